What follows belongs to an exercise in optimizing a design on an open flow for small area, a short achievable clock period and few clock cycles per item; a production flow would make more cautious choices. RTL that was checked went through simulation tests only; none was proved equivalent to the original. Order is by start time. A run may have started before the one above it ended, and the first run may already hold edits. The series may have gaps, and a smaller design here may also do less where the tests do not look. The RTL of runs 3 to 9, 16, 19 and 22 was laid out without a check of its function. Power and IR drop assume default switching activity.

==> design/flow/design.v <==
`timescale 1ns / 1ps
module Barrett_reduce #(
    parameter WIDTH = 24
)(
    input  wire               clk,
    input  wire [2*WIDTH-1:0] prod,  
    input  wire [WIDTH-1:0]   q,     
    input  wire [WIDTH+1:0]   mu,    
    output reg  [WIDTH-1:0]   res
);
    (* use_dsp = "yes" *) reg [3*WIDTH+1:0] r1_big_prod;
    reg [2*WIDTH-1:0] r1_prod; 
    reg [WIDTH-1:0]   r1_q;
    always @(posedge clk) begin
        r1_big_prod <= prod * mu;
        r1_prod     <= prod;
        r1_q        <= q;
    end
    (* use_dsp = "yes" *) reg [WIDTH+2:0] r2_q_times_qhat;
    reg [WIDTH+2:0]   r2_prod_low; 
    reg [WIDTH-1:0]   r2_q;
    wire [WIDTH+2:0] q_hat;
    assign q_hat = r1_big_prod >> 48; 
    always @(posedge clk) begin
        r2_q_times_qhat <= q_hat * r1_q;
        r2_prod_low     <= r1_prod[WIDTH+2:0]; 
        r2_q            <= r1_q;
    end
    wire [WIDTH+2:0] r_raw;
    wire [WIDTH+2:0] r_corr;
    wire [WIDTH-1:0] r_final;
    assign r_raw = r2_prod_low - r2_q_times_qhat;
    assign r_corr  = (r_raw >= r2_q) ? (r_raw - r2_q) : r_raw;
    assign r_final = (r_corr >= r2_q) ? (r_corr - r2_q) : r_corr[WIDTH-1:0];
    always @(posedge clk) begin
        res <= r_final;
    end
endmodule
`timescale 1ns / 1ps
module mod_add #(
    parameter WIDTH = 24
)(
    input  wire [WIDTH-1:0] a,
    input  wire [WIDTH-1:0] b,
    input  wire [WIDTH-1:0] q,  
    output wire [WIDTH-1:0] res
);
    wire [WIDTH:0] sum;
    assign sum = a + b;
    assign res = (sum >= q) ? (sum - q) : sum[WIDTH-1:0];
endmodule
`timescale 1ns / 1ps
module mod_sub #(
    parameter WIDTH = 24
)(
    input  wire [WIDTH-1:0] a,
    input  wire [WIDTH-1:0] b,
    input  wire [WIDTH-1:0] q,  
    output wire [WIDTH-1:0] res
);
    wire [WIDTH:0] sub_res;
    assign sub_res = (a >= b) ? (a - b) : (a + q - b);
    assign res = sub_res[WIDTH-1:0];
endmodule
`timescale 1ns / 1ps
(* use_dsp48="no" *)  
module g1_rom(
    g1,
    mid,
    clk
);
    output reg [23:0] g1;
    input      [8:0]  mid;
    input             clk;
    reg [23:0] lut_val;
    always @(*) begin
        case(mid)
            9'd1:   lut_val = 24'd8380416; 
            9'd2:   lut_val = 24'd4808194;   
            9'd4:   lut_val = 24'd3765607; 
            9'd8:   lut_val = 24'd5178923;  
            9'd16:  lut_val = 24'd7778734; 
            9'd32:  lut_val = 24'd5010068; 
            9'd64:  lut_val = 24'd3602218; 
            9'd128: lut_val = 24'd3073009; 
            default: lut_val = 24'd1;
        endcase
    end
    always @(posedge clk) begin
        g1 <= lut_val;
    end
endmodule
`timescale 1ns / 1ps
module ntt_core #(
    parameter WIDTH = 24
)(
    input  wire          clk,
    input  wire          rst_n,
    input  wire          start,
    output reg           done,
    output reg  [7:0]    ram_addr_a,
    output reg           ram_we_a,        
    output reg  [WIDTH-1:0] ram_wdata_a,
    input  wire [WIDTH-1:0] ram_rdata_a,
    output reg  [7:0]    ram_addr_b,
    output reg           ram_we_b,        
    output reg  [WIDTH-1:0] ram_wdata_b,
    input  wire [WIDTH-1:0] ram_rdata_b
);
    localparam [WIDTH-1:0] Q = 24'd8380417;
    localparam [WIDTH-1:0] G = 24'd1753;
    localparam [25:0]      MU = 26'd33587228;
    localparam [2:0]       MUL_LATENCY = 3'd5;
    localparam S_IDLE           = 6'd0;
    localparam S_PRE_READ       = 6'd1;
    localparam S_PRE_READ_WAIT  = 6'd2;  
    localparam S_PRE_MUL_DAT    = 6'd3;
    localparam S_PRE_WAIT_DAT   = 6'd4;
    localparam S_PRE_MUL_G      = 6'd5;
    localparam S_PRE_WAIT_G     = 6'd6;
    localparam S_BR_CHECK       = 6'd7;
    localparam S_BR_READ_AB     = 6'd8;  
    localparam S_BR_WAIT_AB     = 6'd9; 
    localparam S_BR_WRITE_AB    = 6'd10; 
    localparam S_STAGE_INIT     = 6'd11;
    localparam S_STAGE_INIT_WAIT= 6'd12;
    localparam S_LOOP_I         = 6'd13;
    localparam S_LOOP_J         = 6'd14;
    localparam S_READ_UV        = 6'd15;  
    localparam S_READ_UV_WAIT   = 6'd16; 
    localparam S_CALC_MUL_REQ   = 6'd17; 
    localparam S_CALC_MUL_WAIT  = 6'd18; 
    localparam S_CALC_ADD       = 6'd19; 
    localparam S_WRITE_UV       = 6'd20;  
    localparam S_UPD_GK_REQ     = 6'd21;
    localparam S_UPD_GK_WAIT    = 6'd22;
    localparam S_DONE           = 6'd23;
    reg [5:0] state;
    reg [2:0] wait_cnt;
    reg [8:0] cnt;
    reg [WIDTH-1:0] g_pow;
    reg [7:0] idx_u, idx_rev;
    reg [8:0] mid;
    reg [8:0] i, j;
    reg [WIDTH-1:0] g1, gk;
    reg [WIDTH-1:0] val_u, val_v, prod_y, res_u, res_v;
    reg [WIDTH-1:0] pre_cal_data;
    wire [WIDTH-1:0] mod_add_out, mod_sub_out;
    mod_add #( .WIDTH(WIDTH) ) u_mod_add ( .a(val_u), .b(prod_y), .q(Q), .res(mod_add_out) );
    mod_sub #( .WIDTH(WIDTH) ) u_mod_sub ( .a(val_u), .b(prod_y), .q(Q), .res(mod_sub_out) );
    wire [WIDTH-1:0] g1_rom_out;
    g1_rom u_g1_rom ( .clk(clk), .mid(mid), .g1(g1_rom_out) );
    reg  [WIDTH-1:0] mul_op1, mul_op2;
    wire [WIDTH-1:0] mul_res;
    (* use_dsp = "yes" *) reg [47:0] prod_reg;
    always @(posedge clk) prod_reg <= mul_op1 * mul_op2;
    Barrett_reduce #( .WIDTH(WIDTH) ) u_barrett (
        .clk(clk), .prod(prod_reg), .q(Q), .mu(MU), .res(mul_res)
    );
    function [7:0] bit_reverse(input [7:0] in);
        integer k;
        begin
            for (k = 0; k < 8; k = k + 1) bit_reverse[k] = in[7-k];
        end
    endfunction
    always @(posedge clk or negedge rst_n) begin
        if (!rst_n) begin
            state <= S_IDLE;
            done <= 0;
            ram_we_a <= 0; ram_addr_a <= 0; ram_wdata_a <= 0;
            ram_we_b <= 0; ram_addr_b <= 0; ram_wdata_b <= 0;
            cnt <= 0; g_pow <= 1;
            mid <= 1; mul_op1 <= 0; mul_op2 <= 0;
            val_u <= 0; val_v <= 0;
        end else begin
            case (state)
                S_IDLE: begin
                    done <= 0;
                    ram_we_a <= 0; ram_we_b <= 0;
                    if (start) begin
                        cnt <= 0;
                        g_pow <= 24'd1; 
                        state <= S_PRE_READ;
                    end
                end
                S_PRE_READ: begin
                    ram_we_a <= 0;
                    ram_addr_a <= cnt[7:0];
                    state <= S_PRE_READ_WAIT;
                end
                S_PRE_READ_WAIT: begin
                    state <= S_PRE_MUL_DAT;
                end
                S_PRE_MUL_DAT: begin
                    mul_op1 <= ram_rdata_a;
                    mul_op2 <= g_pow; 
                    wait_cnt <= MUL_LATENCY;
                    state <= S_PRE_WAIT_DAT;
                end
                S_PRE_WAIT_DAT: begin
                    if (wait_cnt == 0) begin
                        pre_cal_data <= mul_res; 
                        mul_op1 <= g_pow; mul_op2 <= G;
                        wait_cnt <= MUL_LATENCY;
                        state <= S_PRE_MUL_G;
                    end else wait_cnt <= wait_cnt - 1;
                end
                S_PRE_MUL_G: begin
                    ram_we_a <= 1;
                    ram_addr_a <= cnt[7:0];
                    ram_wdata_a <= pre_cal_data;
                    state <= S_PRE_WAIT_G;
                end
                S_PRE_WAIT_G: begin
                    ram_we_a <= 0; 
                    if (wait_cnt == 0) begin
                        g_pow <= mul_res;  
                        cnt <= cnt + 1;
                        if (cnt == 255) begin
                            cnt <= 0;
                            state <= S_BR_CHECK; 
                        end else state <= S_PRE_READ;
                    end else wait_cnt <= wait_cnt - 1;
                end
                S_BR_CHECK: begin
                    ram_we_a <= 0; ram_we_b <= 0;
                    if (cnt > 255) begin
                        mid <= 1;
                        state <= S_STAGE_INIT;
                    end else begin
                        idx_u = cnt[7:0];
                        idx_rev = bit_reverse(idx_u);
                        if (idx_u < idx_rev) begin
                            state <= S_BR_READ_AB;
                        end else begin
                            cnt <= cnt + 1;
                            state <= S_BR_CHECK;
                        end
                    end
                end
                S_BR_READ_AB: begin
                    ram_addr_a <= idx_u;
                    ram_addr_b <= idx_rev;
                    state <= S_BR_WAIT_AB;
                end
                S_BR_WAIT_AB: begin
                    state <= S_BR_WRITE_AB;
                end
                S_BR_WRITE_AB: begin
                    ram_we_a <= 1;
                    ram_addr_a <= idx_u;
                    ram_wdata_a <= ram_rdata_b;  
                    ram_we_b <= 1;
                    ram_addr_b <= idx_rev;
                    ram_wdata_b <= ram_rdata_a;  
                    cnt <= cnt + 1;
                    state <= S_BR_CHECK;
                end
                S_STAGE_INIT: begin
                    ram_we_a <= 0; ram_we_b <= 0;
                    if (mid < 256) state <= S_STAGE_INIT_WAIT;
                    else state <= S_DONE;
                end
                S_STAGE_INIT_WAIT: begin
                    g1 <= g1_rom_out;  
                    i <= 0;
                    state <= S_LOOP_I;
                end
                S_LOOP_I: begin
                    if (i < 256) begin
                        gk <= 24'd1;
                        j <= 0; state <= S_LOOP_J;
                    end else begin
                        mid <= mid << 1;  
                        state <= S_STAGE_INIT;
                    end
                end
                S_LOOP_J: begin
                    if (j < mid) state <= S_READ_UV;
                    else begin 
                        i <= i + (mid << 1); 
                        state <= S_LOOP_I;
                    end
                end
                S_READ_UV: begin
                    ram_addr_a <= i + j;
                    ram_addr_b <= i + j + mid;
                    state <= S_READ_UV_WAIT;
                end
                S_READ_UV_WAIT: begin
                    state <= S_CALC_MUL_REQ;
                end
                S_CALC_MUL_REQ: begin
                    val_u <= ram_rdata_a;  
                    val_v <= ram_rdata_b;  
                    mul_op1 <= ram_rdata_b; 
                    mul_op2 <= gk; 
                    wait_cnt <= MUL_LATENCY;
                    state <= S_CALC_MUL_WAIT;
                end
                S_CALC_MUL_WAIT: begin
                    if (wait_cnt == 0) begin
                        prod_y <= mul_res; 
                        state <= S_CALC_ADD;
                    end else wait_cnt <= wait_cnt - 1;
                end
                S_CALC_ADD: begin
                    res_u <= mod_add_out;
                    res_v <= mod_sub_out;
                    state <= S_WRITE_UV;
                end
                S_WRITE_UV: begin
                    ram_we_a <= 1;
                    ram_addr_a <= i + j;
                    ram_wdata_a <= res_u;
                    ram_we_b <= 1;
                    ram_addr_b <= i + j + mid;
                    ram_wdata_b <= res_v;
                    state <= S_UPD_GK_REQ;
                end
                S_UPD_GK_REQ: begin
                    ram_we_a <= 0; ram_we_b <= 0;
                    mul_op1 <= gk; mul_op2 <= g1; 
                    wait_cnt <= MUL_LATENCY;
                    state <= S_UPD_GK_WAIT;
                end
                S_UPD_GK_WAIT: begin
                    if (wait_cnt == 0) begin
                        gk <= mul_res;
                        j <= j + 1;
                        state <= S_LOOP_J;
                    end else wait_cnt <= wait_cnt - 1;
                end
                S_DONE: begin
                    done <= 1;
                    if (start == 0) state <= S_IDLE;
                end
                default: state <= S_IDLE;
            endcase
        end
    end
endmodule
==> design/flow/run.sh <==
#!/bin/bash
# synth_recipe.tcl (not shown) runs the flow's synth.tcl, then flattens the netlist and writes it again
# the make line also repeats each setting of config.mk as NAME=value (left out here)
make -C /OpenROAD-flow-scripts/flow DESIGN_CONFIG=/design/flow/config.mk WORK_HOME=/design/flow/orfs CLKGATE_MAP_FILE= SYNTH_SCRIPT=/design/flow/synth_recipe.tcl finish
==> design/flow/config.mk <==
export PLATFORM = sky130hd
export DESIGN_NAME = ntt_core
export DESIGN_NICKNAME = ntt_core
export VERILOG_FILES = /design/flow/design.v
export SDC_FILE = /design/flow/constraint.sdc
export NUM_CORES = 8
export LEC_CHECK = 0
export CAP_MARGIN = 20
export CORE_MARGIN = 2
export CORE_UTILIZATION = 40
export SLEW_MARGIN = 20
==> design/flow/constraint.sdc <==
create_clock -name core_clock -period 10.0 [get_ports {clk}]
set_input_delay 2.0000 -clock core_clock [delete_from_list [all_inputs] [get_ports {clk}]]
set_output_delay 2.0000 -clock core_clock [all_outputs]
set_load 0.01 [all_outputs]
==> results of run 1 <==
[cell usage after synthesis, types with 8 or more instances]
library cell / number
inv_1: 890
fa_1: 661
ha_1: 589
nand2_1: 577
and2_1: 323
nor2_1: 253
a21oi_1: 210
clkbuf_1: 202
dfxtp_1: 202
xnor2_1: 189
dfrtp_1: 184
edfxtp_1: 171
o21ai_0: 159
a21o_1: 80
xor2_1: 79
nor3_1: 77
a31oi_1: 67
a22oi_1: 58
nand3_1: 57
a222oi_1: 40
o21bai_1: 38
nor2b_1: 36
a22o_1: 34
nand4_1: 30
nand2b_1: 29
and3_1: 26
or3_1: 26
nor4_1: 24
o21a_1: 21
buf_1: 19
o211ai_1: 18
o31ai_1: 15
a211oi_1: 14
nor3b_1: 11
or2_2: 11
nand3b_1: 10
o22ai_1: 9
a2111oi_0: 8
mux2i_1: 8
[through the flow]
stage	area, um2	utilization (%)	cells	hold WS [ps]
after floorplan	54570	-	5614	309.6
after detailed placement	57650	42.56	7341	312.1
after global routing	59980	44.28	7463	331.6
final	59990	44.28	7465	324.4
after global placement	57640	42.55	7340	311.1
after CTS	59980	44.27	7463	325.6
[worst paths after layout]
check | end | slack, ps | cells after the start
worst max register to register | prod_reg[45] | 1400 | 29
min in group asynchronous | ram_wdata_b[4] | 1390 | 1
worst min register to register | u_barrett.r2_prod_low[24] | 320 | 0
max in group asynchronous | mul_op2[20] | 6580 | 3
worst min-delay path | u_barrett.r2_prod_low[24] | 320 | 0
worst max-delay path | prod_reg[45] | 1400 | 29
[area by class of cell]
class,instances,share of cell area [%]
Clock inverter,38,0.8260
Tap cell,1781,3.715
Timing Repair Buffer,174,2.684
Sequential cell,559,23.06
Multi-Input combinational cell,3935,61.07
Antenna cell,2,0.008343
Clock buffer,84,3.054
Inverter,892,5.582
[kinds of logic (layout without fill, tap and decap cells)]
kind of cell / after synthesis / count (layout) / share of synthesized area [%]
AND/OR/NAND/NOR: 1527 / 1527 / 13.62
other: 0 / 2 / 0
adder cells (fa/ha/maj): 1250 / 1250 / 37.76
multiplexers: 11 / 11 / 0.2132
AO/OA/AOI/OAI: 875 / 875 / 10.90
flip-flops: 559 / 559 / 25.36
buffers and inverters: 1120 / 1188 / 7.736
XOR/XNOR: 272 / 272 / 4.421
[metal layers]
metal	GRT usage (%)	vias to the layer above	routed length, um
met5	0	-	65
met4	6.241	11	4523
met3	4.129	246	10450
met2	34.69	1167	69080
met1	30.18	20010	66140
li1	-	18400	-
[worst max-delay path: cells and delay by family, from the launching register on]
kind	cells	cell delay [ps]
AO/OA/AOI/OAI	13	2930
flip-flops	1	1060
XOR/XNOR	1	130
buffers and inverters	5	260
AND/OR/NAND/NOR	2	260
adder cells (fa/ha/maj)	8	3870
[placed cells by master, fill, tap and decap left out, drive strengths merged, types with 10 or more instances in the layout]
cell type	synthesis	layout
dfrtp	184	184
clkdlybuf4s50	0	116
and2	323	323
fa	661	661
nor2b	36	36
nand3	57	57
inv	891	901
o21ai	168	168
edfxtp	171	171
o21a	22	22
and3	26	26
or3	26	26
a21o	80	80
ha	589	589
nor3	80	80
a222oi	40	40
dfxtp	202	202
a21oi	211	211
o31ai	16	16
or2	14	14
nand3b	10	10
nor4	27	27
xor2	79	79
a22oi	58	58
nor2	255	255
xnor2	193	193
o211ai	19	19
nand4	31	31
a211oi	18	18
nor3b	11	11
a31oi	67	67
o21bai	38	38
clkbuf	202	85
nand2b	29	29
nand2	578	578
a22o	34	34
clkinv	1	22
buf	26	57
==> reports/qor.yml, run 1 <==
detailedPlacementHpwl_um: 117600
slew_headroom_pct: 26.28
clk_pin_slew_worst_paths_ps: 70
crit_path_start_kind: "register"
design.portCount: 118
slowest_stage: "dfrtp_1"
finalSetupViolCount: 0
fmaxAchievable_mhz: 116.3
placement_rows: 135
fp.dieW_um: 373.4
yosys_warnings: 3
drt_first_iter_violations: 3077
seq_area_frac_synth_pct: 25.36
globalRouteTotalUtil_pct: 21.78
slew_viol_final: 0
number_of_antenna_violations_at_the_first_check_in_global_routing: 10
crit_path_largest_cell_delay_ps: 1060
io_buffers: 117
timing.clock.skew_ps: 25.44
final-hold-violation-count: 0
critPathLaunch: "mul_op2[9]"
grt_overflow_total: 0
yosys_register_bits: 559
design.core.area_um2: 135500
postSynth.topFlopCell: "dfxtp_1"
tns_ps: 0
grt_setup_unrepaired: "no"
viasPerCell: 5.337
finalWorstSetupSlack_ps: 1402
number_of_library_cell_types_mapped_by_synthesis: 103
die_h_um: 373.4
critical_path_required_ps: 10570
cts.path.max_buffers: 3
cap_viol_max_count: 0
footprint_of_the_multi_input_gates_um2: 36630
postRouteWirelength_um: 150300
wire_per_inst_um: 20.13
largest_register_ffs: 48
detailedPlace.worstSlack_ps: 1443
data_arrival_time_of_the_critical_path_ps: 9170
ctsRootBufferMaster: "clkbuf_16"
fillerInstances: 12980
synth-edff-count: 171
layout_cells_sized_above_1_pct: 4.312
run_status: "timing/DRC/antenna clean"
holdCritStartpoint: "u_barrett.r1_prod[24]"
postCtsResizedCells: 0
tritoncts.num_buffers: 67
max_slew.worst_pin.slew_ps: 1096
clock_sink_count: 559
detailedRoute.firstPassIterationCount: 8
regToRegStartpoint: "mul_op2[9]"
residual_drc_count: 0
netlist_top_cells_area: "fa_1, ha_1, edfxtp_1"
grt_start_max_net_pins: 75
grt_pass1_wl_um: 236500
worstPathMaxFanout: 25
synth_cells: 5614
clock_tree_from_tritoncts: "yes"
synthArstFlopShare_pct: 33.27
routabilityCongestion: 0.8910
timing.final.crit_period_ps: 8598
post_route_ant_nets: 0
via_count: 39840
synthesis.area_per_instance_um2: 9.720
post-synth-top-area-cell: "fa_1"
grt_pass1_vias: 40500
synth_top_cell_area_share_pct: 24.25
final.period_utilization_pct: 85.98
finish.net_count: 6930
area_growth_pct: 9.933
postCtsHoldBufs: 0
regArea_um2: 13840
crit_top_cell: "fa_1"
clk_latency_ps: 650
initial_utilization_pct: 40.28
postCtsSetupRepairBufs: 0
synthesis.area_um2: 54570
cts_max_level: 3
crit_type: "reg -> reg"
endpoint_kind_of_the_worst_setup_timing_path: "register"
floorplan.die_area_um2: 139400
timing.hold.worst.class: "reg -> reg"
Testbench counts, summed over its fixed seeds: cycles 592,952, transforms 24.
Power of run 1 is left out: the tool's default activity adds up to more than one toggle a clock period on the data nets, which glitch-free logic cannot reach.
==> run 2: changes to the inputs <==
==> design/flow/design.v (replaced) <==
`timescale 1ns / 1ps
module modmul (
    input  wire        clk,
    input  wire [22:0] a,
    input  wire [22:0] b,
    output reg  [22:0] r
);
    localparam [23:0] Q = 24'd8380417;
    reg [45:0] p1, p2;
    reg [33:0] t1;
    wire [33:0] t1_n = {1'b0, p2[45:13]} + {10'd0, Q} + {21'd0, p2[12:0]} - {11'd0, p2[12:0], 10'd0};
    wire [23:0] t2   = {3'd0, t1[33:13]} + Q + {11'd0, t1[12:0]} - {1'b0, t1[12:0], 10'd0};
    wire [24:0] t2c  = {1'b0, t2} - {1'b0, Q};
    always @(posedge clk) begin
        p1 <= a * b;
        p2 <= p1;
        t1 <= t1_n;
        r  <= t2c[24] ? t2[22:0] : t2c[22:0];
    end
endmodule
`timescale 1ns / 1ps
module bfly_addsub (
    input  wire [22:0] u,
    input  wire [22:0] t,
    output wire [22:0] s,
    output wire [22:0] d
);
    localparam [23:0] Q = 24'd8380417;
    wire [23:0] sum  = {1'b0, u} + {1'b0, t};
    wire [24:0] sumc = {1'b0, sum} - {1'b0, Q};
    assign s = sumc[24] ? sum[22:0] : sumc[22:0];
    wire [23:0] dif  = {1'b0, u} - {1'b0, t};
    wire [23:0] difc = dif + Q;
    assign d = dif[23] ? difc[22:0] : dif[22:0];
endmodule
`timescale 1ns / 1ps
module g1_rom (
    input  wire [7:0]  k,
    output wire [22:0] z
);
    localparam [5887:0] TAB = 5888'hc8bf504f1d6d824bd6cd5588338b98f90394729edfc62a5a382eb15dc7ad370d9f4b3dab1eb1753410b783b73e9e9207012f7460cdb0ccf863b60d1348e23cf0289a75c876c807a2c97160bdf381282940020ef5b5a14769ca8744850b2162c4481a628efb623f33d60edc11aa63fbf8833cb363539e28234e85cd1d06377c3bae64a453f53cfbcf711a8211f3404112d82d8c94fc5a2f58c3e580339c9497d8e5c56ec8c1f1e191178763e114b452e3d825a730c1d99b6646fe6deaad2f919ce37d67843406a0cd1e651c8283ada36765b7a966b8138caed2dc3be1edf7a258c225a9cf0615e888d57a010bc1713c8e5853c8b6c2d7ba674863b69ffc6ffccbc935d0498c0b2c54c95d083f52edb3fbc2ce0165f60b116ee85e9e57a052566e94d7fe1780c99e363dc8810fbc39df7d775c145f9ffbf983dfcd0aa1262f3cc425fa8658314e87b838c463f19238d89dc7eb25393c0b960acc762f230568bc5433c1b2cfe21ca1161dd9265e7f5a692b9dadc144380a3808fbb38bbf71243dec199fc7a23640f9b875bfd8cb35ff296595673271401f2877378590a80192df2742f87b8e0f1502887d6fe3351c123981ff3d6b01b099bd3de064d81dded8002b4e1422f482a45004162d2870773364e98a5ac1e2c45d73023575027f066ccf42fbb80bda9aa29775ab48209393c5f852a7641fc67ad33d9cc944d7d980fc491119b25ff1d4b277be86bff08e37af15adbe13397fc9a161265944595da9a65c3841c23ec199b5029c4a977b61a1d8fadf898e815b5acc450d4fa606b7b0258fd18f9f1e314a8b46c82d5919a067d1313e69c3560596c98b9b2d21f56f2ea1500d810fa62f55314ac3a21d74f6d745ccf75d3c8138d60f97c15ed73f99a8951ffaecb298aaebe731fb5525df7e89665c19e47e6469851883f65369b812f99cc24f99fd5d5dfc677e17dbedec05d01b4150925a652e2bba89ab69a3696b8ea02ffa497824d54292aa64f9701cf2befa167de42f7f07af383abed07148fe8a00fff8;
    assign z = TAB[k*23 +: 23];
endmodule
`timescale 1ns / 1ps
module ntt_core #(
    parameter WIDTH = 24
)(
    input  wire          clk,
    input  wire          rst_n,
    input  wire          start,
    output reg           done,
    output reg  [7:0]    ram_addr_a,
    output reg           ram_we_a,
    output reg  [WIDTH-1:0] ram_wdata_a,
    input  wire [WIDTH-1:0] ram_rdata_a,
    output reg  [7:0]    ram_addr_b,
    output reg           ram_we_b,
    output reg  [WIDTH-1:0] ram_wdata_b,
    input  wire [WIDTH-1:0] ram_rdata_b
);
    localparam integer WOFS = 14;
    localparam [10:0] CC_LAST = 11'd1035;    
    reg        run;       
    reg        prm;       
    reg [10:0] cc;        
    reg [2:0]  pj;        
    reg [3:0]  pd;        
    reg [1:0]  pm;        
    wire idle = !run && !prm;
    function [7:0] pos;
        input [7:0] g;
        input [1:0] e;
        begin
            case (g[7:6])
                2'd0: pos = {e, g[5:0]};
                2'd1: pos = {g[5:4], e, g[3:0]};
                2'd2: pos = {g[5:2], e, g[1:0]};
                default: pos = {g[5:0], e};
            endcase
        end
    endfunction
    function [3:0] brv4;
        input [3:0] x;
        brv4 = {x[0], x[1], x[2], x[3]};
    endfunction
    wire [10:0] cn  = cc + 11'd1;
    wire [10:0] cw  = cc + 11'd1 - WOFS;       
    wire        rd_n = run && (cn[10] == 1'b0) && (cn[1] == 1'b0);
    wire        wr_n = run && (cc >= WOFS - 1) && (cc < CC_LAST) && (cw[1] == 1'b0);
    wire [7:0]  gr   = cn[9:2];
    wire [7:0]  gw   = cw[9:2];
    wire [2:0]  pj_n   = (pj == 3'd5) ? 3'd0 : pj + 3'd1;
    wire        pf_end = (pj == 3'd5);
    wire        plast  = pf_end && (pd == 4'd8) && (pm == 2'd1);
    wire [3:0]  pd_n   = (pf_end && ((pd != 4'd8 && pm == 2'd3))) ? pd + 4'd1 : pd;
    wire [1:0]  pm_n   = pf_end ? ((pm == 2'd3 || (pd == 4'd8 && pm == 2'd1)) ? 2'd0 : pm + 2'd1) : pm;
    wire        sec_n  = pj_n[0];
    wire [3:0]  xa_n   = {pm_n, sec_n, 1'b0};
    wire [3:0]  xb_n   = {pm_n, sec_n, 1'b1};
    wire [3:0]  ya_n   = xa_n + pd_n;
    wire [3:0]  yb_n   = xb_n + pd_n;
    wire        useb_n = (pj_n[2:1] == 2'd1);     
    wire [7:0]  pa_n   = useb_n ? {ya_n, brv4(xa_n)} : {xa_n, brv4(ya_n)};
    wire [7:0]  pb_n   = useb_n ? {yb_n, brv4(xb_n)} : {xb_n, brv4(yb_n)};
    wire        pwe_n  = (pj_n >= 3'd2);
    reg  [22:0] V;                  
    reg  [22:0] H;                  
    reg  [22:0] S, D;               
    reg  [22:0] U1, U2, U3, U4, U5; 
    reg  [7:0]  tidx;               
    reg  [22:0] W;                  
    wire [22:0] T;                  
    wire [22:0] S_n, D_n;
    wire [22:0] z_rom;
    wire [1:0]  ph = cc[1:0];
    wire [7:0]  gk  = cc[9:2];
    wire [7:0]  gk1 = cc[9:2] - 8'd1;
    reg  [7:0]  tidx_n;
    always @(*) begin
        if (ph[1] == 1'b0) begin
            case (gk[7:6])
                2'd0: tidx_n = 8'd1;
                2'd1: tidx_n = {6'b000001, gk[5:4]};
                2'd2: tidx_n = {4'b0001, gk[5:2]};
                default: tidx_n = {2'b01, gk[5:0]};
            endcase
        end else begin
            case (gk1[7:6])
                2'd0: tidx_n = {7'b0000001, ph[0]};
                2'd1: tidx_n = {5'b00001, gk1[5:4], ph[0]};
                2'd2: tidx_n = {3'b001, gk1[5:2], ph[0]};
                default: tidx_n = {1'b1, gk1[5:0], ph[0]};
            endcase
        end
    end
    g1_rom u_rom (.k(tidx), .z(z_rom));
    modmul u_mul (.clk(clk), .a(V), .b(W), .r(T));
    bfly_addsub u_as (.u(U1), .t(T), .s(S_n), .d(D_n));
    always @(posedge clk) begin
        tidx <= tidx_n;
        W    <= z_rom;
        S    <= S_n;
        D    <= D_n;
        H    <= D;
        case (ph)
            2'd1, 2'd2: V <= ram_rdata_b[22:0];
            2'd3:       V <= S;
            default:    V <= H;
        endcase
        U1 <= U2;
        U2 <= U3;
        U3 <= U4;
        U4 <= (ph == 2'd0) ? S : U5;
        U5 <= (ph == 2'd0) ? D : ram_rdata_a[22:0];
    end
    always @(posedge clk or negedge rst_n) begin
        if (!rst_n) begin
            run <= 1'b0; prm <= 1'b0; done <= 1'b0;
            cc <= 11'd0; pj <= 3'd0; pd <= 4'd1; pm <= 2'd0;
            ram_we_a <= 1'b0; ram_we_b <= 1'b0;
            ram_addr_a <= 8'd64; ram_addr_b <= 8'd192;
            ram_wdata_a <= {WIDTH{1'b0}}; ram_wdata_b <= {WIDTH{1'b0}};
        end else begin
            done <= 1'b0;
            if (prm) begin
                ram_wdata_a <= ram_rdata_a;
                ram_wdata_b <= ram_rdata_b;
            end else begin
                ram_wdata_a <= {1'b0, S};
                ram_wdata_b <= {1'b0, D};
            end
            if (idle) begin
                ram_we_a <= 1'b0; ram_we_b <= 1'b0;
                cc <= 11'd0;
                if (start) begin
                    run <= 1'b1;
                    ram_addr_a <= 8'd0; ram_addr_b <= 8'd128;    
                    cc <= 11'd1;
                end
            end else if (run) begin
                cc <= cn;
                if (cc == CC_LAST) begin
                    run <= 1'b0; prm <= 1'b1;
                    pj <= 3'd0; pd <= 4'd1; pm <= 2'd0;
                    ram_we_a <= 1'b0; ram_we_b <= 1'b0;
                    ram_addr_a <= {4'd0, brv4(4'd1)};
                    ram_addr_b <= {4'd1, brv4(4'd2)};
                end else if (rd_n) begin
                    ram_we_a <= 1'b0; ram_we_b <= 1'b0;
                    ram_addr_a <= pos(gr, cn[0] ? 2'd0 : 2'd1);
                    ram_addr_b <= pos(gr, cn[0] ? 2'd2 : 2'd3);
                end else if (wr_n) begin
                    ram_we_a <= 1'b1; ram_we_b <= 1'b1;
                    ram_addr_a <= pos(gw, cw[0] ? 2'd2 : 2'd0);
                    ram_addr_b <= pos(gw, cw[0] ? 2'd3 : 2'd1);
                end else begin
                    ram_we_a <= 1'b0; ram_we_b <= 1'b0;
                end
            end else begin
                pj <= pj_n; pd <= pd_n; pm <= pm_n;
                if (plast) begin
                    prm <= 1'b0;
                    done <= 1'b1;
                    ram_we_a <= 1'b0; ram_we_b <= 1'b0;
                    ram_addr_a <= 8'd64; ram_addr_b <= 8'd192;
                end else begin
                    ram_we_a <= pwe_n; ram_we_b <= pwe_n;
                    ram_addr_a <= pa_n; ram_addr_b <= pb_n;
                end
            end
        end
    end
endmodule
==> run 2 against run 1 <==
Setup slack improved by 690 ps. Register-to-register slack improved by 690 ps. Clock skew increased by 16 ps. Flip-flop and latch count decreased by 84. Area after synthesis decreased by 15%. First-iteration DRC count increased by 40%. Highest routed layer unchanged. Critical path depth decreased by 6. Core utilization decreased by 0.41 points. Via count increased by 1.4%. Largest cell class unchanged.
==> reports/qor.yml, run 2 <==
worstRegToRegCells: 23  # -21%
synth_most_common_cell: "inv_1"
cap_viol_max_count: 0  # unchanged
clock_tree_from_tritoncts: "yes"
whs_endpoint: "U2[7]"
top_regs: "u_mul.p1 x46, u_mul.p2 x46, u_mul.t1 x34"
synthesis.area_per_instance_um2: 8.297  # -15%
grt_pass1_vias: 39920  # -1.4%
postCtsResizedCells: 0  # unchanged
timing.hold.worst.class: "reg -> reg"
die_h_um: 344.3  # -7.8%
tns_ps: 0  # unchanged
ctsRootBufferMaster: "clkbuf_16"
cts.path.max_buffers: 3  # unchanged
crit_type: "reg -> reg"
synthArstFlopShare_pct: 18.53  # -15 points
initial_utilization_pct: 40.39  # +0.11 points
routabilityCongestion: 1.056  # +18%
holdCritStartpoint: "U3[7]"
fillerInstances: 11450  # -12%
critical_path_required_ps: 10520  # -50 ps
mostFrequentLayoutCell: "inv_1"
clk_pin_slew_worst_paths_ps: 60  # about the same
tritoncts.num_buffers: 51  # -24%
finish.instance_area_um2: 50300  # -16%
number_of_antenna_violations_at_the_first_check_in_global_routing: 8  # -2
timing.final.crit_period_ps: 7905  # -693.8 ps
detailedRoute.firstPassIterationCount: 7  # -1
final-hold-violation-count: 0  # unchanged
cts_max_level: 2  # -1
fmaxAchievable_mhz: 126.5  # +8.8%
regArea_um2: 9977  # -28%
slew_headroom_pct: 21.22  # -5.1 points
fp.dieW_um: 344.3  # -7.8%
slowest_stage: "dfxtp_1"
synth_top_cells_by_count: "inv_1, nand2_1, fa_1, dfxtp_1, a21oi_1"
post_route_ant_nets: 0  # unchanged
postCtsSetupRepairBufs: 0  # unchanged
run_status: "timing/DRC/antenna clean"
crit-reg2reg-capture: "u_mul.p1[38]"
residual_drc_count: 0  # unchanged
post-synth-top-area-cell: "fa_1"
globalRouteTotalUtil_pct: 28.53  # +6.8 points
io_buffers: 117  # unchanged
data_arrival_time_of_the_critical_path_ps: 8420  # -750 ps
layout_common_cells: "inv_1, nand2_1, fa_1, dfxtp_1, a21oi_1"
max_slew.worst_pin.slew_ps: 1167  # +71.27 ps
drt_first_iter_violations: 4311  # +40%
seq_area_frac_synth_pct: 21.50  # -3.9 points
detailedPlacementHpwl_um: 127800  # +8.6%
crit_path_start_kind: "register"
grt_start_max_net_pins: 151  # +100%
via_count: 40410  # +1.4%
crit_path_largest_cell_delay_ps: 1090  # +30 ps
grt_pass1_wl_um: 256500  # +8.5%
yosys_warnings: 2  # -1
grt_overflow_total: 0  # unchanged
synthesis.area_um2: 46310  # -15%
footprint_of_the_multi_input_gates_um2: 32230  # -12%
timing.hold.worst_path_depth: 0  # unchanged
synth_top_cell_area_share_pct: 19.45  # -4.8 points
synth_cells: 5581  # -0.59%
postSynth.topFlopCell: "dfxtp_1"
netlist_top_cells_area: "fa_1, dfxtp_1, ha_1"
crit_path_cell_trace: "and2_1, fa_1, fa_1, inv_1, fa_1, fa_1, inv_1, fa_1, fa_1, inv_1, fa_1, inv_1, ha_1, nand2_1, o21bai_1, a21o_1, a2111oi_0, o21ai_0, a21oi_1, nor2_1, o21ai_0, nor4b_1, a211o_1"
worstPathMaxFanout: 23  # -8.0%
number_of_library_cell_types_mapped_by_synthesis: 95  # -7.8%
placed_cell_area_um2: 48540  # -16%
finish.net_count: 6305  # -9.0%
slew_viol_final: 0  # unchanged
synth-edff-count: 0  # -100%
grt_setup_unrepaired: "no"
area_growth_pct: 8.622
postRouteWirelength_um: 170700  # +14%
wire_per_inst_um: 24.30  # +21%
viasPerCell: 5.754  # +7.8%
design.core.area_um2: 114700  # -15%
placement_rows: 124  # -8.1%
layout_cells_sized_above_1_pct: 5.374  # +1.1 points
clock_sink_count: 475  # -15%
design.portCount: 118  # unchanged
flop2flop_setup_slack_ps: 2100  # +690 ps
crit_top_cell: "fa_1"
yosys_register_bits: 475  # -15%
final.period_utilization_pct: 79.05  # -6.9 points
endpoint_kind_of_the_worst_setup_timing_path: "register"
regToRegStartpoint: "V[14]"
floorplan.die_area_um2: 118500  # -15%
finalSetupViolCount: 0  # unchanged
postCtsHoldBufs: 0  # unchanged
clk_latency_ps: 650  # about the same
timing.clock.skew_ps: 41.03  # +15.59 ps
-- run 2: through the flow --
| stage | hold WS [ps] | worst slack, ps | std cells | utilization [%] |
|---|---|---|---|---|
| after CTS | 310.7 | 2162 | 7020 | 43.86 |
| after detailed placement | 312.1 | 2186 | 6926 | 42.34 |
| after floorplan | 309.6 | 3221 | 5581 | - |
| after global routing | 321.0 | 1686 | 7021 | 43.87 |
| after global placement | 310.8 | 2307 | 6926 | 42.34 |
| final | 310.4 | 2095 | 7023 | 43.87 |
-- run 2: final cells by class --
type | instances | area share, %
Multi-Input combinational cell | 4007 | 64.07
Sequential cell | 475 | 19.83
Inverter | 763 | 5.694
Tap cell | 1512 | 3.761
Timing Repair Buffer | 169 | 3.149
Clock buffer | 65 | 2.721
Clock inverter | 29 | 0.7537
Antenna cell | 3 | 0.01492
-- run 2: routing by layer --
metal,GRT usage [%],share of wire (%)
met4,11.82,5.0
met5,0,0.029
met2,42.68,43
met3,5.754,8.9
met1,40.10,44
-- run 2: worst max-delay path by stage --
stage / startpoint / end / slack [ps]
2_1_floorplan: V[10] / u_mul.p1[38] / 3220
3_3_place_gp: V[21] / u_mul.p1[41] / 2310
3_5_place_dp: V[21] / u_mul.p1[41] / 2190
4_1_cts: V[21] / u_mul.p1[41] / 2160
5_1_grt: V[10] / u_mul.p1[44] / 1690
6_report: V[14] / u_mul.p1[38] / 2100
-- run 2: cell families (layout without fill, tap and decap cells) --
kind of cell	after synthesis	count (layout)	synth area share, %
buffers and inverters	1099	1026	8.951
DFF	475	475	21.50
muxes	131	131	3.358
xor gates and xnor gates	216	216	4.085
and+or+nand+nor	1589	1589	16.05
other	0	3	0
adders and majority gates	788	788	28.58
AOI/OAI and AO/OA	1283	1283	17.47
-- run 2: critical path: cells and delay by family, from the launching register on --
kind,cells,cell delay (ps)
AO/OA/AOI/OAI,7,2150
adder cells (fa/ha/maj),8,3770
buffers and inverters,4,220
flip-flops,1,1090
AND/OR/NAND/NOR,4,570
Testbench counts for the RTL of run 2, summed over its fixed seeds: cycles 29,192, transforms 24.
Power of run 2 is left out for the same reason.
==> run 3: changes to the inputs <==
--- a/design/flow/design.v
+++ b/design/flow/design.v
@@ -1,20 +1,1129 @@
 `timescale 1ns / 1ps
+module booth_enc (
+    input  wire [22:0] b,
+    output wire [11:0] bn,
+    output wire [11:0] b1,
+    output wire [11:0] b2
+);
+    wire [24:0] x = {1'b0, b, 1'b0};    
+    genvar i;
+    generate
+        for (i = 0; i < 12; i = i + 1) begin : g
+            wire h = x[2*i+2], m = x[2*i+1], l = x[2*i];
+            assign bn[i] = h & ~(m & l);
+            assign b1[i] = m ^ l;
+            assign b2[i] = (h & ~m & ~l) | (~h & m & l);
+        end
+    endgenerate
+endmodule
 module modmul (
     input  wire        clk,
     input  wire [22:0] a,
-    input  wire [22:0] b,
+    input  wire [11:0] bn,
+    input  wire [11:0] b1,
+    input  wire [11:0] b2,
     output reg  [22:0] r
 );
-    localparam [23:0] Q = 24'd8380417;
-    reg [45:0] p1, p2;
-    reg [33:0] t1;
-    wire [33:0] t1_n = {1'b0, p2[45:13]} + {10'd0, Q} + {21'd0, p2[12:0]} - {11'd0, p2[12:0], 10'd0};
-    wire [23:0] t2   = {3'd0, t1[33:13]} + Q + {11'd0, t1[12:0]} - {1'b0, t1[12:0], 10'd0};
-    wire [24:0] t2c  = {1'b0, t2} - {1'b0, Q};
+    localparam [24:0] Q = 25'd8380417;
+    reg c0;
+    reg c1;
+    reg c2;
+    reg c3;
+    reg c4;
+    reg c5;
+    reg c6;
+    reg c7;
+    reg c8;
+    reg c9;
+    reg c10;
+    reg c11;
+    reg c12;
+    reg c13;
+    reg c14;
+    reg c15;
+    reg c16;
+    reg c17;
+    reg c18;
+    reg c19;
+    reg c20;
+    reg c21;
+    reg c22;
+    reg c23;
+    reg c24;
+    reg c25;
+    reg c26;
+    reg c27;
+    reg c28;
+    reg c29;
+    reg c30;
+    reg c31;
+    reg c32;
+    reg c33;
+    reg c34;
+    reg c35;
+    reg c36;
+    reg c37;
+    reg c38;
+    reg c39;
+    reg c40;
+    reg c41;
+    reg c42;
+    reg c43;
+    reg c44;
+    reg c45;
+    reg c46;
+    reg c47;
+    reg c48;
+    reg c49;
+    reg c50;
+    reg c51;
+    reg c52;
+    reg c53;
+    reg c54;
+    reg c55;
+    reg c56;
+    reg c57;
+    reg c58;
+    reg c59;
+    reg c60;
+    reg c61;
+    reg c62;
+    reg c63;
+    reg c64;
+    reg c65;
+    reg c66;
+    reg c67;
+    reg c68;
+    reg c69;
+    reg c70;
+    reg c71;
+    reg c72;
+    reg c73;
+    reg c74;
+    reg c75;
+    reg c76;
+    reg c77;
+    reg c78;
+    reg c79;
+    reg c80;
+    reg c81;
+    reg c82;
+    reg c83;
+    reg c84;
+    reg c85;
+    reg c86;
+    reg c87;
+    reg c88;
+    reg c89;
+    reg c90;
+    reg c91;
+    reg c92;
+    reg c93;
+    reg c94;
+    reg c95;
+    reg c96;
+    reg c97;
+    reg c98;
+    reg c99;
+    reg c100;
+    reg c101;
+    reg c102;
+    reg c103;
+    reg c104;
+    reg c105;
+    reg c106;
+    reg c107;
+    reg c108;
+    reg c109;
+    reg c110;
+    reg c111;
+    reg c112;
+    reg c113;
+    reg c114;
+    reg c115;
+    reg c116;
+    reg c117;
+    reg c118;
+    reg c119;
+    reg c120;
+    reg c121;
+    reg c122;
+    reg c123;
+    reg c124;
+    reg c125;
+    reg c126;
+    reg c127;
+    reg c128;
+    reg c129;
+    wire w0 = (b1[0] & a[0]) ^ bn[0];
+    wire w1 = ((b1[0] & a[1]) | (b2[0] & a[0])) ^ bn[0];
+    wire w2 = ((b1[0] & a[2]) | (b2[0] & a[1])) ^ bn[0];
+    wire w3 = ((b1[0] & a[3]) | (b2[0] & a[2])) ^ bn[0];
+    wire w4 = ((b1[0] & a[4]) | (b2[0] & a[3])) ^ bn[0];
+    wire w5 = ((b1[0] & a[5]) | (b2[0] & a[4])) ^ bn[0];
+    wire w6 = ((b1[0] & a[6]) | (b2[0] & a[5])) ^ bn[0];
+    wire w7 = ((b1[0] & a[7]) | (b2[0] & a[6])) ^ bn[0];
+    wire w8 = ((b1[0] & a[8]) | (b2[0] & a[7])) ^ bn[0];
+    wire w9 = ((b1[0] & a[9]) | (b2[0] & a[8])) ^ bn[0];
+    wire w10 = ((b1[0] & a[10]) | (b2[0] & a[9])) ^ bn[0];
+    wire w11 = ((b1[0] & a[11]) | (b2[0] & a[10])) ^ bn[0];
+    wire w12 = ((b1[0] & a[12]) | (b2[0] & a[11])) ^ bn[0];
+    wire w13 = ((b1[0] & a[13]) | (b2[0] & a[12])) ^ bn[0];
+    wire w14 = ((b1[0] & a[14]) | (b2[0] & a[13])) ^ bn[0];
+    wire w15 = ((b1[0] & a[15]) | (b2[0] & a[14])) ^ bn[0];
+    wire w16 = ((b1[0] & a[16]) | (b2[0] & a[15])) ^ bn[0];
+    wire w17 = ((b1[0] & a[17]) | (b2[0] & a[16])) ^ bn[0];
+    wire w18 = ((b1[0] & a[18]) | (b2[0] & a[17])) ^ bn[0];
+    wire w19 = ((b1[0] & a[19]) | (b2[0] & a[18])) ^ bn[0];
+    wire w20 = ((b1[0] & a[20]) | (b2[0] & a[19])) ^ bn[0];
+    wire w21 = ((b1[0] & a[21]) | (b2[0] & a[20])) ^ bn[0];
+    wire w22 = ((b1[0] & a[22]) | (b2[0] & a[21])) ^ bn[0];
+    wire w23 = (b2[0] & a[22]) ^ bn[0];
+    wire w24 = ~bn[0];
+    wire w25 = (b1[1] & a[0]) ^ bn[1];
+    wire w26 = ((b1[1] & a[1]) | (b2[1] & a[0])) ^ bn[1];
+    wire w27 = ((b1[1] & a[2]) | (b2[1] & a[1])) ^ bn[1];
+    wire w28 = ((b1[1] & a[3]) | (b2[1] & a[2])) ^ bn[1];
+    wire w29 = ((b1[1] & a[4]) | (b2[1] & a[3])) ^ bn[1];
+    wire w30 = ((b1[1] & a[5]) | (b2[1] & a[4])) ^ bn[1];
+    wire w31 = ((b1[1] & a[6]) | (b2[1] & a[5])) ^ bn[1];
+    wire w32 = ((b1[1] & a[7]) | (b2[1] & a[6])) ^ bn[1];
+    wire w33 = ((b1[1] & a[8]) | (b2[1] & a[7])) ^ bn[1];
+    wire w34 = ((b1[1] & a[9]) | (b2[1] & a[8])) ^ bn[1];
+    wire w35 = ((b1[1] & a[10]) | (b2[1] & a[9])) ^ bn[1];
+    wire w36 = ((b1[1] & a[11]) | (b2[1] & a[10])) ^ bn[1];
+    wire w37 = ((b1[1] & a[12]) | (b2[1] & a[11])) ^ bn[1];
+    wire w38 = ((b1[1] & a[13]) | (b2[1] & a[12])) ^ bn[1];
+    wire w39 = ((b1[1] & a[14]) | (b2[1] & a[13])) ^ bn[1];
+    wire w40 = ((b1[1] & a[15]) | (b2[1] & a[14])) ^ bn[1];
+    wire w41 = ((b1[1] & a[16]) | (b2[1] & a[15])) ^ bn[1];
+    wire w42 = ((b1[1] & a[17]) | (b2[1] & a[16])) ^ bn[1];
+    wire w43 = ((b1[1] & a[18]) | (b2[1] & a[17])) ^ bn[1];
+    wire w44 = ((b1[1] & a[19]) | (b2[1] & a[18])) ^ bn[1];
+    wire w45 = ((b1[1] & a[20]) | (b2[1] & a[19])) ^ bn[1];
+    wire w46 = ((b1[1] & a[21]) | (b2[1] & a[20])) ^ bn[1];
+    wire w47 = ((b1[1] & a[22]) | (b2[1] & a[21])) ^ bn[1];
+    wire w48 = (b2[1] & a[22]) ^ bn[1];
+    wire w49 = ~bn[1];
+    wire w50 = (b1[2] & a[0]) ^ bn[2];
+    wire w51 = ((b1[2] & a[1]) | (b2[2] & a[0])) ^ bn[2];
+    wire w52 = ((b1[2] & a[2]) | (b2[2] & a[1])) ^ bn[2];
+    wire w53 = ((b1[2] & a[3]) | (b2[2] & a[2])) ^ bn[2];
+    wire w54 = ((b1[2] & a[4]) | (b2[2] & a[3])) ^ bn[2];
+    wire w55 = ((b1[2] & a[5]) | (b2[2] & a[4])) ^ bn[2];
+    wire w56 = ((b1[2] & a[6]) | (b2[2] & a[5])) ^ bn[2];
+    wire w57 = ((b1[2] & a[7]) | (b2[2] & a[6])) ^ bn[2];
+    wire w58 = ((b1[2] & a[8]) | (b2[2] & a[7])) ^ bn[2];
+    wire w59 = ((b1[2] & a[9]) | (b2[2] & a[8])) ^ bn[2];
+    wire w60 = ((b1[2] & a[10]) | (b2[2] & a[9])) ^ bn[2];
+    wire w61 = ((b1[2] & a[11]) | (b2[2] & a[10])) ^ bn[2];
+    wire w62 = ((b1[2] & a[12]) | (b2[2] & a[11])) ^ bn[2];
+    wire w63 = ((b1[2] & a[13]) | (b2[2] & a[12])) ^ bn[2];
+    wire w64 = ((b1[2] & a[14]) | (b2[2] & a[13])) ^ bn[2];
+    wire w65 = ((b1[2] & a[15]) | (b2[2] & a[14])) ^ bn[2];
+    wire w66 = ((b1[2] & a[16]) | (b2[2] & a[15])) ^ bn[2];
+    wire w67 = ((b1[2] & a[17]) | (b2[2] & a[16])) ^ bn[2];
+    wire w68 = ((b1[2] & a[18]) | (b2[2] & a[17])) ^ bn[2];
+    wire w69 = ((b1[2] & a[19]) | (b2[2] & a[18])) ^ bn[2];
+    wire w70 = ((b1[2] & a[20]) | (b2[2] & a[19])) ^ bn[2];
+    wire w71 = ((b1[2] & a[21]) | (b2[2] & a[20])) ^ bn[2];
+    wire w72 = ((b1[2] & a[22]) | (b2[2] & a[21])) ^ bn[2];
+    wire w73 = (b2[2] & a[22]) ^ bn[2];
+    wire w74 = ~bn[2];
+    wire w75 = (b1[3] & a[0]) ^ bn[3];
+    wire w76 = ((b1[3] & a[1]) | (b2[3] & a[0])) ^ bn[3];
+    wire w77 = ((b1[3] & a[2]) | (b2[3] & a[1])) ^ bn[3];
+    wire w78 = ((b1[3] & a[3]) | (b2[3] & a[2])) ^ bn[3];
+    wire w79 = ((b1[3] & a[4]) | (b2[3] & a[3])) ^ bn[3];
+    wire w80 = ((b1[3] & a[5]) | (b2[3] & a[4])) ^ bn[3];
+    wire w81 = ((b1[3] & a[6]) | (b2[3] & a[5])) ^ bn[3];
+    wire w82 = ((b1[3] & a[7]) | (b2[3] & a[6])) ^ bn[3];
+    wire w83 = ((b1[3] & a[8]) | (b2[3] & a[7])) ^ bn[3];
+    wire w84 = ((b1[3] & a[9]) | (b2[3] & a[8])) ^ bn[3];
+    wire w85 = ((b1[3] & a[10]) | (b2[3] & a[9])) ^ bn[3];
+    wire w86 = ((b1[3] & a[11]) | (b2[3] & a[10])) ^ bn[3];
+    wire w87 = ((b1[3] & a[12]) | (b2[3] & a[11])) ^ bn[3];
+    wire w88 = ((b1[3] & a[13]) | (b2[3] & a[12])) ^ bn[3];
+    wire w89 = ((b1[3] & a[14]) | (b2[3] & a[13])) ^ bn[3];
+    wire w90 = ((b1[3] & a[15]) | (b2[3] & a[14])) ^ bn[3];
+    wire w91 = ((b1[3] & a[16]) | (b2[3] & a[15])) ^ bn[3];
+    wire w92 = ((b1[3] & a[17]) | (b2[3] & a[16])) ^ bn[3];
+    wire w93 = ((b1[3] & a[18]) | (b2[3] & a[17])) ^ bn[3];
+    wire w94 = ((b1[3] & a[19]) | (b2[3] & a[18])) ^ bn[3];
+    wire w95 = ((b1[3] & a[20]) | (b2[3] & a[19])) ^ bn[3];
+    wire w96 = ((b1[3] & a[21]) | (b2[3] & a[20])) ^ bn[3];
+    wire w97 = ((b1[3] & a[22]) | (b2[3] & a[21])) ^ bn[3];
+    wire w98 = (b2[3] & a[22]) ^ bn[3];
+    wire w99 = ~bn[3];
+    wire w100 = (b1[4] & a[0]) ^ bn[4];
+    wire w101 = ((b1[4] & a[1]) | (b2[4] & a[0])) ^ bn[4];
+    wire w102 = ((b1[4] & a[2]) | (b2[4] & a[1])) ^ bn[4];
+    wire w103 = ((b1[4] & a[3]) | (b2[4] & a[2])) ^ bn[4];
+    wire w104 = ((b1[4] & a[4]) | (b2[4] & a[3])) ^ bn[4];
+    wire w105 = ((b1[4] & a[5]) | (b2[4] & a[4])) ^ bn[4];
+    wire w106 = ((b1[4] & a[6]) | (b2[4] & a[5])) ^ bn[4];
+    wire w107 = ((b1[4] & a[7]) | (b2[4] & a[6])) ^ bn[4];
+    wire w108 = ((b1[4] & a[8]) | (b2[4] & a[7])) ^ bn[4];
+    wire w109 = ((b1[4] & a[9]) | (b2[4] & a[8])) ^ bn[4];
+    wire w110 = ((b1[4] & a[10]) | (b2[4] & a[9])) ^ bn[4];
+    wire w111 = ((b1[4] & a[11]) | (b2[4] & a[10])) ^ bn[4];
+    wire w112 = ((b1[4] & a[12]) | (b2[4] & a[11])) ^ bn[4];
+    wire w113 = ((b1[4] & a[13]) | (b2[4] & a[12])) ^ bn[4];
+    wire w114 = ((b1[4] & a[14]) | (b2[4] & a[13])) ^ bn[4];
+    wire w115 = ((b1[4] & a[15]) | (b2[4] & a[14])) ^ bn[4];
+    wire w116 = ((b1[4] & a[16]) | (b2[4] & a[15])) ^ bn[4];
+    wire w117 = ((b1[4] & a[17]) | (b2[4] & a[16])) ^ bn[4];
+    wire w118 = ((b1[4] & a[18]) | (b2[4] & a[17])) ^ bn[4];
+    wire w119 = ((b1[4] & a[19]) | (b2[4] & a[18])) ^ bn[4];
+    wire w120 = ((b1[4] & a[20]) | (b2[4] & a[19])) ^ bn[4];
+    wire w121 = ((b1[4] & a[21]) | (b2[4] & a[20])) ^ bn[4];
+    wire w122 = ((b1[4] & a[22]) | (b2[4] & a[21])) ^ bn[4];
+    wire w123 = (b2[4] & a[22]) ^ bn[4];
+    wire w124 = ~bn[4];
+    wire w125 = (b1[5] & a[0]) ^ bn[5];
+    wire w126 = ((b1[5] & a[1]) | (b2[5] & a[0])) ^ bn[5];
+    wire w127 = ((b1[5] & a[2]) | (b2[5] & a[1])) ^ bn[5];
+    wire w128 = ((b1[5] & a[3]) | (b2[5] & a[2])) ^ bn[5];
+    wire w129 = ((b1[5] & a[4]) | (b2[5] & a[3])) ^ bn[5];
+    wire w130 = ((b1[5] & a[5]) | (b2[5] & a[4])) ^ bn[5];
+    wire w131 = ((b1[5] & a[6]) | (b2[5] & a[5])) ^ bn[5];
+    wire w132 = ((b1[5] & a[7]) | (b2[5] & a[6])) ^ bn[5];
+    wire w133 = ((b1[5] & a[8]) | (b2[5] & a[7])) ^ bn[5];
+    wire w134 = ((b1[5] & a[9]) | (b2[5] & a[8])) ^ bn[5];
+    wire w135 = ((b1[5] & a[10]) | (b2[5] & a[9])) ^ bn[5];
+    wire w136 = ((b1[5] & a[11]) | (b2[5] & a[10])) ^ bn[5];
+    wire w137 = ((b1[5] & a[12]) | (b2[5] & a[11])) ^ bn[5];
+    wire w138 = ((b1[5] & a[13]) | (b2[5] & a[12])) ^ bn[5];
+    wire w139 = ((b1[5] & a[14]) | (b2[5] & a[13])) ^ bn[5];
+    wire w140 = ((b1[5] & a[15]) | (b2[5] & a[14])) ^ bn[5];
+    wire w141 = ((b1[5] & a[16]) | (b2[5] & a[15])) ^ bn[5];
+    wire w142 = ((b1[5] & a[17]) | (b2[5] & a[16])) ^ bn[5];
+    wire w143 = ((b1[5] & a[18]) | (b2[5] & a[17])) ^ bn[5];
+    wire w144 = ((b1[5] & a[19]) | (b2[5] & a[18])) ^ bn[5];
+    wire w145 = ((b1[5] & a[20]) | (b2[5] & a[19])) ^ bn[5];
+    wire w146 = ((b1[5] & a[21]) | (b2[5] & a[20])) ^ bn[5];
+    wire w147 = ((b1[5] & a[22]) | (b2[5] & a[21])) ^ bn[5];
+    wire w148 = (b2[5] & a[22]) ^ bn[5];
+    wire w149 = ~bn[5];
+    wire w150 = (b1[6] & a[0]) ^ bn[6];
+    wire w151 = ((b1[6] & a[1]) | (b2[6] & a[0])) ^ bn[6];
+    wire w152 = ((b1[6] & a[2]) | (b2[6] & a[1])) ^ bn[6];
+    wire w153 = ((b1[6] & a[3]) | (b2[6] & a[2])) ^ bn[6];
+    wire w154 = ((b1[6] & a[4]) | (b2[6] & a[3])) ^ bn[6];
+    wire w155 = ((b1[6] & a[5]) | (b2[6] & a[4])) ^ bn[6];
+    wire w156 = ((b1[6] & a[6]) | (b2[6] & a[5])) ^ bn[6];
+    wire w157 = ((b1[6] & a[7]) | (b2[6] & a[6])) ^ bn[6];
+    wire w158 = ((b1[6] & a[8]) | (b2[6] & a[7])) ^ bn[6];
+    wire w159 = ((b1[6] & a[9]) | (b2[6] & a[8])) ^ bn[6];
+    wire w160 = ((b1[6] & a[10]) | (b2[6] & a[9])) ^ bn[6];
+    wire w161 = ((b1[6] & a[11]) | (b2[6] & a[10])) ^ bn[6];
+    wire w162 = ((b1[6] & a[12]) | (b2[6] & a[11])) ^ bn[6];
+    wire w163 = ((b1[6] & a[13]) | (b2[6] & a[12])) ^ bn[6];
+    wire w164 = ((b1[6] & a[14]) | (b2[6] & a[13])) ^ bn[6];
+    wire w165 = ((b1[6] & a[15]) | (b2[6] & a[14])) ^ bn[6];
+    wire w166 = ((b1[6] & a[16]) | (b2[6] & a[15])) ^ bn[6];
+    wire w167 = ((b1[6] & a[17]) | (b2[6] & a[16])) ^ bn[6];
+    wire w168 = ((b1[6] & a[18]) | (b2[6] & a[17])) ^ bn[6];
+    wire w169 = ((b1[6] & a[19]) | (b2[6] & a[18])) ^ bn[6];
+    wire w170 = ((b1[6] & a[20]) | (b2[6] & a[19])) ^ bn[6];
+    wire w171 = ((b1[6] & a[21]) | (b2[6] & a[20])) ^ bn[6];
+    wire w172 = ((b1[6] & a[22]) | (b2[6] & a[21])) ^ bn[6];
+    wire w173 = (b2[6] & a[22]) ^ bn[6];
+    wire w174 = ~bn[6];
+    wire w175 = (b1[7] & a[0]) ^ bn[7];
+    wire w176 = ((b1[7] & a[1]) | (b2[7] & a[0])) ^ bn[7];
+    wire w177 = ((b1[7] & a[2]) | (b2[7] & a[1])) ^ bn[7];
+    wire w178 = ((b1[7] & a[3]) | (b2[7] & a[2])) ^ bn[7];
+    wire w179 = ((b1[7] & a[4]) | (b2[7] & a[3])) ^ bn[7];
+    wire w180 = ((b1[7] & a[5]) | (b2[7] & a[4])) ^ bn[7];
+    wire w181 = ((b1[7] & a[6]) | (b2[7] & a[5])) ^ bn[7];
+    wire w182 = ((b1[7] & a[7]) | (b2[7] & a[6])) ^ bn[7];
+    wire w183 = ((b1[7] & a[8]) | (b2[7] & a[7])) ^ bn[7];
+    wire w184 = ((b1[7] & a[9]) | (b2[7] & a[8])) ^ bn[7];
+    wire w185 = ((b1[7] & a[10]) | (b2[7] & a[9])) ^ bn[7];
+    wire w186 = ((b1[7] & a[11]) | (b2[7] & a[10])) ^ bn[7];
+    wire w187 = ((b1[7] & a[12]) | (b2[7] & a[11])) ^ bn[7];
+    wire w188 = ((b1[7] & a[13]) | (b2[7] & a[12])) ^ bn[7];
+    wire w189 = ((b1[7] & a[14]) | (b2[7] & a[13])) ^ bn[7];
+    wire w190 = ((b1[7] & a[15]) | (b2[7] & a[14])) ^ bn[7];
+    wire w191 = ((b1[7] & a[16]) | (b2[7] & a[15])) ^ bn[7];
+    wire w192 = ((b1[7] & a[17]) | (b2[7] & a[16])) ^ bn[7];
+    wire w193 = ((b1[7] & a[18]) | (b2[7] & a[17])) ^ bn[7];
+    wire w194 = ((b1[7] & a[19]) | (b2[7] & a[18])) ^ bn[7];
+    wire w195 = ((b1[7] & a[20]) | (b2[7] & a[19])) ^ bn[7];
+    wire w196 = ((b1[7] & a[21]) | (b2[7] & a[20])) ^ bn[7];
+    wire w197 = ((b1[7] & a[22]) | (b2[7] & a[21])) ^ bn[7];
+    wire w198 = (b2[7] & a[22]) ^ bn[7];
+    wire w199 = ~bn[7];
+    wire w200 = (b1[8] & a[0]) ^ bn[8];
+    wire w201 = ((b1[8] & a[1]) | (b2[8] & a[0])) ^ bn[8];
+    wire w202 = ((b1[8] & a[2]) | (b2[8] & a[1])) ^ bn[8];
+    wire w203 = ((b1[8] & a[3]) | (b2[8] & a[2])) ^ bn[8];
+    wire w204 = ((b1[8] & a[4]) | (b2[8] & a[3])) ^ bn[8];
+    wire w205 = ((b1[8] & a[5]) | (b2[8] & a[4])) ^ bn[8];
+    wire w206 = ((b1[8] & a[6]) | (b2[8] & a[5])) ^ bn[8];
+    wire w207 = ((b1[8] & a[7]) | (b2[8] & a[6])) ^ bn[8];
+    wire w208 = ((b1[8] & a[8]) | (b2[8] & a[7])) ^ bn[8];
+    wire w209 = ((b1[8] & a[9]) | (b2[8] & a[8])) ^ bn[8];
+    wire w210 = ((b1[8] & a[10]) | (b2[8] & a[9])) ^ bn[8];
+    wire w211 = ((b1[8] & a[11]) | (b2[8] & a[10])) ^ bn[8];
+    wire w212 = ((b1[8] & a[12]) | (b2[8] & a[11])) ^ bn[8];
+    wire w213 = ((b1[8] & a[13]) | (b2[8] & a[12])) ^ bn[8];
+    wire w214 = ((b1[8] & a[14]) | (b2[8] & a[13])) ^ bn[8];
+    wire w215 = ((b1[8] & a[15]) | (b2[8] & a[14])) ^ bn[8];
+    wire w216 = ((b1[8] & a[16]) | (b2[8] & a[15])) ^ bn[8];
+    wire w217 = ((b1[8] & a[17]) | (b2[8] & a[16])) ^ bn[8];
+    wire w218 = ((b1[8] & a[18]) | (b2[8] & a[17])) ^ bn[8];
+    wire w219 = ((b1[8] & a[19]) | (b2[8] & a[18])) ^ bn[8];
+    wire w220 = ((b1[8] & a[20]) | (b2[8] & a[19])) ^ bn[8];
+    wire w221 = ((b1[8] & a[21]) | (b2[8] & a[20])) ^ bn[8];
+    wire w222 = ((b1[8] & a[22]) | (b2[8] & a[21])) ^ bn[8];
+    wire w223 = (b2[8] & a[22]) ^ bn[8];
+    wire w224 = ~bn[8];
+    wire w225 = (b1[9] & a[0]) ^ bn[9];
+    wire w226 = ((b1[9] & a[1]) | (b2[9] & a[0])) ^ bn[9];
+    wire w227 = ((b1[9] & a[2]) | (b2[9] & a[1])) ^ bn[9];
+    wire w228 = ((b1[9] & a[3]) | (b2[9] & a[2])) ^ bn[9];
+    wire w229 = ((b1[9] & a[4]) | (b2[9] & a[3])) ^ bn[9];
+    wire w230 = ((b1[9] & a[5]) | (b2[9] & a[4])) ^ bn[9];
+    wire w231 = ((b1[9] & a[6]) | (b2[9] & a[5])) ^ bn[9];
+    wire w232 = ((b1[9] & a[7]) | (b2[9] & a[6])) ^ bn[9];
+    wire w233 = ((b1[9] & a[8]) | (b2[9] & a[7])) ^ bn[9];
+    wire w234 = ((b1[9] & a[9]) | (b2[9] & a[8])) ^ bn[9];
+    wire w235 = ((b1[9] & a[10]) | (b2[9] & a[9])) ^ bn[9];
+    wire w236 = ((b1[9] & a[11]) | (b2[9] & a[10])) ^ bn[9];
+    wire w237 = ((b1[9] & a[12]) | (b2[9] & a[11])) ^ bn[9];
+    wire w238 = ((b1[9] & a[13]) | (b2[9] & a[12])) ^ bn[9];
+    wire w239 = ((b1[9] & a[14]) | (b2[9] & a[13])) ^ bn[9];
+    wire w240 = ((b1[9] & a[15]) | (b2[9] & a[14])) ^ bn[9];
+    wire w241 = ((b1[9] & a[16]) | (b2[9] & a[15])) ^ bn[9];
+    wire w242 = ((b1[9] & a[17]) | (b2[9] & a[16])) ^ bn[9];
+    wire w243 = ((b1[9] & a[18]) | (b2[9] & a[17])) ^ bn[9];
+    wire w244 = ((b1[9] & a[19]) | (b2[9] & a[18])) ^ bn[9];
+    wire w245 = ((b1[9] & a[20]) | (b2[9] & a[19])) ^ bn[9];
+    wire w246 = ((b1[9] & a[21]) | (b2[9] & a[20])) ^ bn[9];
+    wire w247 = ((b1[9] & a[22]) | (b2[9] & a[21])) ^ bn[9];
+    wire w248 = (b2[9] & a[22]) ^ bn[9];
+    wire w249 = ~bn[9];
+    wire w250 = (b1[10] & a[0]) ^ bn[10];
+    wire w251 = ((b1[10] & a[1]) | (b2[10] & a[0])) ^ bn[10];
+    wire w252 = ((b1[10] & a[2]) | (b2[10] & a[1])) ^ bn[10];
+    wire w253 = ((b1[10] & a[3]) | (b2[10] & a[2])) ^ bn[10];
+    wire w254 = ((b1[10] & a[4]) | (b2[10] & a[3])) ^ bn[10];
+    wire w255 = ((b1[10] & a[5]) | (b2[10] & a[4])) ^ bn[10];
+    wire w256 = ((b1[10] & a[6]) | (b2[10] & a[5])) ^ bn[10];
+    wire w257 = ((b1[10] & a[7]) | (b2[10] & a[6])) ^ bn[10];
+    wire w258 = ((b1[10] & a[8]) | (b2[10] & a[7])) ^ bn[10];
+    wire w259 = ((b1[10] & a[9]) | (b2[10] & a[8])) ^ bn[10];
+    wire w260 = ((b1[10] & a[10]) | (b2[10] & a[9])) ^ bn[10];
+    wire w261 = ((b1[10] & a[11]) | (b2[10] & a[10])) ^ bn[10];
+    wire w262 = ((b1[10] & a[12]) | (b2[10] & a[11])) ^ bn[10];
+    wire w263 = ((b1[10] & a[13]) | (b2[10] & a[12])) ^ bn[10];
+    wire w264 = ((b1[10] & a[14]) | (b2[10] & a[13])) ^ bn[10];
+    wire w265 = ((b1[10] & a[15]) | (b2[10] & a[14])) ^ bn[10];
+    wire w266 = ((b1[10] & a[16]) | (b2[10] & a[15])) ^ bn[10];
+    wire w267 = ((b1[10] & a[17]) | (b2[10] & a[16])) ^ bn[10];
+    wire w268 = ((b1[10] & a[18]) | (b2[10] & a[17])) ^ bn[10];
+    wire w269 = ((b1[10] & a[19]) | (b2[10] & a[18])) ^ bn[10];
+    wire w270 = ((b1[10] & a[20]) | (b2[10] & a[19])) ^ bn[10];
+    wire w271 = ((b1[10] & a[21]) | (b2[10] & a[20])) ^ bn[10];
+    wire w272 = ((b1[10] & a[22]) | (b2[10] & a[21])) ^ bn[10];
+    wire w273 = (b2[10] & a[22]) ^ bn[10];
+    wire w274 = ~bn[10];
+    wire w275 = (b1[11] & a[0]) ^ bn[11];
+    wire w276 = ((b1[11] & a[1]) | (b2[11] & a[0])) ^ bn[11];
+    wire w277 = ((b1[11] & a[2]) | (b2[11] & a[1])) ^ bn[11];
+    wire w278 = ((b1[11] & a[3]) | (b2[11] & a[2])) ^ bn[11];
+    wire w279 = ((b1[11] & a[4]) | (b2[11] & a[3])) ^ bn[11];
+    wire w280 = ((b1[11] & a[5]) | (b2[11] & a[4])) ^ bn[11];
+    wire w281 = ((b1[11] & a[6]) | (b2[11] & a[5])) ^ bn[11];
+    wire w282 = ((b1[11] & a[7]) | (b2[11] & a[6])) ^ bn[11];
+    wire w283 = ((b1[11] & a[8]) | (b2[11] & a[7])) ^ bn[11];
+    wire w284 = ((b1[11] & a[9]) | (b2[11] & a[8])) ^ bn[11];
+    wire w285 = ((b1[11] & a[10]) | (b2[11] & a[9])) ^ bn[11];
+    wire w286 = ((b1[11] & a[11]) | (b2[11] & a[10])) ^ bn[11];
+    wire w287 = ((b1[11] & a[12]) | (b2[11] & a[11])) ^ bn[11];
+    wire w288 = ((b1[11] & a[13]) | (b2[11] & a[12])) ^ bn[11];
+    wire w289 = ((b1[11] & a[14]) | (b2[11] & a[13])) ^ bn[11];
+    wire w290 = ((b1[11] & a[15]) | (b2[11] & a[14])) ^ bn[11];
+    wire w291 = ((b1[11] & a[16]) | (b2[11] & a[15])) ^ bn[11];
+    wire w292 = ((b1[11] & a[17]) | (b2[11] & a[16])) ^ bn[11];
+    wire w293 = ((b1[11] & a[18]) | (b2[11] & a[17])) ^ bn[11];
+    wire w294 = ((b1[11] & a[19]) | (b2[11] & a[18])) ^ bn[11];
+    wire w295 = ((b1[11] & a[20]) | (b2[11] & a[19])) ^ bn[11];
+    wire w296 = ((b1[11] & a[21]) | (b2[11] & a[20])) ^ bn[11];
+    wire w297 = ((b1[11] & a[22]) | (b2[11] & a[21])) ^ bn[11];
+    wire w298 = (b2[11] & a[22]) ^ bn[11];
+    wire w299 = w16 ^ w39;
+    wire w300 = w16 & w39;
+    wire w301 = w17 ^ w40;
+    wire w302 = w17 & w40;
+    wire w303 = w18 ^ w41 ^ w64;
+    wire w304 = (w18 & w41) | (w18 & w64) | (w41 & w64);
+    wire w305 = w87 ^ w110;
+    wire w306 = w87 & w110;
+    wire w307 = w19 ^ w42 ^ w65;
+    wire w308 = (w19 & w42) | (w19 & w65) | (w42 & w65);
+    wire w309 = w88 ^ w111;
+    wire w310 = w88 & w111;
+    wire w311 = w20 ^ w43 ^ w66;
+    wire w312 = (w20 & w43) | (w20 & w66) | (w43 & w66);
+    wire w313 = w89 ^ w112 ^ w135;
+    wire w314 = (w89 & w112) | (w89 & w135) | (w112 & w135);
+    wire w315 = w158 ^ w181;
+    wire w316 = w158 & w181;
+    wire w317 = w21 ^ w44 ^ w67;
+    wire w318 = (w21 & w44) | (w21 & w67) | (w44 & w67);
+    wire w319 = w90 ^ w113 ^ w136;
+    wire w320 = (w90 & w113) | (w90 & w136) | (w113 & w136);
+    wire w321 = w159 ^ w182;
+    wire w322 = w159 & w182;
+    wire w323 = w22 ^ w45 ^ w68;
+    wire w324 = (w22 & w45) | (w22 & w68) | (w45 & w68);
+    wire w325 = w91 ^ w114 ^ w137;
+    wire w326 = (w91 & w114) | (w91 & w137) | (w114 & w137);
+    wire w327 = w160 ^ w183 ^ w206;
+    wire w328 = (w160 & w183) | (w160 & w206) | (w183 & w206);
+    wire w329 = w229 ^ w252;
+    wire w330 = w229 & w252;
+    wire w331 = w23 ^ w46 ^ w69;
+    wire w332 = (w23 & w46) | (w23 & w69) | (w46 & w69);
+    wire w333 = w92 ^ w115 ^ w138;
+    wire w334 = (w92 & w115) | (w92 & w138) | (w115 & w138);
+    wire w335 = w161 ^ w184 ^ w207;
+    wire w336 = (w161 & w184) | (w161 & w207) | (w184 & w207);
+    wire w337 = w230 ^ w253;
+    wire w338 = w230 & w253;
+    wire w339 = w24 ^ w47 ^ w70;
+    wire w340 = (w24 & w47) | (w24 & w70) | (w47 & w70);
+    wire w341 = w93 ^ w116 ^ w139;
+    wire w342 = (w93 & w116) | (w93 & w139) | (w116 & w139);
+    wire w343 = w162 ^ w185 ^ w208;
+    wire w344 = (w162 & w185) | (w162 & w208) | (w185 & w208);
+    wire w345 = w231 ^ w254 ^ w277;
+    wire w346 = (w231 & w254) | (w231 & w277) | (w254 & w277);
+    wire w347 = w48 ^ w71 ^ w94;
+    wire w348 = (w48 & w71) | (w48 & w94) | (w71 & w94);
+    wire w349 = w117 ^ w140 ^ w163;
+    wire w350 = (w117 & w140) | (w117 & w163) | (w140 & w163);
+    wire w351 = w186 ^ w209 ^ w232;
+    wire w352 = (w186 & w209) | (w186 & w232) | (w209 & w232);
+    wire w353 = w255 ^ w278;
+    wire w354 = w255 & w278;
+    wire w355 = w49 ^ w72 ^ w95;
+    wire w356 = (w49 & w72) | (w49 & w95) | (w72 & w95);
+    wire w357 = w118 ^ w141 ^ w164;
+    wire w358 = (w118 & w141) | (w118 & w164) | (w141 & w164);
+    wire w359 = w187 ^ w210 ^ w233;
+    wire w360 = (w187 & w210) | (w187 & w233) | (w210 & w233);
+    wire w361 = w73 ^ w96 ^ w119;
+    wire w362 = (w73 & w96) | (w73 & w119) | (w96 & w119);
+    wire w363 = w142 ^ w165 ^ w188;
+    wire w364 = (w142 & w165) | (w142 & w188) | (w165 & w188);
+    wire w365 = w211 ^ w234;
+    wire w366 = w211 & w234;
+    wire w367 = w74 ^ w97 ^ w120;
+    wire w368 = (w74 & w97) | (w74 & w120) | (w97 & w120);
+    wire w369 = w143 ^ w166 ^ w189;
+    wire w370 = (w143 & w166) | (w143 & w189) | (w166 & w189);
+    wire w371 = w98 ^ w121 ^ w144;
+    wire w372 = (w98 & w121) | (w98 & w144) | (w121 & w144);
+    wire w373 = w167 ^ w190;
+    wire w374 = w167 & w190;
+    wire w375 = w99 ^ w122 ^ w145;
+    wire w376 = (w99 & w122) | (w99 & w145) | (w122 & w145);
+    wire w377 = w123 ^ w146;
+    wire w378 = w123 & w146;
+    wire w379 = w10 ^ w33;
+    wire w380 = w10 & w33;
+    wire w381 = w11 ^ w34;
+    wire w382 = w11 & w34;
+    wire w383 = w12 ^ w35 ^ w58;
+    wire w384 = (w12 & w35) | (w12 & w58) | (w35 & w58);
+    wire w385 = w81 ^ w104;
+    wire w386 = w81 & w104;
+    wire w387 = w13 ^ w36 ^ w59;
+    wire w388 = (w13 & w36) | (w13 & w59) | (w36 & w59);
+    wire w389 = w82 ^ w105;
+    wire w390 = w82 & w105;
+    wire w391 = w14 ^ w37 ^ w60;
+    wire w392 = (w14 & w37) | (w14 & w60) | (w37 & w60);
+    wire w393 = w83 ^ w106 ^ w129;
+    wire w394 = (w83 & w106) | (w83 & w129) | (w106 & w129);
+    wire w395 = w152 ^ w175;
+    wire w396 = w152 & w175;
+    wire w397 = w15 ^ w38 ^ w61;
+    wire w398 = (w15 & w38) | (w15 & w61) | (w38 & w61);
+    wire w399 = w84 ^ w107 ^ w130;
+    wire w400 = (w84 & w107) | (w84 & w130) | (w107 & w130);
+    wire w401 = w153 ^ w176;
+    wire w402 = w153 & w176;
+    wire w403 = w299 ^ w62 ^ w85;
+    wire w404 = (w299 & w62) | (w299 & w85) | (w62 & w85);
+    wire w405 = w108 ^ w131 ^ w154;
+    wire w406 = (w108 & w131) | (w108 & w154) | (w131 & w154);
+    wire w407 = w177 ^ w200 ^ bn[8];
+    wire w408 = (w177 & w200) | (w177 & bn[8]) | (w200 & bn[8]);
+    wire w409 = w300 ^ w301 ^ w63;
+    wire w410 = (w300 & w301) | (w300 & w63) | (w301 & w63);
+    wire w411 = w86 ^ w109 ^ w132;
+    wire w412 = (w86 & w109) | (w86 & w132) | (w109 & w132);
+    wire w413 = w155 ^ w178 ^ w201;
+    wire w414 = (w155 & w178) | (w155 & w201) | (w178 & w201);
+    wire w415 = w302 ^ w303 ^ w305;
+    wire w416 = (w302 & w303) | (w302 & w305) | (w303 & w305);
+    wire w417 = w133 ^ w156 ^ w179;
+    wire w418 = (w133 & w156) | (w133 & w179) | (w156 & w179);
+    wire w419 = w202 ^ w225 ^ bn[9];
+    wire w420 = (w202 & w225) | (w202 & bn[9]) | (w225 & bn[9]);
+    wire w421 = w304 ^ w306 ^ w307;
+    wire w422 = (w304 & w306) | (w304 & w307) | (w306 & w307);
+    wire w423 = w309 ^ w134 ^ w157;
+    wire w424 = (w309 & w134) | (w309 & w157) | (w134 & w157);
+    wire w425 = w180 ^ w203 ^ w226;
+    wire w426 = (w180 & w203) | (w180 & w226) | (w203 & w226);
+    wire w427 = w308 ^ w310 ^ w311;
+    wire w428 = (w308 & w310) | (w308 & w311) | (w310 & w311);
+    wire w429 = w313 ^ w315 ^ w204;
+    wire w430 = (w313 & w315) | (w313 & w204) | (w315 & w204);
+    wire w431 = w227 ^ w250 ^ bn[10];
+    wire w432 = (w227 & w250) | (w227 & bn[10]) | (w250 & bn[10]);
+    wire w433 = w312 ^ w314 ^ w316;
+    wire w434 = (w312 & w314) | (w312 & w316) | (w314 & w316);
+    wire w435 = w317 ^ w319 ^ w321;
+    wire w436 = (w317 & w319) | (w317 & w321) | (w319 & w321);
+    wire w437 = w205 ^ w228 ^ w251;
+    wire w438 = (w205 & w228) | (w205 & w251) | (w228 & w251);
+    wire w439 = w318 ^ w320 ^ w322;
+    wire w440 = (w318 & w320) | (w318 & w322) | (w320 & w322);
+    wire w441 = w323 ^ w325 ^ w327;
+    wire w442 = (w323 & w325) | (w323 & w327) | (w325 & w327);
+    wire w443 = w329 ^ w275 ^ bn[11];
+    wire w444 = (w329 & w275) | (w329 & bn[11]) | (w275 & bn[11]);
+    wire w445 = w324 ^ w326 ^ w328;
+    wire w446 = (w324 & w326) | (w324 & w328) | (w326 & w328);
+    wire w447 = w330 ^ w331 ^ w333;
+    wire w448 = (w330 & w331) | (w330 & w333) | (w331 & w333);
+    wire w449 = w335 ^ w337 ^ w276;
+    wire w450 = (w335 & w337) | (w335 & w276) | (w337 & w276);
+    wire w451 = w332 ^ w334 ^ w336;
+    wire w452 = (w332 & w334) | (w332 & w336) | (w334 & w336);
+    wire w453 = w338 ^ w339 ^ w341;
+    wire w454 = (w338 & w339) | (w338 & w341) | (w339 & w341);
+    wire w455 = w343 ^ w345 ^ 1'b1;
+    wire w456 = (w343 & w345) | (w343 & 1'b1) | (w345 & 1'b1);
+    wire w457 = w340 ^ w342 ^ w344;
+    wire w458 = (w340 & w342) | (w340 & w344) | (w342 & w344);
+    wire w459 = w346 ^ w347 ^ w349;
+    wire w460 = (w346 & w347) | (w346 & w349) | (w347 & w349);
+    wire w461 = w351 ^ w353 ^ 1'b1;
+    wire w462 = (w351 & w353) | (w351 & 1'b1) | (w353 & 1'b1);
+    wire w463 = w348 ^ w350 ^ w352;
+    wire w464 = (w348 & w350) | (w348 & w352) | (w350 & w352);
+    wire w465 = w354 ^ w355 ^ w357;
+    wire w466 = (w354 & w355) | (w354 & w357) | (w355 & w357);
+    wire w467 = w359 ^ w256 ^ w279;
+    wire w468 = (w359 & w256) | (w359 & w279) | (w256 & w279);
+    wire w469 = w356 ^ w358 ^ w360;
+    wire w470 = (w356 & w358) | (w356 & w360) | (w358 & w360);
+    wire w471 = w361 ^ w363 ^ w365;
+    wire w472 = (w361 & w363) | (w361 & w365) | (w363 & w365);
+    wire w473 = w257 ^ w280 ^ 1'b1;
+    wire w474 = (w257 & w280) | (w257 & 1'b1) | (w280 & 1'b1);
+    wire w475 = w362 ^ w364 ^ w366;
+    wire w476 = (w362 & w364) | (w362 & w366) | (w364 & w366);
+    wire w477 = w367 ^ w369 ^ w212;
+    wire w478 = (w367 & w369) | (w367 & w212) | (w369 & w212);
+    wire w479 = w235 ^ w258 ^ w281;
+    wire w480 = (w235 & w258) | (w235 & w281) | (w258 & w281);
+    wire w481 = w368 ^ w370 ^ w371;
+    wire w482 = (w368 & w370) | (w368 & w371) | (w370 & w371);
+    wire w483 = w373 ^ w213 ^ w236;
+    wire w484 = (w373 & w213) | (w373 & w236) | (w213 & w236);
+    wire w485 = w259 ^ w282 ^ 1'b1;
+    wire w486 = (w259 & w282) | (w259 & 1'b1) | (w282 & 1'b1);
+    wire w487 = w372 ^ w374 ^ w375;
+    wire w488 = (w372 & w374) | (w372 & w375) | (w374 & w375);
+    wire w489 = w168 ^ w191 ^ w214;
+    wire w490 = (w168 & w191) | (w168 & w214) | (w191 & w214);
+    wire w491 = w237 ^ w260 ^ w283;
+    wire w492 = (w237 & w260) | (w237 & w283) | (w260 & w283);
+    wire w493 = w376 ^ w377 ^ w169;
+    wire w494 = (w376 & w377) | (w376 & w169) | (w377 & w169);
+    wire w495 = w192 ^ w215 ^ w238;
+    wire w496 = (w192 & w215) | (w192 & w238) | (w215 & w238);
+    wire w497 = w261 ^ w284 ^ 1'b1;
+    wire w498 = (w261 & w284) | (w261 & 1'b1) | (w284 & 1'b1);
+    wire w499 = w378 ^ w124 ^ w147;
+    wire w500 = (w378 & w124) | (w378 & w147) | (w124 & w147);
+    wire w501 = w170 ^ w193 ^ w216;
+    wire w502 = (w170 & w193) | (w170 & w216) | (w193 & w216);
+    wire w503 = w239 ^ w262 ^ w285;
+    wire w504 = (w239 & w262) | (w239 & w285) | (w262 & w285);
+    wire w505 = w148 ^ w171 ^ w194;
+    wire w506 = (w148 & w171) | (w148 & w194) | (w171 & w194);
+    wire w507 = w217 ^ w240 ^ w263;
+    wire w508 = (w217 & w240) | (w217 & w263) | (w240 & w263);
+    wire w509 = w286 ^ 1'b1;
+    wire w510 = w286 & 1'b1;
+    wire w511 = w149 ^ w172 ^ w195;
+    wire w512 = (w149 & w172) | (w149 & w195) | (w172 & w195);
+    wire w513 = w218 ^ w241 ^ w264;
+    wire w514 = (w218 & w241) | (w218 & w264) | (w241 & w264);
+    wire w515 = w173 ^ w196 ^ w219;
+    wire w516 = (w173 & w196) | (w173 & w219) | (w196 & w219);
+    wire w517 = w242 ^ w265;
+    wire w518 = w242 & w265;
+    wire w519 = w174 ^ w197 ^ w220;
+    wire w520 = (w174 & w197) | (w174 & w220) | (w197 & w220);
+    wire w521 = w198 ^ w221;
+    wire w522 = w198 & w221;
+    wire w523 = w6 ^ w29;
+    wire w524 = w6 & w29;
+    wire w525 = w7 ^ w30;
+    wire w526 = w7 & w30;
+    wire w527 = w8 ^ w31 ^ w54;
+    wire w528 = (w8 & w31) | (w8 & w54) | (w31 & w54);
+    wire w529 = w77 ^ w100;
+    wire w530 = w77 & w100;
+    wire w531 = w9 ^ w32 ^ w55;
+    wire w532 = (w9 & w32) | (w9 & w55) | (w32 & w55);
+    wire w533 = w78 ^ w101;
+    wire w534 = w78 & w101;
+    wire w535 = w379 ^ w56 ^ w79;
+    wire w536 = (w379 & w56) | (w379 & w79) | (w56 & w79);
+    wire w537 = w102 ^ w125 ^ bn[5];
+    wire w538 = (w102 & w125) | (w102 & bn[5]) | (w125 & bn[5]);
+    wire w539 = w380 ^ w381 ^ w57;
+    wire w540 = (w380 & w381) | (w380 & w57) | (w381 & w57);
+    wire w541 = w80 ^ w103 ^ w126;
+    wire w542 = (w80 & w103) | (w80 & w126) | (w103 & w126);
+    wire w543 = w382 ^ w383 ^ w385;
+    wire w544 = (w382 & w383) | (w382 & w385) | (w383 & w385);
+    wire w545 = w127 ^ w150 ^ bn[6];
+    wire w546 = (w127 & w150) | (w127 & bn[6]) | (w150 & bn[6]);
+    wire w547 = w384 ^ w386 ^ w387;
+    wire w548 = (w384 & w386) | (w384 & w387) | (w386 & w387);
+    wire w549 = w389 ^ w128 ^ w151;
+    wire w550 = (w389 & w128) | (w389 & w151) | (w128 & w151);
+    wire w551 = w388 ^ w390 ^ w391;
+    wire w552 = (w388 & w390) | (w388 & w391) | (w390 & w391);
+    wire w553 = w393 ^ w395 ^ bn[7];
+    wire w554 = (w393 & w395) | (w393 & bn[7]) | (w395 & bn[7]);
+    wire w555 = w392 ^ w394 ^ w396;
+    wire w556 = (w392 & w394) | (w392 & w396) | (w394 & w396);
+    wire w557 = w397 ^ w399 ^ w401;
+    wire w558 = (w397 & w399) | (w397 & w401) | (w399 & w401);
+    wire w559 = w398 ^ w400 ^ w402;
+    wire w560 = (w398 & w400) | (w398 & w402) | (w400 & w402);
+    wire w561 = w403 ^ w405 ^ w407;
+    wire w562 = (w403 & w405) | (w403 & w407) | (w405 & w407);
+    wire w563 = w404 ^ w406 ^ w408;
+    wire w564 = (w404 & w406) | (w404 & w408) | (w406 & w408);
+    wire w565 = w409 ^ w411 ^ w413;
+    wire w566 = (w409 & w411) | (w409 & w413) | (w411 & w413);
+    wire w567 = w410 ^ w412 ^ w414;
+    wire w568 = (w410 & w412) | (w410 & w414) | (w412 & w414);
+    wire w569 = w415 ^ w417 ^ w419;
+    wire w570 = (w415 & w417) | (w415 & w419) | (w417 & w419);
+    wire w571 = w416 ^ w418 ^ w420;
+    wire w572 = (w416 & w418) | (w416 & w420) | (w418 & w420);
+    wire w573 = w421 ^ w423 ^ w425;
+    wire w574 = (w421 & w423) | (w421 & w425) | (w423 & w425);
+    wire w575 = w422 ^ w424 ^ w426;
+    wire w576 = (w422 & w424) | (w422 & w426) | (w424 & w426);
+    wire w577 = w427 ^ w429 ^ w431;
+    wire w578 = (w427 & w429) | (w427 & w431) | (w429 & w431);
+    wire w579 = w428 ^ w430 ^ w432;
+    wire w580 = (w428 & w430) | (w428 & w432) | (w430 & w432);
+    wire w581 = w433 ^ w435 ^ w437;
+    wire w582 = (w433 & w435) | (w433 & w437) | (w435 & w437);
+    wire w583 = w434 ^ w436 ^ w438;
+    wire w584 = (w434 & w436) | (w434 & w438) | (w436 & w438);
+    wire w585 = w439 ^ w441 ^ w443;
+    wire w586 = (w439 & w441) | (w439 & w443) | (w441 & w443);
+    wire w587 = w440 ^ w442 ^ w444;
+    wire w588 = (w440 & w442) | (w440 & w444) | (w442 & w444);
+    wire w589 = w445 ^ w447 ^ w449;
+    wire w590 = (w445 & w447) | (w445 & w449) | (w447 & w449);
+    wire w591 = w446 ^ w448 ^ w450;
+    wire w592 = (w446 & w448) | (w446 & w450) | (w448 & w450);
+    wire w593 = w451 ^ w453 ^ w455;
+    wire w594 = (w451 & w453) | (w451 & w455) | (w453 & w455);
+    wire w595 = w452 ^ w454 ^ w456;
+    wire w596 = (w452 & w454) | (w452 & w456) | (w454 & w456);
+    wire w597 = w457 ^ w459 ^ w461;
+    wire w598 = (w457 & w459) | (w457 & w461) | (w459 & w461);
+    wire w599 = w458 ^ w460 ^ w462;
+    wire w600 = (w458 & w460) | (w458 & w462) | (w460 & w462);
+    wire w601 = w463 ^ w465 ^ w467;
+    wire w602 = (w463 & w465) | (w463 & w467) | (w465 & w467);
+    wire w603 = w464 ^ w466 ^ w468;
+    wire w604 = (w464 & w466) | (w464 & w468) | (w466 & w468);
+    wire w605 = w469 ^ w471 ^ w473;
+    wire w606 = (w469 & w471) | (w469 & w473) | (w471 & w473);
+    wire w607 = w470 ^ w472 ^ w474;
+    wire w608 = (w470 & w472) | (w470 & w474) | (w472 & w474);
+    wire w609 = w475 ^ w477 ^ w479;
+    wire w610 = (w475 & w477) | (w475 & w479) | (w477 & w479);
+    wire w611 = w476 ^ w478 ^ w480;
+    wire w612 = (w476 & w478) | (w476 & w480) | (w478 & w480);
+    wire w613 = w481 ^ w483 ^ w485;
+    wire w614 = (w481 & w483) | (w481 & w485) | (w483 & w485);
+    wire w615 = w482 ^ w484 ^ w486;
+    wire w616 = (w482 & w484) | (w482 & w486) | (w484 & w486);
+    wire w617 = w487 ^ w489 ^ w491;
+    wire w618 = (w487 & w489) | (w487 & w491) | (w489 & w491);
+    wire w619 = w488 ^ w490 ^ w492;
+    wire w620 = (w488 & w490) | (w488 & w492) | (w490 & w492);
+    wire w621 = w493 ^ w495 ^ w497;
+    wire w622 = (w493 & w495) | (w493 & w497) | (w495 & w497);
+    wire w623 = w494 ^ w496 ^ w498;
+    wire w624 = (w494 & w496) | (w494 & w498) | (w496 & w498);
+    wire w625 = w499 ^ w501 ^ w503;
+    wire w626 = (w499 & w501) | (w499 & w503) | (w501 & w503);
+    wire w627 = w500 ^ w502 ^ w504;
+    wire w628 = (w500 & w502) | (w500 & w504) | (w502 & w504);
+    wire w629 = w505 ^ w507 ^ w509;
+    wire w630 = (w505 & w507) | (w505 & w509) | (w507 & w509);
+    wire w631 = w506 ^ w508 ^ w510;
+    wire w632 = (w506 & w508) | (w506 & w510) | (w508 & w510);
+    wire w633 = w511 ^ w513 ^ w287;
+    wire w634 = (w511 & w513) | (w511 & w287) | (w513 & w287);
+    wire w635 = w512 ^ w514 ^ w515;
+    wire w636 = (w512 & w514) | (w512 & w515) | (w514 & w515);
+    wire w637 = w517 ^ w288 ^ 1'b1;
+    wire w638 = (w517 & w288) | (w517 & 1'b1) | (w288 & 1'b1);
+    wire w639 = w516 ^ w518 ^ w519;
+    wire w640 = (w516 & w518) | (w516 & w519) | (w518 & w519);
+    wire w641 = w243 ^ w266 ^ w289;
+    wire w642 = (w243 & w266) | (w243 & w289) | (w266 & w289);
+    wire w643 = w520 ^ w521 ^ w244;
+    wire w644 = (w520 & w521) | (w520 & w244) | (w521 & w244);
+    wire w645 = w267 ^ w290 ^ 1'b1;
+    wire w646 = (w267 & w290) | (w267 & 1'b1) | (w290 & 1'b1);
+    wire w647 = w522 ^ w199 ^ w222;
+    wire w648 = (w522 & w199) | (w522 & w222) | (w199 & w222);
+    wire w649 = w245 ^ w268 ^ w291;
+    wire w650 = (w245 & w268) | (w245 & w291) | (w268 & w291);
+    wire w651 = w223 ^ w246 ^ w269;
+    wire w652 = (w223 & w246) | (w223 & w269) | (w246 & w269);
+    wire w653 = w292 ^ 1'b1;
+    wire w654 = w292 & 1'b1;
+    wire w655 = w224 ^ w247 ^ w270;
+    wire w656 = (w224 & w247) | (w224 & w270) | (w247 & w270);
+    wire w657 = w248 ^ w271;
+    wire w658 = w248 & w271;
+    wire w659 = w4 ^ w27;
+    wire w660 = w4 & w27;
+    wire w661 = w5 ^ w28;
+    wire w662 = w5 & w28;
+    wire w663 = w523 ^ w52 ^ w75;
+    wire w664 = (w523 & w52) | (w523 & w75) | (w52 & w75);
+    wire w665 = w524 ^ w525 ^ w53;
+    wire w666 = (w524 & w525) | (w524 & w53) | (w525 & w53);
+    wire w667 = w526 ^ w527 ^ w529;
+    wire w668 = (w526 & w527) | (w526 & w529) | (w527 & w529);
+    wire w669 = w528 ^ w530 ^ w531;
+    wire w670 = (w528 & w530) | (w528 & w531) | (w530 & w531);
+    wire w671 = w532 ^ w534 ^ w535;
+    wire w672 = (w532 & w534) | (w532 & w535) | (w534 & w535);
+    wire w673 = w536 ^ w538 ^ w539;
+    wire w674 = (w536 & w538) | (w536 & w539) | (w538 & w539);
+    wire w675 = w540 ^ w542 ^ w543;
+    wire w676 = (w540 & w542) | (w540 & w543) | (w542 & w543);
+    wire w677 = w544 ^ w546 ^ w547;
+    wire w678 = (w544 & w546) | (w544 & w547) | (w546 & w547);
+    wire w679 = w548 ^ w550 ^ w551;
+    wire w680 = (w548 & w550) | (w548 & w551) | (w550 & w551);
+    wire w681 = w552 ^ w554 ^ w555;
+    wire w682 = (w552 & w554) | (w552 & w555) | (w554 & w555);
+    wire w683 = w556 ^ w558 ^ w559;
+    wire w684 = (w556 & w558) | (w556 & w559) | (w558 & w559);
+    wire w685 = w560 ^ w562 ^ w563;
+    wire w686 = (w560 & w562) | (w560 & w563) | (w562 & w563);
+    wire w687 = w564 ^ w566 ^ w567;
+    wire w688 = (w564 & w566) | (w564 & w567) | (w566 & w567);
+    wire w689 = w568 ^ w570 ^ w571;
+    wire w690 = (w568 & w570) | (w568 & w571) | (w570 & w571);
+    wire w691 = w572 ^ w574 ^ w575;
+    wire w692 = (w572 & w574) | (w572 & w575) | (w574 & w575);
+    wire w693 = w576 ^ w578 ^ w579;
+    wire w694 = (w576 & w578) | (w576 & w579) | (w578 & w579);
+    wire w695 = w580 ^ w582 ^ w583;
+    wire w696 = (w580 & w582) | (w580 & w583) | (w582 & w583);
+    wire w697 = w584 ^ w586 ^ w587;
+    wire w698 = (w584 & w586) | (w584 & w587) | (w586 & w587);
+    wire w699 = w588 ^ w590 ^ w591;
+    wire w700 = (w588 & w590) | (w588 & w591) | (w590 & w591);
+    wire w701 = w592 ^ w594 ^ w595;
+    wire w702 = (w592 & w594) | (w592 & w595) | (w594 & w595);
+    wire w703 = w596 ^ w598 ^ w599;
+    wire w704 = (w596 & w598) | (w596 & w599) | (w598 & w599);
+    wire w705 = w600 ^ w602 ^ w603;
+    wire w706 = (w600 & w602) | (w600 & w603) | (w602 & w603);
+    wire w707 = w604 ^ w606 ^ w607;
+    wire w708 = (w604 & w606) | (w604 & w607) | (w606 & w607);
+    wire w709 = w608 ^ w610 ^ w611;
+    wire w710 = (w608 & w610) | (w608 & w611) | (w610 & w611);
+    wire w711 = w612 ^ w614 ^ w615;
+    wire w712 = (w612 & w614) | (w612 & w615) | (w614 & w615);
+    wire w713 = w616 ^ w618 ^ w619;
+    wire w714 = (w616 & w618) | (w616 & w619) | (w618 & w619);
+    wire w715 = w620 ^ w622 ^ w623;
+    wire w716 = (w620 & w622) | (w620 & w623) | (w622 & w623);
+    wire w717 = w624 ^ w626 ^ w627;
+    wire w718 = (w624 & w626) | (w624 & w627) | (w626 & w627);
+    wire w719 = w628 ^ w630 ^ w631;
+    wire w720 = (w628 & w630) | (w628 & w631) | (w630 & w631);
+    wire w721 = w632 ^ w634 ^ w635;
+    wire w722 = (w632 & w634) | (w632 & w635) | (w634 & w635);
+    wire w723 = w636 ^ w638 ^ w639;
+    wire w724 = (w636 & w638) | (w636 & w639) | (w638 & w639);
+    wire w725 = w640 ^ w642 ^ w643;
+    wire w726 = (w640 & w642) | (w640 & w643) | (w642 & w643);
+    wire w727 = w644 ^ w646 ^ w647;
+    wire w728 = (w644 & w646) | (w644 & w647) | (w646 & w647);
+    wire w729 = w648 ^ w650 ^ w651;
+    wire w730 = (w648 & w650) | (w648 & w651) | (w650 & w651);
+    wire w731 = w652 ^ w654 ^ w655;
+    wire w732 = (w652 & w654) | (w652 & w655) | (w654 & w655);
+    wire w733 = w656 ^ w657 ^ w294;
+    wire w734 = (w656 & w657) | (w656 & w294) | (w657 & w294);
+    wire w735 = w658 ^ w249 ^ w272;
+    wire w736 = (w658 & w249) | (w658 & w272) | (w249 & w272);
+    wire w737 = w273 ^ w296;
+    wire w738 = w273 & w296;
+    wire w739 = c3 ^ c4;
+    wire w740 = c3 & c4;
+    wire w741 = c6 ^ c7;
+    wire w742 = c6 & c7;
+    wire w743 = c8 ^ c9 ^ c10;
+    wire w744 = (c8 & c9) | (c8 & c10) | (c9 & c10);
+    wire w745 = c11 ^ c12 ^ c13;
+    wire w746 = (c11 & c12) | (c11 & c13) | (c12 & c13);
+    wire w747 = c14 ^ c15 ^ c16;
+    wire w748 = (c14 & c15) | (c14 & c16) | (c15 & c16);
+    wire w749 = c17 ^ c18 ^ c19;
+    wire w750 = (c17 & c18) | (c17 & c19) | (c18 & c19);
+    wire w751 = c20 ^ c21 ^ c22;
+    wire w752 = (c20 & c21) | (c20 & c22) | (c21 & c22);
+    wire w753 = c23 ^ c24 ^ c25;
+    wire w754 = (c23 & c24) | (c23 & c25) | (c24 & c25);
+    wire w755 = c26 ^ c27 ^ c28;
+    wire w756 = (c26 & c27) | (c26 & c28) | (c27 & c28);
+    wire w757 = c29 ^ c30 ^ c31;
+    wire w758 = (c29 & c30) | (c29 & c31) | (c30 & c31);
+    wire w759 = c32 ^ c33 ^ c34;
+    wire w760 = (c32 & c33) | (c32 & c34) | (c33 & c34);
+    wire w761 = c35 ^ c36 ^ c37;
+    wire w762 = (c35 & c36) | (c35 & c37) | (c36 & c37);
+    wire w763 = c38 ^ c39 ^ c40;
+    wire w764 = (c38 & c39) | (c38 & c40) | (c39 & c40);
+    wire w765 = c41 ^ c42 ^ c43;
+    wire w766 = (c41 & c42) | (c41 & c43) | (c42 & c43);
+    wire w767 = c44 ^ c45 ^ c46;
+    wire w768 = (c44 & c45) | (c44 & c46) | (c45 & c46);
+    wire w769 = c47 ^ c48 ^ c49;
+    wire w770 = (c47 & c48) | (c47 & c49) | (c48 & c49);
+    wire w771 = c50 ^ c51 ^ c52;
+    wire w772 = (c50 & c51) | (c50 & c52) | (c51 & c52);
+    wire w773 = c53 ^ c54 ^ c55;
+    wire w774 = (c53 & c54) | (c53 & c55) | (c54 & c55);
+    wire w775 = c56 ^ c57 ^ c58;
+    wire w776 = (c56 & c57) | (c56 & c58) | (c57 & c58);
+    wire w777 = c59 ^ c60 ^ c61;
+    wire w778 = (c59 & c60) | (c59 & c61) | (c60 & c61);
+    wire w779 = c62 ^ c63 ^ c64;
+    wire w780 = (c62 & c63) | (c62 & c64) | (c63 & c64);
+    wire w781 = c65 ^ c66 ^ c67;
+    wire w782 = (c65 & c66) | (c65 & c67) | (c66 & c67);
+    wire w783 = c68 ^ c69 ^ c70;
+    wire w784 = (c68 & c69) | (c68 & c70) | (c69 & c70);
+    wire w785 = c71 ^ c72 ^ c73;
+    wire w786 = (c71 & c72) | (c71 & c73) | (c72 & c73);
+    wire w787 = c74 ^ c75 ^ c76;
+    wire w788 = (c74 & c75) | (c74 & c76) | (c75 & c76);
+    wire w789 = c77 ^ c78 ^ c79;
+    wire w790 = (c77 & c78) | (c77 & c79) | (c78 & c79);
+    wire w791 = c80 ^ c81 ^ c82;
+    wire w792 = (c80 & c81) | (c80 & c82) | (c81 & c82);
+    wire w793 = c83 ^ c84 ^ c85;
+    wire w794 = (c83 & c84) | (c83 & c85) | (c84 & c85);
+    wire w795 = c86 ^ c87 ^ c88;
+    wire w796 = (c86 & c87) | (c86 & c88) | (c87 & c88);
+    wire w797 = c89 ^ c90 ^ c91;
+    wire w798 = (c89 & c90) | (c89 & c91) | (c90 & c91);
+    wire w799 = c92 ^ c93 ^ c94;
+    wire w800 = (c92 & c93) | (c92 & c94) | (c93 & c94);
+    wire w801 = c95 ^ c96 ^ c97;
+    wire w802 = (c95 & c96) | (c95 & c97) | (c96 & c97);
+    wire w803 = c98 ^ c99 ^ c100;
+    wire w804 = (c98 & c99) | (c98 & c100) | (c99 & c100);
+    wire w805 = c101 ^ c102 ^ c103;
+    wire w806 = (c101 & c102) | (c101 & c103) | (c102 & c103);
+    wire w807 = c104 ^ c105 ^ c106;
+    wire w808 = (c104 & c105) | (c104 & c106) | (c105 & c106);
+    wire w809 = c107 ^ c108 ^ c109;
+    wire w810 = (c107 & c108) | (c107 & c109) | (c108 & c109);
+    wire w811 = c110 ^ c111 ^ c112;
+    wire w812 = (c110 & c111) | (c110 & c112) | (c111 & c112);
+    wire w813 = c113 ^ c114 ^ c115;
+    wire w814 = (c113 & c114) | (c113 & c115) | (c114 & c115);
+    wire w815 = c116 ^ c117 ^ c118;
+    wire w816 = (c116 & c117) | (c116 & c118) | (c117 & c118);
+    wire w817 = c119 ^ c120 ^ 1'b1;
+    wire w818 = (c119 & c120) | (c119 & 1'b1) | (c120 & 1'b1);
+    wire w819 = c121 ^ c122 ^ c123;
+    wire w820 = (c121 & c122) | (c121 & c123) | (c122 & c123);
+    wire w821 = c124 ^ c125 ^ 1'b1;
+    wire w822 = (c124 & c125) | (c124 & 1'b1) | (c125 & 1'b1);
+    wire w823 = c126 ^ c127 ^ c128;
+    wire w824 = (c126 & c127) | (c126 & c128) | (c127 & c128);
+    wire w825 = c129 ^ 1'b1;
+    wire w826 = c129 & 1'b1;
+    always @(posedge clk) begin
+        c0 <= w0;
+        c1 <= bn[0];
+        c2 <= w1;
+        c3 <= w2;
+        c4 <= w25;
+        c5 <= bn[1];
+        c6 <= w3;
+        c7 <= w26;
+        c8 <= w659;
+        c9 <= w50;
+        c10 <= bn[2];
+        c11 <= w660;
+        c12 <= w661;
+        c13 <= w51;
+        c14 <= w662;
+        c15 <= w663;
+        c16 <= bn[3];
+        c17 <= w664;
+        c18 <= w665;
+        c19 <= w76;
+        c20 <= w666;
+        c21 <= w667;
+        c22 <= bn[4];
+        c23 <= w668;
+        c24 <= w669;
+        c25 <= w533;
+        c26 <= w670;
+        c27 <= w671;
+        c28 <= w537;
+        c29 <= w672;
+        c30 <= w673;
+        c31 <= w541;
+        c32 <= w674;
+        c33 <= w675;
+        c34 <= w545;
+        c35 <= w676;
+        c36 <= w677;
+        c37 <= w549;
+        c38 <= w678;
+        c39 <= w679;
+        c40 <= w553;
+        c41 <= w680;
+        c42 <= w681;
+        c43 <= w557;
+        c44 <= w682;
+        c45 <= w683;
+        c46 <= w561;
+        c47 <= w684;
+        c48 <= w685;
+        c49 <= w565;
+        c50 <= w686;
+        c51 <= w687;
+        c52 <= w569;
+        c53 <= w688;
+        c54 <= w689;
+        c55 <= w573;
+        c56 <= w690;
+        c57 <= w691;
+        c58 <= w577;
+        c59 <= w692;
+        c60 <= w693;
+        c61 <= w581;
+        c62 <= w694;
+        c63 <= w695;
+        c64 <= w585;
+        c65 <= w696;
+        c66 <= w697;
+        c67 <= w589;
+        c68 <= w698;
+        c69 <= w699;
+        c70 <= w593;
+        c71 <= w700;
+        c72 <= w701;
+        c73 <= w597;
+        c74 <= w702;
+        c75 <= w703;
+        c76 <= w601;
+        c77 <= w704;
+        c78 <= w705;
+        c79 <= w605;
+        c80 <= w706;
+        c81 <= w707;
+        c82 <= w609;
+        c83 <= w708;
+        c84 <= w709;
+        c85 <= w613;
+        c86 <= w710;
+        c87 <= w711;
+        c88 <= w617;
+        c89 <= w712;
+        c90 <= w713;
+        c91 <= w621;
+        c92 <= w714;
+        c93 <= w715;
+        c94 <= w625;
+        c95 <= w716;
+        c96 <= w717;
+        c97 <= w629;
+        c98 <= w718;
+        c99 <= w719;
+        c100 <= w633;
+        c101 <= w720;
+        c102 <= w721;
+        c103 <= w637;
+        c104 <= w722;
+        c105 <= w723;
+        c106 <= w641;
+        c107 <= w724;
+        c108 <= w725;
+        c109 <= w645;
+        c110 <= w726;
+        c111 <= w727;
+        c112 <= w649;
+        c113 <= w728;
+        c114 <= w729;
+        c115 <= w653;
+        c116 <= w730;
+        c117 <= w731;
+        c118 <= w293;
+        c119 <= w732;
+        c120 <= w733;
+        c121 <= w734;
+        c122 <= w735;
+        c123 <= w295;
+        c124 <= w736;
+        c125 <= w737;
+        c126 <= w738;
+        c127 <= w274;
+        c128 <= w297;
+        c129 <= w298;
+    end
+    wire [45:0] ps = {w824, w822, w820, w818, w816, w814, w812, w810, w808, w806, w804, w802, w800, w798, w796, w794, w792, w790, w788, w786, w784, w782, w780, w778, w776, w774, w772, w770, w768, w766, w764, w762, w760, w758, w756, w754, w752, w750, w748, w746, w744, w742, w740, w739, c2, c0};
+    wire [45:0] pc = {w825, w823, w821, w819, w817, w815, w813, w811, w809, w807, w805, w803, w801, w799, w797, w795, w793, w791, w789, w787, w785, w783, w781, w779, w777, w775, w773, w771, w769, w767, w765, w763, w761, w759, w757, w755, w753, w751, w749, w747, w745, w743, w741, c5, 1'b0, c1};
+    reg  [45:0] p;
+    reg  [33:0] t1;
+    wire [33:0] t1_n = {1'b0, p[45:13]} + {9'd0, Q} + {21'd0, p[12:0]} - {11'd0, p[12:0], 10'd0};
+    wire [24:0] x0 = {4'd0, t1[33:13]} + {12'd0, t1[12:0]} - {2'd0, t1[12:0], 10'd0};
+    wire [24:0] x1 = {4'd0, t1[33:13]} + {12'd0, t1[12:0]} - {2'd0, t1[12:0], 10'd0} + Q;
     always @(posedge clk) begin
-        p1 <= a * b;
-        p2 <= p1;
+        p  <= ps + pc;
         t1 <= t1_n;
-        r  <= t2c[24] ? t2[22:0] : t2c[22:0];
+        r  <= x0[24] ? x1[22:0] : x0[22:0];
     end
 endmodule
@@ -26,11 +1135,11 @@
     output wire [22:0] d
 );
-    localparam [23:0] Q = 24'd8380417;
-    wire [23:0] sum  = {1'b0, u} + {1'b0, t};
-    wire [24:0] sumc = {1'b0, sum} - {1'b0, Q};
-    assign s = sumc[24] ? sum[22:0] : sumc[22:0];
-    wire [23:0] dif  = {1'b0, u} - {1'b0, t};
-    wire [23:0] difc = dif + Q;
-    assign d = dif[23] ? difc[22:0] : dif[22:0];
+    localparam [24:0] Q = 25'd8380417;
+    wire [24:0] s0 = {2'd0, u} + {2'd0, t};
+    wire [24:0] s1 = {2'd0, u} + {2'd0, t} - Q;
+    wire [24:0] d0 = {2'd0, u} - {2'd0, t};
+    wire [24:0] d1 = {2'd0, u} - {2'd0, t} + Q;
+    assign s = s1[24] ? s0[22:0] : s1[22:0];
+    assign d = d0[24] ? d1[22:0] : d0[22:0];
 endmodule
 `timescale 1ns / 1ps
@@ -109,8 +1218,9 @@
     reg  [22:0] U1, U2, U3, U4, U5; 
     reg  [7:0]  tidx;               
-    reg  [22:0] W;                  
+    reg  [11:0] Wn, W1, W2;         
     wire [22:0] T;                  
     wire [22:0] S_n, D_n;
     wire [22:0] z_rom;
+    wire [11:0] zn, z1, z2;
     wire [1:0]  ph = cc[1:0];
     wire [7:0]  gk  = cc[9:2];
@@ -135,9 +1245,12 @@
     end
     g1_rom u_rom (.k(tidx), .z(z_rom));
-    modmul u_mul (.clk(clk), .a(V), .b(W), .r(T));
+    booth_enc u_enc (.b(z_rom), .bn(zn), .b1(z1), .b2(z2));
+    modmul u_mul (.clk(clk), .a(V), .bn(Wn), .b1(W1), .b2(W2), .r(T));
     bfly_addsub u_as (.u(U1), .t(T), .s(S_n), .d(D_n));
     always @(posedge clk) begin
         tidx <= tidx_n;
-        W    <= z_rom;
+        Wn   <= zn;
+        W1   <= z1;
+        W2   <= z2;
         S    <= S_n;
         D    <= D_n;
==> run 3 against run 2 <==
Synthesized cell count down 11%. Clock-buffer cell count up 20. First-iteration DRC count increased by 11%. Non-clock buffer count is 49 higher. Routed wire length down 4.1%. Sequential share of layout area up 4.9 points. Final area is 4.2% lower. Flip-flop and latch count grew 96. Worst hold slack got worse by 13 ps. Via count decreased by 4.7%. Critical path type unchanged.
==> reports/qor.yml, run 3 <==
postCtsResizedCells: 0  # unchanged
clk_pin_slew_worst_paths_ps: 60  # about the same
yosys_warnings: 2  # unchanged
layout_common_cells: "dfxtp_1, inv_1, xnor2_1, nand2_1, nor2_1"
residual_drc_count: 0  # unchanged
net-switching-power_mw: 7.320
synth_top_cells_by_count: "dfxtp_1, inv_1, xnor2_1, nand2_1, nor2_1"
floorplan.die_area_um2: 111400  # -6.0%
holdCritStartpoint: "U3[2]"
cellInternalPower_mw: 8.874
detailedRoute.firstPassIterationCount: 9  # +2
layout_cells_sized_above_1_pct: 8.206  # +2.8 points
post-synth-top-area-cell: "dfxtp_1"
cap_viol_max_count: 0  # unchanged
tns_ps: 0  # unchanged
via_count: 38500  # -4.7%
synthesis.area_um2: 43500  # -6.1%
clock_sink_count: 571  # +20%
final-hold-violation-count: 0  # unchanged
top_regs: "u_mul.p x46, u_mul.t1 x34"
synth_top_cell_area_share_pct: 22.23  # +2.8 points
fmaxAchievable_mhz: 206.6  # +63%
p_seq_share_pct: 23.4
grt_start_max_net_pins: 153  # +1.3%
post_route_ant_nets: 0  # unchanged
p_leak_nw: 20.00
regToRegStartpoint: "tidx[0]"
grt_pass1_vias: 37490  # -6.1%
totalPowerFinal_mw: 16.19
finalWorstSetupSlack_ps: 5161  # +3065 ps
power.clock.fraction_pct: 15.7
netlist_top_cells_area: "dfxtp_1, fa_1, ha_1"
detailedPlace.worstSlack_ps: 5520  # +3335 ps
yosys_register_bits: 571  # +20%
critical_path_required_ps: 10520  # about the same
worstPathMaxFanout: 22  # -4.3%
wire_per_inst_um: 25.70  # +5.7%
sw_frac_of_total_pct: 45.20
finalSetupViolCount: 0  # unchanged
tritoncts.num_buffers: 66  # +29%
slew_viol_final: 0  # unchanged
holdWs_ps: 297.3  # -13.10 ps
number_of_library_cell_types_mapped_by_synthesis: 98  # +3.2%
synthesis.area_per_instance_um2: 8.724  # +5.1%
cts.path.max_buffers: 3  # unchanged
grt_pass1_wl_um: 244000  # -4.8%
timing.hold.worst.class: "reg -> reg"
crit-reg2reg-capture: "W1[3]"
data_arrival_time_of_the_critical_path_ps: 5360  # -3060 ps
area_growth_pct: 10.77
finish.instance_area_um2: 48190  # -4.2%
place_inst: 6242  # -9.9%
synth-edff-count: 0  # unchanged
seq_area_frac_synth_pct: 27.30  # +5.8 points
critPathLaunch: "tidx[0]"
io_buffers: 117  # unchanged
cts_max_level: 3  # +1
ctsRootBufferMaster: "clkbuf_16"
placement_rows: 120  # -3.2%
number_of_antenna_violations_at_the_first_check_in_global_routing: 11  # +3
grt_setup_unrepaired: "no"
flop2flop_setup_slack_ps: 5160  # +3070 ps
critPathCapture: "W1[3]"
routabilityCongestion: 1.095  # +3.8%
largest_register_ffs: 46
design.portCount: 118  # unchanged
initial_utilization_pct: 40.46  # +0.074 points
timing.final.crit_period_ps: 4839  # -3065 ps
worstRegToRegCells: 13  # -43%
final.period_utilization_pct: 48.39  # -31 points
postSynth.topFlopCell: "dfxtp_1"
final-instance-count-excl-fill: 6366  # -9.4%
postCtsSetupRepairBufs: 0  # unchanged
synth_most_common_cell: "dfxtp_1"
die_h_um: 333.8  # -3.0%
clk_latency_ps: 650  # about the same
globalRouteTotalUtil_pct: 28.80  # +0.26 points
finish.net_count: 5465  # -13%
clock_tree_from_tritoncts: "yes"
p_comb_share_pct: 60.9
placed_cell_area_um2: 45850  # -5.6%
vdd.ir_drop.worst_mv: 0.2591
crit_path_start_kind: "register"
max_slew.worst_pin.slew_ps: 1238  # +70.90 ps
postCtsHoldBufs: 0  # unchanged
postRouteWirelength_um: 163600  # -4.1%
endpoint_kind_of_the_worst_setup_timing_path: "register"
power.density_cell_area_nw_per_um2: 336.1
design.core.area_um2: 107500  # -6.2%
timing.clock.skew_ps: 61.10  # +20.07 ps
mostFrequentLayoutCell: "dfxtp_1"
viasPerCell: 6.048  # +5.1%
run_status: "timing/DRC/antenna clean"
slew_headroom_pct: 16.84  # -4.4 points
synth_cells: 4986  # -11%
drt_first_iter_violations: 4786  # +11%
final_util_pct: 44.82  # +0.95 points
fp.dieW_um: 333.8  # -3.0%
synthArstFlopShare_pct: 15.41  # -3.1 points
detailedPlacementHpwl_um: 117000  # -8.5%
grt_overflow_total: 0  # unchanged
crit_type: "reg -> reg"
-- run 3: cell type report --
cell class | count | area [um2]
Timing Repair Buffer | 218 | 1952
Clock buffer | 85 | 1846
Antenna cell | 3 | 7.507
Multi-Input combinational cell | 3617 | 28620
Tap cell | 1403 | 1755
Sequential cell | 571 | 11900
Clock inverter | 36 | 483.0
Inverter | 433 | 1625
Fill cell | 10560 | 59320
-- run 3: worst max-delay path, cell delays in order, from the launching register on --
cell and delay, ps:
dfxtp_1 300, buf_4 280, inv_1 280, ha_1 680, nor2_2 230, nor2_1 560
nor2_1 350, a211oi_1 510, a211oi_1 120, a31oi_1 190, a21oi_1 100, o21ai_0 580
inv_1 180, ha_1 320
-- run 3: per-layer routing --
metal	wire, um	global-route usage, %	up-vias
met4	9203	14.56	2
met1	67420	38.19	18630
met2	71710	44.10	2109
li1	-	-	17250
met3	15230	6.349	513
met5	13	0	-
-- run 3: power by group through the flow --
stage	Clock, mW	Sequential (mW)	Combinational, mW
after floorplan	0	3.65	7.19
after global placement	0	3.83	9.77
after detailed placement	0	3.84	9.80
after CTS	2.60	3.80	9.90
after global routing	2.69	3.87	11.0
final	2.54	3.79	9.87
-- run 3: cells by family (layout without fill, tap and decap cells) --
kind of cell	count (synthesis)	after routing	share of synthesized area [%]
buf+inv	798	772	6.955
xor+xnor	481	481	9.702
fa+ha+maj	510	510	18.59
other cells	0	3	0
simple gates	1100	1100	11.86
flops	571	571	27.30
compound gates	1378	1378	21.24
mux	148	148	4.358
-- run 3: how the worst min path moves through the flow --
stage,endpoint,slack [ps],depth (start not counted)
after floorplan,U1[0],310,0
after global placement,U3[11],310,0
after detailed placement,U2[13],310,0
after CTS,U2[2],290,0
after global routing,U2[2],300,0
final,U2[2],300,0
==> run 4: changes to the inputs <==
--- a/design/flow/config.mk
+++ b/design/flow/config.mk
@@ -6,6 +6,8 @@
 export NUM_CORES = 8
 export LEC_CHECK = 0
+export ABC_CLOCK_PERIOD_IN_PS = 3000
 export CAP_MARGIN = 20
 export CORE_MARGIN = 2
 export CORE_UTILIZATION = 40
+export SETUP_SLACK_MARGIN = 5
 export SLEW_MARGIN = 20
==> run 4 against run 3 <==
Largest cell class unchanged. Routed wire length unchanged. Core utilization unchanged. Flip-flop and latch count unchanged. Clock skew stayed put.
==> reports/qor.yml, run 4 <==
run_status: "timing/DRC/antenna clean"
fillerInstances: 10560  # unchanged
yosys_register_bits: 571  # unchanged
vdd.ir_drop.worst_mv: 0.2591  # unchanged
final.period_utilization_pct: 48.39  # unchanged
grt_start_max_net_pins: 153  # unchanged
crit_path_largest_cell_delay_ps: 680  # about the same
postCtsHoldBufs: 0  # unchanged
synth_top_cell_area_share_pct: 22.23  # unchanged
critical_path_required_ps: 10520  # about the same
worstRegToRegCells: 13  # unchanged
initial_utilization_pct: 40.46  # unchanged
grt_pass1_wl_um: 244000  # unchanged
detailedPlacementHpwl_um: 117000  # unchanged
residual_drc_count: 0  # unchanged
top_regs: "u_mul.p x46, u_mul.t1 x34"
io_buffers: 117  # unchanged
synth_top_cells_by_count: "dfxtp_1, inv_1, xnor2_1, nand2_1, nor2_1"
floorplan.die_area_um2: 111400  # unchanged
synthesis.area_per_instance_um2: 8.724  # unchanged
yosys.area_share.simple_pct: 11.86  # unchanged
routabilityCongestion: 1.095  # unchanged
regArea_um2: 11900  # unchanged
placed_cell_area_um2: 45850  # unchanged
timing.clock.skew_ps: 61.10  # unchanged
footprint_of_the_multi_input_gates_um2: 28620  # unchanged
max_slew.worst_pin.slew_ps: 1238  # unchanged
p_leak_nw: 20.00  # unchanged
synth.mux.area_fraction_pct: 4.358  # unchanged
grt_pass1_vias: 37490  # unchanged
clock_tree_from_tritoncts: "yes"
area_growth_pct: 10.77  # unchanged
synthArstFlopShare_pct: 15.41  # unchanged
viasPerCell: 6.048  # unchanged
crit_type: "reg -> reg"
clock_sink_count: 571  # unchanged
tritoncts.num_buffers: 66  # unchanged
slowest_stage: "ha_1"
cts.path.max_buffers: 3  # unchanged
ctsRootBufferMaster: "clkbuf_16"
clk_latency_ps: 650  # about the same
number_of_library_cell_types_mapped_by_synthesis: 98  # unchanged
layout_common_cells: "dfxtp_1, inv_1, xnor2_1, nand2_1, nor2_1"
grt_overflow_total: 0  # unchanged
timing.hold.worst_path_depth: 0  # unchanged
largest_register_ffs: 46  # unchanged
finish.net_count: 5465  # unchanged
synth-edff-count: 0  # unchanged
synth_most_common_cell: "dfxtp_1"
holdWs_ps: 297.3  # unchanged
clk_pin_slew_worst_paths_ps: 60  # about the same
synth_cells: 4986  # unchanged
synth_top_family_by_area: "compound AO/OA/AOI/OAI gates"
fp.dieW_um: 333.8  # unchanged
postCtsSetupRepairBufs: 0  # unchanged
final-hold-violation-count: 0  # unchanged
seq_area_frac_synth_pct: 27.30  # unchanged
mostFrequentLayoutCell: "dfxtp_1"
post-synth-top-area-cell: "dfxtp_1"
layout_cells_sized_above_1_pct: 8.206  # unchanged
crit_path_cell_trace: "buf_4, inv_1, ha_1, nor2_2, nor2_1, nor2_1, a211oi_1, a211oi_1, a31oi_1, a21oi_1, o21ai_0, inv_1, ha_1"
finish.instance_area_um2: 48190  # unchanged
drt_first_iter_violations: 4786  # unchanged
netlist_top_cells_area: "dfxtp_1, fa_1, ha_1"
grt_setup_unrepaired: "no"
postSynth.topFlopCell: "dfxtp_1"
fmaxAchievable_mhz: 206.6  # unchanged
synthAdderAreaFrac_pct: 18.59  # unchanged
crit_path_start_kind: "register"
wire_per_inst_um: 25.70  # unchanged
slew_headroom_pct: 16.84  # unchanged
slew_viol_final: 0  # unchanged
cap_viol_max_count: 0  # unchanged
worstPathMaxFanout: 22  # unchanged
via_count: 38500  # unchanged
placement_rows: 120  # unchanged
endpoint_kind_of_the_worst_setup_timing_path: "register"
totalPowerFinal_mw: 16.19  # unchanged
die_h_um: 333.8  # unchanged
detailedRoute.firstPassIterationCount: 9  # unchanged
data_arrival_time_of_the_critical_path_ps: 5360  # about the same
timing.hold.worst.class: "reg -> reg"
synthesized_area_fraction_occupied_by_xor_and_xnor_cells_pct: 9.702  # unchanged
yosys_warnings: 2  # unchanged
timing.final.crit_period_ps: 4839  # unchanged
power.density_cell_area_nw_per_um2: 336.1  # unchanged
globalRouteTotalUtil_pct: 28.80  # unchanged
design.portCount: 118  # unchanged
synthesis.area_um2: 43500  # unchanged
postRouteWirelength_um: 163600  # unchanged
cts_max_level: 3  # unchanged
fraction_of_the_mapped_netlist_area_in_compound_gates_pct: 21.24  # unchanged
postCtsResizedCells: 0  # unchanged
design.core.area_um2: 107500  # unchanged
tns_ps: 0  # unchanged
number_of_antenna_violations_at_the_first_check_in_global_routing: 11  # unchanged
post_route_ant_nets: 0  # unchanged
finalSetupViolCount: 0  # unchanged
==> run 4: worst max-delay path, delay by kind of cell (launching register included) <==
family,cells,cell delay (ps)
AOI/OAI and AO/OA,5,1500
adders and majority gates,2,1000
buffers and inverters,3,740
DFF,1,300
and+or+nand+nor,3,1140
==> run 4: layout make-up <==
type,instances,share of cell area [%]
Clock buffer,85,3.830
Multi-Input combinational cell,3617,59.39
Sequential cell,571,24.69
Timing Repair Buffer,218,4.051
Clock inverter,36,1.002
Inverter,433,3.373
Tap cell,1403,3.643
Antenna cell,3,0.01558
==> run 4: report_power, final <==
part	switching (mW)	internal (mW)	leakage, nW	total [mW]
Clock	1.06	1.47	1.12	2.54
Combinational	5.74	4.13	13.8	9.87
Sequential	0.520	3.27	5.12	3.79
Total	7.32	8.87	20.0	16.2
==> run 4: path summary, 6_finish.rpt <==
kind / end / startpoint / slack, ps
worst max register to register: W1[3] / tidx[0] / 5160
worst min register to register: U2[2] / U3[2] / 300
max in group asynchronous: prm / rst_n / 7500
worst max-delay path: W1[3] / tidx[0] / 5160
min in group asynchronous: ram_addr_a[2] / rst_n / 1270
worst min-delay path: U2[2] / U3[2] / 300
==> run 4: cell families (layout without fill, tap and decap cells) <==
logic type,count (synthesis),after routing
multiplexers,148,148
AO/OA/AOI/OAI,1378,1378
flip-flops,571,571
other,0,3
XOR/XNOR,481,481
buffers and inverters,798,772
adder cells (fa/ha/maj),510,510
AND/OR/NAND/NOR,1100,1100
==> run 4: per-stage QoR <==
step	instances	util (%)	setup slack, ps
floorplan	4986	-	6236
global placement	6241	42.64	5336
detailed placement	6242	42.65	5520
CTS	6363	44.81	5480
global route	6364	44.82	5108
finish	6366	44.82	5161
==> run 4: routing by layer <==
layer / GRT usage (%) / vias up / routed length [um]
met1: 38.19 / 18630 / 67420
met3: 6.349 / 513 / 15230
li1: - / 17250 / -
met4: 14.56 / 2 / 9203
met2: 44.10 / 2109 / 71710
met5: 0 / - / 13
==> run 5: changes to the inputs <==
--- a/design/flow/design.v
+++ b/design/flow/design.v
@@ -1218,4 +1218,5 @@
     reg  [22:0] U1, U2, U3, U4, U5; 
     reg  [7:0]  tidx;               
+    reg  [22:0] Z;                  
     reg  [11:0] Wn, W1, W2;         
     wire [22:0] T;                  
@@ -1224,9 +1225,10 @@
     wire [11:0] zn, z1, z2;
     wire [1:0]  ph = cc[1:0];
-    wire [7:0]  gk  = cc[9:2];
-    wire [7:0]  gk1 = cc[9:2] - 8'd1;
+    wire [1:0]  phn = cn[1:0];
+    wire [7:0]  gk  = cn[9:2];
+    wire [7:0]  gk1 = cn[9:2] - 8'd1;
     reg  [7:0]  tidx_n;
     always @(*) begin
-        if (ph[1] == 1'b0) begin
+        if (phn[1] == 1'b0) begin
             case (gk[7:6])
                 2'd0: tidx_n = 8'd1;
@@ -1237,17 +1239,18 @@
         end else begin
             case (gk1[7:6])
-                2'd0: tidx_n = {7'b0000001, ph[0]};
-                2'd1: tidx_n = {5'b00001, gk1[5:4], ph[0]};
-                2'd2: tidx_n = {3'b001, gk1[5:2], ph[0]};
-                default: tidx_n = {1'b1, gk1[5:0], ph[0]};
+                2'd0: tidx_n = {7'b0000001, phn[0]};
+                2'd1: tidx_n = {5'b00001, gk1[5:4], phn[0]};
+                2'd2: tidx_n = {3'b001, gk1[5:2], phn[0]};
+                default: tidx_n = {1'b1, gk1[5:0], phn[0]};
             endcase
         end
     end
     g1_rom u_rom (.k(tidx), .z(z_rom));
-    booth_enc u_enc (.b(z_rom), .bn(zn), .b1(z1), .b2(z2));
+    booth_enc u_enc (.b(Z), .bn(zn), .b1(z1), .b2(z2));
     modmul u_mul (.clk(clk), .a(V), .bn(Wn), .b1(W1), .b2(W2), .r(T));
     bfly_addsub u_as (.u(U1), .t(T), .s(S_n), .d(D_n));
     always @(posedge clk) begin
         tidx <= tidx_n;
+        Z    <= z_rom;
         Wn   <= zn;
         W1   <= z1;
@@ -1295,4 +1298,5 @@
                 if (cc == CC_LAST) begin
                     run <= 1'b0; prm <= 1'b1;
+                    cc <= 11'd0;
                     pj <= 3'd0; pd <= 4'd1; pm <= 2'd0;
                     ram_we_a <= 1'b0; ram_we_b <= 1'b0;
==> design/flow/flow/run.sh (new file) <==
#!/bin/bash
# Layout flow: the standard ORFS flow (standard synthesis unchanged), with the
# setup repair aiming for more slack than the 10 ns clock needs, so that the
# resizer works on the design's real critical paths.
set -euo pipefail
MARGIN=$(cat flow/margin.txt)
bash standard.sh SETUP_SLACK_MARGIN=$MARGIN finish > standard.log 2>&1
==> design/flow/flow/margin.txt (new file) <==
6.5
==> design/flow/standard.sh (new file) <==
#!/bin/bash
# synth_recipe.tcl (not shown) runs the flow's synth.tcl, then flattens the netlist and writes it again
# the make line also repeats each setting of config.mk as NAME=value (left out here)
make -C /OpenROAD-flow-scripts/flow DESIGN_CONFIG=/design/flow/config.mk WORK_HOME=/design/flow/orfs CLKGATE_MAP_FILE= SYNTH_SCRIPT=/design/flow/synth_recipe.tcl "${@:-finish}"
--- a/design/flow/config.mk
+++ b/design/flow/config.mk
@@ -6,8 +6,6 @@
 export NUM_CORES = 8
 export LEC_CHECK = 0
-export ABC_CLOCK_PERIOD_IN_PS = 3000
 export CAP_MARGIN = 20
 export CORE_MARGIN = 2
 export CORE_UTILIZATION = 40
-export SETUP_SLACK_MARGIN = 5
 export SLEW_MARGIN = 20
removed: design/flow/run.sh
==> run 5 against run 4 <==
Still clean on timing, DRC and antenna. Worst hold slack better by 21 ps. Area after synthesis up 2.1%. Global-route usage up 1.4 points. Routed wire length up 8.5%. Critical endpoint is now u_mul.r[20].
==> reports/qor.yml, run 5 <==
synth-edff-count: 0  # unchanged
crit_path_cell_trace: "inv_2, ha_4, inv_2, ha_4, a21o_1, a31o_1, a31o_1, a31o_1, o31a_1, a2111o_1, a22o_4, or4_4, buf_6, nor2_4, xor2_1"
number_of_library_cell_types_mapped_by_synthesis: 88  # -10%
area_growth_pct: 17.84
io_buffers: 117  # unchanged
synthAdderAreaFrac_pct: 17.47  # -1.1 points
floorplan.die_area_um2: 113700  # +2.0%
yosys_warnings: 2  # unchanged
p_leak_nw: 21.27  # +6.4%
via_count: 41560  # +7.9%
grt_setup_unrepaired: "yes"
placement_rows: 122  # +1.7%
detailedPlace.worstSlack_ps: 5468  # -52.03 ps
crit_top_cell: "a31o_1"
clock_tree_from_tritoncts: "yes"
finalWorstSetupSlack_ps: 6223  # +1063 ps
worstRegToRegCells: 15  # +2
final_util_pct: 47.40  # +2.6 points
grt_pass1_wl_um: 259800  # +6.5%
flop2flop_setup_slack_ps: 6220  # +1060 ps
synthArstFlopShare_pct: 14.81  # -0.60 points
worstPathMaxFanout: 6  # -73%
timing.clock.skew_ps: 48.13  # -12.96 ps
tritoncts.num_buffers: 71  # +7.6%
drt_first_iter_violations: 5354  # +12%
design.portCount: 118  # unchanged
clock_sink_count: 594  # +4.0%
synth_top_family_by_area: "compound AO/OA/AOI/OAI gates"
timing.hold.worst_path_depth: 0  # unchanged
routabilityCongestion: 1.078  # -1.6%
final.period_utilization_pct: 37.77  # -11 points
finish.net_count: 5734  # +4.9%
synth_cells: 5167  # +3.6%
fraction_of_the_mapped_netlist_area_in_compound_gates_pct: 23.18  # +1.9 points
crit_path_start_kind: "register"
crit-reg2reg-capture: "u_mul.r[20]"
data_arrival_time_of_the_critical_path_ps: 4340  # -1020 ps
seq_area_frac_synth_pct: 27.79  # +0.49 points
grt_pass1_vias: 39940  # +6.5%
clk_latency_ps: 680  # +30 ps
cts_max_level: 3  # unchanged
grt_overflow_total: 0  # unchanged
residual_drc_count: 0  # unchanged
timing.hold.worst.class: "reg -> reg"
wire_per_inst_um: 26.29  # +2.3%
max_slew.worst_pin.slew_ps: 1256  # +18.25 ps
post-synth-top-area-cell: "dfxtp_1"
globalRouteTotalUtil_pct: 30.23  # +1.4 points
die_h_um: 337.2  # +1.0%
synth.mux.area_fraction_pct: 3.543  # -0.82 points
slew_headroom_pct: 15.95  # -0.89 points
viasPerCell: 6.157  # +1.8%
fmaxAchievable_mhz: 264.8  # +28%
mostFrequentLayoutCell: "dfxtp_1"
detailedPlacementHpwl_um: 120800  # +3.3%
finish.instance_area_um2: 52320  # +8.6%
cts.path.max_buffers: 3  # unchanged
slew_viol_final: 0  # unchanged
layout_common_cells: "dfxtp_1, inv_1, nand2_1, xnor2_1, o21ai_0"
grt_start_max_net_pins: 155  # +1.3%
number_of_antenna_violations_at_the_first_check_in_global_routing: 8  # -3
synth_top_cell_area_share_pct: 22.82  # +0.59 points
postSynth.topFlopCell: "dfxtp_1"
endpoint_kind_of_the_worst_setup_timing_path: "register"
postRouteWirelength_um: 177500  # +8.5%
regToRegStartpoint: "u_mul.t1[3]"
slowest_stage: "or4_4"
netlist_top_cells_area: "dfxtp_1, fa_1, ha_1"
final-hold-violation-count: 0  # unchanged
yosys.area_share.simple_pct: 11.72  # -0.14 points
timing.final.crit_period_ps: 3777  # -1063 ps
crit_type: "reg -> reg"
layout_cells_sized_above_1_pct: 15.01  # +6.8 points
vdd.ir_drop.worst_mv: 0.3061  # +18%
crit_path_largest_cell_delay_ps: 510  # -170 ps
detailedRoute.firstPassIterationCount: 9  # unchanged
holdWs_ps: 318.0  # +20.67 ps
synthesis.area_um2: 44400  # +2.1%
cap_viol_max_count: 0  # unchanged
yosys_register_bits: 594  # +4.0%
critical_path_required_ps: 10570  # +50 ps
synthesized_area_fraction_occupied_by_xor_and_xnor_cells_pct: 9.607  # -0.095 points
power.density_cell_area_nw_per_um2: 364.1  # +8.3%
fp.dieW_um: 337.2  # +1.0%
synth_top_cells_by_count: "dfxtp_1, inv_1, xnor2_1, nand2_1, o21ai_0"
holdCritStartpoint: "U4[13]"
top_regs: "u_mul.p x46, u_mul.t1 x34"
finalSetupViolCount: 0  # unchanged
ctsRootBufferMaster: "clkbuf_16"
run_status: "timing/DRC/antenna clean"
post_route_ant_nets: 0  # unchanged
clk_pin_slew_worst_paths_ps: 60  # about the same
synth_most_common_cell: "dfxtp_1"
initial_utilization_pct: 40.23  # -0.24 points
design.core.area_um2: 110400  # +2.7%
synthesis.area_per_instance_um2: 8.592  # -1.5%
largest_register_ffs: 46  # unchanged
whs_endpoint: "U3[13]"
tns_ps: 0  # unchanged
placed_cell_area_um2: 47010  # +2.5%
[run 5: changes by cell type in the layout (fill, tap and decap cells not counted), moves of 27 or more]
cell	before	now
ha_1	278	217
xnor2_1	385	343
a21oi_1	277	330
nor2_1	305	274
dlygate4sd2_1	0	64
clkdlybuf4s50_1	116	49
buf_4	100	166
inv_1	422	395
o21ai_0	271	337
[run 5: layout make-up]
class	count	area, um2
timing repair buffer	323	2957
multi-input combinational	3786	31010
clock inverter	37	459.2
antenna	3	7.507
clock buffer	95	1999
tap	1488	1862
fill	10570	58050
sequential	594	12400
inverter	423	1618
[run 5: worst max-delay path: cells and delay by family (launching register included)]
| kind | cells | cell delay [ps] |
|---|---|---|
| flip-flops | 1 | 320 |
| buffers and inverters | 3 | 250 |
| adder cells (fa/ha/maj) | 2 | 510 |
| AND/OR/NAND/NOR | 2 | 580 |
| AO/OA/AOI/OAI | 7 | 1840 |
| XOR/XNOR | 1 | 180 |
[run 5: timing repair]
item	CTS	global route
buffers inserted	42	53
hold buffers	0	0
pin swaps	72	102
resized for setup	310	204
setup endpoints to repair	224	130
cloned	3	1
endpoints found under the hold margin	0	0
[run 5: worst max path at each step]
stage	end	slack [ps]	cells after the start	from
2_1_floorplan	u_mul.r[22]	6380	13	u_mul.t1[0]
3_3_place_gp	D[5]	5590	12	u_mul.r[1]
3_5_place_dp	D[17]	5470	12	u_mul.r[1]
4_1_cts	u_mul.r[22]	6130	13	u_mul.t1[0]
5_1_grt	u_mul.r[22]	6110	16	u_mul.t1[10]
6_report	u_mul.r[20]	6220	15	u_mul.t1[3]
[run 5: through the flow]
| stage | total power [mW] | instances |
|---|---|---|
| after detailed placement | 14.03 | 6515 |
| after global routing | 20.37 | 6746 |
| after CTS | 17.98 | 6692 |
| final | 19.05 | 6749 |
| after global placement | 13.98 | 6515 |
| after floorplan | 11.13 | 5167 |
[run 5: per-layer routing]
metal  GRT usage (%)  vias to the layer above  wire length (um)
met2           45.87                     2496             77070
met5               0                        -                30
li1                -                    18260                 -
met3           7.841                      682             18350
met4           16.95                        4             11210
met1           39.00                    20120             70800
[run 5: cell families after synthesis]
group                    count (synthesis)
adder cells (fa/ha/maj)                486
AND/OR/NAND/NOR                       1117
XOR/XNOR                               487
flip-flops                             594
AO/OA/AOI/OAI                         1569
buffers and inverters                  787
multiplexers                           127
[run 5: power breakdown]
part | switching (mW) | internal, mW
combinational | 7.06 | 5.44
sequential | 0.485 | 3.37
clock | 1.15 | 1.55
total | 8.69 | 10.4
==> run 6: changes to the inputs <==
==> design/flow/flow/margin.txt (replaced) <==
7.0
==> run 6 against run 5 <==
Fmax grew 1.1%. Routed wire length is 12% higher. Critical path depth is 2 lower. Sequential share of layout area is 2.1 points lower. Setup slack better by 42 ps. Global-route usage is 2.7 points higher. Register-to-register slack better by 40 ps. Synthesized cell count did not move. Non-clock buffer count increased by 270. Via count is 4.6% higher. Final area increased by 11%. Area after synthesis is the same. Largest power group unchanged. Highest routed layer unchanged.
==> reports/qor.yml, run 6 <==
synth_most_common_cell: "dfxtp_1"
layout_common_cells: "dfxtp_1, inv_1, xnor2_1, nand2_1, buf_4"
tritoncts.num_buffers: 71  # unchanged
power.clock.fraction_pct: 13.9  # -0.2 points
yosys.area_share.simple_pct: 11.72  # unchanged
synthAdderAreaFrac_pct: 17.47  # unchanged
clk_latency_ps: 660  # -20 ps
post-synth-top-area-cell: "dfxtp_1"
data_arrival_time_of_the_critical_path_ps: 4300  # -40 ps
detailedRoute.firstPassIterationCount: 7  # -2
slew_viol_final: 0  # unchanged
finish.net_count: 6004  # +4.7%
detailedPlace.worstSlack_ps: 5333  # -134.8 ps
design.portCount: 118  # unchanged
number_of_library_cell_types_mapped_by_synthesis: 88  # unchanged
whs_endpoint: "U3[22]"
yosys_register_bits: 594  # unchanged
ctsRootBufferMaster: "clkbuf_16"
synth_top_cells_by_count: "dfxtp_1, inv_1, xnor2_1, nand2_1, o21ai_0"
grt_overflow_total: 0  # unchanged
cellInternalPower_mw: 11.53  # +11%
fmaxAchievable_mhz: 267.7  # +1.1%
number_of_antenna_violations_at_the_first_check_in_global_routing: 5  # -3
crit_path_start_kind: "register"
finalSetupViolCount: 0  # unchanged
timing.hold.worst_path_depth: 0  # unchanged
final.period_utilization_pct: 37.35  # -0.42 points
crit_type: "reg -> reg"
globalRouteTotalUtil_pct: 32.95  # +2.7 points
placed_cell_area_um2: 47310  # +0.64%
sw_frac_of_total_pct: 44.81  # -0.80 points
finish.instance_area_um2: 58080  # +11%
fraction_of_the_mapped_netlist_area_in_compound_gates_pct: 23.18  # unchanged
mostFrequentLayoutCell: "dfxtp_1"
seq_area_frac_synth_pct: 27.79  # unchanged
clock_tree_from_tritoncts: "yes"
grt_pass1_vias: 41790  # +4.6%
design.core.area_um2: 110400  # unchanged
clk_pin_slew_worst_paths_ps: 70  # about the same
netlist_top_cells_area: "dfxtp_1, fa_1, ha_1"
top_regs: "u_mul.p x46, u_mul.t1 x34"
grt_start_max_net_pins: 158  # +1.9%
final-hold-violation-count: 0  # unchanged
post_route_ant_nets: 0  # unchanged
fp.dieW_um: 337.2  # unchanged
placement_rows: 122  # unchanged
viasPerCell: 6.192  # +0.56%
synthesized_area_fraction_occupied_by_xor_and_xnor_cells_pct: 9.607  # unchanged
worstRegToRegCells: 13  # -2
detailedPlacementHpwl_um: 124500  # +3.0%
worstPathMaxFanout: 4  # -2
p_leak_nw: 23.61  # +11%
synthArstFlopShare_pct: 14.81  # unchanged
final-instance-count-excl-fill: 7018  # +4.0%
initial_utilization_pct: 40.23  # unchanged
die_h_um: 337.2  # unchanged
timing.hold.worst.class: "reg -> reg"
net-switching-power_mw: 9.364  # +7.8%
place_inst: 6513  # -0.031%
critical_path_required_ps: 10570  # about the same
vdd.ir_drop.worst_mv: 0.2758  # -9.9%
yosys_warnings: 2  # unchanged
power.density_cell_area_nw_per_um2: 359.8  # -1.2%
p_comb_share_pct: 67.5  # +1.9 points
finalWorstSetupSlack_ps: 6265  # +41.97 ps
drt_first_iter_violations: 5440  # +1.6%
area_growth_pct: 30.81
crit-reg2reg-capture: "u_mul.r[20]"
synth_cells: 5167  # unchanged
fillerInstances: 9913  # -6.3%
regToRegStartpoint: "u_mul.t1[0]"
synth-edff-count: 0  # unchanged
layout_cells_sized_above_1_pct: 27.56  # +13 points
floorplan.die_area_um2: 113700  # unchanged
synthesis.area_um2: 44400  # unchanged
synth_top_cell_area_share_pct: 22.82  # unchanged
grt_pass1_wl_um: 279500  # +7.6%
largest_register_ffs: 46  # unchanged
cts_max_level: 3  # unchanged
timing.final.crit_period_ps: 3735  # -41.97 ps
routabilityCongestion: 1.054  # -2.2%
synth.mux.area_fraction_pct: 3.543  # unchanged
run_status: "timing/DRC/antenna clean"
postRouteWirelength_um: 198800  # +12%
postCtsHoldBufs: 0  # unchanged
postSynth.topFlopCell: "dfxtp_1"
endpoint_kind_of_the_worst_setup_timing_path: "register"
critPathLaunch: "u_mul.t1[0]"
synth_top_family_by_area: "compound AO/OA/AOI/OAI gates"
synthesis.area_per_instance_um2: 8.592  # unchanged
clock_sink_count: 594  # unchanged
cts.path.max_buffers: 3  # unchanged
grt_setup_unrepaired: "yes"
flop2flop_setup_slack_ps: 6270  # +40 ps
timing.clock.skew_ps: 33.29  # -14.84 ps
via_count: 43460  # +4.6%
cap_viol_max_count: 0  # unchanged
holdCritStartpoint: "U4[22]"
wire_per_inst_um: 28.32  # +7.7%
slew_headroom_pct: 26.58  # +11 points
io_buffers: 117  # unchanged
max_slew.worst_pin.slew_ps: 1097  # -158.9 ps
residual_drc_count: 0  # unchanged
p_seq_share_pct: 18.6  # -1.7 points
tns_ps: 0  # unchanged
==> run 6: cell counts after synthesis <==
No cell type changed its count.
==> run 6: cell type report <==
type	instances	area, um2	area share [%]
repair buffers	593	6250	10.76
inverters	423	1659	2.857
multi-input cells	3786	33110	57.01
well taps	1488	1862	3.206
flip-flops and latches	594	12550	21.61
diodes	3	7.507	0.01293
clock buffers	89	2061	3.548
clock inverters	42	578.1	0.9953
==> run 6: how the worst max path moves through the flow <==
| stage | end | cells after the start |
|---|---|---|
| floorplan | u_mul.r[22] | 13 |
| global placement | Z[6] | 12 |
| detailed placement | Z[7] | 12 |
| CTS | u_mul.r[20] | 13 |
| global route | u_mul.r[22] | 13 |
| finish | u_mul.r[20] | 13 |
==> run 6: power groups by stage <==
| stage | registers (mW) | logic, mW | clock network (mW) |
|---|---|---|---|
| global route | 3.96 | 15.2 | 3.02 |
| CTS | 3.89 | 12.6 | 2.94 |
| global placement | 3.92 | 10.4 | 0 |
| floorplan | 3.74 | 7.70 | 0 |
| detailed placement | 3.92 | 10.4 | 0 |
| finish | 3.89 | 14.1 | 2.90 |
==> run 6: per-stage QoR <==
step	utilization, %	hold WS [ps]	power, mW
after floorplan	-	309.6	11.45
after global routing	52.62	321.9	22.18
after global placement	42.85	309.8	14.29
after CTS	49.26	319.0	19.40
after detailed placement	42.87	312.1	14.32
final	52.62	319.3	20.90
==> run 6: routing by layer <==
| layer | vias up | share of wire, % | global-route usage [%] | routed length (um) |
|---|---|---|---|---|
| li1 | 18820 | - | - | - |
| met1 | 20840 | 38 | 41.10 | 74960 |
| met2 | 2843 | 43 | 50.64 | 86420 |
| met3 | 948 | 11 | 8.237 | 21250 |
| met4 | 8 | 8.1 | 21.32 | 16070 |
| met5 | - | 0.025 | 0 | 50 |
==> run 6: repair_timing <==
| item | CTS | global route |
|---|---|---|
| buffers inserted | 165 | 170 |
| resized for setup | 928 | 465 |
| cloned | 19 | 16 |
| pin swaps | 173 | 236 |
| setup endpoints to repair | 277 | 241 |
==> run 6: cell families after synthesis <==
| kind of cell | after synthesis |
|---|---|
| AND/OR/NAND/NOR | 1117 |
| buffers and inverters | 787 |
| flip-flops | 594 |
| multiplexers | 127 |
| adder cells (fa/ha/maj) | 486 |
| XOR/XNOR | 487 |
| AO/OA/AOI/OAI | 1569 |
==> run 6: worst max-delay path, cell delays in order (launching register included) <==
cell      delay (ps)
dfxtp_4          360
fa_1             560
inv_2             50
ha_4             240
nand2_2           60
nand4_1          120
a41o_1           270
a31o_1           210
o31a_1           260
a2111o_1         400
a22o_4           260
or4_4            550
nor2_2           140
xor2_1           170
==> run 7: changes to the inputs <==
==> design/flow/flow/margin.txt (replaced) <==
6.0
==> run 7 against run 6 <==
Die area did not move. Clock skew increased by 15 ps. Cell count is 5.0% lower. Register-to-register slack lost 430 ps. Routed wire length shrank 12%. Critical path depth decreased by 1. Non-clock buffer count fell by 352. Critical endpoint is now Z[10]. Largest cell class unchanged. Highest routed layer unchanged.
==> reports/qor.yml, run 7 <==
clk_pin_slew_worst_paths_ps: 70  # about the same
synth_most_common_cell: "dfxtp_1"
mostFrequentLayoutCell: "dfxtp_1"
area_growth_pct: 12.87
max_slew.worst_pin.slew_ps: 1225  # +127.9 ps
endpoint_kind_of_the_worst_setup_timing_path: "register"
clock_sink_count: 594  # unchanged
wire_per_inst_um: 26.24  # -7.4%
holdWs_ps: 321.1  # +1.763 ps
number_of_library_cell_types_mapped_by_synthesis: 88  # unchanged
postSynth.topFlopCell: "dfxtp_1"
post-synth-top-area-cell: "dfxtp_1"
initial_utilization_pct: 40.23  # unchanged
final-hold-violation-count: 0  # unchanged
finalSetupViolCount: 0  # unchanged
grt_overflow_total: 0  # unchanged
design.portCount: 118  # unchanged
viasPerCell: 6.129  # -1.0%
yosys_warnings: 2  # unchanged
synthesis.area_per_instance_um2: 8.592  # unchanged
detailedPlacementHpwl_um: 122200  # -1.8%
worstPathBufferInverterCount: 3  # +2
crit_path_largest_cell_delay_ps: 670  # +110 ps
detailedRoute.firstPassIterationCount: 9  # +2
run_status: "timing/DRC/antenna clean"
final_util_pct: 45.41  # -7.2 points
fmaxAchievable_mhz: 240.0  # -10%
yosys_register_bits: 594  # unchanged
slew_headroom_pct: 18.22  # -8.4 points
crit_top_cell: "buf_4"
placement_rows: 122  # unchanged
data_arrival_time_of_the_critical_path_ps: 4650  # +350 ps
number_of_antenna_violations_at_the_first_check_in_global_routing: 12  # +7
critical_path_required_ps: 10480  # -90 ps
floorplan.die_area_um2: 113700  # unchanged
postRouteWirelength_um: 175000  # -12%
tns_ps: 0  # unchanged
post_route_ant_nets: 0  # unchanged
timing.hold.worst.class: "reg -> reg"
grt_pass1_vias: 39080  # -6.5%
finish.net_count: 5653  # -5.8%
top_regs: "u_mul.p x46, u_mul.t1 x34"
seq_area_frac_synth_pct: 27.79  # unchanged
p_leak_nw: 20.38  # -14%
residual_drc_count: 0  # unchanged
cap_viol_max_count: 0  # unchanged
globalRouteTotalUtil_pct: 29.85  # -3.1 points
cts.path.max_buffers: 3  # unchanged
slew_viol_final: 0  # unchanged
tritoncts.num_buffers: 72  # +1.4%
cts_max_level: 3  # unchanged
netlist_top_cells_area: "dfxtp_1, fa_1, ha_1"
grt_start_max_net_pins: 137  # -13%
design.core.area_um2: 110400  # unchanged
layout_cells_sized_above_1_pct: 9.525  # -18 points
via_count: 40870  # -5.9%
grt_pass1_wl_um: 255900  # -8.5%
clock_tree_from_tritoncts: "yes"
synth-edff-count: 0  # unchanged
io_buffers: 117  # unchanged
synth_cells: 5167  # unchanged
layout_common_cells: "dfxtp_1, inv_1, xnor2_1, nand2_1, o21ai_0"
crit_path_cell_trace: "buf_4, inv_1, ha_1, buf_4, nor2_1, nand2_1, a211oi_1, a21oi_1, o211ai_1, o311ai_0, o311ai_1, o21ai_0"
postCtsHoldBufs: 0  # unchanged
crit_path_start_kind: "register"
routabilityCongestion: 1.113  # +5.6%
fp.dieW_um: 337.2  # unchanged
power.density_cell_area_nw_per_um2: 343.6  # -4.5%
slowest_stage: "nor2_1"
drt_first_iter_violations: 5663  # +4.1%
crit_type: "reg -> reg"
final.period_utilization_pct: 41.66  # +4.3 points
die_h_um: 337.2  # unchanged
grt_setup_unrepaired: "yes"
vdd.ir_drop.worst_mv: 0.2159  # -22%
critPathTopFamily: "compound AO/OA/AOI/OAI gates"
ctsRootBufferMaster: "clkbuf_16"
worstPathMaxFanout: 24  # +20
timing.clock.skew_ps: 48.38  # +15.08 ps
timing.final.crit_period_ps: 4166  # +431.4 ps
synth_top_cells_by_count: "dfxtp_1, inv_1, xnor2_1, nand2_1, o21ai_0"
clk_latency_ps: 660  # about the same
synthesis.area_um2: 44400  # unchanged
synth_top_cell_area_share_pct: 22.82  # unchanged
synthArstFlopShare_pct: 14.81  # unchanged
largest_register_ffs: 46  # unchanged
## run 7: what timing repair did
item,in CTS,in global routing
gates cloned,0,2
pin swaps,3,20
setup buffers,5,15
setup endpoints to repair,49,88
gates resized for setup,18,79
## run 7: logic make-up after synthesis
kind of cell    share of synthesized area (%)
simple gates                            11.72
buf+inv                                 6.691
compound gates                          23.18
xor+xnor                                9.607
fa+ha+maj                               17.47
mux                                     3.543
flops                                   27.79
## run 7: power by group
group	switching, mW	total, mW	leakage (nW)	internal [mW]
Sequential	0.486	3.85	5.31	3.37
Combinational	6.14	10.6	13.8	4.42
Clock	1.16	2.80	1.22	1.64
Total	7.79	17.2	20.4	9.42
## run 7: area by class of cell
cell class	count	area [um2]
clock inverter	39	575.6
multi-input combinational	3786	29580
tap	1488	1862
sequential	594	12370
timing repair buffer	241	2152
fill	10760	60250
antenna	5	12.51
clock buffer	93	1971
inverter	423	1595
## run 7: per-layer routing
layer | track usage (%) | wire length [um] | vias up
met1 | 38.38 | 70250 | 19590
li1 | - | - | 18090
met5 | 0 | 84 | -
met2 | 45.48 | 75150 | 2472
met4 | 16.68 | 11340 | 12
met3 | 7.738 | 18150 | 707
## run 7: path summary, 6_finish.rpt
| kind | to | startpoint | slack [ps] | cells after the start |
|---|---|---|---|---|
| min reg2reg | U2[2] | U3[2] | 320 | 0 |
| max | Z[10] | tidx[0] | 5830 | 12 |
| min | U2[2] | U3[2] | 320 | 0 |
| max reg2reg | Z[10] | tidx[0] | 5830 | 12 |
| min in group asynchronous | pd[2] | rst_n | 1280 | 1 |
| max in group asynchronous | ram_wdata_b[16] | rst_n | 7510 | 2 |
## run 7: metrics by stage
| stage | worst slack [ps] | instance area, um2 | total power [mW] | instances |
|---|---|---|---|---|
| floorplan | 6255 | 44400 | 11.05 | 5167 |
| global placement | 5755 | 46880 | 13.83 | 6509 |
| detailed placement | 5695 | 46890 | 13.88 | 6510 |
| CTS | 6005 | 49550 | 16.86 | 6647 |
| global route | 5896 | 50100 | 18.53 | 6666 |
| finish | 5834 | 50110 | 17.22 | 6669 |
==> run 8: changes to the inputs <==
--- a/design/flow/design.v
+++ b/design/flow/design.v
@@ -23,5 +23,5 @@
     input  wire [11:0] b1,
     input  wire [11:0] b2,
-    output reg  [22:0] r
+    output reg  [24:0] r
 );
     localparam [24:0] Q = 25'd8380417;
@@ -1121,25 +1121,29 @@
     wire [33:0] t1_n = {1'b0, p[45:13]} + {9'd0, Q} + {21'd0, p[12:0]} - {11'd0, p[12:0], 10'd0};
     wire [24:0] x0 = {4'd0, t1[33:13]} + {12'd0, t1[12:0]} - {2'd0, t1[12:0], 10'd0};
-    wire [24:0] x1 = {4'd0, t1[33:13]} + {12'd0, t1[12:0]} - {2'd0, t1[12:0], 10'd0} + Q;
     always @(posedge clk) begin
         p  <= ps + pc;
         t1 <= t1_n;
-        r  <= x0[24] ? x1[22:0] : x0[22:0];
+        r  <= x0;
     end
 endmodule
 `timescale 1ns / 1ps
-module bfly_addsub (
+module bfly_add1 (
     input  wire [22:0] u,
-    input  wire [22:0] t,
-    output wire [22:0] s,
-    output wire [22:0] d
+    input  wire [24:0] x,
+    output wire [24:0] s,
+    output wire [24:0] d
 );
-    localparam [24:0] Q = 25'd8380417;
-    wire [24:0] s0 = {2'd0, u} + {2'd0, t};
-    wire [24:0] s1 = {2'd0, u} + {2'd0, t} - Q;
-    wire [24:0] d0 = {2'd0, u} - {2'd0, t};
-    wire [24:0] d1 = {2'd0, u} - {2'd0, t} + Q;
-    assign s = s1[24] ? s0[22:0] : s1[22:0];
-    assign d = d0[24] ? d1[22:0] : d0[22:0];
+    assign s = {2'd0, u} + x;
+    assign d = {2'd0, u} - x;
+endmodule
+module bfly_red (
+    input  wire [24:0] a,      
+    output wire [22:0] r       
+);
+    wire        neg = a[24];
+    wire        ge  = ~neg & (a[23] | ((&a[22:13]) & (|a[12:0])));    
+    wire [22:0] ap  = a[22:0] - 23'd8191;                                
+    wire [22:0] am  = a[22:0] + 23'd8191;                                
+    assign r = neg ? ap : (ge ? am : a[22:0]);
 endmodule
 `timescale 1ns / 1ps
@@ -1168,6 +1172,5 @@
     input  wire [WIDTH-1:0] ram_rdata_b
 );
-    localparam integer WOFS = 14;
-    localparam [10:0] CC_LAST = 11'd1035;    
+    localparam [10:0] CC_LAST = 11'd1037;    
     reg        run;       
     reg        prm;       
@@ -1193,10 +1196,11 @@
         brv4 = {x[0], x[1], x[2], x[3]};
     endfunction
-    wire [10:0] cn  = cc + 11'd1;
-    wire [10:0] cw  = cc + 11'd1 - WOFS;       
-    wire        rd_n = run && (cn[10] == 1'b0) && (cn[1] == 1'b0);
-    wire        wr_n = run && (cc >= WOFS - 1) && (cc < CC_LAST) && (cw[1] == 1'b0);
-    wire [7:0]  gr   = cn[9:2];
-    wire [7:0]  gw   = cw[9:2];
+    wire [10:0] cn   = cc + 11'd1;
+    wire [8:0]  kn   = cn[10:2];
+    wire [8:0]  kw1  = kn - 9'd3;               
+    wire [8:0]  kw2  = kn - 9'd4;               
+    wire        rd_n = run && (kn[8] == 1'b0) && (cn[0] == 1'b0);
+    wire        w1_n = run && (cn[1:0] == 2'd3) && (kn >= 9'd3) && (kw1[8] == 1'b0);
+    wire        w2_n = run && (cn[1:0] == 2'd1) && (kn >= 9'd4) && (kw2[8] == 1'b0);
     wire [2:0]  pj_n   = (pj == 3'd5) ? 3'd0 : pj + 3'd1;
     wire        pf_end = (pj == 3'd5);
@@ -1215,32 +1219,38 @@
     reg  [22:0] V;                  
     reg  [22:0] H;                  
-    reg  [22:0] S, D;               
+    reg  [24:0] SA, DA;             
     reg  [22:0] U1, U2, U3, U4, U5; 
     reg  [7:0]  tidx;               
     reg  [22:0] Z;                  
     reg  [11:0] Wn, W1, W2;         
-    wire [22:0] T;                  
+    wire [24:0] T;                  
+    wire [24:0] SA_n, DA_n;
     wire [22:0] S_n, D_n;
     wire [22:0] z_rom;
     wire [11:0] zn, z1, z2;
     wire [1:0]  ph = cc[1:0];
-    wire [1:0]  phn = cn[1:0];
-    wire [7:0]  gk  = cn[9:2];
-    wire [7:0]  gk1 = cn[9:2] - 8'd1;
+    wire [22:0] S  = ram_wdata_a[22:0];    
+    wire [22:0] D  = ram_wdata_b[22:0];
+    wire [10:0] ci  = cc + 11'd3;
+    wire [7:0]  gk  = ci[9:2];
+    wire [7:0]  gz1 = (ci[1:0] == 2'd2) ? gk : gk - 8'd1;    
+    wire [7:0]  gz2 = gk - 8'd2;                             
     reg  [7:0]  tidx_n;
     always @(*) begin
-        if (phn[1] == 1'b0) begin
-            case (gk[7:6])
+        if (!run) begin
+            tidx_n = 8'd1;
+        end else if (ci[0] == 1'b0) begin
+            case (gz1[7:6])
                 2'd0: tidx_n = 8'd1;
-                2'd1: tidx_n = {6'b000001, gk[5:4]};
-                2'd2: tidx_n = {4'b0001, gk[5:2]};
-                default: tidx_n = {2'b01, gk[5:0]};
+                2'd1: tidx_n = {6'b000001, gz1[5:4]};
+                2'd2: tidx_n = {4'b0001, gz1[5:2]};
+                default: tidx_n = {2'b01, gz1[5:0]};
             endcase
         end else begin
-            case (gk1[7:6])
-                2'd0: tidx_n = {7'b0000001, phn[0]};
-                2'd1: tidx_n = {5'b00001, gk1[5:4], phn[0]};
-                2'd2: tidx_n = {3'b001, gk1[5:2], phn[0]};
-                default: tidx_n = {1'b1, gk1[5:0], phn[0]};
+            case (gz2[7:6])
+                2'd0: tidx_n = {7'b0000001, ci[1]};
+                2'd1: tidx_n = {5'b00001, gz2[5:4], ci[1]};
+                2'd2: tidx_n = {3'b001, gz2[5:2], ci[1]};
+                default: tidx_n = {1'b1, gz2[5:0], ci[1]};
             endcase
         end
@@ -1249,5 +1259,7 @@
     booth_enc u_enc (.b(Z), .bn(zn), .b1(z1), .b2(z2));
     modmul u_mul (.clk(clk), .a(V), .bn(Wn), .b1(W1), .b2(W2), .r(T));
-    bfly_addsub u_as (.u(U1), .t(T), .s(S_n), .d(D_n));
+    bfly_add1 u_as1 (.u(U1), .x(T), .s(SA_n), .d(DA_n));
+    bfly_red  u_rs  (.a(SA), .r(S_n));
+    bfly_red  u_rd  (.a(DA), .r(D_n));
     always @(posedge clk) begin
         tidx <= tidx_n;
@@ -1256,17 +1268,17 @@
         W1   <= z1;
         W2   <= z2;
-        S    <= S_n;
-        D    <= D_n;
-        H    <= D;
+        SA   <= SA_n;
+        DA   <= DA_n;
+        if (ph == 2'd0) H <= D;
         case (ph)
-            2'd1, 2'd2: V <= ram_rdata_b[22:0];
-            2'd3:       V <= S;
+            2'd1, 2'd3: V <= ram_rdata_b[22:0];
+            2'd0:       V <= S;
             default:    V <= H;
         endcase
         U1 <= U2;
         U2 <= U3;
-        U3 <= U4;
-        U4 <= (ph == 2'd0) ? S : U5;
-        U5 <= (ph == 2'd0) ? D : ram_rdata_a[22:0];
+        U3 <= (ph == 2'd2) ? S : U4;
+        U4 <= U5;
+        U5 <= (ph == 2'd2) ? D : ram_rdata_a[22:0];
     end
     always @(posedge clk or negedge rst_n) begin
@@ -1280,9 +1292,9 @@
             done <= 1'b0;
             if (prm) begin
-                ram_wdata_a <= ram_rdata_a;
-                ram_wdata_b <= ram_rdata_b;
+                ram_wdata_a <= {1'b0, ram_rdata_a[22:0]};
+                ram_wdata_b <= {1'b0, ram_rdata_b[22:0]};
             end else begin
-                ram_wdata_a <= {1'b0, S};
-                ram_wdata_b <= {1'b0, D};
+                ram_wdata_a <= {1'b0, S_n};
+                ram_wdata_b <= {1'b0, D_n};
             end
             if (idle) begin
@@ -1291,5 +1303,4 @@
                 if (start) begin
                     run <= 1'b1;
-                    ram_addr_a <= 8'd0; ram_addr_b <= 8'd128;    
                     cc <= 11'd1;
                 end
@@ -1305,10 +1316,14 @@
                 end else if (rd_n) begin
                     ram_we_a <= 1'b0; ram_we_b <= 1'b0;
-                    ram_addr_a <= pos(gr, cn[0] ? 2'd0 : 2'd1);
-                    ram_addr_b <= pos(gr, cn[0] ? 2'd2 : 2'd3);
-                end else if (wr_n) begin
+                    ram_addr_a <= pos(kn[7:0], cn[1] ? 2'd0 : 2'd1);
+                    ram_addr_b <= pos(kn[7:0], cn[1] ? 2'd2 : 2'd3);
+                end else if (w1_n) begin
+                    ram_we_a <= 1'b1; ram_we_b <= 1'b1;
+                    ram_addr_a <= pos(kw1[7:0], 2'd0);
+                    ram_addr_b <= pos(kw1[7:0], 2'd1);
+                end else if (w2_n) begin
                     ram_we_a <= 1'b1; ram_we_b <= 1'b1;
-                    ram_addr_a <= pos(gw, cw[0] ? 2'd2 : 2'd0);
-                    ram_addr_b <= pos(gw, cw[0] ? 2'd3 : 2'd1);
+                    ram_addr_a <= pos(kw2[7:0], 2'd2);
+                    ram_addr_b <= pos(kw2[7:0], 2'd3);
                 end else begin
                     ram_we_a <= 1'b0; ram_we_b <= 1'b0;
==> design/flow/flow/margin.txt (replaced) <==
6.5
==> run 8 against run 7 <==
Area after synthesis rose by 2.4%. Via count rose by 2.1%. Routed wire length rose by 0.31%. First-iteration DRC count fell by 11%. Sequential power fell by 3%. Final area rose by 3.8%. Flip-flop and latch count rose by 3. Sequential share of layout area fell by 0.33 points. Total power fell by 21%. Die area rose by 2.4%. Synthesized cell count rose by 3.0%.
==> reports/qor.yml, run 8 <==
fillerInstances: 11050  # +2.7%
timing.hold.worst.class: "reg -> reg"
slew_viol_final: 0  # unchanged
synth_most_common_cell: "dfxtp_1"
top_regs: "u_mul.p x46, u_mul.t1 x34"
cts.path.max_buffers: 3  # unchanged
final-instance-count-excl-fill: 6860  # +2.9%
power.clock.fraction_pct: 20.3  # +4.0 points
initial_utilization_pct: 40.36  # +0.13 points
synthesis.area_um2: 45460  # +2.4%
finalWorstSetupSlack_ps: 6027  # +192.9 ps
synthesis.area_per_instance_um2: 8.546  # -0.54%
grt_start_max_net_pins: 194  # +42%
synth_top_cells_by_count: "dfxtp_1, o21ai_0, inv_1, xnor2_1, nand2_1"
regToRegStartpoint: "u_mul.t1[0]"
mostFrequentLayoutCell: "dfxtp_1"
p_comb_share_pct: 52.1  # -9.2 points
design.portCount: 118  # unchanged
postRouteWirelength_um: 175500  # +0.31%
clk_latency_ps: 650  # about the same
power.density_cell_area_nw_per_um2: 260.4  # -24%
netlist_top_cells_area: "dfxtp_1, fa_1, xnor2_1"
worstRegToRegCells: 22  # +10
postCtsHoldBufs: 0  # unchanged
data_arrival_time_of_the_critical_path_ps: 4560  # -90 ps
worstPathMaxFanout: 3  # -88%
sw_frac_of_total_pct: 41.96  # -3.3 points
post-synth-top-area-cell: "dfxtp_1"
run_status: "timing/DRC/antenna clean"
tns_ps: 0  # unchanged
number_of_library_cell_types_mapped_by_synthesis: 105  # +19%
holdCritStartpoint: "U2[7]"
synth.mux.area_fraction_pct: 2.793  # -0.75 points
final.period_utilization_pct: 39.73  # -1.9 points
fraction_of_the_mapped_netlist_area_in_compound_gates_pct: 23.29  # +0.11 points
synthArstFlopShare_pct: 14.41  # -0.41 points
crit_path_start_kind: "register"
grt_pass1_wl_um: 258600  # +1.1%
die_h_um: 341.1  # +1.2%
ctsRootBufferMaster: "clkbuf_16"
synth_cells: 5320  # +3.0%
number_of_antenna_violations_at_the_first_check_in_global_routing: 15  # +3
flop2flop_setup_slack_ps: 6030  # +190 ps
critical_path_required_ps: 10580  # +100 ps
final_util_pct: 46.18  # +0.78 points
floorplan.die_area_um2: 116400  # +2.4%
synthesized_area_fraction_occupied_by_xor_and_xnor_cells_pct: 9.701  # +0.094 points
placed_cell_area_um2: 47850  # +2.0%
cap_viol_max_count: 0  # unchanged
finalSetupViolCount: 0  # unchanged
placement_rows: 123  # +0.82%
detailedPlace.worstSlack_ps: 4968  # -726.8 ps
fmaxAchievable_mhz: 251.7  # +4.9%
synth-edff-count: 23  # +23
synthAdderAreaFrac_pct: 16.88  # -0.60 points
detailedPlacementHpwl_um: 123100  # +0.67%
holdWs_ps: 304.0  # -17.02 ps
totalPowerFinal_mw: 13.55  # -21%
routabilityCongestion: 1.013  # -9.0%
tritoncts.num_buffers: 70  # -2.8%
grt_setup_unrepaired: "yes"
grt_overflow_total: 0  # unchanged
globalRouteTotalUtil_pct: 29.15  # -0.70 points
area_growth_pct: 14.43
yosys.area_share.simple_pct: 12.79  # +1.1 points
post_route_ant_nets: 0  # unchanged
clock_sink_count: 597  # +0.51%
place_inst: 6643  # +2.0%
drt_first_iter_violations: 5027  # -11%
whs_endpoint: "U1[7]"
yosys_warnings: 2  # unchanged
layout_common_cells: "dfxtp_1, inv_1, xnor2_1, nand2_1, o21ai_0"
yosys_register_bits: 597  # +0.51%
finish.instance_area_um2: 52030  # +3.8%
vdd.ir_drop.worst_mv: 0.2224  # +3.0%
net-switching-power_mw: 5.686  # -27%
timing.hold.worst_path_depth: 0  # unchanged
final-hold-violation-count: 0  # unchanged
residual_drc_count: 0  # unchanged
clock_tree_from_tritoncts: "yes"
slew_headroom_pct: 28.80  # +11 points
fp.dieW_um: 341.1  # +1.2%
p_seq_share_pct: 27.6  # +5.2 points
seq_area_frac_synth_pct: 27.75  # -0.036 points
crit_type: "reg -> reg"
endpoint_kind_of_the_worst_setup_timing_path: "register"
largest_register_ffs: 46  # unchanged
cts_max_level: 3  # unchanged
grt_pass1_vias: 39490  # +1.0%
p_leak_nw: 20.93  # +2.7%
timing.final.crit_period_ps: 3973  # -192.9 ps
via_count: 41730  # +2.1%
wire_per_inst_um: 25.59  # -2.5%
clk_pin_slew_worst_paths_ps: 60  # about the same
viasPerCell: 6.084  # -0.74%
detailedRoute.firstPassIterationCount: 9  # unchanged
max_slew.worst_pin.slew_ps: 1064  # -161.0 ps
synth_top_family_by_area: "compound AO/OA/AOI/OAI gates"
design.core.area_um2: 112700  # +2.1%
io_buffers: 113  # -3.4%
finish.net_count: 5820  # +3.0%
cellInternalPower_mw: 7.864  # -17%
postSynth.topFlopCell: "dfxtp_1"
layout_cells_sized_above_1_pct: 12.15  # +2.6 points
crit-reg2reg-capture: "u_mul.r[22]"
synth_top_cell_area_share_pct: 21.49  # -1.3 points
timing.clock.skew_ps: 38.43  # -9.944 ps
==> run 8: cell count changes after synthesis, sizes merged, moves of 24 or more <==
cell    before  now
o21ai      358  417
nand2      359  391
xnor2      370  396
o21bai       8   32
clkbuf     295  328
mux2       101   55
==> run 8: timing repair <==
item	in CTS	in global routing
endpoints found under the setup margin	160	82
pin swaps	33	36
setup buffers	42	32
resized for setup	217	129
gates cloned	1	2
==> run 8: logic make-up (layout without fill, tap and decap cells) <==
family          after synthesis  after routing
compound gates             1622           1623
simple gates               1220           1220
buf+inv                     804            831
flops                       597            597
xor+xnor                    501            501
fa+ha+maj                   480            480
mux                          95             95
other cells                   1             13
==> run 8: how the worst max path moves through the flow <==
stage | start | end | cells after the start
floorplan | u_mul.t1[0] | u_mul.r[22] | 22
global placement | cc[1] | ram_addr_b[6] | 13
detailed placement | cc[1] | ram_addr_a[6] | 13
CTS | u_mul.t1[0] | u_mul.r[22] | 21
global route | u_mul.t1[0] | u_mul.r[22] | 25
finish | u_mul.t1[0] | u_mul.r[22] | 22
==> run 8: critical path, stage by stage (launching register included) <==
cell and delay, ps:
dfxtp_2 350, ha_4 130, inv_2 30, fa_2 350, nor2b_2 140, o21ai_2 70, a21boi_2 200, o21ai_2 90
a21oi_2 190, o2111ai_2 190, nand3_2 170, ha_4 150, inv_2 40, fa_2 390, a21o_1 180, a21oi_2 170
o21ai_2 70, a21oi_2 150, nor2b_1 60, o21a_1 180, o31a_1 270, o21bai_2 180, xor2_1 150
==> run 8: power by group through the flow <==
stage | sequential (mW) | clock [mW] | combinational, mW
floorplan | 3.58 | 0 | 4.91
global placement | 3.77 | 0 | 6.63
detailed placement | 3.78 | 0 | 6.67
CTS | 3.74 | 2.81 | 6.80
global route | 3.82 | 2.91 | 7.78
finish | 3.74 | 2.76 | 7.06
==> run 8: final cells by class <==
cell class,instances,area [um2],area share [%]
timing repair buffer,295,2579,4.957
antenna,11,27.53,0.05291
sequential,597,12670,24.35
inverter,407,1556,2.992
multi-input combinational,3921,30810,59.22
clock buffer,87,1948,3.745
clock inverter,42,563.0,1.082
tap,1500,1877,3.607
==> run 8: metal layers <==
metal  GRT usage, %  up-vias  share of wire [%]
met3          6.066      560                9.0
met1          38.24    20190                 41
li1               -    18730                  -
met5              0        -              0.038
met4          15.03       10                5.7
met2          45.27     2244                 44
==> run 9: changes to the inputs <==
==> design/flow/flow/margin.txt (replaced) <==
6.8
==> run 9 against run 8 <==
Setup slack got worse by 100 ps. Via count grew 1.8%. Sequential power about the same. Critical path depth unchanged. Routed wire length is 1.7% higher. Global-route usage grew 0.24 points. Clock power shrank 2%. Register-to-register slack lost 100 ps. Flip-flop and latch count stayed put. Non-clock buffer count up 102. Still clean. Die area stayed put. Worst hold slack about the same.
==> reports/qor.yml, run 9 <==
design.portCount: 118  # unchanged
fmaxAchievable_mhz: 245.2  # -2.6%
postSynth.topFlopCell: "dfxtp_1"
timing.clock.skew_ps: 55.22  # +16.79 ps
power.density_cell_area_nw_per_um2: 260.9  # +0.17%
regToRegStartpoint: "u_mul.t1[0]"
cts_max_level: 3  # unchanged
endpoint_kind_of_the_worst_setup_timing_path: "register"
synthesis.area_um2: 45460  # unchanged
mostFrequentLayoutCell: "dfxtp_1"
placement_rows: 123  # unchanged
synthesis.area_per_instance_um2: 8.546  # unchanged
clk_latency_ps: 640  # about the same
cap_viol_max_count: 0  # unchanged
yosys.area_share.simple_pct: 12.79  # unchanged
synth_cells: 5320  # unchanged
clk_pin_slew_worst_paths_ps: 60  # about the same
vdd.ir_drop.worst_mv: 0.1910  # -14%
crit_type: "reg -> reg"
finalSetupViolCount: 0  # unchanged
worstPathMaxFanout: 3  # unchanged
yosys_register_bits: 597  # unchanged
synth_top_family_by_area: "compound AO/OA/AOI/OAI gates"
globalRouteTotalUtil_pct: 29.39  # +0.24 points
clock_sink_count: 597  # unchanged
routabilityCongestion: 1.063  # +4.9%
postRouteWirelength_um: 178500  # +1.7%
synth.mux.area_fraction_pct: 2.793  # unchanged
grt_overflow_total: 0  # unchanged
clock_tree_from_tritoncts: "yes"
drt_first_iter_violations: 5167  # +2.8%
p_leak_nw: 21.66  # +3.5%
layout_cells_sized_above_1_pct: 17.35  # +5.2 points
post_route_ant_nets: 0  # unchanged
tritoncts.num_buffers: 71  # +1.4%
design.core.area_um2: 112700  # unchanged
detailedRoute.firstPassIterationCount: 8  # -1
number_of_antenna_violations_at_the_first_check_in_global_routing: 9  # -6
final.period_utilization_pct: 40.78  # +1.0 points
top_regs: "u_mul.p x46, u_mul.t1 x34"
whs_endpoint: "U1[7]"
synth_most_common_cell: "dfxtp_1"
holdCritStartpoint: "U2[7]"
fp.dieW_um: 341.1  # unchanged
finish.net_count: 5925  # +1.8%
holdWs_ps: 304.5  # +0.4290 ps
die_h_um: 341.1  # unchanged
wire_per_inst_um: 25.66  # +0.29%
layout_common_cells: "dfxtp_1, xnor2_1, inv_1, nand2_1, o21ai_0"
grt_setup_unrepaired: "yes"
via_count: 42490  # +1.8%
initial_utilization_pct: 40.36  # unchanged
synthesized_area_fraction_occupied_by_xor_and_xnor_cells_pct: 9.701  # unchanged
run_status: "timing/DRC/antenna clean"
largest_register_ffs: 46  # unchanged
area_growth_pct: 18.78
io_buffers: 113  # unchanged
synth-edff-count: 23  # unchanged
grt_pass1_wl_um: 260900  # +0.88%
data_arrival_time_of_the_critical_path_ps: 4650  # +90 ps
tns_ps: 0  # unchanged
crit_path_start_kind: "register"
postCtsHoldBufs: 0  # unchanged
cts.path.max_buffers: 3  # unchanged
synthArstFlopShare_pct: 14.41  # unchanged
residual_drc_count: 0  # unchanged
timing.final.crit_period_ps: 4078  # +104.8 ps
ctsRootBufferMaster: "clkbuf_16"
floorplan.die_area_um2: 116400  # unchanged
timing.hold.worst.class: "reg -> reg"
seq_area_frac_synth_pct: 27.75  # unchanged
slew_viol_final: 0  # unchanged
crit-reg2reg-capture: "u_mul.r[22]"
post-synth-top-area-cell: "dfxtp_1"
synth_top_cells_by_count: "dfxtp_1, o21ai_0, inv_1, xnor2_1, nand2_1"
synth_top_cell_area_share_pct: 21.49  # unchanged
timing.hold.worst_path_depth: 0  # unchanged
max_slew.worst_pin.slew_ps: 1034  # -30.39 ps
worstRegToRegCells: 22  # unchanged
final-hold-violation-count: 0  # unchanged
fillerInstances: 10840  # -1.9%
fraction_of_the_mapped_netlist_area_in_compound_gates_pct: 23.29  # unchanged
critical_path_required_ps: 10570  # about the same
grt_pass1_vias: 40490  # +2.5%
yosys_warnings: 2  # unchanged
netlist_top_cells_area: "dfxtp_1, fa_1, xnor2_1"
viasPerCell: 6.106  # +0.37%
slew_headroom_pct: 31.09  # +2.3 points
flop2flop_setup_slack_ps: 5920  # -100 ps
synthAdderAreaFrac_pct: 16.88  # unchanged
detailedPlacementHpwl_um: 121500  # -1.2%
number_of_library_cell_types_mapped_by_synthesis: 105  # unchanged
grt_start_max_net_pins: 118  # -39%
==> run 9: cell counts after synthesis <==
Identical to the previous run, type by type.
==> run 9: through the flow <==
step / worst slack [ps] / area (um2) / power [mW] / utilization, % / cells
detailed placement: 4885 / 47760 / 10.48 / 42.40 / 6633
global route: 5719 / 53990 / 15.02 / 47.93 / 6955
CTS: 5932 / 52200 / 13.70 / 46.34 / 6877
finish: 5922 / 54000 / 14.09 / 47.94 / 6958
floorplan: 6271 / 45560 / 8.498 / - / 5321
global placement: 4896 / 47760 / 10.43 / 42.40 / 6633
==> run 9: worst max path at each step <==
stage            startpoint            end  slack (ps)  cells past startpoint
2_1_floorplan   u_mul.t1[0]    u_mul.r[22]        6270                     22
3_3_place_gp          cc[1]  ram_addr_a[0]        4900                     12
3_5_place_dp          cc[1]  ram_addr_b[0]        4880                     12
4_1_cts        u_mul.t1[13]    u_mul.r[22]        5930                     22
5_1_grt         u_mul.t1[0]    u_mul.r[22]        5720                     25
6_report        u_mul.t1[0]    u_mul.r[22]        5920                     22
==> run 9: cell type report <==
type | instances | area (um2) | share of cell area [%]
Timing Repair inverter | 1 | 7.507 | 0.01390
Multi-Input combinational cell | 3922 | 31660 | 58.62
Tap cell | 1500 | 1877 | 3.475
Clock buffer | 101 | 2063 | 3.821
Inverter | 407 | 1598 | 2.959
Clock inverter | 29 | 424.2 | 0.7854
Timing Repair Buffer | 397 | 3642 | 6.745
Antenna cell | 4 | 10.01 | 0.01854
Sequential cell | 597 | 12720 | 23.56
==> run 9: repair_timing <==
action | 4_1_cts | 5_1_grt
resized for setup | 577 | 275
buffers inserted | 108 | 74
cloned | 6 | 3
endpoints found under the setup margin | 215 | 168
pin swaps | 68 | 97
==> run 9: critical path: stages (launching register included) <==
cell and delay, ps:
dfxtp_2 340, ha_4 130, inv_2 30, fa_2 350, nor2b_2 140, o21ai_2 80
a21boi_2 180, o21ai_2 80, a21oi_2 220, o2111ai_4 170, nand3b_1 150, a21oi_2 80
xnor2_2 230, ha_1 290, a21o_1 200, a21oi_2 170, o21ai_2 80, a21oi_2 150
nor2b_1 60, o21a_1 180, o31a_1 290, o21bai_4 220, xor2_1 160
==> run 9: metal layers <==
metal / vias up / global-route usage [%] / routed length, um
met5: - / 0 / 37
met4: 6 / 16.06 / 11870
met3: 678 / 6.785 / 17790
met2: 2420 / 45.41 / 78280
met1: 20450 / 37.99 / 70570
li1: 18930 / - / -
==> run 9: cells by family (layout without fill, tap and decap cells) <==
logic type,Yosys count,after routing
xor+xnor,501,501
buf+inv,804,935
mux,95,95
other cells,1,6
compound gates,1622,1624
flops,597,597
fa+ha+maj,480,480
simple gates,1220,1220
==> run 9: where the power goes <==
part / leakage, nW / internal, mW / switching [mW]
Clock: 1.21 / 1.64 / 1.07
Sequential: 5.35 / 3.19 / 0.536
Combinational: 15.1 / 3.38 / 4.27
Total: 21.7 / 8.20 / 5.89
==> run 10: changes to the inputs <==
--- a/design/flow/design.v
+++ b/design/flow/design.v
@@ -23,5 +23,5 @@
     input  wire [11:0] b1,
     input  wire [11:0] b2,
-    output reg  [24:0] r
+    output reg  [23:0] r
 );
     localparam [24:0] Q = 25'd8380417;
@@ -1119,10 +1119,18 @@
     reg  [45:0] p;
     reg  [33:0] t1;
-    wire [33:0] t1_n = {1'b0, p[45:13]} + {9'd0, Q} + {21'd0, p[12:0]} - {11'd0, p[12:0], 10'd0};
-    wire [24:0] x0 = {4'd0, t1[33:13]} + {12'd0, t1[12:0]} - {2'd0, t1[12:0], 10'd0};
+    wire [33:0] r1a = {1'b0, p[45:13]};
+    wire [33:0] r1b = {21'd0, p[12:0]};
+    wire [33:0] r1c = {11'd0, ~p[12:0], 10'd0};
+    wire [33:0] sm1 = r1a ^ r1b ^ r1c;
+    wire [33:0] cy1 = (r1a & r1b) | (r1a & r1c) | (r1b & r1c);
+    wire [23:0] r2a = {3'd0, t1[33:13]};
+    wire [23:0] r2b = {11'd0, t1[12:0]};
+    wire [23:0] r2c = {1'b0, ~t1[12:0], 10'd0};
+    wire [23:0] sm2 = r2a ^ r2b ^ r2c;
+    wire [23:0] cy2 = (r2a & r2b) | (r2a & r2c) | (r2b & r2c);
     always @(posedge clk) begin
         p  <= ps + pc;
-        t1 <= t1_n;
-        r  <= x0;
+        t1 <= sm1 + {cy1[32:0], 1'b0};
+        r  <= sm2 + {cy2[22:0], 1'b0};
     end
 endmodule
@@ -1130,10 +1138,19 @@
 module bfly_add1 (
     input  wire [22:0] u,
-    input  wire [24:0] x,
-    output wire [24:0] s,
-    output wire [24:0] d
+    input  wire [23:0] x,      
+    output wire [24:0] s,      
+    output wire [24:0] d       
 );
-    assign s = {2'd0, u} + x;
-    assign d = {2'd0, u} - x;
+    localparam [24:0] KS = -25'd1055743;        
+    localparam [24:0] KD = 25'd1055744;         
+    wire [24:0] uu = {2'd0, u};
+    wire [24:0] xs = {1'b0, x};
+    wire [24:0] xd = ~{1'b0, x};
+    wire [24:0] ss = uu ^ xs ^ KS;
+    wire [24:0] sc = (uu & xs) | (uu & KS) | (xs & KS);
+    wire [24:0] ds = uu ^ xd ^ KD;
+    wire [24:0] dc = (uu & xd) | (uu & KD) | (xd & KD);
+    assign s = ss + {sc[23:0], 1'b0};
+    assign d = ds + {dc[23:0], 1'b0};
 endmodule
 module bfly_red (
@@ -1224,5 +1241,5 @@
     reg  [22:0] Z;                  
     reg  [11:0] Wn, W1, W2;         
-    wire [24:0] T;                  
+    wire [23:0] T;                  
     wire [24:0] SA_n, DA_n;
     wire [22:0] S_n, D_n;
==> design/flow/flow/margin.txt (replaced) <==
6.2
==> run 10 against run 9 <==
Still clean on timing, DRC and antenna. Worst hold slack gained 9.2 ps. Setup slack gained 150 ps. Routed wire length shrank 7.6%. Sequential power shrank 2%. Largest cell class unchanged. Non-clock buffer count shrank 145. Total power shrank 9.1%. Core utilization shrank 2.4 points. Final area shrank 6.3%. First-iteration DRC count shrank 10%. Clock skew grew 1.6 ps. Cell count shrank 3.6%. Critical path type unchanged. Critical path depth shrank 12. Highest routed layer unchanged.
==> reports/qor.yml, run 10 <==
timing.clock.skew_ps: 56.79  # +1.573 ps
synthesis.area_per_instance_um2: 8.620  # +0.86%
power.density_cell_area_nw_per_um2: 253.2  # -2.9%
postCtsHoldBufs: 0  # unchanged
timing.hold.worst.class: "reg -> reg"
mostFrequentLayoutCell: "dfxtp_1"
io_buffers: 113  # unchanged
detailedPlacementHpwl_um: 115800  # -4.7%
endpoint_kind_of_the_worst_setup_timing_path: "register"
die_h_um: 338.9  # -0.66%
design.core.area_um2: 111000  # -1.5%
design.portCount: 118  # unchanged
layout_common_cells: "dfxtp_1, nand2_1, inv_1, xnor2_1, o21ai_0"
number_of_library_cell_types_mapped_by_synthesis: 94  # -10%
synth_cells: 5204  # -2.2%
p_comb_share_pct: 50.6  # -3.7 points
fillerInstances: 10790  # -0.52%
post_route_ant_nets: 0  # unchanged
power.clock.fraction_pct: 21.0  # +1.7 points
finish.net_count: 5738  # -3.2%
fmaxAchievable_mhz: 254.6  # +3.8%
globalRouteTotalUtil_pct: 27.70  # -1.7 points
residual_drc_count: 0  # unchanged
synthArstFlopShare_pct: 14.43  # +0.024 points
detailedPlace.worstSlack_ps: 4515  # -370.1 ps
synth_top_cell_area_share_pct: 21.73  # +0.25 points
slew_headroom_pct: 18.44  # -13 points
max_slew.worst_pin.slew_ps: 1215  # +181.5 ps
synth_top_cells_by_count: "dfxtp_1, nand2_1, inv_1, o21ai_0, xnor2_1"
run_status: "timing/DRC/antenna clean"
via_count: 40200  # -5.4%
cellInternalPower_mw: 7.669  # -6.5%
net-switching-power_mw: 5.142  # -13%
timing.final.crit_period_ps: 3927  # -151.1 ps
synth-edff-count: 23  # unchanged
finish.instance_area_um2: 50590  # -6.3%
largest_register_ffs: 46  # unchanged
postSynth.topFlopCell: "dfxtp_1"
worstPathMaxFanout: 22  # +19
slew_viol_final: 0  # unchanged
area_growth_pct: 12.77
final-hold-violation-count: 0  # unchanged
tns_ps: 0  # unchanged
tritoncts.num_buffers: 70  # -1.4%
yosys_warnings: 2  # unchanged
wire_per_inst_um: 24.60  # -4.1%
postRouteWirelength_um: 165000  # -7.6%
sw_frac_of_total_pct: 40.14  # -1.6 points
post-synth-top-area-cell: "dfxtp_1"
cts.path.max_buffers: 3  # unchanged
grt_setup_unrepaired: "yes"
yosys_register_bits: 596  # -0.17%
clk_latency_ps: 640  # about the same
clk_pin_slew_worst_paths_ps: 60  # about the same
placed_cell_area_um2: 47220  # -1.1%
vdd.ir_drop.worst_mv: 0.1817  # -4.9%
final_util_pct: 45.58  # -2.4 points
viasPerCell: 5.992  # -1.9%
floorplan.die_area_um2: 114800  # -1.3%
synth_most_common_cell: "dfxtp_1"
final.period_utilization_pct: 39.27  # -1.5 points
p_seq_share_pct: 28.5  # +2.1 points
top_regs: "u_mul.p x46, u_mul.t1 x34, SA x25"
data_arrival_time_of_the_critical_path_ps: 4370  # -280 ps
cts_max_level: 3  # unchanged
grt_overflow_total: 0  # unchanged
fp.dieW_um: 338.9  # -0.66%
crit_type: "reg -> reg"
grt_start_max_net_pins: 122  # +3.4%
finalSetupViolCount: 0  # unchanged
grt_pass1_vias: 38720  # -4.4%
grt_pass1_wl_um: 245300  # -6.0%
regArea_um2: 12650  # -0.60%
totalPowerFinal_mw: 12.81  # -9.1%
routabilityCongestion: 1.029  # -3.2%
synthesis.area_um2: 44860  # -1.3%
drt_first_iter_violations: 4626  # -10%
initial_utilization_pct: 40.42  # +0.064 points
number_of_antenna_violations_at_the_first_check_in_global_routing: 10  # +1
detailedRoute.firstPassIterationCount: 7  # -1
seq_area_frac_synth_pct: 28.08  # +0.33 points
ctsRootBufferMaster: "clkbuf_16"
footprint_of_the_multi_input_gates_um2: 29750  # -6.0%
p_leak_nw: 20.56  # -5.1%
cap_viol_max_count: 0  # unchanged
crit_path_start_kind: "register"
finalWorstSetupSlack_ps: 6073  # +151.1 ps
critical_path_required_ps: 10440  # -130 ps
layout_cells_sized_above_1_pct: 9.093  # -8.3 points
netlist_top_cells_area: "dfxtp_1, fa_1, ha_1"
clock_tree_from_tritoncts: "yes"
placement_rows: 122  # -0.81%
clock_sink_count: 596  # -0.17%
## run 10: cell count changes after synthesis, moves of 12 or more
cell	delta
ha_1	+51
clkbuf_1	-39
nand3_1	-35
nand2_1	+24
a31oi_1	+23
a21o_1	-20
buf_1	+15
o21ai_0	-14
nor3_1	-12
## run 10: kinds of logic after synthesis
group                    Yosys count  synth area share [%]
AND/OR/NAND/NOR                 1135                 11.66
other                              1              0.008360
XOR/XNOR                         490                 9.567
AO/OA/AOI/OAI                   1578                 22.68
adder cells (fa/ha/maj)          533                 18.62
flip-flops                       596                 28.08
multiplexers                      92                 2.764
buffers and inverters            779                 6.616
## run 10: cell type report
| class | count | area share [%] |
|---|---|---|
| clock buffer | 99 | 4.061 |
| clock inverter | 29 | 0.8212 |
| tap | 1488 | 3.680 |
| sequential | 596 | 25.00 |
| inverter | 406 | 3.040 |
| timing repair buffer | 252 | 4.558 |
| antenna | 7 | 0.03463 |
| multi-input combinational | 3831 | 58.81 |
## run 10: power by group through the flow
stage	Sequential (mW)	Clock, mW	Combinational, mW
global placement	3.69	0	6.22
global route	3.74	2.85	7.20
CTS	3.65	2.74	6.40
finish	3.65	2.68	6.48
floorplan	3.56	0	4.58
detailed placement	3.70	0	6.26
## run 10: repair_timing
action,4_1_cts,5_1_grt
pin swaps,10,13
hold endpoints to repair,0,0
resized for setup,60,73
endpoints found under the setup margin,72,78
buffers inserted,14,26
gates cloned,2,0
## run 10: metal layers
layer	wire length, um	share of wire [%]	GRT usage, %
met4	8394	5.1	13.10
met2	73250	44	42.95
met5	44	0.027	0
met1	68150	41	36.69
met3	15170	9.2	5.922
## run 10: stage by stage
step,std cells,hold WS (ps)
after floorplan,5205,309.6
after global placement,6530,309.9
after detailed placement,6531,312.1
after CTS,6675,314.6
after global routing,6703,326.4
final,6708,313.6
## run 10: final timing paths
kind / to / from / slack (ps) / depth (start not counted)
setup / recovery: Z[13] / tidx[1] / 6070 / 10
hold / removal: U4[19] / U5[19] / 310 / 0
setup reg to reg: Z[13] / tidx[1] / 6070 / 10
hold reg to reg: U4[19] / U5[19] / 310 / 0
max in group asynchronous: prm / rst_n / 7340 / 2
min in group asynchronous: cc[10] / rst_n / 1290 / 1
## run 10: worst max-delay path, cell delays in order (launching register included)
cell	delay, ps
dfxtp_1	310
inv_1	50
buf_4	350
ha_1	690
inv_1	320
nor2_2	490
nor3_1	80
o311ai_0	500
o21ai_0	160
o21ai_0	520
o21ai_0	270
Testbench counts for the RTL of run 10, summed over its fixed seeds: cycles 29,240, transforms 24.
==> run 11: changes to the inputs <==
==> design/flow/flow/margin.txt (replaced) <==
6.5
==> run 11 against run 10 <==
First-iteration DRC count decreased by 9.4%. Setup slack improved by 330 ps. Sequential power about the same. Worst hold slack improved by 9.7 ps. Still clean on timing, DRC and antenna.
==> reports/qor.yml, run 11 <==
run_status: "timing/DRC/antenna clean"
synthArstFlopShare_pct: 14.43  # unchanged
grt_pass1_wl_um: 252800  # +3.1%
timing.hold.worst_path_depth: 0  # unchanged
whs_endpoint: "U1[19]"
number_of_antenna_violations_at_the_first_check_in_global_routing: 7  # -3
place_inst: 6544  # +0.20%
layout_common_cells: "dfxtp_1, nand2_1, inv_1, xnor2_1, o21ai_0"
die_h_um: 338.9  # unchanged
io_buffers: 113  # unchanged
endpoint_kind_of_the_worst_setup_timing_path: "register"
tns_ps: 0  # unchanged
drt_first_iter_violations: 4189  # -9.4%
design.portCount: 118  # unchanged
cts_max_level: 3  # unchanged
synth-edff-count: 23  # unchanged
vdd.ir_drop.worst_mv: 0.1787  # -1.7%
seq_area_frac_synth_pct: 28.08  # unchanged
fmaxAchievable_mhz: 278.3  # +9.3%
top_regs: "u_mul.p x46, u_mul.t1 x34, SA x25"
tritoncts.num_buffers: 70  # unchanged
fp.dieW_um: 338.9  # unchanged
postRouteWirelength_um: 170500  # +3.4%
detailedPlacementHpwl_um: 120300  # +3.9%
clk_latency_ps: 630  # about the same
flop2flop_setup_slack_ps: 6410  # +330 ps
final.period_utilization_pct: 35.93  # -3.3 points
max_slew.worst_pin.slew_ps: 1028  # -186.9 ps
postSynth.topFlopCell: "dfxtp_1"
number_of_library_cell_types_mapped_by_synthesis: 94  # unchanged
ctsRootBufferMaster: "clkbuf_16"
grt_overflow_total: 0  # unchanged
cap_viol_max_count: 0  # unchanged
timing.clock.skew_ps: 32.06  # -24.74 ps
wire_per_inst_um: 25.15  # +2.3%
floorplan.die_area_um2: 114800  # unchanged
power.density_cell_area_nw_per_um2: 254.0  # +0.28%
viasPerCell: 6.050  # +0.97%
p_leak_nw: 21.07  # +2.5%
timing.final.crit_period_ps: 3593  # -333.9 ps
timing.hold.worst.class: "reg -> reg"
area_growth_pct: 15.25
post-synth-top-area-cell: "dfxtp_1"
grt_setup_unrepaired: "yes"
yosys_register_bits: 596  # unchanged
grt_start_max_net_pins: 89  # -27%
largest_register_ffs: 46  # unchanged
via_count: 41020  # +2.1%
netlist_top_cells_area: "dfxtp_1, fa_1, ha_1"
initial_utilization_pct: 40.42  # unchanged
slew_viol_final: 0  # unchanged
synth_cells: 5204  # unchanged
grt_pass1_vias: 39610  # +2.3%
clk_pin_slew_worst_paths_ps: 60  # about the same
clock_sink_count: 596  # unchanged
detailedRoute.firstPassIterationCount: 6  # -1
finalSetupViolCount: 0  # unchanged
final-instance-count-excl-fill: 6780  # +1.1%
synthesis.area_per_instance_um2: 8.620  # unchanged
globalRouteTotalUtil_pct: 28.67  # +0.97 points
worstPathMaxFanout: 83  # +280%
synth_most_common_cell: "dfxtp_1"
residual_drc_count: 0  # unchanged
yosys_warnings: 2  # unchanged
design.core.area_um2: 111000  # unchanged
totalPowerFinal_mw: 13.13  # +2.5%
synth_top_cell_area_share_pct: 21.73  # unchanged
mostFrequentLayoutCell: "dfxtp_1"
synthesis.area_um2: 44860  # unchanged
regToRegStartpoint: "tidx[2]"
post_route_ant_nets: 0  # unchanged
crit_type: "reg -> reg"
critical_path_required_ps: 10430  # about the same
finish.net_count: 5814  # +1.3%
clock_tree_from_tritoncts: "yes"
final-hold-violation-count: 0  # unchanged
synth_top_cells_by_count: "dfxtp_1, nand2_1, inv_1, o21ai_0, xnor2_1"
crit-reg2reg-capture: "Z[3]"
critPathLaunch: "tidx[2]"
worstRegToRegCells: 8  # -2
routabilityCongestion: 1.007  # -2.1%
layout_cells_sized_above_1_pct: 12.65  # +3.6 points
slew_headroom_pct: 31.20  # +13 points
placement_rows: 122  # unchanged
holdCritStartpoint: "U2[19]"
cts.path.max_buffers: 3  # unchanged
crit_path_start_kind: "register"
data_arrival_time_of_the_critical_path_ps: 4020  # -350 ps
run 11: cell type report:
type,count,area [um2]
fill,10890,59270
multi-input combinational,3831,30480
sequential,596,12660
timing repair buffer,328,2861
clock buffer,87,1876
tap,1488,1862
inverter,406,1563
clock inverter,41,390.4
antenna,3,7.507
run 11: power breakdown:
part	switching [mW]	leakage, nW	total [mW]	internal (mW)
Sequential	0.490	5.34	3.67	3.18
Clock	1.05	1.10	2.51	1.45
Combinational	3.87	14.6	6.96	3.09
Total	5.42	21.1	13.1	7.71
run 11: cell families (layout without fill, tap and decap cells):
logic type                 Yosys count  after routing  synth area share [%]
AOI/OAI and AO/OA                 1578           1579                 22.68
xor gates and xnor gates           490            490                 9.567
adders and majority gates          533            533                 18.62
buffers and inverters              779            862                 6.616
DFF                                596            596                 28.08
muxes                               92             92                 2.764
other                                1              5              0.008360
and+or+nand+nor                   1135           1135                 11.66
run 11: critical path, cell delays in order (launching register included):
cell	delay, ps
dfxtp_4	580
buf_16	320
inv_2	70
buf_8	210
nor2_1	700
o31ai_1	210
mux4_2	480
o21ai_0	500
o21ai_2	230
run 11: timing repair:
item / CTS / global route
gates resized for setup: 242 / 152
hold buffers: 0 / 0
setup endpoints to repair: 195 / 97
buffers inserted: 60 / 41
gates cloned: 2 / 2
pin swaps: 30 / 61
run 11: worst max-delay path by stage:
stage	cells past startpoint	endpoint	slack, ps
5_1_grt	15	Z[9]	6330
3_3_place_gp	14	ram_addr_a[7]	4680
3_5_place_dp	14	ram_addr_a[7]	4600
4_1_cts	19	DA[17]	6460
6_report	8	Z[3]	6410
2_1_floorplan	14	DA[23]	6490
run 11: through the flow:
step / hold WS, ps / setup WS [ps] / area (um2) / util (%)
3_3_place_gp: 309.9 / 4679 / 47310 / 42.63
2_1_floorplan: 309.6 / 6495 / 44870 / -
4_1_cts: 323.9 / 6456 / 50690 / 45.68
6_report: 323.4 / 6407 / 51700 / 46.59
3_5_place_dp: 312.1 / 4600 / 47310 / 42.63
5_1_grt: 330.1 / 6326 / 51690 / 46.58
run 11: metal layers:
metal  up-vias  routed length, um  global-route usage [%]
met3       508              15450                   6.113
met4         4               9339                   14.10
met2      2078              75950                   44.67
met1     20030              69780                   37.60
met5         -                 25                       0
li1      18400                  -                       -
==> run 12: changes to the inputs <==
--- a/design/flow/design.v
+++ b/design/flow/design.v
@@ -1166,9 +1166,13 @@
 `timescale 1ns / 1ps
 module g1_rom (
-    input  wire [7:0]  k,
+    input  wire [7:0]  k,       
+    input  wire [7:0]  kn,      
     output wire [22:0] z
 );
-    localparam [5887:0] TAB = 5888'hc8bf504f1d6d824bd6cd5588338b98f90394729edfc62a5a382eb15dc7ad370d9f4b3dab1eb1753410b783b73e9e9207012f7460cdb0ccf863b60d1348e23cf0289a75c876c807a2c97160bdf381282940020ef5b5a14769ca8744850b2162c4481a628efb623f33d60edc11aa63fbf8833cb363539e28234e85cd1d06377c3bae64a453f53cfbcf711a8211f3404112d82d8c94fc5a2f58c3e580339c9497d8e5c56ec8c1f1e191178763e114b452e3d825a730c1d99b6646fe6deaad2f919ce37d67843406a0cd1e651c8283ada36765b7a966b8138caed2dc3be1edf7a258c225a9cf0615e888d57a010bc1713c8e5853c8b6c2d7ba674863b69ffc6ffccbc935d0498c0b2c54c95d083f52edb3fbc2ce0165f60b116ee85e9e57a052566e94d7fe1780c99e363dc8810fbc39df7d775c145f9ffbf983dfcd0aa1262f3cc425fa8658314e87b838c463f19238d89dc7eb25393c0b960acc762f230568bc5433c1b2cfe21ca1161dd9265e7f5a692b9dadc144380a3808fbb38bbf71243dec199fc7a23640f9b875bfd8cb35ff296595673271401f2877378590a80192df2742f87b8e0f1502887d6fe3351c123981ff3d6b01b099bd3de064d81dded8002b4e1422f482a45004162d2870773364e98a5ac1e2c45d73023575027f066ccf42fbb80bda9aa29775ab48209393c5f852a7641fc67ad33d9cc944d7d980fc491119b25ff1d4b277be86bff08e37af15adbe13397fc9a161265944595da9a65c3841c23ec199b5029c4a977b61a1d8fadf898e815b5acc450d4fa606b7b0258fd18f9f1e314a8b46c82d5919a067d1313e69c3560596c98b9b2d21f56f2ea1500d810fa62f55314ac3a21d74f6d745ccf75d3c8138d60f97c15ed73f99a8951ffaecb298aaebe731fb5525df7e89665c19e47e6469851883f65369b812f99cc24f99fd5d5dfc677e17dbedec05d01b4150925a652e2bba89ab69a3696b8ea02ffa497824d54292aa64f9701cf2befa167de42f7f07af383abed07148fe8a00fff8;
-    assign z = TAB[k*23 +: 23];
+    localparam [3071:0] TABL = 3072'hfa875b97a558c5c40e53d62ac177716e14b38f54d0f07e9e380d1861963b89a8f31348763d1c58e702940776853954850b12061df3f30766a97f1cb39cf8d39a3377d7314f9f711a8f90445b1fc5ac66009298e5764c782f0e11297096183b66f36b4b39c678035479905da32db9ae195dc3f6f963b5361546a042e275855b6ee90c7ffce65d7418154c841bb6785165588a17af45666bfe03c6c881e1cf5d28bfbfefea84e795fac181ee88c9234eec94817acc791a2f678cfe508764cfe92b6e0e0211f8bb921066f440f9adf2cd52c673a001dcb211923a1ee32a07d69a88e6e7a1b0e9e936bdb2b4117a9182c8709b2296c58730ba8c19e8580bd51d6a412c5f53bf1967b944cc024464bd4bdf4fc2f5edbecbf858b285da2e170833329cbbd876bf181566253ed6f58f7cfc528d959133e4f96ac6c9d96d5b42a81017a52b43a6d767bf20ac1c159fc2545d98aa398549fd15c13f36147ec9b8cce3e6bab677edf01768225a71526a46d8eafd20935254f9e79e85c8507a1d51c5d14ff8;
+    localparam [2815:0] TABH = 2816'hc8a4f1826cd8338f9475fc5a2b17ad59fdab1750b3739212f4cdcf860c8e302f5cc80c94bd9280035b4768740b2c4662b623d7c123f83363428285d06c3a4a753cf7821406d8494a2e3e73997dc56c1d917634b43da7359946feab91b7d4340ce5183a677a9413ed2be17a0224f0e897a3c148e3c82d674b696ffc9049b2c95df533fce0f616ee9e052e95e1499bdc0fbdf75c79f982d0a62c428654e838bf18d87eb93960763054541b221d61e65da69db442383b3f71dedfc364b87d8dff595271f2b78280df2f860f288fe3c101feb099be041d800e15481002d2772e9ac1c5d23427eccfbbda89774839385241fad1ccd7cfc519ff12766bce315a133c99264599a7843ec3504a9618fa98eb5a50e60302d191e28b02d9a11329c0598b921f2e80dfa75303a74f45d5d138f97ed79a9ffb29ebffb5df1669e44698853612ec25fd5fce16ded01d09653bab6996b02e979542a6700bee7df7ff39ed08f80f;
+    wire [7:0] kh = ~kn;
+    assign z[11:0]  = TABL[k*12 +: 12];
+    assign z[22:12] = TABH[kh*11 +: 11];
 endmodule
 `timescale 1ns / 1ps
@@ -1192,5 +1196,5 @@
     reg        run;       
     reg        prm;       
-    reg [10:0] cc;        
+    reg [10:0] cn;        
     reg [2:0]  pj;        
     reg [3:0]  pd;        
@@ -1213,5 +1217,4 @@
         brv4 = {x[0], x[1], x[2], x[3]};
     endfunction
-    wire [10:0] cn   = cc + 11'd1;
     wire [8:0]  kn   = cn[10:2];
     wire [8:0]  kw1  = kn - 9'd3;               
@@ -1239,4 +1242,5 @@
     reg  [22:0] U1, U2, U3, U4, U5; 
     reg  [7:0]  tidx;               
+    reg  [7:0]  tidxn;              
     reg  [22:0] Z;                  
     reg  [11:0] Wn, W1, W2;         
@@ -1246,8 +1250,8 @@
     wire [22:0] z_rom;
     wire [11:0] zn, z1, z2;
-    wire [1:0]  ph = cc[1:0];
+    wire [1:0]  ph = cn[1:0] - 2'd1;     
     wire [22:0] S  = ram_wdata_a[22:0];    
     wire [22:0] D  = ram_wdata_b[22:0];
-    wire [10:0] ci  = cc + 11'd3;
+    wire [10:0] ci  = cn + 11'd2;
     wire [7:0]  gk  = ci[9:2];
     wire [7:0]  gz1 = (ci[1:0] == 2'd2) ? gk : gk - 8'd1;    
@@ -1273,5 +1277,5 @@
         end
     end
-    g1_rom u_rom (.k(tidx), .z(z_rom));
+    g1_rom u_rom (.k(tidx), .kn(tidxn), .z(z_rom));
     booth_enc u_enc (.b(Z), .bn(zn), .b1(z1), .b2(z2));
     modmul u_mul (.clk(clk), .a(V), .bn(Wn), .b1(W1), .b2(W2), .r(T));
@@ -1281,4 +1285,5 @@
     always @(posedge clk) begin
         tidx <= tidx_n;
+        tidxn <= ~tidx_n;
         Z    <= z_rom;
         Wn   <= zn;
@@ -1302,5 +1307,5 @@
         if (!rst_n) begin
             run <= 1'b0; prm <= 1'b0; done <= 1'b0;
-            cc <= 11'd0; pj <= 3'd0; pd <= 4'd1; pm <= 2'd0;
+            cn <= 11'd1; pj <= 3'd0; pd <= 4'd1; pm <= 2'd0;
             ram_we_a <= 1'b0; ram_we_b <= 1'b0;
             ram_addr_a <= 8'd64; ram_addr_b <= 8'd192;
@@ -1317,14 +1322,14 @@
             if (idle) begin
                 ram_we_a <= 1'b0; ram_we_b <= 1'b0;
-                cc <= 11'd0;
+                cn <= 11'd1;
                 if (start) begin
                     run <= 1'b1;
-                    cc <= 11'd1;
+                    cn <= 11'd2;
                 end
             end else if (run) begin
-                cc <= cn;
-                if (cc == CC_LAST) begin
+                cn <= cn + 11'd1;
+                if (cn == CC_LAST + 11'd1) begin
                     run <= 1'b0; prm <= 1'b1;
-                    cc <= 11'd0;
+                    cn <= 11'd1;
                     pj <= 3'd0; pd <= 4'd1; pm <= 2'd0;
                     ram_we_a <= 1'b0; ram_we_b <= 1'b0;
--- a/design/flow/config.mk
+++ b/design/flow/config.mk
@@ -8,4 +8,4 @@
 export CAP_MARGIN = 20
 export CORE_MARGIN = 2
-export CORE_UTILIZATION = 40
+export CORE_UTILIZATION = 55
 export SLEW_MARGIN = 20
==> run 12 against run 11 <==
Clock skew shrank 4.7 ps. Register-to-register slack improved by 100 ps. Non-clock buffer count shrank 102. Core utilization rose by 14 points. First-iteration DRC count increased by 14%. Via count about the same. Cell count down 5.8%. Synthesized cell count increased by 2.9%. Fmax is 2.9% higher. Still clean.
==> reports/qor.yml, run 12 <==
cts_max_level: 3  # unchanged
postRouteWirelength_um: 153800  # -9.8%
cts.path.max_buffers: 3  # unchanged
synthesized_area_fraction_occupied_by_xor_and_xnor_cells_pct: 9.149  # -0.42 points
grt_pass1_vias: 38550  # -2.7%
residual_drc_count: 0  # unchanged
synthesis.area_um2: 46310  # +3.2%
grt_start_max_net_pins: 94  # +5.6%
drt_first_iter_violations: 4761  # +14%
synth_top_cells_by_count: "dfxtp_1, nand2_1, inv_1, xnor2_1, a21oi_1"
post-synth-top-area-cell: "dfxtp_1"
globalRouteTotalUtil_pct: 34.63  # +6.0 points
run_status: "timing/DRC/antenna clean"
grt_pass1_wl_um: 231200  # -8.5%
timing.final.crit_period_ps: 3491  # -102.7 ps
viasPerCell: 6.417  # +6.1%
endpoint_kind_of_the_worst_setup_timing_path: "register"
synth_cells: 5353  # +2.9%
yosys.area_share.simple_pct: 11.96  # +0.29 points
fillerInstances: 7461  # -31%
crit_type: "reg -> reg"
synth_top_cell_area_share_pct: 21.40  # -0.33 points
layout_common_cells: "dfxtp_1, nand2_1, inv_1, xnor2_1, a21oi_1"
final.period_utilization_pct: 34.91  # -1.0 points
timing.clock.skew_ps: 27.40  # -4.663 ps
number_of_antenna_violations_at_the_first_check_in_global_routing: 4  # -3
post_route_ant_nets: 0  # unchanged
synth.mux.area_fraction_pct: 3.123  # +0.36 points
routabilityCongestion: 1.023  # +1.6%
worstPathMaxFanout: 20  # -76%
slew_viol_final: 0  # unchanged
die_h_um: 294.2  # -13%
detailedRoute.firstPassIterationCount: 8  # +2
tritoncts.num_buffers: 69  # -1.4%
crit_path_cell_trace: "buf_4, ha_1, nand2_1, nand2_1, a21oi_1, mux4_2, mux2i_1, a21oi_1"
cap_viol_max_count: 0  # unchanged
global_route.usage.met3_pct: 6.986  # +0.87 points
postCtsHoldBufs: 0  # unchanged
largest_register_ffs: 46  # unchanged
gr-max-usage-layer: "met2"
worstPathBufferInverterCount: 1  # -2
crit_path_start_kind: "register"
yosys_register_bits: 604  # +1.3%
tns_ps: 0  # unchanged
synthArstFlopShare_pct: 14.24  # -0.19 points
io_buffers: 113  # unchanged
synthesis.area_per_instance_um2: 8.651  # +0.36%
netlist_top_cells_area: "dfxtp_1, fa_1, ha_1"
fmaxAchievable_mhz: 286.5  # +2.9%
mostFrequentLayoutCell: "dfxtp_1"
clock_tree_from_tritoncts: "yes"
design.portCount: 118  # unchanged
flop2flop_setup_slack_ps: 6510  # +100 ps
postSynth.topFlopCell: "dfxtp_1"
slowest_stage: "ha_1"
grt_overflow_total: 0  # unchanged
synth_most_common_cell: "dfxtp_1"
placement_rows: 106  # -13%
fp.dieW_um: 294.2  # -13%
yosys_warnings: 2  # unchanged
seq_area_frac_synth_pct: 27.55  # -0.53 points
slew_headroom_pct: 29.04  # -2.2 points
finish.net_count: 5853  # +0.67%
fraction_of_the_mapped_netlist_area_in_compound_gates_pct: 23.02  # +0.34 points
finalSetupViolCount: 0  # unchanged
top_regs: "u_mul.p x46, u_mul.t1 x34, DA x25"
ctsRootBufferMaster: "clkbuf_16"
critPathTopFamily: "multiplexers"
detailedPlacementHpwl_um: 106600  # -11%
wire_per_inst_um: 24.07  # -4.3%
grt_setup_unrepaired: "yes"
initial_utilization_pct: 55.42  # +15 points
via_count: 41010  # -0.037%
crit_path_largest_cell_delay_ps: 720  # +20 ps
max_slew.worst_pin.slew_ps: 1060  # +32.28 ps
groute.layer.met2.usage_pct: 53.55  # +8.9 points
timing.hold.worst.class: "reg -> reg"
synth_top_family_by_area: "compound AO/OA/AOI/OAI gates"
critical_path_required_ps: 10480  # +50 ps
clock_sink_count: 604  # +1.3%
final-hold-violation-count: 0  # unchanged
synth-edff-count: 23  # unchanged
number_of_library_cell_types_mapped_by_synthesis: 102  # +8.5%
clk_pin_slew_worst_paths_ps: 60  # about the same
layout_cells_sized_above_1_pct: 8.402  # -4.2 points
data_arrival_time_of_the_critical_path_ps: 3970  # -50 ps
clk_latency_ps: 640  # about the same
met1_usage_in_global_routing_pct: 47.10  # +9.5 points
floorplan.die_area_um2: 86530  # -25%
design.core.area_um2: 83560  # -25%
synthAdderAreaFrac_pct: 18.55  # -0.064 points
area_growth_pct: 9.689
-- run 12: changes by cell type in the layout (fill, tap and decap cells not counted), sizes merged, moves of 20 or more --
| cell | before | now |
|---|---|---|
| a21oi | 337 | 366 |
| ha | 305 | 325 |
| nor2 | 292 | 239 |
| buf | 215 | 114 |
| nand3 | 81 | 123 |
| o21ai | 396 | 352 |
| nor3 | 75 | 106 |
-- run 12: logic make-up (layout without fill, tap and decap cells) --
family,Yosys count,in the layout
compound gates,1632,1632
xor+xnor,479,479
fa+ha+maj,552,552
buf+inv,809,763
flops,604,604
mux,106,106
other cells,1,4
simple gates,1170,1170
-- run 12: path summary, 6_finish.rpt --
check / from / to / cells past startpoint
worst max-delay path: tidx[1] / Z[3] / 8
worst min-delay path: U5[5] / U4[5] / 0
worst max register to register: tidx[1] / Z[3] / 8
worst min register to register: U5[5] / U4[5] / 0
max in group asynchronous: rst_n / ram_wdata_b[11] / 2
min in group asynchronous: rst_n / cn[5] / 1
-- run 12: repair_timing --
item                                    4_1_cts  5_1_grt
cloned                                        0        0
setup buffers                                 9       13
resized for setup                            91       45
pin swaps                                     2        4
endpoints found under the setup margin      133       56
-- run 12: metal layers --
layer,share of wire [%],up-vias
met1,41,19530
met2,44,2282
met3,9.8,500
met4,4.6,2
met5,0.0085,-
li1,-,18700
-- run 12: layout make-up --
type,count,area (um2),area share (%)
timing repair buffer,226,1927,3.793
inverter,410,1554,3.059
clock inverter,35,421.7,0.8301
tap,1080,1351,2.660
sequential,604,12790,25.18
antenna,2,5.005,0.009853
multi-input combinational,3941,30730,60.49
clock buffer,92,2017,3.971
-- run 12: worst reg2reg max path, delay by kind of cell, from the launching register on --
family                   cells  cell delay [ps]
AO/OA/AOI/OAI                2              220
AND/OR/NAND/NOR              2              750
buffers and inverters        1              370
flip-flops                   1              370
adder cells (fa/ha/maj)      1              720
multiplexers                 2              910
-- run 12: stage by stage --
step / std cells / worst slack, ps / hold slack, ps / area, um2 / utilization, %
CTS: 6375 / 6450 / 318.1 / 50500 / 60.44
global placement: 6239 / 5762 / 309.7 / 47970 / 57.41
global route: 6390 / 6435 / 329.0 / 50790 / 60.79
finish: 6390 / 6509 / 309.6 / 50790 / 60.79
detailed placement: 6239 / 5771 / 312.1 / 47970 / 57.41
floorplan: 5354 / 6549 / 309.6 / 46310 / -
Testbench counts for the RTL of run 12, summed over its fixed seeds: cycles 29,240, transforms 24.
Power of run 12 is not shown: the default activity estimate is doubtful for this run.
==> run 13: changes to the inputs <==
--- a/design/flow/config.mk
+++ b/design/flow/config.mk
@@ -6,6 +6,7 @@
 export NUM_CORES = 8
 export LEC_CHECK = 0
+export ABC_AREA = 1
 export CAP_MARGIN = 20
 export CORE_MARGIN = 2
-export CORE_UTILIZATION = 55
+export CORE_UTILIZATION = 40
 export SLEW_MARGIN = 20
==> run 13 against run 12 <==
Sequential share of layout area down 0.69 points. First-iteration DRC count up 7.5%. Non-clock buffer count up 13. Register-to-register slack worse by 70 ps. Setup slack worse by 66 ps. Critical endpoint is now Z[9]. Die area up 39%. Critical path type unchanged. Flip-flop and latch count unchanged. Via count up 11%. Worst hold slack better by 8.7 ps. Critical path depth up 2. Fmax down 1.8%.
==> reports/qor.yml, run 13 <==
run_status: "timing/DRC/antenna clean"
viasPerCell: 5.742  # -11%
drt_first_iter_violations: 5118  # +7.5%
ctsRootBufferMaster: "clkbuf_16"
postCtsHoldBufs: 0  # unchanged
globalRouteTotalUtil_pct: 29.84  # -4.8 points
final_util_pct: 45.00  # -16 points
postSynth.topFlopCell: "dfxtp_1"
design.portCount: 118  # unchanged
synthArstFlopShare_pct: 14.24  # unchanged
residual_drc_count: 0  # unchanged
top_regs: "u_mul.p x46, u_mul.t1 x34, DA x25"
die_h_um: 346.3  # +18%
largest_register_ffs: 46  # unchanged
wire_per_inst_um: 23.35  # -3.0%
crit_type: "reg -> reg"
worstPathMaxFanout: 13  # -35%
number_of_library_cell_types_mapped_by_synthesis: 69  # -32%
post_route_ant_nets: 0  # unchanged
final.period_utilization_pct: 35.56  # +0.66 points
netlist_top_cells_area: "dfxtp_1, nand2_1, fa_1"
initial_utilization_pct: 40.34  # -15 points
finalWorstSetupSlack_ps: 6444  # -65.71 ps
slew_viol_final: 0  # unchanged
crit_path_start_kind: "register"
layout_common_cells: "nand2_1, inv_1, nand3_1, dfxtp_1, nor2_1"
number_of_antenna_violations_at_the_first_check_in_global_routing: 7  # +3
clk_latency_ps: 640  # about the same
grt_pass1_wl_um: 274800  # +19%
finish.net_count: 6959  # +19%
yosys_register_bits: 604  # unchanged
synth_cells: 6309  # +18%
cts_max_level: 3  # unchanged
synth_top_cells_by_count: "nand2_1, inv_1, dfxtp_1, nand3_1, nor2_1"
design.core.area_um2: 116200  # +39%
grt_overflow_total: 0  # unchanged
detailedRoute.firstPassIterationCount: 7  # -1
grt_setup_unrepaired: "yes"
detailedPlace.worstSlack_ps: 5879  # +107.5 ps
io_buffers: 113  # unchanged
clk_pin_slew_worst_paths_ps: 60  # about the same
max_slew.worst_pin.slew_ps: 971.6  # -88.86 ps
slew_headroom_pct: 35.14  # +6.1 points
layout_cells_sized_above_1_pct: 6.877  # -1.5 points
grt_pass1_vias: 43590  # +13%
via_count: 45590  # +11%
timing.clock.skew_ps: 30.93  # +3.538 ps
data_arrival_time_of_the_critical_path_ps: 4030  # +60 ps
tns_ps: 0  # unchanged
synthesis.area_um2: 46870  # +1.2%
post-synth-top-area-cell: "dfxtp_1"
floorplan.die_area_um2: 119900  # +39%
synthesis.area_per_instance_um2: 7.430  # -14%
fillerInstances: 11920  # +60%
timing.final.crit_period_ps: 3556  # +65.71 ps
mostFrequentLayoutCell: "nand2_1"
area_growth_pct: 11.55
fp.dieW_um: 346.3  # +18%
placement_rows: 125  # +18%
tritoncts.num_buffers: 70  # +1.4%
detailedPlacementHpwl_um: 134800  # +26%
seq_area_frac_synth_pct: 27.22  # -0.33 points
synth_most_common_cell: "nand2_1"
routabilityCongestion: 0.9964  # -2.6%
clock_tree_from_tritoncts: "yes"
grt_start_max_net_pins: 80  # -15%
cts.path.max_buffers: 3  # unchanged
critical_path_required_ps: 10480  # about the same
final-hold-violation-count: 0  # unchanged
synth_top_cell_area_share_pct: 21.14  # -0.26 points
endpoint_kind_of_the_worst_setup_timing_path: "register"
finalSetupViolCount: 0  # unchanged
synth-edff-count: 23  # unchanged
fmaxAchievable_mhz: 281.2  # -1.8%
cap_viol_max_count: 0  # unchanged
clock_sink_count: 604  # unchanged
postRouteWirelength_um: 185400  # +21%
yosys_warnings: 2  # unchanged
timing.hold.worst.class: "reg -> reg"
==> run 13: changes by cell type in the layout (fill, tap and decap cells not counted), moves of 224 or more <==
cell / change
o22ai_1: +257
a22oi_1: -264
nand3_1: +360
nand2_1: +808
nor2_1: +224
xor2_1: +285
inv_1: +375
xnor2_1: -336
==> run 13: layout make-up <==
type | instances | area, um2 | area share [%]
Sequential cell | 604 | 12810 | 24.49
Antenna cell | 4 | 10.01 | 0.01914
Inverter | 827 | 3211 | 6.140
Tap cell | 1524 | 1907 | 3.647
Timing Repair Buffer | 239 | 2062 | 3.944
Clock buffer | 97 | 1986 | 3.798
Multi-Input combinational cell | 4593 | 29840 | 57.08
Timing Repair inverter | 23 | 127.6 | 0.2441
Clock inverter | 30 | 335.3 | 0.6413
==> run 13: worst max-delay path, stage by stage (launching register included) <==
cell and delay, ps:
dfxtp_2 580, inv_1 400, ha_1 390, nand2_1 350, inv_1 190, o21ai_0 180
nand2_1 240, o21ai_0 230, o21ai_0 110, o21ai_0 510, o21ai_0 200
==> run 13: path summary, 6_finish.rpt <==
check / start / endpoint / slack, ps / depth (start not counted)
worst max register to register: tidx[0] / Z[9] / 6440 / 10
worst max-delay path: tidx[0] / Z[9] / 6440 / 10
min in group asynchronous: rst_n / ram_addr_b[5] / 1310 / 1
worst min-delay path: U2[22] / U1[22] / 320 / 0
max in group asynchronous: rst_n / ram_wdata_a[4] / 7380 / 2
worst min register to register: U2[22] / U1[22] / 320 / 0
==> run 13: cells by family (layout without fill, tap and decap cells) <==
logic type	count (synthesis)	count (layout)	share of synthesized area [%]
simple gates	2377	2377	21.50
buf+inv	1113	1216	9.209
other cells	1	6	0.008000
fa+ha+maj	552	552	18.33
compound gates	1234	1234	15.69
xor+xnor	422	422	7.901
mux	6	6	0.1441
flops	604	604	27.22
==> run 13: stage by stage <==
stage | cells | cell area, um2 | hold WS [ps]
3_3_place_gp | 7724 | 49200 | 310.2
3_5_place_dp | 7725 | 49220 | 312.1
5_1_grt | 7937 | 52280 | 325.1
4_1_cts | 7893 | 51870 | 317.9
2_1_floorplan | 6310 | 46880 | 309.6
6_report | 7941 | 52290 | 318.3
==> run 13: routing by layer <==
metal	global-route usage, %	routed length, um	share of wire [%]
met1	39.76	76710	41
met2	46.80	81460	44
met3	5.479	16610	9.0
met4	13.80	10570	5.7
met5	0	34	0.018
==> run 13: timing repair <==
action / in CTS / in global routing
setup buffers: 29 / 33
gates resized for setup: 113 / 35
endpoints found under the hold margin: 0 / 0
pin swaps: 0 / 1
gates cloned: 12 / 11
setup endpoints to repair: 124 / 30
Power of run 13 is not shown: default switching activity piles up to over one toggle a cycle in this logic, so the estimate is an artifact.
==> run 14: changes to the inputs <==
==> design/flow/flow/margin.txt (replaced) <==
6.4
--- a/design/flow/config.mk
+++ b/design/flow/config.mk
@@ -6,5 +6,4 @@
 export NUM_CORES = 8
 export LEC_CHECK = 0
-export ABC_AREA = 1
 export CAP_MARGIN = 20
 export CORE_MARGIN = 2
==> run 14 against run 13 <==
Flip-flop and latch count unchanged. Critical path depth unchanged. Via count decreased by 10%. Worst hold slack improved by 7.0 ps. Fmax decreased by 3.9%. Final area decreased by 2.0%. Global-route usage decreased by 3.6 points. Setup slack got worse by 140 ps. Register-to-register slack got worse by 140 ps. Largest cell class unchanged.
==> reports/qor.yml, run 14 <==
run_status: "timing/DRC/antenna clean"
synthesis.area_per_instance_um2: 8.651  # +16%
crit_type: "reg -> reg"
area_growth_pct: 10.63
grt_overflow_total: 0  # unchanged
regToRegStartpoint: "tidx[0]"
cts_max_level: 3  # unchanged
data_arrival_time_of_the_critical_path_ps: 4190  # +160 ps
residual_drc_count: 0  # unchanged
critPathLaunch: "tidx[0]"
viasPerCell: 6.003  # +4.6%
wire_per_inst_um: 23.27  # -0.31%
finalSetupViolCount: 0  # unchanged
clk_pin_slew_worst_paths_ps: 60  # about the same
holdCritStartpoint: "U5[16]"
tritoncts.num_buffers: 71  # +1.4%
via_count: 40930  # -10%
clock_sink_count: 604  # unchanged
synth_top_cells_by_count: "dfxtp_1, nand2_1, inv_1, xnor2_1, a21oi_1"
cts.path.max_buffers: 3  # unchanged
max_slew.worst_pin.slew_ps: 901.8  # -69.83 ps
slew_headroom_pct: 39.12  # +4.0 points
layout_cells_sized_above_1_pct: 8.206  # +1.3 points
endpoint_kind_of_the_worst_setup_timing_path: "register"
final-hold-violation-count: 0  # unchanged
largest_register_ffs: 46  # unchanged
die_h_um: 344.2  # -0.60%
synthArstFlopShare_pct: 14.24  # unchanged
cap_viol_max_count: 0  # unchanged
fillerInstances: 11190  # -6.1%
seq_area_frac_synth_pct: 27.55  # +0.33 points
number_of_library_cell_types_mapped_by_synthesis: 102  # +48%
fmaxAchievable_mhz: 270.3  # -3.9%
placement_rows: 124  # -0.80%
post_route_ant_nets: 0  # unchanged
grt_pass1_vias: 39300  # -9.8%
grt_pass1_wl_um: 241800  # -12%
globalRouteTotalUtil_pct: 26.24  # -3.6 points
postRouteWirelength_um: 158600  # -14%
detailedRoute.firstPassIterationCount: 6  # -1
floorplan.die_area_um2: 118500  # -1.2%
mostFrequentLayoutCell: "dfxtp_1"
ctsRootBufferMaster: "clkbuf_16"
io_buffers: 113  # unchanged
timing.final.crit_period_ps: 3700  # +143.9 ps
yosys_register_bits: 604  # unchanged
synthesis.area_um2: 46310  # -1.2%
synth-edff-count: 23  # unchanged
number_of_antenna_violations_at_the_first_check_in_global_routing: 8  # +1
drt_first_iter_violations: 4316  # -16%
finish.net_count: 5849  # -16%
tns_ps: 0  # unchanged
yosys_warnings: 2  # unchanged
synth_cells: 5353  # -15%
crit_path_start_kind: "register"
layout_common_cells: "dfxtp_1, nand2_1, inv_1, xnor2_1, a21oi_1"
grt_start_max_net_pins: 103  # +29%
design.portCount: 118  # unchanged
grt_setup_unrepaired: "yes"
slew_viol_final: 0  # unchanged
post-synth-top-area-cell: "dfxtp_1"
design.core.area_um2: 114700  # -1.3%
synth_top_cell_area_share_pct: 21.40  # +0.26 points
routabilityCongestion: 0.9815  # -1.5%
clk_latency_ps: 630  # about the same
final.period_utilization_pct: 37.00  # +1.4 points
timing.hold.worst.class: "reg -> reg"
clock_tree_from_tritoncts: "yes"
critical_path_required_ps: 10490  # about the same
detailedPlacementHpwl_um: 111100  # -18%
synth_most_common_cell: "dfxtp_1"
postSynth.topFlopCell: "dfxtp_1"
worstPathMaxFanout: 18  # +5
top_regs: "u_mul.p x46, u_mul.t1 x34, DA x25"
initial_utilization_pct: 40.39  # +0.050 points
netlist_top_cells_area: "dfxtp_1, fa_1, ha_1"
timing.clock.skew_ps: 25.85  # -5.079 ps
fp.dieW_um: 344.2  # -0.60%
-- run 14: final timing paths --
kind / end / slack, ps / cells past startpoint
setup / recovery: Z[4] / 6300 / 10
min in group asynchronous: ram_addr_a[3] / 1210 / 1
setup reg to reg: Z[4] / 6300 / 10
max in group asynchronous: ram_wdata_b[12] / 7750 / 2
hold reg to reg: U4[16] / 330 / 0
hold / removal: U4[16] / 330 / 0
-- run 14: worst max-delay path, cell delays in order (launching register included) --
cell and delay [ps]:
dfxtp_1 300, buf_4 290, clkinv_2 350, ha_4 440, nor2b_1 170, buf_4 220
a21oi_1 720, a32oi_1 280, mux4_2 580, nand2_1 100, o31ai_1 70
-- run 14: kinds of logic (layout without fill, tap and decap cells) --
family | after synthesis | count (layout) | share of synthesized area [%]
buf+inv | 809 | 756 | 6.644
compound gates | 1632 | 1632 | 23.02
xor+xnor | 479 | 479 | 9.149
fa+ha+maj | 552 | 552 | 18.55
other cells | 1 | 6 | 0.008098
flops | 604 | 604 | 27.55
mux | 106 | 106 | 3.123
simple gates | 1170 | 1170 | 11.96
-- run 14: timing repair --
action | CTS | global route
resized for setup | 69 | 44
buffers inserted | 12 | 11
pin swaps | 2 | 3
endpoints found under the setup margin | 133 | 69
hold buffers | 0 | 0
-- run 14: final cells by class --
type	instances	area, um2	share of cell area (%)
Antenna cell	4	10.01	0.01954
Clock buffer	94	2017	3.937
Clock inverter	32	349.1	0.6814
Inverter	410	1548	3.021
Multi-Input combinational cell	3941	30670	59.87
Sequential cell	604	12800	24.99
Tap cell	1512	1892	3.693
Timing Repair Buffer	220	1943	3.793
-- run 14: per-layer routing --
metal	share of wire [%]	vias up	track usage, %	wire length [um]
met3	7.9	468	3.803	12470
met1	42	19750	35.82	67070
li1	-	18730	-	-
met4	5.2	2	12.80	8215
met2	45	1976	40.66	70880
met5	0.0082	-	0	13
-- run 14: per-stage QoR --
stage               setup WS, ps  cells  cell area [um2]  hold WS, ps  utilization [%]
finish                      6300   6817            51230        325.3            44.68
global route                6246   6817            51230        330.7            44.68
CTS                         6376   6802            50970        326.0            44.46
detailed placement          5609   6664            48460        312.1            42.27
global placement            5607   6664            48460        310.0            42.27
floorplan                   6549   5354            46310        309.6                -
Power of run 14 is not shown: the default activity estimate is doubtful for this run.
==> run 15: changes to the inputs <==
==> design/flow/flow/margin.txt (replaced) <==
6.5
==> run 15 against run 14 <==
Largest cell class unchanged. Setup slack improved by 220 ps. Sequential share of layout area decreased by 0.067 points. Non-clock buffer count increased by 2. First-iteration DRC count increased by 0.28%. Clock skew increased by 2.2 ps. Critical path depth unchanged. Flip-flop and latch count unchanged. Core utilization increased by 0.15 points. Global-route usage about the same.
==> reports/qor.yml, run 15 <==
detailedRoute.firstPassIterationCount: 6  # unchanged
clk_pin_slew_worst_paths_ps: 60  # about the same
layout_cells_sized_above_1_pct: 8.693  # +0.49 points
critical_path_required_ps: 10550  # +60 ps
grt_start_max_net_pins: 103  # unchanged
timing.clock.skew_ps: 28.04  # +2.188 ps
residual_drc_count: 0  # unchanged
mostFrequentLayoutCell: "dfxtp_1"
synthesis.area_per_instance_um2: 8.651  # unchanged
ctsRootBufferMaster: "clkbuf_16"
drt_first_iter_violations: 4328  # +0.28%
synth_cells: 5353  # unchanged
fmaxAchievable_mhz: 287.0  # +6.2%
cts.path.max_buffers: 3  # unchanged
place_inst: 6664  # unchanged
fraction_of_the_mapped_netlist_area_in_compound_gates_pct: 23.02  # unchanged
via_count: 40930  # +0.0098%
crit_type: "reg -> reg"
design.core.area_um2: 114700  # unchanged
slowest_stage: "o21ai_1"
die_h_um: 344.2  # unchanged
finalSetupViolCount: 0  # unchanged
synthAdderAreaFrac_pct: 18.55  # unchanged
clock_tree_from_tritoncts: "yes"
data_arrival_time_of_the_critical_path_ps: 4040  # -150 ps
synth_top_family_by_area: "compound AO/OA/AOI/OAI gates"
number_of_antenna_violations_at_the_first_check_in_global_routing: 8  # unchanged
seq_area_frac_synth_pct: 27.55  # unchanged
synthesized_area_fraction_occupied_by_xor_and_xnor_cells_pct: 9.149  # unchanged
post-synth-top-area-cell: "dfxtp_1"
area_growth_pct: 10.99
placement_rows: 124  # unchanged
top_regs: "u_mul.p x46, u_mul.t1 x34, DA x25"
synth_most_common_cell: "dfxtp_1"
timing.final.crit_period_ps: 3484  # -216.2 ps
detailedPlacementHpwl_um: 111100  # unchanged
timing.hold.worst.class: "reg -> reg"
synthesis.area_um2: 46310  # unchanged
tritoncts.num_buffers: 71  # unchanged
cap_viol_max_count: 0  # unchanged
yosys_register_bits: 604  # unchanged
fp.dieW_um: 344.2  # unchanged
synth.mux.area_fraction_pct: 3.123  # unchanged
worstPathMaxFanout: 21  # +3
cts_max_level: 3  # unchanged
initial_utilization_pct: 40.39  # unchanged
synthArstFlopShare_pct: 14.24  # unchanged
crit_path_largest_cell_delay_ps: 650  # -70 ps
detailedPlace.worstSlack_ps: 5609  # unchanged
grt_setup_unrepaired: "yes"
timing.hold.worst_path_depth: 0  # unchanged
final.period_utilization_pct: 34.84  # -2.2 points
clock_sink_count: 604  # unchanged
io_buffers: 113  # unchanged
viasPerCell: 6.001  # about the same
run_status: "timing/DRC/antenna clean"
design.portCount: 118  # unchanged
layout_common_cells: "dfxtp_1, nand2_1, inv_1, xnor2_1, a21oi_1"
crit_path_start_kind: "register"
finalWorstSetupSlack_ps: 6516  # +216.2 ps
synth-edff-count: 23  # unchanged
clk_latency_ps: 630  # about the same
floorplan.die_area_um2: 118500  # unchanged
netlist_top_cells_area: "dfxtp_1, fa_1, ha_1"
yosys.area_share.simple_pct: 11.96  # unchanged
grt_pass1_wl_um: 242100  # +0.10%
yosys_warnings: 2  # unchanged
worstRegToRegCells: 10  # unchanged
postRouteWirelength_um: 158900  # +0.13%
endpoint_kind_of_the_worst_setup_timing_path: "register"
wire_per_inst_um: 23.29  # about the same
final-hold-violation-count: 0  # unchanged
globalRouteTotalUtil_pct: 26.26  # about the same
synth_top_cell_area_share_pct: 21.40  # unchanged
largest_register_ffs: 46  # unchanged
grt_pass1_vias: 39390  # +0.22%
finish.net_count: 5851  # +0.034%
final-instance-count-excl-fill: 6820  # +0.044%
tns_ps: 0  # unchanged
crit_path_cell_trace: "buf_4, clkinv_1, buf_4, ha_2, nand2b_1, o21ai_1, o22ai_1, o21ai_0, o21ai_0, a21oi_1"
number_of_library_cell_types_mapped_by_synthesis: 102  # unchanged
slew_headroom_pct: 37.79  # -1.3 points
synth_top_cells_by_count: "dfxtp_1, nand2_1, inv_1, xnor2_1, a21oi_1"
max_slew.worst_pin.slew_ps: 932.1  # +30.24 ps
post_route_ant_nets: 0  # unchanged
postSynth.topFlopCell: "dfxtp_1"
routabilityCongestion: 0.9815  # unchanged
slew_viol_final: 0  # unchanged
grt_overflow_total: 0  # unchanged
-- run 15: cell counts after synthesis --
Identical to the previous run, type by type.
-- run 15: worst paths after layout --
kind	startpoint	endpoint	slack, ps
max reg2reg	tidx[1]	Z[7]	6520
min	U5[18]	U4[18]	330
max	tidx[1]	Z[7]	6520
min reg2reg	U5[18]	U4[18]	330
min in group asynchronous	rst_n	ram_addr_b[1]	1200
max in group asynchronous	rst_n	ram_wdata_b[12]	7750
-- run 15: worst max-delay path, delay by kind of cell, from the launching register on --
kind            cells  cell delay [ps]
flops               1              290
fa+ha+maj           1              550
simple gates        1              340
buf+inv             3              610
compound gates      5             1590
-- run 15: area by class of cell --
class | instances | area [um2]
fillers | 11180 | 63260
inverters | 410 | 1554
well taps | 1512 | 1892
clock buffers | 94 | 2017
repair buffers | 222 | 1929
clock inverters | 32 | 349.1
flip-flops and latches | 604 | 12810
multi-input cells | 3941 | 30830
diodes | 5 | 12.51
-- run 15: what timing repair did --
| item | CTS | global route |
|---|---|---|
| setup buffers | 17 | 8 |
| pin swaps | 3 | 8 |
| gates resized for setup | 107 | 70 |
| endpoints found under the hold margin | 0 | 0 |
| setup endpoints to repair | 170 | 65 |
| hold buffers | 0 | 0 |
-- run 15: per-layer routing --
metal  up-vias  track usage, %  share of wire (%)
met5         -               0             0.0082
met4         2           12.69                5.2
met2      1974           40.78                 45
met1     19750           35.83                 42
li1      18750               -                  -
met3       458           3.803                7.7
-- run 15: cells by family after synthesis --
logic type               after synthesis
AO/OA/AOI/OAI                       1632
AND/OR/NAND/NOR                     1170
buffers and inverters                809
flip-flops                           604
adder cells (fa/ha/maj)              552
XOR/XNOR                             479
multiplexers                         106
other                                  1
-- run 15: metrics by stage --
step                cell area [um2]  hold WS [ps]  utilization [%]
floorplan                     46310         309.6                -
finish                        51400         325.3            44.83
global placement              48460         310.0            42.27
global route                  51400         330.7            44.83
detailed placement            48460         312.1            42.27
CTS                           51010         326.0            44.49
Power of run 15 is not shown: the default activity estimate is doubtful for this run.
==> run 16: changes to the inputs <==
--- a/design/flow/design.v
+++ b/design/flow/design.v
@@ -23,7 +23,8 @@
     input  wire [11:0] b1,
     input  wire [11:0] b2,
-    output reg  [23:0] r
+    output reg  [24:0] r
 );
     localparam [24:0] Q = 25'd8380417;
+    localparam [24:0] NE = -25'd1055743;
     reg c0;
     reg c1;
@@ -1129,8 +1130,12 @@
     wire [23:0] sm2 = r2a ^ r2b ^ r2c;
     wire [23:0] cy2 = (r2a & r2b) | (r2a & r2c) | (r2b & r2c);
+    wire [24:0] q2a = {1'b0, sm2};
+    wire [24:0] q2b = {cy2, 1'b0};
+    wire [24:0] sm3 = q2a ^ q2b ^ NE;
+    wire [24:0] cy3 = (q2a & q2b) | (q2a & NE) | (q2b & NE);
     always @(posedge clk) begin
         p  <= ps + pc;
         t1 <= sm1 + {cy1[32:0], 1'b0};
-        r  <= sm2 + {cy2[22:0], 1'b0};
+        r  <= sm3 + {cy3[23:0], 1'b0};
     end
 endmodule
@@ -1138,19 +1143,10 @@
 module bfly_add1 (
     input  wire [22:0] u,
-    input  wire [23:0] x,      
+    input  wire [24:0] x,      
     output wire [24:0] s,      
     output wire [24:0] d       
 );
-    localparam [24:0] KS = -25'd1055743;        
-    localparam [24:0] KD = 25'd1055744;         
-    wire [24:0] uu = {2'd0, u};
-    wire [24:0] xs = {1'b0, x};
-    wire [24:0] xd = ~{1'b0, x};
-    wire [24:0] ss = uu ^ xs ^ KS;
-    wire [24:0] sc = (uu & xs) | (uu & KS) | (xs & KS);
-    wire [24:0] ds = uu ^ xd ^ KD;
-    wire [24:0] dc = (uu & xd) | (uu & KD) | (xd & KD);
-    assign s = ss + {sc[23:0], 1'b0};
-    assign d = ds + {dc[23:0], 1'b0};
+    assign s = {2'd0, u} + x;
+    assign d = {2'd0, u} - x;
 endmodule
 module bfly_red (
@@ -1245,5 +1241,5 @@
     reg  [22:0] Z;                  
     reg  [11:0] Wn, W1, W2;         
-    wire [23:0] T;                  
+    wire [24:0] T;                  
     wire [24:0] SA_n, DA_n;
     wire [22:0] S_n, D_n;
==> run 16 against run 15 <==
Still clean on timing, DRC and antenna. Clock-buffer cell count decreased by 4. Via count decreased by 0.22%. Die area decreased by 0.23%. Clock skew about the same. Routed wire length decreased by 0.41%. First-iteration DRC count increased by 15%. Largest cell class unchanged.
==> reports/qor.yml, run 16 <==
detailedPlacementHpwl_um: 109600  # -1.4%
synth_top_cell_area_share_pct: 21.49  # +0.093 points
initial_utilization_pct: 40.35  # about the same
finalSetupViolCount: 0  # unchanged
yosys_warnings: 2  # unchanged
placed_cell_area_um2: 48310  # -0.31%
grt_pass1_wl_um: 239900  # -0.91%
post_route_ant_nets: 0  # unchanged
residual_drc_count: 0  # unchanged
clk_latency_ps: 660  # +30 ps
clock_tree_from_tritoncts: "yes"
largest_register_ffs: 46  # unchanged
detailedPlace.worstSlack_ps: 5735  # +125.3 ps
number_of_library_cell_types_mapped_by_synthesis: 105  # +2.9%
ctsRootBufferMaster: "clkbuf_16"
finish.net_count: 5866  # +0.26%
yosys_register_bits: 605  # +0.17%
worstPathMaxFanout: 19  # -9.5%
postRouteWirelength_um: 158200  # -0.41%
worstRegToRegCells: 9  # -1
crit_path_cell_trace: "buf_4, clkinvlp_4, buf_4, ha_1, a21oi_2, inv_1, a211oi_1, a221oi_1, mux4_2"
place_inst: 6691  # +0.41%
synth_top_cells_by_count: "dfxtp_1, nand2_1, inv_1, xnor2_1, o21ai_0"
number_of_antenna_violations_at_the_first_check_in_global_routing: 5  # -3
netlist_top_cells_area: "dfxtp_1, fa_1, ha_1"
design.core.area_um2: 114500  # -0.14%
max_slew.worst_pin.slew_ps: 998.5  # +66.46 ps
worstPathBufferInverterCount: 4  # +1
area_growth_pct: 11.03  # about the same
floorplan.die_area_um2: 118200  # -0.23%
slowest_stage: "a211oi_1"
timing.hold.worst_path_depth: 0  # unchanged
grt_overflow_total: 0  # unchanged
run_status: "timing/DRC/antenna clean"
final_util_pct: 44.80  # about the same
cap_viol_max_count: 0  # unchanged
critPathTopFamily: "compound AO/OA/AOI/OAI gates"
timing.final.crit_period_ps: 3615  # +131.0 ps
layout_common_cells: "dfxtp_1, nand2_1, inv_1, xnor2_1, o21ai_0"
grt_start_max_net_pins: 113  # +9.7%
data_arrival_time_of_the_critical_path_ps: 4120  # +80 ps
final-instance-count-excl-fill: 6859  # +0.57%
detailedRoute.firstPassIterationCount: 6  # unchanged
clock_sink_count: 605  # +0.17%
synthArstFlopShare_pct: 14.21  # -0.024 points
regToRegStartpoint: "tidx[0]"
via_count: 40840  # -0.22%
crit-reg2reg-capture: "Z[3]"
totalPowerFinal_mw: 12.94
fmaxAchievable_mhz: 276.6  # -3.6%
crit_path_largest_cell_delay_ps: 620  # -30 ps
mostFrequentLayoutCell: "dfxtp_1"
drt_first_iter_violations: 4958  # +15%
synth_cells: 5390  # +0.69%
synth-edff-count: 23  # unchanged
placement_rows: 124  # unchanged
fillerInstances: 11240  # +0.56%
crit_path_start_kind: "register"
die_h_um: 343.9  # -0.11%
synth_most_common_cell: "dfxtp_1"
finalWorstSetupSlack_ps: 6385  # -131.0 ps
cts.path.max_buffers: 3  # unchanged
tns_ps: 0  # unchanged
tritoncts.num_buffers: 71  # unchanged
synthesis.area_um2: 46200  # -0.23%
grt_setup_unrepaired: "yes"
routabilityCongestion: 0.9702  # -1.2%
crit_type: "reg -> reg"
vdd.ir_drop.worst_mv: 0.1843
timing.hold.worst.class: "reg -> reg"
fp.dieW_um: 343.9  # -0.11%
whs_endpoint: "U4[11]"
seq_area_frac_synth_pct: 27.66  # +0.11 points
viasPerCell: 5.954  # -0.78%
endpoint_kind_of_the_worst_setup_timing_path: "register"
holdCritStartpoint: "U5[11]"
finish.instance_area_um2: 51290  # -0.20%
postSynth.topFlopCell: "dfxtp_1"
timing.clock.skew_ps: 28.28  # +0.2337 ps
final.period_utilization_pct: 36.15  # +1.3 points
post-synth-top-area-cell: "dfxtp_1"
layout_cells_sized_above_1_pct: 8.458  # -0.24 points
design.portCount: 118  # unchanged
slew_headroom_pct: 33.43  # -4.4 points
critical_path_required_ps: 10500  # -50 ps
final-hold-violation-count: 0  # unchanged
io_buffers: 113  # unchanged
synthesis.area_per_instance_um2: 8.571  # -0.92%
crit_top_cell: "buf_4"
slew_viol_final: 0  # unchanged
wire_per_inst_um: 23.06  # -0.98%
flop2flop_setup_slack_ps: 6390  # -130 ps
p_leak_nw: 21.13
top_regs: "u_mul.p x46, u_mul.t1 x34"
cts_max_level: 3  # unchanged
clk_pin_slew_worst_paths_ps: 60  # about the same
power.density_cell_area_nw_per_um2: 252.2
holdWs_ps: 304.9  # -20.33 ps
globalRouteTotalUtil_pct: 26.19  # -0.069 points
grt_pass1_vias: 38890  # -1.3%
-- run 16: final cells by class --
| class | count | area, um2 | area share (%) |
|---|---|---|---|
| Sequential cell | 605 | 12820 | 25.00 |
| Clock buffer | 90 | 1919 | 3.742 |
| Clock inverter | 41 | 553.0 | 1.078 |
| Tap cell | 1512 | 1892 | 3.688 |
| Antenna cell | 3 | 7.507 | 0.01464 |
| Multi-Input combinational cell | 3956 | 30550 | 59.55 |
| Timing Repair Buffer | 231 | 1952 | 3.805 |
| Inverter | 421 | 1599 | 3.117 |
-- run 16: worst reg2reg max path, delay by kind of cell (launching register included) --
kind	cells	cell delay, ps
compound gates	3	1190
fa+ha+maj	1	450
buf+inv	4	1040
flops	1	310
mux	1	490
-- run 16: what timing repair did --
action / in CTS / in global routing
pin swaps: 2 / 9
setup buffers: 15 / 19
endpoints found under the setup margin: 147 / 67
resized for setup: 106 / 52
hold buffers: 0 / 0
-- run 16: per-layer routing --
metal  vias up  GRT usage [%]  wire [um]
li1      18740              -          -
met4         2          11.23       7420
met1     19630          35.60      66950
met3       425          4.443      13360
met5         -         0.4006         64
met2      2042          40.97      70390
-- run 16: how the worst max path moves through the flow --
stage | from | end | slack [ps] | depth (start not counted)
finish | tidx[0] | Z[3] | 6390 | 9
global placement | cn[2] | tidx[0] | 5740 | 11
detailed placement | cn[2] | tidx[0] | 5730 | 11
floorplan | Wn[7] | u_mul.c78 | 6550 | 9
CTS | tidx[2] | Z[2] | 6490 | 6
global route | tidx[3] | Z[9] | 6280 | 11
-- run 16: logic make-up (layout without fill, tap and decap cells) --
logic type                 Yosys count  after routing  share of synthesized area [%]
muxes                              105            105                          3.104
adders and majority gates          531            531                          18.03
AOI/OAI and AO/OA                 1614           1614                          22.77
buffers and inverters              830            783                          6.855
and+or+nand+nor                   1224           1224                          12.39
xor gates and xnor gates           480            480                          9.189
other                                1              5                       0.008117
DFF                                605            605                          27.66
-- run 16: report_power, final --
group          total (mW)  switching [mW]  internal (mW)
combinational        6.49            3.78           2.71
clock                2.71            1.13           1.58
sequential           3.74           0.537           3.20
total                12.9            5.45           7.49
==> run 17: changes to the inputs <==
--- a/design/flow/design.v
+++ b/design/flow/design.v
@@ -23,8 +23,7 @@
     input  wire [11:0] b1,
     input  wire [11:0] b2,
-    output reg  [24:0] r
+    output reg  [23:0] r
 );
     localparam [24:0] Q = 25'd8380417;
-    localparam [24:0] NE = -25'd1055743;
     reg c0;
     reg c1;
@@ -1130,12 +1129,8 @@
     wire [23:0] sm2 = r2a ^ r2b ^ r2c;
     wire [23:0] cy2 = (r2a & r2b) | (r2a & r2c) | (r2b & r2c);
-    wire [24:0] q2a = {1'b0, sm2};
-    wire [24:0] q2b = {cy2, 1'b0};
-    wire [24:0] sm3 = q2a ^ q2b ^ NE;
-    wire [24:0] cy3 = (q2a & q2b) | (q2a & NE) | (q2b & NE);
     always @(posedge clk) begin
         p  <= ps + pc;
         t1 <= sm1 + {cy1[32:0], 1'b0};
-        r  <= sm3 + {cy3[23:0], 1'b0};
+        r  <= sm2 + {cy2[22:0], 1'b0};
     end
 endmodule
@@ -1143,10 +1138,19 @@
 module bfly_add1 (
     input  wire [22:0] u,
-    input  wire [24:0] x,      
+    input  wire [23:0] x,      
     output wire [24:0] s,      
     output wire [24:0] d       
 );
-    assign s = {2'd0, u} + x;
-    assign d = {2'd0, u} - x;
+    localparam [24:0] KS = -25'd1055743;        
+    localparam [24:0] KD = 25'd1055744;         
+    wire [24:0] uu = {2'd0, u};
+    wire [24:0] xs = {1'b0, x};
+    wire [24:0] xd = ~{1'b0, x};
+    wire [24:0] ss = uu ^ xs ^ KS;
+    wire [24:0] sc = (uu & xs) | (uu & KS) | (xs & KS);
+    wire [24:0] ds = uu ^ xd ^ KD;
+    wire [24:0] dc = (uu & xd) | (uu & KD) | (xd & KD);
+    assign s = ss + {sc[23:0], 1'b0};
+    assign d = ds + {dc[23:0], 1'b0};
 endmodule
 module bfly_red (
@@ -1241,5 +1245,5 @@
     reg  [22:0] Z;                  
     reg  [11:0] Wn, W1, W2;         
-    wire [24:0] T;                  
+    wire [23:0] T;                  
     wire [24:0] SA_n, DA_n;
     wire [22:0] S_n, D_n;
@@ -1294,4 +1298,11 @@
             default:    V <= H;
         endcase
+        if (prm) begin
+            ram_wdata_a <= {1'b0, ram_rdata_a[22:0]};
+            ram_wdata_b <= {1'b0, ram_rdata_b[22:0]};
+        end else begin
+            ram_wdata_a <= {1'b0, S_n};
+            ram_wdata_b <= {1'b0, D_n};
+        end
         U1 <= U2;
         U2 <= U3;
@@ -1306,14 +1317,6 @@
             ram_we_a <= 1'b0; ram_we_b <= 1'b0;
             ram_addr_a <= 8'd64; ram_addr_b <= 8'd192;
-            ram_wdata_a <= {WIDTH{1'b0}}; ram_wdata_b <= {WIDTH{1'b0}};
         end else begin
             done <= 1'b0;
-            if (prm) begin
-                ram_wdata_a <= {1'b0, ram_rdata_a[22:0]};
-                ram_wdata_b <= {1'b0, ram_rdata_b[22:0]};
-            end else begin
-                ram_wdata_a <= {1'b0, S_n};
-                ram_wdata_b <= {1'b0, D_n};
-            end
             if (idle) begin
                 ram_we_a <= 1'b0; ram_we_b <= 1'b0;
==> run 17 against run 16 <==
Final area down 0.70%. Global-route usage up 0.48 points. Routed wire length rose by 2.1%. Total power decreased by 9.3%. Flip-flop and latch count decreased by 1. Setup slack gained 130 ps. Clock-buffer cell count unchanged. Cell count shrank 0.58%. Critical path depth grew 1. Register-to-register slack improved by 130 ps.
==> reports/qor.yml, run 17 <==
globalRouteTotalUtil_pct: 26.68  # +0.48 points
critical_path_required_ps: 10500  # about the same
placed_cell_area_um2: 48060  # -0.51%
clk_pin_slew_worst_paths_ps: 60  # about the same
max_slew.worst_pin.slew_ps: 1004  # +5.509 ps
grt_setup_unrepaired: "yes"
final_util_pct: 44.66  # -0.13 points
totalPowerFinal_mw: 11.73  # -9.3%
synth_top_cells_by_count: "dfxtp_1, nand2_1, inv_1, o21ai_0, xnor2_1"
finalSetupViolCount: 0  # unchanged
synth_top_cell_area_share_pct: 23.60  # +2.1 points
final-instance-count-excl-fill: 6819  # -0.58%
layout_common_cells: "dfxtp_1, nand2_1, inv_1, o21ai_0, xnor2_1"
cts.path.max_buffers: 3  # unchanged
detailedRoute.firstPassIterationCount: 7  # +1
synthesis.area_per_instance_um2: 8.573  # about the same
postRouteWirelength_um: 161500  # +2.1%
via_count: 40730  # -0.26%
synth-edff-count: 23  # unchanged
data_arrival_time_of_the_critical_path_ps: 3990  # -130 ps
cap_viol_max_count: 0  # unchanged
slew_viol_final: 0  # unchanged
grt_pass1_vias: 39530  # +1.7%
io_buffers: 113  # unchanged
number_of_antenna_violations_at_the_first_check_in_global_routing: 9  # +4
mostFrequentLayoutCell: "dfxtp_1"
vdd.ir_drop.worst_mv: 0.1678  # -8.9%
grt_overflow_total: 0  # unchanged
slew_headroom_pct: 33.06  # -0.37 points
post_route_ant_nets: 0  # unchanged
synthArstFlopShare_pct: 6.623  # -7.6 points
crit_type: "reg -> reg"
holdWs_ps: 321.9  # +16.96 ps
endpoint_kind_of_the_worst_setup_timing_path: "register"
finish.net_count: 5848  # -0.31%
viasPerCell: 5.973  # +0.32%
yosys_warnings: 2  # unchanged
largest_register_ffs: 46  # unchanged
worstPathMaxFanout: 24  # +5
fp.dieW_um: 342.7  # -0.33%
final-hold-violation-count: 0  # unchanged
routabilityCongestion: 0.9656  # -0.47%
top_regs: "u_mul.p x46, u_mul.t1 x34, DA x25"
floorplan.die_area_um2: 117500  # -0.66%
power.density_cell_area_nw_per_um2: 230.4  # -8.7%
grt_pass1_wl_um: 242800  # +1.2%
postCtsHoldBufs: 0  # unchanged
yosys_register_bits: 604  # -0.17%
finalWorstSetupSlack_ps: 6513  # +128.0 ps
post-synth-top-area-cell: "dfxtp_1"
design.portCount: 118  # unchanged
synthesis.area_um2: 45890  # -0.67%
cts_max_level: 3  # unchanged
design.core.area_um2: 114000  # -0.41%
synth_most_common_cell: "dfxtp_1"
wire_per_inst_um: 23.69  # +2.7%
ctsRootBufferMaster: "clkbuf_16"
place_inst: 6669  # -0.33%
area_growth_pct: 10.98  # about the same
die_h_um: 342.7  # -0.33%
timing.clock.skew_ps: 25.46  # -2.819 ps
fmaxAchievable_mhz: 286.8  # +3.7%
run_status: "timing/DRC/antenna clean"
initial_utilization_pct: 40.24  # -0.11 points
residual_drc_count: 0  # unchanged
number_of_library_cell_types_mapped_by_synthesis: 105  # unchanged
final.period_utilization_pct: 34.87  # -1.3 points
netlist_top_cells_area: "dfxtp_1, fa_1, ha_1"
drt_first_iter_violations: 4846  # -2.3%
detailedPlace.worstSlack_ps: 5311  # -423.7 ps
timing.hold.worst.class: "reg -> reg"
synth_cells: 5353  # -0.69%
p_leak_nw: 21.12  # about the same
clock_sink_count: 604  # -0.17%
tns_ps: 0  # unchanged
clock_tree_from_tritoncts: "yes"
seq_area_frac_synth_pct: 27.30  # -0.36 points
placement_rows: 124  # unchanged
postSynth.topFlopCell: "dfxtp_1"
clk_latency_ps: 650  # about the same
timing.final.crit_period_ps: 3487  # -128.0 ps
tritoncts.num_buffers: 71  # unchanged
grt_start_max_net_pins: 96  # -15%
finish.instance_area_um2: 50930  # -0.70%
crit_path_start_kind: "register"
detailedPlacementHpwl_um: 111900  # +2.2%
layout_cells_sized_above_1_pct: 8.242  # -0.22 points
-- run 17: cell type report --
class	instances	area, um2
clock buffer	90	1958
clock inverter	38	430.4
multi-input combinational	3951	30640
timing repair buffer	217	1893
inverter	402	1529
tap	1512	1892
fill	11230	63100
antenna	5	12.51
sequential	604	12580
-- run 17: cell families after synthesis --
| group | synth area share (%) |
|---|---|
| AO/OA/AOI/OAI | 22.70 |
| AND/OR/NAND/NOR | 12.43 |
| buffers and inverters | 6.661 |
| flip-flops | 27.30 |
| adder cells (fa/ha/maj) | 18.72 |
| XOR/XNOR | 9.215 |
| multiplexers | 2.966 |
| other | 0.008171 |
-- run 17: worst paths after layout --
kind                                from            end  slack, ps  depth (start not counted)
worst max-delay path            tidxn[0]          Z[16]       6510                         10
worst min-delay path               U3[3]          U2[3]        320                          0
worst max register to register  tidxn[0]          Z[16]       6510                         10
worst min register to register     U3[3]          U2[3]        320                          0
max in group asynchronous          rst_n          cn[3]       7810                          1
min in group asynchronous          rst_n  ram_addr_b[0]       1500                          1
-- run 17: repair_timing --
item | in CTS | in global routing
setup endpoints to repair | 156 | 59
pin swaps | 3 | 8
buffers inserted | 5 | 11
cloned | 0 | 1
gates resized for setup | 115 | 47
-- run 17: report_power, final --
group	switching, mW	internal (mW)	leakage, nW
Sequential	0.520	3.14	5.26
Clock	1.12	1.52	1.16
Combinational	3.13	2.30	14.7
Total	4.77	6.96	21.1
-- run 17: worst max-delay path, cell delays in order (launching register included) --
cell,delay (ps)
dfxtp_1,300
buf_4,350
clkinvlp_4,260
buf_12,180
ha_4,390
nand2b_1,430
nand2_1,130
mux4_2,530
a211oi_1,310
a211oi_1,90
a21oi_1,350
-- run 17: metal layers --
| metal | GRT usage, % | vias up | routed length, um |
|---|---|---|---|
| met4 | 12.85 | 6 | 7645 |
| met3 | 5.031 | 480 | 14010 |
| met5 | 0 | - | 40 |
| li1 | - | 18660 | - |
| met1 | 35.61 | 19530 | 67710 |
| met2 | 41.47 | 2061 | 72130 |
Testbench counts for the RTL of run 17, summed over its fixed seeds: cycles 29,240, transforms 24.
==> run 18: changes to the inputs <==
==> design/flow/flow/margin.txt (replaced) <==
6.6
==> run 18 against run 17 <==
Still clean on timing, DRC and antenna. Final area grew 0.55%. Cell count increased by 0.12%. Setup slack improved by 66 ps. Clock-buffer cell count grew 2. First-iteration DRC count decreased by 4.0%. Non-clock buffer count up 9. Global-route usage is 0.70 points lower. Via count rose by 0.37%. Fmax grew 1.9%. Die area is the same. Critical path type unchanged. Largest cell class unchanged. Largest power group unchanged.
==> reports/qor.yml, run 18 <==
run_status: "timing/DRC/antenna clean"
final_util_pct: 44.91  # +0.25 points
detailedPlacementHpwl_um: 108100  # -3.4%
area_growth_pct: 11.60
floorplan.die_area_um2: 117500  # unchanged
cts.path.max_buffers: 3  # unchanged
grt_pass1_vias: 39260  # -0.69%
fmaxAchievable_mhz: 292.3  # +1.9%
cap_viol_max_count: 0  # unchanged
flop2flop_setup_slack_ps: 6580  # +70 ps
clock_tree_from_tritoncts: "yes"
synth_cells: 5353  # unchanged
totalPowerFinal_mw: 11.82  # +0.72%
synthesis.area_um2: 45890  # unchanged
slew_viol_final: 0  # unchanged
design.core.area_um2: 114000  # unchanged
detailedRoute.firstPassIterationCount: 7  # unchanged
number_of_antenna_violations_at_the_first_check_in_global_routing: 4  # -5
crit_path_largest_cell_delay_ps: 510  # -20 ps
grt_pass1_wl_um: 238300  # -1.9%
synth_most_common_cell: "dfxtp_1"
critPathCapture: "Z[5]"
placement_rows: 124  # unchanged
grt_start_max_net_pins: 95  # -1.0%
crit_path_start_kind: "register"
postSynth.topFlopCell: "dfxtp_1"
fp.dieW_um: 342.7  # unchanged
top_regs: "u_mul.p x46, u_mul.t1 x34, DA x25"
timing.final.crit_period_ps: 3421  # -65.96 ps
wire_per_inst_um: 22.90  # -3.3%
p_leak_nw: 21.19  # +0.35%
critPathLaunch: "tidx[0]"
synthArstFlopShare_pct: 6.623  # unchanged
fillerInstances: 11090  # -1.3%
routabilityCongestion: 1.047  # +8.5%
yosys_register_bits: 604  # unchanged
layout_common_cells: "dfxtp_1, nand2_1, inv_1, o21ai_0, xnor2_1"
crit_type: "reg -> reg"
netlist_top_cells_area: "dfxtp_1, fa_1, ha_1"
residual_drc_count: 0  # unchanged
max_slew.worst_pin.slew_ps: 985.7  # -18.36 ps
number_of_library_cell_types_mapped_by_synthesis: 105  # unchanged
holdCritStartpoint: "U3[6]"
endpoint_kind_of_the_worst_setup_timing_path: "register"
final-hold-violation-count: 0  # unchanged
cts_max_level: 3  # unchanged
detailedPlace.worstSlack_ps: 5877  # +565.8 ps
grt_setup_unrepaired: "yes"
timing.clock.skew_ps: 22.35  # -3.106 ps
finalWorstSetupSlack_ps: 6579  # +65.96 ps
grt_overflow_total: 0  # unchanged
ctsRootBufferMaster: "clkbuf_16"
post_route_ant_nets: 0  # unchanged
post-synth-top-area-cell: "dfxtp_1"
yosys_warnings: 2  # unchanged
postRouteWirelength_um: 156400  # -3.2%
crit_path_cell_trace: "buf_4, clkinvlp_4, ha_4, inv_1, nand2_2, nand2_1, nor2_1, a211oi_1, nor3_2, a21oi_1, mux4_2"
die_h_um: 342.7  # unchanged
postCtsHoldBufs: 0  # unchanged
worstPathMaxFanout: 22  # -8.3%
slew_headroom_pct: 34.29  # +1.2 points
slowest_stage: "mux4_2"
tritoncts.num_buffers: 70  # -1.4%
viasPerCell: 5.989  # +0.26%
finish.net_count: 5857  # +0.15%
seq_area_frac_synth_pct: 27.30  # unchanged
via_count: 40890  # +0.37%
layout_cells_sized_above_1_pct: 9.132  # +0.89 points
drt_first_iter_violations: 4652  # -4.0%
worstRegToRegCells: 11  # +1
timing.hold.worst_path_depth: 0  # unchanged
power.density_cell_area_nw_per_um2: 230.7  # +0.16%
largest_register_ffs: 46  # unchanged
finalSetupViolCount: 0  # unchanged
clk_pin_slew_worst_paths_ps: 60  # about the same
crit-reg2reg-capture: "Z[5]"
io_buffers: 113  # unchanged
clock_sink_count: 604  # unchanged
synth_top_cells_by_count: "dfxtp_1, nand2_1, inv_1, o21ai_0, xnor2_1"
finish.instance_area_um2: 51210  # +0.55%
placed_cell_area_um2: 48030  # about the same
design.portCount: 118  # unchanged
tns_ps: 0  # unchanged
mostFrequentLayoutCell: "dfxtp_1"
initial_utilization_pct: 40.24  # unchanged
globalRouteTotalUtil_pct: 25.98  # -0.70 points
critical_path_required_ps: 10510  # about the same
vdd.ir_drop.worst_mv: 0.1725  # +2.8%
final.period_utilization_pct: 34.21  # -0.66 points
timing.hold.worst.class: "reg -> reg"
regToRegStartpoint: "tidx[0]"
synthesis.area_per_instance_um2: 8.573  # unchanged
data_arrival_time_of_the_critical_path_ps: 3930  # -60 ps
synth-edff-count: 23  # unchanged
clk_latency_ps: 640  # about the same
synth_top_cell_area_share_pct: 23.60  # unchanged
==> run 18: cell counts after synthesis <==
Identical to the previous run, type by type.
==> run 18: timing repair <==
action                                  in CTS  in global routing
buffers inserted                             3                 26
resized for setup                          150                 80
endpoints found under the setup margin     166                 81
gates cloned                                 0                  2
hold endpoints to repair                     0                  0
pin swaps                                    6                 17
==> run 18: routing by layer <==
metal  vias up  track usage (%)  share of wire [%]
li1      18690                -                  -
met3       563            4.699                8.8
met5         -                0                  0
met4         0            12.03                5.4
met1     19450            35.06                 42
met2      2179            40.27                 44
==> run 18: report_power, final <==
part           switching (mW)  total (mW)  internal, mW
Sequential              0.531        3.67          3.14
Combinational            3.13        5.47          2.34
Clock                    1.10        2.68          1.57
==> run 18: through the flow <==
stage                     hold slack [ps]  instances
final                               319.0       6827
after global routing                327.4       6826
after CTS                           318.8       6795
after detailed placement            312.1       6665
after global placement              310.4       6665
after floorplan                     309.6       5354
==> run 18: worst min path at each step <==
stage	end	slack [ps]
final	U2[6]	320
after global routing	U2[6]	330
after CTS	U2[6]	320
after detailed placement	U1[4]	310
after global placement	U4[10]	310
after floorplan	U1[0]	310
==> run 18: final cells by class <==
type	instances	area, um2	share of cell area [%]
multi-input combinational	3951	30780	60.10
tap	1512	1892	3.694
sequential	604	12620	24.63
timing repair inverter	1	5.005	0.009773
clock buffer	92	1976	3.858
timing repair buffer	226	1943	3.794
clock inverter	35	459.2	0.8966
antenna	4	10.01	0.01955
inverter	402	1533	2.993
==> run 18: worst max-delay path: cells and delay by family, from the launching register on <==
| family | cells | cell delay [ps] |
|---|---|---|
| fa+ha+maj | 1 | 450 |
| compound gates | 2 | 170 |
| buf+inv | 3 | 810 |
| flops | 1 | 300 |
| simple gates | 4 | 1010 |
| mux | 1 | 510 |
==> run 18: cell families after synthesis <==
family                   Yosys count  share of synthesized area, %
buffers and inverters            800                         6.661
AND/OR/NAND/NOR                 1224                         12.43
adder cells (fa/ha/maj)          552                         18.72
multiplexers                     103                         2.966
XOR/XNOR                         479                         9.215
other                              1                      0.008171
flip-flops                       604                         27.30
AO/OA/AOI/OAI                   1590                         22.70
==> run 19: changes to the inputs <==
--- a/design/flow/design.v
+++ b/design/flow/design.v
@@ -1166,13 +1166,18 @@
 `timescale 1ns / 1ps
 module g1_rom (
-    input  wire [7:0]  k,       
-    input  wire [7:0]  kn,      
-    output wire [22:0] z
+    input  wire [6:0]  k,       
+    input  wire [6:0]  kn,      
+    output wire [22:0] z0,      
+    output wire [22:0] z1       
 );
-    localparam [3071:0] TABL = 3072'hfa875b97a558c5c40e53d62ac177716e14b38f54d0f07e9e380d1861963b89a8f31348763d1c58e702940776853954850b12061df3f30766a97f1cb39cf8d39a3377d7314f9f711a8f90445b1fc5ac66009298e5764c782f0e11297096183b66f36b4b39c678035479905da32db9ae195dc3f6f963b5361546a042e275855b6ee90c7ffce65d7418154c841bb6785165588a17af45666bfe03c6c881e1cf5d28bfbfefea84e795fac181ee88c9234eec94817acc791a2f678cfe508764cfe92b6e0e0211f8bb921066f440f9adf2cd52c673a001dcb211923a1ee32a07d69a88e6e7a1b0e9e936bdb2b4117a9182c8709b2296c58730ba8c19e8580bd51d6a412c5f53bf1967b944cc024464bd4bdf4fc2f5edbecbf858b285da2e170833329cbbd876bf181566253ed6f58f7cfc528d959133e4f96ac6c9d96d5b42a81017a52b43a6d767bf20ac1c159fc2545d98aa398549fd15c13f36147ec9b8cce3e6bab677edf01768225a71526a46d8eafd20935254f9e79e85c8507a1d51c5d14ff8;
-    localparam [2815:0] TABH = 2816'hc8a4f1826cd8338f9475fc5a2b17ad59fdab1750b3739212f4cdcf860c8e302f5cc80c94bd9280035b4768740b2c4662b623d7c123f83363428285d06c3a4a753cf7821406d8494a2e3e73997dc56c1d917634b43da7359946feab91b7d4340ce5183a677a9413ed2be17a0224f0e897a3c148e3c82d674b696ffc9049b2c95df533fce0f616ee9e052e95e1499bdc0fbdf75c79f982d0a62c428654e838bf18d87eb93960763054541b221d61e65da69db442383b3f71dedfc364b87d8dff595271f2b78280df2f860f288fe3c101feb099be041d800e15481002d2772e9ac1c5d23427eccfbbda89774839385241fad1ccd7cfc519ff12766bce315a133c99264599a7843ec3504a9618fa98eb5a50e60302d191e28b02d9a11329c0598b921f2e80dfa75303a74f45d5d138f97ed79a9ffb29ebffb5df1669e44698853612ec25fd5fce16ded01d09653bab6996b02e979542a6700bee7df7ff39ed08f80f;
-    wire [7:0] kh = ~kn;
-    assign z[11:0]  = TABL[k*12 +: 12];
-    assign z[22:12] = TABH[kh*11 +: 11];
+    localparam [1535:0] TL0 = 1536'h6e0e0211f8bb921066f440f9adf2cd52c673a001dcb211923a1ee32a07d69a88e6e7a1b0e9e936bdb2b4117a9182c8709b2296c58730ba8c19e8580bd51d6a412c5f53bf1967b944cc024464bd4bdf4fc2f5edbecbf858b285da2e170833329cbbd876bf181566253ed6f58f7cfc528d959133e4f96ac6c9d96d5b42a81017a52b43a6d767bf20ac1c159fc2545d98aa398549fd15c13f36147ec9b8cce3e6bab677edf01768225a71526a46d8eafd20935254f9e79e85c8507a1d51c5d14ff8;
+    localparam [1407:0] TH0 = 1408'h9db442383b3f71dedfc364b87d8dff595271f2b78280df2f860f288fe3c101feb099be041d800e15481002d2772e9ac1c5d23427eccfbbda89774839385241fad1ccd7cfc519ff12766bce315a133c99264599a7843ec3504a9618fa98eb5a50e60302d191e28b02d9a11329c0598b921f2e80dfa75303a74f45d5d138f97ed79a9ffb29ebffb5df1669e44698853612ec25fd5fce16ded01d09653bab6996b02e979542a6700bee7df7ff39ed08f80f;
+    localparam [1535:0] TL1 = 1536'hfa875b97a558c5c40e53d62ac177716e14b38f54d0f07e9e380d1861963b89a8f31348763d1c58e702940776853954850b12061df3f30766a97f1cb39cf8d39a3377d7314f9f711a8f90445b1fc5ac66009298e5764c782f0e11297096183b66f36b4b39c678035479905da32db9ae195dc3f6f963b5361546a042e275855b6ee90c7ffce65d7418154c841bb6785165588a17af45666bfe03c6c881e1cf5d28bfbfefea84e795fac181ee88c9234eec94817acc791a2f678cfe508764cfe92b;
+    localparam [1407:0] TH1 = 1408'hc8a4f1826cd8338f9475fc5a2b17ad59fdab1750b3739212f4cdcf860c8e302f5cc80c94bd9280035b4768740b2c4662b623d7c123f83363428285d06c3a4a753cf7821406d8494a2e3e73997dc56c1d917634b43da7359946feab91b7d4340ce5183a677a9413ed2be17a0224f0e897a3c148e3c82d674b696ffc9049b2c95df533fce0f616ee9e052e95e1499bdc0fbdf75c79f982d0a62c428654e838bf18d87eb93960763054541b221d61e65da6;
+    wire [6:0] kh = ~kn;
+    assign z0[11:0]  = TL0[k*12 +: 12];
+    assign z0[22:12] = TH0[kh*11 +: 11];
+    assign z1[11:0]  = TL1[k*12 +: 12];
+    assign z1[22:12] = TH1[kh*11 +: 11];
 endmodule
 `timescale 1ns / 1ps
@@ -1242,11 +1247,13 @@
     reg  [22:0] U1, U2, U3, U4, U5; 
     reg  [7:0]  tidx;               
-    reg  [7:0]  tidxn;              
-    reg  [22:0] Z;                  
+    reg  [6:0]  tidxn;              
+    reg  [22:0] Z0, Z1;             
+    reg         Zs;                 
+    wire [22:0] Z = Zs ? Z1 : Z0;   
     reg  [11:0] Wn, W1, W2;         
     wire [23:0] T;                  
     wire [24:0] SA_n, DA_n;
     wire [22:0] S_n, D_n;
-    wire [22:0] z_rom;
+    wire [22:0] z_rom0, z_rom1;
     wire [11:0] zn, z1, z2;
     wire [1:0]  ph = cn[1:0] - 2'd1;     
@@ -1277,5 +1284,5 @@
         end
     end
-    g1_rom u_rom (.k(tidx), .kn(tidxn), .z(z_rom));
+    g1_rom u_rom (.k(tidx[6:0]), .kn(tidxn), .z0(z_rom0), .z1(z_rom1));
     booth_enc u_enc (.b(Z), .bn(zn), .b1(z1), .b2(z2));
     modmul u_mul (.clk(clk), .a(V), .bn(Wn), .b1(W1), .b2(W2), .r(T));
@@ -1285,6 +1292,8 @@
     always @(posedge clk) begin
         tidx <= tidx_n;
-        tidxn <= ~tidx_n;
-        Z    <= z_rom;
+        tidxn <= ~tidx_n[6:0];
+        Z0   <= z_rom0;
+        Z1   <= z_rom1;
+        Zs   <= tidx[7];
         Wn   <= zn;
         W1   <= z1;
==> run 19 against run 18 <==
Highest routed layer is now met5. Core utilization rose by 0.31 points. Largest cell class unchanged. Total power up 1.8%. Area after synthesis about the same. Die area about the same. Routed wire length decreased by 0.28%. Combinational power is essentially flat. Flip-flop and latch count up 23. Cell count up 0.73%. Critical endpoint is now u_mul.p[43]. Clock skew grew 3.7 ps. Setup slack got worse by 2.2 ps.
==> reports/qor.yml, run 19 <==
run_status: "timing/DRC/antenna clean"
vdd.ir_drop.worst_mv: 0.1573  # -8.8%
synth_cells: 5380  # +0.50%
globalRouteTotalUtil_pct: 25.76  # -0.22 points
design.portCount: 118  # unchanged
synth-edff-count: 23  # unchanged
timing.final.crit_period_ps: 3423  # +2.170 ps
wl_met3_um: 12480  # -8.8%
drt_first_iter_violations: 4617  # -0.75%
crit_path_start_kind: "register"
cts_max_level: 3  # unchanged
synth_top_cell_area_share_pct: 24.61  # +1.0 points
synthArstFlopShare_pct: 6.380  # -0.24 points
grt_setup_unrepaired: "yes"
yosys_register_bits: 627  # +3.8%
synthesis.area_um2: 45880  # about the same
postRouteWirelength_um: 155900  # -0.28%
top_regs: "u_mul.p x46, u_mul.t1 x34, DA x25"
via_count: 40710  # -0.43%
die_h_um: 342.7  # about the same
grt_overflow_total: 0  # unchanged
finalSetupViolCount: 0  # unchanged
finish.net_count: 5903  # +0.79%
slew_viol_final: 0  # unchanged
area_growth_pct: 12.40
layout_cells_sized_above_1_pct: 9.306  # +0.17 points
wl_met2_um: 69270  # +1.2%
routabilityCongestion: 0.9998  # -4.5%
routedLengthMet1_um: 66460  # +0.93%
crit_type: "reg -> reg"
synthesis.area_per_instance_um2: 8.527  # -0.53%
design.core.area_um2: 114000  # unchanged
viasPerCell: 5.919  # -1.2%
mostFrequentLayoutCell: "dfxtp_1"
data_arrival_time_of_the_critical_path_ps: 3970  # +40 ps
tritoncts.num_buffers: 73  # +4.3%
timing.clock.skew_ps: 26.05  # +3.702 ps
clk_pin_slew_worst_paths_ps: 60  # about the same
holdWs_ps: 321.3  # +2.283 ps
ctsRootBufferMaster: "clkbuf_16"
fillerInstances: 11110  # +0.22%
floorplan.die_area_um2: 117400  # about the same
max_slew.worst_pin.slew_ps: 975.8  # -9.825 ps
layout_common_cells: "dfxtp_1, nand2_1, inv_1, xnor2_1, o21ai_0"
yosys_warnings: 2  # unchanged
detailedRoute.firstPassIterationCount: 8  # +1
p_leak_nw: 21.26  # +0.31%
io_buffers: 113  # unchanged
grt_pass1_wl_um: 235600  # -1.1%
timing.hold.worst.class: "reg -> reg"
endpoint_kind_of_the_worst_setup_timing_path: "register"
synth_most_common_cell: "dfxtp_1"
post-synth-top-area-cell: "dfxtp_1"
largest_register_ffs: 46  # unchanged
fmaxAchievable_mhz: 292.1  # about the same
post_route_ant_nets: 0  # unchanged
power.density_cell_area_nw_per_um2: 233.3  # +1.1%
number_of_antenna_violations_at_the_first_check_in_global_routing: 9  # +5
final-hold-violation-count: 0  # unchanged
clock_tree_from_tritoncts: "yes"
clk_latency_ps: 630  # about the same
slew_headroom_pct: 34.70  # +0.41 points
worstPathMaxFanout: 3  # -86%
crit_path_cell_trace: "inv_2, fa_1, inv_2, ha_4, nor2_4, a211oi_4, a221oi_2, or4_4, a2111oi_4, buf_4, buf_6, nor2_4, o31ai_4, a41o_1, xor2_1"
placement_rows: 124  # unchanged
crit_path_largest_cell_delay_ps: 540  # +30 ps
critical_path_required_ps: 10540  # +30 ps
cap_viol_max_count: 0  # unchanged
wire_per_inst_um: 22.67  # -1.0%
cts.path.max_buffers: 3  # unchanged
number_of_library_cell_types_mapped_by_synthesis: 93  # -11%
detailedPlacementHpwl_um: 107700  # -0.40%
final.period_utilization_pct: 34.23  # about the same
clock_sink_count: 627  # +3.8%
grt_pass1_vias: 38770  # -1.3%
residual_drc_count: 0  # unchanged
initial_utilization_pct: 40.23  # about the same
highest_layer: "met5"
slowest_stage: "fa_1"
grt_start_max_net_pins: 97  # +2.1%
postSynth.topFlopCell: "dfxtp_1"
netlist_top_cells_area: "dfxtp_1, fa_1, ha_1"
seq_area_frac_synth_pct: 28.31  # +1.0 points
fp.dieW_um: 342.7  # about the same
tns_ps: 0  # unchanged
synth_top_cells_by_count: "dfxtp_1, nand2_1, inv_1, xnor2_1, o21ai_0"
==> run 19: cell types whose count changed after synthesis, sizes merged, moves of 16 or more <==
cell	change
nor2	+51
dfxtp	+23
xnor2	+23
nor2b	-20
xor2	-19
o22ai	+18
a221oi	+17
inv	+17
nand2b	-17
nor3	-16
==> run 19: area by class of cell <==
cell class	instances	area, um2	area share [%]
flip-flops and latches	627	13060	25.32
multi-input cells	3947	30520	59.19
well taps	1512	1892	3.669
clock buffers	96	2056	3.987
diodes	3	7.507	0.01456
clock inverters	39	488.0	0.9463
inverters	423	1610	3.123
repair buffers	230	1938	3.758
==> run 19: cell families (layout without fill, tap and decap cells) <==
logic type / Yosys count / after routing / share of synthesized area, %
xor gates and xnor gates: 483 / 484 / 9.221
muxes: 112 / 112 / 2.981
adders and majority gates: 552 / 552 / 18.73
and+or+nand+nor: 1220 / 1220 / 11.98
buffers and inverters: 808 / 788 / 6.665
AOI/OAI and AO/OA: 1577 / 1577 / 22.10
other: 1 / 5 / 0.008174
DFF: 627 / 627 / 28.31
==> run 19: power by group <==
| part | switching [mW] | internal (mW) |
|---|---|---|
| registers | 0.529 | 3.24 |
| logic | 3.12 | 2.36 |
| clock network | 1.13 | 1.65 |
==> run 19: per-stage QoR <==
step                      cells  util (%)  total power [mW]  worst slack [ps]  area [um2]
after global placement     6709     42.20             8.973              5835       48120
after floorplan            5381         -             7.388              6667       45890
final                      6877     45.22             12.03              6577       51570
after detailed placement   6709     42.21             9.002              5836       48130
after CTS                  6856     44.70             11.88              6477       50970
after global routing       6876     45.22             12.84              6452       51560
==> run 19: per-layer routing <==
| metal | GRT usage [%] | vias to the layer above |
|---|---|---|
| li1 | - | 18710 |
| met1 | 34.79 | 19620 |
| met2 | 40.15 | 1922 |
| met3 | 3.890 | 451 |
| met4 | 12.67 | 4 |
| met5 | 0 | - |
==> run 19: worst max-delay path: cells and delay by family, from the launching register on <==
family / cells / cell delay, ps
DFF: 1 / 320
and+or+nand+nor: 3 / 610
adders and majority gates: 2 / 810
xor gates and xnor gates: 1 / 140
buffers and inverters: 4 / 370
AOI/OAI and AO/OA: 5 / 1080
==> run 19: repair_timing <==
| item | CTS | global route |
|---|---|---|
| gates resized for setup | 151 | 105 |
| setup buffers | 12 | 17 |
| pin swaps | 19 | 28 |
| gates cloned | 0 | 1 |
| endpoints found under the setup margin | 192 | 105 |
| hold buffers | 0 | 0 |
==> run 19: worst paths after layout <==
kind	from	end	slack, ps	depth (start not counted)
min in group asynchronous	rst_n	ram_addr_b[5]	1490	1
min reg2reg	U2[1]	U1[1]	320	0
min	U2[1]	U1[1]	320	0
max reg2reg	u_mul.c8	u_mul.p[43]	6580	15
max in group asynchronous	rst_n	cn[5]	7890	1
max	u_mul.c8	u_mul.p[43]	6580	15
==> run 20: changes to the inputs <==
--- a/design/flow/design.v
+++ b/design/flow/design.v
@@ -1200,25 +1200,42 @@
     localparam [10:0] CC_LAST = 11'd1037;    
     reg        run;       
-    reg        prm;       
     reg [10:0] cn;        
-    reg [2:0]  pj;        
-    reg [3:0]  pd;        
-    reg [1:0]  pm;        
-    wire idle = !run && !prm;
-    function [7:0] pos;
+    function [1:0] r2;
+        input [1:0] x;
+        r2 = {x[0], x[1]};
+    endfunction
+    function [7:0] posr;
         input [7:0] g;
         input [1:0] e;
         begin
             case (g[7:6])
-                2'd0: pos = {e, g[5:0]};
-                2'd1: pos = {g[5:4], e, g[3:0]};
-                2'd2: pos = {g[5:2], e, g[1:0]};
-                default: pos = {g[5:0], e};
+                2'd0: posr = {e, g[5:0]};
+                2'd1: posr = {g[5:4], e, g[3:0]};
+                2'd2: posr = {g[5:4], g[1:0], e, g[3:2]};
+                default: posr = {g[1:0], r2(g[3:2]), r2(g[5:4]), e};
             endcase
         end
     endfunction
-    function [3:0] brv4;
-        input [3:0] x;
-        brv4 = {x[0], x[1], x[2], x[3]};
+    function [7:0] posw;
+        input [7:0] g;
+        input [1:0] e;
+        begin
+            case (g[7:6])
+                2'd0: posw = {e, g[5:0]};
+                2'd1: posw = {g[5:4], e, g[3:0]};
+                2'd2: posw = {g[5:4], r2(e), r2(g[1:0]), g[3:2]};
+                default: posw = {r2(e), r2(g[3:2]), r2(g[5:4]), r2(g[1:0])};
+            endcase
+        end
+    endfunction
+    function [5:0] nat;
+        input [7:0] g;
+        begin
+            case (g[7:6])
+                2'd0, 2'd1: nat = g[5:0];
+                2'd2: nat = {g[5:4], g[1:0], g[3:2]};
+                default: nat = {g[1:0], g[5:4], g[3:2]};
+            endcase
+        end
     endfunction
     wire [8:0]  kn   = cn[10:2];
@@ -1228,18 +1245,4 @@
     wire        w1_n = run && (cn[1:0] == 2'd3) && (kn >= 9'd3) && (kw1[8] == 1'b0);
     wire        w2_n = run && (cn[1:0] == 2'd1) && (kn >= 9'd4) && (kw2[8] == 1'b0);
-    wire [2:0]  pj_n   = (pj == 3'd5) ? 3'd0 : pj + 3'd1;
-    wire        pf_end = (pj == 3'd5);
-    wire        plast  = pf_end && (pd == 4'd8) && (pm == 2'd1);
-    wire [3:0]  pd_n   = (pf_end && ((pd != 4'd8 && pm == 2'd3))) ? pd + 4'd1 : pd;
-    wire [1:0]  pm_n   = pf_end ? ((pm == 2'd3 || (pd == 4'd8 && pm == 2'd1)) ? 2'd0 : pm + 2'd1) : pm;
-    wire        sec_n  = pj_n[0];
-    wire [3:0]  xa_n   = {pm_n, sec_n, 1'b0};
-    wire [3:0]  xb_n   = {pm_n, sec_n, 1'b1};
-    wire [3:0]  ya_n   = xa_n + pd_n;
-    wire [3:0]  yb_n   = xb_n + pd_n;
-    wire        useb_n = (pj_n[2:1] == 2'd1);     
-    wire [7:0]  pa_n   = useb_n ? {ya_n, brv4(xa_n)} : {xa_n, brv4(ya_n)};
-    wire [7:0]  pb_n   = useb_n ? {yb_n, brv4(xb_n)} : {xb_n, brv4(yb_n)};
-    wire        pwe_n  = (pj_n >= 3'd2);
     reg  [22:0] V;                  
     reg  [22:0] H;                  
@@ -1262,6 +1265,8 @@
     wire [10:0] ci  = cn + 11'd2;
     wire [7:0]  gk  = ci[9:2];
-    wire [7:0]  gz1 = (ci[1:0] == 2'd2) ? gk : gk - 8'd1;    
-    wire [7:0]  gz2 = gk - 8'd2;                             
+    wire [7:0]  gq1 = (ci[1:0] == 2'd2) ? gk : gk - 8'd1;    
+    wire [7:0]  gq2 = gk - 8'd2;                             
+    wire [7:0]  gz1 = {gq1[7:6], nat(gq1)};
+    wire [7:0]  gz2 = {gq2[7:6], nat(gq2)};
     reg  [7:0]  tidx_n;
     always @(*) begin
@@ -1307,11 +1312,6 @@
             default:    V <= H;
         endcase
-        if (prm) begin
-            ram_wdata_a <= {1'b0, ram_rdata_a[22:0]};
-            ram_wdata_b <= {1'b0, ram_rdata_b[22:0]};
-        end else begin
-            ram_wdata_a <= {1'b0, S_n};
-            ram_wdata_b <= {1'b0, D_n};
-        end
+        ram_wdata_a <= {1'b0, S_n};
+        ram_wdata_b <= {1'b0, D_n};
         U1 <= U2;
         U2 <= U3;
@@ -1322,11 +1322,11 @@
     always @(posedge clk or negedge rst_n) begin
         if (!rst_n) begin
-            run <= 1'b0; prm <= 1'b0; done <= 1'b0;
-            cn <= 11'd1; pj <= 3'd0; pd <= 4'd1; pm <= 2'd0;
+            run <= 1'b0; done <= 1'b0;
+            cn <= 11'd1;
             ram_we_a <= 1'b0; ram_we_b <= 1'b0;
             ram_addr_a <= 8'd64; ram_addr_b <= 8'd192;
         end else begin
             done <= 1'b0;
-            if (idle) begin
+            if (!run) begin
                 ram_we_a <= 1'b0; ram_we_b <= 1'b0;
                 cn <= 11'd1;
@@ -1338,36 +1338,24 @@
                 cn <= cn + 11'd1;
                 if (cn == CC_LAST + 11'd1) begin
-                    run <= 1'b0; prm <= 1'b1;
+                    run <= 1'b0;
+                    done <= 1'b1;
                     cn <= 11'd1;
-                    pj <= 3'd0; pd <= 4'd1; pm <= 2'd0;
                     ram_we_a <= 1'b0; ram_we_b <= 1'b0;
-                    ram_addr_a <= {4'd0, brv4(4'd1)};
-                    ram_addr_b <= {4'd1, brv4(4'd2)};
+                    ram_addr_a <= 8'd64; ram_addr_b <= 8'd192;
                 end else if (rd_n) begin
                     ram_we_a <= 1'b0; ram_we_b <= 1'b0;
-                    ram_addr_a <= pos(kn[7:0], cn[1] ? 2'd0 : 2'd1);
-                    ram_addr_b <= pos(kn[7:0], cn[1] ? 2'd2 : 2'd3);
+                    ram_addr_a <= posr(kn[7:0], cn[1] ? 2'd0 : 2'd1);
+                    ram_addr_b <= posr(kn[7:0], cn[1] ? 2'd2 : 2'd3);
                 end else if (w1_n) begin
                     ram_we_a <= 1'b1; ram_we_b <= 1'b1;
-                    ram_addr_a <= pos(kw1[7:0], 2'd0);
-                    ram_addr_b <= pos(kw1[7:0], 2'd1);
+                    ram_addr_a <= posw(kw1[7:0], 2'd0);
+                    ram_addr_b <= posw(kw1[7:0], 2'd1);
                 end else if (w2_n) begin
                     ram_we_a <= 1'b1; ram_we_b <= 1'b1;
-                    ram_addr_a <= pos(kw2[7:0], 2'd2);
-                    ram_addr_b <= pos(kw2[7:0], 2'd3);
+                    ram_addr_a <= posw(kw2[7:0], 2'd2);
+                    ram_addr_b <= posw(kw2[7:0], 2'd3);
                 end else begin
                     ram_we_a <= 1'b0; ram_we_b <= 1'b0;
                 end
-            end else begin
-                pj <= pj_n; pd <= pd_n; pm <= pm_n;
-                if (plast) begin
-                    prm <= 1'b0;
-                    done <= 1'b1;
-                    ram_we_a <= 1'b0; ram_we_b <= 1'b0;
-                    ram_addr_a <= 8'd64; ram_addr_b <= 8'd192;
-                end else begin
-                    ram_we_a <= pwe_n; ram_we_b <= pwe_n;
-                    ram_addr_a <= pa_n; ram_addr_b <= pb_n;
-                end
             end
         end
==> run 20 against run 19 <==
Core utilization is 0.22 points higher. First-iteration DRC count decreased by 7.5%. Fmax increased by 0.57%. Largest cell class unchanged. Clock power is essentially flat. Flip-flop and latch count is 12 lower. Synthesized cell count decreased by 6.2%. Critical endpoint is now Z1[1]. Final area shrank 3.8%. Sequential share of layout area up 0.48 points. Setup slack better by 20 ps.
==> reports/qor.yml, run 20 <==
finalSetupViolCount: 0  # unchanged
crit_top_cell: "buf_4"
slew_viol_final: 0  # unchanged
place_inst: 6349  # -5.4%
vdd.ir_drop.worst_mv: 0.1634  # +3.9%
postRouteWirelength_um: 146900  # -5.8%
slowest_stage: "a211oi_1"
synth-edff-count: 23  # unchanged
mostFrequentLayoutCell: "dfxtp_1"
wire_per_inst_um: 22.59  # -0.37%
ctsRootBufferMaster: "clkbuf_16"
final.period_utilization_pct: 34.04  # -0.20 points
tritoncts.num_buffers: 70  # -4.1%
grt_overflow_total: 0  # unchanged
data_arrival_time_of_the_critical_path_ps: 3860  # -110 ps
clock_sink_count: 615  # -1.9%
layout_common_cells: "dfxtp_1, nand2_1, xnor2_1, inv_1, a21oi_1"
area_growth_pct: 12.26
number_of_library_cell_types_mapped_by_synthesis: 93  # unchanged
initial_utilization_pct: 40.48  # +0.25 points
critPathTopFamily: "compound AO/OA/AOI/OAI gates"
cap_viol_max_count: 0  # unchanged
timing.clock.skew_ps: 28.86  # +2.805 ps
largest_register_ffs: 46  # unchanged
post_route_ant_nets: 0  # unchanged
postSynth.topFlopCell: "dfxtp_1"
crit_type: "reg -> reg"
timing.hold.worst.class: "reg -> reg"
final-instance-count-excl-fill: 6503  # -5.4%
grt_pass1_vias: 36630  # -5.5%
timing.final.crit_period_ps: 3404  # -19.52 ps
globalRouteTotalUtil_pct: 25.32  # -0.44 points
yosys_register_bits: 615  # -1.9%
io_buffers: 113  # unchanged
drt_first_iter_violations: 4273  # -7.5%
power.density_cell_area_nw_per_um2: 237.1  # +1.6%
die_h_um: 336.4  # -1.8%
postCtsHoldBufs: 0  # unchanged
layout_cells_sized_above_1_pct: 9.411  # +0.10 points
cts_max_level: 3  # unchanged
grt_setup_unrepaired: "yes"
fp.dieW_um: 336.4  # -1.8%
grt_pass1_wl_um: 222700  # -5.5%
final-hold-violation-count: 0  # unchanged
synthesis.area_per_instance_um2: 8.760  # +2.7%
synth_cells: 5044  # -6.2%
worstPathBufferInverterCount: 3  # -1
synth_top_cell_area_share_pct: 25.55  # +0.94 points
placement_rows: 121  # -2.4%
crit_path_largest_cell_delay_ps: 580  # +40 ps
regToRegStartpoint: "tidx[1]"
detailedRoute.firstPassIterationCount: 6  # -2
clk_latency_ps: 650  # +20 ps
residual_drc_count: 0  # unchanged
p_leak_nw: 20.73  # -2.5%
synth_most_common_cell: "dfxtp_1"
detailedPlacementHpwl_um: 102400  # -4.9%
synth_top_cells_by_count: "dfxtp_1, xnor2_1, nand2_1, inv_1, a21oi_1"
holdCritStartpoint: "U5[13]"
max_slew.worst_pin.slew_ps: 1151  # +175.5 ps
tns_ps: 0  # unchanged
fmaxAchievable_mhz: 293.8  # +0.57%
number_of_antenna_violations_at_the_first_check_in_global_routing: 4  # -5
seq_area_frac_synth_pct: 28.71  # +0.40 points
yosys_warnings: 2  # unchanged
floorplan.die_area_um2: 113100  # -3.6%
top_regs: "u_mul.p x46, u_mul.t1 x34, DA x25"
slew_headroom_pct: 23.14  # -12 points
clock_tree_from_tritoncts: "yes"
finish.net_count: 5562  # -5.8%
endpoint_kind_of_the_worst_setup_timing_path: "register"
netlist_top_cells_area: "dfxtp_1, fa_1, ha_1"
synthesis.area_um2: 44190  # -3.7%
design.portCount: 118  # unchanged
flop2flop_setup_slack_ps: 6600  # +20 ps
routabilityCongestion: 1.001  # +0.16%
via_count: 38310  # -5.9%
clk_pin_slew_worst_paths_ps: 70  # about the same
crit_path_cell_trace: "buf_4, inv_1, ha_1, buf_4, nor2_4, nor2_1, o21ai_0, a221oi_1, a211oi_1, a21oi_1"
viasPerCell: 5.891  # -0.49%
design.core.area_um2: 109200  # -4.3%
critical_path_required_ps: 10450  # -90 ps
cts.path.max_buffers: 3  # unchanged
worstPathMaxFanout: 21  # +18
synthArstFlopShare_pct: 4.553  # -1.8 points
run_status: "timing/DRC/antenna clean"
grt_start_max_net_pins: 103  # +6.2%
post-synth-top-area-cell: "dfxtp_1"
critPathLaunch: "tidx[1]"
crit_path_start_kind: "register"
==> run 20: layer usage <==
metal | global-route usage (%) | vias up | share of wire (%)
met5 | 0 | - | 0
met3 | 4.758 | 465 | 8.6
met2 | 38.42 | 1979 | 44
li1 | - | 17590 | -
met1 | 34.53 | 18270 | 43
met4 | 12.22 | 0 | 5.1
==> run 20: final cells by class <==
type,instances,area [um2]
clock inverters,32,556.8
well taps,1476,1847
fillers,10700,59550
flip-flops and latches,615,12800
multi-input cells,3687,29100
repair buffers,219,1858
clock buffers,95,1998
diodes,1,2.502
inverters,378,1443
==> run 20: cells by family (layout without fill, tap and decap cells) <==
kind of cell	count (synthesis)	in the layout	synth area share, %
buffers and inverters	743	724	6.399
flip-flops	615	615	28.71
multiplexers	111	111	3.191
AO/OA/AOI/OAI	1482	1482	22.04
adder cells (fa/ha/maj)	543	543	19.15
XOR/XNOR	481	481	9.551
other	1	3	0.008487
AND/OR/NAND/NOR	1068	1068	10.96
==> run 20: worst paths after layout <==
| kind | depth (start not counted) | to |
|---|---|---|
| hold reg to reg | 0 | U4[13] |
| setup reg to reg | 10 | Z1[1] |
| hold / removal | 0 | U4[13] |
| max in group asynchronous | 2 | cn[0] |
| min in group asynchronous | 2 | ram_addr_a[5] |
| setup / recovery | 10 | Z1[1] |
==> run 20: where the power goes <==
| part | switching, mW | internal [mW] |
|---|---|---|
| Sequential | 0.517 | 3.19 |
| Combinational | 2.92 | 2.34 |
| Clock | 1.10 | 1.69 |
| Total | 4.54 | 7.22 |
==> run 20: what timing repair did <==
item	in CTS	in global routing
resized for setup	147	84
pin swaps	5	20
setup buffers	7	19
endpoints found under the setup margin	174	87
gates cloned	0	0
==> run 20: per-stage QoR <==
step	setup slack (ps)	power [mW]	utilization [%]	hold slack (ps)	cell area, um2
2_1_floorplan	6625	7.256	-	309.6	44190
3_3_place_gp	5974	8.734	42.51	310.2	46400
3_5_place_dp	6030	8.751	42.51	312.1	46400
4_1_cts	6551	11.64	44.99	309.9	49100
5_1_grt	6433	12.59	45.44	315.5	49600
6_report	6596	11.76	45.44	311.5	49610
Testbench counts for the RTL of run 20, summed over its fixed seeds: cycles 24,920, transforms 24.
==> run 21: changes to the inputs <==
==> design/flow/flow/margin.txt (replaced) <==
6.5
==> run 21 against run 20 <==
Routed wire length increased by 1.3%. Clock-buffer cell count up 5. Sequential share of layout area hardly changed. Highest routed layer unchanged. Critical endpoint is now ram_wdata_a[10]. Cell count hardly changed. Largest cell class unchanged. Clock power about the same. Largest power group unchanged.
==> reports/qor.yml, run 21 <==
power.density_cell_area_nw_per_um2: 237.2  # about the same
crit_path_start_kind: "register"
fmaxAchievable_mhz: 290.4  # -1.1%
synthAdderAreaFrac_pct: 19.15  # unchanged
cts.path.max_buffers: 3  # unchanged
number_of_library_cell_types_mapped_by_synthesis: 93  # unchanged
cellInternalPower_mw: 7.152  # -0.97%
synth.mux.area_fraction_pct: 3.191  # unchanged
final.period_utilization_pct: 34.43  # +0.39 points
synth_cells: 5044  # unchanged
finalSetupViolCount: 0  # unchanged
p_seq_share_pct: 31.7  # +0.2 points
tns_ps: 0  # unchanged
clk_pin_slew_worst_paths_ps: 60  # about the same
mostFrequentLayoutCell: "dfxtp_1"
fp.dieW_um: 336.4  # unchanged
worstPathMaxFanout: 3  # -86%
top_regs: "u_mul.p x46, u_mul.t1 x34, DA x25"
layout_cells_sized_above_1_pct: 8.690  # -0.72 points
routabilityCongestion: 1.022  # +2.1%
max_slew.worst_pin.slew_ps: 1014  # -137.4 ps
post-synth-top-area-cell: "dfxtp_1"
cts_max_level: 3  # unchanged
timing.final.crit_period_ps: 3443  # +39.38 ps
area_growth_pct: 11.79
synth-edff-count: 23  # unchanged
design.portCount: 118  # unchanged
slowest_stage: "dfxtp_1"
power.clock.fraction_pct: 24.0  # +0.3 points
p_comb_share_pct: 44.3  # -0.4 points
data_arrival_time_of_the_critical_path_ps: 1440  # -2420 ps
floorplan.die_area_um2: 113100  # unchanged
vdd.ir_drop.worst_mv: 0.1796  # +9.9%
clk_latency_ps: 660  # about the same
synthesized_area_fraction_occupied_by_xor_and_xnor_cells_pct: 9.551  # unchanged
post_route_ant_nets: 0  # unchanged
slew_headroom_pct: 31.88  # +8.7 points
synthesis.area_um2: 44190  # unchanged
finish.instance_area_um2: 49400  # -0.42%
grt_overflow_total: 0  # unchanged
placed_cell_area_um2: 46430  # about the same
globalRouteTotalUtil_pct: 25.72  # +0.41 points
viasPerCell: 5.929  # +0.65%
seq_area_frac_synth_pct: 28.71  # unchanged
timing.clock.skew_ps: 34.03  # +5.175 ps
initial_utilization_pct: 40.48  # unchanged
net-switching-power_mw: 4.564  # +0.60%
run_status: "timing/DRC/antenna clean"
synthArstFlopShare_pct: 4.553  # unchanged
synth_most_common_cell: "dfxtp_1"
layout_common_cells: "dfxtp_1, nand2_1, xnor2_1, inv_1, a21oi_1"
cap_viol_max_count: 0  # unchanged
grt_start_max_net_pins: 106  # +2.9%
yosys.area_share.simple_pct: 10.96  # unchanged
detailedPlacementHpwl_um: 103700  # +1.3%
placement_rows: 121  # unchanged
clock_tree_from_tritoncts: "yes"
postRouteWirelength_um: 148800  # +1.3%
synthesis.area_per_instance_um2: 8.760  # unchanged
wire_per_inst_um: 22.87  # +1.3%
synth_top_cell_area_share_pct: 25.55  # unchanged
clock_sink_count: 615  # unchanged
final-hold-violation-count: 0  # unchanged
netlist_top_cells_area: "dfxtp_1, fa_1, ha_1"
synth_top_family_by_area: "compound AO/OA/AOI/OAI gates"
detailedRoute.firstPassIterationCount: 8  # +2
critPathTopFamily: "flip-flops"
critical_path_required_ps: 8000  # -2450 ps
slew_viol_final: 0  # unchanged
p_leak_nw: 20.72  # about the same
postSynth.topFlopCell: "dfxtp_1"
crit_path_largest_cell_delay_ps: 440  # -140 ps
grt_pass1_vias: 36740  # +0.31%
timing.hold.worst.class: "reg -> reg"
tritoncts.num_buffers: 74  # +5.7%
via_count: 38570  # +0.68%
crit_path_cell_trace: "dlygate4sd2_1"
synth_top_cells_by_count: "dfxtp_1, xnor2_1, nand2_1, inv_1, a21oi_1"
die_h_um: 336.4  # unchanged
holdWs_ps: 315.9  # +4.467 ps
grt_pass1_wl_um: 225600  # +1.3%
endpoint_kind_of_the_worst_setup_timing_path: "output pin"
worstPathBufferInverterCount: 1  # -2
yosys_register_bits: 615  # unchanged
fillerInstances: 10700  # -0.019%
fraction_of_the_mapped_netlist_area_in_compound_gates_pct: 22.04  # unchanged
sw_frac_of_total_pct: 38.95  # +0.37 points
grt_setup_unrepaired: "yes"
yosys_warnings: 2  # unchanged
number_of_diodes_added_for_antenna_fixing: 0  # -1
largest_register_ffs: 46  # unchanged
residual_drc_count: 0  # unchanged
ctsRootBufferMaster: "clkbuf_16"
final_util_pct: 45.26  # -0.19 points
design.core.area_um2: 109200  # unchanged
crit_type: "reg -> out"
finish.net_count: 5559  # -0.054%
io_buffers: 113  # unchanged
number_of_antenna_violations_at_the_first_check_in_global_routing: 3  # -1
drt_first_iter_violations: 4286  # +0.30%
## run 21: changes by cell type in the layout (fill, tap and decap cells not counted), sizes merged
cell,before,now
buf,109,99
bufinv,10,7
clkbuf,95,100
clkdlybuf4s15,6,3
clkinv,20,30
clkinvlp,5,2
diode,1,0
dlygate4sd2,56,62
inv,375,376
## run 21: what timing repair did
action	4_1_cts	5_1_grt
buffers inserted	6	9
pin swaps	4	12
resized for setup	118	42
hold buffers	0	0
endpoints found under the setup margin	165	70
## run 21: area by class of cell
class                   instances  area [um2]  area share (%)
repair buffers                212        1807           3.657
clock buffers                 100        2110           4.270
well taps                    1476        1847           3.739
clock inverters                37       513.0           1.038
flip-flops and latches        615       12750           25.81
multi-input cells            3687       28940           58.59
inverters                     378        1430           2.895
## run 21: final timing paths
| check | start | endpoint | slack, ps | depth (start not counted) |
|---|---|---|---|---|
| max | ram_wdata_a[10] | ram_wdata_a[10] | 6560 | 1 |
| max reg2reg | Wn[8] | u_mul.c69 | 6590 | 8 |
| min | U3[9] | U2[9] | 320 | 0 |
| min in group asynchronous | rst_n | ram_addr_a[5] | 1740 | 2 |
| max in group asynchronous | rst_n | cn[0] | 7950 | 2 |
| min reg2reg | U3[9] | U2[9] | 320 | 0 |
## run 21: logic make-up after synthesis
kind of cell,after synthesis
muxes,111
buffers and inverters,743
and+or+nand+nor,1068
AOI/OAI and AO/OA,1482
DFF,615
xor gates and xnor gates,481
other,1
adders and majority gates,543
## run 21: routing by layer
| layer | up-vias | global-route usage [%] | routed length [um] |
|---|---|---|---|
| li1 | 17580 | - | - |
| met1 | 18410 | 35.18 | 62970 |
| met2 | 2109 | 39.17 | 64500 |
| met3 | 472 | 4.625 | 13680 |
| met4 | 0 | 12.23 | 7639 |
| met5 | - | 0 | 0 |
## run 21: power groups by stage
| stage | Sequential (mW) | Combinational (mW) | Clock [mW] |
|---|---|---|---|
| finish | 3.71 | 5.19 | 2.82 |
| global route | 3.78 | 5.74 | 2.97 |
| CTS | 3.71 | 5.08 | 2.87 |
| detailed placement | 3.75 | 5.03 | 0 |
| global placement | 3.75 | 5.01 | 0 |
| floorplan | 3.54 | 3.71 | 0 |
## run 21: stage by stage
step           power [mW]  cells  worst slack (ps)
6_report            11.72   6505              6557
5_1_grt             12.49   6505              6426
3_3_place_gp        8.768   6353              5968
2_1_floorplan       7.256   5045              6560
3_5_place_dp        8.784   6353              6023
4_1_cts             11.67   6496              6503
==> run 22: changes to the inputs <==
--- a/design/flow/design.v
+++ b/design/flow/design.v
@@ -1166,18 +1166,13 @@
 `timescale 1ns / 1ps
 module g1_rom (
-    input  wire [6:0]  k,       
-    input  wire [6:0]  kn,      
-    output wire [22:0] z0,      
-    output wire [22:0] z1       
+    input  wire [7:0]  k,       
+    input  wire [7:0]  kn,      
+    output wire [22:0] z
 );
-    localparam [1535:0] TL0 = 1536'h6e0e0211f8bb921066f440f9adf2cd52c673a001dcb211923a1ee32a07d69a88e6e7a1b0e9e936bdb2b4117a9182c8709b2296c58730ba8c19e8580bd51d6a412c5f53bf1967b944cc024464bd4bdf4fc2f5edbecbf858b285da2e170833329cbbd876bf181566253ed6f58f7cfc528d959133e4f96ac6c9d96d5b42a81017a52b43a6d767bf20ac1c159fc2545d98aa398549fd15c13f36147ec9b8cce3e6bab677edf01768225a71526a46d8eafd20935254f9e79e85c8507a1d51c5d14ff8;
-    localparam [1407:0] TH0 = 1408'h9db442383b3f71dedfc364b87d8dff595271f2b78280df2f860f288fe3c101feb099be041d800e15481002d2772e9ac1c5d23427eccfbbda89774839385241fad1ccd7cfc519ff12766bce315a133c99264599a7843ec3504a9618fa98eb5a50e60302d191e28b02d9a11329c0598b921f2e80dfa75303a74f45d5d138f97ed79a9ffb29ebffb5df1669e44698853612ec25fd5fce16ded01d09653bab6996b02e979542a6700bee7df7ff39ed08f80f;
-    localparam [1535:0] TL1 = 1536'hfa875b97a558c5c40e53d62ac177716e14b38f54d0f07e9e380d1861963b89a8f31348763d1c58e702940776853954850b12061df3f30766a97f1cb39cf8d39a3377d7314f9f711a8f90445b1fc5ac66009298e5764c782f0e11297096183b66f36b4b39c678035479905da32db9ae195dc3f6f963b5361546a042e275855b6ee90c7ffce65d7418154c841bb6785165588a17af45666bfe03c6c881e1cf5d28bfbfefea84e795fac181ee88c9234eec94817acc791a2f678cfe508764cfe92b;
-    localparam [1407:0] TH1 = 1408'hc8a4f1826cd8338f9475fc5a2b17ad59fdab1750b3739212f4cdcf860c8e302f5cc80c94bd9280035b4768740b2c4662b623d7c123f83363428285d06c3a4a753cf7821406d8494a2e3e73997dc56c1d917634b43da7359946feab91b7d4340ce5183a677a9413ed2be17a0224f0e897a3c148e3c82d674b696ffc9049b2c95df533fce0f616ee9e052e95e1499bdc0fbdf75c79f982d0a62c428654e838bf18d87eb93960763054541b221d61e65da6;
-    wire [6:0] kh = ~kn;
-    assign z0[11:0]  = TL0[k*12 +: 12];
-    assign z0[22:12] = TH0[kh*11 +: 11];
-    assign z1[11:0]  = TL1[k*12 +: 12];
-    assign z1[22:12] = TH1[kh*11 +: 11];
+    localparam [3071:0] TABL = 3072'hfa875b97a558c5c40e53d62ac177716e14b38f54d0f07e9e380d1861963b89a8f31348763d1c58e702940776853954850b12061df3f30766a97f1cb39cf8d39a3377d7314f9f711a8f90445b1fc5ac66009298e5764c782f0e11297096183b66f36b4b39c678035479905da32db9ae195dc3f6f963b5361546a042e275855b6ee90c7ffce65d7418154c841bb6785165588a17af45666bfe03c6c881e1cf5d28bfbfefea84e795fac181ee88c9234eec94817acc791a2f678cfe508764cfe92b6e0e0211f8bb921066f440f9adf2cd52c673a001dcb211923a1ee32a07d69a88e6e7a1b0e9e936bdb2b4117a9182c8709b2296c58730ba8c19e8580bd51d6a412c5f53bf1967b944cc024464bd4bdf4fc2f5edbecbf858b285da2e170833329cbbd876bf181566253ed6f58f7cfc528d959133e4f96ac6c9d96d5b42a81017a52b43a6d767bf20ac1c159fc2545d98aa398549fd15c13f36147ec9b8cce3e6bab677edf01768225a71526a46d8eafd20935254f9e79e85c8507a1d51c5d14ff8;
+    localparam [2815:0] TABH = 2816'hc8a4f1826cd8338f9475fc5a2b17ad59fdab1750b3739212f4cdcf860c8e302f5cc80c94bd9280035b4768740b2c4662b623d7c123f83363428285d06c3a4a753cf7821406d8494a2e3e73997dc56c1d917634b43da7359946feab91b7d4340ce5183a677a9413ed2be17a0224f0e897a3c148e3c82d674b696ffc9049b2c95df533fce0f616ee9e052e95e1499bdc0fbdf75c79f982d0a62c428654e838bf18d87eb93960763054541b221d61e65da69db442383b3f71dedfc364b87d8dff595271f2b78280df2f860f288fe3c101feb099be041d800e15481002d2772e9ac1c5d23427eccfbbda89774839385241fad1ccd7cfc519ff12766bce315a133c99264599a7843ec3504a9618fa98eb5a50e60302d191e28b02d9a11329c0598b921f2e80dfa75303a74f45d5d138f97ed79a9ffb29ebffb5df1669e44698853612ec25fd5fce16ded01d09653bab6996b02e979542a6700bee7df7ff39ed08f80f;
+    wire [7:0] kh = ~kn;
+    assign z[11:0]  = TABL[k*12 +: 12];
+    assign z[22:12] = TABH[kh*11 +: 11];
 endmodule
 `timescale 1ns / 1ps
@@ -1250,13 +1245,11 @@
     reg  [22:0] U1, U2, U3, U4, U5; 
     reg  [7:0]  tidx;               
-    reg  [6:0]  tidxn;              
-    reg  [22:0] Z0, Z1;             
-    reg         Zs;                 
-    wire [22:0] Z = Zs ? Z1 : Z0;   
+    reg  [7:0]  tidxn;              
+    reg  [22:0] Z;                  
     reg  [11:0] Wn, W1, W2;         
     wire [23:0] T;                  
     wire [24:0] SA_n, DA_n;
     wire [22:0] S_n, D_n;
-    wire [22:0] z_rom0, z_rom1;
+    wire [22:0] z_rom;
     wire [11:0] zn, z1, z2;
     wire [1:0]  ph = cn[1:0] - 2'd1;     
@@ -1289,5 +1282,5 @@
         end
     end
-    g1_rom u_rom (.k(tidx[6:0]), .kn(tidxn), .z0(z_rom0), .z1(z_rom1));
+    g1_rom u_rom (.k(tidx), .kn(tidxn), .z(z_rom));
     booth_enc u_enc (.b(Z), .bn(zn), .b1(z1), .b2(z2));
     modmul u_mul (.clk(clk), .a(V), .bn(Wn), .b1(W1), .b2(W2), .r(T));
@@ -1297,8 +1290,6 @@
     always @(posedge clk) begin
         tidx <= tidx_n;
-        tidxn <= ~tidx_n[6:0];
-        Z0   <= z_rom0;
-        Z1   <= z_rom1;
-        Zs   <= tidx[7];
+        tidxn <= ~tidx_n;
+        Z    <= z_rom;
         Wn   <= zn;
         W1   <= z1;
==> design/flow/flow/margin.txt (replaced) <==
6.7
==> run 22 against run 21 <==
First-iteration DRC count increased by 0.91%. Routed wire length increased by 1.0%. Fmax increased by 3.3%. Largest cell class unchanged.
==> reports/qor.yml, run 22 <==
grt_overflow_total: 0  # unchanged
max_slew.worst_pin.slew_ps: 1077  # +63.39 ps
crit_path_largest_cell_delay_ps: 700  # +260 ps
synth_most_common_cell: "dfxtp_1"
post_route_ant_nets: 0  # unchanged
footprint_of_the_multi_input_gates_um2: 29710  # +2.6%
groute.layer.met2.usage_pct: 39.68  # +0.51 points
postSynth.topFlopCell: "dfxtp_1"
holdWs_ps: 315.2  # -0.7280 ps
crit_path_cell_trace: "buf_4, ha_1, nor2_1, or3_1, nand2_1, mux4_2, mux4_2"
timing.final.crit_period_ps: 3334  # -108.8 ps
netlist_top_cells_area: "dfxtp_1, fa_1, ha_1"
grt_pass1_wl_um: 227200  # +0.69%
initial_utilization_pct: 40.43  # -0.047 points
fp.dieW_um: 335.9  # -0.12%
fmaxAchievable_mhz: 299.9  # +3.3%
detailedRoute.firstPassIterationCount: 8  # unchanged
synth_top_cell_area_share_pct: 24.57  # -0.98 points
synthArstFlopShare_pct: 4.730  # +0.18 points
mostFrequentLayoutCell: "dfxtp_1"
synthesis.area_per_instance_um2: 8.707  # -0.61%
finalSetupViolCount: 0  # unchanged
endpoint_kind_of_the_worst_setup_timing_path: "register"
critPathTopFamily: "simple AND/OR/NAND/NOR gates"
ctsRootBufferMaster: "clkbuf_16"
cts.path.max_buffers: 3  # unchanged
synth_cells: 5062  # +0.36%
crit_type: "reg -> reg"
final_util_pct: 45.72  # +0.46 points
clk_pin_slew_worst_paths_ps: 60  # about the same
yosys_warnings: 2  # unchanged
slowest_stage: "nor2_1"
timing.clock.skew_ps: 27.22  # -6.816 ps
cap_viol_max_count: 0  # unchanged
synth_top_cells_by_count: "dfxtp_1, xnor2_1, inv_1, a21oi_1, nand2_1"
fillerInstances: 10630  # -0.58%
design.portCount: 118  # unchanged
yosys_register_bits: 592  # -3.7%
global_route.usage.met3_pct: 4.758  # +0.13 points
detailedPlacementHpwl_um: 103700  # about the same
gr-max-usage-layer: "met2"
run_status: "timing/DRC/antenna clean"
residual_drc_count: 0  # unchanged
layout_common_cells: "dfxtp_1, xnor2_1, inv_1, nand2_1, a21oi_1"
cts_max_level: 3  # unchanged
flop2flop_setup_slack_ps: 6670  # +80 ps
synth-edff-count: 23  # unchanged
post-synth-top-area-cell: "dfxtp_1"
finish.net_count: 5582  # +0.41%
grt_pass1_vias: 37430  # +1.9%
grt_start_max_net_pins: 189  # +78%
regArea_um2: 12340  # -3.2%
drt_first_iter_violations: 4325  # +0.91%
final.period_utilization_pct: 33.34  # -1.1 points
area_growth_pct: 13.07
io_buffers: 113  # unchanged
postRouteWirelength_um: 150300  # +1.0%
via_count: 38790  # +0.57%
globalRouteTotalUtil_pct: 25.89  # +0.16 points
timing.hold.worst.class: "reg -> reg"
slew_viol_final: 0  # unchanged
die_h_um: 335.9  # -0.12%
design.core.area_um2: 109000  # -0.14%
placement_rows: 121  # unchanged
final-hold-violation-count: 0  # unchanged
number_of_library_cell_types_mapped_by_synthesis: 99  # +6.5%
layout_cells_sized_above_1_pct: 11.65  # +3.0 points
top_regs: "u_mul.p x46, u_mul.t1 x34, DA x25"
clock_sink_count: 592  # -3.7%
floorplan.die_area_um2: 112900  # -0.25%
seq_area_frac_synth_pct: 27.74  # -0.97 points
met1_usage_in_global_routing_pct: 35.14  # -0.041 points
worstPathBufferInverterCount: 1  # unchanged
postCtsHoldBufs: 0  # unchanged
clk_latency_ps: 630  # -30 ps
critical_path_required_ps: 10470  # +2470 ps
wire_per_inst_um: 23.26  # +1.7%
clock_tree_from_tritoncts: "yes"
slew_headroom_pct: 27.91  # -4.0 points
crit_top_cell: "mux4_2"
routabilityCongestion: 0.9207  # -9.9%
tns_ps: 0  # unchanged
tritoncts.num_buffers: 68  # -8.1%
viasPerCell: 6.002  # +1.2%
synthesis.area_um2: 44070  # -0.25%
largest_register_ffs: 46  # unchanged
grt_setup_unrepaired: "yes"
worstPathMaxFanout: 18  # +15
number_of_antenna_violations_at_the_first_check_in_global_routing: 6  # +3
data_arrival_time_of_the_critical_path_ps: 3810  # +2370 ps
crit_path_start_kind: "register"
==> run 22: cell count changes after synthesis, moves of 11 or more <==
cell | before | now
a31oi_1 | 59 | 79
clkbuf_1 | 288 | 307
dfxtp_1 | 564 | 541
nor2b_1 | 27 | 53
inv_1 | 366 | 348
mux2i_1 | 34 | 16
o211ai_1 | 45 | 56
nand2_1 | 370 | 337
nor3_1 | 106 | 95
==> run 22: what timing repair did <==
action                     CTS  global route
gates cloned                 0             0
pin swaps                   12            25
setup endpoints to repair  198           114
gates resized for setup    290           139
setup buffers               19            15
==> run 22: per-layer routing <==
metal  vias to the layer above  part of all wire [%]
li1                      17690                     -
met1                     18570                    42
met2                      2048                    44
met3                       474                   9.4
met4                         8                   5.0
met5                         -                 0.036
==> run 22: layout make-up <==
class | instances | share of cell area, %
tap | 1414 | 3.550
timing repair buffer | 233 | 4.233
clock inverter | 27 | 0.8386
inverter | 367 | 2.865
multi-input combinational | 3729 | 59.62
clock buffer | 98 | 4.118
antenna | 2 | 0.01004
sequential | 592 | 24.77
==> run 22: per-stage QoR <==
step / setup slack, ps / cells / cell area, um2
after floorplan: 6722 / 5063 / 44080
after CTS: 6698 / 6445 / 49290
after detailed placement: 5321 / 6301 / 46240
after global routing: 6643 / 6460 / 49830
after global placement: 5368 / 6301 / 46240
final: 6666 / 6462 / 49830
==> run 22: worst register-to-register path: cells and delay by family (launching register included) <==
family,cells,cell delay [ps]
and+or+nand+nor,3,1070
muxes,2,1030
adders and majority gates,1,560
DFF,1,290
buffers and inverters,1,230
==> run 22: cell families after synthesis <==
kind of cell,synth area share [%]
simple gates,11.88
other cells,0.008508
buf+inv,6.399
xor+xnor,9.632
flops,27.74
compound gates,22.33
mux,2.816
fa+ha+maj,19.20
==> run 22: path summary, 6_finish.rpt <==
path | end | cells past startpoint | startpoint
setup / recovery | Z[7] | 7 | tidx[0]
hold / removal | U1[18] | 0 | U2[18]
setup reg to reg | Z[7] | 7 | tidx[0]
hold reg to reg | U1[18] | 0 | U2[18]
max in group asynchronous | ram_addr_a[6] | 2 | rst_n
min in group asynchronous | cn[9] | 2 | rst_n
Power of run 22 is not shown: default switching activity piles up to over one toggle a cycle in this logic, so the estimate is an artifact.
==> run 23: changes to the inputs <==
==> design/flow/design.v: back to that of run 20 <==
==> run 23 against run 22 <==
Via count is 0.24% lower. Setup slack improved by 60 ps. Critical path type is now reg -> out. Area after synthesis grew 0.26%.
==> reports/qor.yml, run 23 <==
crit_path_start_kind: "register"
timing.clock.skew_ps: 51.10  # +23.88 ps
data_arrival_time_of_the_critical_path_ps: 1270  # -2540 ps
footprint_of_the_multi_input_gates_um2: 29250  # -1.6%
slew_headroom_pct: 20.26  # -7.6 points
cts.path.max_buffers: 3  # unchanged
synth_top_cell_area_share_pct: 25.55  # +0.98 points
grt_overflow_total: 0  # unchanged
synthesis.area_per_instance_um2: 8.760  # +0.61%
slew_viol_final: 0  # unchanged
via_count: 38690  # -0.24%
endpoint_kind_of_the_worst_setup_timing_path: "output pin"
detailedPlacementHpwl_um: 104700  # +1.0%
cap_viol_max_count: 0  # unchanged
timing.final.crit_period_ps: 3274  # -60.36 ps
layout_cells_sized_above_1_pct: 11.71  # +0.054 points
final-instance-count-excl-fill: 6533  # +1.1%
grt_pass1_wl_um: 227100  # about the same
finalSetupViolCount: 0  # unchanged
synthesis.area_um2: 44190  # +0.26%
clock_sink_count: 615  # +3.9%
grt_start_max_net_pins: 208  # +10%
synth_top_cells_by_count: "dfxtp_1, xnor2_1, nand2_1, inv_1, a21oi_1"
regToRegStartpoint: "tidx[0]"
fillerInstances: 10600  # -0.33%
postCtsHoldBufs: 0  # unchanged
area_growth_pct: 13.17  # about the same
top_regs: "u_mul.p x46, u_mul.t1 x34, DA x25"
run_status: "timing/DRC/antenna clean"
p_comb_share_pct: 45.4
clk_pin_slew_worst_paths_ps: 60  # about the same
clock_tree_from_tritoncts: "yes"
timing.hold.worst.class: "reg -> reg"
number_of_antenna_violations_at_the_first_check_in_global_routing: 3  # -3
synth-edff-count: 23  # unchanged
routabilityCongestion: 0.9895  # +7.5%
post_route_ant_nets: 0  # unchanged
number_of_diodes_added_for_antenna_fixing: 0  # -2
synth_most_common_cell: "dfxtp_1"
finalWorstSetupSlack_ps: 6726  # +60.36 ps
slowest_stage: "dfstp_2"
grt_setup_unrepaired: "yes"
globalRouteTotalUtil_pct: 25.93  # +0.037 points
post-synth-top-area-cell: "dfxtp_1"
seq_area_frac_synth_pct: 28.71  # +0.97 points
yosys_warnings: 2  # unchanged
wire_per_inst_um: 23.06  # -0.86%
netlist_top_cells_area: "dfxtp_1, fa_1, ha_1"
layout_common_cells: "dfxtp_1, nand2_1, xnor2_1, inv_1, a21oi_1"
crit_path_largest_cell_delay_ps: 540  # -160 ps
worstPathBufferInverterCount: 1  # unchanged
placement_rows: 121  # unchanged
design.core.area_um2: 109200  # +0.14%
synth_cells: 5044  # -0.36%
placed_cell_area_um2: 46460  # +0.47%
fmaxAchievable_mhz: 305.5  # +1.8%
sw_frac_of_total_pct: 39.13
postSynth.topFlopCell: "dfxtp_1"
finish.instance_area_um2: 50010  # +0.35%
cts_max_level: 3  # unchanged
power.clock.fraction_pct: 23.1
drt_first_iter_violations: 4409  # +1.9%
residual_drc_count: 0  # unchanged
io_buffers: 113  # unchanged
p_seq_share_pct: 31.5
critPathTopFamily: "flip-flops"
totalPowerFinal_mw: 11.82
critPathLaunch: "ram_addr_a[6]"
tns_ps: 0  # unchanged
clk_latency_ps: 650  # +20 ps
viasPerCell: 5.923  # -1.3%
crit_type: "reg -> out"
holdCritStartpoint: "U3[10]"
detailedPlace.worstSlack_ps: 5799  # +478.4 ps
worstPathMaxFanout: 2  # -16
net-switching-power_mw: 4.625
initial_utilization_pct: 40.48  # +0.047 points
final-hold-violation-count: 0  # unchanged
die_h_um: 336.4  # +0.13%
yosys_register_bits: 615  # +3.9%
detailedRoute.firstPassIterationCount: 7  # -1
final.period_utilization_pct: 32.74  # -0.60 points
design.portCount: 118  # unchanged
vdd.ir_drop.worst_mv: 0.1727
crit_path_cell_trace: "buf_6"
mostFrequentLayoutCell: "dfxtp_1"
cellInternalPower_mw: 7.194
tritoncts.num_buffers: 72  # +5.9%
number_of_library_cell_types_mapped_by_synthesis: 93  # -6.1%
finish.net_count: 5588  # +0.11%
grt_pass1_vias: 37000  # -1.1%
largest_register_ffs: 46  # unchanged
regArea_um2: 12860  # +4.2%
max_slew.worst_pin.slew_ps: 1194  # +117.0 ps
power.density_cell_area_nw_per_um2: 236.3
critical_path_required_ps: 8000  # -2470 ps
place_inst: 6355  # +0.86%
fp.dieW_um: 336.4  # +0.13%
synthArstFlopShare_pct: 4.553  # -0.18 points
ctsRootBufferMaster: "clkbuf_16"
p_leak_nw: 20.81
postRouteWirelength_um: 150600  # +0.23%
floorplan.die_area_um2: 113100  # +0.25%
## run 23: cell families after synthesis
| logic type | Yosys count | share of synthesized area (%) |
|---|---|---|
| other | 1 | 0.008487 |
| muxes | 111 | 3.191 |
| adders and majority gates | 543 | 19.15 |
| buffers and inverters | 743 | 6.399 |
| DFF | 615 | 28.71 |
| xor gates and xnor gates | 481 | 9.551 |
| and+or+nand+nor | 1068 | 10.96 |
| AOI/OAI and AO/OA | 1482 | 22.04 |
## run 23: power groups by stage
| stage | Sequential (mW) | Combinational (mW) | Clock [mW] |
|---|---|---|---|
| final | 3.72 | 5.37 | 2.73 |
| after global routing | 3.80 | 5.95 | 2.89 |
| after floorplan | 3.54 | 3.71 | 0 |
| after CTS | 3.72 | 5.23 | 2.79 |
| after global placement | 3.74 | 5.02 | 0 |
| after detailed placement | 3.74 | 5.05 | 0 |
## run 23: worst paths after layout
| check | endpoint | slack [ps] | cells past startpoint |
|---|---|---|---|
| setup / recovery | ram_addr_a[6] | 6730 | 1 |
| hold / removal | U2[10] | 310 | 0 |
| setup reg to reg | Z1[4] | 6760 | 11 |
| hold reg to reg | U2[10] | 310 | 0 |
| max in group asynchronous | cn[0] | 7940 | 2 |
| min in group asynchronous | ram_addr_a[4] | 1750 | 2 |
## run 23: metal layers
layer | global-route usage (%) | wire length, um | vias up
met3 | 4.181 | 12830 | 484
met1 | 35.43 | 63860 | 18550
li1 | - | - | 17630
met5 | 0 | 26 | -
met4 | 12.87 | 7963 | 4
met2 | 39.62 | 65960 | 2022
## run 23: area by class of cell
type	instances	area share (%)
Timing Repair Buffer	242	4.206
Sequential cell	615	25.71
Timing Repair inverter	1	0.01001
Multi-Input combinational cell	3687	58.49
Clock inverter	39	1.028
Inverter	378	2.912
Clock buffer	95	3.956
Tap cell	1476	3.693
## run 23: repair_timing
action / CTS / global route
setup buffers: 24 / 18
gates resized for setup: 333 / 116
gates cloned: 0 / 2
endpoints found under the hold margin: 0 / 0
pin swaps: 19 / 29
setup endpoints to repair: 209 / 122
## run 23: through the flow
| stage | hold slack (ps) | util [%] |
|---|---|---|
| floorplan | 309.6 | - |
| global placement | 310.0 | 42.56 |
| detailed placement | 312.1 | 42.56 |
| CTS | 310.4 | 45.25 |
| global route | 324.3 | 45.81 |
| finish | 305.4 | 45.81 |
Testbench counts for the RTL of run 23, summed over its fixed seeds: cycles 24,920, transforms 24.
==> run 24: changes to the inputs <==
==> design/flow/flow/margin.txt (replaced) <==
6.9
==> run 24 against run 23 <==
Clock power is 2% lower. Setup slack worse by 22 ps. Critical endpoint is now ram_addr_b[6]. Sequential power is essentially flat. Core utilization rose by 2.0 points. Via count increased by 1.8%. Critical path depth unchanged. Largest cell class unchanged.
==> reports/qor.yml, run 24 <==
run_status: "timing/DRC/antenna clean"
holdCritStartpoint: "U2[15]"
postCtsHoldBufs: 0  # unchanged
synthesis.area_um2: 44190  # unchanged
floorplan.die_area_um2: 113100  # unchanged
layout_cells_sized_above_1_pct: 16.26  # +4.6 points
fmaxAchievable_mhz: 303.4  # -0.67%
crit_path_start_kind: "register"
synth_most_common_cell: "dfxtp_1"
fp.dieW_um: 336.4  # unchanged
finalSetupViolCount: 0  # unchanged
via_count: 39400  # +1.8%
yosys_warnings: 2  # unchanged
p_leak_nw: 21.65  # +4.0%
synth-edff-count: 23  # unchanged
place_inst: 6355  # unchanged
postSynth.topFlopCell: "dfxtp_1"
detailedRoute.firstPassIterationCount: 6  # -1
tritoncts.num_buffers: 71  # -1.4%
clk_pin_slew_worst_paths_ps: 60  # about the same
io_buffers: 113  # unchanged
cts.path.max_buffers: 3  # unchanged
power.density_cell_area_nw_per_um2: 234.9  # -0.63%
routabilityCongestion: 0.9851  # -0.44%
slew_headroom_pct: 18.53  # -1.7 points
largest_register_ffs: 46  # unchanged
timing.final.crit_period_ps: 3296  # +22.21 ps
wire_per_inst_um: 24.10  # +4.5%
synth_top_cell_area_share_pct: 25.55  # unchanged
regToRegStartpoint: "u_mul.r[2]"
detailedPlacementHpwl_um: 106300  # +1.5%
worstRegToRegCells: 12  # +1
synth_top_cells_by_count: "dfxtp_1, xnor2_1, nand2_1, inv_1, a21oi_1"
yosys_register_bits: 615  # unchanged
die_h_um: 336.4  # unchanged
viasPerCell: 5.937  # +0.23%
design.portCount: 118  # unchanged
critPathTopFamily: "flip-flops"
drt_first_iter_violations: 4413  # +0.091%
footprint_of_the_multi_input_gates_um2: 29890  # +2.2%
clock_tree_from_tritoncts: "yes"
tns_ps: 0  # unchanged
design.core.area_um2: 109200  # unchanged
initial_utilization_pct: 40.48  # unchanged
number_of_library_cell_types_mapped_by_synthesis: 93  # unchanged
crit_type: "reg -> out"
wl_met3_um: 14980  # +17%
routedLengthMet1_um: 65440  # +2.5%
number_of_antenna_violations_at_the_first_check_in_global_routing: 2  # -1
vdd.ir_drop.worst_mv: 0.1777  # +2.9%
highest_layer: "met4"
area_growth_pct: 18.11
endpoint_kind_of_the_worst_setup_timing_path: "output pin"
post-synth-top-area-cell: "dfxtp_1"
final-instance-count-excl-fill: 6637  # +1.6%
seq_area_frac_synth_pct: 28.71  # unchanged
post_route_ant_nets: 0  # unchanged
ctsRootBufferMaster: "clkbuf_16"
layout_common_cells: "dfxtp_1, nand2_1, inv_1, xnor2_1, a21oi_1"
worstPathBufferInverterCount: 1  # unchanged
grt_overflow_total: 0  # unchanged
mostFrequentLayoutCell: "dfxtp_1"
whs_endpoint: "U1[15]"
grt_start_max_net_pins: 92  # -56%
regArea_um2: 12950  # +0.73%
cap_viol_max_count: 0  # unchanged
slowest_stage: "dfstp_2"
critical_path_required_ps: 8000  # about the same
worstPathMaxFanout: 2  # unchanged
synth_cells: 5044  # unchanged
final-hold-violation-count: 0  # unchanged
timing.hold.worst.class: "reg -> reg"
max_slew.worst_pin.slew_ps: 1209  # +14.82 ps
clock_sink_count: 615  # unchanged
data_arrival_time_of_the_critical_path_ps: 1300  # +30 ps
finish.net_count: 5693  # +1.9%
timing.hold.worst_path_depth: 0  # unchanged
slew_viol_final: 0  # unchanged
synthArstFlopShare_pct: 4.553  # unchanged
grt_setup_unrepaired: "yes"
grt_pass1_wl_um: 233600  # +2.9%
netlist_top_cells_area: "dfxtp_1, fa_1, ha_1"
globalRouteTotalUtil_pct: 26.78  # +0.85 points
residual_drc_count: 0  # unchanged
grt_pass1_vias: 38130  # +3.0%
placement_rows: 121  # unchanged
clk_latency_ps: 660  # about the same
synthesis.area_per_instance_um2: 8.760  # unchanged
top_regs: "u_mul.p x46, u_mul.t1 x34, DA x25"
crit_path_cell_trace: "buf_6"
timing.clock.skew_ps: 37.37  # -13.73 ps
cts_max_level: 3  # unchanged
crit-reg2reg-capture: "DA[22]"
fillerInstances: 10380  # -2.1%
flop2flop_setup_slack_ps: 6780  # +20 ps
crit_path_largest_cell_delay_ps: 540  # about the same
postRouteWirelength_um: 160000  # +6.2%
final.period_utilization_pct: 32.96  # +0.22 points
wl_met2_um: 71090  # +7.8%
==> run 24: what timing repair did <==
action                     CTS  global route
setup buffers               72            64
gates cloned                 0            14
pin swaps                   40            56
resized for setup          592           214
setup endpoints to repair  259           182
==> run 24: logic make-up after synthesis <==
group           synth area share, %
buf+inv                       6.399
xor+xnor                      9.551
simple gates                  10.96
flops                         28.71
fa+ha+maj                     19.15
other cells                0.008487
mux                           3.191
compound gates                22.04
==> run 24: how the worst max path moves through the flow <==
stage	depth (start not counted)	slack, ps	start	end
floorplan	10	6900	Wn[7]	u_mul.c78
global placement	10	5840	tidx[0]	Z0[2]
detailed placement	10	5900	tidx[0]	Z0[2]
CTS	1	6670	ram_addr_b[6]	ram_addr_b[6]
global route	12	6640	u_mul.r[2]	DA[22]
finish	1	6700	ram_addr_b[6]	ram_addr_b[6]
==> run 24: metal layers <==
metal / vias up / global-route usage [%]
met3: 504 / 4.458
met2: 2127 / 41.71
met1: 18900 / 35.84
li1: 17870 / -
met4: 0 / 13.31
met5: - / 0
==> run 24: area by class of cell <==
type	instances	share of cell area (%)
inverter	378	2.824
timing repair buffer	349	6.857
antenna	1	0.004795
sequential	615	24.81
tap	1476	3.539
multi-input combinational	3687	57.28
clock inverter	38	0.8919
clock buffer	93	3.795
==> run 24: power by group <==
group	switching, mW	internal [mW]	leakage (nW)
combinational	3.15	2.71	15.2
clock	1.14	1.54	1.16
sequential	0.504	3.22	5.30
==> run 24: per-stage QoR <==
| stage | hold WS (ps) | util [%] | area [um2] | total power, mW | setup slack (ps) |
|---|---|---|---|---|---|
| after floorplan | 309.6 | - | 44270 | 7.268 | 6897 |
| after global placement | 310.1 | 42.58 | 46470 | 8.757 | 5839 |
| after detailed placement | 312.1 | 42.58 | 46480 | 8.768 | 5895 |
| after CTS | 302.8 | 46.18 | 50400 | 11.94 | 6667 |
| after global routing | 327.9 | 47.81 | 52190 | 13.08 | 6640 |
| final | 310.2 | 47.81 | 52190 | 12.26 | 6704 |
==> run 25: changes to the inputs <==
==> design/flow/flow/margin.txt (replaced) <==
6.7
--- a/design/flow/config.mk
+++ b/design/flow/config.mk
@@ -8,4 +8,4 @@
 export CAP_MARGIN = 20
 export CORE_MARGIN = 2
-export CORE_UTILIZATION = 40
+export CORE_UTILIZATION = 60
 export SLEW_MARGIN = 20
==> run 25 against run 24 <==
Clock-buffer cell count decreased by 1. Non-clock buffer count decreased by 119. Setup slack got worse by 58 ps. Critical endpoint is now Z0[12]. Total power decreased by 3.0%. Critical path depth increased by 7. Clock skew increased by 27 ps. Synthesized cell count unchanged. Cell count decreased by 9.6%. Global-route usage increased by 10 points. Sequential share of layout area increased by 1.3 points. Largest power group unchanged.
==> reports/qor.yml, run 25 <==
finalSetupViolCount: 0  # unchanged
power.density_cell_area_nw_per_um2: 241.6  # +2.9%
top_regs: "u_mul.p x46, u_mul.t1 x34, DA x25"
fp.dieW_um: 275.4  # -18%
placement_rows: 99  # -18%
number_of_antenna_violations_at_the_first_check_in_global_routing: 3  # +1
synthesized_area_fraction_occupied_by_xor_and_xnor_cells_pct: 9.551  # unchanged
crit_top_cell: "o21ai_0"
residual_drc_count: 0  # unchanged
postRouteWirelength_um: 144000  # -10%
timing.clock.skew_ps: 64.35  # +26.98 ps
synthArstFlopShare_pct: 4.553  # unchanged
detailedPlacementHpwl_um: 98380  # -7.5%
cts.path.max_buffers: 3  # unchanged
cap_viol_max_count: 0  # unchanged
grt_start_max_net_pins: 207  # +130%
sw_frac_of_total_pct: 39.37  # +0.26 points
largest_register_ffs: 46  # unchanged
cts_max_level: 3  # unchanged
data_arrival_time_of_the_critical_path_ps: 3780  # +2480 ps
wire_per_inst_um: 24.01  # -0.40%
initial_utilization_pct: 60.56  # +20 points
timing.final.crit_period_ps: 3354  # +58.02 ps
crit_path_cell_trace: "buf_4, nand2_1, nand2_1, o21ai_0, nand2_1, o21ai_0, o21ai_0, o21ai_0"
crit_type: "reg -> reg"
worstPathMaxFanout: 46  # +44
seq_area_frac_synth_pct: 28.71  # unchanged
crit-reg2reg-capture: "Z0[12]"
clk_pin_slew_worst_paths_ps: 60  # about the same
critical_path_required_ps: 10430  # +2430 ps
finish.net_count: 5573  # -2.1%
fraction_of_the_mapped_netlist_area_in_compound_gates_pct: 22.04  # unchanged
ctsRootBufferMaster: "clkbuf_16"
final.period_utilization_pct: 33.54  # +0.58 points
area_growth_pct: 11.35
final-hold-violation-count: 0  # unchanged
mostFrequentLayoutCell: "dfxtp_1"
clock_tree_from_tritoncts: "yes"
run_status: "timing/DRC/antenna clean"
io_buffers: 113  # unchanged
worstRegToRegCells: 8  # -4
p_seq_share_pct: 31.1  # +0.7 points
floorplan.die_area_um2: 75830  # -33%
synth_top_cells_by_count: "dfxtp_1, xnor2_1, nand2_1, inv_1, a21oi_1"
clock_sink_count: 615  # unchanged
yosys.area_share.simple_pct: 10.96  # unchanged
drt_first_iter_violations: 5398  # +22%
number_of_diodes_added_for_antenna_fixing: 0  # -1
synth_cells: 5044  # unchanged
vdd.ir_drop.worst_mv: 0.3881  # +120%
yosys_warnings: 2  # unchanged
flop2flop_setup_slack_ps: 6650  # -130 ps
slew_headroom_pct: 21.24  # +2.7 points
timing.hold.worst.class: "reg -> reg"
post-synth-top-area-cell: "dfxtp_1"
p_leak_nw: 20.73  # -4.2%
regToRegStartpoint: "tidxn[2]"
net-switching-power_mw: 4.680  # -2.4%
yosys_register_bits: 615  # unchanged
crit_path_start_kind: "register"
synth_top_family_by_area: "compound AO/OA/AOI/OAI gates"
synthesis.area_per_instance_um2: 8.760  # unchanged
grt_pass1_wl_um: 216300  # -7.4%
regArea_um2: 12830  # -0.92%
synth-edff-count: 23  # unchanged
design.core.area_um2: 72960  # -33%
tritoncts.num_buffers: 70  # -1.4%
synthesis.area_um2: 44190  # unchanged
slew_viol_final: 0  # unchanged
routabilityCongestion: 1.015  # +3.0%
synth_most_common_cell: "dfxtp_1"
globalRouteTotalUtil_pct: 36.88  # +10 points
detailedRoute.firstPassIterationCount: 7  # +1
postSynth.topFlopCell: "dfxtp_1"
power.clock.fraction_pct: 22.8  # +1.0 points
max_slew.worst_pin.slew_ps: 1181  # -27.88 ps
critPathCapture: "Z0[12]"
p_comb_share_pct: 46.1  # -1.7 points
finish.instance_area_um2: 49200  # -5.7%
synth.mux.area_fraction_pct: 3.191  # unchanged
layout_common_cells: "dfxtp_1, nand2_1, xnor2_1, inv_1, a21oi_1"
clk_latency_ps: 640  # -20 ps
cellInternalPower_mw: 7.206  # -3.4%
die_h_um: 275.4  # -18%
endpoint_kind_of_the_worst_setup_timing_path: "register"
grt_pass1_vias: 36780  # -3.5%
fmaxAchievable_mhz: 298.1  # -1.7%
layout_cells_sized_above_1_pct: 10.70  # -5.6 points
netlist_top_cells_area: "dfxtp_1, fa_1, ha_1"
footprint_of_the_multi_input_gates_um2: 29190  # -2.4%
number_of_library_cell_types_mapped_by_synthesis: 93  # unchanged
grt_setup_unrepaired: "yes"
postCtsHoldBufs: 0  # unchanged
placed_cell_area_um2: 45730  # -1.6%
critPathLaunch: "tidxn[2]"
tns_ps: 0  # unchanged
grt_overflow_total: 0  # unchanged
fillerInstances: 6013  # -42%
post_route_ant_nets: 0  # unchanged
synth_top_cell_area_share_pct: 25.55  # unchanged
synthAdderAreaFrac_pct: 19.15  # unchanged
via_count: 38830  # -1.5%
slowest_stage: "dfxtp_2"
design.portCount: 118  # unchanged
crit_path_largest_cell_delay_ps: 720  # +180 ps
viasPerCell: 6.475  # +9.1%
-- run 25: cell count changes in the layout (fill, tap and decap cells not counted), moves of 26 or more --
cell	before	now
a22oi_2	26	0
dfxtp_1	472	505
a22oi_1	261	287
clkdlybuf4s15_1	0	33
dfxtp_4	54	22
buf_6	75	15
buf_4	164	104
-- run 25: critical path: cells and delay by family (launching register included) --
kind | cells | cell delay (ps)
flip-flops | 1 | 720
buffers and inverters | 1 | 540
AND/OR/NAND/NOR | 3 | 900
AO/OA/AOI/OAI | 4 | 980
-- run 25: cell families after synthesis --
group | after synthesis
AO/OA/AOI/OAI | 1482
XOR/XNOR | 481
adder cells (fa/ha/maj) | 543
buffers and inverters | 743
flip-flops | 615
multiplexers | 111
other | 1
AND/OR/NAND/NOR | 1068
-- run 25: power by group through the flow --
stage          Combinational, mW  Sequential [mW]  Clock [mW]
2_1_floorplan               3.71             3.54           0
4_1_cts                     5.22             3.69        2.74
5_1_grt                     6.00             3.76        2.85
3_5_place_dp                5.03             3.72           0
6_report                    5.48             3.70        2.71
3_3_place_gp                4.98             3.71           0
-- run 25: worst min path at each step --
stage	endpoint	slack [ps]	start	cells past startpoint
3_3_place_gp	U1[11]	310	U2[11]	0
3_5_place_dp	U1[20]	310	U2[20]	0
5_1_grt	U4[10]	320	U5[10]	0
4_1_cts	U2[21]	320	U3[21]	0
2_1_floorplan	U1[0]	310	U2[0]	0
6_report	U1[22]	320	U2[22]	0
-- run 25: per-layer routing --
metal	wire length, um	vias up	track usage [%]
met5	24	-	0
met3	14990	504	7.482
met1	58320	18450	49.81
met4	7283	4	17.30
li1	-	17600	-
met2	63350	2267	56.82
-- run 25: layout make-up --
| class | instances | share of cell area, % |
|---|---|---|
| flip-flops and latches | 615 | 26.08 |
| clock inverters | 36 | 0.9866 |
| clock buffers | 92 | 4.081 |
| multi-input cells | 3687 | 59.32 |
| well taps | 959 | 2.439 |
| inverters | 378 | 2.960 |
| repair buffers | 230 | 4.137 |
-- run 25: repair_timing --
item | 4_1_cts | 5_1_grt
setup endpoints to repair | 210 | 131
setup buffers | 14 | 30
pin swaps | 20 | 25
gates cloned | 0 | 0
gates resized for setup | 244 | 117
-- run 25: metrics by stage --
step / power (mW) / instances / worst slack (ps) / hold WS [ps] / utilization, %
after floorplan: 7.256 / 5045 / 6710 / 309.6 / -
after global placement: 8.691 / 5825 / 5517 / 310.3 / 62.66
after detailed placement: 8.754 / 5825 / 5613 / 312.1 / 62.67
after CTS: 11.66 / 5967 / 6656 / 316.9 / 66.68
after global routing: 12.62 / 5997 / 6647 / 324.7 / 67.44
final: 11.89 / 5997 / 6646 / 320.5 / 67.44
==> run 26: changes to the inputs <==
--- a/design/flow/config.mk
+++ b/design/flow/config.mk
@@ -8,4 +8,4 @@
 export CAP_MARGIN = 20
 export CORE_MARGIN = 2
-export CORE_UTILIZATION = 60
+export CORE_UTILIZATION = 50
 export SLEW_MARGIN = 20
==> run 26 against run 25 <==
Synthesized cell count unchanged. Critical path depth is 1 lower. Worst hold slack lost 3.9 ps. Total power decreased by 1.6%. First-iteration DRC count is 18% lower. Routed wire length is 2.9% higher. Flip-flop and latch count unchanged. Clock power shrank 6%. Register-to-register slack lost 50 ps. Critical path type unchanged. Largest cell class unchanged. Largest power group unchanged.
==> reports/qor.yml, run 26 <==
run_status: "timing/DRC/antenna clean"
holdCritStartpoint: "U3[15]"
final-hold-violation-count: 0  # unchanged
via_count: 38470  # -0.93%
postSynth.topFlopCell: "dfxtp_1"
io_buffers: 113  # unchanged
synth_top_cells_by_count: "dfxtp_1, xnor2_1, nand2_1, inv_1, a21oi_1"
clock_sink_count: 615  # unchanged
grt_pass1_wl_um: 223200  # +3.2%
tns_ps: 0  # unchanged
sw_frac_of_total_pct: 39.38  # about the same
layout_common_cells: "dfxtp_1, nand2_1, xnor2_1, inv_1, a21oi_1"
fmaxAchievable_mhz: 294.1  # -1.4%
endpoint_kind_of_the_worst_setup_timing_path: "register"
crit-reg2reg-capture: "Z0[18]"
synth_cells: 5044  # unchanged
placement_rows: 109  # +10%
post_route_ant_nets: 0  # unchanged
place_inst: 6042  # +3.7%
synthesis.area_um2: 44190  # unchanged
worstRegToRegCells: 7  # -1
postRouteWirelength_um: 148100  # +2.9%
residual_drc_count: 0  # unchanged
critical_path_required_ps: 10450  # +20 ps
clk_latency_ps: 640  # about the same
power.density_cell_area_nw_per_um2: 236.1  # -2.2%
number_of_library_cell_types_mapped_by_synthesis: 93  # unchanged
top_regs: "u_mul.p x46, u_mul.t1 x34, DA x25"
die_h_um: 301.3  # +9.4%
whs_endpoint: "U2[15]"
synthesis.area_per_instance_um2: 8.760  # unchanged
number_of_diodes_added_for_antenna_fixing: 0  # unchanged
power.clock.fraction_pct: 21.8  # -1.0 points
net-switching-power_mw: 4.605  # -1.6%
finalSetupViolCount: 0  # unchanged
cts_max_level: 3  # unchanged
synth-edff-count: 23  # unchanged
initial_utilization_pct: 50.23  # -10 points
p_comb_share_pct: 46.6  # +0.5 points
totalPowerFinal_mw: 11.69  # -1.6%
grt_start_max_net_pins: 91  # -56%
p_leak_nw: 20.75  # about the same
wire_per_inst_um: 23.80  # -0.84%
floorplan.die_area_um2: 90770  # +20%
data_arrival_time_of_the_critical_path_ps: 3850  # +70 ps
vdd.ir_drop.worst_mv: 0.3146  # -19%
synth_most_common_cell: "dfxtp_1"
detailedRoute.firstPassIterationCount: 6  # -1
layout_cells_sized_above_1_pct: 11.79  # +1.1 points
final.period_utilization_pct: 34.01  # +0.47 points
synth_top_cell_area_share_pct: 25.55  # unchanged
postCtsHoldBufs: 0  # unchanged
finish.instance_area_um2: 49520  # +0.64%
grt_setup_unrepaired: "yes"
ctsRootBufferMaster: "clkbuf_16"
area_growth_pct: 12.06
design.core.area_um2: 87970  # +21%
crit_type: "reg -> reg"
grt_overflow_total: 0  # unchanged
timing.hold.worst_path_depth: 0  # unchanged
max_slew.worst_pin.slew_ps: 1024  # -157.7 ps
drt_first_iter_violations: 4434  # -18%
slew_viol_final: 0  # unchanged
routabilityCongestion: 1.007  # -0.74%
synthArstFlopShare_pct: 4.553  # unchanged
grt_pass1_vias: 36470  # -0.83%
cts.path.max_buffers: 3  # unchanged
timing.clock.skew_ps: 36.27  # -28.09 ps
cellInternalPower_mw: 7.088  # -1.6%
largest_register_ffs: 46  # unchanged
yosys_register_bits: 615  # unchanged
fp.dieW_um: 301.3  # +9.4%
clock_tree_from_tritoncts: "yes"
worstPathMaxFanout: 19  # -59%
placed_cell_area_um2: 46040  # +0.69%
cap_viol_max_count: 0  # unchanged
crit_path_start_kind: "register"
detailedPlacementHpwl_um: 102000  # +3.7%
timing.final.crit_period_ps: 3401  # +46.54 ps
globalRouteTotalUtil_pct: 31.86  # -5.0 points
timing.hold.worst.class: "reg -> reg"
finish.net_count: 5592  # +0.34%
mostFrequentLayoutCell: "dfxtp_1"
netlist_top_cells_area: "dfxtp_1, fa_1, ha_1"
yosys_warnings: 2  # unchanged
regToRegStartpoint: "tidxn[1]"
seq_area_frac_synth_pct: 28.71  # unchanged
viasPerCell: 6.183  # -4.5%
critPathLaunch: "tidxn[1]"
slew_headroom_pct: 31.03  # +9.8 points
flop2flop_setup_slack_ps: 6600  # -50 ps
post-synth-top-area-cell: "dfxtp_1"
number_of_antenna_violations_at_the_first_check_in_global_routing: 0  # -3
design.portCount: 118  # unchanged
p_seq_share_pct: 31.6  # +0.5 points
tritoncts.num_buffers: 69  # -1.4%
final-instance-count-excl-fill: 6222  # +3.8%
clk_pin_slew_worst_paths_ps: 60  # about the same
==> run 26: kinds of logic after synthesis <==
group | count (synthesis) | share of synthesized area, %
compound gates | 1482 | 22.04
simple gates | 1068 | 10.96
buf+inv | 743 | 6.399
flops | 615 | 28.71
fa+ha+maj | 543 | 19.15
xor+xnor | 481 | 9.551
mux | 111 | 3.191
other cells | 1 | 0.008487
==> run 26: how the worst max path moves through the flow <==
stage	end	slack [ps]	depth (start not counted)
global placement	Z0[18]	5310	9
finish	Z0[18]	6600	7
detailed placement	Z0[18]	5380	8
global route	ram_addr_b[0]	6580	3
CTS	Z0[18]	6550	8
floorplan	u_mul.c66	6710	10
==> run 26: cell type report <==
type                            count  area, um2
Timing Repair Buffer              250       2138
Sequential cell                   615      12820
Clock inverter                     42      419.2
Tap cell                         1165       1458
Fill cell                        8090      38450
Multi-Input combinational cell   3687      29330
Inverter                          378       1461
Clock buffer                       85       1888
==> run 26: through the flow <==
step                worst slack, ps  hold WS (ps)  util, %
finish                         6599         316.7    56.29
global route                   6575         317.3    56.29
CTS                            6547         319.1    55.47
detailed placement             5379         312.1    52.34
global placement               5307         309.6    52.34
floorplan                      6710         309.6        -
==> run 26: metal layers <==
layer	part of all wire (%)	wire length (um)	vias to the layer above	GRT usage, %
met3	9.1	13530	403	6.275
li1	-	-	17640	-
met1	43	62990	18480	44.24
met5	0	0	-	0
met2	44	65250	1954	48.61
met4	4.3	6332	0	12.72
==> run 26: repair_timing <==
action	4_1_cts	5_1_grt
resized for setup	273	147
pin swaps	20	30
hold endpoints to repair	0	0
buffers inserted	20	33
setup endpoints to repair	208	157
==> run 26: power groups by stage <==
stage          clock network [mW]  logic, mW  registers [mW]
3_3_place_gp                    0       5.06            3.73
6_report                     2.55       5.45            3.70
5_1_grt                      2.71       6.01            3.77
2_1_floorplan                   0       3.71            3.54
4_1_cts                      2.61       5.20            3.70
3_5_place_dp                    0       5.05            3.73
==> run 26: worst max-delay path, stage by stage (launching register included) <==
cell and delay [ps]:
dfxtp_2 690, ha_1 410, nor2b_1 720, nor3_1 100, a311oi_1 480, a211oi_1 120, a211oi_1 590, a21oi_1 110

## what the ideal ports hide
How much do the figures lean on ideal ports? The routed layouts below were timed once more, with nothing changed but the port constraints.
Step 1, drivers: a clkbuf_16 drives clk and a buf_2 each remaining input, both assumed.
Step 2 moves the port delays by t, midway between the first and last clock arrival at a register: inputs arrive t later, outputs are due t later. That takes back most of the time a late clock gives input paths.
a / b / c = no drivers / after step 1 / after step 2; a / b = the first two.
run | t, ns | setup WS [ns] | worst setup path after step 2 | clock arrival spread, ns
run 1 | 0.712 | 1.402 / 1.402 / 1.402 | register to register | 0.026 / 0.027
run 2 | 0.697 | 2.095 / 2.095 / 2.095 | register to register | 0.044 / 0.045
run 3 | 0.695 | 5.161 / 5.161 / 5.161 | register to register | 0.068 / 0.068
run 4 | 0.695 | 5.161 / 5.161 / 5.161 | register to register | 0.068 / 0.068
run 5 | 0.725 | 6.223 / 6.223 / 6.223 | register to register | 0.049 / 0.048
run 6 | 0.720 | 6.265 / 6.265 / 6.265 | register to register | 0.039 / 0.039
run 7 | 0.711 | 5.834 / 5.834 / 5.834 | register to register | 0.049 / 0.049
run 8 | 0.696 | 6.027 / 6.027 / 6.027 | register to register | 0.045 / 0.046
run 9 | 0.681 | 5.922 / 5.922 / 5.922 | register to register | 0.057 / 0.058
run 10 | 0.683 | 6.073 / 6.073 / 6.073 | register to register | 0.059 / 0.059
run 11 | 0.682 | 6.407 / 6.407 / 6.407 | register to register | 0.039 / 0.039
run 12 | 0.684 | 6.509 / 6.509 / 6.509 | register to register | 0.034 / 0.033
run 13 | 0.695 | 6.444 / 6.444 / 6.444 | register to register | 0.031 / 0.031
run 14 | 0.681 | 6.300 / 6.300 / 6.300 | register to register | 0.031 / 0.031
run 15 | 0.687 | 6.516 / 6.499 / 6.516 | register to register | 0.032 / 0.032
run 16 | 0.706 | 6.385 / 6.385 / 6.385 | register to register | 0.035 / 0.034
run 17 | 0.703 | 6.513 / 6.490 / 6.451 | input to register | 0.030 / 0.031
run 18 | 0.704 | 6.579 / 6.570 / 6.423 | input to register | 0.026 / 0.026
run 19 | 0.694 | 6.577 / 6.577 / 6.577 | register to register | 0.031 / 0.031
run 20 | 0.697 | 6.596 / 6.591 / 6.419 | input to register | 0.033 / 0.033
run 21 | 0.708 | 6.557 / 6.493 / 6.511 | input to register | 0.040 / 0.040
run 22 | 0.694 | 6.666 / 6.648 / 6.561 | input to register | 0.029 / 0.028
run 23 | 0.693 | 6.726 / 6.663 / 6.509 | input to register | 0.067 / 0.067
run 24 | 0.700 | 6.704 / 6.640 / 6.247 | input to register | 0.048 / 0.048
run 25 | 0.678 | 6.646 / 6.635 / 6.459 | input to register | 0.064 / 0.065
run 26 | 0.685 | 6.599 / 6.565 / 6.407 | input to register | 0.036 / 0.037
After both steps every run listed still meets setup and hold. For run 24, which loses most, drivers alone change the setup slack by -0.064 ns; drivers and shift together by -0.457 ns.
